This is an optimization exercise on Yosys and OpenROAD, whose aim is small area and a short achievable clock period, not a production implementation.
RTL that was checked went through simulation tests only; none was proved equivalent to the original.
Order is by start time. A run may have started before the one above it ended, and the first run may already hold edits.
The series may have gaps, and a smaller design here may also do less where the tests do not look.
No functional check of the RTL was part of runs 2, 3, 6 to 9, 13 to 15, 18 and 25.
The clock port is modelled as an ideal driver; clocking choices that lean on that would not hold on a real chip.
No activity file was given, so power comes from the tool's default toggle rates.

[flow/run.sh]
#!/bin/bash
# synth_recipe.tcl (not shown) runs the flow's synth.tcl, then flattens the netlist and writes it again
# the make line also repeats each setting of config.mk as NAME=value (left out here)
make -C /OpenROAD-flow-scripts/flow DESIGN_CONFIG=/design/flow/config.mk WORK_HOME=/design/flow/orfs CLKGATE_MAP_FILE= SYNTH_SCRIPT=/design/flow/synth_recipe.tcl finish
[flow/design.v]
`timescale 1ns / 1ps
module FP32Multi
(
    input         clk,                 
    input         input_valid,         
    input [31:0]  x1,                  
    input [31:0]  x2,                  
    output [31:0] y,                   
    output reg    out_valid            
);
wire [23:0] x1_0 = (x1[30:23] == 8'h00) ? {1'b0, x1[22:0]} : {1'b1, x1[22:0]};
wire [23:0] x2_0 = (x2[30:23] == 8'h00) ? {1'b0, x2[22:0]} : {1'b1, x2[22:0]};
wire [ 1:0] state_0;
assign state_0[1] = (x1[30:23] == 8'hff) | (x2[30:23] == 8'hff);
assign state_0[0] = (x1[30: 0] == 31'h00000000) | (x2[30: 0] == 31'h00000000);
wire signed [9:0] expo_x1_base = (x1[30:23] == 8'h00) ? 126 : 127;
wire signed [9:0] expo_x2_base = (x2[30:23] == 8'h00) ? 126 : 127;
wire signed [9:0] expo_x1 = {2'h0, x1[30:23]};
wire signed [9:0] expo_x2 = {2'h0, x2[30:23]};
reg  signed [ 9:0] expo_1;     
reg         [47:0] mant_1;     
reg                sign_1;     
reg         [ 1:0] state_1;    
reg                valid_1;    
always @(posedge clk) begin
    begin
        expo_1  <= expo_x1 + expo_x2 - expo_x1_base - expo_x2_base;
        mant_1  <= x1_0 * x2_0;
        sign_1  <= x1[31] ^ x2[31];
        state_1 <= state_0;
        valid_1 <= input_valid;  
    end
end
reg  signed [ 9:0] expo_2;     
reg         [47:0] mant_2;     
reg                sign_2;     
reg         [ 1:0] state_2;    
reg                valid_2;    
always @(posedge clk) begin
    begin
        sign_2  <= sign_1;
        state_2 <= state_1;
        valid_2 <= valid_1;  
        if (mant_1[47:36] != 12'h000) begin  
            mant_2 <= mant_1;
            expo_2 <= expo_1;
        end else if (mant_1[35:24] != 12'h000) begin  
            mant_2 <= mant_1 << 12;
            expo_2 <= expo_1 - 12;
        end else if (mant_1[23:12] != 12'h000) begin  
            mant_2 <= mant_1 << 24;
            expo_2 <= expo_1 - 24;
        end else begin  
            mant_2 <= mant_1 << 36;
            expo_2 <= expo_1 - 36;
        end
    end
end
reg  signed [ 9:0] expo_3;     
reg         [47:0] mant_3;     
reg                sign_3;     
reg         [ 1:0] state_3;    
reg                valid_3;    
always @(posedge clk) begin
    begin
        sign_3  <= sign_2;
        state_3 <= state_2;
        valid_3 <= valid_2;  
        if (mant_2[47]) begin
            mant_3 <= mant_2 << 0;
            expo_3 <= expo_2 + 1;
        end else if (mant_2[46]) begin
            mant_3 <= mant_2 << 1;
            expo_3 <= expo_2 + 0;
        end else if (mant_2[45]) begin
            mant_3 <= mant_2 << 2;
            expo_3 <= expo_2 - 1;
        end else if (mant_2[44]) begin
            mant_3 <= mant_2 << 3;
            expo_3 <= expo_2 - 2;
        end else if (mant_2[43]) begin
            mant_3 <= mant_2 << 4;
            expo_3 <= expo_2 - 3;
        end else if (mant_2[42]) begin
            mant_3 <= mant_2 << 5;
            expo_3 <= expo_2 - 4;
        end else if (mant_2[41]) begin
            mant_3 <= mant_2 << 6;
            expo_3 <= expo_2 - 5;
        end else if (mant_2[40]) begin
            mant_3 <= mant_2 << 7;
            expo_3 <= expo_2 - 6;
        end else if (mant_2[39]) begin
            mant_3 <= mant_2 << 8;
            expo_3 <= expo_2 - 7;
        end else if (mant_2[38]) begin
            mant_3 <= mant_2 << 9;
            expo_3 <= expo_2 - 8;
        end else if (mant_2[37]) begin
            mant_3 <= mant_2 << 10;
            expo_3 <= expo_2 - 9;
        end else if (mant_2[36]) begin
            mant_3 <= mant_2 << 11;
            expo_3 <= expo_2 - 10;
        end else begin  
            mant_3 <= 48'h0;
            expo_3 <= 9'h0;
        end
    end
end
reg  signed [ 9:0] expo_4;     
reg         [47:0] mant_4;     
reg                sign_4;     
assign y[31]    = sign_4;                      
assign y[30:23] = expo_4[7:0];                 
assign y[22:0]  = mant_4[46:24];               
always @(posedge clk) begin
    begin
        if (state_3[1]) begin  
            expo_4 <= 9'h0ff;    
            mant_4 <= 48'h0;     
            sign_4 <= sign_3;
        end else if (state_3[0] || (valid_3 && mant_3 == 48'h0)) begin  
            expo_4 <= 9'h000;    
            mant_4 <= 48'h0;     
            sign_4 <= sign_3;
        end else if (expo_3 > 127) begin  
            expo_4 <= 9'h0ff;    
            mant_4 <= 48'h0;
            sign_4 <= sign_3;
        end else if (expo_3 < -126) begin  
            expo_4 <= 9'h000;    
            mant_4 <= mant_3 >> (-126 - expo_3);  
            sign_4 <= sign_3;
        end else begin  
            expo_4 <= expo_3 + 127;   
            mant_4 <= mant_3;         
            sign_4 <= sign_3;
        end
        out_valid <= valid_3;
    end
end
endmodule
[flow/constraint.sdc]
create_clock -name core_clock -period 8.5 [get_ports {clk}]
set_input_delay 1.7000 -clock core_clock [delete_from_list [all_inputs] [get_ports {clk}]]
set_output_delay 1.7000 -clock core_clock [all_outputs]
set_load 0.01 [all_outputs]
[flow/config.mk]
export PLATFORM = sky130hd
export DESIGN_NAME = FP32Multi
export DESIGN_NICKNAME = FP32Multi
export VERILOG_FILES = /design/flow/design.v
export SDC_FILE = /design/flow/constraint.sdc
export NUM_CORES = 4
export LEC_CHECK = 0
export CAP_MARGIN = 20
export CORE_MARGIN = 2
export CORE_UTILIZATION = 40
export SLEW_MARGIN = 20
==> results.ini, run 1 <==
[clocking]
cts_tree=done
clk_root_buffer_cell=sky130_fd_sc_hd__clkbuf_16
worst_skew_pair.late_latency_ps=560
cts_buffers=24
clock_path_buffers=3
clk_transition_reported_paths_ps=70
clock-sinks=219
htreeDepth=1

[global_route]
global_route.overflow_total=0
grt_util_all_layers_pct=22.6
maximum_number_of_pins_on_one_net_before_global_route_repair=81
grt_first_pass_wirelength_mm=155
initial_antenna_violation_count=0
grt_pass1_vias=28200

[setup_path]
setup_crit_end_kind=flop
worst_path_fanout_max=11
worst-endpoint-required_ps=8990
rr_startpoint=expo_2[2]
cp.buffers_inverters=8
r2r_cells=11
reg2reg_setup_slack_ps=4640
setup.worst_path.start_class=primary input
endpoint=mant_1[44]
r2r_end=expo_3[9]
critical-path-top-delay-family=adder cells
arrival_ps=8760
criticalPathCategory=primary input to flop
timing.critical_path.slowest_cell_delay_ps=570
cell_with_the_most_instances_on_the_worst_path=sky130_fd_sc_hd__fa_1
critical_path_depth=27
crit_start=x2[6]
critical_path.slowest_cell=sky130_fd_sc_hd__fa_1

[job]
max_cap_viol_count=0

[timing]
clock-skew-final_ps=25.0
fin_setup_tns_ps=0
finalCritPeriodShare_pct=97.2
max-slew-margin-rel_pct=26.0
fmax_ghz=0.121
fin_hold_ws_ps=328
period_minus_slack_ps=8260
post-route-worst-setup-slack_ps=236
number_of_max_slew_violations_in_the_final_report=0
setup_viol=0
tightest_slew_ps=1110
hold_violations=0

[placement]
detailedPlace.worstSlack_ps=-752
placement.cell_area_um2=35900
port_buffers=98
globalplace.congestion=0.909
dp_hpwl_mm=74.5

[detailed_routing]
num_vias=28157
routedWlPerCell_um=18.6
dr.first_iter.drc_count=2269
drt_drc=0
drt-pass1-iter-count=6
final_antenna_net_count=0
totalWireLength_mm=95.1
routed_via_density=5.50

[layout]
total_area_of_sequential_cells_um2=4390
finalInstanceArea_um2=36900
multi_input_comb_area_um2=25200
synthToLayoutAreaGrowth_pct=12.8
share_of_layout_cells_above_drive_strength_1_pct=8.88
n_antenna_cell=0
finish.net_count=4806
layout.cells.most_common=sky130_fd_sc_hd__nand2_1
mostFrequentLayoutCells=585 x sky130_fd_sc_hd__nand2_1, 553 x sky130_fd_sc_hd__inv_1, 486 x sky130_fd_sc_hd__fa_1
fill_cells=7969

[yosys]
count_of_flip_flops_with_a_built_in_enable_after_synthesis=0
synth_cell_type_count=84
synth_compound_area_share_pct=17.6
synth-seq-cells=219
asyncSetResetFlopFracSynth_pct=0
netlist_area_um2=32800
ys.flop_type=sky130_fd_sc_hd__dfxtp_1
main_combinational_cell_family_by_area_after_synthesis=adder cells
synth_warnings=1
synth-adder-area-share_pct=37.9
synth_seq_area_share_pct=13.4
synthCells=3977
mux_cell_area_share_after_synthesis_pct=1.97
average_footprint_of_a_synthesized_cell_um2=8.24
synth_simple_gate_area_share_pct=16.7
synth-xor-area-share_pct=2.38

[floorplan]
die_width_um=290
die_area_um2=84200
placementRows=104
initial_core_util_pct=40.5
die_h_um=290
design.core.area_um2=80800
ios=99

[status]
run_status=finished clean

[worst_hold_path]
worstHoldPathType=flop to flop

[how the worst min path moves through the flow]
stage / slack, ps / endpoint / startpoint / cells past startpoint
floorplan: 310 / expo_2[0] / expo_1[0] / 0
detailed placement: 310 / state_2[0] / state_1[0] / 0
CTS: 330 / valid_2 / valid_1 / 0
global placement: 310 / sign_4 / sign_3 / 0
finish: 330 / sign_2 / sign_1 / 0
global route: 330 / valid_2 / valid_1 / 0
[cells in the mapped netlist, types with 16 or more instances]
library cell | n | area (µm²)
sky130_fd_sc_hd__buf_1 | 22 | 82.6
sky130_fd_sc_hd__nor2b_1 | 16 | 100
sky130_fd_sc_hd__nor4_1 | 38 | 238
sky130_fd_sc_hd__a211oi_1 | 36 | 270
sky130_fd_sc_hd__mux2i_1 | 33 | 330
sky130_fd_sc_hd__o22ai_1 | 26 | 163
sky130_fd_sc_hd__a22oi_1 | 84 | 631
sky130_fd_sc_hd__nor3_1 | 40 | 200
sky130_fd_sc_hd__o21ai_0 | 171 | 856
sky130_fd_sc_hd__and2_1 | 237 | 1480
sky130_fd_sc_hd__o21bai_1 | 26 | 195
sky130_fd_sc_hd__a21oi_1 | 231 | 1160
sky130_fd_sc_hd__inv_1 | 554 | 2080
sky130_fd_sc_hd__a22o_1 | 18 | 158
sky130_fd_sc_hd__nand2_1 | 585 | 2200
sky130_fd_sc_hd__fa_1 | 486 | 9730
sky130_fd_sc_hd__nor2_1 | 160 | 601
sky130_fd_sc_hd__a21o_1 | 28 | 210
sky130_fd_sc_hd__ha_1 | 214 | 2680
sky130_fd_sc_hd__o211ai_1 | 92 | 691
sky130_fd_sc_hd__clkbuf_1 | 282 | 1060
sky130_fd_sc_hd__nand4_1 | 17 | 106
sky130_fd_sc_hd__a221oi_1 | 27 | 236
sky130_fd_sc_hd__nand3_1 | 39 | 195
sky130_fd_sc_hd__dfxtp_1 | 219 | 4380
sky130_fd_sc_hd__o211a_1 | 31 | 310
sky130_fd_sc_hd__xor2_1 | 32 | 280
sky130_fd_sc_hd__xnor2_1 | 57 | 499
[routing by layer]
layer / routed length (µm) / GRT usage (%) / part of all wire [%]
met3: 6060 / 2.31 / 6.4
met2: 45000 / 37.5 / 47
met5: 0 / 0 / 0
met1: 41800 / 31.4 / 44
met4: 2240 / 5.84 / 2.4
[timing repair]
| item | in CTS | in global routing |
|---|---|---|
| pin swaps | 5 | 19 |
| endpoints found under the setup margin | 3 | 9 |
| gates cloned | 0 | 0 |
| hold endpoints to repair | 0 | 0 |
| gates resized for setup | 3 | 26 |
| hold buffers | 0 | 0 |
| buffers inserted | 0 | 2 |
[metrics by stage]
step / util (%) / std cells
final: 45.7 / 5116
after floorplan: - / 3977
after CTS: 45.6 / 5114
after detailed placement: 44.5 / 5072
after global placement: 44.5 / 5072
after global routing: 45.7 / 5116
[area by class of cell]
| type | count | share of cell area [%] |
|---|---|---|
| clock buffers | 29 | 1.73 |
| clock inverters | 13 | 0.613 |
| inverters | 559 | 5.68 |
| multi-input cells | 2886 | 68.1 |
| flip-flops and latches | 219 | 11.9 |
| well taps | 1060 | 3.59 |
| repair buffers | 350 | 8.37 |
[registers in the layout, summed over array words and instances (netlist names)]
signal	flops
expo_2	10
expo_4	8
valid_2	1
mant_2	48
expo_1	10
sign_4	1
valid_1	1
mant_4	23
valid_3	1
state_1	2
out_valid	1
state_3	2
sign_1	1
mant_1	48
sign_3	1
state_2	2
expo_3	10
mant_3	48
sign_2	1
[worst register-to-register path, cell delays in order, from the launching register on]
cell and delay [ps]:
sky130_fd_sc_hd__dfxtp_1 760, sky130_fd_sc_hd__inv_1 390, sky130_fd_sc_hd__ha_1 350, sky130_fd_sc_hd__nand3_1 100, sky130_fd_sc_hd__nand2_1 80, sky130_fd_sc_hd__a21oi_1 340, sky130_fd_sc_hd__a32oi_1 140, sky130_fd_sc_hd__nor3b_1 210
sky130_fd_sc_hd__a211oi_1 70, sky130_fd_sc_hd__a2111oi_0 430, sky130_fd_sc_hd__a21oi_1 90, sky130_fd_sc_hd__o41ai_1 690
[cells by family (layout without fill, tap and decap cells)]
logic type | count (synthesis) | count (layout)
flip-flops | 219 | 219
XOR/XNOR | 89 | 89
buffers and inverters | 872 | 951
adder cells (fa/ha/maj) | 700 | 700
AO/OA/AOI/OAI | 868 | 868
multiplexers | 52 | 52
AND/OR/NAND/NOR | 1177 | 1177
Power of run 1 is left out: the tool's default activity adds up to more than one toggle a clock period on the data nets, which glitch-free logic cannot reach.
==> run 2, diff against run 1 <==
==> flow/design.v (replaced) <==
`timescale 1ns / 1ps
module FP32Mul_fa (input a, input b, input c, output s, output co);
    assign s  = a ^ b ^ c;
    assign co = (a & b) | (a & c) | (b & c);
endmodule
module FP32Mul_ha (input a, input b, output s, output co);
    assign s  = a ^ b;
    assign co = a & b;
endmodule
module FP32Mul_bsel (input one, input two, input neg, input a1, input a0, output p);
    assign p = ((one & a1) | (two & a0)) ^ neg;
endmodule
module FP32Mul_tree (
    input  [23:0] a,
    input  [11:0] bone,
    input  [11:0] btwo,
    input  [11:0] bneg,
    input         btop,
    output [47:0] sa,
    output [47:0] sb
);
    wire one0 = bone[0];
    wire two0 = btwo[0];
    wire neg0 = bneg[0];
    wire p1;
    FP32Mul_bsel u_p1 (.one(one0), .two(two0), .neg(neg0), .a1(a[0]), .a0(1'b0), .p(p1));
    wire p2;
    FP32Mul_bsel u_p2 (.one(one0), .two(two0), .neg(neg0), .a1(a[1]), .a0(a[0]), .p(p2));
    wire p3;
    FP32Mul_bsel u_p3 (.one(one0), .two(two0), .neg(neg0), .a1(a[2]), .a0(a[1]), .p(p3));
    wire p4;
    FP32Mul_bsel u_p4 (.one(one0), .two(two0), .neg(neg0), .a1(a[3]), .a0(a[2]), .p(p4));
    wire p5;
    FP32Mul_bsel u_p5 (.one(one0), .two(two0), .neg(neg0), .a1(a[4]), .a0(a[3]), .p(p5));
    wire p6;
    FP32Mul_bsel u_p6 (.one(one0), .two(two0), .neg(neg0), .a1(a[5]), .a0(a[4]), .p(p6));
    wire p7;
    FP32Mul_bsel u_p7 (.one(one0), .two(two0), .neg(neg0), .a1(a[6]), .a0(a[5]), .p(p7));
    wire p8;
    FP32Mul_bsel u_p8 (.one(one0), .two(two0), .neg(neg0), .a1(a[7]), .a0(a[6]), .p(p8));
    wire p9;
    FP32Mul_bsel u_p9 (.one(one0), .two(two0), .neg(neg0), .a1(a[8]), .a0(a[7]), .p(p9));
    wire p10;
    FP32Mul_bsel u_p10 (.one(one0), .two(two0), .neg(neg0), .a1(a[9]), .a0(a[8]), .p(p10));
    wire p11;
    FP32Mul_bsel u_p11 (.one(one0), .two(two0), .neg(neg0), .a1(a[10]), .a0(a[9]), .p(p11));
    wire p12;
    FP32Mul_bsel u_p12 (.one(one0), .two(two0), .neg(neg0), .a1(a[11]), .a0(a[10]), .p(p12));
    wire p13;
    FP32Mul_bsel u_p13 (.one(one0), .two(two0), .neg(neg0), .a1(a[12]), .a0(a[11]), .p(p13));
    wire p14;
    FP32Mul_bsel u_p14 (.one(one0), .two(two0), .neg(neg0), .a1(a[13]), .a0(a[12]), .p(p14));
    wire p15;
    FP32Mul_bsel u_p15 (.one(one0), .two(two0), .neg(neg0), .a1(a[14]), .a0(a[13]), .p(p15));
    wire p16;
    FP32Mul_bsel u_p16 (.one(one0), .two(two0), .neg(neg0), .a1(a[15]), .a0(a[14]), .p(p16));
    wire p17;
    FP32Mul_bsel u_p17 (.one(one0), .two(two0), .neg(neg0), .a1(a[16]), .a0(a[15]), .p(p17));
    wire p18;
    FP32Mul_bsel u_p18 (.one(one0), .two(two0), .neg(neg0), .a1(a[17]), .a0(a[16]), .p(p18));
    wire p19;
    FP32Mul_bsel u_p19 (.one(one0), .two(two0), .neg(neg0), .a1(a[18]), .a0(a[17]), .p(p19));
    wire p20;
    FP32Mul_bsel u_p20 (.one(one0), .two(two0), .neg(neg0), .a1(a[19]), .a0(a[18]), .p(p20));
    wire p21;
    FP32Mul_bsel u_p21 (.one(one0), .two(two0), .neg(neg0), .a1(a[20]), .a0(a[19]), .p(p21));
    wire p22;
    FP32Mul_bsel u_p22 (.one(one0), .two(two0), .neg(neg0), .a1(a[21]), .a0(a[20]), .p(p22));
    wire p23;
    FP32Mul_bsel u_p23 (.one(one0), .two(two0), .neg(neg0), .a1(a[22]), .a0(a[21]), .p(p23));
    wire p24;
    FP32Mul_bsel u_p24 (.one(one0), .two(two0), .neg(neg0), .a1(a[23]), .a0(a[22]), .p(p24));
    wire p25;
    FP32Mul_bsel u_p25 (.one(one0), .two(two0), .neg(neg0), .a1(1'b0), .a0(a[23]), .p(p25));
    wire p26 = neg0;
    wire p27 = neg0;
    wire p28 = neg0;
    wire p29 = ~neg0;
    wire one1 = bone[1];
    wire two1 = btwo[1];
    wire neg1 = bneg[1];
    wire p30;
    FP32Mul_bsel u_p30 (.one(one1), .two(two1), .neg(neg1), .a1(a[0]), .a0(1'b0), .p(p30));
    wire p31;
    FP32Mul_bsel u_p31 (.one(one1), .two(two1), .neg(neg1), .a1(a[1]), .a0(a[0]), .p(p31));
    wire p32;
    FP32Mul_bsel u_p32 (.one(one1), .two(two1), .neg(neg1), .a1(a[2]), .a0(a[1]), .p(p32));
    wire p33;
    FP32Mul_bsel u_p33 (.one(one1), .two(two1), .neg(neg1), .a1(a[3]), .a0(a[2]), .p(p33));
    wire p34;
    FP32Mul_bsel u_p34 (.one(one1), .two(two1), .neg(neg1), .a1(a[4]), .a0(a[3]), .p(p34));
    wire p35;
    FP32Mul_bsel u_p35 (.one(one1), .two(two1), .neg(neg1), .a1(a[5]), .a0(a[4]), .p(p35));
    wire p36;
    FP32Mul_bsel u_p36 (.one(one1), .two(two1), .neg(neg1), .a1(a[6]), .a0(a[5]), .p(p36));
    wire p37;
    FP32Mul_bsel u_p37 (.one(one1), .two(two1), .neg(neg1), .a1(a[7]), .a0(a[6]), .p(p37));
    wire p38;
    FP32Mul_bsel u_p38 (.one(one1), .two(two1), .neg(neg1), .a1(a[8]), .a0(a[7]), .p(p38));
    wire p39;
    FP32Mul_bsel u_p39 (.one(one1), .two(two1), .neg(neg1), .a1(a[9]), .a0(a[8]), .p(p39));
    wire p40;
    FP32Mul_bsel u_p40 (.one(one1), .two(two1), .neg(neg1), .a1(a[10]), .a0(a[9]), .p(p40));
    wire p41;
    FP32Mul_bsel u_p41 (.one(one1), .two(two1), .neg(neg1), .a1(a[11]), .a0(a[10]), .p(p41));
    wire p42;
    FP32Mul_bsel u_p42 (.one(one1), .two(two1), .neg(neg1), .a1(a[12]), .a0(a[11]), .p(p42));
    wire p43;
    FP32Mul_bsel u_p43 (.one(one1), .two(two1), .neg(neg1), .a1(a[13]), .a0(a[12]), .p(p43));
    wire p44;
    FP32Mul_bsel u_p44 (.one(one1), .two(two1), .neg(neg1), .a1(a[14]), .a0(a[13]), .p(p44));
    wire p45;
    FP32Mul_bsel u_p45 (.one(one1), .two(two1), .neg(neg1), .a1(a[15]), .a0(a[14]), .p(p45));
    wire p46;
    FP32Mul_bsel u_p46 (.one(one1), .two(two1), .neg(neg1), .a1(a[16]), .a0(a[15]), .p(p46));
    wire p47;
    FP32Mul_bsel u_p47 (.one(one1), .two(two1), .neg(neg1), .a1(a[17]), .a0(a[16]), .p(p47));
    wire p48;
    FP32Mul_bsel u_p48 (.one(one1), .two(two1), .neg(neg1), .a1(a[18]), .a0(a[17]), .p(p48));
    wire p49;
    FP32Mul_bsel u_p49 (.one(one1), .two(two1), .neg(neg1), .a1(a[19]), .a0(a[18]), .p(p49));
    wire p50;
    FP32Mul_bsel u_p50 (.one(one1), .two(two1), .neg(neg1), .a1(a[20]), .a0(a[19]), .p(p50));
    wire p51;
    FP32Mul_bsel u_p51 (.one(one1), .two(two1), .neg(neg1), .a1(a[21]), .a0(a[20]), .p(p51));
    wire p52;
    FP32Mul_bsel u_p52 (.one(one1), .two(two1), .neg(neg1), .a1(a[22]), .a0(a[21]), .p(p52));
    wire p53;
    FP32Mul_bsel u_p53 (.one(one1), .two(two1), .neg(neg1), .a1(a[23]), .a0(a[22]), .p(p53));
    wire p54;
    FP32Mul_bsel u_p54 (.one(one1), .two(two1), .neg(neg1), .a1(1'b0), .a0(a[23]), .p(p54));
    wire p55 = neg1;
    wire p56 = ~neg1;
    wire one2 = bone[2];
    wire two2 = btwo[2];
    wire neg2 = bneg[2];
    wire p57;
    FP32Mul_bsel u_p57 (.one(one2), .two(two2), .neg(neg2), .a1(a[0]), .a0(1'b0), .p(p57));
    wire p58;
    FP32Mul_bsel u_p58 (.one(one2), .two(two2), .neg(neg2), .a1(a[1]), .a0(a[0]), .p(p58));
    wire p59;
    FP32Mul_bsel u_p59 (.one(one2), .two(two2), .neg(neg2), .a1(a[2]), .a0(a[1]), .p(p59));
    wire p60;
    FP32Mul_bsel u_p60 (.one(one2), .two(two2), .neg(neg2), .a1(a[3]), .a0(a[2]), .p(p60));
    wire p61;
    FP32Mul_bsel u_p61 (.one(one2), .two(two2), .neg(neg2), .a1(a[4]), .a0(a[3]), .p(p61));
    wire p62;
    FP32Mul_bsel u_p62 (.one(one2), .two(two2), .neg(neg2), .a1(a[5]), .a0(a[4]), .p(p62));
    wire p63;
    FP32Mul_bsel u_p63 (.one(one2), .two(two2), .neg(neg2), .a1(a[6]), .a0(a[5]), .p(p63));
    wire p64;
    FP32Mul_bsel u_p64 (.one(one2), .two(two2), .neg(neg2), .a1(a[7]), .a0(a[6]), .p(p64));
    wire p65;
    FP32Mul_bsel u_p65 (.one(one2), .two(two2), .neg(neg2), .a1(a[8]), .a0(a[7]), .p(p65));
    wire p66;
    FP32Mul_bsel u_p66 (.one(one2), .two(two2), .neg(neg2), .a1(a[9]), .a0(a[8]), .p(p66));
    wire p67;
    FP32Mul_bsel u_p67 (.one(one2), .two(two2), .neg(neg2), .a1(a[10]), .a0(a[9]), .p(p67));
    wire p68;
    FP32Mul_bsel u_p68 (.one(one2), .two(two2), .neg(neg2), .a1(a[11]), .a0(a[10]), .p(p68));
    wire p69;
    FP32Mul_bsel u_p69 (.one(one2), .two(two2), .neg(neg2), .a1(a[12]), .a0(a[11]), .p(p69));
    wire p70;
    FP32Mul_bsel u_p70 (.one(one2), .two(two2), .neg(neg2), .a1(a[13]), .a0(a[12]), .p(p70));
    wire p71;
    FP32Mul_bsel u_p71 (.one(one2), .two(two2), .neg(neg2), .a1(a[14]), .a0(a[13]), .p(p71));
    wire p72;
    FP32Mul_bsel u_p72 (.one(one2), .two(two2), .neg(neg2), .a1(a[15]), .a0(a[14]), .p(p72));
    wire p73;
    FP32Mul_bsel u_p73 (.one(one2), .two(two2), .neg(neg2), .a1(a[16]), .a0(a[15]), .p(p73));
    wire p74;
    FP32Mul_bsel u_p74 (.one(one2), .two(two2), .neg(neg2), .a1(a[17]), .a0(a[16]), .p(p74));
    wire p75;
    FP32Mul_bsel u_p75 (.one(one2), .two(two2), .neg(neg2), .a1(a[18]), .a0(a[17]), .p(p75));
    wire p76;
    FP32Mul_bsel u_p76 (.one(one2), .two(two2), .neg(neg2), .a1(a[19]), .a0(a[18]), .p(p76));
    wire p77;
    FP32Mul_bsel u_p77 (.one(one2), .two(two2), .neg(neg2), .a1(a[20]), .a0(a[19]), .p(p77));
    wire p78;
    FP32Mul_bsel u_p78 (.one(one2), .two(two2), .neg(neg2), .a1(a[21]), .a0(a[20]), .p(p78));
    wire p79;
    FP32Mul_bsel u_p79 (.one(one2), .two(two2), .neg(neg2), .a1(a[22]), .a0(a[21]), .p(p79));
    wire p80;
    FP32Mul_bsel u_p80 (.one(one2), .two(two2), .neg(neg2), .a1(a[23]), .a0(a[22]), .p(p80));
    wire p81;
    FP32Mul_bsel u_p81 (.one(one2), .two(two2), .neg(neg2), .a1(1'b0), .a0(a[23]), .p(p81));
    wire p82 = neg2;
    wire p83 = ~neg2;
    wire one3 = bone[3];
    wire two3 = btwo[3];
    wire neg3 = bneg[3];
    wire p84;
    FP32Mul_bsel u_p84 (.one(one3), .two(two3), .neg(neg3), .a1(a[0]), .a0(1'b0), .p(p84));
    wire p85;
    FP32Mul_bsel u_p85 (.one(one3), .two(two3), .neg(neg3), .a1(a[1]), .a0(a[0]), .p(p85));
    wire p86;
    FP32Mul_bsel u_p86 (.one(one3), .two(two3), .neg(neg3), .a1(a[2]), .a0(a[1]), .p(p86));
    wire p87;
    FP32Mul_bsel u_p87 (.one(one3), .two(two3), .neg(neg3), .a1(a[3]), .a0(a[2]), .p(p87));
    wire p88;
    FP32Mul_bsel u_p88 (.one(one3), .two(two3), .neg(neg3), .a1(a[4]), .a0(a[3]), .p(p88));
    wire p89;
    FP32Mul_bsel u_p89 (.one(one3), .two(two3), .neg(neg3), .a1(a[5]), .a0(a[4]), .p(p89));
    wire p90;
    FP32Mul_bsel u_p90 (.one(one3), .two(two3), .neg(neg3), .a1(a[6]), .a0(a[5]), .p(p90));
    wire p91;
    FP32Mul_bsel u_p91 (.one(one3), .two(two3), .neg(neg3), .a1(a[7]), .a0(a[6]), .p(p91));
    wire p92;
    FP32Mul_bsel u_p92 (.one(one3), .two(two3), .neg(neg3), .a1(a[8]), .a0(a[7]), .p(p92));
    wire p93;
    FP32Mul_bsel u_p93 (.one(one3), .two(two3), .neg(neg3), .a1(a[9]), .a0(a[8]), .p(p93));
    wire p94;
    FP32Mul_bsel u_p94 (.one(one3), .two(two3), .neg(neg3), .a1(a[10]), .a0(a[9]), .p(p94));
    wire p95;
    FP32Mul_bsel u_p95 (.one(one3), .two(two3), .neg(neg3), .a1(a[11]), .a0(a[10]), .p(p95));
    wire p96;
    FP32Mul_bsel u_p96 (.one(one3), .two(two3), .neg(neg3), .a1(a[12]), .a0(a[11]), .p(p96));
    wire p97;
    FP32Mul_bsel u_p97 (.one(one3), .two(two3), .neg(neg3), .a1(a[13]), .a0(a[12]), .p(p97));
    wire p98;
    FP32Mul_bsel u_p98 (.one(one3), .two(two3), .neg(neg3), .a1(a[14]), .a0(a[13]), .p(p98));
    wire p99;
    FP32Mul_bsel u_p99 (.one(one3), .two(two3), .neg(neg3), .a1(a[15]), .a0(a[14]), .p(p99));
    wire p100;
    FP32Mul_bsel u_p100 (.one(one3), .two(two3), .neg(neg3), .a1(a[16]), .a0(a[15]), .p(p100));
    wire p101;
    FP32Mul_bsel u_p101 (.one(one3), .two(two3), .neg(neg3), .a1(a[17]), .a0(a[16]), .p(p101));
    wire p102;
    FP32Mul_bsel u_p102 (.one(one3), .two(two3), .neg(neg3), .a1(a[18]), .a0(a[17]), .p(p102));
    wire p103;
    FP32Mul_bsel u_p103 (.one(one3), .two(two3), .neg(neg3), .a1(a[19]), .a0(a[18]), .p(p103));
    wire p104;
    FP32Mul_bsel u_p104 (.one(one3), .two(two3), .neg(neg3), .a1(a[20]), .a0(a[19]), .p(p104));
    wire p105;
    FP32Mul_bsel u_p105 (.one(one3), .two(two3), .neg(neg3), .a1(a[21]), .a0(a[20]), .p(p105));
    wire p106;
    FP32Mul_bsel u_p106 (.one(one3), .two(two3), .neg(neg3), .a1(a[22]), .a0(a[21]), .p(p106));
    wire p107;
    FP32Mul_bsel u_p107 (.one(one3), .two(two3), .neg(neg3), .a1(a[23]), .a0(a[22]), .p(p107));
    wire p108;
    FP32Mul_bsel u_p108 (.one(one3), .two(two3), .neg(neg3), .a1(1'b0), .a0(a[23]), .p(p108));
    wire p109 = neg3;
    wire p110 = ~neg3;
    wire one4 = bone[4];
    wire two4 = btwo[4];
    wire neg4 = bneg[4];
    wire p111;
    FP32Mul_bsel u_p111 (.one(one4), .two(two4), .neg(neg4), .a1(a[0]), .a0(1'b0), .p(p111));
    wire p112;
    FP32Mul_bsel u_p112 (.one(one4), .two(two4), .neg(neg4), .a1(a[1]), .a0(a[0]), .p(p112));
    wire p113;
    FP32Mul_bsel u_p113 (.one(one4), .two(two4), .neg(neg4), .a1(a[2]), .a0(a[1]), .p(p113));
    wire p114;
    FP32Mul_bsel u_p114 (.one(one4), .two(two4), .neg(neg4), .a1(a[3]), .a0(a[2]), .p(p114));
    wire p115;
    FP32Mul_bsel u_p115 (.one(one4), .two(two4), .neg(neg4), .a1(a[4]), .a0(a[3]), .p(p115));
    wire p116;
    FP32Mul_bsel u_p116 (.one(one4), .two(two4), .neg(neg4), .a1(a[5]), .a0(a[4]), .p(p116));
    wire p117;
    FP32Mul_bsel u_p117 (.one(one4), .two(two4), .neg(neg4), .a1(a[6]), .a0(a[5]), .p(p117));
    wire p118;
    FP32Mul_bsel u_p118 (.one(one4), .two(two4), .neg(neg4), .a1(a[7]), .a0(a[6]), .p(p118));
    wire p119;
    FP32Mul_bsel u_p119 (.one(one4), .two(two4), .neg(neg4), .a1(a[8]), .a0(a[7]), .p(p119));
    wire p120;
    FP32Mul_bsel u_p120 (.one(one4), .two(two4), .neg(neg4), .a1(a[9]), .a0(a[8]), .p(p120));
    wire p121;
    FP32Mul_bsel u_p121 (.one(one4), .two(two4), .neg(neg4), .a1(a[10]), .a0(a[9]), .p(p121));
    wire p122;
    FP32Mul_bsel u_p122 (.one(one4), .two(two4), .neg(neg4), .a1(a[11]), .a0(a[10]), .p(p122));
    wire p123;
    FP32Mul_bsel u_p123 (.one(one4), .two(two4), .neg(neg4), .a1(a[12]), .a0(a[11]), .p(p123));
    wire p124;
    FP32Mul_bsel u_p124 (.one(one4), .two(two4), .neg(neg4), .a1(a[13]), .a0(a[12]), .p(p124));
    wire p125;
    FP32Mul_bsel u_p125 (.one(one4), .two(two4), .neg(neg4), .a1(a[14]), .a0(a[13]), .p(p125));
    wire p126;
    FP32Mul_bsel u_p126 (.one(one4), .two(two4), .neg(neg4), .a1(a[15]), .a0(a[14]), .p(p126));
    wire p127;
    FP32Mul_bsel u_p127 (.one(one4), .two(two4), .neg(neg4), .a1(a[16]), .a0(a[15]), .p(p127));
    wire p128;
    FP32Mul_bsel u_p128 (.one(one4), .two(two4), .neg(neg4), .a1(a[17]), .a0(a[16]), .p(p128));
    wire p129;
    FP32Mul_bsel u_p129 (.one(one4), .two(two4), .neg(neg4), .a1(a[18]), .a0(a[17]), .p(p129));
    wire p130;
    FP32Mul_bsel u_p130 (.one(one4), .two(two4), .neg(neg4), .a1(a[19]), .a0(a[18]), .p(p130));
    wire p131;
    FP32Mul_bsel u_p131 (.one(one4), .two(two4), .neg(neg4), .a1(a[20]), .a0(a[19]), .p(p131));
    wire p132;
    FP32Mul_bsel u_p132 (.one(one4), .two(two4), .neg(neg4), .a1(a[21]), .a0(a[20]), .p(p132));
    wire p133;
    FP32Mul_bsel u_p133 (.one(one4), .two(two4), .neg(neg4), .a1(a[22]), .a0(a[21]), .p(p133));
    wire p134;
    FP32Mul_bsel u_p134 (.one(one4), .two(two4), .neg(neg4), .a1(a[23]), .a0(a[22]), .p(p134));
    wire p135;
    FP32Mul_bsel u_p135 (.one(one4), .two(two4), .neg(neg4), .a1(1'b0), .a0(a[23]), .p(p135));
    wire p136 = neg4;
    wire p137 = ~neg4;
    wire one5 = bone[5];
    wire two5 = btwo[5];
    wire neg5 = bneg[5];
    wire p138;
    FP32Mul_bsel u_p138 (.one(one5), .two(two5), .neg(neg5), .a1(a[0]), .a0(1'b0), .p(p138));
    wire p139;
    FP32Mul_bsel u_p139 (.one(one5), .two(two5), .neg(neg5), .a1(a[1]), .a0(a[0]), .p(p139));
    wire p140;
    FP32Mul_bsel u_p140 (.one(one5), .two(two5), .neg(neg5), .a1(a[2]), .a0(a[1]), .p(p140));
    wire p141;
    FP32Mul_bsel u_p141 (.one(one5), .two(two5), .neg(neg5), .a1(a[3]), .a0(a[2]), .p(p141));
    wire p142;
    FP32Mul_bsel u_p142 (.one(one5), .two(two5), .neg(neg5), .a1(a[4]), .a0(a[3]), .p(p142));
    wire p143;
    FP32Mul_bsel u_p143 (.one(one5), .two(two5), .neg(neg5), .a1(a[5]), .a0(a[4]), .p(p143));
    wire p144;
    FP32Mul_bsel u_p144 (.one(one5), .two(two5), .neg(neg5), .a1(a[6]), .a0(a[5]), .p(p144));
    wire p145;
    FP32Mul_bsel u_p145 (.one(one5), .two(two5), .neg(neg5), .a1(a[7]), .a0(a[6]), .p(p145));
    wire p146;
    FP32Mul_bsel u_p146 (.one(one5), .two(two5), .neg(neg5), .a1(a[8]), .a0(a[7]), .p(p146));
    wire p147;
    FP32Mul_bsel u_p147 (.one(one5), .two(two5), .neg(neg5), .a1(a[9]), .a0(a[8]), .p(p147));
    wire p148;
    FP32Mul_bsel u_p148 (.one(one5), .two(two5), .neg(neg5), .a1(a[10]), .a0(a[9]), .p(p148));
    wire p149;
    FP32Mul_bsel u_p149 (.one(one5), .two(two5), .neg(neg5), .a1(a[11]), .a0(a[10]), .p(p149));
    wire p150;
    FP32Mul_bsel u_p150 (.one(one5), .two(two5), .neg(neg5), .a1(a[12]), .a0(a[11]), .p(p150));
    wire p151;
    FP32Mul_bsel u_p151 (.one(one5), .two(two5), .neg(neg5), .a1(a[13]), .a0(a[12]), .p(p151));
    wire p152;
    FP32Mul_bsel u_p152 (.one(one5), .two(two5), .neg(neg5), .a1(a[14]), .a0(a[13]), .p(p152));
    wire p153;
    FP32Mul_bsel u_p153 (.one(one5), .two(two5), .neg(neg5), .a1(a[15]), .a0(a[14]), .p(p153));
    wire p154;
    FP32Mul_bsel u_p154 (.one(one5), .two(two5), .neg(neg5), .a1(a[16]), .a0(a[15]), .p(p154));
    wire p155;
    FP32Mul_bsel u_p155 (.one(one5), .two(two5), .neg(neg5), .a1(a[17]), .a0(a[16]), .p(p155));
    wire p156;
    FP32Mul_bsel u_p156 (.one(one5), .two(two5), .neg(neg5), .a1(a[18]), .a0(a[17]), .p(p156));
    wire p157;
    FP32Mul_bsel u_p157 (.one(one5), .two(two5), .neg(neg5), .a1(a[19]), .a0(a[18]), .p(p157));
    wire p158;
    FP32Mul_bsel u_p158 (.one(one5), .two(two5), .neg(neg5), .a1(a[20]), .a0(a[19]), .p(p158));
    wire p159;
    FP32Mul_bsel u_p159 (.one(one5), .two(two5), .neg(neg5), .a1(a[21]), .a0(a[20]), .p(p159));
    wire p160;
    FP32Mul_bsel u_p160 (.one(one5), .two(two5), .neg(neg5), .a1(a[22]), .a0(a[21]), .p(p160));
    wire p161;
    FP32Mul_bsel u_p161 (.one(one5), .two(two5), .neg(neg5), .a1(a[23]), .a0(a[22]), .p(p161));
    wire p162;
    FP32Mul_bsel u_p162 (.one(one5), .two(two5), .neg(neg5), .a1(1'b0), .a0(a[23]), .p(p162));
    wire p163 = neg5;
    wire p164 = ~neg5;
    wire one6 = bone[6];
    wire two6 = btwo[6];
    wire neg6 = bneg[6];
    wire p165;
    FP32Mul_bsel u_p165 (.one(one6), .two(two6), .neg(neg6), .a1(a[0]), .a0(1'b0), .p(p165));
    wire p166;
    FP32Mul_bsel u_p166 (.one(one6), .two(two6), .neg(neg6), .a1(a[1]), .a0(a[0]), .p(p166));
    wire p167;
    FP32Mul_bsel u_p167 (.one(one6), .two(two6), .neg(neg6), .a1(a[2]), .a0(a[1]), .p(p167));
    wire p168;
    FP32Mul_bsel u_p168 (.one(one6), .two(two6), .neg(neg6), .a1(a[3]), .a0(a[2]), .p(p168));
    wire p169;
    FP32Mul_bsel u_p169 (.one(one6), .two(two6), .neg(neg6), .a1(a[4]), .a0(a[3]), .p(p169));
    wire p170;
    FP32Mul_bsel u_p170 (.one(one6), .two(two6), .neg(neg6), .a1(a[5]), .a0(a[4]), .p(p170));
    wire p171;
    FP32Mul_bsel u_p171 (.one(one6), .two(two6), .neg(neg6), .a1(a[6]), .a0(a[5]), .p(p171));
    wire p172;
    FP32Mul_bsel u_p172 (.one(one6), .two(two6), .neg(neg6), .a1(a[7]), .a0(a[6]), .p(p172));
    wire p173;
    FP32Mul_bsel u_p173 (.one(one6), .two(two6), .neg(neg6), .a1(a[8]), .a0(a[7]), .p(p173));
    wire p174;
    FP32Mul_bsel u_p174 (.one(one6), .two(two6), .neg(neg6), .a1(a[9]), .a0(a[8]), .p(p174));
    wire p175;
    FP32Mul_bsel u_p175 (.one(one6), .two(two6), .neg(neg6), .a1(a[10]), .a0(a[9]), .p(p175));
    wire p176;
    FP32Mul_bsel u_p176 (.one(one6), .two(two6), .neg(neg6), .a1(a[11]), .a0(a[10]), .p(p176));
    wire p177;
    FP32Mul_bsel u_p177 (.one(one6), .two(two6), .neg(neg6), .a1(a[12]), .a0(a[11]), .p(p177));
    wire p178;
    FP32Mul_bsel u_p178 (.one(one6), .two(two6), .neg(neg6), .a1(a[13]), .a0(a[12]), .p(p178));
    wire p179;
    FP32Mul_bsel u_p179 (.one(one6), .two(two6), .neg(neg6), .a1(a[14]), .a0(a[13]), .p(p179));
    wire p180;
    FP32Mul_bsel u_p180 (.one(one6), .two(two6), .neg(neg6), .a1(a[15]), .a0(a[14]), .p(p180));
    wire p181;
    FP32Mul_bsel u_p181 (.one(one6), .two(two6), .neg(neg6), .a1(a[16]), .a0(a[15]), .p(p181));
    wire p182;
    FP32Mul_bsel u_p182 (.one(one6), .two(two6), .neg(neg6), .a1(a[17]), .a0(a[16]), .p(p182));
    wire p183;
    FP32Mul_bsel u_p183 (.one(one6), .two(two6), .neg(neg6), .a1(a[18]), .a0(a[17]), .p(p183));
    wire p184;
    FP32Mul_bsel u_p184 (.one(one6), .two(two6), .neg(neg6), .a1(a[19]), .a0(a[18]), .p(p184));
    wire p185;
    FP32Mul_bsel u_p185 (.one(one6), .two(two6), .neg(neg6), .a1(a[20]), .a0(a[19]), .p(p185));
    wire p186;
    FP32Mul_bsel u_p186 (.one(one6), .two(two6), .neg(neg6), .a1(a[21]), .a0(a[20]), .p(p186));
    wire p187;
    FP32Mul_bsel u_p187 (.one(one6), .two(two6), .neg(neg6), .a1(a[22]), .a0(a[21]), .p(p187));
    wire p188;
    FP32Mul_bsel u_p188 (.one(one6), .two(two6), .neg(neg6), .a1(a[23]), .a0(a[22]), .p(p188));
    wire p189;
    FP32Mul_bsel u_p189 (.one(one6), .two(two6), .neg(neg6), .a1(1'b0), .a0(a[23]), .p(p189));
    wire p190 = neg6;
    wire p191 = ~neg6;
    wire one7 = bone[7];
    wire two7 = btwo[7];
    wire neg7 = bneg[7];
    wire p192;
    FP32Mul_bsel u_p192 (.one(one7), .two(two7), .neg(neg7), .a1(a[0]), .a0(1'b0), .p(p192));
    wire p193;
    FP32Mul_bsel u_p193 (.one(one7), .two(two7), .neg(neg7), .a1(a[1]), .a0(a[0]), .p(p193));
    wire p194;
    FP32Mul_bsel u_p194 (.one(one7), .two(two7), .neg(neg7), .a1(a[2]), .a0(a[1]), .p(p194));
    wire p195;
    FP32Mul_bsel u_p195 (.one(one7), .two(two7), .neg(neg7), .a1(a[3]), .a0(a[2]), .p(p195));
    wire p196;
    FP32Mul_bsel u_p196 (.one(one7), .two(two7), .neg(neg7), .a1(a[4]), .a0(a[3]), .p(p196));
    wire p197;
    FP32Mul_bsel u_p197 (.one(one7), .two(two7), .neg(neg7), .a1(a[5]), .a0(a[4]), .p(p197));
    wire p198;
    FP32Mul_bsel u_p198 (.one(one7), .two(two7), .neg(neg7), .a1(a[6]), .a0(a[5]), .p(p198));
    wire p199;
    FP32Mul_bsel u_p199 (.one(one7), .two(two7), .neg(neg7), .a1(a[7]), .a0(a[6]), .p(p199));
    wire p200;
    FP32Mul_bsel u_p200 (.one(one7), .two(two7), .neg(neg7), .a1(a[8]), .a0(a[7]), .p(p200));
    wire p201;
    FP32Mul_bsel u_p201 (.one(one7), .two(two7), .neg(neg7), .a1(a[9]), .a0(a[8]), .p(p201));
    wire p202;
    FP32Mul_bsel u_p202 (.one(one7), .two(two7), .neg(neg7), .a1(a[10]), .a0(a[9]), .p(p202));
    wire p203;
    FP32Mul_bsel u_p203 (.one(one7), .two(two7), .neg(neg7), .a1(a[11]), .a0(a[10]), .p(p203));
    wire p204;
    FP32Mul_bsel u_p204 (.one(one7), .two(two7), .neg(neg7), .a1(a[12]), .a0(a[11]), .p(p204));
    wire p205;
    FP32Mul_bsel u_p205 (.one(one7), .two(two7), .neg(neg7), .a1(a[13]), .a0(a[12]), .p(p205));
    wire p206;
    FP32Mul_bsel u_p206 (.one(one7), .two(two7), .neg(neg7), .a1(a[14]), .a0(a[13]), .p(p206));
    wire p207;
    FP32Mul_bsel u_p207 (.one(one7), .two(two7), .neg(neg7), .a1(a[15]), .a0(a[14]), .p(p207));
    wire p208;
    FP32Mul_bsel u_p208 (.one(one7), .two(two7), .neg(neg7), .a1(a[16]), .a0(a[15]), .p(p208));
    wire p209;
    FP32Mul_bsel u_p209 (.one(one7), .two(two7), .neg(neg7), .a1(a[17]), .a0(a[16]), .p(p209));
    wire p210;
    FP32Mul_bsel u_p210 (.one(one7), .two(two7), .neg(neg7), .a1(a[18]), .a0(a[17]), .p(p210));
    wire p211;
    FP32Mul_bsel u_p211 (.one(one7), .two(two7), .neg(neg7), .a1(a[19]), .a0(a[18]), .p(p211));
    wire p212;
    FP32Mul_bsel u_p212 (.one(one7), .two(two7), .neg(neg7), .a1(a[20]), .a0(a[19]), .p(p212));
    wire p213;
    FP32Mul_bsel u_p213 (.one(one7), .two(two7), .neg(neg7), .a1(a[21]), .a0(a[20]), .p(p213));
    wire p214;
    FP32Mul_bsel u_p214 (.one(one7), .two(two7), .neg(neg7), .a1(a[22]), .a0(a[21]), .p(p214));
    wire p215;
    FP32Mul_bsel u_p215 (.one(one7), .two(two7), .neg(neg7), .a1(a[23]), .a0(a[22]), .p(p215));
    wire p216;
    FP32Mul_bsel u_p216 (.one(one7), .two(two7), .neg(neg7), .a1(1'b0), .a0(a[23]), .p(p216));
    wire p217 = neg7;
    wire p218 = ~neg7;
    wire one8 = bone[8];
    wire two8 = btwo[8];
    wire neg8 = bneg[8];
    wire p219;
    FP32Mul_bsel u_p219 (.one(one8), .two(two8), .neg(neg8), .a1(a[0]), .a0(1'b0), .p(p219));
    wire p220;
    FP32Mul_bsel u_p220 (.one(one8), .two(two8), .neg(neg8), .a1(a[1]), .a0(a[0]), .p(p220));
    wire p221;
    FP32Mul_bsel u_p221 (.one(one8), .two(two8), .neg(neg8), .a1(a[2]), .a0(a[1]), .p(p221));
    wire p222;
    FP32Mul_bsel u_p222 (.one(one8), .two(two8), .neg(neg8), .a1(a[3]), .a0(a[2]), .p(p222));
    wire p223;
    FP32Mul_bsel u_p223 (.one(one8), .two(two8), .neg(neg8), .a1(a[4]), .a0(a[3]), .p(p223));
    wire p224;
    FP32Mul_bsel u_p224 (.one(one8), .two(two8), .neg(neg8), .a1(a[5]), .a0(a[4]), .p(p224));
    wire p225;
    FP32Mul_bsel u_p225 (.one(one8), .two(two8), .neg(neg8), .a1(a[6]), .a0(a[5]), .p(p225));
    wire p226;
    FP32Mul_bsel u_p226 (.one(one8), .two(two8), .neg(neg8), .a1(a[7]), .a0(a[6]), .p(p226));
    wire p227;
    FP32Mul_bsel u_p227 (.one(one8), .two(two8), .neg(neg8), .a1(a[8]), .a0(a[7]), .p(p227));
    wire p228;
    FP32Mul_bsel u_p228 (.one(one8), .two(two8), .neg(neg8), .a1(a[9]), .a0(a[8]), .p(p228));
    wire p229;
    FP32Mul_bsel u_p229 (.one(one8), .two(two8), .neg(neg8), .a1(a[10]), .a0(a[9]), .p(p229));
    wire p230;
    FP32Mul_bsel u_p230 (.one(one8), .two(two8), .neg(neg8), .a1(a[11]), .a0(a[10]), .p(p230));
    wire p231;
    FP32Mul_bsel u_p231 (.one(one8), .two(two8), .neg(neg8), .a1(a[12]), .a0(a[11]), .p(p231));
    wire p232;
    FP32Mul_bsel u_p232 (.one(one8), .two(two8), .neg(neg8), .a1(a[13]), .a0(a[12]), .p(p232));
    wire p233;
    FP32Mul_bsel u_p233 (.one(one8), .two(two8), .neg(neg8), .a1(a[14]), .a0(a[13]), .p(p233));
    wire p234;
    FP32Mul_bsel u_p234 (.one(one8), .two(two8), .neg(neg8), .a1(a[15]), .a0(a[14]), .p(p234));
    wire p235;
    FP32Mul_bsel u_p235 (.one(one8), .two(two8), .neg(neg8), .a1(a[16]), .a0(a[15]), .p(p235));
    wire p236;
    FP32Mul_bsel u_p236 (.one(one8), .two(two8), .neg(neg8), .a1(a[17]), .a0(a[16]), .p(p236));
    wire p237;
    FP32Mul_bsel u_p237 (.one(one8), .two(two8), .neg(neg8), .a1(a[18]), .a0(a[17]), .p(p237));
    wire p238;
    FP32Mul_bsel u_p238 (.one(one8), .two(two8), .neg(neg8), .a1(a[19]), .a0(a[18]), .p(p238));
    wire p239;
    FP32Mul_bsel u_p239 (.one(one8), .two(two8), .neg(neg8), .a1(a[20]), .a0(a[19]), .p(p239));
    wire p240;
    FP32Mul_bsel u_p240 (.one(one8), .two(two8), .neg(neg8), .a1(a[21]), .a0(a[20]), .p(p240));
    wire p241;
    FP32Mul_bsel u_p241 (.one(one8), .two(two8), .neg(neg8), .a1(a[22]), .a0(a[21]), .p(p241));
    wire p242;
    FP32Mul_bsel u_p242 (.one(one8), .two(two8), .neg(neg8), .a1(a[23]), .a0(a[22]), .p(p242));
    wire p243;
    FP32Mul_bsel u_p243 (.one(one8), .two(two8), .neg(neg8), .a1(1'b0), .a0(a[23]), .p(p243));
    wire p244 = neg8;
    wire p245 = ~neg8;
    wire one9 = bone[9];
    wire two9 = btwo[9];
    wire neg9 = bneg[9];
    wire p246;
    FP32Mul_bsel u_p246 (.one(one9), .two(two9), .neg(neg9), .a1(a[0]), .a0(1'b0), .p(p246));
    wire p247;
    FP32Mul_bsel u_p247 (.one(one9), .two(two9), .neg(neg9), .a1(a[1]), .a0(a[0]), .p(p247));
    wire p248;
    FP32Mul_bsel u_p248 (.one(one9), .two(two9), .neg(neg9), .a1(a[2]), .a0(a[1]), .p(p248));
    wire p249;
    FP32Mul_bsel u_p249 (.one(one9), .two(two9), .neg(neg9), .a1(a[3]), .a0(a[2]), .p(p249));
    wire p250;
    FP32Mul_bsel u_p250 (.one(one9), .two(two9), .neg(neg9), .a1(a[4]), .a0(a[3]), .p(p250));
    wire p251;
    FP32Mul_bsel u_p251 (.one(one9), .two(two9), .neg(neg9), .a1(a[5]), .a0(a[4]), .p(p251));
    wire p252;
    FP32Mul_bsel u_p252 (.one(one9), .two(two9), .neg(neg9), .a1(a[6]), .a0(a[5]), .p(p252));
    wire p253;
    FP32Mul_bsel u_p253 (.one(one9), .two(two9), .neg(neg9), .a1(a[7]), .a0(a[6]), .p(p253));
    wire p254;
    FP32Mul_bsel u_p254 (.one(one9), .two(two9), .neg(neg9), .a1(a[8]), .a0(a[7]), .p(p254));
    wire p255;
    FP32Mul_bsel u_p255 (.one(one9), .two(two9), .neg(neg9), .a1(a[9]), .a0(a[8]), .p(p255));
    wire p256;
    FP32Mul_bsel u_p256 (.one(one9), .two(two9), .neg(neg9), .a1(a[10]), .a0(a[9]), .p(p256));
    wire p257;
    FP32Mul_bsel u_p257 (.one(one9), .two(two9), .neg(neg9), .a1(a[11]), .a0(a[10]), .p(p257));
    wire p258;
    FP32Mul_bsel u_p258 (.one(one9), .two(two9), .neg(neg9), .a1(a[12]), .a0(a[11]), .p(p258));
    wire p259;
    FP32Mul_bsel u_p259 (.one(one9), .two(two9), .neg(neg9), .a1(a[13]), .a0(a[12]), .p(p259));
    wire p260;
    FP32Mul_bsel u_p260 (.one(one9), .two(two9), .neg(neg9), .a1(a[14]), .a0(a[13]), .p(p260));
    wire p261;
    FP32Mul_bsel u_p261 (.one(one9), .two(two9), .neg(neg9), .a1(a[15]), .a0(a[14]), .p(p261));
    wire p262;
    FP32Mul_bsel u_p262 (.one(one9), .two(two9), .neg(neg9), .a1(a[16]), .a0(a[15]), .p(p262));
    wire p263;
    FP32Mul_bsel u_p263 (.one(one9), .two(two9), .neg(neg9), .a1(a[17]), .a0(a[16]), .p(p263));
    wire p264;
    FP32Mul_bsel u_p264 (.one(one9), .two(two9), .neg(neg9), .a1(a[18]), .a0(a[17]), .p(p264));
    wire p265;
    FP32Mul_bsel u_p265 (.one(one9), .two(two9), .neg(neg9), .a1(a[19]), .a0(a[18]), .p(p265));
    wire p266;
    FP32Mul_bsel u_p266 (.one(one9), .two(two9), .neg(neg9), .a1(a[20]), .a0(a[19]), .p(p266));
    wire p267;
    FP32Mul_bsel u_p267 (.one(one9), .two(two9), .neg(neg9), .a1(a[21]), .a0(a[20]), .p(p267));
    wire p268;
    FP32Mul_bsel u_p268 (.one(one9), .two(two9), .neg(neg9), .a1(a[22]), .a0(a[21]), .p(p268));
    wire p269;
    FP32Mul_bsel u_p269 (.one(one9), .two(two9), .neg(neg9), .a1(a[23]), .a0(a[22]), .p(p269));
    wire p270;
    FP32Mul_bsel u_p270 (.one(one9), .two(two9), .neg(neg9), .a1(1'b0), .a0(a[23]), .p(p270));
    wire p271 = neg9;
    wire p272 = ~neg9;
    wire one10 = bone[10];
    wire two10 = btwo[10];
    wire neg10 = bneg[10];
    wire p273;
    FP32Mul_bsel u_p273 (.one(one10), .two(two10), .neg(neg10), .a1(a[0]), .a0(1'b0), .p(p273));
    wire p274;
    FP32Mul_bsel u_p274 (.one(one10), .two(two10), .neg(neg10), .a1(a[1]), .a0(a[0]), .p(p274));
    wire p275;
    FP32Mul_bsel u_p275 (.one(one10), .two(two10), .neg(neg10), .a1(a[2]), .a0(a[1]), .p(p275));
    wire p276;
    FP32Mul_bsel u_p276 (.one(one10), .two(two10), .neg(neg10), .a1(a[3]), .a0(a[2]), .p(p276));
    wire p277;
    FP32Mul_bsel u_p277 (.one(one10), .two(two10), .neg(neg10), .a1(a[4]), .a0(a[3]), .p(p277));
    wire p278;
    FP32Mul_bsel u_p278 (.one(one10), .two(two10), .neg(neg10), .a1(a[5]), .a0(a[4]), .p(p278));
    wire p279;
    FP32Mul_bsel u_p279 (.one(one10), .two(two10), .neg(neg10), .a1(a[6]), .a0(a[5]), .p(p279));
    wire p280;
    FP32Mul_bsel u_p280 (.one(one10), .two(two10), .neg(neg10), .a1(a[7]), .a0(a[6]), .p(p280));
    wire p281;
    FP32Mul_bsel u_p281 (.one(one10), .two(two10), .neg(neg10), .a1(a[8]), .a0(a[7]), .p(p281));
    wire p282;
    FP32Mul_bsel u_p282 (.one(one10), .two(two10), .neg(neg10), .a1(a[9]), .a0(a[8]), .p(p282));
    wire p283;
    FP32Mul_bsel u_p283 (.one(one10), .two(two10), .neg(neg10), .a1(a[10]), .a0(a[9]), .p(p283));
    wire p284;
    FP32Mul_bsel u_p284 (.one(one10), .two(two10), .neg(neg10), .a1(a[11]), .a0(a[10]), .p(p284));
    wire p285;
    FP32Mul_bsel u_p285 (.one(one10), .two(two10), .neg(neg10), .a1(a[12]), .a0(a[11]), .p(p285));
    wire p286;
    FP32Mul_bsel u_p286 (.one(one10), .two(two10), .neg(neg10), .a1(a[13]), .a0(a[12]), .p(p286));
    wire p287;
    FP32Mul_bsel u_p287 (.one(one10), .two(two10), .neg(neg10), .a1(a[14]), .a0(a[13]), .p(p287));
    wire p288;
    FP32Mul_bsel u_p288 (.one(one10), .two(two10), .neg(neg10), .a1(a[15]), .a0(a[14]), .p(p288));
    wire p289;
    FP32Mul_bsel u_p289 (.one(one10), .two(two10), .neg(neg10), .a1(a[16]), .a0(a[15]), .p(p289));
    wire p290;
    FP32Mul_bsel u_p290 (.one(one10), .two(two10), .neg(neg10), .a1(a[17]), .a0(a[16]), .p(p290));
    wire p291;
    FP32Mul_bsel u_p291 (.one(one10), .two(two10), .neg(neg10), .a1(a[18]), .a0(a[17]), .p(p291));
    wire p292;
    FP32Mul_bsel u_p292 (.one(one10), .two(two10), .neg(neg10), .a1(a[19]), .a0(a[18]), .p(p292));
    wire p293;
    FP32Mul_bsel u_p293 (.one(one10), .two(two10), .neg(neg10), .a1(a[20]), .a0(a[19]), .p(p293));
    wire p294;
    FP32Mul_bsel u_p294 (.one(one10), .two(two10), .neg(neg10), .a1(a[21]), .a0(a[20]), .p(p294));
    wire p295;
    FP32Mul_bsel u_p295 (.one(one10), .two(two10), .neg(neg10), .a1(a[22]), .a0(a[21]), .p(p295));
    wire p296;
    FP32Mul_bsel u_p296 (.one(one10), .two(two10), .neg(neg10), .a1(a[23]), .a0(a[22]), .p(p296));
    wire p297;
    FP32Mul_bsel u_p297 (.one(one10), .two(two10), .neg(neg10), .a1(1'b0), .a0(a[23]), .p(p297));
    wire p298 = neg10;
    wire p299 = ~neg10;
    wire one11 = bone[11];
    wire two11 = btwo[11];
    wire neg11 = bneg[11];
    wire p300;
    FP32Mul_bsel u_p300 (.one(one11), .two(two11), .neg(neg11), .a1(a[0]), .a0(1'b0), .p(p300));
    wire p301;
    FP32Mul_bsel u_p301 (.one(one11), .two(two11), .neg(neg11), .a1(a[1]), .a0(a[0]), .p(p301));
    wire p302;
    FP32Mul_bsel u_p302 (.one(one11), .two(two11), .neg(neg11), .a1(a[2]), .a0(a[1]), .p(p302));
    wire p303;
    FP32Mul_bsel u_p303 (.one(one11), .two(two11), .neg(neg11), .a1(a[3]), .a0(a[2]), .p(p303));
    wire p304;
    FP32Mul_bsel u_p304 (.one(one11), .two(two11), .neg(neg11), .a1(a[4]), .a0(a[3]), .p(p304));
    wire p305;
    FP32Mul_bsel u_p305 (.one(one11), .two(two11), .neg(neg11), .a1(a[5]), .a0(a[4]), .p(p305));
    wire p306;
    FP32Mul_bsel u_p306 (.one(one11), .two(two11), .neg(neg11), .a1(a[6]), .a0(a[5]), .p(p306));
    wire p307;
    FP32Mul_bsel u_p307 (.one(one11), .two(two11), .neg(neg11), .a1(a[7]), .a0(a[6]), .p(p307));
    wire p308;
    FP32Mul_bsel u_p308 (.one(one11), .two(two11), .neg(neg11), .a1(a[8]), .a0(a[7]), .p(p308));
    wire p309;
    FP32Mul_bsel u_p309 (.one(one11), .two(two11), .neg(neg11), .a1(a[9]), .a0(a[8]), .p(p309));
    wire p310;
    FP32Mul_bsel u_p310 (.one(one11), .two(two11), .neg(neg11), .a1(a[10]), .a0(a[9]), .p(p310));
    wire p311;
    FP32Mul_bsel u_p311 (.one(one11), .two(two11), .neg(neg11), .a1(a[11]), .a0(a[10]), .p(p311));
    wire p312;
    FP32Mul_bsel u_p312 (.one(one11), .two(two11), .neg(neg11), .a1(a[12]), .a0(a[11]), .p(p312));
    wire p313;
    FP32Mul_bsel u_p313 (.one(one11), .two(two11), .neg(neg11), .a1(a[13]), .a0(a[12]), .p(p313));
    wire p314;
    FP32Mul_bsel u_p314 (.one(one11), .two(two11), .neg(neg11), .a1(a[14]), .a0(a[13]), .p(p314));
    wire p315;
    FP32Mul_bsel u_p315 (.one(one11), .two(two11), .neg(neg11), .a1(a[15]), .a0(a[14]), .p(p315));
    wire p316;
    FP32Mul_bsel u_p316 (.one(one11), .two(two11), .neg(neg11), .a1(a[16]), .a0(a[15]), .p(p316));
    wire p317;
    FP32Mul_bsel u_p317 (.one(one11), .two(two11), .neg(neg11), .a1(a[17]), .a0(a[16]), .p(p317));
    wire p318;
    FP32Mul_bsel u_p318 (.one(one11), .two(two11), .neg(neg11), .a1(a[18]), .a0(a[17]), .p(p318));
    wire p319;
    FP32Mul_bsel u_p319 (.one(one11), .two(two11), .neg(neg11), .a1(a[19]), .a0(a[18]), .p(p319));
    wire p320;
    FP32Mul_bsel u_p320 (.one(one11), .two(two11), .neg(neg11), .a1(a[20]), .a0(a[19]), .p(p320));
    wire p321;
    FP32Mul_bsel u_p321 (.one(one11), .two(two11), .neg(neg11), .a1(a[21]), .a0(a[20]), .p(p321));
    wire p322;
    FP32Mul_bsel u_p322 (.one(one11), .two(two11), .neg(neg11), .a1(a[22]), .a0(a[21]), .p(p322));
    wire p323;
    FP32Mul_bsel u_p323 (.one(one11), .two(two11), .neg(neg11), .a1(a[23]), .a0(a[22]), .p(p323));
    wire p324;
    FP32Mul_bsel u_p324 (.one(one11), .two(two11), .neg(neg11), .a1(1'b0), .a0(a[23]), .p(p324));
    wire p325 = neg11;
    wire p326 = ~neg11;
    wire p327 = a[0] & btop;
    wire p328 = a[1] & btop;
    wire p329 = a[2] & btop;
    wire p330 = a[3] & btop;
    wire p331 = a[4] & btop;
    wire p332 = a[5] & btop;
    wire p333 = a[6] & btop;
    wire p334 = a[7] & btop;
    wire p335 = a[8] & btop;
    wire p336 = a[9] & btop;
    wire p337 = a[10] & btop;
    wire p338 = a[11] & btop;
    wire p339 = a[12] & btop;
    wire p340 = a[13] & btop;
    wire p341 = a[14] & btop;
    wire p342 = a[15] & btop;
    wire p343 = a[16] & btop;
    wire p344 = a[17] & btop;
    wire p345 = a[18] & btop;
    wire p346 = a[19] & btop;
    wire p347 = a[20] & btop;
    wire p348 = a[21] & btop;
    wire p349 = a[22] & btop;
    wire p350 = a[23] & btop;
    wire s351, c352;
    FP32Mul_ha u_s351 (.a(p17), .b(p44), .s(s351), .co(c352));
    wire s353, c354;
    FP32Mul_ha u_s353 (.a(p18), .b(p45), .s(s353), .co(c354));
    wire s355, c356;
    FP32Mul_fa u_s355 (.a(p19), .b(p46), .c(p71), .s(s355), .co(c356));
    wire s357, c358;
    FP32Mul_ha u_s357 (.a(p96), .b(p121), .s(s357), .co(c358));
    wire s359, c360;
    FP32Mul_fa u_s359 (.a(p20), .b(p47), .c(p72), .s(s359), .co(c360));
    wire s361, c362;
    FP32Mul_ha u_s361 (.a(p97), .b(p122), .s(s361), .co(c362));
    wire s363, c364;
    FP32Mul_fa u_s363 (.a(p21), .b(p48), .c(p73), .s(s363), .co(c364));
    wire s365, c366;
    FP32Mul_fa u_s365 (.a(p98), .b(p123), .c(p148), .s(s365), .co(c366));
    wire s367, c368;
    FP32Mul_ha u_s367 (.a(p173), .b(p198), .s(s367), .co(c368));
    wire s369, c370;
    FP32Mul_fa u_s369 (.a(p22), .b(p49), .c(p74), .s(s369), .co(c370));
    wire s371, c372;
    FP32Mul_fa u_s371 (.a(p99), .b(p124), .c(p149), .s(s371), .co(c372));
    wire s373, c374;
    FP32Mul_ha u_s373 (.a(p174), .b(p199), .s(s373), .co(c374));
    wire s375, c376;
    FP32Mul_fa u_s375 (.a(p23), .b(p50), .c(p75), .s(s375), .co(c376));
    wire s377, c378;
    FP32Mul_fa u_s377 (.a(p100), .b(p125), .c(p150), .s(s377), .co(c378));
    wire s379, c380;
    FP32Mul_fa u_s379 (.a(p175), .b(p200), .c(p225), .s(s379), .co(c380));
    wire s381, c382;
    FP32Mul_ha u_s381 (.a(p250), .b(p275), .s(s381), .co(c382));
    wire s383, c384;
    FP32Mul_fa u_s383 (.a(p24), .b(p51), .c(p76), .s(s383), .co(c384));
    wire s385, c386;
    FP32Mul_fa u_s385 (.a(p101), .b(p126), .c(p151), .s(s385), .co(c386));
    wire s387, c388;
    FP32Mul_fa u_s387 (.a(p176), .b(p201), .c(p226), .s(s387), .co(c388));
    wire s389, c390;
    FP32Mul_ha u_s389 (.a(p251), .b(p276), .s(s389), .co(c390));
    wire s391, c392;
    FP32Mul_fa u_s391 (.a(p25), .b(p52), .c(p77), .s(s391), .co(c392));
    wire s393, c394;
    FP32Mul_fa u_s393 (.a(p102), .b(p127), .c(p152), .s(s393), .co(c394));
    wire s395, c396;
    FP32Mul_fa u_s395 (.a(p177), .b(p202), .c(p227), .s(s395), .co(c396));
    wire s397, c398;
    FP32Mul_fa u_s397 (.a(p252), .b(p277), .c(p302), .s(s397), .co(c398));
    wire s399, c400;
    FP32Mul_fa u_s399 (.a(p27), .b(p53), .c(p78), .s(s399), .co(c400));
    wire s401, c402;
    FP32Mul_fa u_s401 (.a(p103), .b(p128), .c(p153), .s(s401), .co(c402));
    wire s403, c404;
    FP32Mul_fa u_s403 (.a(p178), .b(p203), .c(p228), .s(s403), .co(c404));
    wire s405, c406;
    FP32Mul_fa u_s405 (.a(p253), .b(p278), .c(p303), .s(s405), .co(c406));
    wire s407, c408;
    FP32Mul_fa u_s407 (.a(p28), .b(p54), .c(p79), .s(s407), .co(c408));
    wire s409, c410;
    FP32Mul_fa u_s409 (.a(p104), .b(p129), .c(p154), .s(s409), .co(c410));
    wire s411, c412;
    FP32Mul_fa u_s411 (.a(p179), .b(p204), .c(p229), .s(s411), .co(c412));
    wire s413, c414;
    FP32Mul_fa u_s413 (.a(p254), .b(p279), .c(p304), .s(s413), .co(c414));
    wire s415, c416;
    FP32Mul_fa u_s415 (.a(p29), .b(p56), .c(p80), .s(s415), .co(c416));
    wire s417, c418;
    FP32Mul_fa u_s417 (.a(p105), .b(p130), .c(p155), .s(s417), .co(c418));
    wire s419, c420;
    FP32Mul_fa u_s419 (.a(p180), .b(p205), .c(p230), .s(s419), .co(c420));
    wire s421, c422;
    FP32Mul_fa u_s421 (.a(p255), .b(p280), .c(p305), .s(s421), .co(c422));
    wire s423 = ~(p81 ^ p106);
    wire c424 = p81 | p106;
    wire s425, c426;
    FP32Mul_fa u_s425 (.a(p131), .b(p156), .c(p181), .s(s425), .co(c426));
    wire s427, c428;
    FP32Mul_fa u_s427 (.a(p206), .b(p231), .c(p256), .s(s427), .co(c428));
    wire s429, c430;
    FP32Mul_ha u_s429 (.a(p281), .b(p306), .s(s429), .co(c430));
    wire s431, c432;
    FP32Mul_fa u_s431 (.a(p83), .b(p107), .c(p132), .s(s431), .co(c432));
    wire s433, c434;
    FP32Mul_fa u_s433 (.a(p157), .b(p182), .c(p207), .s(s433), .co(c434));
    wire s435, c436;
    FP32Mul_fa u_s435 (.a(p232), .b(p257), .c(p282), .s(s435), .co(c436));
    wire s437 = ~(p108 ^ p133);
    wire c438 = p108 | p133;
    wire s439, c440;
    FP32Mul_fa u_s439 (.a(p158), .b(p183), .c(p208), .s(s439), .co(c440));
    wire s441, c442;
    FP32Mul_ha u_s441 (.a(p233), .b(p258), .s(s441), .co(c442));
    wire s443, c444;
    FP32Mul_fa u_s443 (.a(p110), .b(p134), .c(p159), .s(s443), .co(c444));
    wire s445, c446;
    FP32Mul_fa u_s445 (.a(p184), .b(p209), .c(p234), .s(s445), .co(c446));
    wire s447 = ~(p135 ^ p160);
    wire c448 = p135 | p160;
    wire s449, c450;
    FP32Mul_ha u_s449 (.a(p185), .b(p210), .s(s449), .co(c450));
    wire s451, c452;
    FP32Mul_fa u_s451 (.a(p137), .b(p161), .c(p186), .s(s451), .co(c452));
    wire s453 = ~p162;
    wire c454 = p162;
    wire s455, c456;
    FP32Mul_ha u_s455 (.a(p11), .b(p38), .s(s455), .co(c456));
    wire s457, c458;
    FP32Mul_ha u_s457 (.a(p12), .b(p39), .s(s457), .co(c458));
    wire s459, c460;
    FP32Mul_fa u_s459 (.a(p13), .b(p40), .c(p65), .s(s459), .co(c460));
    wire s461, c462;
    FP32Mul_ha u_s461 (.a(p90), .b(p115), .s(s461), .co(c462));
    wire s463, c464;
    FP32Mul_fa u_s463 (.a(p14), .b(p41), .c(p66), .s(s463), .co(c464));
    wire s465, c466;
    FP32Mul_ha u_s465 (.a(p91), .b(p116), .s(s465), .co(c466));
    wire s467, c468;
    FP32Mul_fa u_s467 (.a(p15), .b(p42), .c(p67), .s(s467), .co(c468));
    wire s469, c470;
    FP32Mul_fa u_s469 (.a(p92), .b(p117), .c(p142), .s(s469), .co(c470));
    wire s471, c472;
    FP32Mul_ha u_s471 (.a(p167), .b(p192), .s(s471), .co(c472));
    wire s473, c474;
    FP32Mul_fa u_s473 (.a(p16), .b(p43), .c(p68), .s(s473), .co(c474));
    wire s475, c476;
    FP32Mul_fa u_s475 (.a(p93), .b(p118), .c(p143), .s(s475), .co(c476));
    wire s477, c478;
    FP32Mul_ha u_s477 (.a(p168), .b(p193), .s(s477), .co(c478));
    wire s479, c480;
    FP32Mul_fa u_s479 (.a(p69), .b(p94), .c(p119), .s(s479), .co(c480));
    wire s481, c482;
    FP32Mul_fa u_s481 (.a(p144), .b(p169), .c(p194), .s(s481), .co(c482));
    wire s483, c484;
    FP32Mul_fa u_s483 (.a(p219), .b(p244), .c(s351), .s(s483), .co(c484));
    wire s485, c486;
    FP32Mul_fa u_s485 (.a(p70), .b(p95), .c(p120), .s(s485), .co(c486));
    wire s487, c488;
    FP32Mul_fa u_s487 (.a(p145), .b(p170), .c(p195), .s(s487), .co(c488));
    wire s489, c490;
    FP32Mul_fa u_s489 (.a(p220), .b(c352), .c(s353), .s(s489), .co(c490));
    wire s491, c492;
    FP32Mul_fa u_s491 (.a(p146), .b(p171), .c(p196), .s(s491), .co(c492));
    wire s493, c494;
    FP32Mul_fa u_s493 (.a(p221), .b(p246), .c(p271), .s(s493), .co(c494));
    wire s495, c496;
    FP32Mul_fa u_s495 (.a(c354), .b(s355), .c(s357), .s(s495), .co(c496));
    wire s497, c498;
    FP32Mul_fa u_s497 (.a(p147), .b(p172), .c(p197), .s(s497), .co(c498));
    wire s499, c500;
    FP32Mul_fa u_s499 (.a(p222), .b(p247), .c(c356), .s(s499), .co(c500));
    wire s501, c502;
    FP32Mul_fa u_s501 (.a(c358), .b(s359), .c(s361), .s(s501), .co(c502));
    wire s503, c504;
    FP32Mul_fa u_s503 (.a(p223), .b(p248), .c(p273), .s(s503), .co(c504));
    wire s505, c506;
    FP32Mul_fa u_s505 (.a(p298), .b(c360), .c(c362), .s(s505), .co(c506));
    wire s507, c508;
    FP32Mul_fa u_s507 (.a(s363), .b(s365), .c(s367), .s(s507), .co(c508));
    wire s509, c510;
    FP32Mul_fa u_s509 (.a(p224), .b(p249), .c(p274), .s(s509), .co(c510));
    wire s511, c512;
    FP32Mul_fa u_s511 (.a(c364), .b(c366), .c(c368), .s(s511), .co(c512));
    wire s513, c514;
    FP32Mul_fa u_s513 (.a(s369), .b(s371), .c(s373), .s(s513), .co(c514));
    wire s515, c516;
    FP32Mul_fa u_s515 (.a(p300), .b(p325), .c(c370), .s(s515), .co(c516));
    wire s517, c518;
    FP32Mul_fa u_s517 (.a(c372), .b(c374), .c(s375), .s(s517), .co(c518));
    wire s519, c520;
    FP32Mul_fa u_s519 (.a(s377), .b(s379), .c(s381), .s(s519), .co(c520));
    wire s521, c522;
    FP32Mul_fa u_s521 (.a(p301), .b(c376), .c(c378), .s(s521), .co(c522));
    wire s523, c524;
    FP32Mul_fa u_s523 (.a(c380), .b(c382), .c(s383), .s(s523), .co(c524));
    wire s525, c526;
    FP32Mul_fa u_s525 (.a(s385), .b(s387), .c(s389), .s(s525), .co(c526));
    wire s527, c528;
    FP32Mul_fa u_s527 (.a(p327), .b(c384), .c(c386), .s(s527), .co(c528));
    wire s529, c530;
    FP32Mul_fa u_s529 (.a(c388), .b(c390), .c(s391), .s(s529), .co(c530));
    wire s531, c532;
    FP32Mul_fa u_s531 (.a(s393), .b(s395), .c(s397), .s(s531), .co(c532));
    wire s533, c534;
    FP32Mul_fa u_s533 (.a(p328), .b(c392), .c(c394), .s(s533), .co(c534));
    wire s535, c536;
    FP32Mul_fa u_s535 (.a(c396), .b(c398), .c(s399), .s(s535), .co(c536));
    wire s537, c538;
    FP32Mul_fa u_s537 (.a(s401), .b(s403), .c(s405), .s(s537), .co(c538));
    wire s539, c540;
    FP32Mul_fa u_s539 (.a(p329), .b(c400), .c(c402), .s(s539), .co(c540));
    wire s541, c542;
    FP32Mul_fa u_s541 (.a(c404), .b(c406), .c(s407), .s(s541), .co(c542));
    wire s543, c544;
    FP32Mul_fa u_s543 (.a(s409), .b(s411), .c(s413), .s(s543), .co(c544));
    wire s545, c546;
    FP32Mul_fa u_s545 (.a(p330), .b(c408), .c(c410), .s(s545), .co(c546));
    wire s547, c548;
    FP32Mul_fa u_s547 (.a(c412), .b(c414), .c(s415), .s(s547), .co(c548));
    wire s549, c550;
    FP32Mul_fa u_s549 (.a(s417), .b(s419), .c(s421), .s(s549), .co(c550));
    wire s551, c552;
    FP32Mul_fa u_s551 (.a(p331), .b(c416), .c(c418), .s(s551), .co(c552));
    wire s553, c554;
    FP32Mul_fa u_s553 (.a(c420), .b(c422), .c(s423), .s(s553), .co(c554));
    wire s555, c556;
    FP32Mul_fa u_s555 (.a(s425), .b(s427), .c(s429), .s(s555), .co(c556));
    wire s557, c558;
    FP32Mul_fa u_s557 (.a(p307), .b(p332), .c(c424), .s(s557), .co(c558));
    wire s559, c560;
    FP32Mul_fa u_s559 (.a(c426), .b(c428), .c(c430), .s(s559), .co(c560));
    wire s561, c562;
    FP32Mul_fa u_s561 (.a(s431), .b(s433), .c(s435), .s(s561), .co(c562));
    wire s563, c564;
    FP32Mul_fa u_s563 (.a(p283), .b(p308), .c(p333), .s(s563), .co(c564));
    wire s565, c566;
    FP32Mul_fa u_s565 (.a(c432), .b(c434), .c(c436), .s(s565), .co(c566));
    wire s567, c568;
    FP32Mul_fa u_s567 (.a(s437), .b(s439), .c(s441), .s(s567), .co(c568));
    wire s569, c570;
    FP32Mul_fa u_s569 (.a(p259), .b(p284), .c(p309), .s(s569), .co(c570));
    wire s571, c572;
    FP32Mul_fa u_s571 (.a(p334), .b(c438), .c(c440), .s(s571), .co(c572));
    wire s573, c574;
    FP32Mul_fa u_s573 (.a(c442), .b(s443), .c(s445), .s(s573), .co(c574));
    wire s575, c576;
    FP32Mul_fa u_s575 (.a(p235), .b(p260), .c(p285), .s(s575), .co(c576));
    wire s577, c578;
    FP32Mul_fa u_s577 (.a(p310), .b(p335), .c(c444), .s(s577), .co(c578));
    wire s579, c580;
    FP32Mul_fa u_s579 (.a(c446), .b(s447), .c(s449), .s(s579), .co(c580));
    wire s581, c582;
    FP32Mul_fa u_s581 (.a(p211), .b(p236), .c(p261), .s(s581), .co(c582));
    wire s583, c584;
    FP32Mul_fa u_s583 (.a(p286), .b(p311), .c(p336), .s(s583), .co(c584));
    wire s585, c586;
    FP32Mul_fa u_s585 (.a(c448), .b(c450), .c(s451), .s(s585), .co(c586));
    wire s587, c588;
    FP32Mul_fa u_s587 (.a(p187), .b(p212), .c(p237), .s(s587), .co(c588));
    wire s589, c590;
    FP32Mul_fa u_s589 (.a(p262), .b(p287), .c(p312), .s(s589), .co(c590));
    wire s591, c592;
    FP32Mul_fa u_s591 (.a(p337), .b(c452), .c(s453), .s(s591), .co(c592));
    wire s593, c594;
    FP32Mul_fa u_s593 (.a(p164), .b(p188), .c(p213), .s(s593), .co(c594));
    wire s595, c596;
    FP32Mul_fa u_s595 (.a(p238), .b(p263), .c(p288), .s(s595), .co(c596));
    wire s597, c598;
    FP32Mul_fa u_s597 (.a(p313), .b(p338), .c(c454), .s(s597), .co(c598));
    wire s599 = ~(p189 ^ p214);
    wire c600 = p189 | p214;
    wire s601, c602;
    FP32Mul_fa u_s601 (.a(p239), .b(p264), .c(p289), .s(s601), .co(c602));
    wire s603, c604;
    FP32Mul_ha u_s603 (.a(p314), .b(p339), .s(s603), .co(c604));
    wire s605, c606;
    FP32Mul_fa u_s605 (.a(p191), .b(p215), .c(p240), .s(s605), .co(c606));
    wire s607, c608;
    FP32Mul_fa u_s607 (.a(p265), .b(p290), .c(p315), .s(s607), .co(c608));
    wire s609 = ~(p216 ^ p241);
    wire c610 = p216 | p241;
    wire s611, c612;
    FP32Mul_ha u_s611 (.a(p266), .b(p291), .s(s611), .co(c612));
    wire s613, c614;
    FP32Mul_fa u_s613 (.a(p218), .b(p242), .c(p267), .s(s613), .co(c614));
    wire s615 = ~p243;
    wire c616 = p243;
    wire s617, c618;
    FP32Mul_ha u_s617 (.a(p7), .b(p34), .s(s617), .co(c618));
    wire s619, c620;
    FP32Mul_ha u_s619 (.a(p8), .b(p35), .s(s619), .co(c620));
    wire s621, c622;
    FP32Mul_fa u_s621 (.a(p9), .b(p36), .c(p61), .s(s621), .co(c622));
    wire s623, c624;
    FP32Mul_ha u_s623 (.a(p86), .b(p111), .s(s623), .co(c624));
    wire s625, c626;
    FP32Mul_fa u_s625 (.a(p10), .b(p37), .c(p62), .s(s625), .co(c626));
    wire s627, c628;
    FP32Mul_ha u_s627 (.a(p87), .b(p112), .s(s627), .co(c628));
    wire s629, c630;
    FP32Mul_fa u_s629 (.a(p63), .b(p88), .c(p113), .s(s629), .co(c630));
    wire s631, c632;
    FP32Mul_fa u_s631 (.a(p138), .b(p163), .c(s455), .s(s631), .co(c632));
    wire s633, c634;
    FP32Mul_fa u_s633 (.a(p64), .b(p89), .c(p114), .s(s633), .co(c634));
    wire s635, c636;
    FP32Mul_fa u_s635 (.a(p139), .b(c456), .c(s457), .s(s635), .co(c636));
    wire s637, c638;
    FP32Mul_fa u_s637 (.a(p140), .b(p165), .c(p190), .s(s637), .co(c638));
    wire s639, c640;
    FP32Mul_fa u_s639 (.a(c458), .b(s459), .c(s461), .s(s639), .co(c640));
    wire s641, c642;
    FP32Mul_fa u_s641 (.a(p141), .b(p166), .c(c460), .s(s641), .co(c642));
    wire s643, c644;
    FP32Mul_fa u_s643 (.a(c462), .b(s463), .c(s465), .s(s643), .co(c644));
    wire s645, c646;
    FP32Mul_fa u_s645 (.a(p217), .b(c464), .c(c466), .s(s645), .co(c646));
    wire s647, c648;
    FP32Mul_fa u_s647 (.a(s467), .b(s469), .c(s471), .s(s647), .co(c648));
    wire s649, c650;
    FP32Mul_fa u_s649 (.a(c468), .b(c470), .c(c472), .s(s649), .co(c650));
    wire s651, c652;
    FP32Mul_fa u_s651 (.a(s473), .b(s475), .c(s477), .s(s651), .co(c652));
    wire s653, c654;
    FP32Mul_fa u_s653 (.a(c474), .b(c476), .c(c478), .s(s653), .co(c654));
    wire s655, c656;
    FP32Mul_fa u_s655 (.a(s479), .b(s481), .c(s483), .s(s655), .co(c656));
    wire s657, c658;
    FP32Mul_fa u_s657 (.a(c480), .b(c482), .c(s485), .s(s657), .co(c658));
    wire s659, c660;
    FP32Mul_fa u_s659 (.a(s487), .b(c484), .c(s489), .s(s659), .co(c660));
    wire s661, c662;
    FP32Mul_fa u_s661 (.a(c486), .b(c488), .c(s491), .s(s661), .co(c662));
    wire s663, c664;
    FP32Mul_fa u_s663 (.a(s493), .b(c490), .c(s495), .s(s663), .co(c664));
    wire s665, c666;
    FP32Mul_fa u_s665 (.a(c492), .b(c494), .c(s497), .s(s665), .co(c666));
    wire s667, c668;
    FP32Mul_fa u_s667 (.a(c496), .b(s499), .c(s501), .s(s667), .co(c668));
    wire s669, c670;
    FP32Mul_fa u_s669 (.a(c498), .b(s503), .c(c500), .s(s669), .co(c670));
    wire s671, c672;
    FP32Mul_fa u_s671 (.a(c502), .b(s505), .c(s507), .s(s671), .co(c672));
    wire s673, c674;
    FP32Mul_fa u_s673 (.a(c504), .b(s509), .c(c506), .s(s673), .co(c674));
    wire s675, c676;
    FP32Mul_fa u_s675 (.a(c508), .b(s511), .c(s513), .s(s675), .co(c676));
    wire s677, c678;
    FP32Mul_fa u_s677 (.a(c510), .b(c512), .c(c514), .s(s677), .co(c678));
    wire s679, c680;
    FP32Mul_fa u_s679 (.a(s515), .b(s517), .c(s519), .s(s679), .co(c680));
    wire s681, c682;
    FP32Mul_fa u_s681 (.a(c516), .b(c518), .c(c520), .s(s681), .co(c682));
    wire s683, c684;
    FP32Mul_fa u_s683 (.a(s521), .b(s523), .c(s525), .s(s683), .co(c684));
    wire s685, c686;
    FP32Mul_fa u_s685 (.a(c522), .b(c524), .c(c526), .s(s685), .co(c686));
    wire s687, c688;
    FP32Mul_fa u_s687 (.a(s527), .b(s529), .c(s531), .s(s687), .co(c688));
    wire s689, c690;
    FP32Mul_fa u_s689 (.a(c528), .b(c530), .c(c532), .s(s689), .co(c690));
    wire s691, c692;
    FP32Mul_fa u_s691 (.a(s533), .b(s535), .c(s537), .s(s691), .co(c692));
    wire s693, c694;
    FP32Mul_fa u_s693 (.a(c534), .b(c536), .c(c538), .s(s693), .co(c694));
    wire s695, c696;
    FP32Mul_fa u_s695 (.a(s539), .b(s541), .c(s543), .s(s695), .co(c696));
    wire s697, c698;
    FP32Mul_fa u_s697 (.a(c540), .b(c542), .c(c544), .s(s697), .co(c698));
    wire s699, c700;
    FP32Mul_fa u_s699 (.a(s545), .b(s547), .c(s549), .s(s699), .co(c700));
    wire s701, c702;
    FP32Mul_fa u_s701 (.a(c546), .b(c548), .c(c550), .s(s701), .co(c702));
    wire s703, c704;
    FP32Mul_fa u_s703 (.a(s551), .b(s553), .c(s555), .s(s703), .co(c704));
    wire s705, c706;
    FP32Mul_fa u_s705 (.a(c552), .b(c554), .c(c556), .s(s705), .co(c706));
    wire s707, c708;
    FP32Mul_fa u_s707 (.a(s557), .b(s559), .c(s561), .s(s707), .co(c708));
    wire s709, c710;
    FP32Mul_fa u_s709 (.a(s563), .b(c558), .c(c560), .s(s709), .co(c710));
    wire s711, c712;
    FP32Mul_fa u_s711 (.a(c562), .b(s565), .c(s567), .s(s711), .co(c712));
    wire s713, c714;
    FP32Mul_fa u_s713 (.a(c564), .b(s569), .c(c566), .s(s713), .co(c714));
    wire s715, c716;
    FP32Mul_fa u_s715 (.a(c568), .b(s571), .c(s573), .s(s715), .co(c716));
    wire s717, c718;
    FP32Mul_fa u_s717 (.a(c570), .b(s575), .c(c572), .s(s717), .co(c718));
    wire s719, c720;
    FP32Mul_fa u_s719 (.a(c574), .b(s577), .c(s579), .s(s719), .co(c720));
    wire s721, c722;
    FP32Mul_fa u_s721 (.a(c576), .b(s581), .c(s583), .s(s721), .co(c722));
    wire s723, c724;
    FP32Mul_fa u_s723 (.a(c578), .b(c580), .c(s585), .s(s723), .co(c724));
    wire s725, c726;
    FP32Mul_fa u_s725 (.a(c582), .b(c584), .c(s587), .s(s725), .co(c726));
    wire s727, c728;
    FP32Mul_fa u_s727 (.a(s589), .b(c586), .c(s591), .s(s727), .co(c728));
    wire s729, c730;
    FP32Mul_fa u_s729 (.a(c588), .b(c590), .c(s593), .s(s729), .co(c730));
    wire s731, c732;
    FP32Mul_fa u_s731 (.a(s595), .b(c592), .c(s597), .s(s731), .co(c732));
    wire s733, c734;
    FP32Mul_fa u_s733 (.a(c594), .b(c596), .c(s599), .s(s733), .co(c734));
    wire s735, c736;
    FP32Mul_fa u_s735 (.a(s601), .b(s603), .c(c598), .s(s735), .co(c736));
    wire s737, c738;
    FP32Mul_fa u_s737 (.a(p340), .b(c600), .c(c602), .s(s737), .co(c738));
    wire s739, c740;
    FP32Mul_fa u_s739 (.a(c604), .b(s605), .c(s607), .s(s739), .co(c740));
    wire s741, c742;
    FP32Mul_fa u_s741 (.a(p316), .b(p341), .c(c606), .s(s741), .co(c742));
    wire s743, c744;
    FP32Mul_fa u_s743 (.a(c608), .b(s609), .c(s611), .s(s743), .co(c744));
    wire s745, c746;
    FP32Mul_fa u_s745 (.a(p292), .b(p317), .c(p342), .s(s745), .co(c746));
    wire s747, c748;
    FP32Mul_fa u_s747 (.a(c610), .b(c612), .c(s613), .s(s747), .co(c748));
    wire s749, c750;
    FP32Mul_fa u_s749 (.a(p268), .b(p293), .c(p318), .s(s749), .co(c750));
    wire s751, c752;
    FP32Mul_fa u_s751 (.a(p343), .b(c614), .c(s615), .s(s751), .co(c752));
    wire s753, c754;
    FP32Mul_fa u_s753 (.a(p245), .b(p269), .c(p294), .s(s753), .co(c754));
    wire s755, c756;
    FP32Mul_fa u_s755 (.a(p319), .b(p344), .c(c616), .s(s755), .co(c756));
    wire s757 = ~(p270 ^ p295);
    wire c758 = p270 | p295;
    wire s759, c760;
    FP32Mul_ha u_s759 (.a(p320), .b(p345), .s(s759), .co(c760));
    wire s761, c762;
    FP32Mul_fa u_s761 (.a(p272), .b(p296), .c(p321), .s(s761), .co(c762));
    wire s763 = ~p297;
    wire c764 = p297;
    wire s765, c766;
    FP32Mul_ha u_s765 (.a(p5), .b(p32), .s(s765), .co(c766));
    wire s767, c768;
    FP32Mul_ha u_s767 (.a(p6), .b(p33), .s(s767), .co(c768));
    wire s769, c770;
    FP32Mul_fa u_s769 (.a(p59), .b(p84), .c(p109), .s(s769), .co(c770));
    wire s771, c772;
    FP32Mul_fa u_s771 (.a(p60), .b(p85), .c(c618), .s(s771), .co(c772));
    wire s773, c774;
    FP32Mul_fa u_s773 (.a(p136), .b(c620), .c(s621), .s(s773), .co(c774));
    wire s775, c776;
    FP32Mul_fa u_s775 (.a(c622), .b(c624), .c(s625), .s(s775), .co(c776));
    wire s777, c778;
    FP32Mul_fa u_s777 (.a(c626), .b(c628), .c(s629), .s(s777), .co(c778));
    wire s779, c780;
    FP32Mul_fa u_s779 (.a(c630), .b(s633), .c(c632), .s(s779), .co(c780));
    wire s781, c782;
    FP32Mul_fa u_s781 (.a(c634), .b(s637), .c(c636), .s(s781), .co(c782));
    wire s783, c784;
    FP32Mul_fa u_s783 (.a(c638), .b(c640), .c(s641), .s(s783), .co(c784));
    wire s785, c786;
    FP32Mul_fa u_s785 (.a(c642), .b(c644), .c(s645), .s(s785), .co(c786));
    wire s787, c788;
    FP32Mul_fa u_s787 (.a(c646), .b(c648), .c(s649), .s(s787), .co(c788));
    wire s789, c790;
    FP32Mul_fa u_s789 (.a(c650), .b(c652), .c(s653), .s(s789), .co(c790));
    wire s791, c792;
    FP32Mul_fa u_s791 (.a(c654), .b(s657), .c(c656), .s(s791), .co(c792));
    wire s793, c794;
    FP32Mul_fa u_s793 (.a(c658), .b(s661), .c(c660), .s(s793), .co(c794));
    wire s795, c796;
    FP32Mul_fa u_s795 (.a(c662), .b(s665), .c(c664), .s(s795), .co(c796));
    wire s797, c798;
    FP32Mul_fa u_s797 (.a(c666), .b(c668), .c(s669), .s(s797), .co(c798));
    wire s799, c800;
    FP32Mul_fa u_s799 (.a(c670), .b(c672), .c(s673), .s(s799), .co(c800));
    wire s801, c802;
    FP32Mul_fa u_s801 (.a(c674), .b(c676), .c(s677), .s(s801), .co(c802));
    wire s803, c804;
    FP32Mul_fa u_s803 (.a(c678), .b(c680), .c(s681), .s(s803), .co(c804));
    wire s805, c806;
    FP32Mul_fa u_s805 (.a(c682), .b(c684), .c(s685), .s(s805), .co(c806));
    wire s807, c808;
    FP32Mul_fa u_s807 (.a(c686), .b(c688), .c(s689), .s(s807), .co(c808));
    wire s809, c810;
    FP32Mul_fa u_s809 (.a(c690), .b(c692), .c(s693), .s(s809), .co(c810));
    wire s811, c812;
    FP32Mul_fa u_s811 (.a(c694), .b(c696), .c(s697), .s(s811), .co(c812));
    wire s813, c814;
    FP32Mul_fa u_s813 (.a(c698), .b(c700), .c(s701), .s(s813), .co(c814));
    wire s815, c816;
    FP32Mul_fa u_s815 (.a(c702), .b(c704), .c(s705), .s(s815), .co(c816));
    wire s817, c818;
    FP32Mul_fa u_s817 (.a(c706), .b(c708), .c(s709), .s(s817), .co(c818));
    wire s819, c820;
    FP32Mul_fa u_s819 (.a(c710), .b(c712), .c(s713), .s(s819), .co(c820));
    wire s821, c822;
    FP32Mul_fa u_s821 (.a(c714), .b(c716), .c(s717), .s(s821), .co(c822));
    wire s823, c824;
    FP32Mul_fa u_s823 (.a(s721), .b(c718), .c(c720), .s(s823), .co(c824));
    wire s825, c826;
    FP32Mul_fa u_s825 (.a(c722), .b(s725), .c(c724), .s(s825), .co(c826));
    wire s827, c828;
    FP32Mul_fa u_s827 (.a(c726), .b(s729), .c(c728), .s(s827), .co(c828));
    wire s829, c830;
    FP32Mul_fa u_s829 (.a(c730), .b(s733), .c(c732), .s(s829), .co(c830));
    wire s831, c832;
    FP32Mul_fa u_s831 (.a(c734), .b(s737), .c(s739), .s(s831), .co(c832));
    wire s833, c834;
    FP32Mul_fa u_s833 (.a(c738), .b(c740), .c(s741), .s(s833), .co(c834));
    wire s835, c836;
    FP32Mul_fa u_s835 (.a(s745), .b(c742), .c(c744), .s(s835), .co(c836));
    wire s837, c838;
    FP32Mul_fa u_s837 (.a(c746), .b(s749), .c(c748), .s(s837), .co(c838));
    wire s839, c840;
    FP32Mul_fa u_s839 (.a(c750), .b(s753), .c(c752), .s(s839), .co(c840));
    wire s841, c842;
    FP32Mul_fa u_s841 (.a(c754), .b(s757), .c(s759), .s(s841), .co(c842));
    wire s843, c844;
    FP32Mul_fa u_s843 (.a(p346), .b(c758), .c(c760), .s(s843), .co(c844));
    wire s845, c846;
    FP32Mul_fa u_s845 (.a(p322), .b(p347), .c(c762), .s(s845), .co(c846));
    wire s847, c848;
    FP32Mul_fa u_s847 (.a(p299), .b(p323), .c(p348), .s(s847), .co(c848));
    wire s849 = ~p324;
    wire c850 = p324;
    wire s851, c852;
    FP32Mul_ha u_s851 (.a(p3), .b(p30), .s(s851), .co(c852));
    wire s853, c854;
    FP32Mul_ha u_s853 (.a(p4), .b(p31), .s(s853), .co(c854));
    wire s855, c856;
    FP32Mul_fa u_s855 (.a(p57), .b(p82), .c(s765), .s(s855), .co(c856));
    wire s857, c858;
    FP32Mul_fa u_s857 (.a(p58), .b(c766), .c(s767), .s(s857), .co(c858));
    wire s859, c860;
    FP32Mul_fa u_s859 (.a(s617), .b(c768), .c(s769), .s(s859), .co(c860));
    wire s861, c862;
    FP32Mul_fa u_s861 (.a(s619), .b(c770), .c(s771), .s(s861), .co(c862));
    wire s863, c864;
    FP32Mul_fa u_s863 (.a(s623), .b(c772), .c(s773), .s(s863), .co(c864));
    wire s865, c866;
    FP32Mul_fa u_s865 (.a(s627), .b(c774), .c(s775), .s(s865), .co(c866));
    wire s867, c868;
    FP32Mul_fa u_s867 (.a(s631), .b(c776), .c(s777), .s(s867), .co(c868));
    wire s869, c870;
    FP32Mul_fa u_s869 (.a(s635), .b(c778), .c(s779), .s(s869), .co(c870));
    wire s871, c872;
    FP32Mul_fa u_s871 (.a(s639), .b(c780), .c(s781), .s(s871), .co(c872));
    wire s873, c874;
    FP32Mul_fa u_s873 (.a(s643), .b(c782), .c(s783), .s(s873), .co(c874));
    wire s875, c876;
    FP32Mul_fa u_s875 (.a(s647), .b(c784), .c(s785), .s(s875), .co(c876));
    wire s877, c878;
    FP32Mul_fa u_s877 (.a(s651), .b(c786), .c(s787), .s(s877), .co(c878));
    wire s879, c880;
    FP32Mul_fa u_s879 (.a(s655), .b(c788), .c(s789), .s(s879), .co(c880));
    wire s881, c882;
    FP32Mul_fa u_s881 (.a(s659), .b(c790), .c(s791), .s(s881), .co(c882));
    wire s883, c884;
    FP32Mul_fa u_s883 (.a(s663), .b(c792), .c(s793), .s(s883), .co(c884));
    wire s885, c886;
    FP32Mul_fa u_s885 (.a(s667), .b(c794), .c(s795), .s(s885), .co(c886));
    wire s887, c888;
    FP32Mul_fa u_s887 (.a(s671), .b(c796), .c(s797), .s(s887), .co(c888));
    wire s889, c890;
    FP32Mul_fa u_s889 (.a(s675), .b(c798), .c(s799), .s(s889), .co(c890));
    wire s891, c892;
    FP32Mul_fa u_s891 (.a(s679), .b(c800), .c(s801), .s(s891), .co(c892));
    wire s893, c894;
    FP32Mul_fa u_s893 (.a(s683), .b(c802), .c(s803), .s(s893), .co(c894));
    wire s895, c896;
    FP32Mul_fa u_s895 (.a(s687), .b(c804), .c(s805), .s(s895), .co(c896));
    wire s897, c898;
    FP32Mul_fa u_s897 (.a(s691), .b(c806), .c(s807), .s(s897), .co(c898));
    wire s899, c900;
    FP32Mul_fa u_s899 (.a(s695), .b(c808), .c(s809), .s(s899), .co(c900));
    wire s901, c902;
    FP32Mul_fa u_s901 (.a(s699), .b(c810), .c(s811), .s(s901), .co(c902));
    wire s903, c904;
    FP32Mul_fa u_s903 (.a(s703), .b(c812), .c(s813), .s(s903), .co(c904));
    wire s905, c906;
    FP32Mul_fa u_s905 (.a(s707), .b(c814), .c(s815), .s(s905), .co(c906));
    wire s907, c908;
    FP32Mul_fa u_s907 (.a(s711), .b(c816), .c(s817), .s(s907), .co(c908));
    wire s909, c910;
    FP32Mul_fa u_s909 (.a(s715), .b(c818), .c(s819), .s(s909), .co(c910));
    wire s911, c912;
    FP32Mul_fa u_s911 (.a(s719), .b(c820), .c(s821), .s(s911), .co(c912));
    wire s913, c914;
    FP32Mul_fa u_s913 (.a(s723), .b(c822), .c(s823), .s(s913), .co(c914));
    wire s915, c916;
    FP32Mul_fa u_s915 (.a(s727), .b(c824), .c(s825), .s(s915), .co(c916));
    wire s917, c918;
    FP32Mul_fa u_s917 (.a(s731), .b(c826), .c(s827), .s(s917), .co(c918));
    wire s919, c920;
    FP32Mul_fa u_s919 (.a(s735), .b(c828), .c(s829), .s(s919), .co(c920));
    wire s921, c922;
    FP32Mul_fa u_s921 (.a(c736), .b(s831), .c(c830), .s(s921), .co(c922));
    wire s923, c924;
    FP32Mul_fa u_s923 (.a(s743), .b(c832), .c(s833), .s(s923), .co(c924));
    wire s925, c926;
    FP32Mul_fa u_s925 (.a(s747), .b(c834), .c(s835), .s(s925), .co(c926));
    wire s927, c928;
    FP32Mul_fa u_s927 (.a(s751), .b(c836), .c(s837), .s(s927), .co(c928));
    wire s929, c930;
    FP32Mul_fa u_s929 (.a(s755), .b(c838), .c(s839), .s(s929), .co(c930));
    wire s931, c932;
    FP32Mul_fa u_s931 (.a(c756), .b(s841), .c(c840), .s(s931), .co(c932));
    wire s933, c934;
    FP32Mul_fa u_s933 (.a(s761), .b(c842), .c(s843), .s(s933), .co(c934));
    wire s935, c936;
    FP32Mul_fa u_s935 (.a(s763), .b(c844), .c(s845), .s(s935), .co(c936));
    wire s937, c938;
    FP32Mul_fa u_s937 (.a(c764), .b(s847), .c(c846), .s(s937), .co(c938));
    wire s939, c940;
    FP32Mul_fa u_s939 (.a(p349), .b(c848), .c(s849), .s(s939), .co(c940));
    wire s941, c942;
    FP32Mul_fa u_s941 (.a(p326), .b(p350), .c(c850), .s(s941), .co(c942));
    assign sa = {c940, c938, c936, c934, c932, c930, c928, c926, c924, c922, c920, c918, c916, c914, c912, c910, c908, c906, c904, c902, c900, c898, c896, c894, c892, c890, c888, c886, c884, c882, c880, c878, c876, c874, c872, c870, c868, c866, c864, c862, c860, c858, c856, c854, c852, p55, p2, p1};
    assign sb = {s941, s939, s937, s935, s933, s931, s929, s927, s925, s923, s921, s919, s917, s915, s913, s911, s909, s907, s905, s903, s901, s899, s897, s895, s893, s891, s889, s887, s885, s883, s881, s879, s877, s875, s873, s871, s869, s867, s865, s863, s861, s859, s857, s855, s853, s851, 1'b0, p26};
endmodule
module FP32Multi
(
    input         clk,
    input         input_valid,
    input [31:0]  x1,
    input [31:0]  x2,
    output [31:0] y,
    output reg    out_valid
);
function [4:0] lzc24;
    input [23:0] m;
    reg [31:0] t32;
    reg [15:0] t16;
    reg [7:0]  t8;
    reg [3:0]  t4;
    reg [1:0]  t2;
    reg z16, z8, z4, z2, z1;
    begin
        t32 = {m, 8'hff};
        z16 = ~|t32[31:16];
        t16 = z16 ? t32[15:0] : t32[31:16];
        z8  = ~|t16[15:8];
        t8  = z8 ? t16[7:0] : t16[15:8];
        z4  = ~|t8[7:4];
        t4  = z4 ? t8[3:0] : t8[7:4];
        z2  = ~|t4[3:2];
        t2  = z2 ? t4[1:0] : t4[3:2];
        z1  = ~t2[1];
        lzc24 = {z16, z8, z4, z2, z1};
    end
endfunction
wire [7:0]  e1 = x1[30:23];
wire [7:0]  e2 = x2[30:23];
wire        nz1 = |e1;
wire        nz2 = |e2;
wire        inf_0  = (&e1) | (&e2);
wire        zero_0 = ~(|x1[30:0]) | ~(|x2[30:0]);
wire [8:0]  esum_0 = {1'b0, e1[7:1], e1[0] | ~nz1} + {1'b0, e2[7:1], e2[0] | ~nz2};
wire [4:0]  lz_0 = (lzc24({1'b0, x1[22:0]}) & {5{~nz1}}) | (lzc24({1'b0, x2[22:0]}) & {5{~nz2}});
wire [24:0] bm = {nz2, x2[22:0], 1'b0};
wire [11:0] one_0, two_0, neg_0;
genvar gi;
generate for (gi = 0; gi < 12; gi = gi + 1) begin : g_booth
    assign one_0[gi] = bm[2*gi+1] ^ bm[2*gi];
    assign two_0[gi] = (bm[2*gi+2] & ~bm[2*gi+1] & ~bm[2*gi]) | (~bm[2*gi+2] & bm[2*gi+1] & bm[2*gi]);
    assign neg_0[gi] = bm[2*gi+2] & ~(bm[2*gi+1] & bm[2*gi]);
end endgenerate
reg [23:0] m1_1;
reg [11:0] one_1, two_1, neg_1;
reg        top_1;
reg [8:0]  es_1;
reg [4:0]  lz_1;
reg        s_1, v_1;
always @(posedge clk) begin
    m1_1  <= {nz1, x1[22:0]};
    one_1 <= one_0;
    two_1 <= two_0;
    neg_1 <= neg_0;
    top_1 <= nz2;
    es_1  <= inf_0 ? 9'h1ff : (zero_0 ? 9'h000 : esum_0);
    lz_1  <= lz_0;
    s_1   <= x1[31] ^ x2[31];
    v_1   <= input_valid;
end
wire [47:0] sa_1, sb_1;
FP32Mul_tree u_tree (.a(m1_1), .bone(one_1), .btwo(two_1), .bneg(neg_1), .btop(top_1),
                     .sa(sa_1), .sb(sb_1));
wire signed [10:0] d   = $signed({2'b0, es_1}) - $signed({6'b0, lz_1});
wire        sub_sel    = (d <= 11'sd127);
wire signed [10:0] shs = 11'sd150 - $signed({2'b0, es_1});
wire [5:0]  sh   = sub_sel ? ((shs > 11'sd63) ? 6'd63 : shs[5:0]) : (6'd23 - {1'b0, lz_1});
wire        ovf0 = ~sub_sel & (d >= 11'sd381);
wire        ovf1 = ~sub_sel & (d >= 11'sd382);
wire [7:0]  dm   = d[7:0] - 8'd126;
wire [7:0]  ex   = sub_sel ? {7'd0, d == 11'sd127} : dm;
reg [47:0] sa_2, sb_2;
reg [5:0]  sh_2;
reg [7:0]  ex_2;
reg        sub_2, ovf0_2, ovf1_2, s_2, v_2;
always @(posedge clk) begin
    sa_2   <= sa_1;
    sb_2   <= sb_1;
    sh_2   <= sh;
    ex_2   <= ex;
    sub_2  <= sub_sel;
    ovf0_2 <= ovf0;
    ovf1_2 <= ovf1;
    s_2    <= s_1;
    v_2    <= v_1;
end
wire [47:0] p = sa_2 + sb_2;
wire [24:0] w = p >> sh_2;
reg [24:0] w_3;
reg [7:0]  ex_3;
reg        sub_3, ovf0_3, ovf1_3, s_3, v_3;
always @(posedge clk) begin
    w_3    <= w;
    ex_3   <= ex_2;
    sub_3  <= sub_2;
    ovf0_3 <= ovf0_2;
    ovf1_3 <= ovf1_2;
    s_3    <= s_2;
    v_3    <= v_2;
end
wire        n = ~w_3[24];
reg  [7:0]  ey;
reg  [22:0] fy;
always @* begin
    if (sub_3) begin
        ey = {7'd0, ex_3[0] & w_3[24]};
        fy = w_3[23:1];
    end else if (n ? ovf1_3 : ovf0_3) begin
        ey = 8'hff;
        fy = 23'd0;
    end else begin
        ey = n ? ex_3 - 8'd1 : ex_3;
        fy = n ? w_3[22:0] : w_3[23:1];
    end
end
reg [31:0] y_4;
always @(posedge clk) begin
    y_4       <= {s_3, ey, fy};
    out_valid <= v_3;
end
assign y = y_4;
endmodule
--- a/flow/config.mk
+++ b/flow/config.mk
@@ -8,4 +8,6 @@
 export CAP_MARGIN = 20
 export CORE_MARGIN = 2
 export CORE_UTILIZATION = 40
+export SETUP_SLACK_MARGIN = 5
 export SLEW_MARGIN = 20
+export SYNTH_HIERARCHICAL = 1
==> run 2 against run 1 <==
Still clean. Final area decreased by 4.3%. Via count fell by 12%. First-iteration DRC count rose by 4.5%. Global-route usage is 5.7 points higher. Hold slack got worse by 2.6 ps.
==> results.ini, run 2 <==
[setup_path]
rr_startpoint=one_1[7]
worst-endpoint-required_ps=8980  ; about the same
r2r_cells=7  ; -4
timing.critical_path.slowest_cell_delay_ps=560  ; about the same
critical-path-top-delay-family=simple AND/OR/NAND/NOR gates
criticalPathCategory=primary input to flop
setup.worst_path.start_class=primary input
arrival_ps=4060  ; -4700 ps
critical_path.slowest_cell=sky130_fd_sc_hd__or4_4
critical_path_depth=12  ; -56%
worst_path_fanout_max=6  ; -5
setup_crit_end_kind=flop
cp_cell_sequence=buf_6 > or4_4 > nor4bb_4 > a21oi_4 > buf_4 > buf_4 > nand2_2 > a21oi_2 > nor2_1 > o21ai_2 > buf_4 > o32ai_1
cp.buffers_inverters=4  ; -4
r2r_end=sb_2[32]
reg2reg_setup_slack_ps=4940  ; +300 ps
cell_with_the_most_instances_on_the_worst_path=sky130_fd_sc_hd__buf_4

[global_route]
global_route.overflow_total=0  ; unchanged
initial_antenna_violation_count=3  ; +3
grt_pass1_vias=24839  ; -12%
grt_first_pass_wirelength_mm=153  ; -1.2%
maximum_number_of_pins_on_one_net_before_global_route_repair=47  ; -42%
grt_util_all_layers_pct=28.3  ; +5.7 points

[layout]
mostFrequentLayoutCells=323 x sky130_fd_sc_hd__xnor2_1, 303 x sky130_fd_sc_hd__a22oi_2, 232 x sky130_fd_sc_hd__fa_1
finish.net_count=3508  ; -27%
multi_input_comb_area_um2=22700  ; -9.6%
largestRegisters=sa_2 (48), sb_2 (48), y_4 (32)
fill_cells=5952  ; -25%
total_area_of_sequential_cells_um2=5490  ; +25%
synthToLayoutAreaGrowth_pct=28.2
share_of_layout_cells_above_drive_strength_1_pct=36.2  ; +27 points
layout.cells.most_common=sky130_fd_sc_hd__xnor2_1

[clocking]
htreeDepth=1  ; unchanged
clock-sinks=263  ; +20%
cts_tree=done
clk_transition_reported_paths_ps=60  ; about the same
worst_skew_pair.late_latency_ps=620  ; +60 ps
cts_buffers=28  ; +17%
cts_hold_buf=0  ; unchanged
clock_path_buffers=3  ; unchanged
clk_root_buffer_cell=sky130_fd_sc_hd__clkbuf_16

[yosys]
yosys.area.top_type=sky130_fd_sc_hd__dfxtp_1
synth_cell_type_count=97  ; +15%
ys.flop_type=sky130_fd_sc_hd__dfxtp_1
asyncSetResetFlopFracSynth_pct=0  ; unchanged
yosys.area.top_type_share_pct=19.1  ; -11 points
synth_seq_area_share_pct=19.1  ; +5.7 points
average_footprint_of_a_synthesized_cell_um2=9.93  ; +21%
synth-seq-cells=263  ; +20%
count_of_flip_flops_with_a_built_in_enable_after_synthesis=0  ; unchanged
netlist_area_um2=27600  ; -16%
yosys-top-cells-count=335 x sky130_fd_sc_hd__xnor2_1, 300 x sky130_fd_sc_hd__a22oi_2, 263 x sky130_fd_sc_hd__dfxtp_1
synthCells=2777  ; -30%
synth_warnings=7  ; +6
netlist_top_cells_area=sky130_fd_sc_hd__dfxtp_1 19%, sky130_fd_sc_hd__fa_1 19%, sky130_fd_sc_hd__a22oi_2 14%, sky130_fd_sc_hd__xnor2_1 11%, sky130_fd_sc_hd__ha_1 5.0%
synth_most_common_cell=sky130_fd_sc_hd__xnor2_1

[status]
run_status=finished clean

[detailed_routing]
dr.first_iter.drc_count=2372  ; +4.5%
drt_drc=0  ; unchanged
routedWlPerCell_um=26.7  ; +44%
routed_via_density=6.26  ; +14%
totalWireLength_mm=106  ; +12%
final_antenna_net_count=0  ; unchanged
num_vias=24900  ; -12%
drt-pass1-iter-count=6  ; unchanged

[timing]
finalCritPeriodShare_pct=42.1  ; -55 points
max-slew-margin-rel_pct=30.8  ; +4.8 points
hold_violations=0  ; unchanged
clock-skew-final_ps=46.0  ; +21.0 ps
number_of_max_slew_violations_in_the_final_report=0  ; unchanged
tightest_slew_ps=1040  ; -71.2 ps
grt_setup_unrepaired=yes
fmax_ghz=0.279  ; +130%
fin_setup_tns_ps=0  ; unchanged
setup_viol=0  ; unchanged
period_minus_slack_ps=3580  ; -4690 ps

[floorplan]
die_area_um2=71000  ; -16%
design.core.area_um2=68500  ; -15%
initial_core_util_pct=40.3  ; -0.26 points
ios=99  ; unchanged
placementRows=96  ; -7.7%
die_h_um=267  ; -8.1%
die_width_um=267  ; -8.1%

[job]
max_cap_viol_count=0  ; unchanged

[placement]
port_buffers=98  ; unchanged
dp_hpwl_mm=64.0  ; -14%
globalplace.congestion=0.971  ; +6.8%

[worst_hold_path]
worstHoldPathType=flop to flop
timing.hold.worst.start=ex_2[4]
hold-path-cell-count=0  ; unchanged
worstHoldEndpoint=ex_3[4]

run 2: area by class of cell:
class	instances	area share [%]
Tap cell	882	3.12
Antenna cell	2	0.0142
Sequential cell	263	15.5
Timing Repair Buffer	422	13.2
Clock buffer	31	2.10
Clock inverter	20	0.694
Inverter	89	0.963
Multi-Input combinational cell	2266	64.4
run 2: worst max-delay path by stage:
| stage | slack, ps | startpoint | to |
|---|---|---|---|
| final | 4920 | x1[15] | lz_1[1] |
| after global routing | 4840 | x2[18] | lz_1[0] |
| after CTS | 4850 | x1[19] | lz_1[0] |
| after detailed placement | 3670 | x1[9] | lz_1[0] |
| after global placement | 3620 | x1[9] | lz_1[0] |
| after floorplan | 4540 | x1[15] | lz_1[0] |
run 2: metal layers:
layer | vias to the layer above | global-route usage, % | wire (µm)
li1 | 10565 | - | -
met1 | 12290 | 34.6 | 39800
met2 | 1559 | 46.5 | 48400
met3 | 484 | 5.08 | 9700
met4 | 2 | 16.7 | 8280
met5 | - | 0 | 15
run 2: cell families after synthesis:
| group | after synthesis | synth area share [%] |
|---|---|---|
| AO/OA/AOI/OAI | 803 | 25.6 |
| AND/OR/NAND/NOR | 641 | 11.3 |
| adder cells (fa/ha/maj) | 372 | 24.0 |
| XOR/XNOR | 353 | 11.2 |
| buffers and inverters | 272 | 5.30 |
| flip-flops | 263 | 19.1 |
| multiplexers | 72 | 3.42 |
| other | 1 | 0.0136 |
run 2: stage by stage:
step | area, µm² | std cells | hold slack (ps) | util (%) | setup WS, ps
2_1_floorplan | 27900 | 2801 | 310 | - | 4540
3_3_place_gp | 29000 | 3615 | 311 | 42.3 | 3620
3_5_place_dp | 29000 | 3615 | 312 | 42.3 | 3670
4_1_cts | 32900 | 3817 | 326 | 48.0 | 4850
5_1_grt | 35300 | 3973 | 329 | 51.6 | 4840
6_report | 35300 | 3975 | 326 | 51.6 | 4920
run 2: repair_timing:
action	in CTS	in global routing
buffers inserted	151	155
pin swaps	50	126
setup endpoints to repair	78	60
resized for setup	219	280
cloned	0	1
run 2: Yosys stat by module, one instance, submodules excluded:
module | cells inside | times used | cell area (µm²) | flip-flops and latches
FP32Multi | 1722 | 1 | 14500 | 263
FP32Mul_fa | 1 | 258 | 20.0 | 0
FP32Mul_ha | 1 | 28 | 12.5 | 0
FP32Mul_bsel | 2 | 300 | 21.3 | 0
FP32Mul_tree | 169 | 1 | 1140 | 0
Power of run 2 is not shown: the default activity estimate is doubtful for this run.
==> run 3, diff against run 2 <==
--- a/flow/config.mk
+++ b/flow/config.mk
@@ -5,6 +5,7 @@
 export SDC_FILE = /design/flow/constraint.sdc
 export NUM_CORES = 4
 export LEC_CHECK = 0
+export ABC_AREA = 1
 export CAP_MARGIN = 20
 export CORE_MARGIN = 2
 export CORE_UTILIZATION = 40
==> run 3 against run 2 <==
Wire length rose by 6.7%. Sequential share of layout area rose by 0.14 points. Clock-buffer cell count grew 11. Die area increased by 8.2%. Maximum frequency up 1.9%. Clock skew down 16 ps. Register-to-register slack improved by 50 ps. Via count grew 26%. First-iteration DRC count is 34% higher. Critical path type is now flop to flop. Largest cell class unchanged. Highest routed layer is now met4.
==> results.ini, run 3 <==
[status]
run_status=finished clean

[setup_path]
cp.buffers_inverters=1  ; -3
worst_path_fanout_max=6  ; unchanged
arrival_ps=3980  ; -80 ps
cell_with_the_most_instances_on_the_worst_path=sky130_fd_sc_hd__fa_1
setup_crit_end_kind=flop
critical_path.slowest_cell=sky130_fd_sc_hd__fa_1
timing.critical_path.slowest_cell_delay_ps=540  ; -20 ps
r2r_cells=10  ; +3
rr_startpoint=m1_1[17]
setup.worst_path.start_class=flop
cp_cell_sequence=buf_6 > nand2_1 > nand2_1 > nand2_1 > nand2_1 > fa_1 > fa_1 > fa_1 > fa_1 > fa_1
critical_path_depth=10  ; -2
worst-endpoint-required_ps=8970  ; about the same
crit_start=m1_1[17]
critical-path-top-delay-family=adder cells
criticalPathCategory=flop to flop

[floorplan]
ios=99  ; unchanged
design.core.area_um2=74200  ; +8.4%
die_width_um=277  ; +4.0%
placementRows=100  ; +4.2%
die_h_um=277  ; +4.0%
die_area_um2=76900  ; +8.2%
initial_core_util_pct=40.2  ; about the same

[global_route]
maximum_number_of_pins_on_one_net_before_global_route_repair=56  ; +19%
initial_antenna_violation_count=0  ; -3
grt_pass1_vias=29094  ; +17%
grt_first_pass_wirelength_mm=164  ; +6.8%
global_route.overflow_total=0  ; unchanged
grt_util_all_layers_pct=27.3  ; -0.92 points

[yosys]
synth-seq-cells=263  ; unchanged
synth_cell_type_count=53  ; -45%
count_of_flip_flops_with_a_built_in_enable_after_synthesis=0  ; unchanged
synthCells=4832  ; +74%
ys.flop_type=sky130_fd_sc_hd__dfxtp_1
netlist_top_cells_area=sky130_fd_sc_hd__nand2_1 28%, sky130_fd_sc_hd__dfxtp_1 18%, sky130_fd_sc_hd__fa_1 17%, sky130_fd_sc_hd__nand3_1 11%, sky130_fd_sc_hd__inv_1 8.2%
yosys-top-cells-count=2210 x sky130_fd_sc_hd__nand2_1, 651 x sky130_fd_sc_hd__inv_1, 637 x sky130_fd_sc_hd__nand3_1
average_footprint_of_a_synthesized_cell_um2=6.18  ; -38%
netlist_area_um2=29900  ; +8.3%
asyncSetResetFlopFracSynth_pct=0  ; unchanged
yosys.area.top_type_share_pct=27.8  ; +8.7 points
synth_seq_area_share_pct=17.6  ; -1.5 points
synth_warnings=7  ; unchanged
yosys.area.top_type=sky130_fd_sc_hd__nand2_1
synth_most_common_cell=sky130_fd_sc_hd__nand2_1

[power_and_ir_drop]
p_int_mw=5.81
power_leakage_nw=19.2
combinationalPowerShare_pct=72.2
seqPwrFrac_pct=16.5
totalPowerFinal_mw=12.1
power_density_nw_per_um2=347
power.share.switching_pct=52.1
clock_power_share_pct=11.2
p_switching_mw=6.31
ir_worst_vdd_mv=0.255

[layout]
finish.net_count=5443  ; +55%
n_antenna_cell=0  ; -2
total_area_of_sequential_cells_um2=5460  ; -0.39%
utilization_pct=47.0  ; -4.6 points
synthToLayoutAreaGrowth_pct=16.8
largestRegisters=sa_2 (48), sb_2 (48), y_4 (32)
layout.cells.most_common=sky130_fd_sc_hd__nand2_1
share_of_layout_cells_above_drive_strength_1_pct=8.33  ; -28 points
multi_input_comb_area_um2=21300  ; -6.2%
fill_cells=7534  ; +27%
mostFrequentLayoutCells=2209 x sky130_fd_sc_hd__nand2_1, 647 x sky130_fd_sc_hd__inv_1, 637 x sky130_fd_sc_hd__nand3_1

[placement]
dp_hpwl_mm=70.2  ; +9.8%
detailedPlace.worstSlack_ps=3710  ; +43.4 ps
port_buffers=98  ; unchanged
globalplace.congestion=0.930  ; -4.2%

[timing]
hold_violations=0  ; unchanged
fmax_ghz=0.285  ; +1.9%
finalCritPeriodShare_pct=41.3  ; -0.80 points
clock-skew-final_ps=30.2  ; -15.8 ps
tightest_slew_ps=956  ; -80.9 ps
max-slew-margin-rel_pct=36.2  ; +5.4 points
period_minus_slack_ps=3510  ; -67.8 ps
post-route-worst-setup-slack_ps=4990  ; +67.8 ps
fin_setup_tns_ps=0  ; unchanged
setup_viol=0  ; unchanged
grt_setup_unrepaired=yes
number_of_max_slew_violations_in_the_final_report=0  ; unchanged

[clocking]
cts_tree=done
worst_skew_pair.late_latency_ps=620  ; about the same
clock-sinks=263  ; unchanged
clk_root_buffer_cell=sky130_fd_sc_hd__clkbuf_16
clock_path_buffers=3  ; unchanged
htreeDepth=1  ; unchanged
clk_transition_reported_paths_ps=60  ; about the same
cts_buffers=31  ; +11%

[detailed_routing]
dr.first_iter.drc_count=3173  ; +34%
routed_via_density=5.24  ; -16%
drt-pass1-iter-count=9  ; +3
num_vias=31443  ; +26%
drt_drc=0  ; unchanged
totalWireLength_mm=113  ; +6.7%
routedWlPerCell_um=18.9  ; -29%
final_antenna_net_count=0  ; unchanged

[worst_hold_path]
timing.hold.worst.start=sub_2
worstHoldPathType=flop to flop
hold-path-cell-count=0  ; unchanged

[job]
max_cap_viol_count=0  ; unchanged

## run 3: cell count changes after synthesis, sizes merged, moves of 48 or more
cell and change:
mux2i -48, o21ai -49, nand2 +2076, inv +576, a22oi -308, nand3 +619
xnor2 -322, a21oi -51
## run 3: power by group through the flow
stage	clock network, mW	registers, mW	logic, mW
finish	1.36	2.00	8.75
detailed placement	0	2.13	8.24
global placement	0	2.12	8.15
global route	1.44	2.04	9.75
CTS	1.39	2.04	8.38
floorplan	0	2.04	6.89
## run 3: layer usage
| metal | share of wire (%) | global-route usage [%] | wire (µm) | vias up |
|---|---|---|---|---|
| li1 | - | - | - | 15235 |
| met1 | 39 | 34.7 | 44400 | 14252 |
| met2 | 43 | 44.8 | 49300 | 1566 |
| met3 | 10 | 4.81 | 11500 | 390 |
| met4 | 7.2 | 13.3 | 8120 | 0 |
| met5 | 0 | 0 | 0 | - |
## run 3: worst paths after layout
| check | endpoint | slack, ps |
|---|---|---|
| setup reg to reg | sb_2[30] | 4990 |
| hold / removal | sub_3 | 320 |
| setup / recovery | sb_2[30] | 4990 |
| hold reg to reg | sub_3 | 320 |
## run 3: worst register-to-register path: stages, from the launching register on
cell	delay, ps
sky130_fd_sc_hd__dfxtp_4	450
sky130_fd_sc_hd__buf_6	190
sky130_fd_sc_hd__nand2_1	90
sky130_fd_sc_hd__nand2_1	80
sky130_fd_sc_hd__nand2_1	60
sky130_fd_sc_hd__nand2_1	80
sky130_fd_sc_hd__fa_1	460
sky130_fd_sc_hd__fa_1	530
sky130_fd_sc_hd__fa_1	430
sky130_fd_sc_hd__fa_1	540
sky130_fd_sc_hd__fa_1	460
## run 3: cell type report
type                    instances  area share, %
multi-input cells            3771           61.1
flip-flops and latches        263           15.7
repair buffers                271           9.50
inverters                     667           7.21
well taps                     969           3.48
clock buffers                  42           2.51
clock inverters                16          0.491
## run 3: what timing repair did
item                       4_1_cts  5_1_grt
pin swaps                        5       23
cloned                           0        6
setup buffers                   43       96
resized for setup               74       84
hold buffers                     0        0
setup endpoints to repair       52       42
hold endpoints to repair         0        0
## run 3: per-stage QoR
stage | hold slack (ps) | cells | cell area, µm²
floorplan | 310 | 4856 | 30100
global placement | 310 | 5796 | 31500
detailed placement | 312 | 5796 | 31500
CTS | 311 | 5897 | 33400
global route | 320 | 5999 | 34900
finish | 324 | 5999 | 34900
## run 3: kinds of logic (layout without fill, tap and decap cells)
logic type      Yosys count  count (layout)  synth area share [%]
flops                   263             263                  17.6
simple gates           3128            3128                  43.4
compound gates          214             214                  4.05
other cells               1              25                0.0126
fa+ha+maj               372             372                  22.1
buf+inv                 822             996                  11.7
xor+xnor                 32              32                 0.964
## run 3: Yosys stat by module (local to each module, per instance)
module        flip-flops and latches  area [µm²]
FP32Mul_bsel                       0        27.5
FP32Mul_ha                         0        12.5
FP32Mul_tree                       0        1150
FP32Multi                        263       14900
FP32Mul_fa                         0        20.0
==> run 4, diff against run 3 <==
--- a/flow/design.v
+++ b/flow/design.v
@@ -1367,14 +1367,14 @@
 wire [47:0] sa_1, sb_1;
 FP32Mul_tree u_tree (.a(m1_1), .bone(one_1), .btwo(two_1), .bneg(neg_1), .btop(top_1),
                      .sa(sa_1), .sb(sb_1));
-wire signed [10:0] d   = $signed({2'b0, es_1}) - $signed({6'b0, lz_1});
-wire        sub_sel    = (d <= 11'sd127);
-wire signed [10:0] shs = 11'sd150 - $signed({2'b0, es_1});
-wire [5:0]  sh   = sub_sel ? ((shs > 11'sd63) ? 6'd63 : shs[5:0]) : (6'd23 - {1'b0, lz_1});
-wire        ovf0 = ~sub_sel & (d >= 11'sd381);
-wire        ovf1 = ~sub_sel & (d >= 11'sd382);
-wire [7:0]  dm   = d[7:0] - 8'd126;
-wire [7:0]  ex   = sub_sel ? {7'd0, d == 11'sd127} : dm;
+wire [9:0]  d      = {1'b0, es_1} + 10'd64 - {5'b0, lz_1};
+wire        sub_sel = (d <= 10'd191);
+wire [9:0]  shs    = 10'd150 - {1'b0, es_1};
+wire [5:0]  sh     = sub_sel ? ((|shs[9:6]) ? 6'd63 : shs[5:0]) : (6'd23 - {1'b0, lz_1});
+wire        ovf0   = ~sub_sel & (d >= 10'd445);
+wire        ovf1   = ~sub_sel & (d >= 10'd446);
+wire [7:0]  dm     = d[7:0] - 8'd190;
+wire [7:0]  ex     = sub_sel ? {7'd0, d == 10'd191} : dm;
 reg [47:0] sa_2, sb_2;
 reg [5:0]  sh_2;
 reg [7:0]  ex_2;
==> run 4 against run 3 <==
Critical path type unchanged. Non-clock buffer count decreased by 13. Critical endpoint is now sb_2[22]. Largest power group unchanged. Hold slack better by 1.8 ps. Synthesized cell count shrank 0.10%. Wire length is 0.96% lower. Largest cell class unchanged.
==> results.ini, run 4 <==
[global_route]
grt_first_pass_wirelength_mm=162  ; -0.93%
global_route.overflow_total=0  ; unchanged
initial_antenna_violation_count=1  ; +1
grt_pass1_vias=29093  ; -0.0034%
grt_util_all_layers_pct=26.9  ; -0.39 points
maximum_number_of_pins_on_one_net_before_global_route_repair=53  ; -5.4%

[yosys]
count_of_flip_flops_with_a_built_in_enable_after_synthesis=0  ; unchanged
mux_cell_area_share_after_synthesis_pct=0  ; unchanged
synthCells=4827  ; -0.10%
yosys-top-cells-count=2198 x sky130_fd_sc_hd__nand2_1, 651 x sky130_fd_sc_hd__nand3_1, 649 x sky130_fd_sc_hd__inv_1
average_footprint_of_a_synthesized_cell_um2=6.19  ; about the same
synth-seq-cells=263  ; unchanged
synth_compound_area_share_pct=3.96  ; -0.087 points
synth_cell_type_count=50  ; -5.7%
synth_seq_area_share_pct=17.6  ; about the same
netlist_top_cells_area=sky130_fd_sc_hd__nand2_1 28%, sky130_fd_sc_hd__dfxtp_1 18%, sky130_fd_sc_hd__fa_1 18%, sky130_fd_sc_hd__nand3_1 11%, sky130_fd_sc_hd__inv_1 8.2%
yosys.area.top_type=sky130_fd_sc_hd__nand2_1
synth_warnings=7  ; unchanged
synth-xor-area-share_pct=0.909  ; -0.054 points
synth_most_common_cell=sky130_fd_sc_hd__nand2_1
asyncSetResetFlopFracSynth_pct=0  ; unchanged
main_combinational_cell_family_by_area_after_synthesis=simple AND/OR/NAND/NOR gates
yosys.area.top_type_share_pct=27.6  ; -0.15 points
ys.flop_type=sky130_fd_sc_hd__dfxtp_1
synth-adder-area-share_pct=22.5  ; +0.38 points
netlist_area_um2=29900  ; about the same
synth_simple_gate_area_share_pct=43.2  ; -0.28 points

[setup_path]
arrival_ps=3980  ; about the same
setup.worst_path.start_class=flop
worst-endpoint-required_ps=8980  ; about the same
worst_path_fanout_max=25  ; +19
criticalPathCategory=flop to flop
setup_crit_end_kind=flop

[detailed_routing]
routedWlPerCell_um=18.8  ; -0.63%
dr.first_iter.drc_count=2875  ; -9.4%
drt_drc=0  ; unchanged
routed_via_density=5.26  ; +0.26%
final_antenna_net_count=0  ; unchanged
num_vias=31420  ; -0.073%
totalWireLength_mm=112  ; -0.96%
drt-pass1-iter-count=8  ; -1

[job]
max_cap_viol_count=0  ; unchanged

[floorplan]
design.core.area_um2=74200  ; unchanged
die_width_um=277  ; about the same
die_area_um2=76800  ; about the same
placementRows=100  ; unchanged
die_h_um=277  ; about the same
initial_core_util_pct=40.2  ; about the same
ios=99  ; unchanged

[timing]
period_minus_slack_ps=3490  ; -17.8 ps
tightest_slew_ps=1000  ; +48.1 ps
clock-skew-final_ps=15.1  ; -15.1 ps
hold_violations=0  ; unchanged
max-slew-margin-rel_pct=33.0  ; -3.2 points
fin_setup_tns_ps=0  ; unchanged
number_of_max_slew_violations_in_the_final_report=0  ; unchanged
finalCritPeriodShare_pct=41.1  ; -0.21 points
fin_hold_ws_ps=326  ; +1.85 ps
fmax_ghz=0.286  ; +0.51%
setup_viol=0  ; unchanged
grt_setup_unrepaired=yes

[status]
run_status=finished clean

[clocking]
htreeDepth=1  ; unchanged
clock_path_buffers=3  ; unchanged
cts_hold_buf=0  ; unchanged
worst_skew_pair.late_latency_ps=620  ; about the same
clk_transition_reported_paths_ps=60  ; about the same
clock-sinks=263  ; unchanged
clk_root_buffer_cell=sky130_fd_sc_hd__clkbuf_16
cts_buffers=31  ; unchanged
cts_tree=done

[layout]
utilization_pct=46.9  ; -0.066 points
synthToLayoutAreaGrowth_pct=16.7
share_of_layout_cells_above_drive_strength_1_pct=7.50  ; -0.83 points
mostFrequentLayoutCells=2191 x sky130_fd_sc_hd__nand2_1, 650 x sky130_fd_sc_hd__nand3_1, 647 x sky130_fd_sc_hd__inv_1
fill_cells=7479  ; -0.73%
n_antenna_cell=0  ; unchanged
finish.net_count=5432  ; -0.20%
layout.cells.most_common=sky130_fd_sc_hd__nand2_1
instances_no_fill=5979  ; -0.33%
largestRegisters=sa_2 (48), sb_2 (48), y_4 (32)

[power_and_ir_drop]
power_density_nw_per_um2=351  ; +0.99%
power_leakage_nw=19.2  ; -0.34%
ir_worst_vdd_mv=0.221  ; -13%

[placement]
placed_cells_incl_taps=5789  ; -0.12%
globalplace.congestion=0.960  ; +3.3%
dp_hpwl_mm=69.8  ; -0.64%
port_buffers=98  ; unchanged

[worst_hold_path]
worstHoldPathType=flop to flop

## run 4: logic make-up after synthesis
group / Yosys count
simple gates: 3120
xor+xnor: 31
other cells: 1
buf+inv: 817
flops: 263
fa+ha+maj: 381
compound gates: 214
## run 4: per-stage QoR
step	total power [mW]	instance area [µm²]	setup slack, ps
after floorplan	8.94	30000	4930
after detailed placement	10.3	31400	3760
after global routing	13.4	34800	4880
after CTS	11.9	33400	4950
final	12.2	34800	5010
after global placement	10.2	31400	3810
## run 4: path summary, 6_finish.rpt
| path | from | to | slack [ps] | cells past startpoint |
|---|---|---|---|---|
| setup / recovery | two_1[2] | sb_2[22] | 5010 | 10 |
| hold / removal | v_2 | v_3 | 330 | 0 |
| setup reg to reg | two_1[2] | sb_2[22] | 5010 | 10 |
| hold reg to reg | v_2 | v_3 | 330 | 0 |
## run 4: layer usage
metal	global-route usage, %	wire length [µm]	vias to the layer above
li1	-	-	15210
met1	34.6	44600	14337
met2	44.6	49800	1512
met3	4.30	10400	359
met4	11.8	7450	2
met5	0	14	-
## run 4: layout make-up
type	instances	area (µm²)	area share (%)
flip-flops and latches	263	5440	15.6
clock inverters	19	349	1.00
clock buffers	39	846	2.43
repair buffers	258	3170	9.10
well taps	969	1210	3.48
multi-input cells	3772	21300	61.2
inverters	659	2480	7.12
## run 4: report_power, final
part           total [mW]  internal, mW  leakage, nW  switching [mW]
Clock                1.54         0.956        0.580           0.581
Sequential           2.03          1.77         2.23           0.260
Combinational        8.65          3.23         16.4            5.42
Total                12.2          5.95         19.2            6.26
## run 4: repair_timing
item,in CTS,in global routing
gates resized for setup,60,95
pin swaps,4,15
cloned,0,5
buffers inserted,37,90
endpoints found under the setup margin,55,38
## run 4: worst max-delay path, stage by stage (launching register included)
cell and delay [ps]:
sky130_fd_sc_hd__dfxtp_1 390, sky130_fd_sc_hd__buf_12 220, sky130_fd_sc_hd__nand2_1 100, sky130_fd_sc_hd__nand2_1 60, sky130_fd_sc_hd__nand2_1 40, sky130_fd_sc_hd__nand2_1 70
sky130_fd_sc_hd__fa_2 480, sky130_fd_sc_hd__fa_1 520, sky130_fd_sc_hd__fa_1 410, sky130_fd_sc_hd__fa_1 590, sky130_fd_sc_hd__fa_1 430
## run 4: per-module statistics from Yosys, one instance, submodules excluded
| module | flip-flops and latches | copies in the design | cell area [µm²] | cells inside |
|---|---|---|---|---|
| FP32Mul_tree | 0 | 1 | 1150 | 193 |
| FP32Mul_ha | 0 | 28 | 12.5 | 1 |
| FP32Multi | 263 | 1 | 14900 | 2248 |
| FP32Mul_fa | 0 | 258 | 20.0 | 1 |
| FP32Mul_bsel | 0 | 300 | 27.5 | 7 |
==> run 5, diff against run 4 <==
--- a/flow/config.mk
+++ b/flow/config.mk
@@ -12,3 +12,4 @@
 export SETUP_SLACK_MARGIN = 5
 export SLEW_MARGIN = 20
 export SYNTH_HIERARCHICAL = 1
+export TNS_END_PERCENT = 0
==> run 5 against run 4 <==
Die area unchanged. Global-route usage shrank 0.67 points. Combinational power shrank 2%. Largest cell class unchanged. Highest routed layer is now met4.
==> results.ini, run 5 <==
[status]
run_status=finished clean

[yosys]
synthCells=4827  ; unchanged
synth_warnings=7  ; unchanged
synth_cell_type_count=50  ; unchanged
asyncSetResetFlopFracSynth_pct=0  ; unchanged
synth_most_common_cell=sky130_fd_sc_hd__nand2_1
netlist_top_cells_area=sky130_fd_sc_hd__nand2_1 28%, sky130_fd_sc_hd__dfxtp_1 18%, sky130_fd_sc_hd__fa_1 18%, sky130_fd_sc_hd__nand3_1 11%, sky130_fd_sc_hd__inv_1 8.2%
ys.flop_type=sky130_fd_sc_hd__dfxtp_1
yosys-top-cells-count=2198 x sky130_fd_sc_hd__nand2_1, 651 x sky130_fd_sc_hd__nand3_1, 649 x sky130_fd_sc_hd__inv_1
yosys.area.top_type=sky130_fd_sc_hd__nand2_1
synth_simple_gate_area_share_pct=43.2  ; unchanged
mux_cell_area_share_after_synthesis_pct=0  ; unchanged
netlist_area_um2=29900  ; unchanged
main_combinational_cell_family_by_area_after_synthesis=simple AND/OR/NAND/NOR gates
synth-seq-cells=263  ; unchanged
count_of_flip_flops_with_a_built_in_enable_after_synthesis=0  ; unchanged
yosys.area.top_type_share_pct=27.6  ; unchanged
synth-adder-area-share_pct=22.5  ; unchanged
synth_seq_area_share_pct=17.6  ; unchanged
synth_compound_area_share_pct=3.96  ; unchanged
average_footprint_of_a_synthesized_cell_um2=6.19  ; unchanged
synth-xor-area-share_pct=0.909  ; unchanged

[layout]
utilization_pct=45.3  ; -1.6 points
largestRegisters=sa_2 (48), sb_2 (48), y_4 (32)
synthToLayoutAreaGrowth_pct=12.6
layout.cells.most_common=sky130_fd_sc_hd__nand2_1
finish.net_count=5356  ; -1.4%
instances_no_fill=5902  ; -1.3%
mostFrequentLayoutCells=2195 x sky130_fd_sc_hd__nand2_1, 651 x sky130_fd_sc_hd__nand3_1, 647 x sky130_fd_sc_hd__inv_1
share_of_layout_cells_above_drive_strength_1_pct=5.52  ; -2.0 points
fill_cells=7779  ; +4.0%

[timing]
fin_hold_ws_ps=318  ; -8.26 ps
number_of_max_slew_violations_in_the_final_report=0  ; unchanged
fmax_ghz=0.280  ; -2.1%
clock-skew-final_ps=20.6  ; +5.45 ps
grt_setup_unrepaired=yes
tightest_slew_ps=1010  ; +9.58 ps
period_minus_slack_ps=3570  ; +74.3 ps
fin_setup_tns_ps=0  ; unchanged
max-slew-margin-rel_pct=32.4  ; -0.64 points
hold_violations=0  ; unchanged
setup_viol=0  ; unchanged
finalCritPeriodShare_pct=42.0  ; +0.87 points

[setup_path]
rr_startpoint=one_1[0]
arrival_ps=4020  ; +40 ps
worst-endpoint-required_ps=8950  ; -30 ps
timing.critical_path.slowest_cell_delay_ps=580  ; about the same
r2r_cells=9  ; -1
cell_with_the_most_instances_on_the_worst_path=sky130_fd_sc_hd__fa_1
setup_crit_end_kind=flop
setup.worst_path.start_class=flop
worst_path_fanout_max=25  ; unchanged
critical_path.slowest_cell=sky130_fd_sc_hd__fa_1
cp_cell_sequence=buf_12 > nand2_1 > nand3_1 > nand2_1 > fa_1 > fa_1 > fa_1 > fa_1 > fa_1
criticalPathCategory=flop to flop
r2r_end=sb_2[19]
reg2reg_setup_slack_ps=4930  ; -70 ps

[power_and_ir_drop]
combinationalPowerShare_pct=71.9  ; +1.1 points
power_leakage_nw=18.6  ; -3.2%
p_int_mw=5.67  ; -4.8%
seqPwrFrac_pct=17.0  ; +0.4 points
power_density_nw_per_um2=352  ; +0.30%
power.share.switching_pct=52.1  ; +0.80 points
ir_worst_vdd_mv=0.209  ; -5.3%
p_switching_mw=6.15  ; -1.7%
totalPowerFinal_mw=11.8  ; -3.2%
clock_power_share_pct=11.1  ; -1.5 points

[worst_hold_path]
timing.hold.worst.start=v_3
worstHoldEndpoint=out_valid
worstHoldPathType=flop to flop
hold-path-cell-count=0  ; unchanged

[detailed_routing]
final_antenna_net_count=0  ; unchanged
routedWlPerCell_um=17.5  ; -6.7%
drt_drc=0  ; unchanged
dr.first_iter.drc_count=2577  ; -10%
totalWireLength_mm=103  ; -7.9%
routed_via_density=5.16  ; -1.8%
num_vias=30455  ; -3.1%
drt-pass1-iter-count=8  ; unchanged

[clocking]
clk_transition_reported_paths_ps=70  ; about the same
clock_path_buffers=3  ; unchanged
cts_tree=done
clk_root_buffer_cell=sky130_fd_sc_hd__clkbuf_16
clock-sinks=263  ; unchanged
cts_buffers=29  ; -6.5%
htreeDepth=1  ; unchanged
worst_skew_pair.late_latency_ps=600  ; -20 ps

[floorplan]
die_width_um=277  ; unchanged
initial_core_util_pct=40.2  ; unchanged
design.core.area_um2=74200  ; unchanged
die_h_um=277  ; unchanged
placementRows=100  ; unchanged
ios=99  ; unchanged
die_area_um2=76800  ; unchanged

[global_route]
global_route.overflow_total=0  ; unchanged
initial_antenna_violation_count=0  ; -1
maximum_number_of_pins_on_one_net_before_global_route_repair=55  ; +3.8%
grt_first_pass_wirelength_mm=159  ; -1.9%
grt_pass1_vias=29076  ; -0.058%
grt_util_all_layers_pct=26.3  ; -0.67 points

[placement]
placed_cells_incl_taps=5809  ; +0.35%
globalplace.congestion=0.956  ; -0.48%
port_buffers=98  ; unchanged
dp_hpwl_mm=70.0  ; +0.29%

[job]
max_cap_viol_count=0  ; unchanged

[run 5: cell counts after synthesis]
No cell type changed its count.
[run 5: power by group through the flow]
| stage | combinational (mW) | clock (mW) | sequential, mW |
|---|---|---|---|
| 5_1_grt | 9.60 | 1.40 | 2.05 |
| 3_3_place_gp | 8.18 | 0 | 2.05 |
| 3_5_place_dp | 8.25 | 0 | 2.06 |
| 6_report | 8.49 | 1.32 | 2.01 |
| 4_1_cts | 8.32 | 1.35 | 2.01 |
| 2_1_floorplan | 6.89 | 0 | 2.05 |
[run 5: how the worst max path moves through the flow]
stage | startpoint | end | cells past startpoint | slack [ps]
final | one_1[0] | sb_2[19] | 9 | 4930
after global placement | x1[27] | es_1[8] | 15 | 3780
after CTS | one_1[2] | sb_2[22] | 10 | 4950
after floorplan | x1[27] | es_1[8] | 14 | 4930
after detailed placement | x1[27] | es_1[8] | 15 | 3760
after global routing | x1[9] | lz_1[1] | 18 | 4870
[run 5: area by class of cell]
cell class / instances / area [µm²] / area share (%)
Multi-Input combinational cell: 3772 / 21300 / 63.4
Sequential cell: 263 / 5370 / 16.0
Inverter: 659 / 2480 / 7.38
Timing Repair Buffer: 184 / 2230 / 6.63
Tap cell: 969 / 1210 / 3.61
Clock buffer: 33 / 761 / 2.26
Clock inverter: 21 / 234 / 0.696
Antenna cell: 1 / 2.50 / 0.00745
[run 5: per-stage QoR]
stage | area (µm²) | setup slack, ps
after CTS | 33000 | 4950
after floorplan | 30000 | 4930
final | 33600 | 4930
after global routing | 33600 | 4870
after global placement | 31500 | 3780
after detailed placement | 31500 | 3760
[run 5: modules after synthesis (local to each module, per instance)]
| module | area, µm² | flip-flops and latches | times used | cells |
|---|---|---|---|---|
| FP32Multi | 14900 | 263 | 1 | 2248 |
| FP32Mul_tree | 1150 | 0 | 1 | 193 |
| FP32Mul_bsel | 27.5 | 0 | 300 | 7 |
| FP32Mul_fa | 20.0 | 0 | 258 | 1 |
| FP32Mul_ha | 12.5 | 0 | 28 | 1 |
[run 5: cell families after synthesis]
kind of cell | after synthesis
XOR/XNOR | 31
AO/OA/AOI/OAI | 214
AND/OR/NAND/NOR | 3120
other | 1
buffers and inverters | 817
flip-flops | 263
adder cells (fa/ha/maj) | 381
[run 5: metal layers]
| metal | vias to the layer above | share of wire [%] | GRT usage (%) | routed length, µm |
|---|---|---|---|---|
| li1 | 15056 | - | - | - |
| met3 | 275 | 7.7 | 3.48 | 7960 |
| met2 | 1238 | 45 | 44.2 | 46700 |
| met4 | 0 | 5.4 | 11.4 | 5530 |
| met1 | 13886 | 42 | 33.7 | 43100 |
| met5 | - | 0 | 0 | 0 |
[run 5: repair_timing]
action                     4_1_cts  5_1_grt
pin swaps                        3       18
setup endpoints to repair       52       53
setup buffers                   17       18
hold buffers                     0        0
gates resized for setup         68      101
gates cloned                     0        3
[run 5: worst max-delay path, delay by kind of cell, from the launching register on]
| family | cells | cell delay (ps) |
|---|---|---|
| adder cells (fa/ha/maj) | 5 | 2540 |
| buffers and inverters | 1 | 210 |
| flip-flops | 1 | 360 |
| AND/OR/NAND/NOR | 3 | 300 |
## Run 6: large edit since run 5, in outline
flow/design.v: 1428 -> 1879 lines; modules unchanged: 3
  FP32Mul_add48: new, 261 lines, not shown
  FP32Mul_shr: new, 201 lines, not shown
  FP32Multi: edited, 126 -> 1405 lines, not shown
  removed: FP32Mul_tree
removed: flow/run.sh
==> flow/flow/run.sh (new file) <==
#!/bin/bash
# Layout flow: the standard ORFS flow, with synthesis mapped by the ABC
# script in flow/abc.script (no ABC-side buffering/sizing; OpenROAD sizes
# the gates after placement) at a tighter ABC delay target.
set -euo pipefail
HERE=$(pwd)
ABC_D=${ABC_D:-$(cat flow/abc_d.txt 2>/dev/null || echo 3300)}
{
  cat <<'EOT'
proc abc {args} {
  set new {}
  set skip 0
  foreach a $args {
    if {$skip} { set skip 0; continue }
    if {$a eq "-script"} { lappend new -script $::env(MY_ABC_SCRIPT); set skip 1; continue }
    if {$a eq "-D"} { lappend new -D $::env(MY_ABC_D); set skip 1; continue }
    lappend new $a
  }
  puts "flow abc: $new"
  yosys abc {*}$new
}
EOT
  cat synth_recipe.tcl
} > my_synth.tcl
export MY_ABC_SCRIPT=$HERE/flow/abc.script
export MY_ABC_D=$ABC_D
sed "s#SYNTH_SCRIPT=[^ ]*#SYNTH_SCRIPT=$HERE/my_synth.tcl#" standard.sh > my_standard.sh
bash my_standard.sh > flow_make.log 2>&1
==> flow/flow/abc.script (new file) <==
&get -n
&st
&dch
&nf -R 1000
&put
topo
stime -c
==> flow/standard.sh (new file) <==
#!/bin/bash
# synth_recipe.tcl (not shown) runs the flow's synth.tcl, then flattens the netlist and writes it again
# the make line also repeats each setting of config.mk as NAME=value (left out here)
make -C /OpenROAD-flow-scripts/flow DESIGN_CONFIG=/design/flow/config.mk WORK_HOME=/design/flow/orfs CLKGATE_MAP_FILE= SYNTH_SCRIPT=/design/flow/synth_recipe.tcl "${@:-finish}"
--- a/flow/config.mk
+++ b/flow/config.mk
@@ -5,7 +5,6 @@
 export SDC_FILE = /design/flow/constraint.sdc
 export NUM_CORES = 4
 export LEC_CHECK = 0
-export ABC_AREA = 1
 export CAP_MARGIN = 20
 export CORE_MARGIN = 2
 export CORE_UTILIZATION = 40
==> run 6 against run 5 <==
Setup slack worse by 640 ps. Cell count fell by 46%. Highest routed layer is now met5. Sequential share of layout area rose by 4.0 points.
==> results.ini, run 6 <==
[floorplan]
initial_core_util_pct=40.3  ; about the same
die_width_um=239  ; -14%
die_h_um=239  ; -14%
ios=99  ; unchanged
die_area_um2=57000  ; -26%
placementRows=86  ; -14%
design.core.area_um2=54800  ; -26%

[global_route]
grt_first_pass_wirelength_mm=108  ; -32%
initial_antenna_violation_count=1  ; +1
maximum_number_of_pins_on_one_net_before_global_route_repair=53  ; -3.6%
grt_pass1_vias=19119  ; -34%
grt_util_all_layers_pct=24.4  ; -1.9 points
global_route.overflow_total=0  ; unchanged

[layout]
n_antenna_cell=0  ; -1
share_of_layout_cells_above_drive_strength_1_pct=11.0  ; +5.5 points
top_register=sa_2
largestRegisters=sa_2 (48), sb_2 (47), y_4 (32)
synthToLayoutAreaGrowth_pct=19.6
layout.cells.most_common=sky130_fd_sc_hd__xnor2_1
mostFrequentLayoutCells=338 x sky130_fd_sc_hd__xnor2_1, 300 x sky130_fd_sc_hd__a22oi_1, 264 x sky130_fd_sc_hd__fa_1
largest_register_ffs=48
finish.net_count=2905  ; -46%
instances_no_fill=3180  ; -46%

[yosys]
synth-seq-cells=262  ; -0.38%
asyncSetResetFlopFracSynth_pct=0  ; unchanged
yosys-top-cells-count=341 x sky130_fd_sc_hd__xnor2_1, 300 x sky130_fd_sc_hd__a22oi_1, 266 x sky130_fd_sc_hd__fa_1
netlist_area_um2=22100  ; -26%
average_footprint_of_a_synthesized_cell_um2=9.98  ; +61%
yosys.area.top_type=sky130_fd_sc_hd__fa_1
ys.flop_type=sky130_fd_sc_hd__dfxtp_1
synth_cell_type_count=50  ; unchanged
synth_seq_area_share_pct=23.8  ; +6.1 points
synth_most_common_cell=sky130_fd_sc_hd__xnor2_1
netlist_top_cells_area=sky130_fd_sc_hd__fa_1 24%, sky130_fd_sc_hd__dfxtp_1 24%, sky130_fd_sc_hd__xnor2_1 14%, sky130_fd_sc_hd__a22oi_1 10%, sky130_fd_sc_hd__ha_1 6.8%
count_of_flip_flops_with_a_built_in_enable_after_synthesis=0  ; unchanged
synth_warnings=7  ; unchanged
yosys.area.top_type_share_pct=24.1  ; -3.5 points
synthCells=2210  ; -54%

[setup_path]
worst-endpoint-required_ps=8990  ; +40 ps
setup_crit_end_kind=flop
arrival_ps=4700  ; +680 ps
worst_path_fanout_max=6  ; -76%
setup.worst_path.start_class=primary input
criticalPathCategory=primary input to flop
r2r_cells=24  ; +15

[status]
run_status=finished clean

[detailed_routing]
routed_via_density=5.84  ; +13%
routedWlPerCell_um=22.1  ; +26%
dr.first_iter.drc_count=1615  ; -37%
totalWireLength_mm=70.3  ; -32%
drt_drc=0  ; unchanged
final_antenna_net_count=0  ; unchanged
num_vias=18557  ; -39%
drt-pass1-iter-count=6  ; -2

[timing]
grt_setup_unrepaired=yes
period_minus_slack_ps=4210  ; +642 ps
finalCritPeriodShare_pct=49.5  ; +7.5 points
tightest_slew_ps=1100  ; +87.9 ps
number_of_max_slew_violations_in_the_final_report=0  ; unchanged
max-slew-margin-rel_pct=26.5  ; -5.9 points
fmax_ghz=0.238  ; -15%
clock-skew-final_ps=13.3  ; -7.28 ps
setup_viol=0  ; unchanged
fin_setup_tns_ps=0  ; unchanged
hold_violations=0  ; unchanged

[clocking]
clock-sinks=262  ; -0.38%
clk_root_buffer_cell=sky130_fd_sc_hd__clkbuf_16
worst_skew_pair.late_latency_ps=580  ; -20 ps
cts_tree=done
htreeDepth=1  ; unchanged
clk_transition_reported_paths_ps=60  ; about the same
cts_buffers=29  ; unchanged
clock_path_buffers=3  ; unchanged

[placement]
port_buffers=98  ; unchanged
dp_hpwl_mm=47.6  ; -32%
placed_cells_incl_taps=3094  ; -47%
globalplace.congestion=0.938  ; -1.9%

[worst_hold_path]
hold-path-cell-count=0  ; unchanged
worstHoldPathType=flop to flop

[job]
max_cap_viol_count=0  ; unchanged

[run 6: cell count changes in the layout (fill, tap and decap cells not counted), sizes merged, moves of 32 or more]
cell	change
a21oi	+32
clkinv	+94
nand2	-2076
a22oi	+300
nor2	-37
nand3	-643
xnor2	+327
o21ai	+51
inv	-656
[run 6: worst paths after layout]
check	startpoint	endpoint	slack [ps]
max reg2reg	sb_2[0]	w_3[5]	4330
min reg2reg	ex_2[4]	ex_3[4]	320
min	ex_2[4]	ex_3[4]	320
max	x2[8]	lz_1[0]	4290
[run 6: critical path: stages]
cell and delay (ps):
sky130_fd_sc_hd__clkdlybuf4s15_2 210, sky130_fd_sc_hd__or4_1 520, sky130_fd_sc_hd__nor4_1 230, sky130_fd_sc_hd__and4_4 310, sky130_fd_sc_hd__buf_4 130, sky130_fd_sc_hd__a21oi_1 90
sky130_fd_sc_hd__nand3b_1 150, sky130_fd_sc_hd__nor4_4 60, sky130_fd_sc_hd__buf_4 150, sky130_fd_sc_hd__o21ai_0 100, sky130_fd_sc_hd__nand3_2 160, sky130_fd_sc_hd__nor4bb_4 380
sky130_fd_sc_hd__nand2_1 120, sky130_fd_sc_hd__nand3b_1 130, sky130_fd_sc_hd__a31oi_1 60, sky130_fd_sc_hd__o31ai_1 200
[run 6: what timing repair did]
item | CTS | global route
hold buffers | 0 | 0
pin swaps | 45 | 48
gates resized for setup | 109 | 82
hold endpoints to repair | 0 | 0
setup buffers | 23 | 9
setup endpoints to repair | 94 | 96
[run 6: layout make-up]
class	instances	area, µm²
fillers	5095	28400
well taps	704	881
repair buffers	188	1680
clock buffers	39	823
multi-input cells	1874	17200
clock inverters	15	159
inverters	98	377
flip-flops and latches	262	5270
[run 6: logic make-up after synthesis]
group,share of synthesized area [%]
flops,23.8
fa+ha+maj,31.0
buf+inv,1.67
compound gates,18.7
simple gates,9.17
other cells,0.0170
mux,1.15
xor+xnor,14.5
[run 6: stage by stage]
stage / util, % / hold WS, ps / instance area (µm²) / setup slack, ps
3_3_place_gp: 44.8 / 311 / 24500 / 3340
5_1_grt: 48.2 / 329 / 26400 / 4110
6_report: 48.2 / 320 / 26400 / 4290
4_1_cts: 47.5 / 319 / 26000 / 4400
2_1_floorplan: - / 310 / 22200 / 4280
3_5_place_dp: 44.8 / 312 / 24500 / 3340
[run 6: per-module statistics from Yosys, one instance, submodules excluded]
module | area [µm²] | flops+latches | copies in the design
FP32Multi | 8210 | 262 | 1
FP32Mul_add48 | 1910 | 0 | 1
FP32Mul_shr | 1540 | 0 | 1
FP32Mul_fa | 20.0 | 0 | 258
FP32Mul_bsel | 16.3 | 0 | 300
FP32Mul_ha | 12.5 | 0 | 28
[run 6: routing by layer]
metal | part of all wire, % | GRT usage [%] | vias up | wire (µm)
li1 | - | - | 8344 | -
met1 | 41 | 31.1 | 9008 | 28800
met2 | 45 | 39.6 | 972 | 31900
met3 | 9.4 | 5.55 | 231 | 6580
met4 | 4.3 | 10.7 | 2 | 3030
met5 | 0.018 | 0 | - | 13
Power of run 6 is not shown: the default activity estimate is doubtful for this run.
==> run 7, diff against run 6 <==
--- a/flow/config.mk
+++ b/flow/config.mk
@@ -7,7 +7,8 @@
 export LEC_CHECK = 0
 export CAP_MARGIN = 20
 export CORE_MARGIN = 2
-export CORE_UTILIZATION = 40
+export CORE_UTILIZATION = 60
+export PLACE_DENSITY = 0.72
 export SETUP_SLACK_MARGIN = 5
 export SLEW_MARGIN = 20
 export SYNTH_HIERARCHICAL = 1
==> run 7 against run 6 <==
Still clean on timing, DRC and antenna. First-iteration DRC count increased by 19%. Register-to-register slack improved by 110 ps. Clock-buffer cell count decreased by 4.
==> results.ini, run 7 <==
[global_route]
groute.layer.met1.usage_pct=44.7  ; +14 points
grt_use_met3_pct=10.7  ; +5.1 points
initial_antenna_violation_count=2  ; +1
global_route.overflow_total=0  ; unchanged
grt_pass1_vias=20033  ; +4.8%
grt_busiest_layer=met2
grt_first_pass_wirelength_mm=109  ; +0.71%
grt_util_all_layers_pct=36.5  ; +12 points
maximum_number_of_pins_on_one_net_before_global_route_repair=53  ; unchanged
groute.layer.met2.usage_pct=60.3  ; +21 points

[yosys]
synthCells=2210  ; unchanged
netlist_top_cells_area=sky130_fd_sc_hd__fa_1 24%, sky130_fd_sc_hd__dfxtp_1 24%, sky130_fd_sc_hd__xnor2_1 14%, sky130_fd_sc_hd__a22oi_1 10%, sky130_fd_sc_hd__ha_1 6.8%
synth_simple_gate_area_share_pct=9.17  ; unchanged
synth_most_common_cell=sky130_fd_sc_hd__xnor2_1
synth_warnings=7  ; unchanged
synth_seq_area_share_pct=23.8  ; unchanged
synth-adder-area-share_pct=31.0  ; unchanged
average_footprint_of_a_synthesized_cell_um2=9.98  ; unchanged
synth-seq-cells=262  ; unchanged
yosys.area.top_type_share_pct=24.1  ; unchanged
yosys-top-cells-count=341 x sky130_fd_sc_hd__xnor2_1, 300 x sky130_fd_sc_hd__a22oi_1, 266 x sky130_fd_sc_hd__fa_1
synth-xor-area-share_pct=14.5  ; unchanged
ys.flop_type=sky130_fd_sc_hd__dfxtp_1
count_of_flip_flops_with_a_built_in_enable_after_synthesis=0  ; unchanged
asyncSetResetFlopFracSynth_pct=0  ; unchanged
yosys.area.top_type=sky130_fd_sc_hd__fa_1
synth_cell_type_count=50  ; unchanged
main_combinational_cell_family_by_area_after_synthesis=adder cells
synth_compound_area_share_pct=18.7  ; unchanged
netlist_area_um2=22100  ; unchanged
mux_cell_area_share_after_synthesis_pct=1.15  ; unchanged

[layout]
layout.cells.most_common=sky130_fd_sc_hd__xnor2_1
top_register=sa_2
synthToLayoutAreaGrowth_pct=18.3
largestRegisters=sa_2 (48), sb_2 (47), y_4 (32)
total_area_of_sequential_cells_um2=5260  ; -0.17%
mostFrequentLayoutCells=339 x sky130_fd_sc_hd__xnor2_1, 300 x sky130_fd_sc_hd__a22oi_1, 264 x sky130_fd_sc_hd__fa_1
multi_input_comb_area_um2=17100  ; -0.47%
share_of_layout_cells_above_drive_strength_1_pct=10.5  ; -0.57 points
finish.net_count=2918  ; +0.45%
largest_register_ffs=48  ; unchanged
fill_cells=2790  ; -45%

[setup_path]
criticalPathCategory=primary input to flop
cp_cell_sequence=clkdlybuf4s50_1 > or4_4 > nor4_4 > buf_4 > a41oi_2 > nor4bb_2 > nand4_1 > buf_4 > o21ai_0 > nor2_1 > and3_1 > nor3_1 > o21ai_1 > o31ai_1
setup.worst_path.start_class=primary input
timing.critical_path.slowest_cell_delay_ps=510  ; about the same
critical_path.slowest_cell=sky130_fd_sc_hd__or4_4
cell_with_the_most_instances_on_the_worst_path=sky130_fd_sc_hd__buf_4
setup_crit_end_kind=flop
arrival_ps=4590  ; -110 ps
worst_path_fanout_max=7  ; +1
worst-endpoint-required_ps=8960  ; -30 ps

[detailed_routing]
routedWlPerCell_um=23.5  ; +6.5%
drt_drc=0  ; unchanged
final_antenna_net_count=0  ; unchanged
routed_via_density=6.45  ; +11%
drt-pass1-iter-count=7  ; +1
totalWireLength_mm=69.6  ; -0.97%
num_vias=19073  ; +2.8%
dr.first_iter.drc_count=1922  ; +19%

[floorplan]
die_area_um2=38300  ; -33%
die_h_um=196  ; -18%
design.core.area_um2=36400  ; -33%
ios=99  ; unchanged
placementRows=70  ; -19%
initial_core_util_pct=60.5  ; +20 points
die_width_um=196  ; -18%

[clocking]
clk_transition_reported_paths_ps=60  ; about the same
cts_hold_buf=0  ; unchanged
cts_buffers=28  ; -3.4%
worst_skew_pair.late_latency_ps=580  ; about the same
clk_root_buffer_cell=sky130_fd_sc_hd__clkbuf_16
clock_path_buffers=3  ; unchanged
cts_tree=done
clock-sinks=262  ; unchanged
htreeDepth=1  ; unchanged

[placement]
dp_hpwl_mm=47.3  ; -0.50%
port_buffers=98  ; unchanged
globalplace.congestion=0.974  ; +3.8%

[timing]
tightest_slew_ps=1130  ; +26.4 ps
grt_setup_unrepaired=yes
finalCritPeriodShare_pct=48.6  ; -0.93 points
setup_viol=0  ; unchanged
max-slew-margin-rel_pct=24.7  ; -1.8 points
fmax_ghz=0.242  ; +1.9%
period_minus_slack_ps=4130  ; -78.7 ps
clock-skew-final_ps=17.1  ; +3.81 ps
hold_violations=0  ; unchanged
fin_setup_tns_ps=0  ; unchanged
number_of_max_slew_violations_in_the_final_report=0  ; unchanged

[status]
run_status=finished clean

[job]
max_cap_viol_count=0  ; unchanged

[worst_hold_path]
worstHoldPathType=flop to flop

==> run 7: cell types whose count changed in the layout (fill, tap and decap cells not counted), moves of 7 or more <==
cell	before	now
sky130_fd_sc_hd__a21oi_1	115	124
sky130_fd_sc_hd__buf_4	86	98
sky130_fd_sc_hd__o21ai_0	77	84
sky130_fd_sc_hd__dfxtp_2	16	9
sky130_fd_sc_hd__dfxtp_1	246	253
sky130_fd_sc_hd__a21oi_2	27	19
==> run 7: metal layers <==
layer / up-vias / part of all wire [%]
li1: 8364 / -
met5: - / 0
met1: 9211 / 37
met4: 0 / 4.6
met3: 255 / 12
met2: 1243 / 46
==> run 7: worst paths after layout <==
check	start	end	slack, ps	cells after the start
worst min-delay path	v_1	v_2	330	0
worst max register to register	sb_2[0]	w_3[1]	4440	23
worst max-delay path	x1[18]	lz_1[0]	4370	14
worst min register to register	v_1	v_2	330	0
==> run 7: logic make-up after synthesis <==
logic type / count (synthesis)
adder cells (fa/ha/maj): 386
flip-flops: 262
multiplexers: 25
AND/OR/NAND/NOR: 435
buffers and inverters: 98
AO/OA/AOI/OAI: 637
XOR/XNOR: 366
other: 1
==> run 7: worst max-delay path, delay by kind of cell <==
kind                   cells  cell delay (ps)
buffers and inverters      3              800
and+or+nand+nor            7             1710
AOI/OAI and AO/OA          4              390
==> run 7: final cells by class <==
| type | instances | area share (%) |
|---|---|---|
| diodes | 2 | 0.0192 |
| clock buffers | 35 | 2.90 |
| clock inverters | 16 | 0.892 |
| inverters | 98 | 1.43 |
| multi-input cells | 1875 | 65.6 |
| flip-flops and latches | 262 | 20.1 |
| well taps | 468 | 2.24 |
| repair buffers | 201 | 6.78 |
==> run 7: stage by stage <==
step	hold WS, ps	setup WS [ps]	util (%)	area [µm²]	cells
4_1_cts	327	4510	71.3	26000	2949
3_5_place_dp	313	3360	66.6	24300	2866
6_report	326	4370	71.6	26100	2957
2_1_floorplan	310	4280	-	22200	2234
5_1_grt	331	4200	71.6	26100	2955
3_3_place_gp	310	3410	66.6	24300	2866
==> run 7: repair_timing <==
action / in CTS / in global routing
setup endpoints to repair: 91 / 94
cloned: 1 / 0
gates resized for setup: 154 / 23
buffers inserted: 31 / 6
pin swaps: 63 / 15
==> run 7: Yosys stat by module, one instance, submodules excluded <==
module	cell area (µm²)	cells inside
FP32Multi	8210	761
FP32Mul_add48	1910	259
FP32Mul_shr	1540	304
FP32Mul_fa	20.0	1
FP32Mul_bsel	16.3	2
FP32Mul_ha	12.5	1
Power of run 7 is not shown: the default activity estimate is doubtful for this run.
## Run 8: large edit since run 7, in outline
flow/design.v: 1879 -> 1879 lines; modules unchanged: 5
  FP32Multi: edited, 1405 -> 1405 lines, shown in part
==> module FP32Multi, changes in run 8, first 37 of 766 lines <==
@@ -749,23 +749,23 @@
     wire p349 = m1_1[22] & top_1;
     wire p350 = m1_1[23] & top_1;
     wire s351, c352;
-    FP32Mul_ha u_s351 (.a(p17), .b(p44), .s(s351), .co(c352));
+    FP32Mul_ha u_s351 (.a(p244), .b(p17), .s(s351), .co(c352));
     wire s353, c354;
     FP32Mul_ha u_s353 (.a(p18), .b(p45), .s(s353), .co(c354));
     wire s355, c356;
-    FP32Mul_fa u_s355 (.a(p19), .b(p46), .c(p71), .s(s355), .co(c356));
+    FP32Mul_fa u_s355 (.a(p271), .b(p19), .c(p46), .s(s355), .co(c356));
     wire s357, c358;
-    FP32Mul_ha u_s357 (.a(p96), .b(p121), .s(s357), .co(c358));
+    FP32Mul_ha u_s357 (.a(p71), .b(p96), .s(s357), .co(c358));
     wire s359, c360;
     FP32Mul_fa u_s359 (.a(p20), .b(p47), .c(p72), .s(s359), .co(c360));
     wire s361, c362;
     FP32Mul_ha u_s361 (.a(p97), .b(p122), .s(s361), .co(c362));
     wire s363, c364;
-    FP32Mul_fa u_s363 (.a(p21), .b(p48), .c(p73), .s(s363), .co(c364));
+    FP32Mul_fa u_s363 (.a(p298), .b(p21), .c(p48), .s(s363), .co(c364));
     wire s365, c366;
-    FP32Mul_fa u_s365 (.a(p98), .b(p123), .c(p148), .s(s365), .co(c366));
+    FP32Mul_fa u_s365 (.a(p73), .b(p98), .c(p123), .s(s365), .co(c366));
     wire s367, c368;
-    FP32Mul_ha u_s367 (.a(p173), .b(p198), .s(s367), .co(c368));
+    FP32Mul_ha u_s367 (.a(p148), .b(p173), .s(s367), .co(c368));
     wire s369, c370;
     FP32Mul_fa u_s369 (.a(p22), .b(p49), .c(p74), .s(s369), .co(c370));
     wire s371, c372;
@@ -773,13 +773,13 @@
     wire s373, c374;
     FP32Mul_ha u_s373 (.a(p174), .b(p199), .s(s373), .co(c374));
     wire s375, c376;
-    FP32Mul_fa u_s375 (.a(p23), .b(p50), .c(p75), .s(s375), .co(c376));
+    FP32Mul_fa u_s375 (.a(p325), .b(p23), .c(p50), .s(s375), .co(c376));
     wire s377, c378;
==> flow/flow/abc.script (replaced) <==
&get -n
&st
&dch
&nf
&st
&syn2
&if -g -K 6
&synch2
&nf
&st
&syn2
&if -g -K 6
&synch2
&nf
&st
&syn2
&if -g -K 6
&synch2
&nf
&put
topo
stime -c
--- a/flow/config.mk
+++ b/flow/config.mk
@@ -7,8 +7,7 @@
 export LEC_CHECK = 0
 export CAP_MARGIN = 20
 export CORE_MARGIN = 2
-export CORE_UTILIZATION = 60
-export PLACE_DENSITY = 0.72
+export CORE_UTILIZATION = 40
 export SETUP_SLACK_MARGIN = 5
 export SLEW_MARGIN = 20
 export SYNTH_HIERARCHICAL = 1
==> run 8 against run 7 <==
Synthesized cell count shrank 0.95%. First-iteration DRC count shrank 1.5%. Sequential share of layout area shrank 0.66 points. Critical path depth grew 3. Die area grew 55%. Synthesized area grew 4.0%. Maximum frequency grew 1.3%. Global-route usage shrank 12 points. Critical endpoint is now w_3[3].
==> results.ini, run 8 <==
[timing]
period_minus_slack_ps=4080  ; -52.9 ps
hold_violations=0  ; unchanged
finalCritPeriodShare_pct=48.0  ; -0.62 points
fin_setup_tns_ps=0  ; unchanged
grt_setup_unrepaired=yes
tightest_slew_ps=1060  ; -70.6 ps
post-route-worst-setup-slack_ps=4420  ; +52.9 ps
clock-skew-final_ps=37.8  ; +20.7 ps
fmax_ghz=0.245  ; +1.3%
number_of_max_slew_violations_in_the_final_report=0  ; unchanged
setup_viol=0  ; unchanged
max-slew-margin-rel_pct=29.5  ; +4.8 points

[setup_path]
worst_path_fanout_max=4  ; -3
criticalPathCategory=flop to flop
rr_startpoint=sa_2[0]
critical-path-top-delay-family=compound AO/OA/AOI/OAI gates
cell_with_the_most_instances_on_the_worst_path=sky130_fd_sc_hd__mux4_2
setup_crit_end_kind=flop
worst-endpoint-required_ps=8960  ; about the same
critical_path.slowest_cell=sky130_fd_sc_hd__mux4_2
timing.critical_path.slowest_cell_delay_ps=510  ; about the same
crit_start=sa_2[0]
arrival_ps=4540  ; -50 ps
cp.buffers_inverters=2  ; -1
cp_cell_sequence=ha_2 > clkinv_2 > fa_2 > nand2b_4 > a21oi_4 > a21bo_1 > a41o_1 > a41oi_4 > o31ai_4 > buf_4 > o21a_1 > nor2_1 > xnor2_2 > nand2b_1 > mux4_2 > mux4_2 > mux2i_1
setup.worst_path.start_class=flop

[yosys]
yosys-top-cells-count=335 x sky130_fd_sc_hd__xnor2_1, 308 x sky130_fd_sc_hd__a22oi_1, 266 x sky130_fd_sc_hd__fa_1
count_of_flip_flops_with_a_built_in_enable_after_synthesis=0  ; unchanged
synth_seq_area_share_pct=22.9  ; -0.91 points
netlist_top_cells_area=sky130_fd_sc_hd__fa_1 23%, sky130_fd_sc_hd__dfxtp_1 23%, sky130_fd_sc_hd__xnor2_1 13%, sky130_fd_sc_hd__a22oi_1 10%, sky130_fd_sc_hd__ha_1 6.5%
synthCells=2189  ; -0.95%
synth_cell_type_count=66  ; +32%
asyncSetResetFlopFracSynth_pct=0  ; unchanged
netlist_area_um2=22900  ; +4.0%
synth-seq-cells=262  ; unchanged
yosys.area.top_type=sky130_fd_sc_hd__fa_1
ys.flop_type=sky130_fd_sc_hd__dfxtp_1
average_footprint_of_a_synthesized_cell_um2=10.5  ; +5.0%
synth_warnings=7  ; unchanged
yosys.area.top_type_share_pct=23.2  ; -0.92 points
synth_most_common_cell=sky130_fd_sc_hd__xnor2_1

[detailed_routing]
drt_drc=0  ; unchanged
routed_via_density=5.95  ; -7.8%
num_vias=19022  ; -0.27%
totalWireLength_mm=74.1  ; +6.4%
final_antenna_net_count=0  ; unchanged
drt-pass1-iter-count=7  ; unchanged
dr.first_iter.drc_count=1893  ; -1.5%
routedWlPerCell_um=23.2  ; -1.6%

[clocking]
worst_skew_pair.late_latency_ps=570  ; about the same
cts_tree=done
clock-sinks=262  ; unchanged
clock_path_buffers=3  ; unchanged
clk_transition_reported_paths_ps=60  ; about the same
cts_buffers=34  ; +21%
htreeDepth=2  ; +1
clk_root_buffer_cell=sky130_fd_sc_hd__clkbuf_16

[layout]
largest_register_ffs=48  ; unchanged
largestRegisters=sa_2 (48), sb_2 (47), y_4 (32)
n_antenna_cell=0  ; -2
layout.cells.most_common=sky130_fd_sc_hd__xnor2_1
fill_cells=5222  ; +87%
share_of_layout_cells_above_drive_strength_1_pct=8.44  ; -2.0 points
synthToLayoutAreaGrowth_pct=17.8
finish.net_count=2870  ; -1.6%
instances_no_fill=3198  ; +8.2%
multi_input_comb_area_um2=17700  ; +3.4%
total_area_of_sequential_cells_um2=5260  ; about the same
mostFrequentLayoutCells=324 x sky130_fd_sc_hd__xnor2_1, 307 x sky130_fd_sc_hd__a22oi_1, 265 x sky130_fd_sc_hd__fa_1
top_register=sa_2

[global_route]
grt_pass1_vias=19870  ; -0.81%
maximum_number_of_pins_on_one_net_before_global_route_repair=62  ; +17%
global_route.overflow_total=0  ; unchanged
grt_util_all_layers_pct=24.9  ; -12 points
grt_first_pass_wirelength_mm=115  ; +6.3%
initial_antenna_violation_count=2  ; unchanged

[placement]
placed_cells_incl_taps=3128  ; +9.1%
port_buffers=98  ; unchanged
dp_hpwl_mm=49.6  ; +4.8%
detailedPlace.worstSlack_ps=3970  ; +615 ps
globalplace.congestion=0.914  ; -6.2%

[floorplan]
initial_core_util_pct=40.6  ; -20 points
placementRows=87  ; +24%
die_width_um=243  ; +24%
ios=99  ; unchanged
design.core.area_um2=56500  ; +55%
die_area_um2=59300  ; +55%
die_h_um=243  ; +24%

[job]
max_cap_viol_count=0  ; unchanged

[worst_hold_path]
worstHoldPathType=flop to flop
timing.hold.worst.start=ex_2[7]

[status]
run_status=finished clean

-- run 8: cell count changes after synthesis, moves of 20 or more --
cell                       previous run  this run
sky130_fd_sc_hd__a21oi_1            143        78
sky130_fd_sc_hd__mux2i_1             22        55
sky130_fd_sc_hd__mux4_2               0        25
sky130_fd_sc_hd__nand2_1            143        77
sky130_fd_sc_hd__nand2b_1            10        30
sky130_fd_sc_hd__nor3_1               7        33
sky130_fd_sc_hd__o21ai_0            117        55
-- run 8: timing repair --
item | in CTS | in global routing
hold buffers | 0 | 0
setup buffers | 10 | 0
gates resized for setup | 32 | 7
endpoints found under the setup margin | 83 | 81
pin swaps | 18 | 1
-- run 8: area by class of cell --
class | instances | share of cell area [%]
timing repair buffer | 169 | 5.61
multi-input combinational | 1852 | 65.6
inverter | 99 | 1.38
clock inverter | 19 | 1.03
sequential | 262 | 19.5
clock buffer | 41 | 3.44
tap | 756 | 3.50
-- run 8: worst paths after layout --
path                            slack (ps)  cells after the start       to
worst min register to register         320                      0  ex_3[7]
worst max register to register        4420                     17   w_3[3]
worst min-delay path                   320                      0  ex_3[7]
worst max-delay path                  4420                     17   w_3[3]
-- run 8: logic make-up after synthesis --
| family | share of synthesized area (%) |
|---|---|
| DFF | 22.9 |
| buffers and inverters | 1.62 |
| other | 0.0164 |
| xor gates and xnor gates | 13.6 |
| and+or+nand+nor | 8.11 |
| adders and majority gates | 29.8 |
| muxes | 5.45 |
| AOI/OAI and AO/OA | 18.6 |
-- run 8: per-layer routing --
metal	GRT usage (%)	vias to the layer above	share of wire, %
met5	0.327	-	0.018
met4	8.84	2	3.5
met3	6.10	202	9.6
met2	40.8	1008	46
met1	31.9	9372	41
li1	-	8438	-
-- run 8: metrics by stage --
stage                     hold WS (ps)  instance area (µm²)  util [%]
after detailed placement           312                25500      45.1
after floorplan                    310                23100         -
final                              325                27000      47.8
after CTS                          325                27000      47.7
after global placement             312                25500      45.1
after global routing               331                27000      47.8
-- run 8: modules after synthesis, one instance, submodules excluded --
module         times used  flops+latches
FP32Mul_add48           1              0
FP32Mul_bsel          300              0
FP32Mul_fa            258              0
FP32Mul_ha             28              0
FP32Mul_shr             1              0
FP32Multi               1            262
-- run 8: worst register-to-register path, stage by stage (launching register included) --
cell and delay, ps:
sky130_fd_sc_hd__dfxtp_1 310, sky130_fd_sc_hd__ha_2 170, sky130_fd_sc_hd__clkinv_2 50, sky130_fd_sc_hd__fa_2 330, sky130_fd_sc_hd__nand2b_4 160, sky130_fd_sc_hd__a21oi_4 140
sky130_fd_sc_hd__a21bo_1 170, sky130_fd_sc_hd__a41o_1 280, sky130_fd_sc_hd__a41oi_4 210, sky130_fd_sc_hd__o31ai_4 290, sky130_fd_sc_hd__buf_4 160, sky130_fd_sc_hd__o21a_1 120
sky130_fd_sc_hd__nor2_1 70, sky130_fd_sc_hd__xnor2_2 270, sky130_fd_sc_hd__nand2b_1 110, sky130_fd_sc_hd__mux4_2 500, sky130_fd_sc_hd__mux4_2 510, sky130_fd_sc_hd__mux2i_1 140
Power of run 8 is not shown: the default activity estimate is doubtful for this run.
==> run 9, diff against run 8 <==
--- a/flow/design.v
+++ b/flow/design.v
@@ -472,6 +472,66 @@
     assign w[23] = sh[0] ? l4_24 : l4_23;
     assign w[24] = sh[0] ? l4_25 : l4_24;
 endmodule
+module FP32Mul_lzc (input [22:0] f, output [4:0] lz);
+    wire v0_0 = 1'b0 | f[22];
+    wire v0_1 = f[21] | f[20];
+    wire v0_2 = f[19] | f[18];
+    wire v0_3 = f[17] | f[16];
+    wire v0_4 = f[15] | f[14];
+    wire v0_5 = f[13] | f[12];
+    wire v0_6 = f[11] | f[10];
+    wire v0_7 = f[9] | f[8];
+    wire v0_8 = f[7] | f[6];
+    wire v0_9 = f[5] | f[4];
+    wire v0_10 = f[3] | f[2];
+    wire v0_11 = f[1] | f[0];
+    wire v0_12 = 1'b1 | 1'b1;
+    wire v0_13 = 1'b1 | 1'b1;
+    wire v0_14 = 1'b1 | 1'b1;
+    wire v0_15 = 1'b1 | 1'b1;
+    wire v1_0 = v0_0 | v0_1;
+    wire q1_0_0 = v0_0 ? ~1'b0 : ~f[21];
+    wire v1_1 = v0_2 | v0_3;
+    wire q1_1_0 = v0_2 ? ~f[19] : ~f[17];
+    wire v1_2 = v0_4 | v0_5;
+    wire q1_2_0 = v0_4 ? ~f[15] : ~f[13];
+    wire v1_3 = v0_6 | v0_7;
+    wire q1_3_0 = v0_6 ? ~f[11] : ~f[9];
+    wire v1_4 = v0_8 | v0_9;
+    wire q1_4_0 = v0_8 ? ~f[7] : ~f[5];
+    wire v1_5 = v0_10 | v0_11;
+    wire q1_5_0 = v0_10 ? ~f[3] : ~f[1];
+    wire v1_6 = v0_12 | v0_13;
+    wire q1_6_0 = v0_12 ? ~1'b1 : ~1'b1;
+    wire v1_7 = v0_14 | v0_15;
+    wire q1_7_0 = v0_14 ? ~1'b1 : ~1'b1;
+    wire v2_0 = v1_0 | v1_1;
+    wire q2_0_0 = v1_0 ? ~v0_0 : ~v0_2;
+    wire q2_0_1 = v1_0 ? q1_0_0 : q1_1_0;
+    wire v2_1 = v1_2 | v1_3;
+    wire q2_1_0 = v1_2 ? ~v0_4 : ~v0_6;
+    wire q2_1_1 = v1_2 ? q1_2_0 : q1_3_0;
+    wire v2_2 = v1_4 | v1_5;
+    wire q2_2_0 = v1_4 ? ~v0_8 : ~v0_10;
+    wire q2_2_1 = v1_4 ? q1_4_0 : q1_5_0;
+    wire v2_3 = v1_6 | v1_7;
+    wire q2_3_0 = v1_6 ? ~v0_12 : ~v0_14;
+    wire q2_3_1 = v1_6 ? q1_6_0 : q1_7_0;
+    wire v3_0 = v2_0 | v2_1;
+    wire q3_0_0 = v2_0 ? ~v1_0 : ~v1_2;
+    wire q3_0_1 = v2_0 ? q2_0_0 : q2_1_0;
+    wire q3_0_2 = v2_0 ? q2_0_1 : q2_1_1;
+    wire v3_1 = v2_2 | v2_3;
+    wire q3_1_0 = v2_2 ? ~v1_4 : ~v1_6;
+    wire q3_1_1 = v2_2 ? q2_2_0 : q2_3_0;
+    wire q3_1_2 = v2_2 ? q2_2_1 : q2_3_1;
+    wire v4_0 = v3_0 | v3_1;
+    assign lz[4] = ~v3_0;
+    assign lz[3] = v3_0 ? ~v2_0 : ~v2_2;
+    assign lz[2] = v3_0 ? q3_0_0 : q3_1_0;
+    assign lz[1] = v3_0 ? q3_0_1 : q3_1_1;
+    assign lz[0] = v3_0 ? q3_0_2 : q3_1_2;
+endmodule
 module FP32Multi
 (
     input         clk,
@@ -481,28 +541,6 @@
     output [31:0] y,
     output reg    out_valid
 );
-function [4:0] lzc24;
-    input [23:0] m;
-    reg [31:0] t32;
-    reg [15:0] t16;
-    reg [7:0]  t8;
-    reg [3:0]  t4;
-    reg [1:0]  t2;
-    reg z16, z8, z4, z2, z1;
-    begin
-        t32 = {m, 8'hff};
-        z16 = ~|t32[31:16];
-        t16 = z16 ? t32[15:0] : t32[31:16];
-        z8  = ~|t16[15:8];
-        t8  = z8 ? t16[7:0] : t16[15:8];
-        z4  = ~|t8[7:4];
-        t4  = z4 ? t8[3:0] : t8[7:4];
-        z2  = ~|t4[3:2];
-        t2  = z2 ? t4[1:0] : t4[3:2];
-        z1  = ~t2[1];
-        lzc24 = {z16, z8, z4, z2, z1};
-    end
-endfunction
 wire [7:0]  e1 = x1[30:23];
 wire [7:0]  e2 = x2[30:23];
 wire        nz1 = |e1;
@@ -510,7 +548,10 @@
 wire        inf_0  = (&e1) | (&e2);
 wire        zero_0 = ~(|x1[30:0]) | ~(|x2[30:0]);
 wire [8:0]  esum_0 = {1'b0, e1[7:1], e1[0] | ~nz1} + {1'b0, e2[7:1], e2[0] | ~nz2};
-wire [4:0]  lz_0 = (lzc24({1'b0, x1[22:0]}) & {5{~nz1}}) | (lzc24({1'b0, x2[22:0]}) & {5{~nz2}});
+wire [4:0]  lzf1, lzf2;
+FP32Mul_lzc u_lzc1 (.f(x1[22:0]), .lz(lzf1));
+FP32Mul_lzc u_lzc2 (.f(x2[22:0]), .lz(lzf2));
+wire [4:0]  lz_0 = (lzf1 & {5{~nz1}}) | (lzf2 & {5{~nz2}});
 wire [24:0] bm = {nz2, x2[22:0], 1'b0};
 wire [11:0] one_0, two_0, neg_0;
 genvar gi;
==> flow/flow/abc.script (replaced) <==
&get -n
&st
&dch
&nf -R 1000
&put
topo
stime -c
--- a/flow/config.mk
+++ b/flow/config.mk
@@ -7,8 +7,8 @@
 export LEC_CHECK = 0
 export CAP_MARGIN = 20
 export CORE_MARGIN = 2
-export CORE_UTILIZATION = 40
+export CORE_UTILIZATION = 60
+export PLACE_DENSITY = 0.72
 export SETUP_SLACK_MARGIN = 5
 export SLEW_MARGIN = 20
 export SYNTH_HIERARCHICAL = 1
-export TNS_END_PERCENT = 0
==> run 9 against run 8 <==
Flip-flop and latch count is the same. Final area up 2.2%. Still clean. Wire length up 2.2%. Synthesized area shrank 3.6%. Maximum frequency is 1.1% higher. Setup slack better by 44 ps. First-iteration DRC count rose by 21%. Register-to-register slack improved by 40 ps. Clock skew is 22 ps lower.
==> results.ini, run 9 <==
[setup_path]
setup_crit_end_kind=flop
rr_startpoint=sb_2[0]
worst-endpoint-required_ps=9000  ; +40 ps
r2r_cells=24  ; +7
criticalPathCategory=flop to flop
critical_path.slowest_cell=sky130_fd_sc_hd__fa_2
cp_cell_sequence=ha_4 > inv_4 > fa_2 > nor2_2 > a211oi_2 > o31a_1 > o31ai_4 > and3_4 > a2111oi_4 > buf_4 > buf_8 > buf_4 > nor4b_4 > a211oi_2 > xnor2_1 > inv_2 > a21oi_1 > o21ai_1 > a21oi_1 > a21oi_2 > a21o_1 > a21oi_2 > nor2_1 > a21oi_1
reg2reg_setup_slack_ps=4470  ; +40 ps
worst_path_fanout_max=5  ; +1
setup.worst_path.start_class=flop
r2r_end=w_3[1]
arrival_ps=4530  ; about the same
cell_with_the_most_instances_on_the_worst_path=sky130_fd_sc_hd__a21oi_1
timing.critical_path.slowest_cell_delay_ps=380  ; -130 ps

[global_route]
global_route.overflow_total=0  ; unchanged
maximum_number_of_pins_on_one_net_before_global_route_repair=53  ; -15%
initial_antenna_violation_count=1  ; -1
grt_util_all_layers_pct=35.9  ; +11 points
grt_pass1_vias=19840  ; -0.15%
grt_first_pass_wirelength_mm=107  ; -7.2%

[floorplan]
die_area_um2=38400  ; -35%
die_width_um=196  ; -20%
die_h_um=196  ; -20%
ios=99  ; unchanged
placementRows=70  ; -20%
initial_core_util_pct=60.7  ; +20 points
design.core.area_um2=36400  ; -36%

[detailed_routing]
routedWlPerCell_um=25.4  ; +9.4%
drt-pass1-iter-count=10  ; +3
num_vias=19774  ; +4.0%
dr.first_iter.drc_count=2288  ; +21%
drt_drc=0  ; unchanged
routed_via_density=6.62  ; +11%
final_antenna_net_count=0  ; unchanged
totalWireLength_mm=75.7  ; +2.2%

[layout]
mostFrequentLayoutCells=334 x sky130_fd_sc_hd__xnor2_1, 274 x sky130_fd_sc_hd__a22oi_1, 237 x sky130_fd_sc_hd__fa_1
finish.net_count=2950  ; +2.8%
largest_register_ffs=48  ; unchanged
share_of_layout_cells_above_drive_strength_1_pct=15.6  ; +7.2 points
synthToLayoutAreaGrowth_pct=24.9
largestRegisters=sa_2 (48), sb_2 (47), y_4 (32)
utilization_pct=75.7  ; +28 points
n_antenna_cell=0  ; unchanged
layout.cells.most_common=sky130_fd_sc_hd__xnor2_1
top_register=sa_2

[timing]
period_minus_slack_ps=4030  ; -43.7 ps
tightest_slew_ps=821  ; -236 ps
finalCritPeriodShare_pct=47.5  ; -0.51 points
grt_setup_unrepaired=yes
fin_hold_ws_ps=325  ; +0.305 ps
fmax_ghz=0.248  ; +1.1%
fin_setup_tns_ps=0  ; unchanged
setup_viol=0  ; unchanged
number_of_max_slew_violations_in_the_final_report=0  ; unchanged
max-slew-margin-rel_pct=44.9  ; +15 points
hold_violations=0  ; unchanged
clock-skew-final_ps=16.0  ; -21.8 ps

[yosys]
synthCells=2227  ; +1.7%
average_footprint_of_a_synthesized_cell_um2=9.92  ; -5.3%
netlist_top_cells_area=sky130_fd_sc_hd__fa_1 24%, sky130_fd_sc_hd__dfxtp_1 24%, sky130_fd_sc_hd__xnor2_1 14%, sky130_fd_sc_hd__a22oi_1 10%, sky130_fd_sc_hd__ha_1 6.8%
synth-seq-cells=262  ; unchanged
yosys-top-cells-count=342 x sky130_fd_sc_hd__xnor2_1, 300 x sky130_fd_sc_hd__a22oi_1, 266 x sky130_fd_sc_hd__fa_1
yosys.area.top_type=sky130_fd_sc_hd__fa_1
synth_cell_type_count=49  ; -26%
synth_warnings=7  ; unchanged
synth_seq_area_share_pct=23.7  ; +0.86 points
asyncSetResetFlopFracSynth_pct=0  ; unchanged
yosys.area.top_type_share_pct=24.1  ; +0.87 points
ys.flop_type=sky130_fd_sc_hd__dfxtp_1
count_of_flip_flops_with_a_built_in_enable_after_synthesis=0  ; unchanged
netlist_area_um2=22100  ; -3.6%
synth_most_common_cell=sky130_fd_sc_hd__xnor2_1

[clocking]
clock_path_buffers=3  ; unchanged
clock-sinks=262  ; unchanged
clk_root_buffer_cell=sky130_fd_sc_hd__clkbuf_16
clk_transition_reported_paths_ps=60  ; about the same
cts_tree=done
worst_skew_pair.late_latency_ps=570  ; about the same
cts_buffers=27  ; -21%
cts_hold_buf=0  ; unchanged
htreeDepth=1  ; -1

[worst_hold_path]
timing.hold.worst.start=sub_2
worstHoldEndpoint=sub_3
worstHoldPathType=flop to flop
hold-path-cell-count=0  ; unchanged

[job]
max_cap_viol_count=0  ; unchanged

[placement]
port_buffers=98  ; unchanged
dp_hpwl_mm=45.3  ; -8.7%
globalplace.congestion=0.960  ; +5.0%

[status]
run_status=finished clean

## run 9: metal layers
| layer | vias up | part of all wire (%) | GRT usage (%) |
|---|---|---|---|
| met5 | - | 0 | 0 |
| met4 | 0 | 6.9 | 16.3 |
| met3 | 417 | 14 | 11.7 |
| met2 | 1456 | 44 | 56.8 |
| met1 | 9414 | 36 | 44.9 |
| li1 | 8487 | - | - |
## run 9: logic make-up after synthesis
| logic type | count (synthesis) | share of synthesized area, % |
|---|---|---|
| buf+inv | 95 | 1.61 |
| xor+xnor | 363 | 14.4 |
| other cells | 1 | 0.0170 |
| fa+ha+maj | 386 | 30.9 |
| compound gates | 630 | 18.5 |
| mux | 24 | 1.10 |
| flops | 262 | 23.7 |
| simple gates | 466 | 9.77 |
## run 9: metrics by stage
step	worst slack, ps	cells	area, µm²
floorplan	4460	2251	22300
global placement	4010	2871	24300
detailed placement	3830	2871	24300
CTS	4420	2945	26000
global route	4270	2986	27600
finish	4470	2986	27600
## run 9: worst max-delay path by stage
stage	startpoint	to
after floorplan	sb_2[0]	w_3[16]
after global placement	sb_2[0]	w_3[17]
after detailed placement	sb_2[0]	w_3[17]
after CTS	sa_2[0]	w_3[23]
after global routing	sb_2[0]	w_3[23]
final	sb_2[0]	w_3[1]
## run 9: area by class of cell
cell class                      count  area [µm²]
Multi-Input combinational cell   1894       17500
Fill cell                        2590        8840
Sequential cell                   262        5390
Timing Repair Buffer              218        2880
Clock buffer                       33         728
Tap cell                          468         586
Inverter                           95         362
Clock inverter                     16         165
## run 9: timing repair
item,4_1_cts,5_1_grt
buffers inserted,24,20
pin swaps,50,85
gates cloned,1,21
gates resized for setup,139,248
endpoints found under the setup margin,81,66
## run 9: critical path, delay by kind of cell (launching register included)
| kind | cells | cell delay, ps |
|---|---|---|
| adders and majority gates | 2 | 520 |
| AOI/OAI and AO/OA | 12 | 1700 |
| DFF | 1 | 340 |
| and+or+nand+nor | 4 | 660 |
| buffers and inverters | 5 | 560 |
| xor gates and xnor gates | 1 | 180 |
## run 9: modules after synthesis, one instance, submodules excluded
module	cell area, µm²	times used
FP32Multi	7830	1
FP32Mul_add48	1910	1
FP32Mul_shr	1540	1
FP32Mul_lzc	213	2
FP32Mul_fa	20.0	258
FP32Mul_bsel	16.3	300
FP32Mul_ha	12.5	28
Power of run 9 is not shown: the default activity estimate is doubtful for this run.
==> run 10, diff against run 9 <==
--- a/flow/design.v
+++ b/flow/design.v
@@ -271,206 +271,155 @@
     assign s[46] = p0[46] ^ G126;
     assign s[47] = p0[47] ^ G127;
 endmodule
-module FP32Mul_shr (input [47:0] p, input [5:0] sh, output [24:0] w);
-    wire l0_0 = sh[5] ? p[32] : p[0];
-    wire l0_1 = sh[5] ? p[33] : p[1];
-    wire l0_2 = sh[5] ? p[34] : p[2];
-    wire l0_3 = sh[5] ? p[35] : p[3];
-    wire l0_4 = sh[5] ? p[36] : p[4];
-    wire l0_5 = sh[5] ? p[37] : p[5];
-    wire l0_6 = sh[5] ? p[38] : p[6];
-    wire l0_7 = sh[5] ? p[39] : p[7];
-    wire l0_8 = sh[5] ? p[40] : p[8];
-    wire l0_9 = sh[5] ? p[41] : p[9];
-    wire l0_10 = sh[5] ? p[42] : p[10];
-    wire l0_11 = sh[5] ? p[43] : p[11];
-    wire l0_12 = sh[5] ? p[44] : p[12];
-    wire l0_13 = sh[5] ? p[45] : p[13];
-    wire l0_14 = sh[5] ? p[46] : p[14];
-    wire l0_15 = sh[5] ? p[47] : p[15];
-    wire l0_16 = ~sh[5] & p[16];
-    wire l0_17 = ~sh[5] & p[17];
-    wire l0_18 = ~sh[5] & p[18];
-    wire l0_19 = ~sh[5] & p[19];
-    wire l0_20 = ~sh[5] & p[20];
-    wire l0_21 = ~sh[5] & p[21];
-    wire l0_22 = ~sh[5] & p[22];
-    wire l0_23 = ~sh[5] & p[23];
-    wire l0_24 = ~sh[5] & p[24];
-    wire l0_25 = ~sh[5] & p[25];
-    wire l0_26 = ~sh[5] & p[26];
-    wire l0_27 = ~sh[5] & p[27];
-    wire l0_28 = ~sh[5] & p[28];
-    wire l0_29 = ~sh[5] & p[29];
-    wire l0_30 = ~sh[5] & p[30];
-    wire l0_31 = ~sh[5] & p[31];
-    wire l0_32 = ~sh[5] & p[32];
-    wire l0_33 = ~sh[5] & p[33];
-    wire l0_34 = ~sh[5] & p[34];
-    wire l0_35 = ~sh[5] & p[35];
-    wire l0_36 = ~sh[5] & p[36];
-    wire l0_37 = ~sh[5] & p[37];
-    wire l0_38 = ~sh[5] & p[38];
-    wire l0_39 = ~sh[5] & p[39];
-    wire l0_40 = ~sh[5] & p[40];
-    wire l0_41 = ~sh[5] & p[41];
-    wire l0_42 = ~sh[5] & p[42];
-    wire l0_43 = ~sh[5] & p[43];
-    wire l0_44 = ~sh[5] & p[44];
-    wire l0_45 = ~sh[5] & p[45];
-    wire l0_46 = ~sh[5] & p[46];
-    wire l0_47 = ~sh[5] & p[47];
-    wire l1_0 = sh[4] ? l0_16 : l0_0;
-    wire l1_1 = sh[4] ? l0_17 : l0_1;
-    wire l1_2 = sh[4] ? l0_18 : l0_2;
-    wire l1_3 = sh[4] ? l0_19 : l0_3;
-    wire l1_4 = sh[4] ? l0_20 : l0_4;
-    wire l1_5 = sh[4] ? l0_21 : l0_5;
-    wire l1_6 = sh[4] ? l0_22 : l0_6;
-    wire l1_7 = sh[4] ? l0_23 : l0_7;
-    wire l1_8 = sh[4] ? l0_24 : l0_8;
-    wire l1_9 = sh[4] ? l0_25 : l0_9;
-    wire l1_10 = sh[4] ? l0_26 : l0_10;
-    wire l1_11 = sh[4] ? l0_27 : l0_11;
-    wire l1_12 = sh[4] ? l0_28 : l0_12;
-    wire l1_13 = sh[4] ? l0_29 : l0_13;
-    wire l1_14 = sh[4] ? l0_30 : l0_14;
-    wire l1_15 = sh[4] ? l0_31 : l0_15;
-    wire l1_16 = sh[4] ? l0_32 : l0_16;
-    wire l1_17 = sh[4] ? l0_33 : l0_17;
-    wire l1_18 = sh[4] ? l0_34 : l0_18;
-    wire l1_19 = sh[4] ? l0_35 : l0_19;
-    wire l1_20 = sh[4] ? l0_36 : l0_20;
-    wire l1_21 = sh[4] ? l0_37 : l0_21;
-    wire l1_22 = sh[4] ? l0_38 : l0_22;
-    wire l1_23 = sh[4] ? l0_39 : l0_23;
-    wire l1_24 = sh[4] ? l0_40 : l0_24;
-    wire l1_25 = sh[4] ? l0_41 : l0_25;
-    wire l1_26 = sh[4] ? l0_42 : l0_26;
-    wire l1_27 = sh[4] ? l0_43 : l0_27;
-    wire l1_28 = sh[4] ? l0_44 : l0_28;
-    wire l1_29 = sh[4] ? l0_45 : l0_29;
-    wire l1_30 = sh[4] ? l0_46 : l0_30;
-    wire l1_31 = sh[4] ? l0_47 : l0_31;
-    wire l1_32 = ~sh[4] & l0_32;
-    wire l1_33 = ~sh[4] & l0_33;
-    wire l1_34 = ~sh[4] & l0_34;
-    wire l1_35 = ~sh[4] & l0_35;
-    wire l1_36 = ~sh[4] & l0_36;
-    wire l1_37 = ~sh[4] & l0_37;
-    wire l1_38 = ~sh[4] & l0_38;
-    wire l1_39 = ~sh[4] & l0_39;
-    wire l2_0 = sh[3] ? l1_8 : l1_0;
-    wire l2_1 = sh[3] ? l1_9 : l1_1;
-    wire l2_2 = sh[3] ? l1_10 : l1_2;
-    wire l2_3 = sh[3] ? l1_11 : l1_3;
-    wire l2_4 = sh[3] ? l1_12 : l1_4;
-    wire l2_5 = sh[3] ? l1_13 : l1_5;
-    wire l2_6 = sh[3] ? l1_14 : l1_6;
-    wire l2_7 = sh[3] ? l1_15 : l1_7;
-    wire l2_8 = sh[3] ? l1_16 : l1_8;
-    wire l2_9 = sh[3] ? l1_17 : l1_9;
-    wire l2_10 = sh[3] ? l1_18 : l1_10;
-    wire l2_11 = sh[3] ? l1_19 : l1_11;
-    wire l2_12 = sh[3] ? l1_20 : l1_12;
-    wire l2_13 = sh[3] ? l1_21 : l1_13;
-    wire l2_14 = sh[3] ? l1_22 : l1_14;
-    wire l2_15 = sh[3] ? l1_23 : l1_15;
-    wire l2_16 = sh[3] ? l1_24 : l1_16;
-    wire l2_17 = sh[3] ? l1_25 : l1_17;
-    wire l2_18 = sh[3] ? l1_26 : l1_18;
-    wire l2_19 = sh[3] ? l1_27 : l1_19;
-    wire l2_20 = sh[3] ? l1_28 : l1_20;
-    wire l2_21 = sh[3] ? l1_29 : l1_21;
-    wire l2_22 = sh[3] ? l1_30 : l1_22;
-    wire l2_23 = sh[3] ? l1_31 : l1_23;
-    wire l2_24 = sh[3] ? l1_32 : l1_24;
-    wire l2_25 = sh[3] ? l1_33 : l1_25;
-    wire l2_26 = sh[3] ? l1_34 : l1_26;
-    wire l2_27 = sh[3] ? l1_35 : l1_27;
-    wire l2_28 = sh[3] ? l1_36 : l1_28;
-    wire l2_29 = sh[3] ? l1_37 : l1_29;
-    wire l2_30 = sh[3] ? l1_38 : l1_30;
-    wire l2_31 = sh[3] ? l1_39 : l1_31;
-    wire l3_0 = sh[2] ? l2_4 : l2_0;
-    wire l3_1 = sh[2] ? l2_5 : l2_1;
-    wire l3_2 = sh[2] ? l2_6 : l2_2;
-    wire l3_3 = sh[2] ? l2_7 : l2_3;
-    wire l3_4 = sh[2] ? l2_8 : l2_4;
-    wire l3_5 = sh[2] ? l2_9 : l2_5;
-    wire l3_6 = sh[2] ? l2_10 : l2_6;
-    wire l3_7 = sh[2] ? l2_11 : l2_7;
-    wire l3_8 = sh[2] ? l2_12 : l2_8;
-    wire l3_9 = sh[2] ? l2_13 : l2_9;
-    wire l3_10 = sh[2] ? l2_14 : l2_10;
-    wire l3_11 = sh[2] ? l2_15 : l2_11;
-    wire l3_12 = sh[2] ? l2_16 : l2_12;
-    wire l3_13 = sh[2] ? l2_17 : l2_13;
-    wire l3_14 = sh[2] ? l2_18 : l2_14;
-    wire l3_15 = sh[2] ? l2_19 : l2_15;
-    wire l3_16 = sh[2] ? l2_20 : l2_16;
-    wire l3_17 = sh[2] ? l2_21 : l2_17;
-    wire l3_18 = sh[2] ? l2_22 : l2_18;
-    wire l3_19 = sh[2] ? l2_23 : l2_19;
-    wire l3_20 = sh[2] ? l2_24 : l2_20;
-    wire l3_21 = sh[2] ? l2_25 : l2_21;
-    wire l3_22 = sh[2] ? l2_26 : l2_22;
-    wire l3_23 = sh[2] ? l2_27 : l2_23;
-    wire l3_24 = sh[2] ? l2_28 : l2_24;
-    wire l3_25 = sh[2] ? l2_29 : l2_25;
-    wire l3_26 = sh[2] ? l2_30 : l2_26;
-    wire l3_27 = sh[2] ? l2_31 : l2_27;
-    wire l4_0 = sh[1] ? l3_2 : l3_0;
-    wire l4_1 = sh[1] ? l3_3 : l3_1;
-    wire l4_2 = sh[1] ? l3_4 : l3_2;
-    wire l4_3 = sh[1] ? l3_5 : l3_3;
-    wire l4_4 = sh[1] ? l3_6 : l3_4;
-    wire l4_5 = sh[1] ? l3_7 : l3_5;
-    wire l4_6 = sh[1] ? l3_8 : l3_6;
-    wire l4_7 = sh[1] ? l3_9 : l3_7;
-    wire l4_8 = sh[1] ? l3_10 : l3_8;
-    wire l4_9 = sh[1] ? l3_11 : l3_9;
-    wire l4_10 = sh[1] ? l3_12 : l3_10;
-    wire l4_11 = sh[1] ? l3_13 : l3_11;
-    wire l4_12 = sh[1] ? l3_14 : l3_12;
-    wire l4_13 = sh[1] ? l3_15 : l3_13;
-    wire l4_14 = sh[1] ? l3_16 : l3_14;
-    wire l4_15 = sh[1] ? l3_17 : l3_15;
-    wire l4_16 = sh[1] ? l3_18 : l3_16;
-    wire l4_17 = sh[1] ? l3_19 : l3_17;
-    wire l4_18 = sh[1] ? l3_20 : l3_18;
-    wire l4_19 = sh[1] ? l3_21 : l3_19;
-    wire l4_20 = sh[1] ? l3_22 : l3_20;
-    wire l4_21 = sh[1] ? l3_23 : l3_21;
-    wire l4_22 = sh[1] ? l3_24 : l3_22;
-    wire l4_23 = sh[1] ? l3_25 : l3_23;
-    wire l4_24 = sh[1] ? l3_26 : l3_24;
-    wire l4_25 = sh[1] ? l3_27 : l3_25;
-    assign w[0] = sh[0] ? l4_1 : l4_0;
-    assign w[1] = sh[0] ? l4_2 : l4_1;
-    assign w[2] = sh[0] ? l4_3 : l4_2;
-    assign w[3] = sh[0] ? l4_4 : l4_3;
-    assign w[4] = sh[0] ? l4_5 : l4_4;
-    assign w[5] = sh[0] ? l4_6 : l4_5;
-    assign w[6] = sh[0] ? l4_7 : l4_6;
-    assign w[7] = sh[0] ? l4_8 : l4_7;
-    assign w[8] = sh[0] ? l4_9 : l4_8;
-    assign w[9] = sh[0] ? l4_10 : l4_9;
-    assign w[10] = sh[0] ? l4_11 : l4_10;
-    assign w[11] = sh[0] ? l4_12 : l4_11;
-    assign w[12] = sh[0] ? l4_13 : l4_12;
-    assign w[13] = sh[0] ? l4_14 : l4_13;
-    assign w[14] = sh[0] ? l4_15 : l4_14;
-    assign w[15] = sh[0] ? l4_16 : l4_15;
-    assign w[16] = sh[0] ? l4_17 : l4_16;
-    assign w[17] = sh[0] ? l4_18 : l4_17;
-    assign w[18] = sh[0] ? l4_19 : l4_18;
-    assign w[19] = sh[0] ? l4_20 : l4_19;
-    assign w[20] = sh[0] ? l4_21 : l4_20;
-    assign w[21] = sh[0] ? l4_22 : l4_21;
-    assign w[22] = sh[0] ? l4_23 : l4_22;
-    assign w[23] = sh[0] ? l4_24 : l4_23;
-    assign w[24] = sh[0] ? l4_25 : l4_24;
+module FP32Mul_shr (input [47:0] p, input [3:0] sh, output [27:0] w);
+    wire l0_0 = sh[3] ? p[32] : p[0];
+    wire l0_1 = sh[3] ? p[33] : p[1];
+    wire l0_2 = sh[3] ? p[34] : p[2];
+    wire l0_3 = sh[3] ? p[35] : p[3];
+    wire l0_4 = sh[3] ? p[36] : p[4];
+    wire l0_5 = sh[3] ? p[37] : p[5];
+    wire l0_6 = sh[3] ? p[38] : p[6];
+    wire l0_7 = sh[3] ? p[39] : p[7];
+    wire l0_8 = sh[3] ? p[40] : p[8];
+    wire l0_9 = sh[3] ? p[41] : p[9];
+    wire l0_10 = sh[3] ? p[42] : p[10];
+    wire l0_11 = sh[3] ? p[43] : p[11];
+    wire l0_12 = sh[3] ? p[44] : p[12];
+    wire l0_13 = sh[3] ? p[45] : p[13];
+    wire l0_14 = sh[3] ? p[46] : p[14];
+    wire l0_15 = sh[3] ? p[47] : p[15];
+    wire l0_16 = ~sh[3] & p[16];
+    wire l0_17 = ~sh[3] & p[17];
+    wire l0_18 = ~sh[3] & p[18];
+    wire l0_19 = ~sh[3] & p[19];
+    wire l0_20 = ~sh[3] & p[20];
+    wire l0_21 = ~sh[3] & p[21];
+    wire l0_22 = ~sh[3] & p[22];
+    wire l0_23 = ~sh[3] & p[23];
+    wire l0_24 = ~sh[3] & p[24];
+    wire l0_25 = ~sh[3] & p[25];
+    wire l0_26 = ~sh[3] & p[26];
+    wire l0_27 = ~sh[3] & p[27];
+    wire l0_28 = ~sh[3] & p[28];
+    wire l0_29 = ~sh[3] & p[29];
+    wire l0_30 = ~sh[3] & p[30];
+    wire l0_31 = ~sh[3] & p[31];
+    wire l0_32 = ~sh[3] & p[32];
+    wire l0_33 = ~sh[3] & p[33];
+    wire l0_34 = ~sh[3] & p[34];
+    wire l0_35 = ~sh[3] & p[35];
+    wire l0_36 = ~sh[3] & p[36];
+    wire l0_37 = ~sh[3] & p[37];
+    wire l0_38 = ~sh[3] & p[38];
+    wire l0_39 = ~sh[3] & p[39];
+    wire l0_40 = ~sh[3] & p[40];
+    wire l0_41 = ~sh[3] & p[41];
+    wire l0_42 = ~sh[3] & p[42];
+    wire l0_43 = ~sh[3] & p[43];
+    wire l0_44 = ~sh[3] & p[44];
+    wire l0_45 = ~sh[3] & p[45];
+    wire l0_46 = ~sh[3] & p[46];
+    wire l0_47 = ~sh[3] & p[47];
+    wire l1_0 = sh[2] ? l0_16 : l0_0;
+    wire l1_1 = sh[2] ? l0_17 : l0_1;
+    wire l1_2 = sh[2] ? l0_18 : l0_2;
+    wire l1_3 = sh[2] ? l0_19 : l0_3;
+    wire l1_4 = sh[2] ? l0_20 : l0_4;
+    wire l1_5 = sh[2] ? l0_21 : l0_5;
+    wire l1_6 = sh[2] ? l0_22 : l0_6;
+    wire l1_7 = sh[2] ? l0_23 : l0_7;
+    wire l1_8 = sh[2] ? l0_24 : l0_8;
+    wire l1_9 = sh[2] ? l0_25 : l0_9;
+    wire l1_10 = sh[2] ? l0_26 : l0_10;
+    wire l1_11 = sh[2] ? l0_27 : l0_11;
+    wire l1_12 = sh[2] ? l0_28 : l0_12;
+    wire l1_13 = sh[2] ? l0_29 : l0_13;
+    wire l1_14 = sh[2] ? l0_30 : l0_14;
+    wire l1_15 = sh[2] ? l0_31 : l0_15;
+    wire l1_16 = sh[2] ? l0_32 : l0_16;
+    wire l1_17 = sh[2] ? l0_33 : l0_17;
+    wire l1_18 = sh[2] ? l0_34 : l0_18;
+    wire l1_19 = sh[2] ? l0_35 : l0_19;
+    wire l1_20 = sh[2] ? l0_36 : l0_20;
+    wire l1_21 = sh[2] ? l0_37 : l0_21;
+    wire l1_22 = sh[2] ? l0_38 : l0_22;
+    wire l1_23 = sh[2] ? l0_39 : l0_23;
+    wire l1_24 = sh[2] ? l0_40 : l0_24;
+    wire l1_25 = sh[2] ? l0_41 : l0_25;
+    wire l1_26 = sh[2] ? l0_42 : l0_26;
+    wire l1_27 = sh[2] ? l0_43 : l0_27;
+    wire l1_28 = sh[2] ? l0_44 : l0_28;
+    wire l1_29 = sh[2] ? l0_45 : l0_29;
+    wire l1_30 = sh[2] ? l0_46 : l0_30;
+    wire l1_31 = sh[2] ? l0_47 : l0_31;
+    wire l1_32 = ~sh[2] & l0_32;
+    wire l1_33 = ~sh[2] & l0_33;
+    wire l1_34 = ~sh[2] & l0_34;
+    wire l1_35 = ~sh[2] & l0_35;
+    wire l1_36 = ~sh[2] & l0_36;
+    wire l1_37 = ~sh[2] & l0_37;
+    wire l1_38 = ~sh[2] & l0_38;
+    wire l1_39 = ~sh[2] & l0_39;
+    wire l2_0 = sh[1] ? l1_8 : l1_0;
+    wire l2_1 = sh[1] ? l1_9 : l1_1;
+    wire l2_2 = sh[1] ? l1_10 : l1_2;
+    wire l2_3 = sh[1] ? l1_11 : l1_3;
+    wire l2_4 = sh[1] ? l1_12 : l1_4;
+    wire l2_5 = sh[1] ? l1_13 : l1_5;
+    wire l2_6 = sh[1] ? l1_14 : l1_6;
+    wire l2_7 = sh[1] ? l1_15 : l1_7;
+    wire l2_8 = sh[1] ? l1_16 : l1_8;
+    wire l2_9 = sh[1] ? l1_17 : l1_9;
+    wire l2_10 = sh[1] ? l1_18 : l1_10;
+    wire l2_11 = sh[1] ? l1_19 : l1_11;
+    wire l2_12 = sh[1] ? l1_20 : l1_12;
+    wire l2_13 = sh[1] ? l1_21 : l1_13;
+    wire l2_14 = sh[1] ? l1_22 : l1_14;
+    wire l2_15 = sh[1] ? l1_23 : l1_15;
+    wire l2_16 = sh[1] ? l1_24 : l1_16;
+    wire l2_17 = sh[1] ? l1_25 : l1_17;
+    wire l2_18 = sh[1] ? l1_26 : l1_18;
+    wire l2_19 = sh[1] ? l1_27 : l1_19;
+    wire l2_20 = sh[1] ? l1_28 : l1_20;
+    wire l2_21 = sh[1] ? l1_29 : l1_21;
+    wire l2_22 = sh[1] ? l1_30 : l1_22;
+    wire l2_23 = sh[1] ? l1_31 : l1_23;
+    wire l2_24 = sh[1] ? l1_32 : l1_24;
+    wire l2_25 = sh[1] ? l1_33 : l1_25;
+    wire l2_26 = sh[1] ? l1_34 : l1_26;
+    wire l2_27 = sh[1] ? l1_35 : l1_27;
+    wire l2_28 = sh[1] ? l1_36 : l1_28;
+    wire l2_29 = sh[1] ? l1_37 : l1_29;
+    wire l2_30 = sh[1] ? l1_38 : l1_30;
+    wire l2_31 = sh[1] ? l1_39 : l1_31;
+    assign w[0] = sh[0] ? l2_4 : l2_0;
+    assign w[1] = sh[0] ? l2_5 : l2_1;
+    assign w[2] = sh[0] ? l2_6 : l2_2;
+    assign w[3] = sh[0] ? l2_7 : l2_3;
+    assign w[4] = sh[0] ? l2_8 : l2_4;
+    assign w[5] = sh[0] ? l2_9 : l2_5;
+    assign w[6] = sh[0] ? l2_10 : l2_6;
+    assign w[7] = sh[0] ? l2_11 : l2_7;
+    assign w[8] = sh[0] ? l2_12 : l2_8;
+    assign w[9] = sh[0] ? l2_13 : l2_9;
+    assign w[10] = sh[0] ? l2_14 : l2_10;
+    assign w[11] = sh[0] ? l2_15 : l2_11;
+    assign w[12] = sh[0] ? l2_16 : l2_12;
+    assign w[13] = sh[0] ? l2_17 : l2_13;
+    assign w[14] = sh[0] ? l2_18 : l2_14;
+    assign w[15] = sh[0] ? l2_19 : l2_15;
+    assign w[16] = sh[0] ? l2_20 : l2_16;
+    assign w[17] = sh[0] ? l2_21 : l2_17;
+    assign w[18] = sh[0] ? l2_22 : l2_18;
+    assign w[19] = sh[0] ? l2_23 : l2_19;
+    assign w[20] = sh[0] ? l2_24 : l2_20;
+    assign w[21] = sh[0] ? l2_25 : l2_21;
+    assign w[22] = sh[0] ? l2_26 : l2_22;
+    assign w[23] = sh[0] ? l2_27 : l2_23;
+    assign w[24] = sh[0] ? l2_28 : l2_24;
+    assign w[25] = sh[0] ? l2_29 : l2_25;
+    assign w[26] = sh[0] ? l2_30 : l2_26;
+    assign w[27] = sh[0] ? l2_31 : l2_27;
 endmodule
 module FP32Mul_lzc (input [22:0] f, output [4:0] lz);
     wire v0_0 = 1'b0 | f[22];
@@ -564,6 +513,7 @@
 reg [11:0] one_1, two_1, neg_1;
 reg        top_1;
 reg [8:0]  es_1;
+reg        inf_1, zero_1;
 reg [4:0]  lz_1;
 reg        s_1, v_1;
 always @(posedge clk) begin
@@ -572,7 +522,9 @@
     two_1 <= two_0;
     neg_1 <= neg_0;
     top_1 <= nz2;
-    es_1  <= inf_0 ? 9'h1ff : (zero_0 ? 9'h000 : esum_0);
+    es_1  <= esum_0;
+    inf_1 <= inf_0;
+    zero_1 <= zero_0;
     lz_1  <= lz_0;
     s_1   <= x1[31] ^ x2[31];
     v_1   <= input_valid;
@@ -1857,9 +1809,10 @@
     FP32Mul_fa u_s941 (.a(p326), .b(p350), .c(c850), .s(s941), .co(c942));
     wire [47:0] sa_1 = {c940, c938, c936, c934, c932, c930, c928, c926, c924, c922, c920, c918, c916, c914, c912, c910, c908, c906, c904, c902, c900, c898, c896, c894, c892, c890, c888, c886, c884, c882, c880, c878, c876, c874, c872, c870, c868, c866, c864, c862, c860, c858, c856, c854, c852, p30, p2, p26};
     wire [47:0] sb_1 = {s941, s939, s937, s935, s933, s931, s929, s927, s925, s923, s921, s919, s917, s915, s913, s911, s909, s907, s905, s903, s901, s899, s897, s895, s893, s891, s889, s887, s885, s883, s881, s879, s877, s875, s873, s871, s869, s867, s865, s863, s861, s859, s857, s855, s853, s851, 1'b0, p1};
-wire [9:0]  d      = {1'b0, es_1} + 10'd64 - {5'b0, lz_1};
+wire [8:0]  es_f   = inf_1 ? 9'h1ff : (zero_1 ? 9'h000 : es_1);
+wire [9:0]  d      = {1'b0, es_f} + 10'd64 - {5'b0, lz_1};
 wire        sub_sel = (d <= 10'd191);
-wire [9:0]  shs    = 10'd150 - {1'b0, es_1};
+wire [9:0]  shs    = 10'd150 - {1'b0, es_f};
 wire [5:0]  sh     = sub_sel ? ((|shs[9:6]) ? 6'd63 : shs[5:0]) : (6'd23 - {1'b0, lz_1});
 wire        ovf0   = ~sub_sel & (d >= 10'd445);
 wire        ovf1   = ~sub_sel & (d >= 10'd446);
@@ -1881,14 +1834,16 @@
     v_2    <= v_1;
 end
 wire [47:0] p;
-wire [24:0] w;
+wire [27:0] w4;
 FP32Mul_add48 u_add (.a(sa_2), .b(sb_2), .s(p));
-FP32Mul_shr   u_shr (.p(p), .sh(sh_2), .w(w));
-reg [24:0] w_3;
+FP32Mul_shr   u_shr (.p(p), .sh(sh_2[5:2]), .w(w4));
+reg [27:0] w4_3;
+reg [1:0]  shl_3;
 reg [7:0]  ex_3;
 reg        sub_3, ovf0_3, ovf1_3, s_3, v_3;
 always @(posedge clk) begin
-    w_3    <= w;
+    w4_3   <= w4;
+    shl_3  <= sh_2[1:0];
     ex_3   <= ex_2;
     sub_3  <= sub_2;
     ovf0_3 <= ovf0_2;
@@ -1896,6 +1851,8 @@
     s_3    <= s_2;
     v_3    <= v_2;
 end
+wire [25:0] w2_3 = shl_3[1] ? w4_3[27:2] : w4_3[25:0];
+wire [24:0] w_3  = shl_3[0] ? w2_3[25:1] : w2_3[24:0];
 wire        n = ~w_3[24];
 reg  [7:0]  ey;
 reg  [22:0] fy;
--- a/flow/flow/run.sh
+++ b/flow/flow/run.sh
@@ -22,6 +22,8 @@
 EOT
   cat synth_recipe.tcl
 } > my_synth.tcl
+# optional extra ORFS settings
+[ -f flow/env.sh ] && source flow/env.sh
 export MY_ABC_SCRIPT=$HERE/flow/abc.script
 export MY_ABC_D=$ABC_D
 sed "s#SYNTH_SCRIPT=[^ ]*#SYNTH_SCRIPT=$HERE/my_synth.tcl#" standard.sh > my_standard.sh
==> flow/flow/abc.script (replaced) <==
&get -n
&st
&dch
&nf
&st
&syn2
&if -g -K 6
&synch2
&nf
&st
&syn2
&if -g -K 6
&synch2
&nf
&st
&syn2
&if -g -K 6
&synch2
&nf
&put
topo
stime -c
==> flow/flow/env.sh (new file) <==
export BUFFER_PORTS_ARGS="-buffer_cell sky130_fd_sc_hd__buf_1"
--- a/flow/config.mk
+++ b/flow/config.mk
@@ -12,3 +12,4 @@
 export SETUP_SLACK_MARGIN = 5
 export SLEW_MARGIN = 20
 export SYNTH_HIERARCHICAL = 1
+export TNS_END_PERCENT = 0
==> run 10 against run 9 <==
Critical path depth shrank 16. Cell count decreased by 2.2%. Synthesized area rose by 3.2%. Hold slack worse by 1.5 ps. Register-to-register slack better by 410 ps. Flip-flop and latch count rose by 7. Largest cell class unchanged. Non-clock buffer count down 41. Synthesized cell count down 3.4%. Maximum frequency rose by 11%. First-iteration DRC count down 14%. Wire length is 9.8% lower. Setup slack better by 410 ps. Critical path type unchanged.
==> results.ini, run 10 <==
[timing]
tightest_slew_ps=1020  ; +195 ps
period_minus_slack_ps=3620  ; -414 ps
hold_violations=0  ; unchanged
post-route-worst-setup-slack_ps=4880  ; +414 ps
grt_setup_unrepaired=yes
number_of_max_slew_violations_in_the_final_report=0  ; unchanged
setup_viol=0  ; unchanged
finalCritPeriodShare_pct=42.6  ; -4.9 points
clock-skew-final_ps=13.1  ; -2.94 ps
fin_setup_tns_ps=0  ; unchanged
fmax_ghz=0.276  ; +11%
max-slew-margin-rel_pct=32.2  ; -13 points

[floorplan]
die_area_um2=39600  ; +3.1%
ios=99  ; unchanged
placementRows=71  ; +1.4%
die_width_um=199  ; +1.5%
design.core.area_um2=37600  ; +3.1%
initial_core_util_pct=60.7  ; about the same
die_h_um=199  ; +1.5%

[layout]
largest_register_ffs=48  ; unchanged
mostFrequentLayoutCells=337 x sky130_fd_sc_hd__xnor2_1, 301 x sky130_fd_sc_hd__a22oi_1, 264 x sky130_fd_sc_hd__fa_1
finish.net_count=2836  ; -3.9%
instances_no_fill=2920  ; -2.2%
top_register=sa_2
synthToLayoutAreaGrowth_pct=14.0
largestRegisters=sa_2 (48), sb_2 (47), y_4 (32)
share_of_layout_cells_above_drive_strength_1_pct=9.84  ; -5.8 points
layout.cells.most_common=sky130_fd_sc_hd__xnor2_1
fill_cells=2859  ; +10%

[clocking]
clk_root_buffer_cell=sky130_fd_sc_hd__clkbuf_16
clk_transition_reported_paths_ps=60  ; about the same
htreeDepth=1  ; unchanged
cts_tree=done
clock_path_buffers=3  ; unchanged
clock-sinks=269  ; +2.7%
worst_skew_pair.late_latency_ps=580  ; about the same
cts_hold_buf=0  ; unchanged
cts_buffers=30  ; +11%

[global_route]
initial_antenna_violation_count=2  ; +1
grt_pass1_vias=19579  ; -1.3%
maximum_number_of_pins_on_one_net_before_global_route_repair=48  ; -9.4%
global_route.overflow_total=0  ; unchanged
grt_util_all_layers_pct=35.1  ; -0.73 points
grt_first_pass_wirelength_mm=107  ; +0.27%

[setup_path]
critical_path.slowest_cell=sky130_fd_sc_hd__fa_1
setup.worst_path.start_class=flop
setup_crit_end_kind=flop
arrival_ps=4070  ; -460 ps
cp.buffers_inverters=1  ; -4
criticalPathCategory=flop to flop
timing.critical_path.slowest_cell_delay_ps=520  ; +140 ps
critical-path-top-delay-family=adder cells
cell_with_the_most_instances_on_the_worst_path=sky130_fd_sc_hd__fa_1
cp_cell_sequence=buf_4 > a22oi_1 > xnor2_1 > fa_1 > fa_1 > fa_1 > fa_1 > fa_1
worst-endpoint-required_ps=8950  ; -50 ps
worst_path_fanout_max=25  ; +20

[yosys]
synth_most_common_cell=sky130_fd_sc_hd__xnor2_1
yosys.area.top_type_share_pct=23.6  ; -0.48 points
netlist_area_um2=22800  ; +3.2%
synth_seq_area_share_pct=23.6  ; -0.12 points
synth_cell_type_count=58  ; +18%
netlist_top_cells_area=sky130_fd_sc_hd__dfxtp_1 24%, sky130_fd_sc_hd__fa_1 23%, sky130_fd_sc_hd__xnor2_1 13%, sky130_fd_sc_hd__a22oi_1 10%, sky130_fd_sc_hd__ha_1 6.6%
ys.flop_type=sky130_fd_sc_hd__dfxtp_1
count_of_flip_flops_with_a_built_in_enable_after_synthesis=0  ; unchanged
synthCells=2151  ; -3.4%
yosys-top-cells-count=344 x sky130_fd_sc_hd__xnor2_1, 303 x sky130_fd_sc_hd__a22oi_1, 269 x sky130_fd_sc_hd__dfxtp_1
synth-seq-cells=269  ; +2.7%
synth_warnings=7  ; unchanged
average_footprint_of_a_synthesized_cell_um2=10.6  ; +6.8%
asyncSetResetFlopFracSynth_pct=0  ; unchanged
yosys.area.top_type=sky130_fd_sc_hd__dfxtp_1

[placement]
globalplace.congestion=0.963  ; +0.34%
dp_hpwl_mm=46.0  ; +1.6%
port_buffers=98  ; unchanged
detailedPlace.worstSlack_ps=4280  ; +447 ps
placed_cells_incl_taps=2842  ; -1.0%

[job]
max_cap_viol_count=0  ; unchanged

[detailed_routing]
routedWlPerCell_um=23.4  ; -7.7%
final_antenna_net_count=0  ; unchanged
drt_drc=0  ; unchanged
drt-pass1-iter-count=7  ; -3
num_vias=18953  ; -4.2%
totalWireLength_mm=68.3  ; -9.8%
routed_via_density=6.49  ; -2.0%
dr.first_iter.drc_count=1958  ; -14%

[status]
run_status=finished clean

[power_and_ir_drop]
power_leakage_nw=9.85
power_density_nw_per_um2=427
ir_worst_vdd_mv=0.214

[worst_hold_path]
worstHoldPathType=flop to flop

==> run 10: logic make-up (layout without fill, tap and decap cells) <==
group | Yosys count | count (layout) | synth area share, %
XOR/XNOR | 362 | 362 | 13.9
multiplexers | 82 | 82 | 5.12
adder cells (fa/ha/maj) | 386 | 386 | 29.9
buffers and inverters | 95 | 328 | 1.56
AO/OA/AOI/OAI | 567 | 567 | 17.4
flip-flops | 269 | 269 | 23.6
AND/OR/NAND/NOR | 389 | 389 | 8.43
other | 1 | 26 | 0.0164
==> run 10: power by group <==
part / internal (mW) / total, mW / leakage (nW) / switching, mW
logic: 3.37 / 7.70 / 7.07 / 4.33
registers: 1.84 / 2.10 / 2.26 / 0.267
clock network: 0.770 / 1.30 / 0.509 / 0.530
==> run 10: worst paths after layout <==
check / from / endpoint / slack [ps] / depth (start not counted)
hold / removal: ex_2[7] / ex_3[7] / 320 / 0
hold reg to reg: ex_2[7] / ex_3[7] / 320 / 0
setup reg to reg: one_1[4] / sb_2[26] / 4880 / 8
setup / recovery: one_1[4] / sb_2[26] / 4880 / 8
==> run 10: stage by stage <==
stage          power (mW)  hold WS (ps)  utilization [%]  area [µm²]
5_1_grt              12.0           329             69.2       26000
4_1_cts              10.8           325             68.5       25800
6_report             11.1           324             69.2       26000
3_3_place_gp         8.98           310             64.8       24400
3_5_place_dp         9.20           312             64.9       24400
2_1_floorplan        6.92           310                -       22900
==> run 10: metal layers <==
metal / global-route usage [%] / part of all wire [%] / up-vias
met1: 45.4 / 39 / 9226
met3: 9.99 / 11 / 274
met4: 16.9 / 5.0 / 2
li1: - / - / 8276
met2: 54.5 / 45 / 1175
met5: 0 / 0.019 / -
==> run 10: what timing repair did <==
item / CTS / global route
cloned: 0 / 0
endpoints found under the setup margin: 91 / 81
pin swaps: 25 / 26
endpoints found under the hold margin: 0 / 0
buffers inserted: 15 / 6
gates resized for setup: 61 / 47
==> run 10: worst reg2reg max path: cells and delay by family (launching register included) <==
| family | cells | cell delay [ps] |
|---|---|---|
| fa+ha+maj | 5 | 2340 |
| buf+inv | 1 | 350 |
| flops | 1 | 300 |
| xor+xnor | 1 | 300 |
| compound gates | 1 | 200 |
==> run 10: area by class of cell <==
cell class | count | area [µm²] | share of cell area, %
multi-input cells | 1811 | 17500 | 67.3
clock buffers | 44 | 903 | 3.48
flip-flops and latches | 269 | 5440 | 20.9
clock inverters | 12 | 124 | 0.477
diodes | 1 | 2.50 | 0.00963
repair buffers | 177 | 1020 | 3.94
inverters | 95 | 362 | 1.39
well taps | 511 | 639 | 2.46
==> run 10: modules after synthesis (local to each module, per instance), a selection <==
module | cells inside | flip-flops and latches | area, µm²
FP32Mul_fa | 1 | 0 | 20.0
FP32Mul_lzc | 44 | 0 | 241
FP32Multi | 740 | 269 | 8690
FP32Mul_shr | 183 | 0 | 1320
FP32Mul_bsel | 2 | 0 | 16.3
FP32Mul_add48 | 254 | 0 | 1910
==> run 11, diff against run 10 <==
==> flow/flow/abc.script (replaced) <==
&get -n
&st
&dch
&nf -R 1000
&put
topo
stime -c
==> run 11 against run 10 <==
Highest routed layer unchanged. First-iteration DRC count rose by 0.10%. Largest power group unchanged. Critical endpoint is now sb_2[24]. Die area fell by 1.8%. Critical path depth did not move. Via count fell by 0.56%. Still clean on timing, DRC and antenna.
==> results.ini, run 11 <==
[status]
run_status=finished clean

[floorplan]
initial_core_util_pct=61.0  ; +0.32 points
placementRows=70  ; -1.4%
die_width_um=197  ; -0.90%
die_area_um2=38900  ; -1.8%
die_h_um=197  ; -0.90%
ios=99  ; unchanged
design.core.area_um2=36700  ; -2.3%

[setup_path]
worst_path_fanout_max=25  ; unchanged
arrival_ps=4110  ; +40 ps
worst-endpoint-required_ps=8940  ; about the same
setup_crit_end_kind=flop
crit_start=m1_1[15]
setup.worst_path.start_class=flop
criticalPathCategory=flop to flop
rr_startpoint=m1_1[15]

[yosys]
synthCells=2166  ; +0.70%
mux_cell_area_share_after_synthesis_pct=3.06  ; -2.1 points
synth-xor-area-share_pct=14.4  ; +0.46 points
synth_seq_area_share_pct=24.1  ; +0.44 points
main_combinational_cell_family_by_area_after_synthesis=adder cells
netlist_area_um2=22400  ; -1.8%
synth_cell_type_count=50  ; -14%
netlist_top_cells_area=sky130_fd_sc_hd__dfxtp_1 24%, sky130_fd_sc_hd__fa_1 24%, sky130_fd_sc_hd__xnor2_1 13%, sky130_fd_sc_hd__a22oi_1 10%, sky130_fd_sc_hd__ha_1 6.7%
yosys-top-cells-count=341 x sky130_fd_sc_hd__xnor2_1, 300 x sky130_fd_sc_hd__a22oi_1, 269 x sky130_fd_sc_hd__dfxtp_1
yosys.area.top_type=sky130_fd_sc_hd__dfxtp_1
synth-adder-area-share_pct=30.5  ; +0.56 points
synth_most_common_cell=sky130_fd_sc_hd__xnor2_1
yosys.area.top_type_share_pct=24.1  ; +0.44 points
synth_simple_gate_area_share_pct=8.70  ; +0.27 points
count_of_flip_flops_with_a_built_in_enable_after_synthesis=0  ; unchanged
asyncSetResetFlopFracSynth_pct=0  ; unchanged
average_footprint_of_a_synthesized_cell_um2=10.3  ; -2.5%
synth_warnings=7  ; unchanged
ys.flop_type=sky130_fd_sc_hd__dfxtp_1
synth_compound_area_share_pct=17.7  ; +0.30 points
synth-seq-cells=269  ; unchanged

[clocking]
clock_path_buffers=3  ; unchanged
clk_root_buffer_cell=sky130_fd_sc_hd__clkbuf_16
clk_transition_reported_paths_ps=60  ; about the same
cts_buffers=29  ; -3.3%
cts_tree=done
clock-sinks=269  ; unchanged
worst_skew_pair.late_latency_ps=580  ; about the same
htreeDepth=1  ; unchanged
cts_hold_buf=0  ; unchanged

[layout]
fill_cells=2864  ; +0.17%
finish.net_count=2844  ; +0.28%
multi_input_comb_area_um2=17100  ; -2.3%
largestRegisters=sa_2 (48), sb_2 (47), y_4 (32)
total_area_of_sequential_cells_um2=5430  ; -0.21%
layout.cells.most_common=sky130_fd_sc_hd__xnor2_1
top_register=sa_2
largest_register_ffs=48  ; unchanged
share_of_layout_cells_above_drive_strength_1_pct=8.21  ; -1.6 points
mostFrequentLayoutCells=340 x sky130_fd_sc_hd__xnor2_1, 300 x sky130_fd_sc_hd__a22oi_1, 263 x sky130_fd_sc_hd__fa_1
synthToLayoutAreaGrowth_pct=13.9

[power_and_ir_drop]
p_switching_mw=5.09  ; -0.63%
combinationalPowerShare_pct=68.9  ; -0.5 points
ir_worst_vdd_mv=0.231  ; +8.3%
power.share.switching_pct=46.7  ; +0.48 points
clock_power_share_pct=11.9  ; +0.2 points
seqPwrFrac_pct=19.2  ; +0.3 points
power_leakage_nw=9.63  ; -2.1%
power_density_nw_per_um2=428  ; +0.29%
p_int_mw=5.82  ; -2.5%

[timing]
setup_viol=0  ; unchanged
clock-skew-final_ps=19.1  ; +6.08 ps
finalCritPeriodShare_pct=43.1  ; +0.52 points
grt_setup_unrepaired=yes
fmax_ghz=0.273  ; -1.2%
hold_violations=0  ; unchanged
fin_setup_tns_ps=0  ; unchanged
period_minus_slack_ps=3660  ; +43.9 ps
max-slew-margin-rel_pct=33.2  ; +1.0 points
tightest_slew_ps=993  ; -22.4 ps
number_of_max_slew_violations_in_the_final_report=0  ; unchanged
fin_hold_ws_ps=326  ; +2.50 ps

[job]
max_cap_viol_count=0  ; unchanged

[detailed_routing]
routed_via_density=6.54  ; +0.79%
drt-pass1-iter-count=9  ; +2
totalWireLength_mm=68.4  ; about the same
final_antenna_net_count=0  ; unchanged
dr.first_iter.drc_count=1960  ; +0.10%
drt_drc=0  ; unchanged
num_vias=18847  ; -0.56%
routedWlPerCell_um=23.7  ; +1.4%

[global_route]
grt_first_pass_wirelength_mm=106  ; -0.85%
maximum_number_of_pins_on_one_net_before_global_route_repair=51  ; +6.3%
global_route.overflow_total=0  ; unchanged
grt_pass1_vias=19507  ; -0.37%
grt_util_all_layers_pct=35.4  ; +0.31 points
initial_antenna_violation_count=1  ; -1

[placement]
dp_hpwl_mm=45.2  ; -1.7%
port_buffers=98  ; unchanged
globalplace.congestion=0.975  ; +1.2%

[worst_hold_path]
timing.hold.worst.start=v_3
worstHoldPathType=flop to flop

==> run 11: power by group through the flow <==
stage / registers [mW] / clock network [mW] / logic [mW]
CTS: 2.09 / 1.32 / 7.28
global placement: 2.09 / 0 / 6.69
detailed placement: 2.10 / 0 / 6.86
floorplan: 2.17 / 0 / 4.59
global route: 2.13 / 1.37 / 8.25
finish: 2.10 / 1.30 / 7.52
==> run 11: per-module statistics from Yosys (local to each module, per instance) <==
module	copies in the design	flip-flops and latches	cells inside
FP32Multi	1	269	732
FP32Mul_add48	1	0	259
FP32Mul_shr	1	0	205
FP32Mul_lzc	2	0	42
FP32Mul_fa	258	0	1
FP32Mul_bsel	300	0	2
FP32Mul_ha	28	0	1
==> run 11: logic make-up after synthesis <==
logic type	after synthesis
XOR/XNOR	367
multiplexers	64
AO/OA/AOI/OAI	591
other	1
adder cells (fa/ha/maj)	386
AND/OR/NAND/NOR	393
buffers and inverters	95
flip-flops	269
==> run 11: critical path, cell delays in order, from the launching register on <==
cell and delay [ps]:
sky130_fd_sc_hd__dfxtp_1 300, sky130_fd_sc_hd__buf_4 380, sky130_fd_sc_hd__a22oi_1 180, sky130_fd_sc_hd__xnor2_1 260, sky130_fd_sc_hd__fa_1 490, sky130_fd_sc_hd__fa_1 500
sky130_fd_sc_hd__fa_1 390, sky130_fd_sc_hd__fa_1 560, sky130_fd_sc_hd__fa_1 440
==> run 11: layout make-up <==
| class | instances | share of cell area [%] |
|---|---|---|
| antenna | 1 | 0.00982 |
| inverter | 95 | 1.43 |
| clock inverter | 10 | 0.687 |
| clock buffer | 41 | 3.18 |
| timing repair buffer | 171 | 4.03 |
| sequential | 269 | 21.3 |
| multi-input combinational | 1826 | 67.1 |
| tap | 468 | 2.30 |
==> run 11: timing repair <==
| item | CTS | global route |
|---|---|---|
| gates resized for setup | 112 | 14 |
| pin swaps | 40 | 12 |
| endpoints found under the setup margin | 94 | 82 |
| buffers inserted | 14 | 1 |
==> run 11: through the flow <==
step           utilization, %  setup slack (ps)  power [mW]  instances  instance area [µm²]
3_3_place_gp             65.2              4150        8.78       2814                23900
3_5_place_dp             65.2              4100        8.96       2814                23900
6_report                 69.5              4840        10.9       2881                25500
4_1_cts                  69.3              4930        10.7       2879                25400
2_1_floorplan               -              4720        6.76       2190                22500
5_1_grt                  69.4              4710        11.8       2880                25500
==> run 11: final timing paths <==
path	endpoint	slack, ps	cells after the start
max	sb_2[24]	4840	8
min	out_valid	330	0
max reg2reg	sb_2[24]	4840	8
min reg2reg	out_valid	330	0
==> run 11: routing by layer <==
layer | track usage (%) | up-vias | wire, µm
li1 | - | 8225 | -
met1 | 45.0 | 9008 | 26000
met2 | 56.6 | 1330 | 30500
met3 | 10.3 | 282 | 8550
met4 | 15.2 | 2 | 3290
met5 | 0 | - | 8
==> run 12, diff against run 11 <==
==> flow/config.mk (replaced) <==
export PLATFORM = sky130hd
export DESIGN_NAME = FP32Multi
export DESIGN_NICKNAME = FP32Multi
export VERILOG_FILES = /design/flow/design.v
export SDC_FILE = /design/flow/constraint.sdc
export NUM_CORES = 4
export LEC_CHECK = 0
export CAP_MARGIN = 10
export CORE_MARGIN = 2
export CORE_UTILIZATION = 70
export PLACE_DENSITY = 0.8
export SETUP_SLACK_MARGIN = 5
export SLEW_MARGIN = 10
export SYNTH_HIERARCHICAL = 1
export TNS_END_PERCENT = 0
==> run 12 against run 11 <==
Hold slack lost 1.3 ps. Cell count is 2.2% lower. Clock power is 4% lower. Register-to-register slack about the same. Wire length fell by 0.43%. Via count grew 1.0%. Synthesized cell count is the same. Combinational power grew 1%. Critical path depth stayed put. Critical path type unchanged. Critical endpoint is now sb_2[30]. Largest power group unchanged. Highest routed layer unchanged.
==> results.ini, run 12 <==
[timing]
post-route-worst-setup-slack_ps=4820  ; -14.2 ps
fin_setup_tns_ps=0  ; unchanged
grt_setup_unrepaired=yes
number_of_max_slew_violations_in_the_final_report=0  ; unchanged
period_minus_slack_ps=3680  ; +14.2 ps
fmax_ghz=0.272  ; -0.39%
finalCritPeriodShare_pct=43.3  ; +0.17 points
setup_viol=0  ; unchanged
max-slew-margin-rel_pct=26.1  ; -7.1 points
clock-skew-final_ps=16.4  ; -2.69 ps
tightest_slew_ps=1110  ; +114 ps
hold_violations=0  ; unchanged

[detailed_routing]
routedWlPerCell_um=24.2  ; +1.8%
drt_drc=0  ; unchanged
dr.first_iter.drc_count=2313  ; +18%
routed_via_density=6.76  ; +3.3%
totalWireLength_mm=68.1  ; -0.43%
final_antenna_net_count=0  ; unchanged
drt-pass1-iter-count=9  ; unchanged
num_vias=19038  ; +1.0%

[layout]
n_antenna_cell=0  ; -1
layout.cells.most_common=sky130_fd_sc_hd__xnor2_1
share_of_layout_cells_above_drive_strength_1_pct=8.07  ; -0.13 points
finish.net_count=2846  ; +0.070%
synthToLayoutAreaGrowth_pct=13.3
finalInstanceArea_um2=25400  ; -0.53%
top_register=sa_2
fill_cells=2101  ; -27%
largest_register_ffs=48  ; unchanged
utilization_pct=80.3  ; +11 points
largestRegisters=sa_2 (48), sb_2 (47), y_4 (32)
mostFrequentLayoutCells=339 x sky130_fd_sc_hd__xnor2_1, 300 x sky130_fd_sc_hd__a22oi_1, 264 x sky130_fd_sc_hd__fa_1
instances_no_fill=2817  ; -2.2%

[global_route]
global_route.overflow_total=0  ; unchanged
initial_antenna_violation_count=4  ; +3
grt_util_all_layers_pct=40.7  ; +5.2 points
grt_pass1_vias=19969  ; +2.4%
maximum_number_of_pins_on_one_net_before_global_route_repair=51  ; unchanged
grt_first_pass_wirelength_mm=106  ; -0.52%

[clocking]
cts_hold_buf=0  ; unchanged
clk_root_buffer_cell=sky130_fd_sc_hd__clkbuf_16
clk_transition_reported_paths_ps=60  ; about the same
clock_path_buffers=3  ; unchanged
cts_tree=done
cts_buffers=29  ; unchanged
worst_skew_pair.late_latency_ps=590  ; about the same
clock-sinks=269  ; unchanged
htreeDepth=1  ; unchanged

[power_and_ir_drop]
combinationalPowerShare_pct=69.6  ; +0.7 points
power_density_nw_per_um2=432  ; +0.99%
p_int_mw=5.79  ; -0.48%
power_leakage_nw=9.64  ; about the same
seqPwrFrac_pct=19.0  ; -0.2 points
clock_power_share_pct=11.4  ; -0.5 points
power.share.switching_pct=47.2  ; +0.50 points
ir_worst_vdd_mv=0.261  ; +13%
p_switching_mw=5.17  ; +1.5%

[setup_path]
setup_crit_end_kind=flop
worst-endpoint-required_ps=8960  ; +20 ps
rr_startpoint=one_1[5]
reg2reg_setup_slack_ps=4820  ; about the same
r2r_end=sb_2[30]
crit_start=one_1[5]
worst_path_fanout_max=25  ; unchanged
r2r_cells=8  ; unchanged
arrival_ps=4140  ; +30 ps
criticalPathCategory=flop to flop
setup.worst_path.start_class=flop

[worst_hold_path]
timing.hold.worst.start=ex_2[2]
worstHoldPathType=flop to flop
hold-path-cell-count=0  ; unchanged
worstHoldEndpoint=ex_3[2]

[yosys]
synth_warnings=7  ; unchanged
netlist_area_um2=22400  ; unchanged
synthCells=2166  ; unchanged
synth_most_common_cell=sky130_fd_sc_hd__xnor2_1
netlist_top_cells_area=sky130_fd_sc_hd__dfxtp_1 24%, sky130_fd_sc_hd__fa_1 24%, sky130_fd_sc_hd__xnor2_1 13%, sky130_fd_sc_hd__a22oi_1 10%, sky130_fd_sc_hd__ha_1 6.7%
ys.flop_type=sky130_fd_sc_hd__dfxtp_1
synth-seq-cells=269  ; unchanged
synth_seq_area_share_pct=24.1  ; unchanged
count_of_flip_flops_with_a_built_in_enable_after_synthesis=0  ; unchanged
yosys.area.top_type=sky130_fd_sc_hd__dfxtp_1
yosys-top-cells-count=341 x sky130_fd_sc_hd__xnor2_1, 300 x sky130_fd_sc_hd__a22oi_1, 269 x sky130_fd_sc_hd__dfxtp_1
asyncSetResetFlopFracSynth_pct=0  ; unchanged
synth_cell_type_count=50  ; unchanged
average_footprint_of_a_synthesized_cell_um2=10.3  ; unchanged
yosys.area.top_type_share_pct=24.1  ; unchanged

[floorplan]
die_area_um2=33400  ; -14%
ios=99  ; unchanged
die_h_um=183  ; -7.3%
design.core.area_um2=31600  ; -14%
initial_core_util_pct=70.9  ; +9.9 points
placementRows=65  ; -7.1%
die_width_um=183  ; -7.3%

[status]
run_status=finished clean

[placement]
placement.cell_area_um2=23800  ; -0.35%
dp_hpwl_mm=44.4  ; -1.9%
globalplace.congestion=0.987  ; +1.2%
detailedPlace.worstSlack_ps=4120  ; +20.4 ps
placed_cells_incl_taps=2748  ; -2.3%
port_buffers=98  ; unchanged

[job]
max_cap_viol_count=0  ; unchanged

[run 12: cell counts after synthesis]
No cell type changed its count.
[run 12: power groups by stage]
stage	Sequential, mW	Clock [mW]	Combinational, mW
global route	2.12	1.31	8.32
finish	2.09	1.25	7.63
CTS	2.08	1.27	7.34
global placement	2.08	0	6.61
detailed placement	2.09	0	6.88
floorplan	2.17	0	4.59
[run 12: through the flow]
step | hold WS [ps] | total power [mW]
2_1_floorplan | 310 | 6.76
3_3_place_gp | 310 | 8.69
6_report | 325 | 11.0
5_1_grt | 329 | 11.8
4_1_cts | 322 | 10.7
3_5_place_dp | 312 | 8.97
[run 12: routing by layer]
metal	routed length [µm]	global-route usage, %
met5	40	0
met1	24900	50.8
met4	3880	20.3
met2	30200	64.3
met3	8950	12.5
[run 12: how the worst max path moves through the flow]
stage                     to  depth (start not counted)
CTS                  w4_3[3]                         20
floorplan            es_1[8]                         12
global route        w4_3[11]                         17
global placement    w4_3[17]                         17
detailed placement  w4_3[17]                         17
finish              sb_2[30]                          8
[run 12: logic make-up after synthesis]
kind of cell,Yosys count,share of synthesized area (%)
buffers and inverters,95,1.59
XOR/XNOR,367,14.4
flip-flops,269,24.1
AND/OR/NAND/NOR,393,8.70
AO/OA/AOI/OAI,591,17.7
other,1,0.0168
multiplexers,64,3.06
adder cells (fa/ha/maj),386,30.5
[run 12: cell type report]
| cell class | count | area [µm²] | share of cell area [%] |
|---|---|---|---|
| multi-input cells | 1826 | 17100 | 67.6 |
| flip-flops and latches | 269 | 5420 | 21.4 |
| repair buffers | 173 | 993 | 3.92 |
| clock buffers | 41 | 831 | 3.28 |
| well taps | 402 | 503 | 1.98 |
| inverters | 95 | 363 | 1.43 |
| clock inverters | 11 | 114 | 0.449 |
[run 12: per-module statistics from Yosys (local to each module, per instance)]
module | cells inside | flip-flops and latches | copies in the design
FP32Multi | 732 | 269 | 1
FP32Mul_add48 | 259 | 0 | 1
FP32Mul_shr | 205 | 0 | 1
FP32Mul_lzc | 42 | 0 | 2
FP32Mul_fa | 1 | 0 | 258
FP32Mul_bsel | 2 | 0 | 300
FP32Mul_ha | 1 | 0 | 28
[run 12: repair_timing]
item / in CTS / in global routing
endpoints found under the setup margin: 91 / 81
setup buffers: 17 / 0
pin swaps: 32 / 5
gates cloned: 0 / 0
gates resized for setup: 88 / 20
[run 12: critical path, stage by stage (launching register included)]
cell and delay, ps:
sky130_fd_sc_hd__dfxtp_1 310, sky130_fd_sc_hd__buf_4 380, sky130_fd_sc_hd__a22oi_1 190, sky130_fd_sc_hd__xnor2_1 300, sky130_fd_sc_hd__fa_1 490, sky130_fd_sc_hd__fa_1 500, sky130_fd_sc_hd__fa_1 450, sky130_fd_sc_hd__fa_1 540
sky130_fd_sc_hd__fa_1 410
==> run 13, diff against run 12 <==
--- a/flow/design.v
+++ b/flow/design.v
@@ -271,155 +271,95 @@
     assign s[46] = p0[46] ^ G126;
     assign s[47] = p0[47] ^ G127;
 endmodule
-module FP32Mul_shr (input [47:0] p, input [3:0] sh, output [27:0] w);
-    wire l0_0 = sh[3] ? p[32] : p[0];
-    wire l0_1 = sh[3] ? p[33] : p[1];
-    wire l0_2 = sh[3] ? p[34] : p[2];
-    wire l0_3 = sh[3] ? p[35] : p[3];
-    wire l0_4 = sh[3] ? p[36] : p[4];
-    wire l0_5 = sh[3] ? p[37] : p[5];
-    wire l0_6 = sh[3] ? p[38] : p[6];
-    wire l0_7 = sh[3] ? p[39] : p[7];
-    wire l0_8 = sh[3] ? p[40] : p[8];
-    wire l0_9 = sh[3] ? p[41] : p[9];
-    wire l0_10 = sh[3] ? p[42] : p[10];
-    wire l0_11 = sh[3] ? p[43] : p[11];
-    wire l0_12 = sh[3] ? p[44] : p[12];
-    wire l0_13 = sh[3] ? p[45] : p[13];
-    wire l0_14 = sh[3] ? p[46] : p[14];
-    wire l0_15 = sh[3] ? p[47] : p[15];
-    wire l0_16 = ~sh[3] & p[16];
-    wire l0_17 = ~sh[3] & p[17];
-    wire l0_18 = ~sh[3] & p[18];
-    wire l0_19 = ~sh[3] & p[19];
-    wire l0_20 = ~sh[3] & p[20];
-    wire l0_21 = ~sh[3] & p[21];
-    wire l0_22 = ~sh[3] & p[22];
-    wire l0_23 = ~sh[3] & p[23];
-    wire l0_24 = ~sh[3] & p[24];
-    wire l0_25 = ~sh[3] & p[25];
-    wire l0_26 = ~sh[3] & p[26];
-    wire l0_27 = ~sh[3] & p[27];
-    wire l0_28 = ~sh[3] & p[28];
-    wire l0_29 = ~sh[3] & p[29];
-    wire l0_30 = ~sh[3] & p[30];
-    wire l0_31 = ~sh[3] & p[31];
-    wire l0_32 = ~sh[3] & p[32];
-    wire l0_33 = ~sh[3] & p[33];
-    wire l0_34 = ~sh[3] & p[34];
-    wire l0_35 = ~sh[3] & p[35];
-    wire l0_36 = ~sh[3] & p[36];
-    wire l0_37 = ~sh[3] & p[37];
-    wire l0_38 = ~sh[3] & p[38];
-    wire l0_39 = ~sh[3] & p[39];
-    wire l0_40 = ~sh[3] & p[40];
-    wire l0_41 = ~sh[3] & p[41];
-    wire l0_42 = ~sh[3] & p[42];
-    wire l0_43 = ~sh[3] & p[43];
-    wire l0_44 = ~sh[3] & p[44];
-    wire l0_45 = ~sh[3] & p[45];
-    wire l0_46 = ~sh[3] & p[46];
-    wire l0_47 = ~sh[3] & p[47];
-    wire l1_0 = sh[2] ? l0_16 : l0_0;
-    wire l1_1 = sh[2] ? l0_17 : l0_1;
-    wire l1_2 = sh[2] ? l0_18 : l0_2;
-    wire l1_3 = sh[2] ? l0_19 : l0_3;
-    wire l1_4 = sh[2] ? l0_20 : l0_4;
-    wire l1_5 = sh[2] ? l0_21 : l0_5;
-    wire l1_6 = sh[2] ? l0_22 : l0_6;
-    wire l1_7 = sh[2] ? l0_23 : l0_7;
-    wire l1_8 = sh[2] ? l0_24 : l0_8;
-    wire l1_9 = sh[2] ? l0_25 : l0_9;
-    wire l1_10 = sh[2] ? l0_26 : l0_10;
-    wire l1_11 = sh[2] ? l0_27 : l0_11;
-    wire l1_12 = sh[2] ? l0_28 : l0_12;
-    wire l1_13 = sh[2] ? l0_29 : l0_13;
-    wire l1_14 = sh[2] ? l0_30 : l0_14;
-    wire l1_15 = sh[2] ? l0_31 : l0_15;
-    wire l1_16 = sh[2] ? l0_32 : l0_16;
-    wire l1_17 = sh[2] ? l0_33 : l0_17;
-    wire l1_18 = sh[2] ? l0_34 : l0_18;
-    wire l1_19 = sh[2] ? l0_35 : l0_19;
-    wire l1_20 = sh[2] ? l0_36 : l0_20;
-    wire l1_21 = sh[2] ? l0_37 : l0_21;
-    wire l1_22 = sh[2] ? l0_38 : l0_22;
-    wire l1_23 = sh[2] ? l0_39 : l0_23;
-    wire l1_24 = sh[2] ? l0_40 : l0_24;
-    wire l1_25 = sh[2] ? l0_41 : l0_25;
-    wire l1_26 = sh[2] ? l0_42 : l0_26;
-    wire l1_27 = sh[2] ? l0_43 : l0_27;
-    wire l1_28 = sh[2] ? l0_44 : l0_28;
-    wire l1_29 = sh[2] ? l0_45 : l0_29;
-    wire l1_30 = sh[2] ? l0_46 : l0_30;
-    wire l1_31 = sh[2] ? l0_47 : l0_31;
-    wire l1_32 = ~sh[2] & l0_32;
-    wire l1_33 = ~sh[2] & l0_33;
-    wire l1_34 = ~sh[2] & l0_34;
-    wire l1_35 = ~sh[2] & l0_35;
-    wire l1_36 = ~sh[2] & l0_36;
-    wire l1_37 = ~sh[2] & l0_37;
-    wire l1_38 = ~sh[2] & l0_38;
-    wire l1_39 = ~sh[2] & l0_39;
-    wire l2_0 = sh[1] ? l1_8 : l1_0;
-    wire l2_1 = sh[1] ? l1_9 : l1_1;
-    wire l2_2 = sh[1] ? l1_10 : l1_2;
-    wire l2_3 = sh[1] ? l1_11 : l1_3;
-    wire l2_4 = sh[1] ? l1_12 : l1_4;
-    wire l2_5 = sh[1] ? l1_13 : l1_5;
-    wire l2_6 = sh[1] ? l1_14 : l1_6;
-    wire l2_7 = sh[1] ? l1_15 : l1_7;
-    wire l2_8 = sh[1] ? l1_16 : l1_8;
-    wire l2_9 = sh[1] ? l1_17 : l1_9;
-    wire l2_10 = sh[1] ? l1_18 : l1_10;
-    wire l2_11 = sh[1] ? l1_19 : l1_11;
-    wire l2_12 = sh[1] ? l1_20 : l1_12;
-    wire l2_13 = sh[1] ? l1_21 : l1_13;
-    wire l2_14 = sh[1] ? l1_22 : l1_14;
-    wire l2_15 = sh[1] ? l1_23 : l1_15;
-    wire l2_16 = sh[1] ? l1_24 : l1_16;
-    wire l2_17 = sh[1] ? l1_25 : l1_17;
-    wire l2_18 = sh[1] ? l1_26 : l1_18;
-    wire l2_19 = sh[1] ? l1_27 : l1_19;
-    wire l2_20 = sh[1] ? l1_28 : l1_20;
-    wire l2_21 = sh[1] ? l1_29 : l1_21;
-    wire l2_22 = sh[1] ? l1_30 : l1_22;
-    wire l2_23 = sh[1] ? l1_31 : l1_23;
-    wire l2_24 = sh[1] ? l1_32 : l1_24;
-    wire l2_25 = sh[1] ? l1_33 : l1_25;
-    wire l2_26 = sh[1] ? l1_34 : l1_26;
-    wire l2_27 = sh[1] ? l1_35 : l1_27;
-    wire l2_28 = sh[1] ? l1_36 : l1_28;
-    wire l2_29 = sh[1] ? l1_37 : l1_29;
-    wire l2_30 = sh[1] ? l1_38 : l1_30;
-    wire l2_31 = sh[1] ? l1_39 : l1_31;
-    assign w[0] = sh[0] ? l2_4 : l2_0;
-    assign w[1] = sh[0] ? l2_5 : l2_1;
-    assign w[2] = sh[0] ? l2_6 : l2_2;
-    assign w[3] = sh[0] ? l2_7 : l2_3;
-    assign w[4] = sh[0] ? l2_8 : l2_4;
-    assign w[5] = sh[0] ? l2_9 : l2_5;
-    assign w[6] = sh[0] ? l2_10 : l2_6;
-    assign w[7] = sh[0] ? l2_11 : l2_7;
-    assign w[8] = sh[0] ? l2_12 : l2_8;
-    assign w[9] = sh[0] ? l2_13 : l2_9;
-    assign w[10] = sh[0] ? l2_14 : l2_10;
-    assign w[11] = sh[0] ? l2_15 : l2_11;
-    assign w[12] = sh[0] ? l2_16 : l2_12;
-    assign w[13] = sh[0] ? l2_17 : l2_13;
-    assign w[14] = sh[0] ? l2_18 : l2_14;
-    assign w[15] = sh[0] ? l2_19 : l2_15;
-    assign w[16] = sh[0] ? l2_20 : l2_16;
-    assign w[17] = sh[0] ? l2_21 : l2_17;
-    assign w[18] = sh[0] ? l2_22 : l2_18;
-    assign w[19] = sh[0] ? l2_23 : l2_19;
-    assign w[20] = sh[0] ? l2_24 : l2_20;
-    assign w[21] = sh[0] ? l2_25 : l2_21;
-    assign w[22] = sh[0] ? l2_26 : l2_22;
-    assign w[23] = sh[0] ? l2_27 : l2_23;
-    assign w[24] = sh[0] ? l2_28 : l2_24;
-    assign w[25] = sh[0] ? l2_29 : l2_25;
-    assign w[26] = sh[0] ? l2_30 : l2_26;
-    assign w[27] = sh[0] ? l2_31 : l2_27;
+module FP32Mul_shr (input [47:0] p, input [1:0] sh, output [39:0] w);
+    wire l0_0 = sh[1] ? p[32] : p[0];
+    wire l0_1 = sh[1] ? p[33] : p[1];
+    wire l0_2 = sh[1] ? p[34] : p[2];
+    wire l0_3 = sh[1] ? p[35] : p[3];
+    wire l0_4 = sh[1] ? p[36] : p[4];
+    wire l0_5 = sh[1] ? p[37] : p[5];
+    wire l0_6 = sh[1] ? p[38] : p[6];
+    wire l0_7 = sh[1] ? p[39] : p[7];
+    wire l0_8 = sh[1] ? p[40] : p[8];
+    wire l0_9 = sh[1] ? p[41] : p[9];
+    wire l0_10 = sh[1] ? p[42] : p[10];
+    wire l0_11 = sh[1] ? p[43] : p[11];
+    wire l0_12 = sh[1] ? p[44] : p[12];
+    wire l0_13 = sh[1] ? p[45] : p[13];
+    wire l0_14 = sh[1] ? p[46] : p[14];
+    wire l0_15 = sh[1] ? p[47] : p[15];
+    wire l0_16 = ~sh[1] & p[16];
+    wire l0_17 = ~sh[1] & p[17];
+    wire l0_18 = ~sh[1] & p[18];
+    wire l0_19 = ~sh[1] & p[19];
+    wire l0_20 = ~sh[1] & p[20];
+    wire l0_21 = ~sh[1] & p[21];
+    wire l0_22 = ~sh[1] & p[22];
+    wire l0_23 = ~sh[1] & p[23];
+    wire l0_24 = ~sh[1] & p[24];
+    wire l0_25 = ~sh[1] & p[25];
+    wire l0_26 = ~sh[1] & p[26];
+    wire l0_27 = ~sh[1] & p[27];
+    wire l0_28 = ~sh[1] & p[28];
+    wire l0_29 = ~sh[1] & p[29];
+    wire l0_30 = ~sh[1] & p[30];
+    wire l0_31 = ~sh[1] & p[31];
+    wire l0_32 = ~sh[1] & p[32];
+    wire l0_33 = ~sh[1] & p[33];
+    wire l0_34 = ~sh[1] & p[34];
+    wire l0_35 = ~sh[1] & p[35];
+    wire l0_36 = ~sh[1] & p[36];
+    wire l0_37 = ~sh[1] & p[37];
+    wire l0_38 = ~sh[1] & p[38];
+    wire l0_39 = ~sh[1] & p[39];
+    wire l0_40 = ~sh[1] & p[40];
+    wire l0_41 = ~sh[1] & p[41];
+    wire l0_42 = ~sh[1] & p[42];
+    wire l0_43 = ~sh[1] & p[43];
+    wire l0_44 = ~sh[1] & p[44];
+    wire l0_45 = ~sh[1] & p[45];
+    wire l0_46 = ~sh[1] & p[46];
+    wire l0_47 = ~sh[1] & p[47];
+    assign w[0] = sh[0] ? l0_16 : l0_0;
+    assign w[1] = sh[0] ? l0_17 : l0_1;
+    assign w[2] = sh[0] ? l0_18 : l0_2;
+    assign w[3] = sh[0] ? l0_19 : l0_3;
+    assign w[4] = sh[0] ? l0_20 : l0_4;
+    assign w[5] = sh[0] ? l0_21 : l0_5;
+    assign w[6] = sh[0] ? l0_22 : l0_6;
+    assign w[7] = sh[0] ? l0_23 : l0_7;
+    assign w[8] = sh[0] ? l0_24 : l0_8;
+    assign w[9] = sh[0] ? l0_25 : l0_9;
+    assign w[10] = sh[0] ? l0_26 : l0_10;
+    assign w[11] = sh[0] ? l0_27 : l0_11;
+    assign w[12] = sh[0] ? l0_28 : l0_12;
+    assign w[13] = sh[0] ? l0_29 : l0_13;
+    assign w[14] = sh[0] ? l0_30 : l0_14;
+    assign w[15] = sh[0] ? l0_31 : l0_15;
+    assign w[16] = sh[0] ? l0_32 : l0_16;
+    assign w[17] = sh[0] ? l0_33 : l0_17;
+    assign w[18] = sh[0] ? l0_34 : l0_18;
+    assign w[19] = sh[0] ? l0_35 : l0_19;
+    assign w[20] = sh[0] ? l0_36 : l0_20;
+    assign w[21] = sh[0] ? l0_37 : l0_21;
+    assign w[22] = sh[0] ? l0_38 : l0_22;
+    assign w[23] = sh[0] ? l0_39 : l0_23;
+    assign w[24] = sh[0] ? l0_40 : l0_24;
+    assign w[25] = sh[0] ? l0_41 : l0_25;
+    assign w[26] = sh[0] ? l0_42 : l0_26;
+    assign w[27] = sh[0] ? l0_43 : l0_27;
+    assign w[28] = sh[0] ? l0_44 : l0_28;
+    assign w[29] = sh[0] ? l0_45 : l0_29;
+    assign w[30] = sh[0] ? l0_46 : l0_30;
+    assign w[31] = sh[0] ? l0_47 : l0_31;
+    assign w[32] = ~sh[0] & l0_32;
+    assign w[33] = ~sh[0] & l0_33;
+    assign w[34] = ~sh[0] & l0_34;
+    assign w[35] = ~sh[0] & l0_35;
+    assign w[36] = ~sh[0] & l0_36;
+    assign w[37] = ~sh[0] & l0_37;
+    assign w[38] = ~sh[0] & l0_38;
+    assign w[39] = ~sh[0] & l0_39;
 endmodule
 module FP32Mul_lzc (input [22:0] f, output [4:0] lz);
     wire v0_0 = 1'b0 | f[22];
@@ -496,7 +436,7 @@
 wire        nz2 = |e2;
 wire        inf_0  = (&e1) | (&e2);
 wire        zero_0 = ~(|x1[30:0]) | ~(|x2[30:0]);
-wire [8:0]  esum_0 = {1'b0, e1[7:1], e1[0] | ~nz1} + {1'b0, e2[7:1], e2[0] | ~nz2};
+wire [8:0]  esum_0 = {1'b0, e1} + {1'b0, e2};
 wire [4:0]  lzf1, lzf2;
 FP32Mul_lzc u_lzc1 (.f(x1[22:0]), .lz(lzf1));
 FP32Mul_lzc u_lzc2 (.f(x2[22:0]), .lz(lzf2));
@@ -532,8 +472,7 @@
     wire one0 = one_1[0];
     wire two0 = two_1[0];
     wire neg0 = neg_1[0];
-    wire p1;
-    FP32Mul_bsel u_p1 (.one(one0), .two(two0), .neg(neg0), .a1(m1_1[0]), .a0(1'b0), .p(p1));
+    wire p1 = (one0 & m1_1[0]) ^ neg0;
     wire p2;
     FP32Mul_bsel u_p2 (.one(one0), .two(two0), .neg(neg0), .a1(m1_1[1]), .a0(m1_1[0]), .p(p2));
     wire p3;
@@ -580,8 +519,7 @@
     FP32Mul_bsel u_p23 (.one(one0), .two(two0), .neg(neg0), .a1(m1_1[22]), .a0(m1_1[21]), .p(p23));
     wire p24;
     FP32Mul_bsel u_p24 (.one(one0), .two(two0), .neg(neg0), .a1(m1_1[23]), .a0(m1_1[22]), .p(p24));
-    wire p25;
-    FP32Mul_bsel u_p25 (.one(one0), .two(two0), .neg(neg0), .a1(1'b0), .a0(m1_1[23]), .p(p25));
+    wire p25 = (two0 & m1_1[23]) ^ neg0;
     wire p26 = neg0;
     wire p27 = neg0;
     wire p28 = neg0;
@@ -589,8 +527,7 @@
     wire one1 = one_1[1];
     wire two1 = two_1[1];
     wire neg1 = neg_1[1];
-    wire p30;
-    FP32Mul_bsel u_p30 (.one(one1), .two(two1), .neg(neg1), .a1(m1_1[0]), .a0(1'b0), .p(p30));
+    wire p30 = (one1 & m1_1[0]) ^ neg1;
     wire p31;
     FP32Mul_bsel u_p31 (.one(one1), .two(two1), .neg(neg1), .a1(m1_1[1]), .a0(m1_1[0]), .p(p31));
     wire p32;
@@ -637,15 +574,13 @@
     FP32Mul_bsel u_p52 (.one(one1), .two(two1), .neg(neg1), .a1(m1_1[22]), .a0(m1_1[21]), .p(p52));
     wire p53;
     FP32Mul_bsel u_p53 (.one(one1), .two(two1), .neg(neg1), .a1(m1_1[23]), .a0(m1_1[22]), .p(p53));
-    wire p54;
-    FP32Mul_bsel u_p54 (.one(one1), .two(two1), .neg(neg1), .a1(1'b0), .a0(m1_1[23]), .p(p54));
+    wire p54 = (two1 & m1_1[23]) ^ neg1;
     wire p55 = neg1;
     wire p56 = ~neg1;
     wire one2 = one_1[2];
     wire two2 = two_1[2];
     wire neg2 = neg_1[2];
-    wire p57;
-    FP32Mul_bsel u_p57 (.one(one2), .two(two2), .neg(neg2), .a1(m1_1[0]), .a0(1'b0), .p(p57));
+    wire p57 = (one2 & m1_1[0]) ^ neg2;
     wire p58;
     FP32Mul_bsel u_p58 (.one(one2), .two(two2), .neg(neg2), .a1(m1_1[1]), .a0(m1_1[0]), .p(p58));
     wire p59;
@@ -692,15 +627,13 @@
     FP32Mul_bsel u_p79 (.one(one2), .two(two2), .neg(neg2), .a1(m1_1[22]), .a0(m1_1[21]), .p(p79));
     wire p80;
     FP32Mul_bsel u_p80 (.one(one2), .two(two2), .neg(neg2), .a1(m1_1[23]), .a0(m1_1[22]), .p(p80));
-    wire p81;
-    FP32Mul_bsel u_p81 (.one(one2), .two(two2), .neg(neg2), .a1(1'b0), .a0(m1_1[23]), .p(p81));
+    wire p81 = (two2 & m1_1[23]) ^ neg2;
     wire p82 = neg2;
     wire p83 = ~neg2;
     wire one3 = one_1[3];
     wire two3 = two_1[3];
     wire neg3 = neg_1[3];
-    wire p84;
-    FP32Mul_bsel u_p84 (.one(one3), .two(two3), .neg(neg3), .a1(m1_1[0]), .a0(1'b0), .p(p84));
+    wire p84 = (one3 & m1_1[0]) ^ neg3;
     wire p85;
     FP32Mul_bsel u_p85 (.one(one3), .two(two3), .neg(neg3), .a1(m1_1[1]), .a0(m1_1[0]), .p(p85));
     wire p86;
@@ -747,15 +680,13 @@
     FP32Mul_bsel u_p106 (.one(one3), .two(two3), .neg(neg3), .a1(m1_1[22]), .a0(m1_1[21]), .p(p106));
     wire p107;
     FP32Mul_bsel u_p107 (.one(one3), .two(two3), .neg(neg3), .a1(m1_1[23]), .a0(m1_1[22]), .p(p107));
-    wire p108;
-    FP32Mul_bsel u_p108 (.one(one3), .two(two3), .neg(neg3), .a1(1'b0), .a0(m1_1[23]), .p(p108));
+    wire p108 = (two3 & m1_1[23]) ^ neg3;
     wire p109 = neg3;
     wire p110 = ~neg3;
     wire one4 = one_1[4];
     wire two4 = two_1[4];
     wire neg4 = neg_1[4];
-    wire p111;
-    FP32Mul_bsel u_p111 (.one(one4), .two(two4), .neg(neg4), .a1(m1_1[0]), .a0(1'b0), .p(p111));
+    wire p111 = (one4 & m1_1[0]) ^ neg4;
     wire p112;
     FP32Mul_bsel u_p112 (.one(one4), .two(two4), .neg(neg4), .a1(m1_1[1]), .a0(m1_1[0]), .p(p112));
     wire p113;
@@ -802,15 +733,13 @@
     FP32Mul_bsel u_p133 (.one(one4), .two(two4), .neg(neg4), .a1(m1_1[22]), .a0(m1_1[21]), .p(p133));
     wire p134;
     FP32Mul_bsel u_p134 (.one(one4), .two(two4), .neg(neg4), .a1(m1_1[23]), .a0(m1_1[22]), .p(p134));
-    wire p135;
-    FP32Mul_bsel u_p135 (.one(one4), .two(two4), .neg(neg4), .a1(1'b0), .a0(m1_1[23]), .p(p135));
+    wire p135 = (two4 & m1_1[23]) ^ neg4;
     wire p136 = neg4;
     wire p137 = ~neg4;
     wire one5 = one_1[5];
     wire two5 = two_1[5];
     wire neg5 = neg_1[5];
-    wire p138;
-    FP32Mul_bsel u_p138 (.one(one5), .two(two5), .neg(neg5), .a1(m1_1[0]), .a0(1'b0), .p(p138));
+    wire p138 = (one5 & m1_1[0]) ^ neg5;
     wire p139;
     FP32Mul_bsel u_p139 (.one(one5), .two(two5), .neg(neg5), .a1(m1_1[1]), .a0(m1_1[0]), .p(p139));
     wire p140;
@@ -857,15 +786,13 @@
     FP32Mul_bsel u_p160 (.one(one5), .two(two5), .neg(neg5), .a1(m1_1[22]), .a0(m1_1[21]), .p(p160));
     wire p161;
     FP32Mul_bsel u_p161 (.one(one5), .two(two5), .neg(neg5), .a1(m1_1[23]), .a0(m1_1[22]), .p(p161));
-    wire p162;
-    FP32Mul_bsel u_p162 (.one(one5), .two(two5), .neg(neg5), .a1(1'b0), .a0(m1_1[23]), .p(p162));
+    wire p162 = (two5 & m1_1[23]) ^ neg5;
     wire p163 = neg5;
     wire p164 = ~neg5;
     wire one6 = one_1[6];
     wire two6 = two_1[6];
     wire neg6 = neg_1[6];
-    wire p165;
-    FP32Mul_bsel u_p165 (.one(one6), .two(two6), .neg(neg6), .a1(m1_1[0]), .a0(1'b0), .p(p165));
+    wire p165 = (one6 & m1_1[0]) ^ neg6;
     wire p166;
     FP32Mul_bsel u_p166 (.one(one6), .two(two6), .neg(neg6), .a1(m1_1[1]), .a0(m1_1[0]), .p(p166));
     wire p167;
@@ -912,15 +839,13 @@
     FP32Mul_bsel u_p187 (.one(one6), .two(two6), .neg(neg6), .a1(m1_1[22]), .a0(m1_1[21]), .p(p187));
     wire p188;
     FP32Mul_bsel u_p188 (.one(one6), .two(two6), .neg(neg6), .a1(m1_1[23]), .a0(m1_1[22]), .p(p188));
-    wire p189;
-    FP32Mul_bsel u_p189 (.one(one6), .two(two6), .neg(neg6), .a1(1'b0), .a0(m1_1[23]), .p(p189));
+    wire p189 = (two6 & m1_1[23]) ^ neg6;
     wire p190 = neg6;
     wire p191 = ~neg6;
     wire one7 = one_1[7];
     wire two7 = two_1[7];
     wire neg7 = neg_1[7];
-    wire p192;
-    FP32Mul_bsel u_p192 (.one(one7), .two(two7), .neg(neg7), .a1(m1_1[0]), .a0(1'b0), .p(p192));
+    wire p192 = (one7 & m1_1[0]) ^ neg7;
     wire p193;
     FP32Mul_bsel u_p193 (.one(one7), .two(two7), .neg(neg7), .a1(m1_1[1]), .a0(m1_1[0]), .p(p193));
     wire p194;
@@ -967,15 +892,13 @@
     FP32Mul_bsel u_p214 (.one(one7), .two(two7), .neg(neg7), .a1(m1_1[22]), .a0(m1_1[21]), .p(p214));
     wire p215;
     FP32Mul_bsel u_p215 (.one(one7), .two(two7), .neg(neg7), .a1(m1_1[23]), .a0(m1_1[22]), .p(p215));
-    wire p216;
-    FP32Mul_bsel u_p216 (.one(one7), .two(two7), .neg(neg7), .a1(1'b0), .a0(m1_1[23]), .p(p216));
+    wire p216 = (two7 & m1_1[23]) ^ neg7;
     wire p217 = neg7;
     wire p218 = ~neg7;
     wire one8 = one_1[8];
     wire two8 = two_1[8];
     wire neg8 = neg_1[8];
-    wire p219;
-    FP32Mul_bsel u_p219 (.one(one8), .two(two8), .neg(neg8), .a1(m1_1[0]), .a0(1'b0), .p(p219));
+    wire p219 = (one8 & m1_1[0]) ^ neg8;
     wire p220;
     FP32Mul_bsel u_p220 (.one(one8), .two(two8), .neg(neg8), .a1(m1_1[1]), .a0(m1_1[0]), .p(p220));
     wire p221;
@@ -1022,15 +945,13 @@
     FP32Mul_bsel u_p241 (.one(one8), .two(two8), .neg(neg8), .a1(m1_1[22]), .a0(m1_1[21]), .p(p241));
     wire p242;
     FP32Mul_bsel u_p242 (.one(one8), .two(two8), .neg(neg8), .a1(m1_1[23]), .a0(m1_1[22]), .p(p242));
-    wire p243;
-    FP32Mul_bsel u_p243 (.one(one8), .two(two8), .neg(neg8), .a1(1'b0), .a0(m1_1[23]), .p(p243));
+    wire p243 = (two8 & m1_1[23]) ^ neg8;
     wire p244 = neg8;
     wire p245 = ~neg8;
     wire one9 = one_1[9];
     wire two9 = two_1[9];
     wire neg9 = neg_1[9];
-    wire p246;
-    FP32Mul_bsel u_p246 (.one(one9), .two(two9), .neg(neg9), .a1(m1_1[0]), .a0(1'b0), .p(p246));
+    wire p246 = (one9 & m1_1[0]) ^ neg9;
     wire p247;
     FP32Mul_bsel u_p247 (.one(one9), .two(two9), .neg(neg9), .a1(m1_1[1]), .a0(m1_1[0]), .p(p247));
     wire p248;
@@ -1077,15 +998,13 @@
     FP32Mul_bsel u_p268 (.one(one9), .two(two9), .neg(neg9), .a1(m1_1[22]), .a0(m1_1[21]), .p(p268));
     wire p269;
     FP32Mul_bsel u_p269 (.one(one9), .two(two9), .neg(neg9), .a1(m1_1[23]), .a0(m1_1[22]), .p(p269));
-    wire p270;
-    FP32Mul_bsel u_p270 (.one(one9), .two(two9), .neg(neg9), .a1(1'b0), .a0(m1_1[23]), .p(p270));
+    wire p270 = (two9 & m1_1[23]) ^ neg9;
     wire p271 = neg9;
     wire p272 = ~neg9;
     wire one10 = one_1[10];
     wire two10 = two_1[10];
     wire neg10 = neg_1[10];
-    wire p273;
-    FP32Mul_bsel u_p273 (.one(one10), .two(two10), .neg(neg10), .a1(m1_1[0]), .a0(1'b0), .p(p273));
+    wire p273 = (one10 & m1_1[0]) ^ neg10;
     wire p274;
     FP32Mul_bsel u_p274 (.one(one10), .two(two10), .neg(neg10), .a1(m1_1[1]), .a0(m1_1[0]), .p(p274));
     wire p275;
@@ -1132,15 +1051,13 @@
     FP32Mul_bsel u_p295 (.one(one10), .two(two10), .neg(neg10), .a1(m1_1[22]), .a0(m1_1[21]), .p(p295));
     wire p296;
     FP32Mul_bsel u_p296 (.one(one10), .two(two10), .neg(neg10), .a1(m1_1[23]), .a0(m1_1[22]), .p(p296));
-    wire p297;
-    FP32Mul_bsel u_p297 (.one(one10), .two(two10), .neg(neg10), .a1(1'b0), .a0(m1_1[23]), .p(p297));
+    wire p297 = (two10 & m1_1[23]) ^ neg10;
     wire p298 = neg10;
     wire p299 = ~neg10;
     wire one11 = one_1[11];
     wire two11 = two_1[11];
     wire neg11 = neg_1[11];
-    wire p300;
-    FP32Mul_bsel u_p300 (.one(one11), .two(two11), .neg(neg11), .a1(m1_1[0]), .a0(1'b0), .p(p300));
+    wire p300 = (one11 & m1_1[0]) ^ neg11;
     wire p301;
     FP32Mul_bsel u_p301 (.one(one11), .two(two11), .neg(neg11), .a1(m1_1[1]), .a0(m1_1[0]), .p(p301));
     wire p302;
@@ -1187,8 +1104,7 @@
     FP32Mul_bsel u_p322 (.one(one11), .two(two11), .neg(neg11), .a1(m1_1[22]), .a0(m1_1[21]), .p(p322));
     wire p323;
     FP32Mul_bsel u_p323 (.one(one11), .two(two11), .neg(neg11), .a1(m1_1[23]), .a0(m1_1[22]), .p(p323));
-    wire p324;
-    FP32Mul_bsel u_p324 (.one(one11), .two(two11), .neg(neg11), .a1(1'b0), .a0(m1_1[23]), .p(p324));
+    wire p324 = (two11 & m1_1[23]) ^ neg11;
     wire p325 = neg11;
     wire p326 = ~neg11;
     wire p327 = m1_1[0] & top_1;
@@ -1809,13 +1725,13 @@
     FP32Mul_fa u_s941 (.a(p326), .b(p350), .c(c850), .s(s941), .co(c942));
     wire [47:0] sa_1 = {c940, c938, c936, c934, c932, c930, c928, c926, c924, c922, c920, c918, c916, c914, c912, c910, c908, c906, c904, c902, c900, c898, c896, c894, c892, c890, c888, c886, c884, c882, c880, c878, c876, c874, c872, c870, c868, c866, c864, c862, c860, c858, c856, c854, c852, p30, p2, p26};
     wire [47:0] sb_1 = {s941, s939, s937, s935, s933, s931, s929, s927, s925, s923, s921, s919, s917, s915, s913, s911, s909, s907, s905, s903, s901, s899, s897, s895, s893, s891, s889, s887, s885, s883, s881, s879, s877, s875, s873, s871, s869, s867, s865, s863, s861, s859, s857, s855, s853, s851, 1'b0, p1};
-wire [8:0]  es_f   = inf_1 ? 9'h1ff : (zero_1 ? 9'h000 : es_1);
+wire [8:0]  es_f   = es_1 + {8'd0, ~m1_1[23] | ~top_1};
 wire [9:0]  d      = {1'b0, es_f} + 10'd64 - {5'b0, lz_1};
-wire        sub_sel = (d <= 10'd191);
+wire        sub_sel = ~inf_1 & (zero_1 | (d <= 10'd191));
 wire [9:0]  shs    = 10'd150 - {1'b0, es_f};
 wire [5:0]  sh     = sub_sel ? ((|shs[9:6]) ? 6'd63 : shs[5:0]) : (6'd23 - {1'b0, lz_1});
-wire        ovf0   = ~sub_sel & (d >= 10'd445);
-wire        ovf1   = ~sub_sel & (d >= 10'd446);
+wire        ovf0   = inf_1 | (~sub_sel & (d >= 10'd445));
+wire        ovf1   = inf_1 | (~sub_sel & (d >= 10'd446));
 wire [7:0]  dm     = d[7:0] - 8'd190;
 wire [7:0]  ex     = sub_sel ? {7'd0, d == 10'd191} : dm;
 reg [47:0] sa_2, sb_2;
@@ -1834,16 +1750,16 @@
     v_2    <= v_1;
 end
 wire [47:0] p;
-wire [27:0] w4;
+wire [39:0] w16;
 FP32Mul_add48 u_add (.a(sa_2), .b(sb_2), .s(p));
-FP32Mul_shr   u_shr (.p(p), .sh(sh_2[5:2]), .w(w4));
-reg [27:0] w4_3;
-reg [1:0]  shl_3;
+FP32Mul_shr   u_shr (.p(p), .sh(sh_2[5:4]), .w(w16));
+reg [39:0] w16_3;
+reg [3:0]  shl_3;
 reg [7:0]  ex_3;
 reg        sub_3, ovf0_3, ovf1_3, s_3, v_3;
 always @(posedge clk) begin
-    w4_3   <= w4;
-    shl_3  <= sh_2[1:0];
+    w16_3  <= w16;
+    shl_3  <= sh_2[3:0];
     ex_3   <= ex_2;
     sub_3  <= sub_2;
     ovf0_3 <= ovf0_2;
@@ -1851,8 +1767,10 @@
     s_3    <= s_2;
     v_3    <= v_2;
 end
-wire [25:0] w2_3 = shl_3[1] ? w4_3[27:2] : w4_3[25:0];
-wire [24:0] w_3  = shl_3[0] ? w2_3[25:1] : w2_3[24:0];
+wire [31:0] w8_3 = shl_3[3] ? w16_3[39:8] : w16_3[31:0];
+wire [27:0] w4_3 = shl_3[2] ? w8_3[31:4]  : w8_3[27:0];
+wire [25:0] w2_3 = shl_3[1] ? w4_3[27:2]  : w4_3[25:0];
+wire [24:0] w_3  = shl_3[0] ? w2_3[25:1]  : w2_3[24:0];
 wire        n = ~w_3[24];
 reg  [7:0]  ey;
 reg  [22:0] fy;
==> flow/config.mk (replaced) <==
export PLATFORM = sky130hd
export DESIGN_NAME = FP32Multi
export DESIGN_NICKNAME = FP32Multi
export VERILOG_FILES = /design/flow/design.v
export SDC_FILE = /design/flow/constraint.sdc
export NUM_CORES = 4
export LEC_CHECK = 0
export CAP_MARGIN = 20
export CORE_MARGIN = 2
export CORE_UTILIZATION = 60
export PLACE_DENSITY = 0.72
export SETUP_SLACK_MARGIN = 5
export SLEW_MARGIN = 20
export SYNTH_HIERARCHICAL = 1
export TNS_END_PERCENT = 0
==> run 13 against run 12 <==
Still clean. Non-clock buffer count down 12. Sequential share of layout area is 0.93 points higher. Maximum frequency rose by 0.37%. Wire length shrank 0.43%. Flip-flop and latch count is 14 higher. Combinational power down 7.1%. Synthesized cell count up 0.83%. Global-route usage down 5.9 points. Synthesized area grew 1.5%. Critical path type unchanged. Critical endpoint is now sb_2[24]. Highest routed layer is now met4.
==> results.ini, run 13 <==
[floorplan]
die_area_um2=39400  ; +18%
design.core.area_um2=37500  ; +19%
die_width_um=199  ; +8.6%
ios=99  ; unchanged
die_h_um=199  ; +8.6%
initial_core_util_pct=60.6  ; -10 points
placementRows=71  ; +9.2%

[layout]
mostFrequentLayoutCells=341 x sky130_fd_sc_hd__xnor2_1, 293 x sky130_fd_sc_hd__a22oi_1, 264 x sky130_fd_sc_hd__fa_1
layout.cells.most_common=sky130_fd_sc_hd__xnor2_1
finalInstanceArea_um2=25800  ; +1.6%
top_register=sa_2
utilization_pct=68.7  ; -12 points
share_of_layout_cells_above_drive_strength_1_pct=7.57  ; -0.51 points
n_antenna_cell=0  ; unchanged
instances_no_fill=2916  ; +3.5%
largestRegisters=sa_2 (48), sb_2 (47), w16_3 (40)
finish.net_count=2836  ; -0.35%
fill_cells=2956  ; +41%
largest_register_ffs=48  ; unchanged
synthToLayoutAreaGrowth_pct=13.4  ; about the same

[placement]
port_buffers=98  ; unchanged
dp_hpwl_mm=44.8  ; +0.87%
globalplace.congestion=0.934  ; -5.4%
placed_cells_incl_taps=2838  ; +3.3%
placement.cell_area_um2=24100  ; +1.2%

[setup_path]
rr_startpoint=m1_1[4]
r2r_end=sb_2[24]
setup.worst_path.start_class=flop
setup_crit_end_kind=flop
worst-endpoint-required_ps=8960  ; about the same
arrival_ps=4130  ; about the same
criticalPathCategory=flop to flop
worst_path_fanout_max=20  ; -20%
reg2reg_setup_slack_ps=4840  ; about the same
r2r_cells=8  ; unchanged
crit_start=m1_1[4]

[detailed_routing]
totalWireLength_mm=67.8  ; -0.43%
final_antenna_net_count=0  ; unchanged
drt-pass1-iter-count=7  ; -2
routedWlPerCell_um=23.2  ; -3.8%
dr.first_iter.drc_count=2254  ; -2.6%
drt_drc=0  ; unchanged
routed_via_density=6.40  ; -5.3%
num_vias=18670  ; -1.9%

[timing]
period_minus_slack_ps=3660  ; -13.5 ps
grt_setup_unrepaired=yes
number_of_max_slew_violations_in_the_final_report=0  ; unchanged
fmax_ghz=0.273  ; +0.37%
setup_viol=0  ; unchanged
tightest_slew_ps=1040  ; -66.0 ps
hold_violations=0  ; unchanged
max-slew-margin-rel_pct=30.0  ; +3.9 points
clock-skew-final_ps=21.1  ; +4.63 ps
fin_hold_ws_ps=325  ; -0.407 ps
finalCritPeriodShare_pct=43.1  ; -0.16 points
fin_setup_tns_ps=0  ; unchanged

[global_route]
global_route.overflow_total=0  ; unchanged
grt_util_all_layers_pct=34.8  ; -5.9 points
grt_pass1_vias=19245  ; -3.6%
initial_antenna_violation_count=0  ; -4
grt_first_pass_wirelength_mm=105  ; -0.44%
maximum_number_of_pins_on_one_net_before_global_route_repair=66  ; +29%

[status]
run_status=finished clean

[yosys]
netlist_area_um2=22700  ; +1.5%
synth-seq-cells=283  ; +5.2%
average_footprint_of_a_synthesized_cell_um2=10.4  ; +0.69%
yosys-top-cells-count=343 x sky130_fd_sc_hd__xnor2_1, 293 x sky130_fd_sc_hd__a22oi_1, 283 x sky130_fd_sc_hd__dfxtp_1
asyncSetResetFlopFracSynth_pct=0  ; unchanged
ys.flop_type=sky130_fd_sc_hd__dfxtp_1
synth_cell_type_count=48  ; -4.0%
count_of_flip_flops_with_a_built_in_enable_after_synthesis=0  ; unchanged
synth_most_common_cell=sky130_fd_sc_hd__xnor2_1
synth_seq_area_share_pct=24.9  ; +0.87 points
yosys.area.top_type=sky130_fd_sc_hd__dfxtp_1
synthCells=2184  ; +0.83%
synth_warnings=7  ; unchanged
yosys.area.top_type_share_pct=24.9  ; +0.87 points
netlist_top_cells_area=sky130_fd_sc_hd__dfxtp_1 25%, sky130_fd_sc_hd__fa_1 23%, sky130_fd_sc_hd__xnor2_1 13%, sky130_fd_sc_hd__a22oi_1 9.7%, sky130_fd_sc_hd__ha_1 6.7%

[clocking]
cts_hold_buf=0  ; unchanged
clk_root_buffer_cell=sky130_fd_sc_hd__clkbuf_16
clock_path_buffers=3  ; unchanged
clk_transition_reported_paths_ps=60  ; about the same
cts_tree=done
cts_buffers=31  ; +6.9%
worst_skew_pair.late_latency_ps=600  ; about the same
htreeDepth=1  ; unchanged
clock-sinks=283  ; +5.2%

[worst_hold_path]
worstHoldPathType=flop to flop
timing.hold.worst.start=s_2
worstHoldEndpoint=s_3
hold-path-cell-count=0  ; unchanged

[job]
max_cap_viol_count=0  ; unchanged

[power_and_ir_drop]
ir_worst_vdd_mv=0.210  ; -19%
power_density_nw_per_um2=417  ; -3.5%
power_leakage_nw=9.51  ; -1.4%

run 13: kinds of logic after synthesis:
| kind of cell | count (synthesis) | share of synthesized area, % |
|---|---|---|
| AO/OA/AOI/OAI | 556 | 16.4 |
| XOR/XNOR | 378 | 14.6 |
| adder cells (fa/ha/maj) | 388 | 30.1 |
| buffers and inverters | 82 | 1.35 |
| flip-flops | 283 | 24.9 |
| multiplexers | 58 | 2.78 |
| other | 1 | 0.0165 |
| AND/OR/NAND/NOR | 438 | 9.79 |
run 13: final cells by class:
type	instances	area, µm²	area share, %
clock buffers	42	868	3.37
well taps	511	639	2.48
flip-flops and latches	283	5750	22.3
inverters	82	312	1.21
clock inverters	14	198	0.767
multi-input cells	1823	17100	66.4
repair buffers	161	903	3.51
run 13: worst max path at each step:
| stage | cells past startpoint | end | slack [ps] |
|---|---|---|---|
| finish | 8 | sb_2[24] | 4840 |
| global route | 19 | sh_2[5] | 4780 |
| CTS | 8 | sb_2[24] | 4940 |
| detailed placement | 18 | sh_2[3] | 4200 |
| global placement | 18 | ex_2[0] | 4310 |
| floorplan | 6 | sb_2[26] | 4750 |
run 13: routing by layer:
metal  GRT usage [%]  part of all wire [%]  wire length [µm]  vias up
met1            44.8                    39             26600     9092
li1                -                     -                 -     8194
met3            10.7                    11              7770      258
met2            55.1                    45             30500     1126
met5               0                     0                 0        -
met4            13.5                   4.4              2980        0
run 13: timing repair:
| item | CTS | global route |
|---|---|---|
| gates resized for setup | 67 | 21 |
| endpoints found under the setup margin | 105 | 109 |
| gates cloned | 4 | 0 |
| endpoints found under the hold margin | 0 | 0 |
| pin swaps | 17 | 15 |
| buffers inserted | 16 | 2 |
run 13: power by group:
part / total, mW / internal [mW] / switching (mW)
Sequential: 2.27 / 1.95 / 0.319
Combinational: 7.09 / 3.06 / 4.02
Clock: 1.39 / 0.838 / 0.556
run 13: per-stage QoR:
stage | setup WS (ps) | power [mW]
after global placement | 4310 | 8.71
after detailed placement | 4200 | 8.96
after CTS | 4940 | 10.6
after floorplan | 4750 | 6.88
after global routing | 4780 | 11.6
final | 4840 | 10.8
run 13: modules after synthesis (local to each module, per instance):
| module | cells inside | copies in the design | flops+latches | cell area, µm² |
|---|---|---|---|---|
| FP32Multi | 898 | 1 | 283 | 9750 |
| FP32Mul_add48 | 259 | 1 | 0 | 1910 |
| FP32Mul_shr | 105 | 1 | 0 | 637 |
| FP32Mul_lzc | 42 | 2 | 0 | 213 |
| FP32Mul_fa | 1 | 258 | 0 | 20.0 |
| FP32Mul_bsel | 2 | 276 | 0 | 16.3 |
| FP32Mul_ha | 1 | 28 | 0 | 12.5 |
run 13: worst max-delay path, cell delays in order (launching register included):
cell and delay [ps]:
sky130_fd_sc_hd__dfxtp_1 540, sky130_fd_sc_hd__buf_6 330, sky130_fd_sc_hd__a22oi_1 160, sky130_fd_sc_hd__xnor2_1 170
sky130_fd_sc_hd__ha_1 340, sky130_fd_sc_hd__fa_1 460, sky130_fd_sc_hd__fa_1 470, sky130_fd_sc_hd__fa_1 620
sky130_fd_sc_hd__fa_1 430
==> run 14, diff against run 13 <==
--- a/flow/design.v
+++ b/flow/design.v
@@ -271,95 +271,155 @@
     assign s[46] = p0[46] ^ G126;
     assign s[47] = p0[47] ^ G127;
 endmodule
-module FP32Mul_shr (input [47:0] p, input [1:0] sh, output [39:0] w);
-    wire l0_0 = sh[1] ? p[32] : p[0];
-    wire l0_1 = sh[1] ? p[33] : p[1];
-    wire l0_2 = sh[1] ? p[34] : p[2];
-    wire l0_3 = sh[1] ? p[35] : p[3];
-    wire l0_4 = sh[1] ? p[36] : p[4];
-    wire l0_5 = sh[1] ? p[37] : p[5];
-    wire l0_6 = sh[1] ? p[38] : p[6];
-    wire l0_7 = sh[1] ? p[39] : p[7];
-    wire l0_8 = sh[1] ? p[40] : p[8];
-    wire l0_9 = sh[1] ? p[41] : p[9];
-    wire l0_10 = sh[1] ? p[42] : p[10];
-    wire l0_11 = sh[1] ? p[43] : p[11];
-    wire l0_12 = sh[1] ? p[44] : p[12];
-    wire l0_13 = sh[1] ? p[45] : p[13];
-    wire l0_14 = sh[1] ? p[46] : p[14];
-    wire l0_15 = sh[1] ? p[47] : p[15];
-    wire l0_16 = ~sh[1] & p[16];
-    wire l0_17 = ~sh[1] & p[17];
-    wire l0_18 = ~sh[1] & p[18];
-    wire l0_19 = ~sh[1] & p[19];
-    wire l0_20 = ~sh[1] & p[20];
-    wire l0_21 = ~sh[1] & p[21];
-    wire l0_22 = ~sh[1] & p[22];
-    wire l0_23 = ~sh[1] & p[23];
-    wire l0_24 = ~sh[1] & p[24];
-    wire l0_25 = ~sh[1] & p[25];
-    wire l0_26 = ~sh[1] & p[26];
-    wire l0_27 = ~sh[1] & p[27];
-    wire l0_28 = ~sh[1] & p[28];
-    wire l0_29 = ~sh[1] & p[29];
-    wire l0_30 = ~sh[1] & p[30];
-    wire l0_31 = ~sh[1] & p[31];
-    wire l0_32 = ~sh[1] & p[32];
-    wire l0_33 = ~sh[1] & p[33];
-    wire l0_34 = ~sh[1] & p[34];
-    wire l0_35 = ~sh[1] & p[35];
-    wire l0_36 = ~sh[1] & p[36];
-    wire l0_37 = ~sh[1] & p[37];
-    wire l0_38 = ~sh[1] & p[38];
-    wire l0_39 = ~sh[1] & p[39];
-    wire l0_40 = ~sh[1] & p[40];
-    wire l0_41 = ~sh[1] & p[41];
-    wire l0_42 = ~sh[1] & p[42];
-    wire l0_43 = ~sh[1] & p[43];
-    wire l0_44 = ~sh[1] & p[44];
-    wire l0_45 = ~sh[1] & p[45];
-    wire l0_46 = ~sh[1] & p[46];
-    wire l0_47 = ~sh[1] & p[47];
-    assign w[0] = sh[0] ? l0_16 : l0_0;
-    assign w[1] = sh[0] ? l0_17 : l0_1;
-    assign w[2] = sh[0] ? l0_18 : l0_2;
-    assign w[3] = sh[0] ? l0_19 : l0_3;
-    assign w[4] = sh[0] ? l0_20 : l0_4;
-    assign w[5] = sh[0] ? l0_21 : l0_5;
-    assign w[6] = sh[0] ? l0_22 : l0_6;
-    assign w[7] = sh[0] ? l0_23 : l0_7;
-    assign w[8] = sh[0] ? l0_24 : l0_8;
-    assign w[9] = sh[0] ? l0_25 : l0_9;
-    assign w[10] = sh[0] ? l0_26 : l0_10;
-    assign w[11] = sh[0] ? l0_27 : l0_11;
-    assign w[12] = sh[0] ? l0_28 : l0_12;
-    assign w[13] = sh[0] ? l0_29 : l0_13;
-    assign w[14] = sh[0] ? l0_30 : l0_14;
-    assign w[15] = sh[0] ? l0_31 : l0_15;
-    assign w[16] = sh[0] ? l0_32 : l0_16;
-    assign w[17] = sh[0] ? l0_33 : l0_17;
-    assign w[18] = sh[0] ? l0_34 : l0_18;
-    assign w[19] = sh[0] ? l0_35 : l0_19;
-    assign w[20] = sh[0] ? l0_36 : l0_20;
-    assign w[21] = sh[0] ? l0_37 : l0_21;
-    assign w[22] = sh[0] ? l0_38 : l0_22;
-    assign w[23] = sh[0] ? l0_39 : l0_23;
-    assign w[24] = sh[0] ? l0_40 : l0_24;
-    assign w[25] = sh[0] ? l0_41 : l0_25;
-    assign w[26] = sh[0] ? l0_42 : l0_26;
-    assign w[27] = sh[0] ? l0_43 : l0_27;
-    assign w[28] = sh[0] ? l0_44 : l0_28;
-    assign w[29] = sh[0] ? l0_45 : l0_29;
-    assign w[30] = sh[0] ? l0_46 : l0_30;
-    assign w[31] = sh[0] ? l0_47 : l0_31;
-    assign w[32] = ~sh[0] & l0_32;
-    assign w[33] = ~sh[0] & l0_33;
-    assign w[34] = ~sh[0] & l0_34;
-    assign w[35] = ~sh[0] & l0_35;
-    assign w[36] = ~sh[0] & l0_36;
-    assign w[37] = ~sh[0] & l0_37;
-    assign w[38] = ~sh[0] & l0_38;
-    assign w[39] = ~sh[0] & l0_39;
+module FP32Mul_shr (input [47:0] p, input [3:0] sh, output [27:0] w);
+    wire l0_0 = sh[3] ? p[32] : p[0];
+    wire l0_1 = sh[3] ? p[33] : p[1];
+    wire l0_2 = sh[3] ? p[34] : p[2];
+    wire l0_3 = sh[3] ? p[35] : p[3];
+    wire l0_4 = sh[3] ? p[36] : p[4];
+    wire l0_5 = sh[3] ? p[37] : p[5];
+    wire l0_6 = sh[3] ? p[38] : p[6];
+    wire l0_7 = sh[3] ? p[39] : p[7];
+    wire l0_8 = sh[3] ? p[40] : p[8];
+    wire l0_9 = sh[3] ? p[41] : p[9];
+    wire l0_10 = sh[3] ? p[42] : p[10];
+    wire l0_11 = sh[3] ? p[43] : p[11];
+    wire l0_12 = sh[3] ? p[44] : p[12];
+    wire l0_13 = sh[3] ? p[45] : p[13];
+    wire l0_14 = sh[3] ? p[46] : p[14];
+    wire l0_15 = sh[3] ? p[47] : p[15];
+    wire l0_16 = ~sh[3] & p[16];
+    wire l0_17 = ~sh[3] & p[17];
+    wire l0_18 = ~sh[3] & p[18];
+    wire l0_19 = ~sh[3] & p[19];
+    wire l0_20 = ~sh[3] & p[20];
+    wire l0_21 = ~sh[3] & p[21];
+    wire l0_22 = ~sh[3] & p[22];
+    wire l0_23 = ~sh[3] & p[23];
+    wire l0_24 = ~sh[3] & p[24];
+    wire l0_25 = ~sh[3] & p[25];
+    wire l0_26 = ~sh[3] & p[26];
+    wire l0_27 = ~sh[3] & p[27];
+    wire l0_28 = ~sh[3] & p[28];
+    wire l0_29 = ~sh[3] & p[29];
+    wire l0_30 = ~sh[3] & p[30];
+    wire l0_31 = ~sh[3] & p[31];
+    wire l0_32 = ~sh[3] & p[32];
+    wire l0_33 = ~sh[3] & p[33];
+    wire l0_34 = ~sh[3] & p[34];
+    wire l0_35 = ~sh[3] & p[35];
+    wire l0_36 = ~sh[3] & p[36];
+    wire l0_37 = ~sh[3] & p[37];
+    wire l0_38 = ~sh[3] & p[38];
+    wire l0_39 = ~sh[3] & p[39];
+    wire l0_40 = ~sh[3] & p[40];
+    wire l0_41 = ~sh[3] & p[41];
+    wire l0_42 = ~sh[3] & p[42];
+    wire l0_43 = ~sh[3] & p[43];
+    wire l0_44 = ~sh[3] & p[44];
+    wire l0_45 = ~sh[3] & p[45];
+    wire l0_46 = ~sh[3] & p[46];
+    wire l0_47 = ~sh[3] & p[47];
+    wire l1_0 = sh[2] ? l0_16 : l0_0;
+    wire l1_1 = sh[2] ? l0_17 : l0_1;
+    wire l1_2 = sh[2] ? l0_18 : l0_2;
+    wire l1_3 = sh[2] ? l0_19 : l0_3;
+    wire l1_4 = sh[2] ? l0_20 : l0_4;
+    wire l1_5 = sh[2] ? l0_21 : l0_5;
+    wire l1_6 = sh[2] ? l0_22 : l0_6;
+    wire l1_7 = sh[2] ? l0_23 : l0_7;
+    wire l1_8 = sh[2] ? l0_24 : l0_8;
+    wire l1_9 = sh[2] ? l0_25 : l0_9;
+    wire l1_10 = sh[2] ? l0_26 : l0_10;
+    wire l1_11 = sh[2] ? l0_27 : l0_11;
+    wire l1_12 = sh[2] ? l0_28 : l0_12;
+    wire l1_13 = sh[2] ? l0_29 : l0_13;
+    wire l1_14 = sh[2] ? l0_30 : l0_14;
+    wire l1_15 = sh[2] ? l0_31 : l0_15;
+    wire l1_16 = sh[2] ? l0_32 : l0_16;
+    wire l1_17 = sh[2] ? l0_33 : l0_17;
+    wire l1_18 = sh[2] ? l0_34 : l0_18;
+    wire l1_19 = sh[2] ? l0_35 : l0_19;
+    wire l1_20 = sh[2] ? l0_36 : l0_20;
+    wire l1_21 = sh[2] ? l0_37 : l0_21;
+    wire l1_22 = sh[2] ? l0_38 : l0_22;
+    wire l1_23 = sh[2] ? l0_39 : l0_23;
+    wire l1_24 = sh[2] ? l0_40 : l0_24;
+    wire l1_25 = sh[2] ? l0_41 : l0_25;
+    wire l1_26 = sh[2] ? l0_42 : l0_26;
+    wire l1_27 = sh[2] ? l0_43 : l0_27;
+    wire l1_28 = sh[2] ? l0_44 : l0_28;
+    wire l1_29 = sh[2] ? l0_45 : l0_29;
+    wire l1_30 = sh[2] ? l0_46 : l0_30;
+    wire l1_31 = sh[2] ? l0_47 : l0_31;
+    wire l1_32 = ~sh[2] & l0_32;
+    wire l1_33 = ~sh[2] & l0_33;
+    wire l1_34 = ~sh[2] & l0_34;
+    wire l1_35 = ~sh[2] & l0_35;
+    wire l1_36 = ~sh[2] & l0_36;
+    wire l1_37 = ~sh[2] & l0_37;
+    wire l1_38 = ~sh[2] & l0_38;
+    wire l1_39 = ~sh[2] & l0_39;
+    wire l2_0 = sh[1] ? l1_8 : l1_0;
+    wire l2_1 = sh[1] ? l1_9 : l1_1;
+    wire l2_2 = sh[1] ? l1_10 : l1_2;
+    wire l2_3 = sh[1] ? l1_11 : l1_3;
+    wire l2_4 = sh[1] ? l1_12 : l1_4;
+    wire l2_5 = sh[1] ? l1_13 : l1_5;
+    wire l2_6 = sh[1] ? l1_14 : l1_6;
+    wire l2_7 = sh[1] ? l1_15 : l1_7;
+    wire l2_8 = sh[1] ? l1_16 : l1_8;
+    wire l2_9 = sh[1] ? l1_17 : l1_9;
+    wire l2_10 = sh[1] ? l1_18 : l1_10;
+    wire l2_11 = sh[1] ? l1_19 : l1_11;
+    wire l2_12 = sh[1] ? l1_20 : l1_12;
+    wire l2_13 = sh[1] ? l1_21 : l1_13;
+    wire l2_14 = sh[1] ? l1_22 : l1_14;
+    wire l2_15 = sh[1] ? l1_23 : l1_15;
+    wire l2_16 = sh[1] ? l1_24 : l1_16;
+    wire l2_17 = sh[1] ? l1_25 : l1_17;
+    wire l2_18 = sh[1] ? l1_26 : l1_18;
+    wire l2_19 = sh[1] ? l1_27 : l1_19;
+    wire l2_20 = sh[1] ? l1_28 : l1_20;
+    wire l2_21 = sh[1] ? l1_29 : l1_21;
+    wire l2_22 = sh[1] ? l1_30 : l1_22;
+    wire l2_23 = sh[1] ? l1_31 : l1_23;
+    wire l2_24 = sh[1] ? l1_32 : l1_24;
+    wire l2_25 = sh[1] ? l1_33 : l1_25;
+    wire l2_26 = sh[1] ? l1_34 : l1_26;
+    wire l2_27 = sh[1] ? l1_35 : l1_27;
+    wire l2_28 = sh[1] ? l1_36 : l1_28;
+    wire l2_29 = sh[1] ? l1_37 : l1_29;
+    wire l2_30 = sh[1] ? l1_38 : l1_30;
+    wire l2_31 = sh[1] ? l1_39 : l1_31;
+    assign w[0] = sh[0] ? l2_4 : l2_0;
+    assign w[1] = sh[0] ? l2_5 : l2_1;
+    assign w[2] = sh[0] ? l2_6 : l2_2;
+    assign w[3] = sh[0] ? l2_7 : l2_3;
+    assign w[4] = sh[0] ? l2_8 : l2_4;
+    assign w[5] = sh[0] ? l2_9 : l2_5;
+    assign w[6] = sh[0] ? l2_10 : l2_6;
+    assign w[7] = sh[0] ? l2_11 : l2_7;
+    assign w[8] = sh[0] ? l2_12 : l2_8;
+    assign w[9] = sh[0] ? l2_13 : l2_9;
+    assign w[10] = sh[0] ? l2_14 : l2_10;
+    assign w[11] = sh[0] ? l2_15 : l2_11;
+    assign w[12] = sh[0] ? l2_16 : l2_12;
+    assign w[13] = sh[0] ? l2_17 : l2_13;
+    assign w[14] = sh[0] ? l2_18 : l2_14;
+    assign w[15] = sh[0] ? l2_19 : l2_15;
+    assign w[16] = sh[0] ? l2_20 : l2_16;
+    assign w[17] = sh[0] ? l2_21 : l2_17;
+    assign w[18] = sh[0] ? l2_22 : l2_18;
+    assign w[19] = sh[0] ? l2_23 : l2_19;
+    assign w[20] = sh[0] ? l2_24 : l2_20;
+    assign w[21] = sh[0] ? l2_25 : l2_21;
+    assign w[22] = sh[0] ? l2_26 : l2_22;
+    assign w[23] = sh[0] ? l2_27 : l2_23;
+    assign w[24] = sh[0] ? l2_28 : l2_24;
+    assign w[25] = sh[0] ? l2_29 : l2_25;
+    assign w[26] = sh[0] ? l2_30 : l2_26;
+    assign w[27] = sh[0] ? l2_31 : l2_27;
 endmodule
 module FP32Mul_lzc (input [22:0] f, output [4:0] lz);
     wire v0_0 = 1'b0 | f[22];
@@ -1750,16 +1810,16 @@
     v_2    <= v_1;
 end
 wire [47:0] p;
-wire [39:0] w16;
+wire [27:0] w4;
 FP32Mul_add48 u_add (.a(sa_2), .b(sb_2), .s(p));
-FP32Mul_shr   u_shr (.p(p), .sh(sh_2[5:4]), .w(w16));
-reg [39:0] w16_3;
-reg [3:0]  shl_3;
+FP32Mul_shr   u_shr (.p(p), .sh(sh_2[5:2]), .w(w4));
+reg [27:0] w4_3;
+reg [1:0]  shl_3;
 reg [7:0]  ex_3;
 reg        sub_3, ovf0_3, ovf1_3, s_3, v_3;
 always @(posedge clk) begin
-    w16_3  <= w16;
-    shl_3  <= sh_2[3:0];
+    w4_3   <= w4;
+    shl_3  <= sh_2[1:0];
     ex_3   <= ex_2;
     sub_3  <= sub_2;
     ovf0_3 <= ovf0_2;
@@ -1767,10 +1827,8 @@
     s_3    <= s_2;
     v_3    <= v_2;
 end
-wire [31:0] w8_3 = shl_3[3] ? w16_3[39:8] : w16_3[31:0];
-wire [27:0] w4_3 = shl_3[2] ? w8_3[31:4]  : w8_3[27:0];
-wire [25:0] w2_3 = shl_3[1] ? w4_3[27:2]  : w4_3[25:0];
-wire [24:0] w_3  = shl_3[0] ? w2_3[25:1]  : w2_3[24:0];
+wire [25:0] w2_3 = shl_3[1] ? w4_3[27:2] : w4_3[25:0];
+wire [24:0] w_3  = shl_3[0] ? w2_3[25:1] : w2_3[24:0];
 wire        n = ~w_3[24];
 reg  [7:0]  ey;
 reg  [22:0] fy;
==> run 14 against run 13 <==
Critical endpoint is now sb_2[29]. Maximum frequency is 1.0% higher. Clock-buffer cell count is 6 lower. Final area is 0.96% higher. Critical path type unchanged. Still clean.
==> results.ini, run 14 <==
[layout]
layout.cells.most_common=sky130_fd_sc_hd__xnor2_1
largestRegisters=sa_2 (48), sb_2 (47), y_4 (32)
n_antenna_cell=0  ; unchanged
total_area_of_sequential_cells_um2=5460  ; -5.1%
fill_cells=2760  ; -6.6%
share_of_layout_cells_above_drive_strength_1_pct=11.2  ; +3.7 points
largest_register_ffs=48  ; unchanged
top_register=sa_2
synthToLayoutAreaGrowth_pct=16.4
mostFrequentLayoutCells=337 x sky130_fd_sc_hd__xnor2_1, 276 x sky130_fd_sc_hd__a22oi_1, 263 x sky130_fd_sc_hd__fa_1
multi_input_comb_area_um2=17300  ; +1.4%
finish.net_count=2836  ; unchanged

[yosys]
synth_warnings=7  ; unchanged
asyncSetResetFlopFracSynth_pct=0  ; unchanged
synth-seq-cells=269  ; -4.9%
yosys.area.top_type=sky130_fd_sc_hd__dfxtp_1
netlist_area_um2=22300  ; -1.7%
average_footprint_of_a_synthesized_cell_um2=10.3  ; -0.91%
synthCells=2166  ; -0.82%
count_of_flip_flops_with_a_built_in_enable_after_synthesis=0  ; unchanged
yosys.area.top_type_share_pct=24.1  ; -0.82 points
synth_most_common_cell=sky130_fd_sc_hd__xnor2_1
synth_seq_area_share_pct=24.1  ; -0.82 points
synth_cell_type_count=49  ; +2.1%
yosys-top-cells-count=344 x sky130_fd_sc_hd__xnor2_1, 276 x sky130_fd_sc_hd__a22oi_1, 269 x sky130_fd_sc_hd__dfxtp_1
netlist_top_cells_area=sky130_fd_sc_hd__dfxtp_1 24%, sky130_fd_sc_hd__fa_1 24%, sky130_fd_sc_hd__xnor2_1 13%, sky130_fd_sc_hd__a22oi_1 9.3%, sky130_fd_sc_hd__ha_1 6.8%
ys.flop_type=sky130_fd_sc_hd__dfxtp_1

[detailed_routing]
dr.first_iter.drc_count=1885  ; -16%
drt-pass1-iter-count=9  ; +2
routed_via_density=6.53  ; +2.0%
final_antenna_net_count=0  ; unchanged
num_vias=18763  ; +0.50%
routedWlPerCell_um=24.4  ; +4.8%
totalWireLength_mm=70.0  ; +3.3%
drt_drc=0  ; unchanged

[worst_hold_path]
hold-path-cell-count=0  ; unchanged
worstHoldEndpoint=ex_3[5]
worstHoldPathType=flop to flop
timing.hold.worst.start=ex_2[5]

[global_route]
initial_antenna_violation_count=0  ; unchanged
groute.layer.met1.usage_pct=44.1  ; -0.64 points
maximum_number_of_pins_on_one_net_before_global_route_repair=51  ; -23%
grt_use_met3_pct=11.2  ; +0.48 points
global_route.overflow_total=0  ; unchanged
grt_first_pass_wirelength_mm=108  ; +2.3%
groute.layer.met2.usage_pct=59.3  ; +4.1 points
grt_busiest_layer=met2
grt_pass1_vias=19725  ; +2.5%
grt_util_all_layers_pct=36.1  ; +1.2 points

[timing]
max-slew-margin-rel_pct=35.4  ; +5.4 points
hold_violations=0  ; unchanged
finalCritPeriodShare_pct=42.7  ; -0.43 points
fmax_ghz=0.276  ; +1.0%
clock-skew-final_ps=18.0  ; -3.05 ps
tightest_slew_ps=965  ; -76.3 ps
grt_setup_unrepaired=yes
period_minus_slack_ps=3630  ; -36.8 ps
number_of_max_slew_violations_in_the_final_report=0  ; unchanged
setup_viol=0  ; unchanged
fin_setup_tns_ps=0  ; unchanged

[setup_path]
reg2reg_setup_slack_ps=4870  ; +40 ps
setup_crit_end_kind=flop
criticalPathCategory=flop to flop
timing.critical_path.slowest_cell_delay_ps=590  ; -30 ps
worst-endpoint-required_ps=8940  ; -20 ps
rr_startpoint=one_1[3]
worst_path_fanout_max=24  ; +20%
r2r_cells=8  ; unchanged
cp_cell_sequence=buf_6 > a22oi_1 > xnor2_1 > fa_1 > fa_1 > fa_1 > fa_1 > fa_1
cell_with_the_most_instances_on_the_worst_path=sky130_fd_sc_hd__fa_1
r2r_end=sb_2[29]
setup.worst_path.start_class=flop
critical_path.slowest_cell=sky130_fd_sc_hd__fa_1
arrival_ps=4070  ; -60 ps

[placement]
port_buffers=98  ; unchanged
dp_hpwl_mm=45.7  ; +2.0%
globalplace.congestion=0.950  ; +1.7%

[clocking]
htreeDepth=1  ; unchanged
clock_path_buffers=3  ; unchanged
clock-sinks=269  ; -4.9%
clk_transition_reported_paths_ps=60  ; about the same
clk_root_buffer_cell=sky130_fd_sc_hd__clkbuf_16
cts_tree=done
cts_hold_buf=0  ; unchanged
cts_buffers=29  ; -6.5%
worst_skew_pair.late_latency_ps=590  ; about the same

[floorplan]
initial_core_util_pct=61.0  ; +0.38 points
ios=99  ; unchanged
design.core.area_um2=36600  ; -2.3%
die_width_um=197  ; -0.85%
die_area_um2=38800  ; -1.7%
placementRows=70  ; -1.4%
die_h_um=197  ; -0.85%

[job]
max_cap_viol_count=0  ; unchanged

[status]
run_status=finished clean

==> run 14: through the flow <==
stage	area (µm²)	hold WS (ps)	setup slack (ps)	instances	util, %
after floorplan	22400	310	4860	2166	-
after global placement	23800	310	4290	2783	64.9
after detailed placement	23800	312	4220	2783	64.9
after CTS	25500	324	4950	2865	69.7
after global routing	26000	333	4770	2873	71.0
final	26000	323	4870	2873	71.0
==> run 14: how the worst max path moves through the flow <==
stage,cells past startpoint,start,slack (ps),endpoint
after floorplan,15,sa_2[5],4860,w4_3[16]
after global placement,16,m1_1[23],4290,sh_2[4]
after detailed placement,16,m1_1[23],4220,sh_2[4]
after CTS,8,one_1[7],4950,sb_2[30]
after global routing,20,sb_2[0],4770,w4_3[1]
final,8,one_1[3],4870,sb_2[29]
==> run 14: layer usage <==
metal | wire length (µm) | share of wire (%)
met3 | 8590 | 12
met1 | 25700 | 37
met4 | 3340 | 4.8
met5 | 0 | 0
met2 | 32300 | 46
==> run 14: logic make-up after synthesis <==
family / share of synthesized area [%]
simple gates: 9.20
fa+ha+maj: 30.7
other cells: 0.0168
xor+xnor: 14.7
flops: 24.1
compound gates: 16.8
mux: 3.07
buf+inv: 1.46
==> run 14: timing repair <==
action,CTS,global route
gates resized for setup,111,92
cloned,4,0
endpoints found under the setup margin,87,81
pin swaps,39,47
setup buffers,24,8
==> run 14: layout make-up <==
type	instances	share of cell area, %
multi-input combinational	1813	66.7
sequential	269	21.0
timing repair buffer	182	4.71
clock buffer	36	3.12
tap	468	2.25
inverter	87	1.27
clock inverter	18	0.996
==> run 14: worst max-delay path: cells and delay by family, from the launching register on <==
kind / cells / cell delay [ps]
DFF: 1 / 330
xor gates and xnor gates: 1 / 180
AOI/OAI and AO/OA: 1 / 170
adders and majority gates: 5 / 2500
buffers and inverters: 1 / 290
==> run 14: modules after synthesis, one instance, submodules excluded <==
module | flops+latches | cell area, µm² | cells inside
FP32Mul_shr | 0 | 1070 | 205
FP32Mul_ha | 0 | 12.5 | 1
FP32Multi | 269 | 8920 | 780
FP32Mul_fa | 0 | 20.0 | 1
FP32Mul_add48 | 0 | 1910 | 259
FP32Mul_lzc | 0 | 213 | 42
FP32Mul_bsel | 0 | 16.3 | 2
Power of run 14 is not shown: the default activity estimate is doubtful for this run.
==> run 15, diff against run 14 <==
--- a/flow/config.mk
+++ b/flow/config.mk
@@ -8,6 +8,7 @@
 export CAP_MARGIN = 20
 export CORE_MARGIN = 2
 export CORE_UTILIZATION = 60
+export CTS_BUF_LIST = sky130_fd_sc_hd__clkbuf_4 sky130_fd_sc_hd__clkbuf_8
 export PLACE_DENSITY = 0.72
 export SETUP_SLACK_MARGIN = 5
 export SLEW_MARGIN = 20
==> run 15 against run 14 <==
Clock-buffer cell count rose by 27. Synthesized cell count unchanged. Via count increased by 0.98%. First-iteration DRC count is 5.3% higher. Die area is the same. Flip-flop and latch count stayed put. Still clean. Cell count is 1.0% higher. Critical path depth did not move. Utilization grew 0.099 points. Final area grew 0.14%. Hold slack worse by 2.1 ps. Setup slack better by 18 ps.
==> results.ini, run 15 <==
[clocking]
clk_root_buffer_cell=sky130_fd_sc_hd__clkbuf_8
cts_tree=done
worst_skew_pair.late_latency_ps=610  ; +20 ps
clock_path_buffers=3  ; unchanged
clk_transition_reported_paths_ps=60  ; about the same
cts_buffers=46  ; +59%
htreeDepth=2  ; +1
clock-sinks=269  ; unchanged

[status]
run_status=finished clean

[yosys]
netlist_area_um2=22300  ; unchanged
synth_most_common_cell=sky130_fd_sc_hd__xnor2_1
synth_seq_area_share_pct=24.1  ; unchanged
yosys.area.top_type=sky130_fd_sc_hd__dfxtp_1
synth-seq-cells=269  ; unchanged
synth_warnings=7  ; unchanged
yosys-top-cells-count=344 x sky130_fd_sc_hd__xnor2_1, 276 x sky130_fd_sc_hd__a22oi_1, 269 x sky130_fd_sc_hd__dfxtp_1
asyncSetResetFlopFracSynth_pct=0  ; unchanged
synthCells=2166  ; unchanged
count_of_flip_flops_with_a_built_in_enable_after_synthesis=0  ; unchanged
average_footprint_of_a_synthesized_cell_um2=10.3  ; unchanged
ys.flop_type=sky130_fd_sc_hd__dfxtp_1
yosys.area.top_type_share_pct=24.1  ; unchanged
synth_cell_type_count=49  ; unchanged
netlist_top_cells_area=sky130_fd_sc_hd__dfxtp_1 24%, sky130_fd_sc_hd__fa_1 24%, sky130_fd_sc_hd__xnor2_1 13%, sky130_fd_sc_hd__a22oi_1 9.3%, sky130_fd_sc_hd__ha_1 6.8%

[layout]
largestRegisters=sa_2 (48), sb_2 (47), y_4 (32)
layout.cells.most_common=sky130_fd_sc_hd__xnor2_1
fill_cells=2785  ; +0.91%
share_of_layout_cells_above_drive_strength_1_pct=12.4  ; +1.1 points
n_antenna_cell=0  ; unchanged
finish.net_count=2851  ; +0.53%
top_register=sa_2
synthToLayoutAreaGrowth_pct=16.6
mostFrequentLayoutCells=337 x sky130_fd_sc_hd__xnor2_1, 276 x sky130_fd_sc_hd__a22oi_1, 263 x sky130_fd_sc_hd__fa_1
largest_register_ffs=48  ; unchanged

[placement]
port_buffers=98  ; unchanged
globalplace.congestion=0.950  ; unchanged
dp_hpwl_mm=45.7  ; unchanged

[global_route]
maximum_number_of_pins_on_one_net_before_global_route_repair=51  ; unchanged
global_route.overflow_total=0  ; unchanged
grt_pass1_vias=19810  ; +0.43%
grt_first_pass_wirelength_mm=107  ; -0.55%
groute.layer.met2.usage_pct=58.4  ; -0.86 points
grt_busiest_layer=met2
grt_util_all_layers_pct=35.9  ; -0.15 points
grt_use_met3_pct=11.1  ; -0.15 points
initial_antenna_violation_count=1  ; +1
groute.layer.met1.usage_pct=43.6  ; -0.49 points

[setup_path]
arrival_ps=4070  ; about the same
setup.worst_path.start_class=flop
criticalPathCategory=flop to flop
worst-endpoint-required_ps=8960  ; +20 ps
setup_crit_end_kind=flop
reg2reg_setup_slack_ps=4890  ; +20 ps
worst_path_fanout_max=24  ; unchanged

[timing]
number_of_max_slew_violations_in_the_final_report=0  ; unchanged
clock-skew-final_ps=34.9  ; +16.8 ps
hold_violations=0  ; unchanged
tightest_slew_ps=986  ; +21.5 ps
grt_setup_unrepaired=yes
period_minus_slack_ps=3610  ; -18.4 ps
setup_viol=0  ; unchanged
max-slew-margin-rel_pct=34.0  ; -1.4 points
fmax_ghz=0.277  ; +0.51%
finalCritPeriodShare_pct=42.5  ; -0.22 points
fin_setup_tns_ps=0  ; unchanged

[detailed_routing]
totalWireLength_mm=69.8  ; -0.34%
dr.first_iter.drc_count=1985  ; +5.3%
routed_via_density=6.53  ; about the same
routedWlPerCell_um=24.0  ; -1.4%
final_antenna_net_count=0  ; unchanged
drt_drc=0  ; unchanged
num_vias=18947  ; +0.98%
drt-pass1-iter-count=6  ; -3

[floorplan]
initial_core_util_pct=61.0  ; unchanged
ios=99  ; unchanged
placementRows=70  ; unchanged
die_h_um=197  ; unchanged
die_area_um2=38800  ; unchanged
design.core.area_um2=36600  ; unchanged
die_width_um=197  ; unchanged

[worst_hold_path]
worstHoldPathType=flop to flop

[job]
max_cap_viol_count=0  ; unchanged

## run 15: cell counts after synthesis
No cell type changed its count.
## run 15: final timing paths
| check | start | end | depth (start not counted) |
|---|---|---|---|
| setup / recovery | one_1[3] | sb_2[29] | 8 |
| hold / removal | ex_2[5] | ex_3[5] | 0 |
| setup reg to reg | one_1[3] | sb_2[29] | 8 |
| hold reg to reg | ex_2[5] | ex_3[5] | 0 |
## run 15: layout make-up
class	instances	area, µm²	share of cell area (%)
clock buffer	63	792	3.04
clock inverter	23	372	1.43
inverter	87	330	1.27
multi-input combinational	1813	17300	66.5
sequential	269	5460	21.0
tap	468	586	2.25
timing repair buffer	180	1200	4.60
## run 15: logic make-up (layout without fill, tap and decap cells)
logic type	Yosys count	in the layout	synth area share, %
compound gates	562	562	16.8
simple gates	420	423	9.20
fa+ha+maj	388	388	30.7
xor+xnor	375	375	14.7
flops	269	269	24.1
buf+inv	87	353	1.46
mux	64	64	3.07
other cells	1	1	0.0168
## run 15: routing by layer
metal	routed length, µm	share of wire [%]	up-vias
met1	25800	37	9188
met5	9	0.013	-
met4	3630	5.2	2
li1	-	-	8225
met2	32200	46	1219
met3	8180	12	313
## run 15: per-module statistics from Yosys (local to each module, per instance)
module | copies in the design | flip-flops and latches | area, µm²
FP32Mul_lzc | 2 | 0 | 213
FP32Mul_bsel | 276 | 0 | 16.3
FP32Multi | 1 | 269 | 8920
FP32Mul_add48 | 1 | 0 | 1910
FP32Mul_shr | 1 | 0 | 1070
FP32Mul_ha | 28 | 0 | 12.5
FP32Mul_fa | 258 | 0 | 20.0
## run 15: through the flow
step / util, % / hold slack (ps) / area [µm²] / setup slack, ps / instances
2_1_floorplan: - / 310 / 22400 / 4860 / 2166
3_3_place_gp: 64.9 / 310 / 23800 / 4290 / 2783
3_5_place_dp: 64.9 / 312 / 23800 / 4220 / 2783
4_1_cts: 70.0 / 324 / 25600 / 4950 / 2895
5_1_grt: 71.1 / 333 / 26000 / 4760 / 2903
6_report: 71.1 / 321 / 26000 / 4890 / 2903
## run 15: worst max-delay path, cell delays in order, from the launching register on
cell	delay, ps
sky130_fd_sc_hd__dfxtp_1	350
sky130_fd_sc_hd__buf_8	260
sky130_fd_sc_hd__a22oi_1	170
sky130_fd_sc_hd__xnor2_1	180
sky130_fd_sc_hd__fa_1	590
sky130_fd_sc_hd__fa_1	450
sky130_fd_sc_hd__fa_1	460
sky130_fd_sc_hd__fa_1	550
sky130_fd_sc_hd__fa_1	440
## run 15: repair_timing
action,in CTS,in global routing
resized for setup,113,86
setup endpoints to repair,87,78
buffers inserted,22,8
pin swaps,39,50
hold buffers,0,0
gates cloned,4,0
Power of run 15 is not shown: the default activity estimate is doubtful for this run.
==> run 16, diff against run 15 <==
--- a/flow/design.v
+++ b/flow/design.v
@@ -10,9 +10,9 @@
 module FP32Mul_bsel (input one, input two, input neg, input a1, input a0, output p);
     assign p = ((one & a1) | (two & a0)) ^ neg;
 endmodule
-module FP32Mul_add48 (input [47:0] a, input [47:0] b, output [47:0] s);
-    wire [47:0] p0 = a ^ b;
-    wire [47:0] g0 = a & b;
+module FP32Mul_add (input [42:0] a, input [42:0] b, output [42:0] s);
+    wire [42:0] p0 = a ^ b;
+    wire [42:0] g0 = a & b;
     wire G1 = g0[1] | (p0[1] & g0[0]);
     wire G2 = g0[3] | (p0[3] & g0[2]);
     wire P2 = p0[3] & p0[2];
@@ -54,222 +54,182 @@
     wire P20 = p0[39] & p0[38];
     wire G21 = g0[41] | (p0[41] & g0[40]);
     wire P21 = p0[41] & p0[40];
-    wire G22 = g0[43] | (p0[43] & g0[42]);
-    wire P22 = p0[43] & p0[42];
-    wire G23 = g0[45] | (p0[45] & g0[44]);
-    wire P23 = p0[45] & p0[44];
-    wire G24 = g0[47] | (p0[47] & g0[46]);
-    wire P24 = p0[47] & p0[46];
-    wire G25 = g0[2] | (p0[2] & G1);
-    wire G26 = G2 | (P2 & G1);
-    wire G27 = g0[6] | (p0[6] & G3);
-    wire P27 = p0[6] & P3;
-    wire G28 = G4 | (P4 & G3);
-    wire P28 = P4 & P3;
-    wire G29 = g0[10] | (p0[10] & G5);
-    wire P29 = p0[10] & P5;
-    wire G30 = G6 | (P6 & G5);
-    wire P30 = P6 & P5;
-    wire G31 = g0[14] | (p0[14] & G7);
-    wire P31 = p0[14] & P7;
-    wire G32 = G8 | (P8 & G7);
-    wire P32 = P8 & P7;
-    wire G33 = g0[18] | (p0[18] & G9);
-    wire P33 = p0[18] & P9;
-    wire G34 = G10 | (P10 & G9);
-    wire P34 = P10 & P9;
-    wire G35 = g0[22] | (p0[22] & G11);
-    wire P35 = p0[22] & P11;
-    wire G36 = G12 | (P12 & G11);
-    wire P36 = P12 & P11;
-    wire G37 = g0[26] | (p0[26] & G13);
-    wire P37 = p0[26] & P13;
-    wire G38 = G14 | (P14 & G13);
-    wire P38 = P14 & P13;
-    wire G39 = g0[30] | (p0[30] & G15);
-    wire P39 = p0[30] & P15;
-    wire G40 = G16 | (P16 & G15);
-    wire P40 = P16 & P15;
-    wire G41 = g0[34] | (p0[34] & G17);
-    wire P41 = p0[34] & P17;
-    wire G42 = G18 | (P18 & G17);
-    wire P42 = P18 & P17;
-    wire G43 = g0[38] | (p0[38] & G19);
-    wire P43 = p0[38] & P19;
-    wire G44 = G20 | (P20 & G19);
-    wire P44 = P20 & P19;
-    wire G45 = g0[42] | (p0[42] & G21);
-    wire P45 = p0[42] & P21;
-    wire G46 = G22 | (P22 & G21);
-    wire P46 = P22 & P21;
-    wire G47 = g0[46] | (p0[46] & G23);
-    wire P47 = p0[46] & P23;
-    wire G48 = G24 | (P24 & G23);
-    wire P48 = P24 & P23;
-    wire G49 = g0[4] | (p0[4] & G26);
-    wire G50 = G3 | (P3 & G26);
-    wire G51 = G27 | (P27 & G26);
-    wire G52 = G28 | (P28 & G26);
-    wire G53 = g0[12] | (p0[12] & G30);
-    wire P53 = p0[12] & P30;
-    wire G54 = G7 | (P7 & G30);
-    wire P54 = P7 & P30;
-    wire G55 = G31 | (P31 & G30);
-    wire P55 = P31 & P30;
-    wire G56 = G32 | (P32 & G30);
-    wire P56 = P32 & P30;
-    wire G57 = g0[20] | (p0[20] & G34);
-    wire P57 = p0[20] & P34;
-    wire G58 = G11 | (P11 & G34);
-    wire P58 = P11 & P34;
-    wire G59 = G35 | (P35 & G34);
-    wire P59 = P35 & P34;
-    wire G60 = G36 | (P36 & G34);
-    wire P60 = P36 & P34;
-    wire G61 = g0[28] | (p0[28] & G38);
-    wire P61 = p0[28] & P38;
-    wire G62 = G15 | (P15 & G38);
-    wire P62 = P15 & P38;
-    wire G63 = G39 | (P39 & G38);
-    wire P63 = P39 & P38;
-    wire G64 = G40 | (P40 & G38);
-    wire P64 = P40 & P38;
-    wire G65 = g0[36] | (p0[36] & G42);
-    wire P65 = p0[36] & P42;
-    wire G66 = G19 | (P19 & G42);
-    wire P66 = P19 & P42;
-    wire G67 = G43 | (P43 & G42);
-    wire P67 = P43 & P42;
-    wire G68 = G44 | (P44 & G42);
-    wire P68 = P44 & P42;
-    wire G69 = g0[44] | (p0[44] & G46);
-    wire P69 = p0[44] & P46;
-    wire G70 = G23 | (P23 & G46);
-    wire P70 = P23 & P46;
-    wire G71 = G47 | (P47 & G46);
-    wire P71 = P47 & P46;
-    wire G72 = G48 | (P48 & G46);
-    wire P72 = P48 & P46;
-    wire G73 = g0[8] | (p0[8] & G52);
-    wire G74 = G5 | (P5 & G52);
-    wire G75 = G29 | (P29 & G52);
-    wire G76 = G30 | (P30 & G52);
-    wire G77 = G53 | (P53 & G52);
-    wire G78 = G54 | (P54 & G52);
-    wire G79 = G55 | (P55 & G52);
-    wire G80 = G56 | (P56 & G52);
-    wire G81 = g0[24] | (p0[24] & G60);
-    wire P81 = p0[24] & P60;
-    wire G82 = G13 | (P13 & G60);
-    wire P82 = P13 & P60;
-    wire G83 = G37 | (P37 & G60);
-    wire P83 = P37 & P60;
-    wire G84 = G38 | (P38 & G60);
-    wire P84 = P38 & P60;
-    wire G85 = G61 | (P61 & G60);
-    wire P85 = P61 & P60;
-    wire G86 = G62 | (P62 & G60);
-    wire P86 = P62 & P60;
-    wire G87 = G63 | (P63 & G60);
-    wire P87 = P63 & P60;
-    wire G88 = G64 | (P64 & G60);
-    wire P88 = P64 & P60;
-    wire G89 = g0[40] | (p0[40] & G68);
-    wire P89 = p0[40] & P68;
-    wire G90 = G21 | (P21 & G68);
-    wire P90 = P21 & P68;
-    wire G91 = G45 | (P45 & G68);
-    wire P91 = P45 & P68;
-    wire G92 = G46 | (P46 & G68);
-    wire P92 = P46 & P68;
-    wire G93 = G69 | (P69 & G68);
-    wire P93 = P69 & P68;
-    wire G94 = G70 | (P70 & G68);
-    wire P94 = P70 & P68;
-    wire G95 = G71 | (P71 & G68);
-    wire P95 = P71 & P68;
-    wire G96 = G72 | (P72 & G68);
-    wire P96 = P72 & P68;
-    wire G97 = g0[16] | (p0[16] & G80);
-    wire G98 = G9 | (P9 & G80);
-    wire G99 = G33 | (P33 & G80);
-    wire G100 = G34 | (P34 & G80);
-    wire G101 = G57 | (P57 & G80);
-    wire G102 = G58 | (P58 & G80);
-    wire G103 = G59 | (P59 & G80);
-    wire G104 = G60 | (P60 & G80);
-    wire G105 = G81 | (P81 & G80);
-    wire G106 = G82 | (P82 & G80);
-    wire G107 = G83 | (P83 & G80);
-    wire G108 = G84 | (P84 & G80);
-    wire G109 = G85 | (P85 & G80);
-    wire G110 = G86 | (P86 & G80);
-    wire G111 = G87 | (P87 & G80);
-    wire G112 = G88 | (P88 & G80);
-    wire G113 = g0[32] | (p0[32] & G112);
-    wire G114 = G17 | (P17 & G112);
-    wire G115 = G41 | (P41 & G112);
-    wire G116 = G42 | (P42 & G112);
-    wire G117 = G65 | (P65 & G112);
-    wire G118 = G66 | (P66 & G112);
-    wire G119 = G67 | (P67 & G112);
-    wire G120 = G68 | (P68 & G112);
-    wire G121 = G89 | (P89 & G112);
-    wire G122 = G90 | (P90 & G112);
-    wire G123 = G91 | (P91 & G112);
-    wire G124 = G92 | (P92 & G112);
-    wire G125 = G93 | (P93 & G112);
-    wire G126 = G94 | (P94 & G112);
-    wire G127 = G95 | (P95 & G112);
-    wire G128 = G96 | (P96 & G112);
+    wire G22 = g0[2] | (p0[2] & G1);
+    wire G23 = G2 | (P2 & G1);
+    wire G24 = g0[6] | (p0[6] & G3);
+    wire P24 = p0[6] & P3;
+    wire G25 = G4 | (P4 & G3);
+    wire P25 = P4 & P3;
+    wire G26 = g0[10] | (p0[10] & G5);
+    wire P26 = p0[10] & P5;
+    wire G27 = G6 | (P6 & G5);
+    wire P27 = P6 & P5;
+    wire G28 = g0[14] | (p0[14] & G7);
+    wire P28 = p0[14] & P7;
+    wire G29 = G8 | (P8 & G7);
+    wire P29 = P8 & P7;
+    wire G30 = g0[18] | (p0[18] & G9);
+    wire P30 = p0[18] & P9;
+    wire G31 = G10 | (P10 & G9);
+    wire P31 = P10 & P9;
+    wire G32 = g0[22] | (p0[22] & G11);
+    wire P32 = p0[22] & P11;
+    wire G33 = G12 | (P12 & G11);
+    wire P33 = P12 & P11;
+    wire G34 = g0[26] | (p0[26] & G13);
+    wire P34 = p0[26] & P13;
+    wire G35 = G14 | (P14 & G13);
+    wire P35 = P14 & P13;
+    wire G36 = g0[30] | (p0[30] & G15);
+    wire P36 = p0[30] & P15;
+    wire G37 = G16 | (P16 & G15);
+    wire P37 = P16 & P15;
+    wire G38 = g0[34] | (p0[34] & G17);
+    wire P38 = p0[34] & P17;
+    wire G39 = G18 | (P18 & G17);
+    wire P39 = P18 & P17;
+    wire G40 = g0[38] | (p0[38] & G19);
+    wire P40 = p0[38] & P19;
+    wire G41 = G20 | (P20 & G19);
+    wire P41 = P20 & P19;
+    wire G42 = g0[42] | (p0[42] & G21);
+    wire P42 = p0[42] & P21;
+    wire G43 = g0[4] | (p0[4] & G23);
+    wire G44 = G3 | (P3 & G23);
+    wire G45 = G24 | (P24 & G23);
+    wire G46 = G25 | (P25 & G23);
+    wire G47 = g0[12] | (p0[12] & G27);
+    wire P47 = p0[12] & P27;
+    wire G48 = G7 | (P7 & G27);
+    wire P48 = P7 & P27;
+    wire G49 = G28 | (P28 & G27);
+    wire P49 = P28 & P27;
+    wire G50 = G29 | (P29 & G27);
+    wire P50 = P29 & P27;
+    wire G51 = g0[20] | (p0[20] & G31);
+    wire P51 = p0[20] & P31;
+    wire G52 = G11 | (P11 & G31);
+    wire P52 = P11 & P31;
+    wire G53 = G32 | (P32 & G31);
+    wire P53 = P32 & P31;
+    wire G54 = G33 | (P33 & G31);
+    wire P54 = P33 & P31;
+    wire G55 = g0[28] | (p0[28] & G35);
+    wire P55 = p0[28] & P35;
+    wire G56 = G15 | (P15 & G35);
+    wire P56 = P15 & P35;
+    wire G57 = G36 | (P36 & G35);
+    wire P57 = P36 & P35;
+    wire G58 = G37 | (P37 & G35);
+    wire P58 = P37 & P35;
+    wire G59 = g0[36] | (p0[36] & G39);
+    wire P59 = p0[36] & P39;
+    wire G60 = G19 | (P19 & G39);
+    wire P60 = P19 & P39;
+    wire G61 = G40 | (P40 & G39);
+    wire P61 = P40 & P39;
+    wire G62 = G41 | (P41 & G39);
+    wire P62 = P41 & P39;
+    wire G63 = g0[8] | (p0[8] & G46);
+    wire G64 = G5 | (P5 & G46);
+    wire G65 = G26 | (P26 & G46);
+    wire G66 = G27 | (P27 & G46);
+    wire G67 = G47 | (P47 & G46);
+    wire G68 = G48 | (P48 & G46);
+    wire G69 = G49 | (P49 & G46);
+    wire G70 = G50 | (P50 & G46);
+    wire G71 = g0[24] | (p0[24] & G54);
+    wire P71 = p0[24] & P54;
+    wire G72 = G13 | (P13 & G54);
+    wire P72 = P13 & P54;
+    wire G73 = G34 | (P34 & G54);
+    wire P73 = P34 & P54;
+    wire G74 = G35 | (P35 & G54);
+    wire P74 = P35 & P54;
+    wire G75 = G55 | (P55 & G54);
+    wire P75 = P55 & P54;
+    wire G76 = G56 | (P56 & G54);
+    wire P76 = P56 & P54;
+    wire G77 = G57 | (P57 & G54);
+    wire P77 = P57 & P54;
+    wire G78 = G58 | (P58 & G54);
+    wire P78 = P58 & P54;
+    wire G79 = g0[40] | (p0[40] & G62);
+    wire P79 = p0[40] & P62;
+    wire G80 = G21 | (P21 & G62);
+    wire P80 = P21 & P62;
+    wire G81 = G42 | (P42 & G62);
+    wire P81 = P42 & P62;
+    wire G82 = g0[16] | (p0[16] & G70);
+    wire G83 = G9 | (P9 & G70);
+    wire G84 = G30 | (P30 & G70);
+    wire G85 = G31 | (P31 & G70);
+    wire G86 = G51 | (P51 & G70);
+    wire G87 = G52 | (P52 & G70);
+    wire G88 = G53 | (P53 & G70);
+    wire G89 = G54 | (P54 & G70);
+    wire G90 = G71 | (P71 & G70);
+    wire G91 = G72 | (P72 & G70);
+    wire G92 = G73 | (P73 & G70);
+    wire G93 = G74 | (P74 & G70);
+    wire G94 = G75 | (P75 & G70);
+    wire G95 = G76 | (P76 & G70);
+    wire G96 = G77 | (P77 & G70);
+    wire G97 = G78 | (P78 & G70);
+    wire G98 = g0[32] | (p0[32] & G97);
+    wire G99 = G17 | (P17 & G97);
+    wire G100 = G38 | (P38 & G97);
+    wire G101 = G39 | (P39 & G97);
+    wire G102 = G59 | (P59 & G97);
+    wire G103 = G60 | (P60 & G97);
+    wire G104 = G61 | (P61 & G97);
+    wire G105 = G62 | (P62 & G97);
+    wire G106 = G79 | (P79 & G97);
+    wire G107 = G80 | (P80 & G97);
+    wire G108 = G81 | (P81 & G97);
     assign s[0] = p0[0];
     assign s[1] = p0[1] ^ g0[0];
     assign s[2] = p0[2] ^ G1;
-    assign s[3] = p0[3] ^ G25;
-    assign s[4] = p0[4] ^ G26;
-    assign s[5] = p0[5] ^ G49;
-    assign s[6] = p0[6] ^ G50;
-    assign s[7] = p0[7] ^ G51;
-    assign s[8] = p0[8] ^ G52;
-    assign s[9] = p0[9] ^ G73;
-    assign s[10] = p0[10] ^ G74;
-    assign s[11] = p0[11] ^ G75;
-    assign s[12] = p0[12] ^ G76;
-    assign s[13] = p0[13] ^ G77;
-    assign s[14] = p0[14] ^ G78;
-    assign s[15] = p0[15] ^ G79;
-    assign s[16] = p0[16] ^ G80;
-    assign s[17] = p0[17] ^ G97;
-    assign s[18] = p0[18] ^ G98;
-    assign s[19] = p0[19] ^ G99;
-    assign s[20] = p0[20] ^ G100;
-    assign s[21] = p0[21] ^ G101;
-    assign s[22] = p0[22] ^ G102;
-    assign s[23] = p0[23] ^ G103;
-    assign s[24] = p0[24] ^ G104;
-    assign s[25] = p0[25] ^ G105;
-    assign s[26] = p0[26] ^ G106;
-    assign s[27] = p0[27] ^ G107;
-    assign s[28] = p0[28] ^ G108;
-    assign s[29] = p0[29] ^ G109;
-    assign s[30] = p0[30] ^ G110;
-    assign s[31] = p0[31] ^ G111;
-    assign s[32] = p0[32] ^ G112;
-    assign s[33] = p0[33] ^ G113;
-    assign s[34] = p0[34] ^ G114;
-    assign s[35] = p0[35] ^ G115;
-    assign s[36] = p0[36] ^ G116;
-    assign s[37] = p0[37] ^ G117;
-    assign s[38] = p0[38] ^ G118;
-    assign s[39] = p0[39] ^ G119;
-    assign s[40] = p0[40] ^ G120;
-    assign s[41] = p0[41] ^ G121;
-    assign s[42] = p0[42] ^ G122;
-    assign s[43] = p0[43] ^ G123;
-    assign s[44] = p0[44] ^ G124;
-    assign s[45] = p0[45] ^ G125;
-    assign s[46] = p0[46] ^ G126;
-    assign s[47] = p0[47] ^ G127;
+    assign s[3] = p0[3] ^ G22;
+    assign s[4] = p0[4] ^ G23;
+    assign s[5] = p0[5] ^ G43;
+    assign s[6] = p0[6] ^ G44;
+    assign s[7] = p0[7] ^ G45;
+    assign s[8] = p0[8] ^ G46;
+    assign s[9] = p0[9] ^ G63;
+    assign s[10] = p0[10] ^ G64;
+    assign s[11] = p0[11] ^ G65;
+    assign s[12] = p0[12] ^ G66;
+    assign s[13] = p0[13] ^ G67;
+    assign s[14] = p0[14] ^ G68;
+    assign s[15] = p0[15] ^ G69;
+    assign s[16] = p0[16] ^ G70;
+    assign s[17] = p0[17] ^ G82;
+    assign s[18] = p0[18] ^ G83;
+    assign s[19] = p0[19] ^ G84;
+    assign s[20] = p0[20] ^ G85;
+    assign s[21] = p0[21] ^ G86;
+    assign s[22] = p0[22] ^ G87;
+    assign s[23] = p0[23] ^ G88;
+    assign s[24] = p0[24] ^ G89;
+    assign s[25] = p0[25] ^ G90;
+    assign s[26] = p0[26] ^ G91;
+    assign s[27] = p0[27] ^ G92;
+    assign s[28] = p0[28] ^ G93;
+    assign s[29] = p0[29] ^ G94;
+    assign s[30] = p0[30] ^ G95;
+    assign s[31] = p0[31] ^ G96;
+    assign s[32] = p0[32] ^ G97;
+    assign s[33] = p0[33] ^ G98;
+    assign s[34] = p0[34] ^ G99;
+    assign s[35] = p0[35] ^ G100;
+    assign s[36] = p0[36] ^ G101;
+    assign s[37] = p0[37] ^ G102;
+    assign s[38] = p0[38] ^ G103;
+    assign s[39] = p0[39] ^ G104;
+    assign s[40] = p0[40] ^ G105;
+    assign s[41] = p0[41] ^ G106;
+    assign s[42] = p0[42] ^ G107;
 endmodule
 module FP32Mul_shr (input [47:0] p, input [3:0] sh, output [27:0] w);
     wire l0_0 = sh[3] ? p[32] : p[0];
@@ -1783,47 +1743,61 @@
     FP32Mul_fa u_s939 (.a(p324), .b(s849), .c(c848), .s(s939), .co(c940));
     wire s941, c942;
     FP32Mul_fa u_s941 (.a(p326), .b(p350), .c(c850), .s(s941), .co(c942));
-    wire [47:0] sa_1 = {c940, c938, c936, c934, c932, c930, c928, c926, c924, c922, c920, c918, c916, c914, c912, c910, c908, c906, c904, c902, c900, c898, c896, c894, c892, c890, c888, c886, c884, c882, c880, c878, c876, c874, c872, c870, c868, c866, c864, c862, c860, c858, c856, c854, c852, p30, p2, p26};
-    wire [47:0] sb_1 = {s941, s939, s937, s935, s933, s931, s929, s927, s925, s923, s921, s919, s917, s915, s913, s911, s909, s907, s905, s903, s901, s899, s897, s895, s893, s891, s889, s887, s885, s883, s881, s879, s877, s875, s873, s871, s869, s867, s865, s863, s861, s859, s857, s855, s853, s851, 1'b0, p1};
+    wire s943, c944;
+    FP32Mul_ha u_s943 (.a(p26), .b(p1), .s(s943), .co(c944));
+    wire s945, c946;
+    FP32Mul_ha u_s945 (.a(p2), .b(c944), .s(s945), .co(c946));
+    wire s947, c948;
+    FP32Mul_fa u_s947 (.a(p30), .b(s851), .c(c946), .s(s947), .co(c948));
+    wire s949, c950;
+    FP32Mul_fa u_s949 (.a(c852), .b(s853), .c(c948), .s(s949), .co(c950));
+    wire s951, c952;
+    FP32Mul_fa u_s951 (.a(c854), .b(s855), .c(c950), .s(s951), .co(c952));
+    wire s953, c954;
+    FP32Mul_fa u_s953 (.a(c856), .b(s857), .c(c952), .s(s953), .co(c954));
+    wire [41:0] sa_1 = {c940, c938, c936, c934, c932, c930, c928, c926, c924, c922, c920, c918, c916, c914, c912, c910, c908, c906, c904, c902, c900, c898, c896, c894, c892, c890, c888, c886, c884, c882, c880, c878, c876, c874, c872, c870, c868, c866, c864, c862, c860, c858};
+    wire [41:0] sb_1 = {s941, s939, s937, s935, s933, s931, s929, s927, s925, s923, s921, s919, s917, s915, s913, s911, s909, s907, s905, s903, s901, s899, s897, s895, s893, s891, s889, s887, s885, s883, s881, s879, s877, s875, s873, s871, s869, s867, s865, s863, s861, s859};
+    wire [5:0] plo_1 = {s953, s951, s949, s947, s945, s943};
+    wire cin_1 = c954;
 wire [8:0]  es_f   = es_1 + {8'd0, ~m1_1[23] | ~top_1};
 wire [9:0]  d      = {1'b0, es_f} + 10'd64 - {5'b0, lz_1};
 wire        sub_sel = ~inf_1 & (zero_1 | (d <= 10'd191));
 wire [9:0]  shs    = 10'd150 - {1'b0, es_f};
 wire [5:0]  sh     = sub_sel ? ((|shs[9:6]) ? 6'd63 : shs[5:0]) : (6'd23 - {1'b0, lz_1});
-wire        ovf0   = inf_1 | (~sub_sel & (d >= 10'd445));
-wire        ovf1   = inf_1 | (~sub_sel & (d >= 10'd446));
+wire        big    = inf_1 | (~sub_sel & (d >= 10'd446));
 wire [7:0]  dm     = d[7:0] - 8'd190;
 wire [7:0]  ex     = sub_sel ? {7'd0, d == 10'd191} : dm;
-reg [47:0] sa_2, sb_2;
+reg [42-1:0] sa_2, sb_2;
+reg [6-1:0] plo_2;
+reg        cin_2;
 reg [5:0]  sh_2;
 reg [7:0]  ex_2;
-reg        sub_2, ovf0_2, ovf1_2, s_2, v_2;
+reg        big_2, s_2, v_2;
 always @(posedge clk) begin
     sa_2   <= sa_1;
     sb_2   <= sb_1;
+    plo_2  <= plo_1;
+    cin_2  <= cin_1;
     sh_2   <= sh;
     ex_2   <= ex;
-    sub_2  <= sub_sel;
-    ovf0_2 <= ovf0;
-    ovf1_2 <= ovf1;
+    big_2  <= big;
     s_2    <= s_1;
     v_2    <= v_1;
 end
-wire [47:0] p;
+wire [42:0] phi;
+wire [47:0] p = {phi[42:1], plo_2};
 wire [27:0] w4;
-FP32Mul_add48 u_add (.a(sa_2), .b(sb_2), .s(p));
+FP32Mul_add   u_add (.a({sa_2, cin_2}), .b({sb_2, cin_2}), .s(phi));
 FP32Mul_shr   u_shr (.p(p), .sh(sh_2[5:2]), .w(w4));
 reg [27:0] w4_3;
 reg [1:0]  shl_3;
 reg [7:0]  ex_3;
-reg        sub_3, ovf0_3, ovf1_3, s_3, v_3;
+reg        big_3, s_3, v_3;
 always @(posedge clk) begin
     w4_3   <= w4;
     shl_3  <= sh_2[1:0];
     ex_3   <= ex_2;
-    sub_3  <= sub_2;
-    ovf0_3 <= ovf0_2;
-    ovf1_3 <= ovf1_2;
+    big_3  <= big_2;
     s_3    <= s_2;
     v_3    <= v_2;
 end
@@ -1833,10 +1807,10 @@
 reg  [7:0]  ey;
 reg  [22:0] fy;
 always @* begin
-    if (sub_3) begin
+    if (~big_3 & ~|ex_3[7:1]) begin
         ey = {7'd0, ex_3[0] & w_3[24]};
         fy = w_3[23:1];
-    end else if (n ? ovf1_3 : ovf0_3) begin
+    end else if (big_3 | (~n & (&ex_3))) begin
         ey = 8'hff;
         fy = 23'd0;
     end else begin
==> flow/flow/abc.script (replaced) <==
&get -n
&st
&dch
&nf
&st
&syn2
&if -g -K 6
&synch2
&nf
&st
&syn2
&if -g -K 6
&synch2
&nf
&st
&syn2
&if -g -K 6
&synch2
&nf
&put
topo
stime -c
--- a/flow/config.mk
+++ b/flow/config.mk
@@ -8,7 +8,6 @@
 export CAP_MARGIN = 20
 export CORE_MARGIN = 2
 export CORE_UTILIZATION = 60
-export CTS_BUF_LIST = sky130_fd_sc_hd__clkbuf_4 sky130_fd_sc_hd__clkbuf_8
 export PLACE_DENSITY = 0.72
 export SETUP_SLACK_MARGIN = 5
 export SLEW_MARGIN = 20
==> run 16 against run 15 <==
Critical path depth unchanged. Cell count decreased by 0.62%. Synthesized cell count decreased by 0.78%. Critical path type unchanged. Largest cell class unchanged.
==> results.ini, run 16 <==
[layout]
layout.cells.most_common=sky130_fd_sc_hd__xnor2_1
largestRegisters=sa_2 (42), sb_2 (42), y_4 (32)
utilization_pct=68.0  ; -3.2 points
fill_cells=2949  ; +5.9%
total_area_of_sequential_cells_um2=5280  ; -3.3%
finish.net_count=2808  ; -1.5%
share_of_layout_cells_above_drive_strength_1_pct=8.60  ; -3.8 points
multi_input_comb_area_um2=17200  ; -0.40%
synthToLayoutAreaGrowth_pct=12.4
mostFrequentLayoutCells=347 x sky130_fd_sc_hd__xnor2_1, 278 x sky130_fd_sc_hd__a22oi_1, 268 x sky130_fd_sc_hd__fa_1
finalInstanceArea_um2=25400  ; -2.4%

[timing]
hold_violations=0  ; unchanged
tightest_slew_ps=805  ; -181 ps
period_minus_slack_ps=3810  ; +197 ps
finalCritPeriodShare_pct=44.8  ; +2.3 points
clock-skew-final_ps=15.6  ; -19.3 ps
number_of_max_slew_violations_in_the_final_report=0  ; unchanged
fmax_ghz=0.263  ; -5.2%
post-route-worst-setup-slack_ps=4690  ; -197 ps
setup_viol=0  ; unchanged
fin_setup_tns_ps=0  ; unchanged
max-slew-margin-rel_pct=46.2  ; +12 points
grt_setup_unrepaired=yes

[placement]
placement.cell_area_um2=24100  ; +1.3%
detailedPlace.worstSlack_ps=4040  ; -177 ps
dp_hpwl_mm=46.3  ; +1.4%
globalplace.congestion=0.916  ; -3.6%
port_buffers=98  ; unchanged

[global_route]
grt_pass1_vias=19737  ; -0.37%
maximum_number_of_pins_on_one_net_before_global_route_repair=48  ; -5.9%
grt_util_all_layers_pct=35.8  ; -0.11 points
initial_antenna_violation_count=2  ; +1
global_route.overflow_total=0  ; unchanged
grt_first_pass_wirelength_mm=108  ; +0.30%

[setup_path]
endpoint=sb_2[16]
critical_path_depth=8  ; unchanged
criticalPathCategory=flop to flop
reg2reg_setup_slack_ps=4690  ; -200 ps
r2r_cells=8  ; unchanged
worst_path_fanout_max=25  ; +4.2%
critical-path-top-delay-family=adder cells
setup.worst_path.start_class=flop
cp_cell_sequence=buf_4 > a22oi_1 > xnor2_1 > fa_1 > fa_1 > fa_1 > fa_1 > fa_1
timing.critical_path.slowest_cell_delay_ps=570  ; -20 ps
r2r_end=sb_2[16]
crit_start=m1_1[16]
critical_path.slowest_cell=sky130_fd_sc_hd__fa_1
cp.buffers_inverters=1  ; unchanged
arrival_ps=4240  ; +170 ps
worst-endpoint-required_ps=8940  ; -20 ps
cell_with_the_most_instances_on_the_worst_path=sky130_fd_sc_hd__fa_1
rr_startpoint=m1_1[16]
setup_crit_end_kind=flop

[detailed_routing]
final_antenna_net_count=0  ; unchanged
drt-pass1-iter-count=8  ; +2
totalWireLength_mm=70.2  ; +0.63%
num_vias=19227  ; +1.5%
routed_via_density=6.66  ; +2.1%
drt_drc=0  ; unchanged
routedWlPerCell_um=24.3  ; +1.3%
dr.first_iter.drc_count=2123  ; +7.0%

[yosys]
synth-seq-cells=261  ; -3.0%
yosys.area.top_type=sky130_fd_sc_hd__fa_1
synth_seq_area_share_pct=23.1  ; -1.0 points
count_of_flip_flops_with_a_built_in_enable_after_synthesis=0  ; unchanged
ys.flop_type=sky130_fd_sc_hd__dfxtp_1
synthCells=2149  ; -0.78%
synth_most_common_cell=sky130_fd_sc_hd__xnor2_1
yosys.area.top_type_share_pct=23.9  ; -0.20 points
average_footprint_of_a_synthesized_cell_um2=10.5  ; +2.0%
netlist_area_um2=22600  ; +1.2%
synth_cell_type_count=54  ; +10%
netlist_top_cells_area=sky130_fd_sc_hd__fa_1 24%, sky130_fd_sc_hd__dfxtp_1 23%, sky130_fd_sc_hd__xnor2_1 14%, sky130_fd_sc_hd__a22oi_1 9.2%, sky130_fd_sc_hd__ha_1 6.6%
synth_warnings=7  ; unchanged
yosys-top-cells-count=349 x sky130_fd_sc_hd__xnor2_1, 278 x sky130_fd_sc_hd__a22oi_1, 270 x sky130_fd_sc_hd__fa_1
asyncSetResetFlopFracSynth_pct=0  ; unchanged

[clocking]
cts_buffers=28  ; -39%
worst_skew_pair.late_latency_ps=580  ; -30 ps
cts_tree=done
clk_transition_reported_paths_ps=60  ; about the same
clk_root_buffer_cell=sky130_fd_sc_hd__clkbuf_16
clock-sinks=261  ; -3.0%
clock_path_buffers=3  ; unchanged
htreeDepth=1  ; -1
cts_hold_buf=0  ; unchanged

[power_and_ir_drop]
ir_worst_vdd_mv=0.273
totalPowerFinal_mw=10.8
power_leakage_nw=9.50
power_density_nw_per_um2=425

[floorplan]
die_area_um2=39200  ; +1.2%
die_width_um=198  ; +0.59%
initial_core_util_pct=60.4  ; -0.57 points
die_h_um=198  ; +0.59%
ios=99  ; unchanged
design.core.area_um2=37400  ; +2.2%
placementRows=71  ; +1.4%

[job]
max_cap_viol_count=0  ; unchanged

[worst_hold_path]
worstHoldPathType=flop to flop

[status]
run_status=finished clean

-- run 16: cell count changes in the layout (fill, tap and decap cells not counted), sizes merged, moves of 12 or more --
| cell | previous run | this run |
|---|---|---|
| a211oi | 35 | 19 |
| a21oi | 106 | 94 |
| and2 | 36 | 20 |
| clkbuf | 63 | 36 |
| mux2 | 26 | 12 |
| mux4 | 1 | 27 |
| nand2 | 120 | 134 |
| nor2 | 101 | 82 |
| nor3 | 18 | 31 |
| o21ai | 86 | 54 |
-- run 16: modules after synthesis (local to each module, per instance) --
module	times used	flip-flops and latches
FP32Mul_lzc	2	0
FP32Mul_bsel	276	0
FP32Mul_shr	1	0
FP32Mul_ha	30	0
FP32Mul_fa	262	0
FP32Mul_add	1	0
FP32Multi	1	261
-- run 16: through the flow --
stage / hold WS [ps] / instances
global route: 320 / 2883
floorplan: 310 / 2149
detailed placement: 312 / 2816
finish: 311 / 2885
global placement: 310 / 2816
CTS: 303 / 2881
-- run 16: layout make-up --
cell class / count / area share [%]
antenna: 2 / 0.0197
clock buffer: 36 / 3.11
clock inverter: 14 / 0.650
inverter: 95 / 1.42
multi-input combinational: 1793 / 67.8
sequential: 261 / 20.8
tap: 511 / 2.52
timing repair buffer: 173 / 3.69
-- run 16: worst min path at each step --
stage | slack [ps] | from | end | cells past startpoint
3_5_place_dp | 310 | big_2 | big_3 | 0
6_report | 310 | ex_2[5] | ex_3[5] | 0
5_1_grt | 320 | ex_2[4] | ex_3[4] | 0
2_1_floorplan | 310 | big_2 | big_3 | 0
3_3_place_gp | 310 | v_3 | out_valid | 0
4_1_cts | 300 | ex_2[5] | ex_3[5] | 0
-- run 16: worst reg2reg max path, cell delays in order (launching register included) --
cell	delay [ps]
sky130_fd_sc_hd__dfxtp_1	310
sky130_fd_sc_hd__buf_4	400
sky130_fd_sc_hd__a22oi_1	240
sky130_fd_sc_hd__xnor2_1	190
sky130_fd_sc_hd__fa_1	520
sky130_fd_sc_hd__fa_1	540
sky130_fd_sc_hd__fa_1	410
sky130_fd_sc_hd__fa_1	570
sky130_fd_sc_hd__fa_1	480
-- run 16: what timing repair did --
action / in CTS / in global routing
setup endpoints to repair: 80 / 77
resized for setup: 54 / 12
pin swaps: 15 / 9
buffers inserted: 15 / 2
-- run 16: logic make-up (layout without fill, tap and decap cells) --
logic type                 Yosys count  after routing  synth area share, %
AOI/OAI and AO/OA                  546            546                 16.7
xor gates and xnor gates           369            369                 14.3
adders and majority gates          390            390                 30.6
buffers and inverters               95            318                 1.58
DFF                                261            261                 23.1
muxes                               72             72                 4.75
other                                0              2                    0
and+or+nand+nor                    416            416                 8.99
-- run 16: report_power, final --
part | leakage, nW | internal, mW | total [mW] | switching, mW
clock | 0.461 | 0.722 | 1.24 | 0.518
combinational | 6.84 | 3.23 | 7.51 | 4.28
sequential | 2.19 | 1.78 | 2.05 | 0.266
total | 9.50 | 5.73 | 10.8 | 5.06
-- run 16: routing by layer --
| metal | track usage [%] | part of all wire [%] | up-vias |
|---|---|---|---|
| li1 | - | - | 8192 |
| met1 | 44.0 | 37 | 9303 |
| met3 | 11.4 | 13 | 352 |
| met5 | 0.766 | 0 | - |
| met4 | 18.8 | 5.8 | 0 |
| met2 | 56.5 | 44 | 1380 |
==> run 17, diff against run 16 <==
==> flow/flow/abc.script (replaced) <==
&get -n
&st
&dch
&nf -R 1000
&put
topo
stime -c
==> run 17 against run 16 <==
Still clean. First-iteration DRC count is 10% higher. Total power up 0.66%. Highest routed layer is now met5. Register-to-register slack gained 260 ps.
==> results.ini, run 17 <==
[power_and_ir_drop]
ir_worst_vdd_mv=0.198  ; -27%
power_leakage_nw=9.70  ; +2.1%
power_density_nw_per_um2=423  ; -0.46%

[yosys]
synth-seq-cells=261  ; unchanged
count_of_flip_flops_with_a_built_in_enable_after_synthesis=0  ; unchanged
synth_most_common_cell=sky130_fd_sc_hd__xnor2_1
synth_cell_type_count=45  ; -17%
synthCells=2134  ; -0.70%
yosys.area.top_type=sky130_fd_sc_hd__fa_1
average_footprint_of_a_synthesized_cell_um2=10.3  ; -2.0%
asyncSetResetFlopFracSynth_pct=0  ; unchanged
yosys-top-cells-count=338 x sky130_fd_sc_hd__xnor2_1, 276 x sky130_fd_sc_hd__a22oi_1, 270 x sky130_fd_sc_hd__fa_1
yosys.area.top_type_share_pct=24.6  ; +0.66 points
netlist_top_cells_area=sky130_fd_sc_hd__fa_1 25%, sky130_fd_sc_hd__dfxtp_1 24%, sky130_fd_sc_hd__xnor2_1 13%, sky130_fd_sc_hd__a22oi_1 9.4%, sky130_fd_sc_hd__ha_1 6.8%
synth_warnings=7  ; unchanged
netlist_area_um2=22000  ; -2.7%
synth_seq_area_share_pct=23.8  ; +0.64 points
ys.flop_type=sky130_fd_sc_hd__dfxtp_1

[timing]
period_minus_slack_ps=3540  ; -261 ps
setup_viol=0  ; unchanged
max-slew-margin-rel_pct=38.8  ; -7.4 points
fin_setup_tns_ps=0  ; unchanged
fmax_ghz=0.282  ; +7.4%
number_of_max_slew_violations_in_the_final_report=0  ; unchanged
grt_setup_unrepaired=yes
finalCritPeriodShare_pct=41.7  ; -3.1 points
tightest_slew_ps=914  ; +109 ps
clock-skew-final_ps=28.3  ; +12.7 ps
hold_violations=0  ; unchanged

[setup_path]
r2r_cells=8  ; unchanged
r2r_end=sa_2[25]
arrival_ps=4000  ; -240 ps
setup_crit_end_kind=flop
rr_startpoint=m1_1[15]
reg2reg_setup_slack_ps=4960  ; +260 ps
worst-endpoint-required_ps=8960  ; +20 ps
crit_start=m1_1[15]
setup.worst_path.start_class=flop
criticalPathCategory=flop to flop
endpoint=sa_2[25]
worst_path_fanout_max=25  ; unchanged

[detailed_routing]
met3RoutedLength_mm=8.87  ; +0.68%
drt-pass1-iter-count=7  ; -1
routed_via_density=6.59  ; -1.2%
dr.first_iter.drc_count=2339  ; +10%
final_antenna_net_count=0  ; unchanged
top_metal_used=met5
drt_drc=0  ; unchanged
routedWlPerCell_um=24.8  ; +1.8%
wl_met2_mm=31.1  ; -0.37%
routed_metal_1_wirelength_mm=27.0  ; +3.6%
totalWireLength_mm=70.4  ; +0.30%
num_vias=18720  ; -2.6%

[clocking]
worst_skew_pair.late_latency_ps=600  ; +20 ps
htreeDepth=1  ; unchanged
cts_buffers=29  ; +3.6%
clk_root_buffer_cell=sky130_fd_sc_hd__clkbuf_16
clock_path_buffers=3  ; unchanged
clk_transition_reported_paths_ps=60  ; about the same
cts_tree=done
clock-sinks=261  ; unchanged

[layout]
total_area_of_sequential_cells_um2=5310  ; +0.52%
fill_cells=2731  ; -7.4%
share_of_layout_cells_above_drive_strength_1_pct=10.4  ; +1.8 points
finish.net_count=2807  ; -0.036%
mostFrequentLayoutCells=334 x sky130_fd_sc_hd__xnor2_1, 273 x sky130_fd_sc_hd__a22oi_1, 264 x sky130_fd_sc_hd__fa_1
n_antenna_cell=0  ; -2
synthToLayoutAreaGrowth_pct=16.8
layout.cells.most_common=sky130_fd_sc_hd__xnor2_1
instances_no_fill=2842  ; -1.5%
largestRegisters=sa_2 (42), sb_2 (42), y_4 (32)
multi_input_comb_area_um2=16900  ; -1.7%

[floorplan]
die_width_um=195  ; -1.3%
die_area_um2=38200  ; -2.6%
initial_core_util_pct=60.5  ; +0.077 points
placementRows=70  ; -1.4%
design.core.area_um2=36300  ; -2.8%
ios=99  ; unchanged
die_h_um=195  ; -1.3%

[placement]
placed_cells_incl_taps=2752  ; -2.3%
dp_hpwl_mm=45.2  ; -2.5%
globalplace.congestion=0.947  ; +3.4%
port_buffers=98  ; unchanged

[global_route]
grt_util_all_layers_pct=35.5  ; -0.31 points
grt_pass1_vias=18895  ; -4.3%
global_route.overflow_total=0  ; unchanged
grt_first_pass_wirelength_mm=105  ; -2.7%
maximum_number_of_pins_on_one_net_before_global_route_repair=51  ; +6.3%
initial_antenna_violation_count=2  ; unchanged

[worst_hold_path]
worstHoldPathType=flop to flop

[status]
run_status=finished clean

[job]
max_cap_viol_count=0  ; unchanged

==> run 17: cell types whose count changed in the layout (fill, tap and decap cells not counted), sizes merged, moves of 14 or more <==
| cell | delta |
|---|---|
| a21oi | +19 |
| a211oi | +14 |
| nor3 | -15 |
| nor2b | +19 |
| o21ai | +31 |
| mux4 | -27 |
==> run 17: worst min-delay path by stage <==
stage / from / endpoint / slack, ps / depth (start not counted)
6_report: ex_2[5] / ex_3[5] / 330 / 0
5_1_grt: ex_2[5] / ex_3[5] / 330 / 0
4_1_cts: ex_2[5] / ex_3[5] / 330 / 0
3_5_place_dp: ex_2[5] / ex_3[5] / 310 / 0
3_3_place_gp: s_1 / s_2 / 310 / 0
2_1_floorplan: big_2 / big_3 / 310 / 0
==> run 17: Yosys stat by module, one instance, submodules excluded <==
module        cells  cell area, µm²  flip-flops and latches
FP32Multi       776            8740                     261
FP32Mul_ha        1            12.5                       0
FP32Mul_lzc      42             213                       0
FP32Mul_add     225            1650                       0
FP32Mul_bsel      2            16.3                       0
FP32Mul_shr     205            1070                       0
FP32Mul_fa        1            20.0                       0
==> run 17: stage by stage <==
stage / setup slack [ps] / hold WS [ps] / area (µm²) / utilization, % / total power [mW]
floorplan: 4870 / 310 / 22000 / - / 6.69
global placement: 4450 / 313 / 23400 / 64.3 / 8.61
detailed placement: 4350 / 312 / 23400 / 64.3 / 8.81
CTS: 4980 / 326 / 24800 / 68.2 / 10.3
global route: 4860 / 328 / 25700 / 70.7 / 11.7
finish: 4960 / 327 / 25700 / 70.7 / 10.9
==> run 17: where the power goes <==
group / internal (mW) / leakage [nW] / switching, mW
combinational: 3.17 / 7.00 / 4.31
sequential: 1.80 / 2.20 / 0.255
clock: 0.785 / 0.500 / 0.546
total: 5.76 / 9.70 / 5.11
==> run 17: what timing repair did <==
item / in CTS / in global routing
setup buffers: 13 / 16
pin swaps: 11 / 34
gates resized for setup: 65 / 152
hold buffers: 0 / 0
cloned: 2 / 5
endpoints found under the setup margin: 86 / 74
==> run 17: logic make-up (layout without fill, tap and decap cells) <==
logic type / count (synthesis) / count (layout) / synth area share [%]
flops: 261 / 261 / 23.8
fa+ha+maj: 390 / 390 / 31.4
mux: 63 / 63 / 3.00
xor+xnor: 366 / 366 / 14.6
compound gates: 562 / 563 / 16.9
simple gates: 402 / 405 / 8.81
buf+inv: 90 / 326 / 1.54
==> run 17: layer usage <==
layer  vias up  track usage, %
li1       8070               -
met1      9063            45.8
met2      1311            56.1
met3       272            10.4
met4         4            14.6
met5         -               0
==> run 17: layout make-up <==
class,instances,area share (%)
clock buffers,34,3.01
clock inverters,20,0.964
inverters,90,1.31
multi-input cells,1787,65.9
flip-flops and latches,261,20.6
well taps,468,2.28
repair buffers,182,5.85
==> run 17: critical path: stages, from the launching register on <==
cell	delay [ps]
sky130_fd_sc_hd__dfxtp_1	320
sky130_fd_sc_hd__buf_6	310
sky130_fd_sc_hd__a22oi_1	170
sky130_fd_sc_hd__xnor2_1	200
sky130_fd_sc_hd__fa_1	640
sky130_fd_sc_hd__fa_1	460
sky130_fd_sc_hd__fa_1	410
sky130_fd_sc_hd__fa_1	480
sky130_fd_sc_hd__fa_1	430
==> run 18: too many edits to list; what changed since run 17 <==
flow/design.v: 1827 -> 1900 lines; modules unchanged: 4
  FP32Mul_x3: new, 3 lines
  FP32Mul_mj: new, 3 lines
  FP32Mul_add: edited, 221 -> 229 lines, not shown
  FP32Mul_shr: edited, 150 -> 122 lines, not shown
  FP32Multi: edited, 1384 -> 1471 lines, shown in part
==> module FP32Mul_x3 as of run 18 <==
module FP32Mul_x3 (input a, input b, input c, output s);
    assign s = (a ^ b) ^ c;
endmodule
==> module FP32Mul_mj as of run 18 <==
module FP32Mul_mj (input a, input b, input c, output co);
    assign co = (a & b) | (a & c) | (b & c);
endmodule
==> module FP32Multi, changes in run 18, first 33 of 422 lines <==
@@ -1127,85 +1127,125 @@
     wire s767, c768;
     FP32Mul_ha u_s767 (.a(p6), .b(p33), .s(s767), .co(c768));
     wire s769, c770;
-    FP32Mul_fa u_s769 (.a(p34), .b(p59), .c(p84), .s(s769), .co(c770));
+    FP32Mul_x3 u_s769 (.a(p34), .b(p59), .c(p84), .s(s769));
+    FP32Mul_mj u_c770 (.a(p34), .b(p59), .c(p84), .co(c770));
     wire s771, c772;
-    FP32Mul_fa u_s771 (.a(p60), .b(p85), .c(c618), .s(s771), .co(c772));
+    FP32Mul_x3 u_s771 (.a(p60), .b(p85), .c(c618), .s(s771));
+    FP32Mul_mj u_c772 (.a(p60), .b(p85), .c(c618), .co(c772));
     wire s773, c774;
-    FP32Mul_fa u_s773 (.a(p111), .b(c620), .c(s623), .s(s773), .co(c774));
+    FP32Mul_x3 u_s773 (.a(p111), .b(c620), .c(s623), .s(s773));
+    FP32Mul_mj u_c774 (.a(p111), .b(c620), .c(s623), .co(c774));
     wire s775, c776;
-    FP32Mul_fa u_s775 (.a(c624), .b(s627), .c(c622), .s(s775), .co(c776));
+    FP32Mul_x3 u_s775 (.a(c624), .b(s627), .c(c622), .s(s775));
+    FP32Mul_mj u_c776 (.a(c624), .b(s627), .c(c622), .co(c776));
     wire s777, c778;
-    FP32Mul_fa u_s777 (.a(c628), .b(c626), .c(s629), .s(s777), .co(c778));
+    FP32Mul_x3 u_s777 (.a(c628), .b(c626), .c(s629), .s(s777));
+    FP32Mul_mj u_c778 (.a(c628), .b(c626), .c(s629), .co(c778));
     wire s779, c780;
-    FP32Mul_fa u_s779 (.a(c630), .b(s633), .c(c632), .s(s779), .co(c780));
+    FP32Mul_x3 u_s779 (.a(c630), .b(s633), .c(c632), .s(s779));
+    FP32Mul_mj u_c780 (.a(c630), .b(s633), .c(c632), .co(c780));
     wire s781, c782;
-    FP32Mul_fa u_s781 (.a(c634), .b(s637), .c(c636), .s(s781), .co(c782));
+    FP32Mul_x3 u_s781 (.a(c634), .b(s637), .c(c636), .s(s781));
+    FP32Mul_mj u_c782 (.a(c634), .b(s637), .c(c636), .co(c782));
     wire s783, c784;
-    FP32Mul_fa u_s783 (.a(c638), .b(s641), .c(c640), .s(s783), .co(c784));
==> run 18 against run 17 <==
Still clean on timing, DRC and antenna. Clock skew is 15 ps lower. First-iteration DRC count fell by 24%. Global-route usage shrank 1.3 points. Wire length down 1.2%. Register-to-register slack better by 20 ps. Final area grew 0.96%. Non-clock buffer count shrank 10. Sequential share of layout area is 0.059 points higher. Flip-flop and latch count increased by 6. Largest power group unchanged.
==> results.ini, run 18 <==
[status]
run_status=finished clean

[setup_path]
timing.critical_path.slowest_cell_delay_ps=590  ; -50 ps
cell_with_the_most_instances_on_the_worst_path=sky130_fd_sc_hd__fa_1
criticalPathCategory=flop to flop
r2r_cells=7  ; -1
worst_path_fanout_max=26  ; +4.0%
setup_crit_end_kind=flop
arrival_ps=3960  ; -40 ps
reg2reg_setup_slack_ps=4970  ; +20 ps
cp_cell_sequence=buf_4 > xnor2_1 > fa_1 > fa_1 > fa_1 > maj3_1 > maj3_1
worst-endpoint-required_ps=8930  ; -30 ps
endpoint=sa_2[26]
critical_path.slowest_cell=sky130_fd_sc_hd__fa_1
r2r_end=sa_2[26]
crit_start=neg_1[6]
setup.worst_path.start_class=flop
rr_startpoint=neg_1[6]

[timing]
max-slew-margin-rel_pct=27.5  ; -11 points
clock-skew-final_ps=13.0  ; -15.2 ps
grt_setup_unrepaired=yes
fmax_ghz=0.283  ; +0.48%
fin_setup_tns_ps=0  ; unchanged
hold_violations=0  ; unchanged
period_minus_slack_ps=3530  ; -16.8 ps
post-route-worst-setup-slack_ps=4970  ; +16.8 ps
finalCritPeriodShare_pct=41.5  ; -0.20 points
tightest_slew_ps=1080  ; +165 ps
number_of_max_slew_violations_in_the_final_report=0  ; unchanged
setup_viol=0  ; unchanged

[detailed_routing]
final_antenna_net_count=0  ; unchanged
dr.first_iter.drc_count=1775  ; -24%
drt_drc=0  ; unchanged
num_vias=19594  ; +4.7%
routedWlPerCell_um=22.9  ; -7.6%
routed_via_density=6.45  ; -2.1%
drt-pass1-iter-count=7  ; unchanged
totalWireLength_mm=69.6  ; -1.2%

[global_route]
maximum_number_of_pins_on_one_net_before_global_route_repair=66  ; +29%
grt_first_pass_wirelength_mm=109  ; +4.1%
initial_antenna_violation_count=1  ; -1
grt_util_all_layers_pct=34.2  ; -1.3 points
grt_pass1_vias=20054  ; +6.1%
global_route.overflow_total=0  ; unchanged

[placement]
detailedPlace.worstSlack_ps=4310  ; -32.3 ps
globalplace.congestion=0.934  ; -1.4%
dp_hpwl_mm=45.8  ; +1.5%
port_buffers=98  ; unchanged

[worst_hold_path]
worstHoldPathType=flop to flop

[power_and_ir_drop]
power_density_nw_per_um2=442  ; +4.6%
power.share.switching_pct=44.9  ; -2.1 points
ir_worst_vdd_mv=0.221  ; +12%
power_leakage_nw=9.56  ; -1.5%
totalPowerFinal_mw=11.5  ; +5.6%
combinationalPowerShare_pct=70.6  ; +1.8 points
seqPwrFrac_pct=18.2  ; -0.7 points
clock_power_share_pct=11.2  ; -1.1 points
p_switching_mw=5.15  ; +0.75%
p_int_mw=6.32  ; +9.8%

[job]
max_cap_viol_count=0  ; unchanged

[floorplan]
initial_core_util_pct=61.2  ; +0.66 points
die_h_um=200  ; +2.4%
die_width_um=200  ; +2.4%
ios=99  ; unchanged
placementRows=71  ; +1.4%
die_area_um2=40100  ; +4.9%
design.core.area_um2=37800  ; +3.9%

[yosys]
synth_cell_type_count=45  ; unchanged
synth-seq-cells=267  ; +2.3%
netlist_top_cells_area=sky130_fd_sc_hd__dfxtp_1 23%, sky130_fd_sc_hd__xnor2_1 19%, sky130_fd_sc_hd__fa_1 16%, sky130_fd_sc_hd__a22oi_1 9.0%, sky130_fd_sc_hd__ha_1 6.6%
count_of_flip_flops_with_a_built_in_enable_after_synthesis=0  ; unchanged
synth_most_common_cell=sky130_fd_sc_hd__xnor2_1
netlist_area_um2=23100  ; +5.0%
synth_warnings=7  ; unchanged
yosys.area.top_type=sky130_fd_sc_hd__dfxtp_1
ys.flop_type=sky130_fd_sc_hd__dfxtp_1
average_footprint_of_a_synthesized_cell_um2=10.0  ; -2.7%
synth_seq_area_share_pct=23.1  ; -0.61 points
synthCells=2303  ; +7.9%
yosys-top-cells-count=514 x sky130_fd_sc_hd__xnor2_1, 276 x sky130_fd_sc_hd__a22oi_1, 267 x sky130_fd_sc_hd__dfxtp_1
asyncSetResetFlopFracSynth_pct=0  ; unchanged
yosys.area.top_type_share_pct=23.1  ; -1.4 points

[layout]
synthToLayoutAreaGrowth_pct=12.3
finish.net_count=2879  ; +2.6%
share_of_layout_cells_above_drive_strength_1_pct=6.41  ; -4.0 points
layout.cells.most_common=sky130_fd_sc_hd__xnor2_1
mostFrequentLayoutCells=511 x sky130_fd_sc_hd__xnor2_1, 276 x sky130_fd_sc_hd__a22oi_1, 252 x sky130_fd_sc_hd__dfxtp_1
largestRegisters=sa_2 (43), sb_2 (43)

[clocking]
clock_path_buffers=3  ; unchanged
cts_buffers=29  ; unchanged
clock-sinks=267  ; +2.3%
clk_root_buffer_cell=sky130_fd_sc_hd__clkbuf_16
cts_tree=done
htreeDepth=1  ; unchanged
worst_skew_pair.late_latency_ps=580  ; -20 ps
clk_transition_reported_paths_ps=70  ; about the same

-- run 18: cell types whose count changed after synthesis, sizes merged, moves of 9 or more --
cell    delta
nor3b     +17
o21ai      -9
fa        -85
a211oi    -24
a21oi     -34
mux2      +24
mux2i     +27
a31oi     +10
nor2b     -24
and2      +18
maj3      +83
xnor2    +176
nor2      -20
-- run 18: worst max-delay path, delay by kind of cell (launching register included) --
family	cells	cell delay, ps
XOR/XNOR	1	210
adder cells (fa/ha/maj)	5	2330
buffers and inverters	1	510
flip-flops	1	310
-- run 18: worst min-delay path by stage --
stage | start | to | slack, ps | cells past startpoint
after CTS | v_2 | v_3 | 330 | 0
after floorplan | big_2 | big_3 | 310 | 0
final | s_3 | y_4[31] | 330 | 0
after detailed placement | v_2 | v_3 | 310 | 0
after global routing | ex_2[4] | ex_3[4] | 330 | 0
after global placement | s_2 | s_3 | 310 | 0
-- run 18: cells by family (layout without fill, tap and decap cells) --
kind of cell / count (synthesis) / after routing / share of synthesized area (%)
AND/OR/NAND/NOR: 389 / 389 / 8.36
buffers and inverters: 85 / 309 / 1.38
adder cells (fa/ha/maj): 390 / 390 / 26.2
multiplexers: 114 / 114 / 5.20
AO/OA/AOI/OAI: 519 / 519 / 15.2
other: 0 / 1 / 0
flip-flops: 267 / 267 / 23.1
XOR/XNOR: 539 / 539 / 20.4
-- run 18: final cells by class --
type	count	area (µm²)
Antenna cell	1	2.50
Clock buffer	42	845
Clock inverter	10	128
Fill cell	3024	11800
Inverter	85	319
Multi-Input combinational cell	1951	17600
Sequential cell	267	5370
Tap cell	511	639
Timing Repair Buffer	172	1050
-- run 18: timing repair --
item / 4_1_cts / 5_1_grt
setup endpoints to repair: 77 / 75
hold buffers: 0 / 0
pin swaps: 0 / 12
buffers inserted: 0 / 11
resized for setup: 11 / 65
-- run 18: per-layer routing --
layer / vias up / global-route usage [%] / part of all wire [%]
met1: 9390 / 42.7 / 39
met5: - / 0 / 0
met3: 280 / 9.71 / 11
met4: 0 / 16.1 / 5.1
met2: 1262 / 54.6 / 45
li1: 8662 / - / -
-- run 18: stage by stage --
stage	cells	hold slack, ps	area (µm²)	utilization (%)
after floorplan	2303	310	23100	-
after global placement	2975	312	24600	65.1
after detailed placement	2975	312	24600	65.1
after CTS	3027	326	25600	67.8
after global routing	3038	328	25900	68.7
final	3039	326	25900	68.7
-- run 18: power by group through the flow --
stage               logic, mW  registers, mW  clock network, mW
finish                   8.10           2.09               1.28
global route             8.78           2.13               1.36
CTS                      7.81           2.08               1.31
detailed placement       7.72           2.11                  0
global placement         7.54           2.10                  0
floorplan                5.84           2.14                  0
-- run 18: modules after synthesis, one instance, submodules excluded --
| module | flops+latches | copies in the design | area (µm²) | cells |
|---|---|---|---|---|
| FP32Mul_add | 0 | 1 | 1710 | 230 |
| FP32Mul_bsel | 0 | 276 | 16.3 | 2 |
| FP32Mul_fa | 0 | 177 | 20.0 | 1 |
| FP32Mul_ha | 0 | 30 | 12.5 | 1 |
| FP32Mul_lzc | 0 | 2 | 213 | 42 |
| FP32Mul_mj | 0 | 83 | 10.0 | 1 |
| FP32Mul_shr | 0 | 1 | 881 | 138 |
| FP32Mul_x3 | 0 | 84 | 17.5 | 2 |
| FP32Multi | 267 | 1 | 9370 | 841 |
==> run 19: too many edits to list; what changed since run 18 <==
flow/design.v: 1900 -> 1831 lines; modules unchanged: 4
  FP32Mul_add: edited, 229 -> 221 lines, not shown
  FP32Mul_shr: edited, 122 -> 150 lines, not shown
  FP32Multi: edited, 1471 -> 1388 lines, shown in part
  removed: FP32Mul_x3, FP32Mul_mj
==> module FP32Multi, changes in run 19, first 33 of 409 lines <==
@@ -1127,125 +1127,85 @@
     wire s767, c768;
     FP32Mul_ha u_s767 (.a(p6), .b(p33), .s(s767), .co(c768));
     wire s769, c770;
-    FP32Mul_x3 u_s769 (.a(p34), .b(p59), .c(p84), .s(s769));
-    FP32Mul_mj u_c770 (.a(p34), .b(p59), .c(p84), .co(c770));
+    FP32Mul_fa u_s769 (.a(p34), .b(p59), .c(p84), .s(s769), .co(c770));
     wire s771, c772;
-    FP32Mul_x3 u_s771 (.a(p60), .b(p85), .c(c618), .s(s771));
-    FP32Mul_mj u_c772 (.a(p60), .b(p85), .c(c618), .co(c772));
+    FP32Mul_fa u_s771 (.a(p60), .b(p85), .c(c618), .s(s771), .co(c772));
     wire s773, c774;
-    FP32Mul_x3 u_s773 (.a(p111), .b(c620), .c(s623), .s(s773));
-    FP32Mul_mj u_c774 (.a(p111), .b(c620), .c(s623), .co(c774));
+    FP32Mul_fa u_s773 (.a(p111), .b(c620), .c(s623), .s(s773), .co(c774));
     wire s775, c776;
-    FP32Mul_x3 u_s775 (.a(c624), .b(s627), .c(c622), .s(s775));
-    FP32Mul_mj u_c776 (.a(c624), .b(s627), .c(c622), .co(c776));
+    FP32Mul_fa u_s775 (.a(c624), .b(s627), .c(c622), .s(s775), .co(c776));
     wire s777, c778;
-    FP32Mul_x3 u_s777 (.a(c628), .b(c626), .c(s629), .s(s777));
-    FP32Mul_mj u_c778 (.a(c628), .b(c626), .c(s629), .co(c778));
+    FP32Mul_fa u_s777 (.a(c628), .b(c626), .c(s629), .s(s777), .co(c778));
     wire s779, c780;
-    FP32Mul_x3 u_s779 (.a(c630), .b(s633), .c(c632), .s(s779));
-    FP32Mul_mj u_c780 (.a(c630), .b(s633), .c(c632), .co(c780));
+    FP32Mul_fa u_s779 (.a(c630), .b(s633), .c(c632), .s(s779), .co(c780));
     wire s781, c782;
-    FP32Mul_x3 u_s781 (.a(c634), .b(s637), .c(c636), .s(s781));
-    FP32Mul_mj u_c782 (.a(c634), .b(s637), .c(c636), .co(c782));
+    FP32Mul_fa u_s781 (.a(c634), .b(s637), .c(c636), .s(s781), .co(c782));
     wire s783, c784;
-    FP32Mul_x3 u_s783 (.a(c638), .b(s641), .c(c640), .s(s783));
==> flow/flow/abc.script (replaced) <==
&get -n
&st
&dch
&nf -R 50
&put
topo
stime -c
==> run 19 against run 18 <==
Still clean on timing, DRC and antenna. Clock-buffer cell count decreased by 2. Non-clock buffer count decreased by 3. Wire length decreased by 1.9%. Synthesized area decreased by 3.3%. Highest routed layer unchanged.
==> results.ini, run 19 <==
[floorplan]
die_h_um=197  ; -1.6%
placementRows=70  ; -1.4%
ios=99  ; unchanged
initial_core_util_pct=61.0  ; -0.15 points
die_width_um=197  ; -1.6%
design.core.area_um2=36600  ; -3.0%
die_area_um2=38800  ; -3.2%

[yosys]
ys.flop_type=sky130_fd_sc_hd__dfxtp_1
yosys.area.top_type=sky130_fd_sc_hd__fa_1
synthCells=2100  ; -8.8%
asyncSetResetFlopFracSynth_pct=0  ; unchanged
yosys-top-cells-count=346 x sky130_fd_sc_hd__xnor2_1, 287 x sky130_fd_sc_hd__a22oi_1, 270 x sky130_fd_sc_hd__fa_1
average_footprint_of_a_synthesized_cell_um2=10.6  ; +6.1%
synth_warnings=7  ; unchanged
synth_cell_type_count=46  ; +2.2%
synth_seq_area_share_pct=23.4  ; +0.25 points
netlist_top_cells_area=sky130_fd_sc_hd__fa_1 24%, sky130_fd_sc_hd__dfxtp_1 23%, sky130_fd_sc_hd__xnor2_1 14%, sky130_fd_sc_hd__a22oi_1 9.6%, sky130_fd_sc_hd__ha_1 6.8%
synth-seq-cells=261  ; -2.2%
count_of_flip_flops_with_a_built_in_enable_after_synthesis=0  ; unchanged
netlist_area_um2=22300  ; -3.3%
synth_most_common_cell=sky130_fd_sc_hd__xnor2_1
yosys.area.top_type_share_pct=24.2  ; +1.1 points

[layout]
fill_cells=2700  ; -11%
synthToLayoutAreaGrowth_pct=15.2
instances_no_fill=2791  ; -8.2%
n_antenna_cell=0  ; -1
layout.cells.most_common=sky130_fd_sc_hd__xnor2_1
mostFrequentLayoutCells=341 x sky130_fd_sc_hd__xnor2_1, 283 x sky130_fd_sc_hd__a22oi_1, 267 x sky130_fd_sc_hd__fa_1
largestRegisters=sa_2 (42), sb_2 (42), y_4 (32)
share_of_layout_cells_above_drive_strength_1_pct=8.48  ; +2.1 points
finish.net_count=2758  ; -4.2%

[timing]
finalCritPeriodShare_pct=41.6  ; +0.11 points
max-slew-margin-rel_pct=30.9  ; +3.4 points
fmax_ghz=0.283  ; -0.27%
tightest_slew_ps=1040  ; -42.8 ps
setup_viol=0  ; unchanged
period_minus_slack_ps=3540  ; +9.51 ps
fin_hold_ws_ps=325  ; -0.0680 ps
fin_setup_tns_ps=0  ; unchanged
grt_setup_unrepaired=yes
number_of_max_slew_violations_in_the_final_report=0  ; unchanged
hold_violations=0  ; unchanged
clock-skew-final_ps=14.4  ; +1.36 ps
post-route-worst-setup-slack_ps=4960  ; -9.51 ps

[setup_path]
arrival_ps=4000  ; +40 ps
rr_startpoint=m1_1[15]
worst_path_fanout_max=25  ; -3.8%
setup_crit_end_kind=flop
worst-endpoint-required_ps=8960  ; +30 ps
r2r_end=sb_2[16]
r2r_cells=8  ; +1
criticalPathCategory=flop to flop
reg2reg_setup_slack_ps=4960  ; about the same
setup.worst_path.start_class=flop

[status]
run_status=finished clean

[placement]
detailedPlace.worstSlack_ps=4300  ; -19.6 ps
dp_hpwl_mm=44.1  ; -3.8%
port_buffers=98  ; unchanged
placed_cells_incl_taps=2717  ; -8.7%
globalplace.congestion=0.963  ; +3.0%

[detailed_routing]
totalWireLength_mm=68.3  ; -1.9%
drt-pass1-iter-count=9  ; +2
dr.first_iter.drc_count=2304  ; +30%
num_vias=18386  ; -6.2%
final_antenna_net_count=0  ; unchanged
routedWlPerCell_um=24.5  ; +6.9%
drt_drc=0  ; unchanged
routed_via_density=6.59  ; +2.2%

[worst_hold_path]
timing.hold.worst.start=s_2
worstHoldEndpoint=s_3
hold-path-cell-count=0  ; unchanged
worstHoldPathType=flop to flop

[clocking]
clk_root_buffer_cell=sky130_fd_sc_hd__clkbuf_16
cts_buffers=29  ; unchanged
cts_tree=done
clock_path_buffers=3  ; unchanged
cts_hold_buf=0  ; unchanged
clk_transition_reported_paths_ps=60  ; about the same
clock-sinks=261  ; -2.2%
worst_skew_pair.late_latency_ps=590  ; about the same
htreeDepth=1  ; unchanged

[global_route]
initial_antenna_violation_count=0  ; -1
maximum_number_of_pins_on_one_net_before_global_route_repair=57  ; -14%
grt_first_pass_wirelength_mm=104  ; -4.7%
global_route.overflow_total=0  ; unchanged
grt_util_all_layers_pct=34.5  ; +0.30 points
grt_pass1_vias=18677  ; -6.9%

[power_and_ir_drop]
seqPwrFrac_pct=19.5  ; +1.3 points
p_int_mw=5.73  ; -9.4%
totalPowerFinal_mw=10.5  ; -8.1%
clock_power_share_pct=12.5  ; +1.3 points
power_leakage_nw=9.92  ; +3.7%
combinationalPowerShare_pct=68.0  ; -2.6 points
power.share.switching_pct=45.7  ; +0.82 points
power_density_nw_per_um2=410  ; -7.3%
p_switching_mw=4.82  ; -6.4%
ir_worst_vdd_mv=0.214  ; -3.5%

[job]
max_cap_viol_count=0  ; unchanged

==> run 19: cell count changes after synthesis, sizes merged, moves of 10 or more <==
cell | previous run | this run
xnor2 | 514 | 346
maj3 | 83 | 0
mux2 | 48 | 25
mux2i | 66 | 89
fa | 185 | 270
o21ai | 76 | 55
nor2 | 66 | 47
nand2 | 130 | 105
nand2b | 16 | 30
nand3b | 10 | 20
nor3b | 17 | 5
a22oi | 276 | 287
==> run 19: cell families (layout without fill, tap and decap cells) <==
group	Yosys count	count (layout)	synth area share, %
simple gates	362	362	8.38
xor+xnor	371	371	14.5
mux	117	117	5.55
compound gates	510	511	15.7
buf+inv	88	310	1.48
flops	261	261	23.4
fa+ha+maj	391	391	31.0
==> run 19: timing repair <==
| item | in CTS | in global routing |
|---|---|---|
| pin swaps | 5 | 19 |
| endpoints found under the setup margin | 93 | 76 |
| gates resized for setup | 46 | 121 |
| cloned | 1 | 4 |
| buffers inserted | 5 | 11 |
==> run 19: worst max path at each step <==
stage / from / to / slack [ps]
3_5_place_dp: cin_2 / w4_3[0] / 4300
5_1_grt: one_1[4] / sb_2[24] / 4960
6_report: m1_1[15] / sb_2[16] / 4960
3_3_place_gp: cin_2 / w4_3[0] / 4360
4_1_cts: neg_1[3] / sb_2[25] / 4940
2_1_floorplan: es_1[0] / sh_2[3] / 4860
==> run 19: per-module statistics from Yosys, one instance, submodules excluded <==
module | flops+latches | cells inside | times used
FP32Multi | 261 | 795 | 1
FP32Mul_add | 0 | 225 | 1
FP32Mul_shr | 0 | 152 | 1
FP32Mul_lzc | 0 | 42 | 2
FP32Mul_fa | 0 | 1 | 262
FP32Mul_bsel | 0 | 2 | 276
FP32Mul_ha | 0 | 1 | 30
==> run 19: power groups by stage <==
stage	Combinational (mW)	Sequential [mW]	Clock [mW]
2_1_floorplan	4.59	2.10	0
3_3_place_gp	6.38	2.07	0
3_5_place_dp	6.62	2.08	0
4_1_cts	6.78	2.05	1.34
5_1_grt	7.85	2.09	1.39
6_report	7.17	2.06	1.32
==> run 19: critical path: stages (launching register included) <==
cell and delay [ps]:
sky130_fd_sc_hd__dfxtp_1 350, sky130_fd_sc_hd__buf_8 250, sky130_fd_sc_hd__a22oi_1 150, sky130_fd_sc_hd__xnor2_1 170, sky130_fd_sc_hd__fa_1 590, sky130_fd_sc_hd__fa_1 460
sky130_fd_sc_hd__fa_1 420, sky130_fd_sc_hd__fa_2 600, sky130_fd_sc_hd__fa_1 420
==> run 19: layer usage <==
metal	GRT usage [%]	up-vias	wire, µm
li1	-	7974	-
met1	45.3	8848	25700
met2	54.2	1298	30400
met3	10.2	266	9080
met4	12.5	0	3080
met5	0	-	0
==> run 19: per-stage QoR <==
step           utilization, %  cell area, µm²
2_1_floorplan               -           22400
3_3_place_gp             64.7           23700
3_5_place_dp             64.7           23700
4_1_cts                  68.1           24900
5_1_grt                  70.3           25700
6_report                 70.3           25700
==> run 19: cell type report <==
class                      instances  area [µm²]  area share (%)
timing repair buffer             169        1440            5.61
clock inverter                    13         176           0.686
sequential                       261        5300            20.6
clock buffer                      40         847            3.29
tap                              468         586            2.28
inverter                          88         332            1.29
multi-input combinational       1752       17000            66.2
==> run 20, diff against run 19 <==
==> flow/flow/abc.script (replaced) <==
&get -n
&st
&dch
&nf -R 1000
&put
topo
stime -c
==> run 20 against run 19 <==
Maximum frequency increased by 0.60%. Total power increased by 1.1%. Sequential share of layout area increased by 0.36 points. Critical endpoint is now sb_2[26]. Wire length increased by 0.30%. Register-to-register slack improved by 20 ps. Non-clock buffer count decreased by 2. Hold slack got worse by 12 ps. First-iteration DRC count decreased by 12%. Global-route usage increased by 0.68 points. Synthesized area decreased by 0.66%.
==> results.ini, run 20 <==
[yosys]
synth-seq-cells=261  ; unchanged
count_of_flip_flops_with_a_built_in_enable_after_synthesis=0  ; unchanged
ys.flop_type=sky130_fd_sc_hd__dfxtp_1
synth_cell_type_count=48  ; +4.3%
synth_most_common_cell=sky130_fd_sc_hd__xnor2_1
synthCells=2154  ; +2.6%
synth_warnings=7  ; unchanged
average_footprint_of_a_synthesized_cell_um2=10.3  ; -3.2%
yosys-top-cells-count=344 x sky130_fd_sc_hd__xnor2_1, 276 x sky130_fd_sc_hd__a22oi_1, 270 x sky130_fd_sc_hd__fa_1
yosys.area.top_type=sky130_fd_sc_hd__fa_1
netlist_area_um2=22200  ; -0.66%
asyncSetResetFlopFracSynth_pct=0  ; unchanged
synth_seq_area_share_pct=23.5  ; +0.16 points
yosys.area.top_type_share_pct=24.4  ; +0.16 points
netlist_top_cells_area=sky130_fd_sc_hd__fa_1 24%, sky130_fd_sc_hd__dfxtp_1 24%, sky130_fd_sc_hd__xnor2_1 14%, sky130_fd_sc_hd__a22oi_1 9.3%, sky130_fd_sc_hd__ha_1 6.8%

[setup_path]
rr_startpoint=m1_1[15]
r2r_cells=8  ; unchanged
r2r_end=sb_2[26]
cell_with_the_most_instances_on_the_worst_path=sky130_fd_sc_hd__fa_1
criticalPathCategory=flop to flop
worst-endpoint-required_ps=8960  ; about the same
setup.worst_path.start_class=flop
arrival_ps=3980  ; -20 ps
timing.critical_path.slowest_cell_delay_ps=560  ; -40 ps
critical_path.slowest_cell=sky130_fd_sc_hd__fa_1
worst_path_fanout_max=25  ; unchanged
cp_cell_sequence=buf_6 > a22oi_1 > xnor2_1 > fa_1 > fa_1 > fa_1 > fa_1 > fa_1
reg2reg_setup_slack_ps=4980  ; +20 ps
setup_crit_end_kind=flop

[clocking]
cts_tree=done
clk_root_buffer_cell=sky130_fd_sc_hd__clkbuf_16
cts_hold_buf=0  ; unchanged
clk_transition_reported_paths_ps=70  ; about the same
worst_skew_pair.late_latency_ps=600  ; about the same
htreeDepth=1  ; unchanged
cts_buffers=31  ; +6.9%
clock_path_buffers=3  ; unchanged
clock-sinks=261  ; unchanged

[global_route]
groute.layer.met1.usage_pct=45.3  ; about the same
grt_pass1_vias=19178  ; +2.7%
global_route.overflow_total=0  ; unchanged
grt_util_all_layers_pct=35.1  ; +0.68 points
maximum_number_of_pins_on_one_net_before_global_route_repair=51  ; -11%
grt_use_met3_pct=9.35  ; -0.81 points
initial_antenna_violation_count=0  ; unchanged
grt_busiest_layer=met2
grt_first_pass_wirelength_mm=105  ; +1.0%
groute.layer.met2.usage_pct=56.6  ; +2.4 points

[job]
max_cap_viol_count=0  ; unchanged

[detailed_routing]
drt_drc=0  ; unchanged
routedWlPerCell_um=24.1  ; -1.6%
num_vias=18643  ; +1.4%
routed_via_density=6.55  ; -0.56%
dr.first_iter.drc_count=2036  ; -12%
drt-pass1-iter-count=7  ; -2
final_antenna_net_count=0  ; unchanged
totalWireLength_mm=68.5  ; +0.30%

[layout]
largestRegisters=sa_2 (42), sb_2 (42), y_4 (32)
fill_cells=2793  ; +3.4%
mostFrequentLayoutCells=340 x sky130_fd_sc_hd__xnor2_1, 276 x sky130_fd_sc_hd__a22oi_1, 269 x sky130_fd_sc_hd__fa_1
synthToLayoutAreaGrowth_pct=13.9
n_antenna_cell=0  ; unchanged
finish.net_count=2812  ; +2.0%
layout.cells.most_common=sky130_fd_sc_hd__xnor2_1
share_of_layout_cells_above_drive_strength_1_pct=7.95  ; -0.53 points
instances_no_fill=2846  ; +2.0%

[floorplan]
ios=99  ; unchanged
initial_core_util_pct=60.8  ; -0.26 points
die_h_um=196  ; -0.32%
die_area_um2=38500  ; -0.65%
placementRows=70  ; unchanged
die_width_um=196  ; -0.32%
design.core.area_um2=36500  ; -0.24%

[timing]
max-slew-margin-rel_pct=34.8  ; +3.8 points
period_minus_slack_ps=3520  ; -21.3 ps
setup_viol=0  ; unchanged
fmax_ghz=0.284  ; +0.60%
fin_setup_tns_ps=0  ; unchanged
clock-skew-final_ps=23.7  ; +9.27 ps
fin_hold_ws_ps=313  ; -12.1 ps
grt_setup_unrepaired=yes
tightest_slew_ps=970  ; -66.6 ps
finalCritPeriodShare_pct=41.4  ; -0.25 points
number_of_max_slew_violations_in_the_final_report=0  ; unchanged
post-route-worst-setup-slack_ps=4980  ; +21.3 ps
hold_violations=0  ; unchanged

[power_and_ir_drop]
ir_worst_vdd_mv=0.205  ; -4.2%
power_leakage_nw=9.76  ; -1.6%
power_density_nw_per_um2=422  ; +2.9%

[worst_hold_path]
worstHoldEndpoint=ex_3[4]
worstHoldPathType=flop to flop
hold-path-cell-count=0  ; unchanged
timing.hold.worst.start=ex_2[4]

[placement]
placed_cells_incl_taps=2772  ; +2.0%
globalplace.congestion=0.991  ; +3.0%
detailedPlace.worstSlack_ps=4290  ; -1.73 ps
dp_hpwl_mm=45.1  ; +2.2%
port_buffers=98  ; unchanged

[status]
run_status=finished clean

[run 20: changes by cell type in the layout (fill, tap and decap cells not counted), sizes merged, moves of 8 or more]
| cell | change |
|---|---|
| nand3b | -10 |
| nor2 | +38 |
| o211ai | -9 |
| a21oi | +32 |
| o21ai | +31 |
| nand2b | -16 |
| a22oi | -11 |
| mux2i | -29 |
| o2bb2ai | -8 |
| nand2 | +29 |
[run 20: stage by stage]
step                utilization (%)  instance area (µm²)  power, mW
global route                   69.2                25300       11.5
finish                         69.2                25300       10.7
global placement               64.5                23600       8.49
CTS                            67.8                24800       10.2
detailed placement             64.5                23600       8.76
floorplan                         -                22200       6.69
[run 20: layout make-up]
type / count / area (µm²) / area share, %
Multi-Input combinational cell: 1804 / 16900 / 66.7
Sequential cell: 261 / 5300 / 21.0
Timing Repair Buffer: 167 / 1140 / 4.49
Clock buffer: 38 / 842 / 3.33
Tap cell: 468 / 586 / 2.32
Inverter: 90 / 338 / 1.34
Clock inverter: 18 / 229 / 0.906
[run 20: cell families (layout without fill, tap and decap cells)]
logic type / Yosys count / count (layout) / share of synthesized area [%]
simple gates: 409 / 409 / 8.89
flops: 261 / 261 / 23.5
compound gates: 547 / 548 / 16.3
xor+xnor: 371 / 371 / 14.6
mux: 85 / 85 / 3.97
buf+inv: 90 / 313 / 1.52
fa+ha+maj: 391 / 391 / 31.2
[run 20: metal layers]
metal | wire, µm | vias to the layer above
met1 | 26400 | 9088
met4 | 3040 | 0
met3 | 7930 | 236
met2 | 31100 | 1211
met5 | 0 | -
li1 | - | 8108
[run 20: power breakdown]
group          switching (mW)  internal [mW]  total [mW]
registers               0.278           1.80        2.08
clock network           0.556          0.829        1.38
logic                    4.13           3.07        7.20
total                    4.96           5.70        10.7
[run 20: modules after synthesis (local to each module, per instance), a selection]
module,flip-flops and latches,copies in the design,cells,cell area (µm²)
FP32Mul_shr,0,1,205,1070
FP32Mul_lzc,0,2,42,213
FP32Mul_fa,0,262,1,20.0
FP32Multi,261,1,796,8940
FP32Mul_add,0,1,225,1650
FP32Mul_ha,0,30,1,12.5
[run 20: what timing repair did]
action | CTS | global route
cloned | 0 | 1
resized for setup | 32 | 96
pin swaps | 3 | 14
endpoints found under the setup margin | 83 | 77
setup buffers | 4 | 13
hold endpoints to repair | 0 | 0
[run 20: worst max path at each step]
stage | startpoint | to | slack, ps | cells after the start
floorplan | es_1[0] | sh_2[5] | 4880 | 15
global placement | es_1[0] | sh_2[3] | 4420 | 16
detailed placement | es_1[0] | sh_2[3] | 4290 | 16
CTS | m1_1[18] | sb_2[17] | 4910 | 7
global route | two_1[6] | sb_2[17] | 4950 | 8
finish | m1_1[15] | sb_2[26] | 4980 | 8
[run 20: worst max-delay path: cells and delay by family (launching register included)]
| kind | cells | cell delay [ps] |
|---|---|---|
| adders and majority gates | 5 | 2420 |
| DFF | 1 | 330 |
| buffers and inverters | 1 | 280 |
| xor gates and xnor gates | 1 | 180 |
| AOI/OAI and AO/OA | 1 | 160 |
==> run 21, diff against run 20 <==
--- a/flow/flow/run.sh
+++ b/flow/flow/run.sh
@@ -1,7 +1,10 @@
 #!/bin/bash
-# Layout flow: the standard ORFS flow, with synthesis mapped by the ABC
-# script in flow/abc.script (no ABC-side buffering/sizing; OpenROAD sizes
-# the gates after placement) at a tighter ABC delay target.
+# Layout flow: the standard ORFS flow (standard.sh) unchanged except for
+#  - synthesis: the same script, but ABC maps with flow/abc.script (area
+#    oriented, no ABC-side buffering or sizing; OpenROAD sizes the gates
+#    after placement);
+#  - flow/env.sh: extra ORFS settings (port buffers are buf_1 cells).
+# All tool output goes to flow_make.log and ORFS's own logs under orfs/logs.
 set -euo pipefail
 HERE=$(pwd)
 ABC_D=${ABC_D:-$(cat flow/abc_d.txt 2>/dev/null || echo 3300)}
--- a/flow/config.mk
+++ b/flow/config.mk
@@ -8,6 +8,8 @@
 export CAP_MARGIN = 20
 export CORE_MARGIN = 2
 export CORE_UTILIZATION = 60
+export CTS_CLUSTER_DIAMETER = 70
+export CTS_CLUSTER_SIZE = 25
 export PLACE_DENSITY = 0.72
 export SETUP_SLACK_MARGIN = 5
 export SLEW_MARGIN = 20
==> run 21 against run 20 <==
Synthesized area unchanged. Flip-flop and latch count unchanged. Cell count down 0.49%. Sequential share of layout area up 0.10 points. Final area down 0.48%. Utilization down 0.33 points. Total power down 1.3%. Critical endpoint is now sb_2[19]. Largest power group unchanged. Highest routed layer is now met5.
==> results.ini, run 21 <==
[timing]
post-route-worst-setup-slack_ps=4960  ; -25.2 ps
fmax_ghz=0.282  ; -0.71%
hold_violations=0  ; unchanged
fin_setup_tns_ps=0  ; unchanged
tightest_slew_ps=928  ; -41.4 ps
setup_viol=0  ; unchanged
max-slew-margin-rel_pct=37.6  ; +2.8 points
clock-skew-final_ps=21.7  ; -1.99 ps
number_of_max_slew_violations_in_the_final_report=0  ; unchanged
finalCritPeriodShare_pct=41.7  ; +0.30 points
grt_setup_unrepaired=yes
period_minus_slack_ps=3540  ; +25.2 ps

[layout]
n_antenna_cell=0  ; unchanged
mostFrequentLayoutCells=340 x sky130_fd_sc_hd__xnor2_1, 276 x sky130_fd_sc_hd__a22oi_1, 268 x sky130_fd_sc_hd__fa_1
synthToLayoutAreaGrowth_pct=13.4
finish.net_count=2803  ; -0.32%
fill_cells=2809  ; +0.57%
instances_no_fill=2832  ; -0.49%
multi_input_comb_area_um2=16900  ; about the same
largestRegisters=sa_2 (42), sb_2 (42), y_4 (32)
utilization_pct=68.9  ; -0.33 points
layout.cells.most_common=sky130_fd_sc_hd__xnor2_1
total_area_of_sequential_cells_um2=5300  ; unchanged
share_of_layout_cells_above_drive_strength_1_pct=7.32  ; -0.63 points

[floorplan]
placementRows=70  ; unchanged
initial_core_util_pct=60.8  ; unchanged
die_width_um=196  ; unchanged
ios=99  ; unchanged
die_h_um=196  ; unchanged
design.core.area_um2=36500  ; unchanged
die_area_um2=38500  ; unchanged

[yosys]
netlist_area_um2=22200  ; unchanged
yosys-top-cells-count=344 x sky130_fd_sc_hd__xnor2_1, 276 x sky130_fd_sc_hd__a22oi_1, 270 x sky130_fd_sc_hd__fa_1
yosys.area.top_type_share_pct=24.4  ; unchanged
ys.flop_type=sky130_fd_sc_hd__dfxtp_1
synth-seq-cells=261  ; unchanged
synth_most_common_cell=sky130_fd_sc_hd__xnor2_1
synth_seq_area_share_pct=23.5  ; unchanged
synthCells=2154  ; unchanged
yosys.area.top_type=sky130_fd_sc_hd__fa_1
count_of_flip_flops_with_a_built_in_enable_after_synthesis=0  ; unchanged
netlist_top_cells_area=sky130_fd_sc_hd__fa_1 24%, sky130_fd_sc_hd__dfxtp_1 24%, sky130_fd_sc_hd__xnor2_1 14%, sky130_fd_sc_hd__a22oi_1 9.3%, sky130_fd_sc_hd__ha_1 6.8%
asyncSetResetFlopFracSynth_pct=0  ; unchanged
synth_warnings=7  ; unchanged
average_footprint_of_a_synthesized_cell_um2=10.3  ; unchanged
synth_cell_type_count=48  ; unchanged

[placement]
detailedPlace.worstSlack_ps=4290  ; unchanged
dp_hpwl_mm=45.1  ; unchanged
globalplace.congestion=0.991  ; unchanged
port_buffers=98  ; unchanged
placed_cells_incl_taps=2772  ; unchanged

[detailed_routing]
final_antenna_net_count=0  ; unchanged
dr.first_iter.drc_count=2225  ; +9.3%
routed_via_density=6.58  ; +0.44%
drt_drc=0  ; unchanged
num_vias=18632  ; -0.059%
totalWireLength_mm=68.5  ; about the same
drt-pass1-iter-count=7  ; unchanged
routedWlPerCell_um=24.2  ; +0.47%

[setup_path]
setup.worst_path.start_class=flop
reg2reg_setup_slack_ps=4960  ; -30 ps
arrival_ps=3970  ; about the same
worst_path_fanout_max=25  ; unchanged
rr_startpoint=m1_1[7]
setup_crit_end_kind=flop
r2r_end=sb_2[19]
r2r_cells=8  ; unchanged
criticalPathCategory=flop to flop
worst-endpoint-required_ps=8930  ; -30 ps

[power_and_ir_drop]
ir_worst_vdd_mv=0.207  ; +1.2%
clock_power_share_pct=12.1  ; -0.9 points
combinationalPowerShare_pct=68.2  ; +0.7 points
power_density_nw_per_um2=418  ; -0.85%
p_int_mw=5.50  ; -3.5%
power_leakage_nw=9.67  ; -0.90%
seqPwrFrac_pct=19.7  ; +0.2 points
power.share.switching_pct=47.7  ; +1.2 points
p_switching_mw=5.02  ; +1.2%
totalPowerFinal_mw=10.5  ; -1.3%

[clocking]
worst_skew_pair.late_latency_ps=560  ; -40 ps
htreeDepth=1  ; unchanged
clock_path_buffers=3  ; unchanged
cts_buffers=24  ; -23%
clock-sinks=261  ; unchanged
clk_root_buffer_cell=sky130_fd_sc_hd__clkbuf_16
cts_tree=done
clk_transition_reported_paths_ps=90  ; +20 ps

[global_route]
grt_util_all_layers_pct=35.1  ; -0.045 points
initial_antenna_violation_count=1  ; +1
maximum_number_of_pins_on_one_net_before_global_route_repair=51  ; unchanged
grt_pass1_vias=19196  ; +0.094%
grt_first_pass_wirelength_mm=105  ; +0.16%
global_route.overflow_total=0  ; unchanged

[worst_hold_path]
timing.hold.worst.start=ex_2[5]
hold-path-cell-count=0  ; unchanged
worstHoldPathType=flop to flop
worstHoldEndpoint=ex_3[5]

[job]
max_cap_viol_count=0  ; unchanged

[status]
run_status=finished clean

run 21: cell counts after synthesis:
No cell type changed its count.
run 21: how the worst max path moves through the flow:
stage | start | end | slack [ps] | depth (start not counted)
5_1_grt | cin_2 | w4_3[9] | 4900 | 16
3_3_place_gp | es_1[0] | sh_2[3] | 4420 | 16
2_1_floorplan | es_1[0] | sh_2[5] | 4880 | 15
6_report | m1_1[7] | sb_2[19] | 4960 | 8
4_1_cts | neg_1[0] | sb_2[21] | 4910 | 7
3_5_place_dp | es_1[0] | sh_2[3] | 4290 | 16
run 21: logic make-up after synthesis:
logic type,after synthesis,synth area share [%]
AOI/OAI and AO/OA,547,16.3
muxes,85,3.97
xor gates and xnor gates,371,14.6
adders and majority gates,391,31.2
and+or+nand+nor,409,8.89
buffers and inverters,90,1.52
DFF,261,23.5
run 21: layer usage:
layer,GRT usage (%),wire length [µm],vias up
li1,-,-,8090
met2,56.9,31400,1240
met5,1.28,65,-
met3,8.54,7940,236
met1,45.3,26200,9064
met4,13.9,2860,2
run 21: per-stage QoR:
| step | hold slack (ps) | area, µm² |
|---|---|---|
| detailed placement | 313 | 23600 |
| global route | 318 | 25200 |
| global placement | 310 | 23600 |
| finish | 323 | 25200 |
| CTS | 314 | 24600 |
| floorplan | 310 | 22200 |
run 21: final cells by class:
cell class | instances | area share (%)
sequential | 261 | 21.1
inverter | 90 | 1.34
clock inverter | 19 | 1.22
tap | 468 | 2.33
multi-input combinational | 1804 | 67.0
clock buffer | 25 | 2.49
timing repair buffer | 165 | 4.58
run 21: power groups by stage:
| stage | logic, mW | clock network (mW) | registers, mW |
|---|---|---|---|
| 6_report | 7.18 | 1.27 | 2.07 |
| 5_1_grt | 7.91 | 1.33 | 2.10 |
| 4_1_cts | 6.78 | 1.29 | 2.07 |
| 3_5_place_dp | 6.66 | 0 | 2.10 |
| 3_3_place_gp | 6.40 | 0 | 2.09 |
| 2_1_floorplan | 4.55 | 0 | 2.14 |
run 21: critical path, stage by stage (launching register included):
cell                      delay (ps)
sky130_fd_sc_hd__dfxtp_1         330
sky130_fd_sc_hd__buf_6           270
sky130_fd_sc_hd__a22oi_1         160
sky130_fd_sc_hd__xnor2_1         260
sky130_fd_sc_hd__fa_1            480
sky130_fd_sc_hd__fa_1            520
sky130_fd_sc_hd__fa_1            440
sky130_fd_sc_hd__fa_1            450
sky130_fd_sc_hd__fa_1            460
run 21: what timing repair did:
item / in CTS / in global routing
setup buffers: 4 / 11
gates resized for setup: 38 / 96
endpoints found under the setup margin: 84 / 74
cloned: 0 / 1
hold buffers: 0 / 0
pin swaps: 3 / 14
run 21: Yosys stat by module (local to each module, per instance):
| module | times used | cells inside | flip-flops and latches | area [µm²] |
|---|---|---|---|---|
| FP32Multi | 1 | 796 | 261 | 8940 |
| FP32Mul_fa | 262 | 1 | 0 | 20.0 |
| FP32Mul_lzc | 2 | 42 | 0 | 213 |
| FP32Mul_ha | 30 | 1 | 0 | 12.5 |
| FP32Mul_bsel | 276 | 2 | 0 | 16.3 |
| FP32Mul_shr | 1 | 205 | 0 | 1070 |
| FP32Mul_add | 1 | 225 | 0 | 1650 |
==> run 22, diff against run 21 <==
--- a/flow/config.mk
+++ b/flow/config.mk
@@ -8,8 +8,8 @@
 export CAP_MARGIN = 20
 export CORE_MARGIN = 2
 export CORE_UTILIZATION = 60
-export CTS_CLUSTER_DIAMETER = 70
-export CTS_CLUSTER_SIZE = 25
+export CTS_CLUSTER_DIAMETER = 100
+export CTS_CLUSTER_SIZE = 30
 export PLACE_DENSITY = 0.72
 export SETUP_SLACK_MARGIN = 5
 export SLEW_MARGIN = 20
==> run 22 against run 21 <==
Still clean. Cell count is 0.88% lower. Die area is the same. Sequential power is essentially flat. First-iteration DRC count down 0.13%. Via count decreased by 0.61%. Synthesized area is the same. Flip-flop and latch count stayed put. Hold slack improved by 14 ps. Non-clock buffer count down 3. Setup slack worse by 14 ps. Clock skew about the same. Sequential share of layout area increased by 0.45 points. Critical endpoint is now sb_2[26]. Highest routed layer unchanged.
==> results.ini, run 22 <==
[setup_path]
setup.worst_path.start_class=flop
worst-endpoint-required_ps=8890  ; -40 ps
setup_crit_end_kind=flop
rr_startpoint=one_1[4]
r2r_end=sb_2[26]
arrival_ps=3950  ; -20 ps
r2r_cells=8  ; unchanged
criticalPathCategory=flop to flop
reg2reg_setup_slack_ps=4940  ; about the same
worst_path_fanout_max=24  ; -4.0%

[floorplan]
die_area_um2=38500  ; unchanged
die_h_um=196  ; unchanged
design.core.area_um2=36500  ; unchanged
placementRows=70  ; unchanged
initial_core_util_pct=60.8  ; unchanged
die_width_um=196  ; unchanged
ios=99  ; unchanged

[timing]
setup_viol=0  ; unchanged
finalCritPeriodShare_pct=41.8  ; +0.17 points
fin_setup_tns_ps=0  ; unchanged
number_of_max_slew_violations_in_the_final_report=0  ; unchanged
period_minus_slack_ps=3560  ; +14.1 ps
post-route-worst-setup-slack_ps=4940  ; -14.1 ps
fmax_ghz=0.281  ; -0.40%
clock-skew-final_ps=21.3  ; -0.390 ps
max-slew-margin-rel_pct=37.0  ; -0.52 points
tightest_slew_ps=936  ; +7.79 ps
hold_violations=0  ; unchanged
grt_setup_unrepaired=yes

[placement]
placement.cell_area_um2=23600  ; unchanged
detailedPlace.worstSlack_ps=4290  ; unchanged
port_buffers=98  ; unchanged
globalplace.congestion=0.991  ; unchanged
dp_hpwl_mm=45.1  ; unchanged

[yosys]
ys.flop_type=sky130_fd_sc_hd__dfxtp_1
netlist_area_um2=22200  ; unchanged
yosys.area.top_type=sky130_fd_sc_hd__fa_1
synth_warnings=7  ; unchanged
synth-seq-cells=261  ; unchanged
netlist_top_cells_area=sky130_fd_sc_hd__fa_1 24%, sky130_fd_sc_hd__dfxtp_1 24%, sky130_fd_sc_hd__xnor2_1 14%, sky130_fd_sc_hd__a22oi_1 9.3%, sky130_fd_sc_hd__ha_1 6.8%
average_footprint_of_a_synthesized_cell_um2=10.3  ; unchanged
synth_most_common_cell=sky130_fd_sc_hd__xnor2_1
synthCells=2154  ; unchanged
yosys-top-cells-count=344 x sky130_fd_sc_hd__xnor2_1, 276 x sky130_fd_sc_hd__a22oi_1, 270 x sky130_fd_sc_hd__fa_1
asyncSetResetFlopFracSynth_pct=0  ; unchanged
yosys.area.top_type_share_pct=24.4  ; unchanged
count_of_flip_flops_with_a_built_in_enable_after_synthesis=0  ; unchanged
synth_cell_type_count=48  ; unchanged
synth_seq_area_share_pct=23.5  ; unchanged

[layout]
utilization_pct=67.4  ; -1.4 points
share_of_layout_cells_above_drive_strength_1_pct=6.24  ; -1.1 points
mostFrequentLayoutCells=339 x sky130_fd_sc_hd__xnor2_1, 276 x sky130_fd_sc_hd__a22oi_1, 269 x sky130_fd_sc_hd__fa_1
n_antenna_cell=0  ; unchanged
synthToLayoutAreaGrowth_pct=11.0
layout.cells.most_common=sky130_fd_sc_hd__xnor2_1
finalInstanceArea_um2=24600  ; -2.1%
largestRegisters=sa_2 (42), sb_2 (42), y_4 (32)
finish.net_count=2790  ; -0.46%

[power_and_ir_drop]
totalPowerFinal_mw=10.0  ; -4.7%
power.share.switching_pct=48.3  ; +0.62 points
power_leakage_nw=9.42  ; -2.6%
p_int_mw=5.18  ; -5.8%
power_density_nw_per_um2=407  ; -2.7%
p_switching_mw=4.84  ; -3.5%
combinationalPowerShare_pct=71.3  ; +3.1 points
ir_worst_vdd_mv=0.174  ; -16%
clock_power_share_pct=8.0  ; -4.1 points
seqPwrFrac_pct=20.7  ; +1.0 points

[global_route]
global_route.overflow_total=0  ; unchanged
grt_util_all_layers_pct=34.7  ; -0.40 points
maximum_number_of_pins_on_one_net_before_global_route_repair=51  ; unchanged
initial_antenna_violation_count=0  ; -1
grt_first_pass_wirelength_mm=104  ; -1.2%
grt_pass1_vias=19039  ; -0.82%

[clocking]
clk_transition_reported_paths_ps=110  ; +20 ps
clock_path_buffers=3  ; unchanged
worst_skew_pair.late_latency_ps=530  ; -30 ps
htreeDepth=1  ; unchanged
clk_root_buffer_cell=sky130_fd_sc_hd__clkbuf_16
cts_buffers=14  ; -42%
cts_hold_buf=0  ; unchanged
cts_tree=done
clock-sinks=261  ; unchanged

[detailed_routing]
routedWlPerCell_um=24.0  ; -0.75%
drt_drc=0  ; unchanged
drt-pass1-iter-count=6  ; -1
totalWireLength_mm=67.4  ; -1.6%
routed_via_density=6.60  ; +0.28%
dr.first_iter.drc_count=2222  ; -0.13%
num_vias=18519  ; -0.61%
final_antenna_net_count=0  ; unchanged

[worst_hold_path]
timing.hold.worst.start=v_2
worstHoldPathType=flop to flop
hold-path-cell-count=0  ; unchanged
worstHoldEndpoint=v_3

[status]
run_status=finished clean

[job]
max_cap_viol_count=0  ; unchanged

run 22: area by class of cell:
class | count | area [µm²]
Inverter | 90 | 338
Clock inverter | 7 | 88.8
Multi-Input combinational cell | 1804 | 16900
Sequential cell | 261 | 5300
Fill cell | 2877 | 11900
Clock buffer | 15 | 375
Timing Repair Buffer | 162 | 1090
Tap cell | 468 | 586
run 22: power by group through the flow:
| stage | Sequential (mW) | Clock, mW | Combinational, mW |
|---|---|---|---|
| floorplan | 2.14 | 0 | 4.55 |
| global placement | 2.09 | 0 | 6.40 |
| detailed placement | 2.10 | 0 | 6.66 |
| CTS | 2.07 | 0.811 | 6.77 |
| global route | 2.11 | 0.852 | 7.87 |
| finish | 2.07 | 0.803 | 7.15 |
run 22: logic make-up (layout without fill, tap and decap cells):
family	after synthesis	in the layout	share of synthesized area [%]
AO/OA/AOI/OAI	547	548	16.3
AND/OR/NAND/NOR	409	409	8.89
adder cells (fa/ha/maj)	391	391	31.2
XOR/XNOR	371	371	14.6
flip-flops	261	261	23.5
buffers and inverters	90	274	1.52
multiplexers	85	85	3.97
run 22: worst max path at each step:
stage	slack (ps)	end	start
6_report	4940	sb_2[26]	one_1[4]
2_1_floorplan	4880	sh_2[5]	es_1[0]
4_1_cts	4900	sb_2[21]	two_1[3]
3_3_place_gp	4420	sh_2[3]	es_1[0]
3_5_place_dp	4290	sh_2[3]	es_1[0]
5_1_grt	4880	sb_2[22]	m1_1[11]
run 22: layer usage:
metal | vias up | global-route usage (%) | part of all wire (%) | routed length (µm)
met4 | 2 | 13.2 | 3.8 | 2550
met3 | 236 | 7.98 | 12 | 7770
li1 | 8045 | - | - | -
met1 | 8947 | 45.2 | 39 | 26100
met5 | - | 1.28 | 0.085 | 57
met2 | 1289 | 56.4 | 46 | 30900
run 22: per-module statistics from Yosys (local to each module, per instance):
module	flops+latches	cells inside	cell area, µm²	times used
FP32Mul_fa	0	1	20.0	262
FP32Multi	261	796	8940	1
FP32Mul_add	0	225	1650	1
FP32Mul_shr	0	205	1070	1
FP32Mul_ha	0	1	12.5	30
FP32Mul_lzc	0	42	213	2
FP32Mul_bsel	0	2	16.3	276
run 22: timing repair:
action | 4_1_cts | 5_1_grt
gates resized for setup | 36 | 92
pin swaps | 3 | 9
buffers inserted | 4 | 8
cloned | 0 | 1
endpoints found under the setup margin | 85 | 77
run 22: metrics by stage:
step / hold WS (ps) / instances
2_1_floorplan: 310 / 2154
3_3_place_gp: 310 / 2772
3_5_place_dp: 313 / 2772
4_1_cts: 336 / 2798
5_1_grt: 344 / 2807
6_report: 337 / 2807
run 22: worst max-delay path, stage by stage, from the launching register on:
cell and delay [ps]:
sky130_fd_sc_hd__dfxtp_1 360, sky130_fd_sc_hd__buf_8 260, sky130_fd_sc_hd__a22oi_1 160, sky130_fd_sc_hd__xnor2_1 280, sky130_fd_sc_hd__fa_1 500, sky130_fd_sc_hd__fa_1 440
sky130_fd_sc_hd__fa_1 420, sky130_fd_sc_hd__fa_1 480, sky130_fd_sc_hd__fa_1 530
==> run 23, diff against run 22 <==
--- a/flow/config.mk
+++ b/flow/config.mk
@@ -7,10 +7,10 @@
 export LEC_CHECK = 0
 export CAP_MARGIN = 20
 export CORE_MARGIN = 2
-export CORE_UTILIZATION = 60
+export CORE_UTILIZATION = 65
 export CTS_CLUSTER_DIAMETER = 100
 export CTS_CLUSTER_SIZE = 30
-export PLACE_DENSITY = 0.72
+export PLACE_DENSITY = 0.78
 export SETUP_SLACK_MARGIN = 5
 export SLEW_MARGIN = 20
 export SYNTH_HIERARCHICAL = 1
==> run 23 against run 22 <==
Global-route usage up 3.1 points. Synthesized cell count unchanged. Critical path depth is the same. Flip-flop and latch count is the same. Sequential share of layout area shrank 0.30 points. Via count grew 2.0%. Critical endpoint is now sa_2[25]. Still clean on timing, DRC and antenna.
==> results.ini, run 23 <==
[layout]
n_antenna_cell=0  ; unchanged
instances_no_fill=2798  ; -0.32%
mostFrequentLayoutCells=337 x sky130_fd_sc_hd__xnor2_1, 276 x sky130_fd_sc_hd__a22oi_1, 267 x sky130_fd_sc_hd__fa_1
synthToLayoutAreaGrowth_pct=12.1
finish.net_count=2803  ; +0.47%
share_of_layout_cells_above_drive_strength_1_pct=7.79  ; +1.5 points
layout.cells.most_common=sky130_fd_sc_hd__xnor2_1
largestRegisters=sa_2 (42), sb_2 (42), y_4 (32)
finalInstanceArea_um2=24900  ; +1.0%

[global_route]
grt_util_all_layers_pct=37.8  ; +3.1 points
grt_first_pass_wirelength_mm=105  ; +1.2%
grt_pass1_vias=19579  ; +2.8%
global_route.overflow_total=0  ; unchanged
initial_antenna_violation_count=1  ; +1
maximum_number_of_pins_on_one_net_before_global_route_repair=51  ; unchanged

[placement]
dp_hpwl_mm=44.4  ; -1.4%
port_buffers=98  ; unchanged
globalplace.congestion=0.920  ; -7.2%
placed_cells_incl_taps=2757  ; -0.54%
placement.cell_area_um2=23600  ; about the same

[setup_path]
rr_startpoint=m1_1[11]
r2r_end=sa_2[25]
criticalPathCategory=flop to flop
r2r_cells=8  ; unchanged
setup_crit_end_kind=flop
timing.critical_path.slowest_cell_delay_ps=520  ; about the same
worst_path_fanout_max=25  ; +4.2%
worst-endpoint-required_ps=8890  ; about the same
reg2reg_setup_slack_ps=4920  ; -20 ps
critical-path-top-delay-family=adder cells
arrival_ps=3960  ; about the same
critical_path.slowest_cell=sky130_fd_sc_hd__fa_1
cell_with_the_most_instances_on_the_worst_path=sky130_fd_sc_hd__fa_1
cp_cell_sequence=buf_6 > a22oi_1 > xnor2_1 > fa_1 > fa_1 > fa_1 > fa_1 > fa_1
setup.worst_path.start_class=flop
cp.buffers_inverters=1  ; unchanged

[job]
max_cap_viol_count=0  ; unchanged

[timing]
tightest_slew_ps=950  ; +13.8 ps
hold_violations=0  ; unchanged
finalCritPeriodShare_pct=42.1  ; +0.24 points
setup_viol=0  ; unchanged
clock-skew-final_ps=26.1  ; +4.75 ps
fmax_ghz=0.280  ; -0.57%
fin_setup_tns_ps=0  ; unchanged
period_minus_slack_ps=3580  ; +20.2 ps
grt_setup_unrepaired=yes
number_of_max_slew_violations_in_the_final_report=0  ; unchanged
max-slew-margin-rel_pct=36.1  ; -0.93 points

[clocking]
worst_skew_pair.late_latency_ps=520  ; about the same
clock-sinks=261  ; unchanged
clock_path_buffers=3  ; unchanged
cts_buffers=13  ; -1
clk_transition_reported_paths_ps=120  ; about the same
clk_root_buffer_cell=sky130_fd_sc_hd__clkbuf_16
htreeDepth=1  ; unchanged
cts_tree=done

[yosys]
average_footprint_of_a_synthesized_cell_um2=10.3  ; unchanged
synthCells=2154  ; unchanged
yosys-top-cells-count=344 x sky130_fd_sc_hd__xnor2_1, 276 x sky130_fd_sc_hd__a22oi_1, 270 x sky130_fd_sc_hd__fa_1
netlist_top_cells_area=sky130_fd_sc_hd__fa_1 24%, sky130_fd_sc_hd__dfxtp_1 24%, sky130_fd_sc_hd__xnor2_1 14%, sky130_fd_sc_hd__a22oi_1 9.3%, sky130_fd_sc_hd__ha_1 6.8%
netlist_area_um2=22200  ; unchanged
synth_cell_type_count=48  ; unchanged
synth-seq-cells=261  ; unchanged
asyncSetResetFlopFracSynth_pct=0  ; unchanged
count_of_flip_flops_with_a_built_in_enable_after_synthesis=0  ; unchanged
synth_seq_area_share_pct=23.5  ; unchanged
ys.flop_type=sky130_fd_sc_hd__dfxtp_1
synth_warnings=7  ; unchanged
yosys.area.top_type_share_pct=24.4  ; unchanged
yosys.area.top_type=sky130_fd_sc_hd__fa_1
synth_most_common_cell=sky130_fd_sc_hd__xnor2_1

[floorplan]
ios=99  ; unchanged
die_h_um=189  ; -3.8%
placementRows=67  ; -4.3%
design.core.area_um2=33600  ; -8.0%
die_area_um2=35600  ; -7.5%
initial_core_util_pct=66.0  ; +5.3 points
die_width_um=189  ; -3.8%

[detailed_routing]
routed_metal_1_wirelength_mm=24.9  ; -4.3%
wl_met2_mm=30.2  ; -2.5%
routedWlPerCell_um=24.3  ; +1.2%
met3RoutedLength_mm=9.30  ; +20%
drt-pass1-iter-count=7  ; +1
final_antenna_net_count=0  ; unchanged
num_vias=18884  ; +2.0%
dr.first_iter.drc_count=2477  ; +11%
top_metal_used=met4
totalWireLength_mm=68.0  ; +0.92%
drt_drc=0  ; unchanged
routed_via_density=6.75  ; +2.3%

[worst_hold_path]
timing.hold.worst.start=ex_2[0]
hold-path-cell-count=0  ; unchanged
worstHoldEndpoint=ex_3[0]
worstHoldPathType=flop to flop

[power_and_ir_drop]
power_leakage_nw=9.54  ; +1.3%
totalPowerFinal_mw=10.2  ; +2.0%
ir_worst_vdd_mv=0.194  ; +12%
power_density_nw_per_um2=410  ; +0.91%

[status]
run_status=finished clean

[run 23: per-module statistics from Yosys, one instance, submodules excluded]
module / cells / area (µm²)
FP32Multi: 796 / 8940
FP32Mul_add: 225 / 1650
FP32Mul_shr: 205 / 1070
FP32Mul_lzc: 42 / 213
FP32Mul_fa: 1 / 20.0
FP32Mul_bsel: 2 / 16.3
FP32Mul_ha: 1 / 12.5
[run 23: cell type report]
| cell class | instances | area (µm²) |
|---|---|---|
| clock buffers | 14 | 339 |
| clock inverters | 5 | 56.3 |
| inverters | 90 | 338 |
| flip-flops and latches | 261 | 5280 |
| multi-input cells | 1804 | 17000 |
| fillers | 2453 | 8730 |
| repair buffers | 176 | 1360 |
| well taps | 448 | 561 |
[run 23: stage by stage]
stage | hold WS, ps | setup WS (ps) | util (%)
global placement | 309 | 4480 | 70.1
floorplan | 310 | 4880 | -
global route | 339 | 4900 | 74.0
finish | 334 | 4920 | 74.0
detailed placement | 312 | 4330 | 70.1
CTS | 328 | 4950 | 71.6
[run 23: logic make-up after synthesis]
logic type	count (synthesis)	synth area share, %
compound gates	547	16.3
simple gates	409	8.89
fa+ha+maj	391	31.2
xor+xnor	371	14.6
flops	261	23.5
buf+inv	90	1.52
mux	85	3.97
[run 23: worst max-delay path by stage]
stage | startpoint | end | slack (ps) | depth (start not counted)
after floorplan | es_1[0] | sh_2[5] | 4880 | 15
after global placement | es_1[0] | sh_2[0] | 4480 | 15
after detailed placement | es_1[0] | sh_2[3] | 4330 | 16
after CTS | m1_1[16] | sb_2[13] | 4950 | 8
after global routing | es_1[3] | ex_2[4] | 4900 | 14
final | m1_1[11] | sa_2[25] | 4920 | 8
[run 23: power breakdown]
part           switching [mW]  internal, mW  leakage [nW]
combinational            4.25          3.18          7.15
clock                   0.428         0.304         0.195
sequential              0.270          1.79          2.20
[run 23: routing by layer]
layer	vias to the layer above	GRT usage [%]
li1	8053	-
met5	-	0
met4	0	16.6
met1	9049	47.8
met3	354	11.2
met2	1428	60.1
[run 23: what timing repair did]
action | in CTS | in global routing
resized for setup | 27 | 162
gates cloned | 0 | 3
buffers inserted | 3 | 16
pin swaps | 2 | 26
hold buffers | 0 | 0
endpoints found under the setup margin | 83 | 75
## Run 24: large edit since run 23, in outline
flow/design.v: 1831 -> 1847 lines; modules unchanged: 5
  FP32Mul_x3: new, 3 lines
  FP32Mul_mj: new, 3 lines
  FP32Mul_shr: edited, 150 -> 122 lines, not shown
  FP32Multi: edited, 1388 -> 1426 lines, shown in part
==> module FP32Mul_x3 as of run 24 <==
module FP32Mul_x3 (input a, input b, input c, output s);
    assign s = (a ^ b) ^ c;
endmodule
==> module FP32Mul_mj as of run 24 <==
module FP32Mul_mj (input a, input b, input c, output co);
    assign co = (a & b) | (a & c) | (b & c);
endmodule
==> module FP32Multi, changes in run 24, first 35 of 380 lines <==
@@ -713,103 +713,140 @@
     wire s353, c354;
     FP32Mul_ha u_s353 (.a(p18), .b(p45), .s(s353), .co(c354));
     wire s355, c356;
-    FP32Mul_fa u_s355 (.a(p271), .b(p19), .c(p46), .s(s355), .co(c356));
+    FP32Mul_x3 u_s355 (.a(p271), .b(p19), .c(p46), .s(s355));
+    FP32Mul_mj u_c356 (.a(p271), .b(p19), .c(p46), .co(c356));
     wire s357, c358;
     FP32Mul_ha u_s357 (.a(p71), .b(p96), .s(s357), .co(c358));
     wire s359, c360;
-    FP32Mul_fa u_s359 (.a(p20), .b(p47), .c(p72), .s(s359), .co(c360));
+    FP32Mul_x3 u_s359 (.a(p20), .b(p47), .c(p72), .s(s359));
+    FP32Mul_mj u_c360 (.a(p20), .b(p47), .c(p72), .co(c360));
     wire s361, c362;
     FP32Mul_ha u_s361 (.a(p97), .b(p122), .s(s361), .co(c362));
     wire s363, c364;
-    FP32Mul_fa u_s363 (.a(p298), .b(p21), .c(p48), .s(s363), .co(c364));
+    FP32Mul_x3 u_s363 (.a(p298), .b(p21), .c(p48), .s(s363));
+    FP32Mul_mj u_c364 (.a(p298), .b(p21), .c(p48), .co(c364));
     wire s365, c366;
-    FP32Mul_fa u_s365 (.a(p73), .b(p98), .c(p123), .s(s365), .co(c366));
+    FP32Mul_x3 u_s365 (.a(p73), .b(p98), .c(p123), .s(s365));
+    FP32Mul_mj u_c366 (.a(p73), .b(p98), .c(p123), .co(c366));
     wire s367, c368;
     FP32Mul_ha u_s367 (.a(p148), .b(p173), .s(s367), .co(c368));
     wire s369, c370;
-    FP32Mul_fa u_s369 (.a(p22), .b(p49), .c(p74), .s(s369), .co(c370));
+    FP32Mul_x3 u_s369 (.a(p22), .b(p49), .c(p74), .s(s369));
+    FP32Mul_mj u_c370 (.a(p22), .b(p49), .c(p74), .co(c370));
     wire s371, c372;
-    FP32Mul_fa u_s371 (.a(p99), .b(p124), .c(p149), .s(s371), .co(c372));
+    FP32Mul_x3 u_s371 (.a(p99), .b(p124), .c(p149), .s(s371));
+    FP32Mul_mj u_c372 (.a(p99), .b(p124), .c(p149), .co(c372));
     wire s373, c374;
     FP32Mul_ha u_s373 (.a(p174), .b(p199), .s(s373), .co(c374));
--- a/flow/config.mk
+++ b/flow/config.mk
@@ -7,10 +7,10 @@
 export LEC_CHECK = 0
 export CAP_MARGIN = 20
 export CORE_MARGIN = 2
-export CORE_UTILIZATION = 65
+export CORE_UTILIZATION = 60
 export CTS_CLUSTER_DIAMETER = 100
 export CTS_CLUSTER_SIZE = 30
-export PLACE_DENSITY = 0.78
+export PLACE_DENSITY = 0.72
 export SETUP_SLACK_MARGIN = 5
 export SLEW_MARGIN = 20
 export SYNTH_HIERARCHICAL = 1
==> run 24 against run 23 <==
Still clean. Flip-flop and latch count grew 5. Clock skew shrank 13 ps. Combinational power shrank 9.3%. Global-route usage shrank 4.1 points. Sequential share of layout area grew 0.43 points. Total power shrank 5.5%. Critical endpoint is now sb_2[22]. Largest power group unchanged.
==> results.ini, run 24 <==
[power_and_ir_drop]
ir_worst_vdd_mv=0.200  ; +2.9%
power_density_nw_per_um2=386  ; -5.9%
power_leakage_nw=9.30  ; -2.5%

[status]
run_status=finished clean

[detailed_routing]
drt_drc=0  ; unchanged
totalWireLength_mm=66.2  ; -2.7%
routed_via_density=6.38  ; -5.5%
drt-pass1-iter-count=7  ; unchanged
final_antenna_net_count=0  ; unchanged
dr.first_iter.drc_count=2253  ; -9.0%
routedWlPerCell_um=22.9  ; -5.8%
num_vias=18423  ; -2.4%

[yosys]
yosys.area.top_type_share_pct=23.5  ; -0.89 points
netlist_top_cells_area=sky130_fd_sc_hd__dfxtp_1 23%, sky130_fd_sc_hd__fa_1 21%, sky130_fd_sc_hd__xnor2_1 16%, sky130_fd_sc_hd__a22oi_1 9.1%, sky130_fd_sc_hd__ha_1 6.7%
asyncSetResetFlopFracSynth_pct=0  ; unchanged
synth_warnings=7  ; unchanged
synthCells=2203  ; +2.3%
count_of_flip_flops_with_a_built_in_enable_after_synthesis=0  ; unchanged
yosys.area.top_type=sky130_fd_sc_hd__dfxtp_1
synth-seq-cells=266  ; +1.9%
synth_cell_type_count=47  ; -2.1%
synth_seq_area_share_pct=23.5  ; -0.074 points
synth_most_common_cell=sky130_fd_sc_hd__xnor2_1
ys.flop_type=sky130_fd_sc_hd__dfxtp_1
netlist_area_um2=22700  ; +2.2%
average_footprint_of_a_synthesized_cell_um2=10.3  ; about the same
yosys-top-cells-count=418 x sky130_fd_sc_hd__xnor2_1, 276 x sky130_fd_sc_hd__a22oi_1, 266 x sky130_fd_sc_hd__dfxtp_1

[placement]
detailedPlace.worstSlack_ps=4330  ; -1.75 ps
placement.cell_area_um2=24100  ; +2.1%
port_buffers=98  ; unchanged
placed_cells_incl_taps=2856  ; +3.6%
globalplace.congestion=0.915  ; -0.60%
dp_hpwl_mm=45.6  ; +2.6%

[layout]
n_antenna_cell=0  ; unchanged
largestRegisters=sa_2 (42), sb_2 (42)
share_of_layout_cells_above_drive_strength_1_pct=5.72  ; -2.1 points
instances_no_fill=2889  ; +3.3%
layout.cells.most_common=sky130_fd_sc_hd__xnor2_1
synthToLayoutAreaGrowth_pct=10.2
finalInstanceArea_um2=25000  ; +0.48%
mostFrequentLayoutCells=410 x sky130_fd_sc_hd__xnor2_1, 276 x sky130_fd_sc_hd__a22oi_1, 235 x sky130_fd_sc_hd__dfxtp_1
fill_cells=3066  ; +25%
finish.net_count=2793  ; -0.36%

[setup_path]
criticalPathCategory=flop to flop
arrival_ps=3920  ; -40 ps
setup.worst_path.start_class=flop
cell_with_the_most_instances_on_the_worst_path=sky130_fd_sc_hd__fa_1
cp_cell_sequence=buf_4 > a22oi_1 > xnor2_1 > xnor2_1 > xnor2_1 > fa_1 > fa_1 > fa_1 > fa_1
critical_path.slowest_cell=sky130_fd_sc_hd__fa_1
worst-endpoint-required_ps=8910  ; +20 ps
worst_path_fanout_max=25  ; unchanged
timing.critical_path.slowest_cell_delay_ps=530  ; about the same
setup_crit_end_kind=flop

[floorplan]
placementRows=71  ; +6.0%
die_h_um=198  ; +5.1%
ios=99  ; unchanged
die_area_um2=39400  ; +11%
initial_core_util_pct=60.5  ; -5.5 points
design.core.area_um2=37500  ; +12%
die_width_um=198  ; +5.1%

[timing]
period_minus_slack_ps=3510  ; -64.3 ps
clock-skew-final_ps=13.4  ; -12.7 ps
setup_viol=0  ; unchanged
post-route-worst-setup-slack_ps=4990  ; +64.3 ps
number_of_max_slew_violations_in_the_final_report=0  ; unchanged
hold_violations=0  ; unchanged
max-slew-margin-rel_pct=23.9  ; -12 points
fin_setup_tns_ps=0  ; unchanged
grt_setup_unrepaired=yes
finalCritPeriodShare_pct=41.3  ; -0.76 points
tightest_slew_ps=1140  ; +192 ps
fmax_ghz=0.285  ; +1.8%

[global_route]
grt_util_all_layers_pct=33.7  ; -4.1 points
grt_use_met3_pct=8.48  ; -2.7 points
grt_first_pass_wirelength_mm=103  ; -2.3%
maximum_number_of_pins_on_one_net_before_global_route_repair=66  ; +29%
global_route.overflow_total=0  ; unchanged
initial_antenna_violation_count=1  ; unchanged
groute.layer.met1.usage_pct=45.3  ; -2.5 points
grt_busiest_layer=met2
groute.layer.met2.usage_pct=52.6  ; -7.5 points
grt_pass1_vias=18556  ; -5.2%

[clocking]
htreeDepth=1  ; unchanged
cts_buffers=14  ; +1
clk_root_buffer_cell=sky130_fd_sc_hd__clkbuf_16
worst_skew_pair.late_latency_ps=520  ; about the same
cts_tree=done
cts_hold_buf=0  ; unchanged
clock_path_buffers=3  ; unchanged
clock-sinks=266  ; +1.9%
clk_transition_reported_paths_ps=110  ; about the same

[job]
max_cap_viol_count=0  ; unchanged

[worst_hold_path]
worstHoldPathType=flop to flop

-- run 24: changes by cell type in the layout (fill, tap and decap cells not counted), sizes merged, moves of 11 or more --
cell and delta:
nor3b +15, a21oi -33, buf -20, nor2 -17
o21ai -11, fa -37, xnor2 +74, maj3 +37
mux2 +23
-- run 24: stage by stage --
stage	utilization [%]	hold slack, ps	power (mW)
after global routing	66.7	330	10.5
after floorplan	-	310	6.59
final	66.7	335	9.66
after CTS	65.8	319	9.50
after global placement	64.1	310	8.36
after detailed placement	64.2	312	8.61
-- run 24: kinds of logic after synthesis --
group           count (synthesis)  synth area share [%]
compound gates                514                  15.4
xor+xnor                      444                  17.1
fa+ha+maj                     391                  28.9
buf+inv                        85                  1.41
flops                         266                  23.5
mux                           114                  5.29
simple gates                  389                  8.47
-- run 24: power by group --
part	switching (mW)	internal, mW
registers	0.309	1.82
logic	3.77	2.96
clock network	0.456	0.342
total	4.54	5.12
-- run 24: critical path, delay by kind of cell (launching register included) --
kind | cells | cell delay [ps]
buf+inv | 1 | 360
compound gates | 1 | 180
flops | 1 | 320
xor+xnor | 3 | 660
fa+ha+maj | 4 | 1870
-- run 24: per-module statistics from Yosys, one instance, submodules excluded --
module        copies in the design  cell area [µm²]  flops+latches  cells inside
FP32Multi                        1             9350            266           840
FP32Mul_add                      1             1650              0           223
FP32Mul_shr                      1              881              0           138
FP32Mul_lzc                      2              213              0            42
FP32Mul_fa                     225             20.0              0             1
FP32Mul_x3                      37             17.5              0             2
FP32Mul_bsel                   276             16.3              0             2
FP32Mul_ha                      30             12.5              0             1
FP32Mul_mj                      37             10.0              0             1
-- run 24: cell type report --
type / instances / area [µm²] / area share [%]
well taps: 511 / 639 / 2.56
clock buffers: 15 / 375 / 1.50
inverters: 85 / 319 / 1.28
multi-input cells: 1853 / 17200 / 68.9
flip-flops and latches: 266 / 5410 / 21.6
clock inverters: 6 / 78.8 / 0.315
repair buffers: 153 / 951 / 3.80
-- run 24: repair_timing --
| action | in CTS | in global routing |
|---|---|---|
| gates cloned | 1 | 0 |
| setup buffers | 5 | 6 |
| gates resized for setup | 34 | 64 |
| endpoints found under the setup margin | 96 | 81 |
| pin swaps | 4 | 17 |
-- run 24: final timing paths --
path	depth (start not counted)	slack (ps)	end	start
min reg2reg	0	330	ex_3[4]	ex_2[4]
max	9	4990	sb_2[22]	m1_1[7]
max reg2reg	9	4990	sb_2[22]	m1_1[7]
min	0	330	ex_3[4]	ex_2[4]
-- run 24: routing by layer --
metal / wire length (µm) / vias up
met5: 34 / -
met4: 2590 / 2
met3: 7750 / 181
met2: 29300 / 1124
met1: 26500 / 8897
li1: - / 8219
--- run 25: outline of the changes from run 24 ---
flow/design.v: 1847 -> 1917 lines; modules unchanged: 8
  FP32Multi: edited, 1426 -> 1496 lines, shown in part
==> module FP32Multi, changes in run 25, first 35 of 516 lines <==
@@ -854,161 +854,231 @@
     wire s457, c458;
     FP32Mul_ha u_s457 (.a(p12), .b(p39), .s(s457), .co(c458));
     wire s459, c460;
-    FP32Mul_fa u_s459 (.a(p190), .b(p13), .c(p40), .s(s459), .co(c460));
+    FP32Mul_x3 u_s459 (.a(p190), .b(p13), .c(p40), .s(s459));
+    FP32Mul_mj u_c460 (.a(p190), .b(p13), .c(p40), .co(c460));
     wire s461, c462;
     FP32Mul_ha u_s461 (.a(p65), .b(p90), .s(s461), .co(c462));
     wire s463, c464;
-    FP32Mul_fa u_s463 (.a(p14), .b(p41), .c(p66), .s(s463), .co(c464));
+    FP32Mul_x3 u_s463 (.a(p14), .b(p41), .c(p66), .s(s463));
+    FP32Mul_mj u_c464 (.a(p14), .b(p41), .c(p66), .co(c464));
     wire s465, c466;
     FP32Mul_ha u_s465 (.a(p91), .b(p116), .s(s465), .co(c466));
     wire s467, c468;
-    FP32Mul_fa u_s467 (.a(p217), .b(p15), .c(p42), .s(s467), .co(c468));
+    FP32Mul_x3 u_s467 (.a(p217), .b(p15), .c(p42), .s(s467));
+    FP32Mul_mj u_c468 (.a(p217), .b(p15), .c(p42), .co(c468));
     wire s469, c470;
-    FP32Mul_fa u_s469 (.a(p67), .b(p92), .c(p117), .s(s469), .co(c470));
+    FP32Mul_x3 u_s469 (.a(p67), .b(p92), .c(p117), .s(s469));
+    FP32Mul_mj u_c470 (.a(p67), .b(p92), .c(p117), .co(c470));
     wire s471, c472;
     FP32Mul_ha u_s471 (.a(p142), .b(p167), .s(s471), .co(c472));
     wire s473, c474;
-    FP32Mul_fa u_s473 (.a(p16), .b(p43), .c(p68), .s(s473), .co(c474));
+    FP32Mul_x3 u_s473 (.a(p16), .b(p43), .c(p68), .s(s473));
+    FP32Mul_mj u_c474 (.a(p16), .b(p43), .c(p68), .co(c474));
     wire s475, c476;
-    FP32Mul_fa u_s475 (.a(p93), .b(p118), .c(p143), .s(s475), .co(c476));
+    FP32Mul_x3 u_s475 (.a(p93), .b(p118), .c(p143), .s(s475));
+    FP32Mul_mj u_c476 (.a(p93), .b(p118), .c(p143), .co(c476));
     wire s477, c478;
     FP32Mul_ha u_s477 (.a(p168), .b(p193), .s(s477), .co(c478));
==> run 25 against run 24 <==
Synthesized area rose by 2.3%. Combinational power up 8.0%. Clock-buffer cell count rose by 1. Setup slack gained 13 ps. Non-clock buffer count increased by 15. Clock skew is 20 ps higher. Global-route usage fell by 0.28 points. Utilization increased by 0.11 points. Total power up 5.3%. First-iteration DRC count is 0.75% lower. Flip-flop and latch count unchanged. Wire length grew 4.9%.
==> results.ini, run 25 <==
[power_and_ir_drop]
power.share.switching_pct=47.0  ; about the same
power_leakage_nw=9.25  ; -0.44%
clock_power_share_pct=8.1  ; -0.2 points
p_switching_mw=4.78  ; +5.4%
p_int_mw=5.39  ; +5.3%
combinationalPowerShare_pct=71.5  ; +1.8 points
seqPwrFrac_pct=20.4  ; -1.6 points
power_density_nw_per_um2=397  ; +2.7%
totalPowerFinal_mw=10.2  ; +5.3%
ir_worst_vdd_mv=0.196  ; -2.0%

[setup_path]
criticalPathCategory=flop to flop
worst-endpoint-required_ps=8900  ; about the same
cp_cell_sequence=buf_4 > a22oi_1 > xnor2_1 > xnor2_1 > xnor2_1 > maj3_1 > fa_1 > fa_1 > fa_1
setup_crit_end_kind=flop
rr_startpoint=two_1[4]
timing.critical_path.slowest_cell_delay_ps=550  ; +20 ps
crit_start=two_1[4]
critical_path.slowest_cell=sky130_fd_sc_hd__fa_1
r2r_end=sb_2[22]
arrival_ps=3900  ; -20 ps
critical-path-top-delay-family=adder cells
reg2reg_setup_slack_ps=5000  ; about the same
worst_path_fanout_max=24  ; -4.0%
r2r_cells=9  ; unchanged
setup.worst_path.start_class=flop
cp.buffers_inverters=1  ; unchanged

[detailed_routing]
dr.first_iter.drc_count=2236  ; -0.75%
final_antenna_net_count=0  ; unchanged
totalWireLength_mm=69.4  ; +4.9%
num_vias=19609  ; +6.4%
routedWlPerCell_um=22.7  ; -0.81%
drt_drc=0  ; unchanged
routed_via_density=6.42  ; +0.69%
drt-pass1-iter-count=6  ; -1

[timing]
post-route-worst-setup-slack_ps=5000  ; +12.8 ps
finalCritPeriodShare_pct=41.2  ; -0.15 points
max-slew-margin-rel_pct=30.5  ; +6.6 points
hold_violations=0  ; unchanged
clock-skew-final_ps=33.2  ; +19.8 ps
tightest_slew_ps=1040  ; -101 ps
period_minus_slack_ps=3500  ; -12.8 ps
fmax_ghz=0.286  ; +0.37%
number_of_max_slew_violations_in_the_final_report=0  ; unchanged
setup_viol=0  ; unchanged
fin_setup_tns_ps=0  ; unchanged
grt_setup_unrepaired=yes

[clocking]
clk_transition_reported_paths_ps=110  ; about the same
clk_root_buffer_cell=sky130_fd_sc_hd__clkbuf_16
cts_tree=done
cts_buffers=14  ; unchanged
cts_hold_buf=0  ; unchanged
worst_skew_pair.late_latency_ps=530  ; about the same
clock_path_buffers=3  ; unchanged
clock-sinks=266  ; unchanged
htreeDepth=1  ; unchanged

[floorplan]
initial_core_util_pct=60.5  ; about the same
die_area_um2=40300  ; +2.3%
placementRows=72  ; +1.4%
design.core.area_um2=38400  ; +2.4%
ios=99  ; unchanged
die_width_um=201  ; +1.1%
die_h_um=201  ; +1.1%

[yosys]
yosys.area.top_type_share_pct=22.9  ; -0.53 points
netlist_area_um2=23200  ; +2.3%
netlist_top_cells_area=sky130_fd_sc_hd__dfxtp_1 23%, sky130_fd_sc_hd__xnor2_1 21%, sky130_fd_sc_hd__fa_1 14%, sky130_fd_sc_hd__a22oi_1 8.9%, sky130_fd_sc_hd__ha_1 6.5%
synth_seq_area_share_pct=22.9  ; -0.53 points
synth-seq-cells=266  ; unchanged
synthCells=2343  ; +6.4%
synth_warnings=7  ; unchanged
count_of_flip_flops_with_a_built_in_enable_after_synthesis=0  ; unchanged
yosys.area.top_type=sky130_fd_sc_hd__dfxtp_1
yosys-top-cells-count=558 x sky130_fd_sc_hd__xnor2_1, 276 x sky130_fd_sc_hd__a22oi_1, 266 x sky130_fd_sc_hd__dfxtp_1
asyncSetResetFlopFracSynth_pct=0  ; unchanged
synth_most_common_cell=sky130_fd_sc_hd__xnor2_1
average_footprint_of_a_synthesized_cell_um2=9.91  ; -3.8%
ys.flop_type=sky130_fd_sc_hd__dfxtp_1
synth_cell_type_count=47  ; unchanged

[layout]
finish.net_count=2877  ; +3.0%
largestRegisters=sa_2 (42), sb_2 (42)
mostFrequentLayoutCells=554 x sky130_fd_sc_hd__xnor2_1, 276 x sky130_fd_sc_hd__a22oi_1, 241 x sky130_fd_sc_hd__dfxtp_1
share_of_layout_cells_above_drive_strength_1_pct=5.68  ; -0.034 points
synthToLayoutAreaGrowth_pct=10.4
layout.cells.most_common=sky130_fd_sc_hd__xnor2_1

[job]
max_cap_viol_count=0  ; unchanged

[global_route]
global_route.overflow_total=0  ; unchanged
grt_pass1_vias=19432  ; +4.7%
maximum_number_of_pins_on_one_net_before_global_route_repair=66  ; unchanged
grt_first_pass_wirelength_mm=106  ; +3.6%
initial_antenna_violation_count=5  ; +4
grt_util_all_layers_pct=33.4  ; -0.28 points

[placement]
detailedPlace.worstSlack_ps=4630  ; +301 ps
port_buffers=98  ; unchanged
dp_hpwl_mm=46.6  ; +2.1%
globalplace.congestion=0.929  ; +1.6%

[worst_hold_path]
worstHoldPathType=flop to flop
hold-path-cell-count=0  ; unchanged
worstHoldEndpoint=out_valid
timing.hold.worst.start=v_3

[status]
run_status=finished clean

[run 25: kinds of logic after synthesis]
group | after synthesis | synth area share (%)
xor+xnor | 584 | 22.0
compound gates | 514 | 15.0
fa+ha+maj | 391 | 25.2
simple gates | 389 | 8.28
flops | 266 | 22.9
mux | 114 | 5.17
buf+inv | 85 | 1.37
[run 25: how the worst max path moves through the flow]
| stage | to | slack (ps) | cells past startpoint |
|---|---|---|---|
| final | sb_2[22] | 5000 | 9 |
| after global routing | ex_2[5] | 4950 | 16 |
| after CTS | w8_3[4] | 4840 | 15 |
| after detailed placement | sb_2[26] | 4630 | 9 |
| after global placement | sh_2[4] | 4460 | 16 |
| after floorplan | sb_2[26] | 4770 | 8 |
[run 25: cell type report]
type                       instances  area (µm²)
inverter                          85         319
clock buffer                      16         389
multi-input combinational       1992       17700
clock inverter                     6         106
sequential                       266        5380
fill                            3164       12700
timing repair buffer             168        1050
tap                              518         648
antenna                            3        7.51
[run 25: repair_timing]
item / 4_1_cts / 5_1_grt
gates resized for setup: 14 / 74
pin swaps: 2 / 11
setup buffers: 0 / 11
setup endpoints to repair: 90 / 89
[run 25: per-module statistics from Yosys, one instance, submodules excluded]
module        cell area (µm²)  cells  flops+latches  copies in the design
FP32Mul_x3               17.5      2              0                   107
FP32Mul_bsel             16.3      2              0                   276
FP32Multi                9350    840            266                     1
FP32Mul_shr               881    138              0                     1
FP32Mul_ha               12.5      1              0                    30
FP32Mul_mj               10.0      1              0                   107
FP32Mul_add              1650    223              0                     1
FP32Mul_lzc               213     42              0                     2
FP32Mul_fa               20.0      1              0                   155
[run 25: per-stage QoR]
stage	cell area (µm²)	hold slack [ps]	std cells	utilization (%)
final	25600	336	3054	66.8
after global routing	25600	342	3051	66.8
after CTS	25200	337	3040	65.7
after detailed placement	24700	312	3018	64.3
after global placement	24700	311	3017	64.3
after floorplan	23200	310	2343	-
[run 25: per-layer routing]
metal / up-vias / routed length [µm] / global-route usage (%)
met2: 1212 / 31400 / 54.2
li1: 8731 / - / -
met5: - / 42 / 0
met4: 4 / 2770 / 12.9
met1: 9425 / 27900 / 43.4
met3: 237 / 7260 / 7.81
[run 25: power by group through the flow]
stage | clock [mW] | sequential (mW) | combinational [mW]
2_1_floorplan | 0 | 2.14 | 4.69
3_3_place_gp | 0 | 2.09 | 6.59
3_5_place_dp | 0 | 2.10 | 6.87
4_1_cts | 0.841 | 2.07 | 6.93
5_1_grt | 0.879 | 2.11 | 7.91
6_report | 0.823 | 2.07 | 7.27
==> run 26, diff against run 25 <==
==> flow/design.v: back to that of run 24 <==
--- a/flow/flow/run.sh
+++ b/flow/flow/run.sh
@@ -3,8 +3,7 @@
 #  - synthesis: the same script, but ABC maps with flow/abc.script (area
 #    oriented, no ABC-side buffering or sizing; OpenROAD sizes the gates
 #    after placement);
-#  - flow/env.sh: extra ORFS settings (port buffers are buf_1 cells).
-# All tool output goes to flow_make.log and ORFS's own logs under orfs/logs.
+#  - flow/env.sh: extra ORFS settings (port buffers are buf_1 cells);
 set -euo pipefail
 HERE=$(pwd)
 ABC_D=${ABC_D:-$(cat flow/abc_d.txt 2>/dev/null || echo 3300)}
@@ -30,4 +29,10 @@
 export MY_ABC_SCRIPT=$HERE/flow/abc.script
 export MY_ABC_D=$ABC_D
 sed "s#SYNTH_SCRIPT=[^ ]*#SYNTH_SCRIPT=$HERE/my_synth.tcl#" standard.sh > my_standard.sh
-bash my_standard.sh > flow_make.log 2>&1
+# 1. standard flow up to clock tree synthesis
+bash my_standard.sh cts > flow_make.log 2>&1
+# 2. useful clock skew between the register banks (see flow/skew.tcl)
+R=$HERE/orfs/results/sky130hd/FP32Multi/base
+SKEW_IN=$R/4_cts.odb SKEW_OUT=$R/4_cts.odb openroad -no_init -exit flow/skew.tcl > skew.log 2>&1
+touch $R/4_cts.odb
+bash my_standard.sh > flow_make2.log 2>&1
==> flow/flow/skew.tcl (new file) <==
# Useful clock skew between the pipeline banks, applied after clock tree
# synthesis:
#  - the first bank (r1) gets its own two-level branch from the clock port
#    (a second root buffer), so it clocks earlier than the others: this moves
#    time from the input paths (which have slack) to the r1 -> r2 paths;
#  - the third bank (r3) gets one more buffer level, so it clocks later:
#    this moves time from the r3 -> r4 paths (which have slack) to the
#    r2 -> r3 paths.
set in_odb  $::env(SKEW_IN)
set out_odb $::env(SKEW_OUT)
set group_max [expr {[info exists ::env(SKEW_GROUP)] ? $::env(SKEW_GROUP) : 14}]
set bufname [expr {[info exists ::env(SKEW_BUF)] ? $::env(SKEW_BUF) : "sky130_fd_sc_hd__clkbuf_16"}]
set latebuf [expr {[info exists ::env(SKEW_LATEBUF)] ? $::env(SKEW_LATEBUF) : "sky130_fd_sc_hd__clkbuf_4"}]
read_db $in_odb
set db [ord::get_db]
set block [ord::get_db_block]
set clknet [[$block findBTerm clk] getNet]
set rootmaster [$db findMaster "sky130_fd_sc_hd__clkbuf_16"]
set master [$db findMaster $bufname]
set pat {^(m1_1|one_1|two_1|neg_1|top_1|es_1|lz_1|inf_1|zero_1|s_1|v_1)(\\?\[|\$)}
set flops {}
foreach inst [$block getInsts] {
  set n [$inst getName]
  if {[regexp $pat $n] && [string match "sky130_fd_sc_hd__df*" [[$inst getMaster] getName]]} {
    lappend flops $inst
  }
}
puts "SKEW: [llength $flops] r1 registers"
# recursive bisection into groups of at most group_max
proc split_groups {insts maxn} {
  if {[llength $insts] <= $maxn} { return [list $insts] }
  set xs {}; set ys {}
  foreach i $insts { lassign [$i getLocation] x y; lappend xs $x; lappend ys $y }
  set dx [expr {[tcl::mathfunc::max {*}$xs] - [tcl::mathfunc::min {*}$xs]}]
  set dy [expr {[tcl::mathfunc::max {*}$ys] - [tcl::mathfunc::min {*}$ys]}]
  set idx [expr {$dx >= $dy ? 0 : 1}]
  set sorted [lsort -command [list cmp_loc $idx] $insts]
  set h [expr {[llength $sorted] / 2}]
  return [concat [split_groups [lrange $sorted 0 [expr {$h-1}]] $maxn] [split_groups [lrange $sorted $h end] $maxn]]
}
proc cmp_loc {idx a b} {
  set va [lindex [$a getLocation] $idx]; set vb [lindex [$b getLocation] $idx]
  return [expr {$va < $vb ? -1 : ($va > $vb ? 1 : 0)}]
}
# a second root buffer on the clock port, near the r1 registers, drives
# their branch buffers (the port then drives two cells)
set sx 0; set sy 0
foreach i $flops { lassign [$i getLocation] x y; set sx [expr {$sx + $x}]; set sy [expr {$sy + $y}] }
set root [odb::dbInst_create $block $rootmaster "skewroot"]
$root setLocation [expr {int($sx / [llength $flops])}] [expr {int($sy / [llength $flops])}]
$root setPlacementStatus PLACED
set rootnet [odb::dbNet_create $block "skewrootnet"]
$rootnet setSigType CLOCK
[$root findITerm A] connect $clknet
[$root findITerm X] connect $rootnet
set k 0
foreach g [split_groups $flops $group_max] {
  set sx 0; set sy 0
  foreach i $g { lassign [$i getLocation] x y; set sx [expr {$sx + $x}]; set sy [expr {$sy + $y}] }
  set cx [expr {int($sx / [llength $g])}]; set cy [expr {int($sy / [llength $g])}]
  set buf [odb::dbInst_create $block $master "skewbuf_$k"]
  $buf setLocation $cx $cy
  $buf setPlacementStatus PLACED
  set net [odb::dbNet_create $block "skewnet_$k"]
  $net setSigType CLOCK
  [$buf findITerm A] connect $rootnet
  [$buf findITerm X] connect $net
  foreach i $g {
    set it [$i findITerm CLK]
    $it disconnect
    $it connect $net
  }
  incr k
}
puts "SKEW: $k branch buffers"
set latepat {^(w8_3|shl_3|ex_3|big_3|s_3|v_3)(\\?\[|\$)}
set late {}
foreach inst [$block getInsts] {
  set n [$inst getName]
  if {[regexp $latepat $n] && [string match "sky130_fd_sc_hd__df*" [[$inst getMaster] getName]]} {
    lappend late $inst
  }
}
puts "SKEW: [llength $late] r3 registers"
set bynet [dict create]
foreach i $late {
  set net [[$i findITerm CLK] getNet]
  dict lappend bynet [$net getName] $i
}
set lmaster [$db findMaster $latebuf]
set k 0
dict for {netname insts} $bynet {
  set leafnet [$block findNet $netname]
  foreach g [split_groups $insts $group_max] {
    set sx 0; set sy 0
    foreach i $g { lassign [$i getLocation] x y; set sx [expr {$sx + $x}]; set sy [expr {$sy + $y}] }
    set cx [expr {int($sx / [llength $g])}]; set cy [expr {int($sy / [llength $g])}]
    set buf [odb::dbInst_create $block $lmaster "skewlate_$k"]
    $buf setLocation $cx $cy
    $buf setPlacementStatus PLACED
    set net [odb::dbNet_create $block "skewlatenet_$k"]
    $net setSigType CLOCK
    [$buf findITerm A] connect $leafnet
    [$buf findITerm X] connect $net
    foreach i $g {
      set it [$i findITerm CLK]
      $it disconnect
      $it connect $net
    }
    incr k
  }
}
puts "SKEW: $k late buffers"

# clock buffers left without sinks are removed
set changed 1
while {$changed} {
  set changed 0
  foreach inst [$block getInsts] {
    set m [[$inst getMaster] getName]
    if {[string match "sky130_fd_sc_hd__clkbuf_*" $m] && ![string match "skewbuf_*" [$inst getName]]} {
      set x [$inst findITerm X]
      set n [$x getNet]
      if {$n ne "NULL" && [llength [$n getITerms]] == 1 && [llength [$n getBTerms]] == 0} {
        puts "SKEW: removing idle [$inst getName]"
        [$inst findITerm A] disconnect
        $x disconnect
        odb::dbInst_destroy $inst
        odb::dbNet_destroy $n
        set changed 1
        break
      }
    }
  }
}
detailed_placement
check_placement -verbose
write_db $out_odb
==> run 26 against run 25 <==
Still clean. Non-clock buffer count fell by 5. First-iteration DRC count fell by 0.85%. Total power fell by 3.4%. Wire length decreased by 4.0%. Clock skew grew 190 ps. Global-route usage is 0.63 points higher. Sequential power grew 3%. Synthesized cell count down 6.0%. Clock-buffer cell count down 3. Flip-flop and latch count is the same. Critical path depth is 1 lower. Via count shrank 5.6%. Critical path type unchanged. Critical endpoint is now sb_2[23]. Highest routed layer is now met4.
==> results.ini, run 26 <==
[floorplan]
initial_core_util_pct=60.5  ; about the same
design.core.area_um2=37500  ; -2.3%
ios=99  ; unchanged
die_h_um=198  ; -1.1%
die_width_um=198  ; -1.1%
placementRows=71  ; -1.4%
die_area_um2=39400  ; -2.2%

[layout]
share_of_layout_cells_above_drive_strength_1_pct=5.36  ; -0.32 points
layout.cells.most_common=sky130_fd_sc_hd__xnor2_1
largestRegisters=sa_2 (42), sb_2 (42)
fill_cells=3072  ; -2.9%
n_antenna_cell=0  ; -3
utilization_pct=66.5  ; -0.28 points
mostFrequentLayoutCells=414 x sky130_fd_sc_hd__xnor2_1, 276 x sky130_fd_sc_hd__a22oi_1, 240 x sky130_fd_sc_hd__dfxtp_1
synthToLayoutAreaGrowth_pct=9.92
multi_input_comb_area_um2=17200  ; -3.3%
total_area_of_sequential_cells_um2=5390  ; +0.21%
finish.net_count=2801  ; -2.6%

[detailed_routing]
totalWireLength_mm=66.6  ; -4.0%
final_antenna_net_count=0  ; unchanged
drt-pass1-iter-count=7  ; +1
drt_drc=0  ; unchanged
routed_via_density=6.39  ; -0.48%
routedWlPerCell_um=23.0  ; +1.2%
num_vias=18512  ; -5.6%
dr.first_iter.drc_count=2217  ; -0.85%

[setup_path]
worst-endpoint-required_ps=8890  ; about the same
cell_with_the_most_instances_on_the_worst_path=sky130_fd_sc_hd__fa_1
cp.buffers_inverters=0  ; -1
setup.worst_path.start_class=flop
reg2reg_setup_slack_ps=5020  ; +20 ps
cp_cell_sequence=a22oi_1 > xnor2_1 > xnor2_1 > xnor2_1 > fa_1 > fa_1 > fa_1 > fa_1
critical_path.slowest_cell=sky130_fd_sc_hd__dfxtp_2
setup_crit_end_kind=flop
r2r_end=sb_2[23]
worst_path_fanout_max=24  ; unchanged
criticalPathCategory=flop to flop
arrival_ps=3870  ; -30 ps
timing.critical_path.slowest_cell_delay_ps=750  ; +200 ps
critical-path-top-delay-family=adder cells
rr_startpoint=two_1[3]
r2r_cells=8  ; -1

[yosys]
count_of_flip_flops_with_a_built_in_enable_after_synthesis=0  ; unchanged
netlist_top_cells_area=sky130_fd_sc_hd__dfxtp_1 23%, sky130_fd_sc_hd__fa_1 21%, sky130_fd_sc_hd__xnor2_1 16%, sky130_fd_sc_hd__a22oi_1 9.1%, sky130_fd_sc_hd__ha_1 6.7%
synthCells=2203  ; -6.0%
synth_warnings=7  ; unchanged
asyncSetResetFlopFracSynth_pct=0  ; unchanged
synth-seq-cells=266  ; unchanged
netlist_area_um2=22700  ; -2.3%
synth_most_common_cell=sky130_fd_sc_hd__xnor2_1
synth_seq_area_share_pct=23.5  ; +0.53 points
yosys.area.top_type=sky130_fd_sc_hd__dfxtp_1
average_footprint_of_a_synthesized_cell_um2=10.3  ; +3.9%
ys.flop_type=sky130_fd_sc_hd__dfxtp_1
yosys.area.top_type_share_pct=23.5  ; +0.53 points
yosys-top-cells-count=418 x sky130_fd_sc_hd__xnor2_1, 276 x sky130_fd_sc_hd__a22oi_1, 266 x sky130_fd_sc_hd__dfxtp_1
synth_cell_type_count=47  ; unchanged

[status]
run_status=finished clean

[placement]
globalplace.congestion=0.915  ; -1.5%
port_buffers=98  ; unchanged
dp_hpwl_mm=45.6  ; -2.1%

[timing]
fin_hold_ws_ps=125  ; -211 ps
max-slew-margin-rel_pct=24.8  ; -5.7 points
period_minus_slack_ps=3480  ; -16.8 ps
fin_setup_tns_ps=0  ; unchanged
hold_violations=0  ; unchanged
setup_viol=0  ; unchanged
finalCritPeriodShare_pct=41.0  ; -0.20 points
tightest_slew_ps=1130  ; +87.0 ps
number_of_max_slew_violations_in_the_final_report=0  ; unchanged
clock-skew-final_ps=227  ; +194 ps
fmax_ghz=0.287  ; +0.48%
grt_setup_unrepaired=yes

[global_route]
global_route.overflow_total=0  ; unchanged
grt_first_pass_wirelength_mm=104  ; -2.7%
grt_pass1_vias=18666  ; -3.9%
grt_util_all_layers_pct=34.0  ; +0.63 points
initial_antenna_violation_count=1  ; -4
maximum_number_of_pins_on_one_net_before_global_route_repair=66  ; unchanged

[power_and_ir_drop]
p_switching_mw=4.57  ; -4.3%
combinationalPowerShare_pct=67.8  ; -3.7 points
clock_power_share_pct=10.5  ; +2.4 points
p_int_mw=5.25  ; -2.5%
power_leakage_nw=9.30  ; +0.45%
ir_worst_vdd_mv=0.253  ; +29%
power.share.switching_pct=46.5  ; -0.47 points
seqPwrFrac_pct=21.7  ; +1.3 points
totalPowerFinal_mw=9.83  ; -3.4%
power_density_nw_per_um2=394  ; -0.65%

[job]
max_cap_viol_count=0  ; unchanged

[clocking]
cts_buffers=14  ; unchanged
htreeDepth=1  ; unchanged
clk_transition_reported_paths_ps=90  ; -20 ps
clk_root_buffer_cell=sky130_fd_sc_hd__clkbuf_16
clock_path_buffers=3  ; unchanged
worst_skew_pair.late_latency_ps=690  ; +160 ps
clock-sinks=266  ; unchanged
cts_tree=done

[worst_hold_path]
timing.hold.worst.start=ex_2[3]
worstHoldEndpoint=ex_3[3]
worstHoldPathType=flop to flop
hold-path-cell-count=0  ; unchanged

==> run 26: cell types whose count changed after synthesis <==
| cell | before | now |
|---|---|---|
| sky130_fd_sc_hd__xnor2_1 | 558 | 418 |
| sky130_fd_sc_hd__fa_1 | 163 | 233 |
| sky130_fd_sc_hd__maj3_1 | 107 | 37 |
==> run 26: worst max path at each step <==
stage,from,end,slack (ps),cells past startpoint
CTS,m1_1[21],sb_2[22],4940,7
global route,cin_2,w8_3[5],4970,15
floorplan,neg_1[5],sb_2[19],4810,6
finish,two_1[3],sb_2[23],5020,8
global placement,es_1[0],sh_2[4],4470,16
detailed placement,es_1[0],sh_2[2],4330,16
==> run 26: what timing repair did <==
item | 4_1_cts | 5_1_grt
setup endpoints to repair | 96 | 47
gates cloned | 1 | 0
hold buffers | 0 | 0
resized for setup | 34 | 14
pin swaps | 4 | 6
setup buffers | 5 | 1
==> run 26: final cells by class <==
type                            instances  area share [%]
Timing Repair Buffer                  148            3.06
Multi-Input combinational cell       1853            68.8
Tap cell                              511            2.56
Sequential cell                       266            21.6
Inverter                               85            1.28
Clock inverter                          6           0.316
Buffer                                 15            1.08
Clock buffer                           13            1.30
==> run 26: metal layers <==
| metal | track usage, % | part of all wire, % | up-vias |
|---|---|---|---|
| met5 | 0 | 0 | - |
| met4 | 13.3 | 4.0 | 0 |
| met1 | 45.8 | 41 | 9022 |
| met3 | 8.27 | 11 | 189 |
| li1 | - | - | 8240 |
| met2 | 53.1 | 44 | 1061 |
==> run 26: through the flow <==
step	instance area, µm²	worst slack, ps	instances
6_report	24900	5020	2897
3_5_place_dp	24100	4330	2856
3_3_place_gp	24000	4470	2856
4_1_cts	24700	4940	2883
2_1_floorplan	22700	4810	2203
5_1_grt	24900	4970	2897
==> run 26: kinds of logic after synthesis <==
family,synth area share (%)
compound gates,15.4
xor+xnor,17.1
fa+ha+maj,28.9
buf+inv,1.41
flops,23.5
mux,5.29
simple gates,8.47
==> run 26: power by group through the flow <==
stage / clock network, mW / logic, mW / registers (mW)
floorplan: 0 / 4.45 / 2.14
global placement: 0 / 6.22 / 2.14
detailed placement: 0 / 6.46 / 2.15
CTS: 0.815 / 6.56 / 2.12
global route: 1.09 / 7.41 / 2.18
finish: 1.03 / 6.66 / 2.13
==> run 26: modules after synthesis, one instance, submodules excluded, a selection <==
module / cell area (µm²) / cells
FP32Mul_mj: 10.0 / 1
FP32Mul_shr: 881 / 138
FP32Mul_lzc: 213 / 42
FP32Mul_bsel: 16.3 / 2
FP32Mul_ha: 12.5 / 1
FP32Mul_add: 1650 / 223
==> run 27, diff against run 26 <==
--- a/flow/flow/run.sh
+++ b/flow/flow/run.sh
@@ -31,7 +31,8 @@
 sed "s#SYNTH_SCRIPT=[^ ]*#SYNTH_SCRIPT=$HERE/my_synth.tcl#" standard.sh > my_standard.sh
 # 1. standard flow up to clock tree synthesis
 bash my_standard.sh cts > flow_make.log 2>&1
-# 2. useful clock skew between the register banks (see flow/skew.tcl)
+# 2. give the first register bank its own, shorter clock branches (useful
+#    skew for the r1 -> r2 paths; see flow/skew.tcl)
 R=$HERE/orfs/results/sky130hd/FP32Multi/base
 SKEW_IN=$R/4_cts.odb SKEW_OUT=$R/4_cts.odb openroad -no_init -exit flow/skew.tcl > skew.log 2>&1
 touch $R/4_cts.odb
==> flow/flow/skew.tcl (replaced) <==
# Give the first pipeline bank (r1) its own clock branch straight off the
# root clock buffer: its registers then clock earlier than the others, which
# moves time from the input paths (which have slack) to the r1 -> r2 paths.
set in_odb  $::env(SKEW_IN)
set out_odb $::env(SKEW_OUT)
set group_max [expr {[info exists ::env(SKEW_GROUP)] ? $::env(SKEW_GROUP) : 14}]
set bufname [expr {[info exists ::env(SKEW_BUF)] ? $::env(SKEW_BUF) : "sky130_fd_sc_hd__clkbuf_16"}]
read_db $in_odb
set db [ord::get_db]
set block [ord::get_db_block]
set rootnet [$block findNet clknet_0_clk]
if {$rootnet eq "NULL"} { puts "SKEW: no root clock net"; exit 1 }
set master [$db findMaster $bufname]
set pat {^(m1_1|one_1|two_1|neg_1|top_1|es_1|lz_1|inf_1|zero_1|s_1|v_1)(\\?\[|\$)}
set flops {}
foreach inst [$block getInsts] {
  set n [$inst getName]
  if {[regexp $pat $n] && [string match "sky130_fd_sc_hd__df*" [[$inst getMaster] getName]]} {
    lappend flops $inst
  }
}
puts "SKEW: [llength $flops] r1 registers"
# recursive bisection into groups of at most group_max
proc split_groups {insts maxn} {
  if {[llength $insts] <= $maxn} { return [list $insts] }
  set xs {}; set ys {}
  foreach i $insts { lassign [$i getLocation] x y; lappend xs $x; lappend ys $y }
  set dx [expr {[tcl::mathfunc::max {*}$xs] - [tcl::mathfunc::min {*}$xs]}]
  set dy [expr {[tcl::mathfunc::max {*}$ys] - [tcl::mathfunc::min {*}$ys]}]
  set idx [expr {$dx >= $dy ? 0 : 1}]
  set sorted [lsort -command [list cmp_loc $idx] $insts]
  set h [expr {[llength $sorted] / 2}]
  return [concat [split_groups [lrange $sorted 0 [expr {$h-1}]] $maxn] [split_groups [lrange $sorted $h end] $maxn]]
}
proc cmp_loc {idx a b} {
  set va [lindex [$a getLocation] $idx]; set vb [lindex [$b getLocation] $idx]
  return [expr {$va < $vb ? -1 : ($va > $vb ? 1 : 0)}]
}
set k 0
foreach g [split_groups $flops $group_max] {
  set sx 0; set sy 0
  foreach i $g { lassign [$i getLocation] x y; set sx [expr {$sx + $x}]; set sy [expr {$sy + $y}] }
  set cx [expr {int($sx / [llength $g])}]; set cy [expr {int($sy / [llength $g])}]
  set buf [odb::dbInst_create $block $master "skewbuf_$k"]
  $buf setLocation $cx $cy
  $buf setPlacementStatus PLACED
  set net [odb::dbNet_create $block "skewnet_$k"]
  $net setSigType CLOCK
  [$buf findITerm A] connect $rootnet
  [$buf findITerm X] connect $net
  foreach i $g {
    set it [$i findITerm CLK]
    $it disconnect
    $it connect $net
  }
  incr k
}
puts "SKEW: $k branch buffers"
# clock buffers left without sinks are removed
set changed 1
while {$changed} {
  set changed 0
  foreach inst [$block getInsts] {
    set m [[$inst getMaster] getName]
    if {[string match "sky130_fd_sc_hd__clkbuf_*" $m] && ![string match "skewbuf_*" [$inst getName]]} {
      set x [$inst findITerm X]
      set n [$x getNet]
      if {$n ne "NULL" && [llength [$n getITerms]] == 1 && [llength [$n getBTerms]] == 0} {
        puts "SKEW: removing idle [$inst getName]"
        [$inst findITerm A] disconnect
        $x disconnect
        odb::dbInst_destroy $inst
        odb::dbNet_destroy $n
        set changed 1
        break
      }
    }
  }
}
detailed_placement
check_placement -verbose
write_db $out_odb
==> run 27 against run 26 <==
Flip-flop and latch count stayed put. Non-clock buffer count down 7. Cell count fell by 0.24%. Clock power is 6% lower. Critical endpoint is now sb_2[26]. Combinational power about the same. Highest routed layer unchanged. Synthesized area unchanged. Sequential power is essentially flat. Clock skew grew 41 ps. Still clean on timing, DRC and antenna. Final area is 0.34% lower. Sequential share of layout area hardly changed.
==> results.ini, run 27 <==
[timing]
max-slew-margin-rel_pct=24.7  ; -0.074 points
finalCritPeriodShare_pct=40.3  ; -0.66 points
fmax_ghz=0.292  ; +1.6%
clock-skew-final_ps=268  ; +41.4 ps
tightest_slew_ps=1130  ; +1.12 ps
hold_violations=0  ; unchanged
post-route-worst-setup-slack_ps=5080  ; +56.5 ps
setup_viol=0  ; unchanged
fin_setup_tns_ps=0  ; unchanged
fin_hold_ws_ps=106  ; -18.7 ps
grt_setup_unrepaired=yes
number_of_max_slew_violations_in_the_final_report=0  ; unchanged
period_minus_slack_ps=3420  ; -56.5 ps

[clocking]
htreeDepth=1  ; unchanged
clk_transition_reported_paths_ps=110  ; +20 ps
clock_path_buffers=3  ; unchanged
clk_root_buffer_cell=sky130_fd_sc_hd__clkbuf_16
worst_skew_pair.late_latency_ps=630  ; -60 ps
cts_buffers=14  ; unchanged
cts_hold_buf=0  ; unchanged
cts_tree=done
clock-sinks=266  ; unchanged

[setup_path]
worst_path_fanout_max=24  ; unchanged
arrival_ps=3920  ; +50 ps
worst-endpoint-required_ps=8990  ; +100 ps
setup.worst_path.start_class=flop
cell_with_the_most_instances_on_the_worst_path=sky130_fd_sc_hd__fa_1
cp_cell_sequence=a22oi_1 > xnor2_1 > xnor2_1 > xnor2_1 > fa_1 > fa_1 > fa_1 > fa_1
setup_crit_end_kind=flop
reg2reg_setup_slack_ps=5080  ; +60 ps
criticalPathCategory=flop to flop
r2r_cells=8  ; unchanged
rr_startpoint=one_1[4]
critical_path.slowest_cell=sky130_fd_sc_hd__dfxtp_2
r2r_end=sb_2[26]
timing.critical_path.slowest_cell_delay_ps=730  ; -20 ps

[detailed_routing]
final_antenna_net_count=0  ; unchanged
num_vias=18517  ; +0.027%
totalWireLength_mm=66.5  ; about the same
drt-pass1-iter-count=7  ; unchanged
routedWlPerCell_um=23.0  ; +0.17%
routed_via_density=6.41  ; +0.27%
dr.first_iter.drc_count=1995  ; -10%
drt_drc=0  ; unchanged

[yosys]
synthCells=2203  ; unchanged
netlist_area_um2=22700  ; unchanged
synth_seq_area_share_pct=23.5  ; unchanged
average_footprint_of_a_synthesized_cell_um2=10.3  ; unchanged
yosys.area.top_type=sky130_fd_sc_hd__dfxtp_1
count_of_flip_flops_with_a_built_in_enable_after_synthesis=0  ; unchanged
asyncSetResetFlopFracSynth_pct=0  ; unchanged
netlist_top_cells_area=sky130_fd_sc_hd__dfxtp_1 23%, sky130_fd_sc_hd__fa_1 21%, sky130_fd_sc_hd__xnor2_1 16%, sky130_fd_sc_hd__a22oi_1 9.1%, sky130_fd_sc_hd__ha_1 6.7%
yosys.area.top_type_share_pct=23.5  ; unchanged
synth_most_common_cell=sky130_fd_sc_hd__xnor2_1
ys.flop_type=sky130_fd_sc_hd__dfxtp_1
synth_cell_type_count=47  ; unchanged
synth-seq-cells=266  ; unchanged
synth_warnings=7  ; unchanged
yosys-top-cells-count=418 x sky130_fd_sc_hd__xnor2_1, 276 x sky130_fd_sc_hd__a22oi_1, 266 x sky130_fd_sc_hd__dfxtp_1

[floorplan]
design.core.area_um2=37500  ; unchanged
die_area_um2=39400  ; unchanged
die_width_um=198  ; unchanged
initial_core_util_pct=60.5  ; unchanged
placementRows=71  ; unchanged
die_h_um=198  ; unchanged
ios=99  ; unchanged

[layout]
n_antenna_cell=0  ; unchanged
finish.net_count=2794  ; -0.25%
utilization_pct=66.3  ; -0.23 points
layout.cells.most_common=sky130_fd_sc_hd__xnor2_1
share_of_layout_cells_above_drive_strength_1_pct=5.09  ; -0.28 points
mostFrequentLayoutCells=416 x sky130_fd_sc_hd__xnor2_1, 276 x sky130_fd_sc_hd__a22oi_1, 240 x sky130_fd_sc_hd__dfxtp_1
synthToLayoutAreaGrowth_pct=9.54
largestRegisters=sa_2 (42), sb_2 (42)

[placement]
globalplace.congestion=0.915  ; unchanged
port_buffers=98  ; unchanged
detailedPlace.worstSlack_ps=4330  ; unchanged
dp_hpwl_mm=45.6  ; unchanged

[power_and_ir_drop]
power.share.switching_pct=46.7  ; +0.17 points
p_switching_mw=4.57  ; about the same
clock_power_share_pct=9.9  ; -0.6 points
ir_worst_vdd_mv=0.260  ; +2.8%
combinationalPowerShare_pct=68.4  ; +0.6 points
p_int_mw=5.22  ; -0.70%
power_leakage_nw=9.25  ; -0.54%
power_density_nw_per_um2=394  ; about the same
seqPwrFrac_pct=21.8  ; about the same

[global_route]
grt_util_all_layers_pct=34.3  ; +0.27 points
initial_antenna_violation_count=1  ; unchanged
grt_first_pass_wirelength_mm=104  ; about the same
global_route.overflow_total=0  ; unchanged
grt_pass1_vias=18617  ; -0.26%
maximum_number_of_pins_on_one_net_before_global_route_repair=66  ; unchanged

[worst_hold_path]
timing.hold.worst.start=s_1
hold-path-cell-count=0  ; unchanged
worstHoldEndpoint=s_2
worstHoldPathType=flop to flop

[status]
run_status=finished clean

[job]
max_cap_viol_count=0  ; unchanged

[run 27: layout make-up]
type / count / area, µm²
flip-flops and latches: 266 / 5370
well taps: 511 / 639
clock buffers: 13 / 325
repair buffers: 148 / 763
plain buffers: 8 / 200
fillers: 3085 / 12600
clock inverters: 6 / 78.8
multi-input cells: 1853 / 17200
inverters: 85 / 319
[run 27: how the worst max path moves through the flow]
stage,startpoint,to,slack [ps],depth (start not counted)
floorplan,neg_1[5],sb_2[19],4810,6
global placement,es_1[0],sh_2[4],4470,16
detailed placement,es_1[0],sh_2[2],4330,16
CTS,m1_1[21],sb_2[22],4940,7
global route,cin_2,w8_3[5],4900,15
finish,one_1[4],sb_2[26],5080,8
[run 27: per-module statistics from Yosys, one instance, submodules excluded]
| module | cells | copies in the design | area [µm²] | flip-flops and latches |
|---|---|---|---|---|
| FP32Mul_ha | 1 | 30 | 12.5 | 0 |
| FP32Mul_fa | 1 | 225 | 20.0 | 0 |
| FP32Mul_add | 223 | 1 | 1650 | 0 |
| FP32Mul_lzc | 42 | 2 | 213 | 0 |
| FP32Mul_mj | 1 | 37 | 10.0 | 0 |
| FP32Multi | 840 | 1 | 9350 | 266 |
| FP32Mul_x3 | 2 | 37 | 17.5 | 0 |
| FP32Mul_shr | 138 | 1 | 881 | 0 |
| FP32Mul_bsel | 2 | 276 | 16.3 | 0 |
[run 27: timing repair]
item                       4_1_cts  5_1_grt
cloned                           1        0
pin swaps                        4        9
setup endpoints to repair       96       45
setup buffers                    5        1
resized for setup               34        8
[run 27: logic make-up (layout without fill, tap and decap cells)]
group	count (synthesis)	in the layout	share of synthesized area, %
compound gates	514	514	15.4
xor+xnor	444	444	17.1
fa+ha+maj	391	391	28.9
buf+inv	85	260	1.41
flops	266	266	23.5
mux	114	114	5.29
simple gates	389	390	8.47
[run 27: critical path, delay by kind of cell (launching register included)]
| family | cells | cell delay, ps |
|---|---|---|
| compound gates | 1 | 210 |
| xor+xnor | 3 | 700 |
| fa+ha+maj | 4 | 1900 |
| flops | 1 | 730 |
[run 27: power by group through the flow]
stage,Sequential [mW],Clock (mW),Combinational (mW)
6_report,2.13,0.965,6.69
5_1_grt,2.18,1.02,7.45
4_1_cts,2.12,0.815,6.56
3_5_place_dp,2.15,0,6.46
3_3_place_gp,2.14,0,6.22
2_1_floorplan,2.14,0,4.45
[run 27: stage by stage]
step / std cells / cell area, µm² / power [mW]
after detailed placement: 2856 / 24100 / 8.61
after floorplan: 2203 / 22700 / 6.59
after CTS: 2883 / 24700 / 9.50
after global routing: 2890 / 24900 / 10.6
after global placement: 2856 / 24000 / 8.36
final: 2890 / 24900 / 9.79
[run 27: routing by layer]
| layer | wire length, µm | global-route usage (%) | vias up |
|---|---|---|---|
| li1 | - | - | 8218 |
| met1 | 26300 | 45.7 | 8908 |
| met2 | 29200 | 52.9 | 1173 |
| met3 | 8010 | 9.10 | 218 |
| met4 | 3020 | 14.7 | 0 |
| met5 | 0 | 0 | - |
==> run 28, diff against run 27 <==
--- a/flow/flow/run.sh
+++ b/flow/flow/run.sh
@@ -31,8 +31,7 @@
 sed "s#SYNTH_SCRIPT=[^ ]*#SYNTH_SCRIPT=$HERE/my_synth.tcl#" standard.sh > my_standard.sh
 # 1. standard flow up to clock tree synthesis
 bash my_standard.sh cts > flow_make.log 2>&1
-# 2. give the first register bank its own, shorter clock branches (useful
-#    skew for the r1 -> r2 paths; see flow/skew.tcl)
+# 2. useful clock skew between the register banks (see flow/skew.tcl)
 R=$HERE/orfs/results/sky130hd/FP32Multi/base
 SKEW_IN=$R/4_cts.odb SKEW_OUT=$R/4_cts.odb openroad -no_init -exit flow/skew.tcl > skew.log 2>&1
 touch $R/4_cts.odb
--- a/flow/flow/skew.tcl
+++ b/flow/flow/skew.tcl
@@ -1,6 +1,11 @@
-# Give the first pipeline bank (r1) its own clock branch straight off the
-# root clock buffer: its registers then clock earlier than the others, which
-# moves time from the input paths (which have slack) to the r1 -> r2 paths.
+# Useful clock skew between the pipeline banks, applied after clock tree
+# synthesis:
+#  - the first bank (r1) gets its own branch buffers straight off the root
+#    clock buffer, so it clocks earlier than the others: this moves time from
+#    the input paths (which have slack) to the r1 -> r2 paths;
+#  - the third bank (r3) gets one more buffer level below its leaf buffers,
+#    so it clocks later: this moves time from the r3 -> r4 paths (which have
+#    slack) to the r2 -> r3 paths.
 set in_odb  $::env(SKEW_IN)
 set out_odb $::env(SKEW_OUT)
 set group_max [expr {[info exists ::env(SKEW_GROUP)] ? $::env(SKEW_GROUP) : 14}]
@@ -56,6 +61,54 @@
   incr k
 }
 puts "SKEW: $k branch buffers"
+# Later banks: one more buffer level below their leaf buffers.
+proc add_late_level {pat bufname prefix} {
+  global block db group_max
+  set regs {}
+  foreach inst [$block getInsts] {
+    set n [$inst getName]
+    if {[regexp $pat $n] && [string match "sky130_fd_sc_hd__df*" [[$inst getMaster] getName]]} {
+      lappend regs $inst
+    }
+  }
+  set bynet [dict create]
+  foreach i $regs {
+    set net [[$i findITerm CLK] getNet]
+    dict lappend bynet [$net getName] $i
+  }
+  set m [$db findMaster $bufname]
+  set k 0
+  dict for {netname insts} $bynet {
+    set leafnet [$block findNet $netname]
+    foreach g [split_groups $insts $group_max] {
+      set sx 0; set sy 0
+      foreach i $g { lassign [$i getLocation] x y; set sx [expr {$sx + $x}]; set sy [expr {$sy + $y}] }
+      set buf [odb::dbInst_create $block $m "${prefix}_$k"]
+      $buf setLocation [expr {int($sx / [llength $g])}] [expr {int($sy / [llength $g])}]
+      $buf setPlacementStatus PLACED
+      set net [odb::dbNet_create $block "${prefix}net_$k"]
+      $net setSigType CLOCK
+      [$buf findITerm A] connect $leafnet
+      [$buf findITerm X] connect $net
+      foreach i $g {
+        set it [$i findITerm CLK]
+        $it disconnect
+        $it connect $net
+      }
+      incr k
+    }
+  }
+  puts "SKEW: [llength $regs] registers matching $pat behind $k $bufname"
+}
+set r2buf [expr {[info exists ::env(SKEW_R2BUF)] ? $::env(SKEW_R2BUF) : ""}]
+set r3buf [expr {[info exists ::env(SKEW_R3BUF)] ? $::env(SKEW_R3BUF) : "sky130_fd_sc_hd__clkbuf_4"}]
+if {$r2buf ne ""} {
+  add_late_level {^(sa_2|sb_2|plo_2|cin_2|sh_2|ex_2|big_2|s_2|v_2)(\\?\[|\$)} $r2buf skewr2
+}
+if {$r3buf ne ""} {
+  add_late_level {^(w8_3|shl_3|ex_3|big_3|s_3|v_3)(\\?\[|\$)} $r3buf skewr3
+}
+
 # clock buffers left without sinks are removed
 set changed 1
 while {$changed} {
==> run 28 against run 27 <==
Register-to-register slack hardly changed. Utilization is 0.067 points higher. Final area is 0.10% higher. Critical path type unchanged. Critical endpoint is now sb_2[23]. Largest cell class unchanged.
==> results.ini, run 28 <==
[timing]
fmax_ghz=0.293  ; +0.30%
finalCritPeriodShare_pct=40.2  ; -0.12 points
grt_setup_unrepaired=yes
tightest_slew_ps=1130  ; -3.26 ps
number_of_max_slew_violations_in_the_final_report=0  ; unchanged
max-slew-margin-rel_pct=24.9  ; +0.22 points
fin_setup_tns_ps=0  ; unchanged
period_minus_slack_ps=3410  ; -10.1 ps
hold_violations=0  ; unchanged
setup_viol=0  ; unchanged
clock-skew-final_ps=267  ; -1.44 ps
fin_hold_ws_ps=126  ; +19.9 ps

[power_and_ir_drop]
clock_power_share_pct=10.3  ; +0.4 points
seqPwrFrac_pct=21.8  ; about the same
combinationalPowerShare_pct=67.9  ; -0.5 points
power_density_nw_per_um2=393  ; -0.12%
power_leakage_nw=9.27  ; +0.27%
ir_worst_vdd_mv=0.257  ; -1.2%
power.share.switching_pct=46.6  ; -0.083 points
p_switching_mw=4.57  ; -0.19%
p_int_mw=5.22  ; +0.14%

[layout]
n_antenna_cell=0  ; unchanged
synthToLayoutAreaGrowth_pct=9.66
finish.net_count=2800  ; +0.21%
layout.cells.most_common=sky130_fd_sc_hd__xnor2_1
mostFrequentLayoutCells=416 x sky130_fd_sc_hd__xnor2_1, 276 x sky130_fd_sc_hd__a22oi_1, 240 x sky130_fd_sc_hd__dfxtp_1
share_of_layout_cells_above_drive_strength_1_pct=5.20  ; +0.11 points
finalInstanceArea_um2=24900  ; +0.10%
largestRegisters=sa_2 (42), sb_2 (42)

[clocking]
clk_root_buffer_cell=sky130_fd_sc_hd__clkbuf_16
clock-sinks=266  ; unchanged
clock_path_buffers=3  ; unchanged
htreeDepth=1  ; unchanged
cts_tree=done
cts_buffers=14  ; unchanged
clk_transition_reported_paths_ps=90  ; -20 ps
worst_skew_pair.late_latency_ps=630  ; about the same
cts_hold_buf=0  ; unchanged

[placement]
placement.cell_area_um2=24100  ; unchanged
port_buffers=98  ; unchanged
dp_hpwl_mm=45.6  ; unchanged
globalplace.congestion=0.915  ; unchanged

[floorplan]
placementRows=71  ; unchanged
die_width_um=198  ; unchanged
ios=99  ; unchanged
die_h_um=198  ; unchanged
design.core.area_um2=37500  ; unchanged
die_area_um2=39400  ; unchanged
initial_core_util_pct=60.5  ; unchanged

[global_route]
grt_pass1_vias=18641  ; +0.13%
grt_first_pass_wirelength_mm=104  ; +0.13%
maximum_number_of_pins_on_one_net_before_global_route_repair=66  ; unchanged
global_route.overflow_total=0  ; unchanged
grt_util_all_layers_pct=34.4  ; +0.052 points
initial_antenna_violation_count=1  ; unchanged

[yosys]
synth_most_common_cell=sky130_fd_sc_hd__xnor2_1
synthCells=2203  ; unchanged
yosys.area.top_type_share_pct=23.5  ; unchanged
synth_cell_type_count=47  ; unchanged
synth_warnings=7  ; unchanged
yosys.area.top_type=sky130_fd_sc_hd__dfxtp_1
asyncSetResetFlopFracSynth_pct=0  ; unchanged
netlist_area_um2=22700  ; unchanged
yosys-top-cells-count=418 x sky130_fd_sc_hd__xnor2_1, 276 x sky130_fd_sc_hd__a22oi_1, 266 x sky130_fd_sc_hd__dfxtp_1
synth-seq-cells=266  ; unchanged
netlist_top_cells_area=sky130_fd_sc_hd__dfxtp_1 23%, sky130_fd_sc_hd__fa_1 21%, sky130_fd_sc_hd__xnor2_1 16%, sky130_fd_sc_hd__a22oi_1 9.1%, sky130_fd_sc_hd__ha_1 6.7%
count_of_flip_flops_with_a_built_in_enable_after_synthesis=0  ; unchanged
average_footprint_of_a_synthesized_cell_um2=10.3  ; unchanged
ys.flop_type=sky130_fd_sc_hd__dfxtp_1
synth_seq_area_share_pct=23.5  ; unchanged

[worst_hold_path]
worstHoldPathType=flop to flop
hold-path-cell-count=0  ; unchanged
timing.hold.worst.start=s_1
worstHoldEndpoint=s_2

[detailed_routing]
final_antenna_net_count=0  ; unchanged
drt-pass1-iter-count=7  ; unchanged
dr.first_iter.drc_count=2020  ; +1.3%
routed_via_density=6.41  ; about the same
totalWireLength_mm=66.7  ; +0.26%
num_vias=18569  ; +0.28%
routedWlPerCell_um=23.0  ; about the same
drt_drc=0  ; unchanged

[setup_path]
worst-endpoint-required_ps=8990  ; about the same
arrival_ps=3910  ; about the same
rr_startpoint=one_1[3]
worst_path_fanout_max=24  ; unchanged
r2r_cells=8  ; unchanged
setup_crit_end_kind=flop
setup.worst_path.start_class=flop
r2r_end=sb_2[23]
criticalPathCategory=flop to flop
reg2reg_setup_slack_ps=5090  ; about the same

[status]
run_status=finished clean

[job]
max_cap_viol_count=0  ; unchanged

[run 28: critical path, stage by stage (launching register included)]
cell,delay (ps)
sky130_fd_sc_hd__dfxtp_2,740
sky130_fd_sc_hd__a22oi_1,220
sky130_fd_sc_hd__xnor2_1,290
sky130_fd_sc_hd__xnor2_1,180
sky130_fd_sc_hd__xnor2_1,180
sky130_fd_sc_hd__fa_1,470
sky130_fd_sc_hd__fa_1,490
sky130_fd_sc_hd__fa_1,530
sky130_fd_sc_hd__fa_1,420
[run 28: Yosys stat by module (local to each module, per instance), a selection]
| module | cells inside | copies in the design |
|---|---|---|
| FP32Mul_shr | 138 | 1 |
| FP32Mul_bsel | 2 | 276 |
| FP32Multi | 840 | 1 |
| FP32Mul_lzc | 42 | 2 |
| FP32Mul_x3 | 2 | 37 |
| FP32Mul_add | 223 | 1 |
[run 28: kinds of logic (layout without fill, tap and decap cells)]
group	count (synthesis)	count (layout)	synth area share, %
buffers and inverters	85	266	1.41
muxes	114	114	5.29
DFF	266	266	23.5
adders and majority gates	391	391	28.9
and+or+nand+nor	389	390	8.47
xor gates and xnor gates	444	444	17.1
AOI/OAI and AO/OA	514	514	15.4
[run 28: worst max path at each step]
| stage | startpoint | endpoint | slack (ps) |
|---|---|---|---|
| after floorplan | neg_1[5] | sb_2[19] | 4810 |
| after global placement | es_1[0] | sh_2[4] | 4470 |
| after detailed placement | es_1[0] | sh_2[2] | 4330 |
| after CTS | m1_1[21] | sb_2[22] | 4940 |
| after global routing | cin_2 | w8_3[5] | 4970 |
| final | one_1[3] | sb_2[23] | 5090 |
[run 28: power by group through the flow]
stage	Combinational, mW	Sequential (mW)	Clock, mW
after floorplan	4.45	2.14	0
after global placement	6.22	2.14	0
after detailed placement	6.46	2.15	0
after CTS	6.56	2.12	0.815
after global routing	7.41	2.18	1.07
final	6.65	2.13	1.01
[run 28: cell type report]
class	count	area (µm²)
multi-input cells	1853	17100
fillers	3084	12600
flip-flops and latches	266	5370
repair buffers	148	763
well taps	511	639
clock buffers	13	325
inverters	85	319
plain buffers	14	245
clock inverters	6	78.8
[run 28: timing repair]
item | 4_1_cts | 5_1_grt
cloned | 1 | 0
gates resized for setup | 34 | 4
buffers inserted | 5 | 1
pin swaps | 4 | 4
endpoints found under the setup margin | 96 | 30
endpoints found under the hold margin | 0 | 0
[run 28: layer usage]
metal	global-route usage (%)	wire length [µm]	part of all wire (%)
met5	0	0	0
met1	45.8	26700	40
met4	14.3	2660	4.0
met2	53.1	29600	44
met3	9.10	7800	12
[run 28: through the flow]
step | util (%) | total power [mW] | worst slack [ps] | instances
finish | 66.4 | 9.79 | 5090 | 2896
global route | 66.4 | 10.7 | 4970 | 2896
CTS | 65.8 | 9.50 | 4940 | 2883
detailed placement | 64.2 | 8.61 | 4330 | 2856
global placement | 64.1 | 8.36 | 4470 | 2856
floorplan | - | 6.59 | 4810 | 2203
==> run 29, diff against run 28 <==
--- a/flow/flow/skew.tcl
+++ b/flow/flow/skew.tcl
@@ -3,9 +3,10 @@
 #  - the first bank (r1) gets its own branch buffers straight off the root
 #    clock buffer, so it clocks earlier than the others: this moves time from
 #    the input paths (which have slack) to the r1 -> r2 paths;
-#  - the third bank (r3) gets one more buffer level below its leaf buffers,
-#    so it clocks later: this moves time from the r3 -> r4 paths (which have
-#    slack) to the r2 -> r3 paths.
+#  - the second bank (r2) gets one more buffer level below its leaf buffers,
+#    and the third bank (r3) a delay buffer and a buffer, so r2 clocks a
+#    little later and r3 later still: this moves time from the r3 -> r4
+#    paths (which have slack) to the r1 -> r2 and r2 -> r3 paths.
 set in_odb  $::env(SKEW_IN)
 set out_odb $::env(SKEW_OUT)
 set group_max [expr {[info exists ::env(SKEW_GROUP)] ? $::env(SKEW_GROUP) : 14}]
@@ -100,13 +101,17 @@
   }
   puts "SKEW: [llength $regs] registers matching $pat behind $k $bufname"
 }
-set r2buf [expr {[info exists ::env(SKEW_R2BUF)] ? $::env(SKEW_R2BUF) : ""}]
-set r3buf [expr {[info exists ::env(SKEW_R3BUF)] ? $::env(SKEW_R3BUF) : "sky130_fd_sc_hd__clkbuf_4"}]
+set r2buf [expr {[info exists ::env(SKEW_R2BUF)] ? $::env(SKEW_R2BUF) : "sky130_fd_sc_hd__clkbuf_16"}]
+set r3buf [expr {[info exists ::env(SKEW_R3BUF)] ? $::env(SKEW_R3BUF) : "sky130_fd_sc_hd__clkdlybuf4s25_2"}]
 if {$r2buf ne ""} {
   add_late_level {^(sa_2|sb_2|plo_2|cin_2|sh_2|ex_2|big_2|s_2|v_2)(\\?\[|\$)} $r2buf skewr2
 }
+set r3buf2 [expr {[info exists ::env(SKEW_R3BUF2)] ? $::env(SKEW_R3BUF2) : "sky130_fd_sc_hd__clkbuf_8"}]
 if {$r3buf ne ""} {
   add_late_level {^(w8_3|shl_3|ex_3|big_3|s_3|v_3)(\\?\[|\$)} $r3buf skewr3
+}
+if {$r3buf2 ne ""} {
+  add_late_level {^(w8_3|shl_3|ex_3|big_3|s_3|v_3)(\\?\[|\$)} $r3buf2 skewr3b
 }
 
 # clock buffers left without sinks are removed
==> run 29 against run 28 <==
Still clean. Hold slack worse by 97 ps. Critical path depth rose by 7. Clock skew increased by 170 ps. First-iteration DRC count is 14% higher. Die area did not move. Via count increased by 0.22%. Non-clock buffer count is 21 higher. Total power is 4.8% higher. Critical path type unchanged. Largest cell class unchanged.
==> results.ini, run 29 <==
[layout]
instances_no_fill=2917  ; +0.73%
mostFrequentLayoutCells=417 x sky130_fd_sc_hd__xnor2_1, 276 x sky130_fd_sc_hd__a22oi_1, 240 x sky130_fd_sc_hd__dfxtp_1
fill_cells=3029  ; -1.8%
share_of_layout_cells_above_drive_strength_1_pct=5.82  ; +0.62 points
layout.cells.most_common=sky130_fd_sc_hd__xnor2_1
largestRegisters=sa_2 (42), sb_2 (42)
finish.net_count=2821  ; +0.75%
utilization_pct=67.5  ; +1.2 points
n_antenna_cell=0  ; unchanged
synthToLayoutAreaGrowth_pct=11.6
finalInstanceArea_um2=25300  ; +1.8%

[yosys]
synth_most_common_cell=sky130_fd_sc_hd__xnor2_1
asyncSetResetFlopFracSynth_pct=0  ; unchanged
synth_cell_type_count=47  ; unchanged
average_footprint_of_a_synthesized_cell_um2=10.3  ; unchanged
ys.flop_type=sky130_fd_sc_hd__dfxtp_1
count_of_flip_flops_with_a_built_in_enable_after_synthesis=0  ; unchanged
netlist_area_um2=22700  ; unchanged
yosys.area.top_type_share_pct=23.5  ; unchanged
synthCells=2203  ; unchanged
synth_seq_area_share_pct=23.5  ; unchanged
synth-seq-cells=266  ; unchanged
synth_warnings=7  ; unchanged
yosys-top-cells-count=418 x sky130_fd_sc_hd__xnor2_1, 276 x sky130_fd_sc_hd__a22oi_1, 266 x sky130_fd_sc_hd__dfxtp_1
netlist_top_cells_area=sky130_fd_sc_hd__dfxtp_1 23%, sky130_fd_sc_hd__fa_1 21%, sky130_fd_sc_hd__xnor2_1 16%, sky130_fd_sc_hd__a22oi_1 9.1%, sky130_fd_sc_hd__ha_1 6.7%
yosys.area.top_type=sky130_fd_sc_hd__dfxtp_1

[setup_path]
criticalPathCategory=flop to flop
setup.worst_path.start_class=flop
crit_start=cin_2
worst_path_fanout_max=5  ; -79%
setup_crit_end_kind=flop
reg2reg_setup_slack_ps=5190  ; +100 ps
r2r_end=w8_3[5]
arrival_ps=4150  ; +240 ps
endpoint=w8_3[5]
rr_startpoint=cin_2
worst-endpoint-required_ps=9340  ; +350 ps
r2r_cells=15  ; +7

[job]
max_cap_viol_count=0  ; unchanged

[placement]
dp_hpwl_mm=45.6  ; unchanged
placed_cells_incl_taps=2856  ; unchanged
placement.cell_area_um2=24100  ; unchanged
port_buffers=98  ; unchanged
globalplace.congestion=0.915  ; unchanged

[power_and_ir_drop]
ir_worst_vdd_mv=0.264  ; +2.8%
power_leakage_nw=9.48  ; +2.3%
power_density_nw_per_um2=405  ; +2.9%

[clocking]
clk_transition_reported_paths_ps=50  ; -40 ps
clk_root_buffer_cell=sky130_fd_sc_hd__clkbuf_16
clock_path_buffers=3  ; unchanged
cts_buffers=14  ; unchanged
cts_tree=done
clock-sinks=266  ; unchanged
htreeDepth=1  ; unchanged
worst_skew_pair.late_latency_ps=1020  ; +390 ps

[timing]
setup_viol=0  ; unchanged
grt_setup_unrepaired=yes
clock-skew-final_ps=439  ; +172 ps
fmax_ghz=0.302  ; +3.1%
period_minus_slack_ps=3310  ; -103 ps
fin_setup_tns_ps=0  ; unchanged
tightest_slew_ps=1130  ; +6.79 ps
number_of_max_slew_violations_in_the_final_report=0  ; unchanged
hold_violations=0  ; unchanged
finalCritPeriodShare_pct=39.0  ; -1.2 points
max-slew-margin-rel_pct=24.5  ; -0.45 points

[detailed_routing]
dr.first_iter.drc_count=2298  ; +14%
final_antenna_net_count=0  ; unchanged
routed_via_density=6.38  ; -0.51%
totalWireLength_mm=67.4  ; +1.0%
num_vias=18609  ; +0.22%
drt_drc=0  ; unchanged
routedWlPerCell_um=23.1  ; +0.32%
drt-pass1-iter-count=7  ; unchanged

[global_route]
initial_antenna_violation_count=1  ; unchanged
global_route.overflow_total=0  ; unchanged
grt_util_all_layers_pct=34.8  ; +0.40 points
grt_pass1_vias=18944  ; +1.6%
maximum_number_of_pins_on_one_net_before_global_route_repair=66  ; unchanged
grt_first_pass_wirelength_mm=105  ; +1.2%

[floorplan]
placementRows=71  ; unchanged
initial_core_util_pct=60.5  ; unchanged
die_area_um2=39400  ; unchanged
die_h_um=198  ; unchanged
design.core.area_um2=37500  ; unchanged
ios=99  ; unchanged
die_width_um=198  ; unchanged

[worst_hold_path]
worstHoldPathType=flop to flop

[status]
run_status=finished clean

-- run 29: cell counts after synthesis --
Identical to the previous run, type by type.
-- run 29: kinds of logic after synthesis --
kind of cell,synth area share [%]
compound gates,15.4
xor+xnor,17.1
fa+ha+maj,28.9
simple gates,8.47
flops,23.5
mux,5.29
buf+inv,1.41
-- run 29: metrics by stage --
stage | setup WS (ps) | power [mW] | hold slack (ps)
after floorplan | 4810 | 6.59 | 310
after global placement | 4470 | 8.36 | 310
after detailed placement | 4330 | 8.61 | 312
after CTS | 4940 | 9.50 | 319
after global routing | 4960 | 11.1 | 12.3
final | 5190 | 10.3 | 29.6
-- run 29: worst min path at each step --
stage,start,endpoint,depth (start not counted),slack [ps]
2_1_floorplan,big_2,big_3,0,310
3_3_place_gp,s_1,s_2,0,310
3_5_place_dp,ex_2[3],ex_3[3],0,310
4_1_cts,ex_2[4],ex_3[4],0,320
5_1_grt,ex_2[4],ex_3[4],0,10
6_report,ex_2[4],ex_3[4],0,30
-- run 29: timing repair --
item / CTS / global route
buffers inserted: 5 / 0
endpoints found under the setup margin: 96 / 3
resized for setup: 34 / 1
hold buffers: 0 / 2
pin swaps: 4 / 0
endpoints found under the hold margin: 0 / 2
gates cloned: 1 / 0
-- run 29: layout make-up --
type,count,area (µm²),share of cell area [%]
clock buffer,13,325,1.28
sequential,266,5370,21.2
clock inverter,6,78.8,0.311
multi-input combinational,1853,17100,67.6
buffer,34,693,2.74
timing repair buffer,149,776,3.06
tap,511,639,2.52
inverter,85,319,1.26
-- run 29: worst max-delay path: stages, from the launching register on --
cell and delay (ps):
sky130_fd_sc_hd__dfxtp_1 320, sky130_fd_sc_hd__ha_1 150, sky130_fd_sc_hd__clkinv_1 70, sky130_fd_sc_hd__fa_1 400
sky130_fd_sc_hd__nor2_1 150, sky130_fd_sc_hd__a211oi_2 70, sky130_fd_sc_hd__o31a_1 400, sky130_fd_sc_hd__o31ai_1 260
sky130_fd_sc_hd__buf_4 190, sky130_fd_sc_hd__nand3_1 150, sky130_fd_sc_hd__o2111ai_4 180, sky130_fd_sc_hd__fa_1 530
sky130_fd_sc_hd__mux2i_1 160, sky130_fd_sc_hd__nor2_1 50, sky130_fd_sc_hd__a311oi_1 270, sky130_fd_sc_hd__a21oi_1 60
-- run 29: per-module statistics from Yosys (local to each module, per instance) --
module	cells inside	copies in the design	flip-flops and latches	area, µm²
FP32Mul_x3	2	37	0	17.5
FP32Mul_bsel	2	276	0	16.3
FP32Mul_lzc	42	2	0	213
FP32Mul_add	223	1	0	1650
FP32Mul_ha	1	30	0	12.5
FP32Multi	840	1	266	9350
FP32Mul_shr	138	1	0	881
FP32Mul_mj	1	37	0	10.0
FP32Mul_fa	1	225	0	20.0
-- run 29: routing by layer --
layer  part of all wire (%)  wire length [µm]  up-vias  track usage, %
met3                     11              7490      194            8.94
met2                     45             30100     1101            54.2
met1                     40             27300     9032            46.1
li1                       -                 -     8282               -
met4                    3.9              2600        0            14.5
met5                      0                 0        -               0
-- run 29: power breakdown --
part	internal, mW	total, mW	switching [mW]
combinational	2.92	6.67	3.76
clock	0.849	1.45	0.596
sequential	1.82	2.14	0.312
total	5.59	10.3	4.67
==> run 30, diff against run 29 <==
--- a/flow/flow/skew.tcl
+++ b/flow/flow/skew.tcl
@@ -101,7 +101,7 @@
   }
   puts "SKEW: [llength $regs] registers matching $pat behind $k $bufname"
 }
-set r2buf [expr {[info exists ::env(SKEW_R2BUF)] ? $::env(SKEW_R2BUF) : "sky130_fd_sc_hd__clkbuf_16"}]
+set r2buf [expr {[info exists ::env(SKEW_R2BUF)] ? $::env(SKEW_R2BUF) : "sky130_fd_sc_hd__clkbuf_8"}]
 set r3buf [expr {[info exists ::env(SKEW_R3BUF)] ? $::env(SKEW_R3BUF) : "sky130_fd_sc_hd__clkdlybuf4s25_2"}]
 if {$r2buf ne ""} {
   add_late_level {^(sa_2|sb_2|plo_2|cin_2|sh_2|ex_2|big_2|s_2|v_2)(\\?\[|\$)} $r2buf skewr2
==> run 30 against run 29 <==
Clock power fell by 12%. Hold slack better by 9.5 ps. Total power shrank 1.8%. Still clean. Via count is 0.40% higher. First-iteration DRC count decreased by 8.3%. Utilization decreased by 0.42 points. Register-to-register slack got worse by 50 ps.
==> results.ini, run 30 <==
[yosys]
asyncSetResetFlopFracSynth_pct=0  ; unchanged
yosys-top-cells-count=418 x sky130_fd_sc_hd__xnor2_1, 276 x sky130_fd_sc_hd__a22oi_1, 266 x sky130_fd_sc_hd__dfxtp_1
synth_cell_type_count=47  ; unchanged
yosys.area.top_type=sky130_fd_sc_hd__dfxtp_1
average_footprint_of_a_synthesized_cell_um2=10.3  ; unchanged
synth_warnings=7  ; unchanged
yosys.area.top_type_share_pct=23.5  ; unchanged
netlist_top_cells_area=sky130_fd_sc_hd__dfxtp_1 23%, sky130_fd_sc_hd__fa_1 21%, sky130_fd_sc_hd__xnor2_1 16%, sky130_fd_sc_hd__a22oi_1 9.1%, sky130_fd_sc_hd__ha_1 6.7%
synthCells=2203  ; unchanged
netlist_area_um2=22700  ; unchanged
synth_seq_area_share_pct=23.5  ; unchanged
count_of_flip_flops_with_a_built_in_enable_after_synthesis=0  ; unchanged
ys.flop_type=sky130_fd_sc_hd__dfxtp_1
synth_most_common_cell=sky130_fd_sc_hd__xnor2_1
synth-seq-cells=266  ; unchanged

[floorplan]
die_h_um=198  ; unchanged
die_area_um2=39400  ; unchanged
placementRows=71  ; unchanged
initial_core_util_pct=60.5  ; unchanged
ios=99  ; unchanged
design.core.area_um2=37500  ; unchanged
die_width_um=198  ; unchanged

[global_route]
initial_antenna_violation_count=1  ; unchanged
grt_pass1_vias=18870  ; -0.39%
global_route.overflow_total=0  ; unchanged
maximum_number_of_pins_on_one_net_before_global_route_repair=66  ; unchanged
grt_first_pass_wirelength_mm=104  ; -0.47%
grt_util_all_layers_pct=34.6  ; -0.17 points

[detailed_routing]
drt_drc=0  ; unchanged
totalWireLength_mm=67.0  ; -0.56%
routedWlPerCell_um=23.0  ; -0.56%
dr.first_iter.drc_count=2108  ; -8.3%
final_antenna_net_count=0  ; unchanged
routed_via_density=6.40  ; +0.40%
num_vias=18683  ; +0.40%
drt-pass1-iter-count=7  ; unchanged

[power_and_ir_drop]
p_switching_mw=4.63  ; -0.84%
p_int_mw=5.44  ; -2.7%
clock_power_share_pct=12.8  ; -1.3 points
totalPowerFinal_mw=10.1  ; -1.8%
combinationalPowerShare_pct=66.0  ; +0.9 points
ir_worst_vdd_mv=0.265  ; +0.23%
power.share.switching_pct=45.9  ; +0.46 points
power_leakage_nw=9.41  ; -0.76%
seqPwrFrac_pct=21.2  ; +0.4 points
power_density_nw_per_um2=400  ; -1.2%

[clocking]
clk_transition_reported_paths_ps=60  ; about the same
cts_tree=done
cts_buffers=14  ; unchanged
worst_skew_pair.late_latency_ps=1010  ; about the same
clk_root_buffer_cell=sky130_fd_sc_hd__clkbuf_16
clock_path_buffers=3  ; unchanged
clock-sinks=266  ; unchanged
htreeDepth=1  ; unchanged

[layout]
mostFrequentLayoutCells=417 x sky130_fd_sc_hd__xnor2_1, 276 x sky130_fd_sc_hd__a22oi_1, 240 x sky130_fd_sc_hd__dfxtp_1
finish.net_count=2821  ; unchanged
n_antenna_cell=0  ; unchanged
finalInstanceArea_um2=25200  ; -0.62%
share_of_layout_cells_above_drive_strength_1_pct=5.82  ; unchanged
largestRegisters=sa_2 (42), sb_2 (42)
synthToLayoutAreaGrowth_pct=10.9
layout.cells.most_common=sky130_fd_sc_hd__xnor2_1

[timing]
tightest_slew_ps=1120  ; -13.0 ps
number_of_max_slew_violations_in_the_final_report=0  ; unchanged
grt_setup_unrepaired=yes
clock-skew-final_ps=436  ; -2.56 ps
post-route-worst-setup-slack_ps=5140  ; -49.3 ps
period_minus_slack_ps=3360  ; +49.3 ps
finalCritPeriodShare_pct=39.5  ; +0.58 points
fmax_ghz=0.298  ; -1.5%
setup_viol=0  ; unchanged
fin_hold_ws_ps=39.1  ; +9.54 ps
hold_violations=0  ; unchanged
max-slew-margin-rel_pct=25.4  ; +0.87 points
fin_setup_tns_ps=0  ; unchanged

[placement]
dp_hpwl_mm=45.6  ; unchanged
globalplace.congestion=0.915  ; unchanged
placement.cell_area_um2=24100  ; unchanged
port_buffers=98  ; unchanged
detailedPlace.worstSlack_ps=4330  ; unchanged

[setup_path]
worst-endpoint-required_ps=9110  ; -230 ps
cp.buffers_inverters=0  ; -2
timing.critical_path.slowest_cell_delay_ps=760  ; +230 ps
r2r_cells=8  ; -7
setup_crit_end_kind=flop
crit_start=one_1[3]
worst_path_fanout_max=24  ; +19
rr_startpoint=one_1[3]
cell_with_the_most_instances_on_the_worst_path=sky130_fd_sc_hd__fa_1
critical-path-top-delay-family=adder cells
reg2reg_setup_slack_ps=5140  ; -50 ps
critical_path_depth=8  ; -7
critical_path.slowest_cell=sky130_fd_sc_hd__dfxtp_2
arrival_ps=3970  ; -180 ps
criticalPathCategory=flop to flop
cp_cell_sequence=a22oi_1 > xnor2_1 > xnor2_1 > xnor2_1 > fa_1 > fa_1 > fa_1 > fa_1
setup.worst_path.start_class=flop

[worst_hold_path]
timing.hold.worst.start=ex_2[4]
hold-path-cell-count=0  ; unchanged
worstHoldPathType=flop to flop

[status]
run_status=finished clean

[job]
max_cap_viol_count=0  ; unchanged

[run 30: per-module statistics from Yosys (local to each module, per instance)]
module	copies in the design	cells	flip-flops and latches	area, µm²
FP32Multi	1	840	266	9350
FP32Mul_add	1	223	0	1650
FP32Mul_shr	1	138	0	881
FP32Mul_lzc	2	42	0	213
FP32Mul_fa	225	1	0	20.0
FP32Mul_x3	37	2	0	17.5
FP32Mul_bsel	276	2	0	16.3
FP32Mul_ha	30	1	0	12.5
FP32Mul_mj	37	1	0	10.0
[run 30: power by group through the flow]
stage / registers (mW) / logic (mW) / clock network (mW)
floorplan: 2.14 / 4.45 / 0
global placement: 2.14 / 6.22 / 0
detailed placement: 2.15 / 6.46 / 0
CTS: 2.12 / 6.56 / 0.815
global route: 2.18 / 7.40 / 1.36
finish: 2.14 / 6.65 / 1.28
[run 30: metrics by stage]
| step | utilization [%] | std cells |
|---|---|---|
| 6_report | 67.1 | 2917 |
| 5_1_grt | 67.1 | 2917 |
| 4_1_cts | 65.8 | 2883 |
| 3_5_place_dp | 64.2 | 2856 |
| 3_3_place_gp | 64.1 | 2856 |
| 2_1_floorplan | - | 2203 |
[run 30: worst paths after layout]
check              to
max          sb_2[23]
min           ex_3[4]
max reg2reg  sb_2[23]
min reg2reg   ex_3[4]
[run 30: cells by family after synthesis]
kind of cell | after synthesis | synth area share [%]
fa+ha+maj | 391 | 28.9
compound gates | 514 | 15.4
mux | 114 | 5.29
xor+xnor | 444 | 17.1
buf+inv | 85 | 1.41
flops | 266 | 23.5
simple gates | 389 | 8.47
[run 30: area by class of cell]
cell class                 count  area, µm²
buffer                        34        536
multi-input combinational   1853      17100
timing repair buffer         149        776
tap                          511        639
clock inverter                 6       78.8
sequential                   266       5370
clock buffer                  13        325
inverter                      85        319
fill                        3046      12300
[run 30: what timing repair did]
item,in CTS,in global routing
pin swaps,4,0
hold endpoints to repair,0,2
hold buffers,0,2
resized for setup,34,1
buffers inserted,5,0
cloned,1,0
endpoints found under the setup margin,96,3
[run 30: per-layer routing]
metal  vias to the layer above  track usage (%)  routed length, µm
met5                         -                0                  0
met4                         0             14.4               2740
met3                       191             9.36               7960
met2                      1167             53.6              29700
met1                      9041             45.9              26600
li1                       8284                -                  -
==> run 31, diff against run 30 <==
--- a/flow/flow/skew.tcl
+++ b/flow/flow/skew.tcl
@@ -101,7 +101,7 @@
   }
   puts "SKEW: [llength $regs] registers matching $pat behind $k $bufname"
 }
-set r2buf [expr {[info exists ::env(SKEW_R2BUF)] ? $::env(SKEW_R2BUF) : "sky130_fd_sc_hd__clkbuf_8"}]
+set r2buf [expr {[info exists ::env(SKEW_R2BUF)] ? $::env(SKEW_R2BUF) : "sky130_fd_sc_hd__clkbuf_16"}]
 set r3buf [expr {[info exists ::env(SKEW_R3BUF)] ? $::env(SKEW_R3BUF) : "sky130_fd_sc_hd__clkdlybuf4s25_2"}]
 if {$r2buf ne ""} {
   add_late_level {^(sa_2|sb_2|plo_2|cin_2|sh_2|ex_2|big_2|s_2|v_2)(\\?\[|\$)} $r2buf skewr2
==> run 31 against run 30 <==
Still clean on timing, DRC and antenna. Hold slack got worse by 9.5 ps. Wire length up 0.56%. Total power is 1.9% higher. Setup slack improved by 49 ps. Final area increased by 0.63%. Sequential power about the same. Critical path depth increased by 7. Clock skew rose by 2.6 ps. Cell count unchanged. Maximum frequency up 1.5%. Flip-flop and latch count stayed put. Via count decreased by 0.40%. Largest power group unchanged.
==> results.ini, run 31 <==
[setup_path]
critical_path.slowest_cell=sky130_fd_sc_hd__fa_1
worst_path_fanout_max=5  ; -79%
worst-endpoint-required_ps=9340  ; +230 ps
setup.worst_path.start_class=flop
timing.critical_path.slowest_cell_delay_ps=530  ; -230 ps
arrival_ps=4150  ; +180 ps
crit_start=cin_2
reg2reg_setup_slack_ps=5190  ; +50 ps
endpoint=w8_3[5]
r2r_end=w8_3[5]
cp_cell_sequence=ha_1 > clkinv_1 > fa_1 > nor2_1 > a211oi_2 > o31a_1 > o31ai_1 > buf_4 > nand3_1 > o2111ai_4 > fa_1 > mux2i_1 > nor2_1 > a311oi_1 > a21oi_1
rr_startpoint=cin_2
setup_crit_end_kind=flop
r2r_cells=15  ; +7
criticalPathCategory=flop to flop

[layout]
largestRegisters=sa_2 (42), sb_2 (42)
mostFrequentLayoutCells=417 x sky130_fd_sc_hd__xnor2_1, 276 x sky130_fd_sc_hd__a22oi_1, 240 x sky130_fd_sc_hd__dfxtp_1
synthToLayoutAreaGrowth_pct=11.6
finish.net_count=2821  ; unchanged
share_of_layout_cells_above_drive_strength_1_pct=5.82  ; unchanged
layout.cells.most_common=sky130_fd_sc_hd__xnor2_1
n_antenna_cell=0  ; unchanged

[floorplan]
initial_core_util_pct=60.5  ; unchanged
die_width_um=198  ; unchanged
placementRows=71  ; unchanged
die_h_um=198  ; unchanged
die_area_um2=39400  ; unchanged
ios=99  ; unchanged
design.core.area_um2=37500  ; unchanged

[detailed_routing]
num_vias=18609  ; -0.40%
final_antenna_net_count=0  ; unchanged
totalWireLength_mm=67.4  ; +0.56%
routedWlPerCell_um=23.1  ; +0.56%
dr.first_iter.drc_count=2298  ; +9.0%
drt-pass1-iter-count=7  ; unchanged
routed_via_density=6.38  ; -0.40%
drt_drc=0  ; unchanged

[yosys]
synth_warnings=7  ; unchanged
netlist_top_cells_area=sky130_fd_sc_hd__dfxtp_1 23%, sky130_fd_sc_hd__fa_1 21%, sky130_fd_sc_hd__xnor2_1 16%, sky130_fd_sc_hd__a22oi_1 9.1%, sky130_fd_sc_hd__ha_1 6.7%
netlist_area_um2=22700  ; unchanged
synthCells=2203  ; unchanged
synth_most_common_cell=sky130_fd_sc_hd__xnor2_1
average_footprint_of_a_synthesized_cell_um2=10.3  ; unchanged
ys.flop_type=sky130_fd_sc_hd__dfxtp_1
synth-seq-cells=266  ; unchanged
yosys.area.top_type_share_pct=23.5  ; unchanged
count_of_flip_flops_with_a_built_in_enable_after_synthesis=0  ; unchanged
yosys.area.top_type=sky130_fd_sc_hd__dfxtp_1
synth_cell_type_count=47  ; unchanged
yosys-top-cells-count=418 x sky130_fd_sc_hd__xnor2_1, 276 x sky130_fd_sc_hd__a22oi_1, 266 x sky130_fd_sc_hd__dfxtp_1
asyncSetResetFlopFracSynth_pct=0  ; unchanged
synth_seq_area_share_pct=23.5  ; unchanged

[global_route]
initial_antenna_violation_count=1  ; unchanged
grt_util_all_layers_pct=34.8  ; +0.17 points
maximum_number_of_pins_on_one_net_before_global_route_repair=66  ; unchanged
grt_first_pass_wirelength_mm=105  ; +0.48%
grt_pass1_vias=18944  ; +0.39%
global_route.overflow_total=0  ; unchanged

[clocking]
clk_root_buffer_cell=sky130_fd_sc_hd__clkbuf_16
cts_buffers=14  ; unchanged
clock-sinks=266  ; unchanged
clk_transition_reported_paths_ps=50  ; about the same
worst_skew_pair.late_latency_ps=1020  ; about the same
cts_tree=done
clock_path_buffers=3  ; unchanged
htreeDepth=1  ; unchanged

[power_and_ir_drop]
power_leakage_nw=9.48  ; +0.76%
power_density_nw_per_um2=405  ; +1.2%
ir_worst_vdd_mv=0.264  ; -0.23%
totalPowerFinal_mw=10.3  ; +1.9%

[timing]
number_of_max_slew_violations_in_the_final_report=0  ; unchanged
fin_setup_tns_ps=0  ; unchanged
setup_viol=0  ; unchanged
period_minus_slack_ps=3310  ; -49.3 ps
clock-skew-final_ps=439  ; +2.56 ps
finalCritPeriodShare_pct=39.0  ; -0.58 points
fmax_ghz=0.302  ; +1.5%
max-slew-margin-rel_pct=24.5  ; -0.87 points
post-route-worst-setup-slack_ps=5190  ; +49.3 ps
hold_violations=0  ; unchanged
fin_hold_ws_ps=29.6  ; -9.54 ps
tightest_slew_ps=1130  ; +13.0 ps
grt_setup_unrepaired=yes

[job]
max_cap_viol_count=0  ; unchanged

[placement]
detailedPlace.worstSlack_ps=4330  ; unchanged
dp_hpwl_mm=45.6  ; unchanged
globalplace.congestion=0.915  ; unchanged
port_buffers=98  ; unchanged

[worst_hold_path]
worstHoldPathType=flop to flop

[status]
run_status=finished clean

==> run 31: how the worst min path moves through the flow <==
stage	start	end	slack, ps	cells after the start
floorplan	big_2	big_3	310	0
global placement	s_1	s_2	310	0
CTS	ex_2[4]	ex_3[4]	320	0
detailed placement	ex_2[3]	ex_3[3]	310	0
global route	ex_2[4]	ex_3[4]	10	0
finish	ex_2[4]	ex_3[4]	30	0
==> run 31: cell type report <==
| class | instances | area (µm²) |
|---|---|---|
| flip-flops and latches | 266 | 5370 |
| multi-input cells | 1853 | 17100 |
| fillers | 3029 | 12200 |
| well taps | 511 | 639 |
| plain buffers | 34 | 693 |
| inverters | 85 | 319 |
| repair buffers | 149 | 776 |
| clock inverters | 6 | 78.8 |
| clock buffers | 13 | 325 |
==> run 31: what timing repair did <==
action | CTS | global route
endpoints found under the hold margin | 0 | 2
gates cloned | 1 | 0
hold buffers | 0 | 2
resized for setup | 34 | 1
setup endpoints to repair | 96 | 3
setup buffers | 5 | 0
pin swaps | 4 | 0
==> run 31: through the flow <==
| step | std cells | instance area (µm²) | util [%] |
|---|---|---|---|
| floorplan | 2203 | 22700 | - |
| global placement | 2856 | 24000 | 64.1 |
| CTS | 2883 | 24700 | 65.8 |
| global route | 2917 | 25300 | 67.5 |
| finish | 2917 | 25300 | 67.5 |
| detailed placement | 2856 | 24100 | 64.2 |
==> run 31: cell families (layout without fill, tap and decap cells) <==
| kind of cell | Yosys count | in the layout | share of synthesized area (%) |
|---|---|---|---|
| AO/OA/AOI/OAI | 514 | 514 | 15.4 |
| XOR/XNOR | 444 | 444 | 17.1 |
| adder cells (fa/ha/maj) | 391 | 391 | 28.9 |
| AND/OR/NAND/NOR | 389 | 390 | 8.47 |
| flip-flops | 266 | 266 | 23.5 |
| multiplexers | 114 | 114 | 5.29 |
| buffers and inverters | 85 | 287 | 1.41 |
==> run 31: per-layer routing <==
metal	vias up	part of all wire, %	GRT usage (%)
met1	9032	40	46.1
met2	1101	45	54.2
li1	8282	-	-
met4	0	3.9	14.5
met3	194	11	8.94
met5	-	0	0
==> run 31: report_power, final <==
| group | switching [mW] | internal, mW | total, mW |
|---|---|---|---|
| Clock | 0.596 | 0.849 | 1.45 |
| Sequential | 0.312 | 1.82 | 2.14 |
| Combinational | 3.76 | 2.92 | 6.67 |
| Total | 4.67 | 5.59 | 10.3 |
==> run 31: worst max-delay path: cells and delay by family (launching register included) <==
kind                       cells  cell delay, ps
muxes                          1             160
adders and majority gates      3            1080
AOI/OAI and AO/OA              6            1240
and+or+nand+nor                3             350
buffers and inverters          2             260
DFF                            1             320
==> run 31: modules after synthesis, one instance, submodules excluded, a selection <==
module       flip-flops and latches  cells  times used
FP32Mul_x3                        0      2          37
FP32Multi                       266    840           1
FP32Mul_mj                        0      1          37
FP32Mul_shr                       0    138           1
FP32Mul_ha                        0      1          30
FP32Mul_add                       0    223           1
FP32Mul_lzc                       0     42           2

-- re-timing with driven ports --
Ports are ideal in the flow. The routed layouts listed here were re-timed in OpenROAD. Step 1, drivers: a clkbuf_16 drives clk and a buf_2 each remaining input, both assumed. Step 2, shift: input delay + t, output delay - t, t = (earliest + latest rising clock arrival at the registers) / 2. This alone moves slack from input paths to output paths. Three values: no drivers, after step 1, after step 2; two values: the first two.
run | t (ns) | setup slack, ns | worst hold slack (ns) | worst setup path after step 2 | clock arrival spread, ns | worst register clock-pin slew, ns
run 1 | 0.603 | 0.236 / 0.263 / -0.341 | 0.328 / 0.328 / 0.328 | input to register | 0.025 / 0.025 | 0.07 / 0.07
run 2 | 0.654 | 4.921 / 4.936 / 4.297 | 0.326 / 0.326 / 0.326 | input to register | 0.046 / 0.046 | 0.08 / 0.08
run 3 | 0.671 | 4.989 / 4.989 / 4.383 | 0.324 / 0.324 / 0.324 | input to register | 0.030 / 0.030 | 0.07 / 0.07
run 4 | 0.671 | 5.007 / 5.007 / 4.453 | 0.326 / 0.326 / 0.326 | input to register | 0.016 / 0.016 | 0.06 / 0.06
run 5 | 0.655 | 4.933 / 4.933 / 4.420 | 0.318 / 0.318 / 0.318 | input to register | 0.021 / 0.021 | 0.08 / 0.08
run 6 | 0.635 | 4.291 / 4.330 / 3.694 | 0.320 / 0.320 / 0.320 | input to register | 0.015 / 0.015 | 0.07 / 0.07
run 7 | 0.626 | 4.370 / 4.401 / 3.775 | 0.326 / 0.326 / 0.326 | input to register | 0.017 / 0.018 | 0.07 / 0.07
run 8 | 0.607 | 4.422 / 4.422 / 3.959 | 0.325 / 0.325 / 0.325 | input to register | 0.038 / 0.037 | 0.07 / 0.07
run 9 | 0.618 | 4.466 / 4.466 / 4.466 | 0.325 / 0.325 / 0.325 | register to register | 0.017 / 0.016 | 0.07 / 0.07
run 10 | 0.634 | 4.880 / 4.880 / 4.441 | 0.324 / 0.324 / 0.324 | input to register | 0.014 / 0.014 | 0.06 / 0.06
run 11 | 0.629 | 4.836 / 4.836 / 4.343 | 0.326 / 0.326 / 0.326 | input to register | 0.022 / 0.023 | 0.06 / 0.06
run 12 | 0.635 | 4.822 / 4.822 / 4.365 | 0.325 / 0.325 / 0.325 | input to register | 0.016 / 0.016 | 0.07 / 0.07
run 13 | 0.645 | 4.835 / 4.835 / 4.835 | 0.325 / 0.325 / 0.325 | register to register | 0.021 / 0.021 | 0.07 / 0.07
run 14 | 0.637 | 4.872 / 4.872 / 4.761 | 0.323 / 0.323 / 0.323 | input to register | 0.020 / 0.020 | 0.07 / 0.07
run 15 | 0.642 | 4.891 / 4.891 / 4.753 | 0.321 / 0.321 / 0.321 | input to register | 0.038 / 0.038 | 0.07 / 0.07
run 16 | 0.633 | 4.694 / 4.694 / 4.694 | 0.311 / 0.311 / 0.311 | register to register | 0.017 / 0.018 | 0.07 / 0.07
run 17 | 0.640 | 4.955 / 4.955 / 4.762 | 0.327 / 0.327 / 0.327 | input to register | 0.029 / 0.030 | 0.07 / 0.07
run 18 | 0.637 | 4.972 / 4.972 / 4.743 | 0.326 / 0.326 / 0.326 | input to register | 0.014 / 0.013 | 0.07 / 0.07
run 19 | 0.631 | 4.963 / 4.963 / 4.963 | 0.325 / 0.325 / 0.325 | register to register | 0.014 / 0.014 | 0.07 / 0.07
run 20 | 0.646 | 4.984 / 4.984 / 4.913 | 0.313 / 0.313 / 0.313 | input to register | 0.025 / 0.024 | 0.07 / 0.07
run 21 | 0.608 | 4.959 / 4.959 / 4.911 | 0.323 / 0.323 / 0.323 | input to register | 0.022 / 0.022 | 0.09 / 0.09
run 22 | 0.573 | 4.945 / 4.945 / 4.885 | 0.337 / 0.337 / 0.337 | input to register | 0.022 / 0.021 | 0.11 / 0.11
run 23 | 0.567 | 4.925 / 4.925 / 4.925 | 0.334 / 0.334 / 0.334 | register to register | 0.027 / 0.028 | 0.12 / 0.12
run 24 | 0.571 | 4.989 / 4.989 / 4.877 | 0.335 / 0.335 / 0.335 | input to register | 0.013 / 0.013 | 0.11 / 0.11
run 25 | 0.573 | 5.002 / 5.002 / 4.859 | 0.336 / 0.336 / 0.336 | input to register | 0.034 / 0.035 | 0.11 / 0.11
run 26 | 0.579 | 5.019 / 5.018 / 4.671 | 0.125 / 0.125 / 0.125 | input to register | 0.356 / 0.357 | 0.11 / 0.11
run 27 | 0.556 | 5.075 / 5.075 / 4.721 | 0.106 / 0.106 / 0.106 | input to register | 0.269 / 0.268 | 0.11 / 0.11
run 28 | 0.637 | 5.085 / 5.085 / 4.634 | 0.126 / 0.126 / 0.126 | input to register | 0.436 / 0.437 | 0.11 / 0.11
run 29 | 0.746 | 5.188 / 5.188 / 4.528 | 0.030 / 0.030 / 0.030 | input to register | 0.652 / 0.653 | 0.08 / 0.08
run 30 | 0.744 | 5.139 / 5.139 / 4.524 | 0.039 / 0.039 / 0.039 | input to register | 0.646 / 0.646 | 0.10 / 0.10
run 31 | 0.746 | 5.188 / 5.188 / 4.528 | 0.030 / 0.030 / 0.030 | input to register | 0.652 / 0.653 | 0.08 / 0.08
Clock arrivals are far apart in 5 of these runs, so t is only a midpoint there and step 2 fits no single register. With both steps, setup timing fails in run 1, where it was met with ideal ports.
